From an optimization exercise on the open Yosys and OpenROAD flow, aimed at small area and a short achievable clock period; shortcuts taken in it are not production practice. RTL that was checked went through simulation tests only; none was proved equivalent to the original. Order is by start time. A run may have started before the one above it ended, and the first run may already hold edits. Not every run is shown, and edits may drop behaviour that the tests do not exercise. No functional check of the RTL was part of runs 1 to 3.

===== design/flow/design.v =====
module fsm_pe (RD, FDi, clk, rst, GD, FDo, result, result_ld);
	parameter DATA_WIDTH=16,
			reset=0,
			calc_0=1,
			calc_1=2,
			ld_result=3,
			drain_0=4,
			drain_1=5;
	input [(2*DATA_WIDTH)-1:0] RD;
	input [DATA_WIDTH-1:0] FDi;
	input clk, rst, result_ld;
	output reg [DATA_WIDTH-1:0] FDo;
	output reg [(2*DATA_WIDTH)-1:0] GD;
	output reg [(2*DATA_WIDTH)-1:0] result;
	wire [(2*DATA_WIDTH)-1:0] multi;
	reg [2:0] p_state, n_state;
	always @(*)
	begin
		case (p_state)
			reset:     n_state = calc_0;
			calc_0:    n_state = result_ld ? ld_result : calc_1;
			calc_1:    n_state = result_ld ? ld_result : calc_0;
			ld_result: n_state = drain_0;
			drain_0:   n_state = drain_1;
			drain_1:   n_state = drain_0;
			default:   n_state = reset;
		endcase
	end
	assign multi = RD*FDi;
	always @(posedge clk)
	begin
		if (rst) begin
			p_state <= reset;
			result  <= 0;
			FDo     <= 0;
			GD      <= 0;
		end
		else begin
			p_state <= n_state;
			case (n_state)
				reset: begin
					result <= 0;
					FDo    <= 0;
					GD     <= 0;
				end
				calc_0, calc_1: begin
					result <= result + multi;
					FDo    <= FDi;
					GD     <= RD;
				end
				ld_result: begin
					GD <= result;
				end
				default: begin  
					GD <= RD;
				end
			endcase
		end
	end
endmodule
`timescale 1ns/1ns
module systolic_array_4x4(
		      FDi0, FDi4, FDi8, FDi12,
		      RD0, RD1, RD2, RD3,
		      clk, rst, result_ld,
		      FDo0, FDo4, FDo8, FDo12,
		      sa_GD0, sa_GD1, sa_GD2, sa_GD3);
	parameter DATA_WIDTH=16;
	input [DATA_WIDTH-1:0] FDi0, FDi4, FDi8, FDi12;
	input [(2*DATA_WIDTH)-1:0] RD0, RD1, RD2, RD3;
	input clk, rst, result_ld;
	output [(2*DATA_WIDTH)-1:0] sa_GD0, sa_GD1, sa_GD2, sa_GD3;
	output [DATA_WIDTH-1:0] FDo0, FDo4, FDo8, FDo12;
	wire [(2*DATA_WIDTH)-1:0] result[0:15];
	wire [(2*DATA_WIDTH)-1:0] GD[0:15];
	wire [DATA_WIDTH-1:0] FDo[0:15];
	fsm_pe P0 (RD0, FDi0, clk, rst, GD[0], FDo0, result[0], result_ld);
	fsm_pe P1 (RD1, FDo0, clk, rst, GD[1], FDo[1], result[1], result_ld);
	fsm_pe P2 (RD2, FDo[1], clk, rst, GD[2], FDo[2], result[2], result_ld);
	fsm_pe P3 (RD3, FDo[2], clk, rst, GD[3], FDo[3], result[3], result_ld);
	fsm_pe P4 (GD[0], FDi4, clk, rst, GD[4], FDo4, result[4], result_ld);
	fsm_pe P8 (GD[4], FDi8, clk, rst, GD[8], FDo8, result[8], result_ld);
	fsm_pe P12 (GD[8], FDi12, clk, rst, sa_GD0, FDo12, result[12], result_ld);
	fsm_pe P5 (GD[1], FDo4, clk, rst, GD[5], FDo[5], result[5], result_ld);
	fsm_pe P6 (GD[2], FDo[5], clk, rst, GD[6], FDo[6], result[6], result_ld);
	fsm_pe P7 (GD[3], FDo[6], clk, rst, GD[7], FDo[7], result[7], result_ld);
	fsm_pe P9 (GD[5], FDo8, clk, rst, GD[9], FDo[9], result[9], result_ld);
	fsm_pe P10 (GD[6], FDo[9], clk, rst, GD[10], FDo[10], result[10], result_ld);
	fsm_pe P11 (GD[7], FDo[10], clk, rst, GD[11], FDo[11], result[11], result_ld);
	fsm_pe P13 (GD[9], FDo12, clk, rst, sa_GD1, FDo[13], result[13], result_ld);
	fsm_pe P14 (GD[10], FDo[13], clk, rst, sa_GD2, FDo[14], result[14], result_ld);
	fsm_pe P15 (GD[11], FDo[14], clk, rst, sa_GD3, FDo[15], result[15], result_ld);
endmodule

===== design/flow/run.sh =====
#!/bin/bash
# synth_recipe.tcl (not shown) runs the flow's synth.tcl, then flattens the netlist and writes it again
# the make line also repeats each setting of config.mk as NAME=value (left out here)
make -C /OpenROAD-flow-scripts/flow DESIGN_CONFIG=/design/flow/config.mk WORK_HOME=/design/flow/orfs CLKGATE_MAP_FILE= SYNTH_SCRIPT=/design/flow/synth_recipe.tcl finish

===== design/flow/config.mk =====
export PLATFORM = sky130hd
export DESIGN_NAME = systolic_array_4x4
export DESIGN_NICKNAME = systolic_array_4x4
export VERILOG_FILES = /design/flow/design.v
export SDC_FILE = /design/flow/constraint.sdc
export NUM_CORES = 4
export LEC_CHECK = 0
export CAP_MARGIN = 20
export CORE_MARGIN = 2
export CORE_UTILIZATION = 40
export SLEW_MARGIN = 20

===== design/flow/constraint.sdc =====
create_clock -name core_clock -period 7.5 [get_ports {clk}]
set_input_delay 1.5000 -clock core_clock [delete_from_list [all_inputs] [get_ports {clk}]]
set_output_delay 1.5000 -clock core_clock [all_outputs]
set_load 0.01 [all_outputs]

==> results.py, run 1 <==
metrics = {
    "outcome": {
        "outcome": "timing/DRC/antenna clean",
    },
    "final_layout": {
        "mostFrequentLayoutCell": "inv_1",
        "final_cell_mix": "inv_1 (7201), fa_1 (5344), nand2_1 (4216), and2_1 (2270), buf_4 (1293)",
        "nNetsFinal": 35100,
        "synthToLayoutAreaGrowth_pct": 11.1,
        "final_area_sq_um": 268000,
        "fin_util_pct": 44.5,
        "layout-drive-gt1-share_pct": 6.30,
    },
    "synthesis": {
        "yosysWarnings": 2,
        "synth_area_sq_um": 241000,
        "synth_cells": 28000,
        "synth_compound_area_share_pct": 7.06,
        "synth-main-ff-cell": "dfxtp_1",
        "synth_top_family_by_area": "adder cells",
        "synth-simple-area-share_pct": 15.7,
        "syn_avg_cell_area_sq_um": 8.62,
        "synth_cell_types": 83,
        "yosysSeqAreaShare_pct": 10.5,
        "async_flop_share_pct": 0,
        "synth_xor_area_share_pct": 3.13,
        "synth_seq_cells": 1264,
        "synth-edff-count": 0,
        "synthAdderAreaFrac_pct": 50.1,
        "muxShareOfSynthArea_pct": 0.0586,
    },
    "clock_tree": {
        "clock_insertion_delay_worst_skew_ns": 0.98,
        "cts_tree": "yes",
        "clkSinkCount": 1264,
        "clock_path_buffers": 4,
        "numCtsBuffers": 177,
        "cts-root-buf": "clkbuf_16",
        "htreeDepth": 4,
        "path_clk_slew_ns": 0.06,
    },
    "worst_setup_path": {
        "r2r_cells": 22,
        "worstPathArrival_ns": 8.01,
        "regToRegStartpoint": "P6.FDo[5]$_SDFFE_PP0P_",
        "reg2reg_slack_ns": 0.35,
        "critPathCaptureType": "flop",
        "startpoint_type": "input pin",
        "cp_max_fo": 13,
        "rr_endpoint": "P7.result[30]$_SDFFE_PP0P_",
        "path_class": "in -> reg",
        "critPathRequiredTime_ns": 8.34,
    },
    "route": {
        "drt-met1-wl_um": 311000,
        "drt_pre_antenna_iters": 6,
        "wl_um": 713000,
        "wl_per_cell_um": 19.5,
        "wl_met2_um": 329000,
        "wl_met3_um": 46000,
        "highest_layer": "met4",
        "vias": 184000,
        "ant_nets": 0,
        "drc": 0,
        "viasPerCell": 5.01,
        "drt_iter0_drc": 12600,
    },
    "placed_design": {
        "place_hpwl_um": 579000,
        "gp_congestion": 0.918,
        "dpl_cell_area_sq_um": 261000,
        "portBuffers": 386,
    },
    "sta": {
        "period_minus_slack_ns": 7.17,
        "max_slew_margin_pct": 24.4,
        "fmax_ghz": 0.139,
        "fin_crit_sh_pct": 95.6,
        "setup_viol": 0,
        "fin_worst_skew_ns": 0.108,
        "finalHoldViolCount": 0,
        "worstMarginPinSlew_ns": 1.13,
        "drv_slew": 0,
        "rsz0062_at_grt": "no",
        "fin_setup_tns_ns": 0,
    },
    "global_routing": {
        "overflow": 0,
        "antenna_found_initial": 33,
        "grt_max_degree": 131,
        "grt_pass1_vias": 200000,
        "grt.total_usage_pct": 23.7,
        "grt_first_pass_wirelength_um": 1150000,
    },
    "hold_path": {
        "hold_path_depth": 2,
        "hp-start": "P13.result[27]$_SDFFE_PP0P_",
        "hold_path.class": "reg -> reg",
        "min_to": "P13.result[27]$_SDFFE_PP0P_",
    },
    "floorplan": {
        "dieArea_sq_um": 609000,
        "io-pin-count": 387,
        "core-area_sq_um": 602000,
        "die_y_um": 780,
        "row_count": 285,
        "start_util_pct": 40.1,
        "fp.dieW_um": 780,
    },
    "flow_run": {
        "maxCapViolations": 0,
    },
}
Yosys cell counts, drive strengths merged, types with 18 or more instances:
master | instances | area (sq um)
a32oi | 32 | 280
clkbuf | 1434 | 5380
nor2b | 62 | 388
ha | 1088 | 13600
buf | 34 | 130
o21bai | 62 | 465
a22oi | 991 | 7440
and3 | 29 | 181
or3 | 43 | 269
xnor2 | 643 | 5630
nand2b | 92 | 576
a21oi | 388 | 1950
a31oi | 56 | 350
inv | 7203 | 27000
a211o | 27 | 236
a21o | 193 | 1450
nor2 | 1305 | 4900
a211oi | 60 | 450
nand4 | 22 | 138
xor2 | 219 | 1920
o211ai | 23 | 173
o31ai | 18 | 135
o21ai | 256 | 1280
nor3 | 101 | 505
nand2 | 4217 | 15800
a22o | 131 | 1150
dfxtp | 1264 | 25300
and2 | 2270 | 14200
fa | 5344 | 107000
o21a | 55 | 413
nand3 | 64 | 320
cell type report:
type | instances | area, sq um
fill | 58900 | 334000
multi-input combinational | 18000 | 184000
inverter | 7203 | 27000
sequential | 1264 | 25300
timing repair buffer | 1772 | 15500
tap | 8036 | 10100
clock buffer | 219 | 4840
clock inverter | 106 | 1550
antenna | 41 | 103
layer usage:
layer  GRT usage [%]  vias up
met5               0        -
met4            7.82        0
met3            3.15      969
met2            38.6     5796
met1            32.9    94800
li1                -    82200
worst max path at each step:
stage              from                     endpoint  slack [ns]  cells past startpoint
2_1_floorplan  FDi12[7]  P12.result[31]$_SDFFE_PP0P_       0.006                     23
3_5_place_dp     RD1[6]   P1.result[29]$_SDFFE_PP0P_       -0.84                     23
4_1_cts          RD1[6]   P1.result[31]$_SDFFE_PP0P_        0.17                     25
3_3_place_gp     RD1[6]   P1.result[29]$_SDFFE_PP0P_       -0.80                     23
5_1_grt          RD1[4]   P1.result[31]$_SDFFE_PP0P_        0.03                     25
6_report       FDi12[4]  P12.result[31]$_SDFFE_PP0P_        0.33                     25
worst max-delay path, cell delays in order:
cell and delay [ns]:
clkdlybuf4s50_1 0.46, buf_12 0.18, buf_12 0.15, and2_1 0.15, fa_1 0.53, inv_1 0.05
fa_1 0.46, fa_1 0.51, fa_1 0.55, inv_1 0.05, fa_1 0.47, inv_1 0.05
fa_1 0.47, inv_1 0.04, ha_1 0.30, a21oi_1 0.15, o21ai_1 0.11, a22o_1 0.20
a31o_2 0.26, a31oi_1 0.24, o31ai_1 0.16, or4_1 0.42, a31oi_1 0.23, xnor2_1 0.10
a22o_1 0.23
timing repair:
action                     4_1_cts  5_1_grt
resized for setup                0       10
setup buffers                    0        1
setup endpoints to repair        0        4
hold buffers                     0        0
cell families (layout without fill, tap and decap cells):
logic type | Yosys count | count (layout)
muxes | 13 | 13
adders and majority gates | 6443 | 6443
buffers and inverters | 8671 | 9300
DFF | 1264 | 1264
xor gates and xnor gates | 862 | 862
AOI/OAI and AO/OA | 2427 | 2427
other | 0 | 41
and+or+nand+nor | 8283 | 8283
metrics by stage:
step	std cells	setup WS, ns	hold slack [ns]
global route	36700	0.0257	0.491
floorplan	28000	0.00611	0.430
finish	36700	0.327	0.457
detailed placement	36300	-0.838	0.453
CTS	36600	0.167	0.460
global placement	36300	-0.802	0.452
Power of run 1 is not shown: the default activity estimate is doubtful for this run.
==> inputs of run 2 (changes only) <==
==> design/flow/design.v (replaced) <==
module fsm_pe #(parameter DATA_WIDTH = 16, parameter DEFER = 0, parameter FDO_HOLD = 1) (
	input  clk, rst, calc, load,
	input  [(2*DATA_WIDTH)-1:0] RD,
	input  [DATA_WIDTH-1:0] FDi,
	output reg [(2*DATA_WIDTH)-1:0] GD,
	output reg [DATA_WIDTH-1:0] FDo
);
	reg  [(2*DATA_WIDTH)-1:0] acc;
	wire [(2*DATA_WIDTH)-1:0] sum = DEFER ? acc + GD * FDo : acc + RD * FDi;
	always @(posedge clk) begin
		if (rst) begin
			acc <= 0;
			GD  <= 0;
			FDo <= 0;
		end else begin
			acc <= sum;
			if (load) GD <= DEFER ? sum : acc;
			else      GD <= RD;
			if (calc || !FDO_HOLD) FDo <= FDi;
		end
	end
endmodule
`timescale 1ns/1ns
module systolic_array_4x4(
		      FDi0, FDi4, FDi8, FDi12,
		      RD0, RD1, RD2, RD3,
		      clk, rst, result_ld,
		      FDo0, FDo4, FDo8, FDo12,
		      sa_GD0, sa_GD1, sa_GD2, sa_GD3);
	parameter DATA_WIDTH=16;
	input [DATA_WIDTH-1:0] FDi0, FDi4, FDi8, FDi12;
	input [(2*DATA_WIDTH)-1:0] RD0, RD1, RD2, RD3;
	input clk, rst, result_ld;
	output [(2*DATA_WIDTH)-1:0] sa_GD0, sa_GD1, sa_GD2, sa_GD3;
	output [DATA_WIDTH-1:0] FDo0, FDo4, FDo8, FDo12;
	localparam S_RESET = 2'd0, S_CALC = 2'd1, S_LOAD = 2'd2, S_DRAIN = 2'd3;
	reg [1:0] state;
	reg [1:0] n_state;
	always @(*) begin
		case (state)
			S_RESET: n_state = S_CALC;
			S_CALC:  n_state = result_ld ? S_LOAD : S_CALC;
			default: n_state = S_DRAIN;
		endcase
	end
	always @(posedge clk)
		if (rst) state <= S_RESET;
		else     state <= n_state;
	wire calc = (n_state == S_CALC);
	wire load = (n_state == S_LOAD);
	wire [(2*DATA_WIDTH)-1:0] RD_n [0:3];
	wire [DATA_WIDTH-1:0]     FD_w [0:3];
	assign RD_n[0] = RD0; assign RD_n[1] = RD1; assign RD_n[2] = RD2; assign RD_n[3] = RD3;
	assign FD_w[0] = FDi0; assign FD_w[1] = FDi4; assign FD_w[2] = FDi8; assign FD_w[3] = FDi12;
	wire [(2*DATA_WIDTH)-1:0] GD  [0:15];
	wire [DATA_WIDTH-1:0]     FDo [0:15];
	genvar r, c;
	generate
		for (r = 0; r < 4; r = r + 1) begin : row
			for (c = 0; c < 4; c = c + 1) begin : col
				fsm_pe #(.DATA_WIDTH(DATA_WIDTH), .DEFER((r == 0 || c == 0) ? 1 : 0),
				         .FDO_HOLD(c == 0 ? 1 : 0)) pe (
					.clk(clk), .rst(rst), .calc(calc), .load(load),
					.RD (r == 0 ? RD_n[c] : GD[(r-1)*4 + c]),
					.FDi(c == 0 ? FD_w[r] : FDo[r*4 + c - 1]),
					.GD (GD[r*4 + c]),
					.FDo(FDo[r*4 + c]));
			end
		end
	endgenerate
	assign sa_GD0 = GD[12]; assign sa_GD1 = GD[13]; assign sa_GD2 = GD[14]; assign sa_GD3 = GD[15];
	assign FDo0 = FDo[0]; assign FDo4 = FDo[4]; assign FDo8 = FDo[8]; assign FDo12 = FDo[12];
endmodule
==> run 2 against run 1 <==
Still clean on timing, DRC and antenna. Sequential share of layout area rose by 0.28 points. Die area is 3.0% lower. Core utilization decreased by 0.76 points. Register-to-register slack got worse by 0.05 ns. Synthesized area is 3.1% lower. Global-route usage is 0.58 points lower. Critical path type is now reg -> reg. Critical endpoint is now row[1].col[3].pe.acc[30]$_SDFF_PP0_. Highest routed layer is now met5.
==> results.py, run 2 <==
metrics = {
    "hold_path": {
        "hold_path_depth": 2,
        "min_to": "row[2].col[3].pe.GD[4]$_SDFF_PP0_",
        "hp-start": "row[2].col[3].pe.acc[4]$_SDFF_PP0_",
        "hold_path.class": "reg -> reg",
    },
    "global_routing": {
        "grt_max_degree": 151,
        "grt_first_pass_wirelength_um": 1080000,
        "antenna_found_initial": 33,
        "grt.total_usage_pct": 23.2,
        "overflow": 0,
        "grt_pass1_vias": 191000,
    },
    "clock_tree": {
        "htreeDepth": 4,
        "cts_tree": "yes",
        "numCtsBuffers": 179,
        "cts-root-buf": "clkbuf_16",
        "clock_insertion_delay_worst_skew_ns": 0.99,
        "clkSinkCount": 1234,
        "clock_path_buffers": 4,
        "path_clk_slew_ns": 0.06,
        "post_cts_buffers": 0,
    },
    "final_layout": {
        "fillCellCount": 57200,
        "final_area_sq_um": 255000,
        "nNetsFinal": 33800,
        "top_regs": "row.col.pe.GD (512), row.col.pe.acc (512), row.col.pe.FDo (208)",
        "mostFrequentLayoutCell": "inv_1",
        "multi_input_area_sq_um": 177000,
        "regArea_sq_um": 24800,
        "final_cell_mix": "inv_1 (7255), fa_1 (5344), nand2_1 (5228), and2_1 (2040), dfxtp_1 (1178)",
        "synthToLayoutAreaGrowth_pct": 8.97,
        "layout-drive-gt1-share_pct": 4.23,
        "layout.cells.non_filler": 35100,
    },
    "synthesis": {
        "synth_top_area_cell": "fa_1",
        "yosysSeqAreaShare_pct": 10.6,
        "synth-main-ff-cell": "dfxtp_1",
        "synthTopCellsByArea": "fa_1 (46%), inv_1 (12%), dfxtp_1 (11%)",
        "synth_cells": 27300,
        "async_flop_share_pct": 0,
        "synth_area_sq_um": 234000,
        "synth-edff-count": 0,
        "syn_avg_cell_area_sq_um": 8.56,
        "yosysTopAreaCellShare_pct": 45.8,
        "synth_cell_types": 82,
        "synth_seq_cells": 1234,
        "yosys-top-cells-count": "inv_1 (7256), fa_1 (5344), nand2_1 (5229), and2_1 (2040), clkbuf_1 (1363)",
        "yosysMostFrequentCell": "inv_1",
        "yosysWarnings": 4,
    },
    "placed_design": {
        "dpl_cell_area_sq_um": 248000,
        "place_inst": 34800,
        "place_hpwl_um": 536000,
        "gp_congestion": 0.899,
        "pre_cts_slack_ns": 0.222,
        "portBuffers": 386,
    },
    "floorplan": {
        "dieArea_sq_um": 591000,
        "core-area_sq_um": 582000,
        "fp.dieW_um": 769,
        "die_y_um": 769,
        "start_util_pct": 40.2,
        "row_count": 280,
        "io-pin-count": 387,
    },
    "sta": {
        "fin_worst_skew_ns": 0.0996,
        "period_minus_slack_ns": 7.20,
        "layout_setup_ws_ns": 0.298,
        "finalHoldViolCount": 0,
        "fmax_ghz": 0.139,
        "setup_viol": 0,
        "drv_slew": 0,
        "worstMarginPinSlew_ns": 1.10,
        "fin_crit_sh_pct": 96.0,
        "max_slew_margin_pct": 26.8,
        "fin_setup_tns_ns": 0,
        "rsz0062_at_grt": "no",
    },
    "worst_setup_path": {
        "path_class": "reg -> reg",
        "critPathCaptureType": "flop",
        "cp_max_fo": 16,
        "regToRegStartpoint": "row[0].col[3].pe.GD[7]$_SDFF_PP0_",
        "r2r_cells": 23,
        "startpoint_type": "flop",
        "rr_endpoint": "row[1].col[3].pe.acc[30]$_SDFF_PP0_",
        "worstPathArrival_ns": 8.00,
        "reg2reg_slack_ns": 0.30,
        "critPathRequiredTime_ns": 8.30,
    },
    "flow_run": {
        "maxCapViolations": 0,
    },
    "route": {
        "ant_nets": 0,
        "drt_iter0_drc": 10200,
        "wl_um": 666000,
        "drc": 0,
        "vias": 172000,
        "drt_pre_antenna_iters": 6,
        "wl_per_cell_um": 19.0,
        "viasPerCell": 4.91,
    },
    "outcome": {
        "outcome": "timing/DRC/antenna clean",
    },
}
-- run 2: cell count changes after synthesis, sizes merged, moves of 131 or more --
cell   previous run  this run
nor2b            62       270
a22oi           991         3
a22o            131         0
nand2          4217      5229
and2           2270      2040
nor2           1305       636
a21oi           388       740
-- run 2: per-layer routing --
metal / part of all wire (%) / track usage, % / up-vias
li1: - / - / 76900
met1: 43 / 31.4 / 89200
met2: 47 / 38.8 / 5154
met3: 6.4 / 3.20 / 1071
met4: 3.4 / 6.80 / 8
met5: 0.0086 / 0 / -
-- run 2: how the worst max path moves through the flow --
stage | from | to | slack (ns) | cells after the start
after floorplan | row[2].col[0].pe.FDo[1]$_SDFFE_PP0N_ | row[2].col[1].pe.acc[30]$_SDFF_PP0_ | 0.78 | 25
after global placement | row[3].col[0].pe.FDo[6]$_SDFFE_PP0N_ | row[3].col[0].pe.GD[31]$_SDFF_PP0_ | 0.24 | 25
after detailed placement | row[3].col[2].pe.FDo[2]$_SDFF_PP0_ | row[3].col[3].pe.acc[30]$_SDFF_PP0_ | 0.22 | 23
after CTS | row[3].col[0].pe.FDo[6]$_SDFFE_PP0N_ | row[3].col[0].pe.GD[31]$_SDFF_PP0_ | 0.14 | 25
after global routing | row[2].col[0].pe.FDo[1]$_SDFFE_PP0N_ | row[2].col[0].pe.GD[30]$_SDFF_PP0_ | 0.008 | 23
final | row[0].col[3].pe.GD[7]$_SDFF_PP0_ | row[1].col[3].pe.acc[30]$_SDFF_PP0_ | 0.30 | 23
-- run 2: layout make-up --
class | instances | share of cell area (%)
Multi-Input combinational cell | 17400 | 69.3
Clock buffer | 230 | 1.94
Clock inverter | 96 | 0.563
Timing Repair Buffer | 1125 | 3.92
Sequential cell | 1234 | 9.73
Antenna cell | 18 | 0.0177
Inverter | 7256 | 10.7
Tap cell | 7755 | 3.81
-- run 2: timing repair --
action / in CTS / in global routing
gates resized for setup: 0 / 27
setup endpoints to repair: 0 / 19
hold buffers: 0 / 0
-- run 2: critical path: stages, from the launching register on --
cell	delay, ns
dfxtp_1	0.83
buf_4	0.31
nand2_1	0.09
fa_1	0.49
fa_1	0.49
fa_1	0.53
fa_1	0.55
inv_1	0.05
fa_1	0.47
inv_1	0.05
fa_1	0.47
inv_1	0.04
ha_1	0.35
nand3_1	0.09
o31ai_1	0.37
buf_4	0.20
a31oi_1	0.15
o31ai_1	0.43
o21a_1	0.27
nor4_2	0.08
o41ai_1	0.40
a21oi_1	0.13
xor2_1	0.15
nor2_1	0.05
-- run 2: cells by family (layout without fill, tap and decap cells) --
group | count (synthesis) | count (layout) | share of synthesized area (%)
and+or+nand+nor | 8548 | 8548 | 16.5
adders and majority gates | 6432 | 6432 | 51.6
buffers and inverters | 8665 | 8707 | 13.9
AOI/OAI and AO/OA | 1570 | 1570 | 4.18
muxes | 2 | 2 | 0.00910
xor gates and xnor gates | 856 | 856 | 3.21
other | 0 | 18 | 0
DFF | 1234 | 1234 | 10.6
-- run 2: per-stage QoR --
stage | hold slack (ns) | utilization [%]
floorplan | 0.429 | -
global placement | 0.442 | 42.7
detailed placement | 0.445 | 42.7
CTS | 0.415 | 43.8
global route | 0.455 | 43.8
finish | 0.418 | 43.8
Power of run 2 is not shown: the default activity estimate is doubtful for this run.
==> inputs of run 3 (changes only) <==
==> design/flow/design.v (replaced) <==
module fsm_pe (A, B, S, C, SO, CO);
	input  [31:0] A;
	input  [15:0] B;
	input  [31:0] S, C;
	output [31:0] SO, CO;
	wire one0;
	wire two0;
	wire neg0;
	wire pp1;
	wire q2;
	wire pp3;
	wire q4;
	wire pp5;
	wire q6;
	wire pp7;
	wire q8;
	wire pp9;
	wire q10;
	wire pp11;
	wire q12;
	wire pp13;
	wire q14;
	wire pp15;
	wire q16;
	wire pp17;
	wire q18;
	wire pp19;
	wire q20;
	wire pp21;
	wire q22;
	wire pp23;
	wire q24;
	wire pp25;
	wire q26;
	wire pp27;
	wire q28;
	wire pp29;
	wire q30;
	wire pp31;
	wire q32;
	wire pp33;
	wire q34;
	wire pp35;
	wire q36;
	wire pp37;
	wire q38;
	wire pp39;
	wire q40;
	wire pp41;
	wire q42;
	wire pp43;
	wire q44;
	wire pp45;
	wire q46;
	wire pp47;
	wire q48;
	wire pp49;
	wire q50;
	wire pp51;
	wire q52;
	wire pp53;
	wire q54;
	wire pp55;
	wire q56;
	wire pp57;
	wire q58;
	wire pp59;
	wire q60;
	wire pp61;
	wire q62;
	wire pp63;
	wire q64;
	wire one1;
	wire two1;
	wire neg1;
	wire pp65;
	wire q66;
	wire pp67;
	wire q68;
	wire pp69;
	wire q70;
	wire pp71;
	wire q72;
	wire pp73;
	wire q74;
	wire pp75;
	wire q76;
	wire pp77;
	wire q78;
	wire pp79;
	wire q80;
	wire pp81;
	wire q82;
	wire pp83;
	wire q84;
	wire pp85;
	wire q86;
	wire pp87;
	wire q88;
	wire pp89;
	wire q90;
	wire pp91;
	wire q92;
	wire pp93;
	wire q94;
	wire pp95;
	wire q96;
	wire pp97;
	wire q98;
	wire pp99;
	wire q100;
	wire pp101;
	wire q102;
	wire pp103;
	wire q104;
	wire pp105;
	wire q106;
	wire pp107;
	wire q108;
	wire pp109;
	wire q110;
	wire pp111;
	wire q112;
	wire pp113;
	wire q114;
	wire pp115;
	wire q116;
	wire pp117;
	wire q118;
	wire pp119;
	wire q120;
	wire pp121;
	wire q122;
	wire pp123;
	wire q124;
	wire one2;
	wire two2;
	wire neg2;
	wire pp125;
	wire q126;
	wire pp127;
	wire q128;
	wire pp129;
	wire q130;
	wire pp131;
	wire q132;
	wire pp133;
	wire q134;
	wire pp135;
	wire q136;
	wire pp137;
	wire q138;
	wire pp139;
	wire q140;
	wire pp141;
	wire q142;
	wire pp143;
	wire q144;
	wire pp145;
	wire q146;
	wire pp147;
	wire q148;
	wire pp149;
	wire q150;
	wire pp151;
	wire q152;
	wire pp153;
	wire q154;
	wire pp155;
	wire q156;
	wire pp157;
	wire q158;
	wire pp159;
	wire q160;
	wire pp161;
	wire q162;
	wire pp163;
	wire q164;
	wire pp165;
	wire q166;
	wire pp167;
	wire q168;
	wire pp169;
	wire q170;
	wire pp171;
	wire q172;
	wire pp173;
	wire q174;
	wire pp175;
	wire q176;
	wire pp177;
	wire q178;
	wire pp179;
	wire q180;
	wire one3;
	wire two3;
	wire neg3;
	wire pp181;
	wire q182;
	wire pp183;
	wire q184;
	wire pp185;
	wire q186;
	wire pp187;
	wire q188;
	wire pp189;
	wire q190;
	wire pp191;
	wire q192;
	wire pp193;
	wire q194;
	wire pp195;
	wire q196;
	wire pp197;
	wire q198;
	wire pp199;
	wire q200;
	wire pp201;
	wire q202;
	wire pp203;
	wire q204;
	wire pp205;
	wire q206;
	wire pp207;
	wire q208;
	wire pp209;
	wire q210;
	wire pp211;
	wire q212;
	wire pp213;
	wire q214;
	wire pp215;
	wire q216;
	wire pp217;
	wire q218;
	wire pp219;
	wire q220;
	wire pp221;
	wire q222;
	wire pp223;
	wire q224;
	wire pp225;
	wire q226;
	wire pp227;
	wire q228;
	wire pp229;
	wire q230;
	wire pp231;
	wire q232;
	wire one4;
	wire two4;
	wire neg4;
	wire pp233;
	wire q234;
	wire pp235;
	wire q236;
	wire pp237;
	wire q238;
	wire pp239;
	wire q240;
	wire pp241;
	wire q242;
	wire pp243;
	wire q244;
	wire pp245;
	wire q246;
	wire pp247;
	wire q248;
	wire pp249;
	wire q250;
	wire pp251;
	wire q252;
	wire pp253;
	wire q254;
	wire pp255;
	wire q256;
	wire pp257;
	wire q258;
	wire pp259;
	wire q260;
	wire pp261;
	wire q262;
	wire pp263;
	wire q264;
	wire pp265;
	wire q266;
	wire pp267;
	wire q268;
	wire pp269;
	wire q270;
	wire pp271;
	wire q272;
	wire pp273;
	wire q274;
	wire pp275;
	wire q276;
	wire pp277;
	wire q278;
	wire pp279;
	wire q280;
	wire one5;
	wire two5;
	wire neg5;
	wire pp281;
	wire q282;
	wire pp283;
	wire q284;
	wire pp285;
	wire q286;
	wire pp287;
	wire q288;
	wire pp289;
	wire q290;
	wire pp291;
	wire q292;
	wire pp293;
	wire q294;
	wire pp295;
	wire q296;
	wire pp297;
	wire q298;
	wire pp299;
	wire q300;
	wire pp301;
	wire q302;
	wire pp303;
	wire q304;
	wire pp305;
	wire q306;
	wire pp307;
	wire q308;
	wire pp309;
	wire q310;
	wire pp311;
	wire q312;
	wire pp313;
	wire q314;
	wire pp315;
	wire q316;
	wire pp317;
	wire q318;
	wire pp319;
	wire q320;
	wire pp321;
	wire q322;
	wire pp323;
	wire q324;
	wire one6;
	wire two6;
	wire neg6;
	wire pp325;
	wire q326;
	wire pp327;
	wire q328;
	wire pp329;
	wire q330;
	wire pp331;
	wire q332;
	wire pp333;
	wire q334;
	wire pp335;
	wire q336;
	wire pp337;
	wire q338;
	wire pp339;
	wire q340;
	wire pp341;
	wire q342;
	wire pp343;
	wire q344;
	wire pp345;
	wire q346;
	wire pp347;
	wire q348;
	wire pp349;
	wire q350;
	wire pp351;
	wire q352;
	wire pp353;
	wire q354;
	wire pp355;
	wire q356;
	wire pp357;
	wire q358;
	wire pp359;
	wire q360;
	wire pp361;
	wire q362;
	wire pp363;
	wire q364;
	wire one7;
	wire two7;
	wire neg7;
	wire pp365;
	wire q366;
	wire pp367;
	wire q368;
	wire pp369;
	wire q370;
	wire pp371;
	wire q372;
	wire pp373;
	wire q374;
	wire pp375;
	wire q376;
	wire pp377;
	wire q378;
	wire pp379;
	wire q380;
	wire pp381;
	wire q382;
	wire pp383;
	wire q384;
	wire pp385;
	wire q386;
	wire pp387;
	wire q388;
	wire pp389;
	wire q390;
	wire pp391;
	wire q392;
	wire pp393;
	wire q394;
	wire pp395;
	wire q396;
	wire pp397;
	wire q398;
	wire pp399;
	wire q400;
	wire pp401;
	wire pp402;
	wire pp403;
	wire pp404;
	wire pp405;
	wire pp406;
	wire pp407;
	wire pp408;
	wire pp409;
	wire pp410;
	wire pp411;
	wire pp412;
	wire pp413;
	wire pp414;
	wire pp415;
	wire pp416;
	wire s417;
	wire c418;
	wire s419;
	wire c420;
	wire s421;
	wire c422;
	wire s423;
	wire c424;
	wire s425;
	wire c426;
	wire s427;
	wire c428;
	wire s429;
	wire c430;
	wire s431;
	wire c432;
	wire s433;
	wire c434;
	wire s435;
	wire c436;
	wire s437;
	wire c438;
	wire s439;
	wire c440;
	wire s441;
	wire c442;
	wire s443;
	wire c444;
	wire s445;
	wire c446;
	wire s447;
	wire c448;
	wire s449;
	wire c450;
	wire s451;
	wire c452;
	wire s453;
	wire c454;
	wire s455;
	wire c456;
	wire s457;
	wire c458;
	wire s459;
	wire c460;
	wire s461;
	wire c462;
	wire s463;
	wire c464;
	wire s465;
	wire c466;
	wire s467;
	wire c468;
	wire s469;
	wire c470;
	wire s471;
	wire c472;
	wire s473;
	wire c474;
	wire s475;
	wire c476;
	wire s477;
	wire c478;
	wire s479;
	wire c480;
	wire s481;
	wire c482;
	wire s483;
	wire c484;
	wire s485;
	wire c486;
	wire s487;
	wire c488;
	wire s489;
	wire c490;
	wire s491;
	wire c492;
	wire s493;
	wire c494;
	wire s495;
	wire c496;
	wire s497;
	wire c498;
	wire s499;
	wire c500;
	wire s501;
	wire c502;
	wire s503;
	wire c504;
	wire s505;
	wire c506;
	wire s507;
	wire c508;
	wire s509;
	wire c510;
	wire s511;
	wire c512;
	wire s513;
	wire c514;
	wire s515;
	wire c516;
	wire s517;
	wire c518;
	wire s519;
	wire c520;
	wire s521;
	wire c522;
	wire s523;
	wire c524;
	wire s525;
	wire c526;
	wire s527;
	wire c528;
	wire s529;
	wire c530;
	wire s531;
	wire c532;
	wire s533;
	wire c534;
	wire s535;
	wire c536;
	wire s537;
	wire c538;
	wire s539;
	wire c540;
	wire s541;
	wire c542;
	wire s543;
	wire c544;
	wire s545;
	wire c546;
	wire s547;
	wire c548;
	wire s549;
	wire c550;
	wire s551;
	wire c552;
	wire s553;
	wire c554;
	wire s555;
	wire c556;
	wire s557;
	wire c558;
	wire s559;
	wire c560;
	wire s561;
	wire c562;
	wire s563;
	wire c564;
	wire s565;
	wire c566;
	wire s567;
	wire c568;
	wire s569;
	wire c570;
	wire s571;
	wire c572;
	wire s573;
	wire c574;
	wire s575;
	wire c576;
	wire s577;
	wire c578;
	wire s579;
	wire c580;
	wire s581;
	wire c582;
	wire s583;
	wire c584;
	wire s585;
	wire c586;
	wire s587;
	wire c588;
	wire s589;
	wire c590;
	wire s591;
	wire c592;
	wire s593;
	wire c594;
	wire s595;
	wire c596;
	wire s597;
	wire c598;
	wire s599;
	wire c600;
	wire s601;
	wire c602;
	wire s603;
	wire c604;
	wire s605;
	wire c606;
	wire s607;
	wire c608;
	wire s609;
	wire c610;
	wire s611;
	wire c612;
	wire s613;
	wire c614;
	wire s615;
	wire c616;
	wire s617;
	wire c618;
	wire s619;
	wire c620;
	wire s621;
	wire c622;
	wire s623;
	wire c624;
	wire s625;
	wire c626;
	wire s627;
	wire c628;
	wire s629;
	wire c630;
	wire s631;
	wire c632;
	wire s633;
	wire c634;
	wire s635;
	wire c636;
	wire s637;
	wire c638;
	wire s639;
	wire c640;
	wire s641;
	wire c642;
	wire s643;
	wire c644;
	wire s645;
	wire c646;
	wire s647;
	wire c648;
	wire s649;
	wire c650;
	wire s651;
	wire c652;
	wire s653;
	wire c654;
	wire s655;
	wire c656;
	wire s657;
	wire c658;
	wire s659;
	wire c660;
	wire s661;
	wire c662;
	wire s663;
	wire c664;
	wire s665;
	wire c666;
	wire s667;
	wire c668;
	wire s669;
	wire c670;
	wire s671;
	wire c672;
	wire s673;
	wire c674;
	wire s675;
	wire c676;
	wire s677;
	wire c678;
	wire s679;
	wire c680;
	wire s681;
	wire c682;
	wire s683;
	wire c684;
	wire s685;
	wire c686;
	wire s687;
	wire c688;
	wire s689;
	wire c690;
	wire s691;
	wire c692;
	wire s693;
	wire c694;
	wire s695;
	wire c696;
	wire s697;
	wire c698;
	wire s699;
	wire c700;
	wire s701;
	wire c702;
	wire s703;
	wire c704;
	wire s705;
	wire c706;
	wire s707;
	wire c708;
	wire s709;
	wire c710;
	wire s711;
	wire c712;
	wire s713;
	wire c714;
	wire s715;
	wire c716;
	wire s717;
	wire c718;
	wire s719;
	wire c720;
	wire s721;
	wire c722;
	wire s723;
	wire c724;
	wire s725;
	wire c726;
	wire s727;
	wire c728;
	wire s729;
	wire c730;
	wire s731;
	wire c732;
	wire s733;
	wire c734;
	wire s735;
	wire c736;
	wire s737;
	wire c738;
	wire s739;
	wire c740;
	wire s741;
	wire c742;
	wire s743;
	wire c744;
	wire s745;
	wire c746;
	wire s747;
	wire c748;
	wire s749;
	wire c750;
	wire s751;
	wire c752;
	wire s753;
	wire c754;
	wire s755;
	wire c756;
	wire s757;
	wire c758;
	wire s759;
	wire c760;
	wire s761;
	wire c762;
	wire s763;
	wire c764;
	wire s765;
	wire c766;
	wire s767;
	wire c768;
	wire s769;
	wire c770;
	wire s771;
	wire c772;
	wire s773;
	wire c774;
	wire s775;
	wire c776;
	wire s777;
	wire c778;
	wire s779;
	wire c780;
	wire s781;
	wire c782;
	wire s783;
	wire c784;
	wire s785;
	wire c786;
	wire s787;
	wire c788;
	wire s789;
	wire c790;
	wire s791;
	wire c792;
	wire s793;
	wire c794;
	wire s795;
	wire c796;
	wire s797;
	wire c798;
	wire s799;
	wire c800;
	wire s801;
	wire c802;
	wire s803;
	wire c804;
	wire s805;
	wire c806;
	wire s807;
	wire c808;
	wire s809;
	wire c810;
	wire s811;
	wire c812;
	wire s813;
	wire c814;
	wire s815;
	wire c816;
	wire s817;
	wire c818;
	wire s819;
	wire c820;
	wire s821;
	wire c822;
	wire s823;
	wire c824;
	wire s825;
	wire c826;
	wire s827;
	wire c828;
	wire s829;
	wire c830;
	wire s831;
	wire s832;
	wire s833;
	wire s834;
	wire s835;
	wire s836;
	wire s837;
	wire s838;
	wire s839;
	assign one0 = B[0] ^ 1'b0;
	assign two0 = (B[1] & ~B[0] & ~1'b0) | (~B[1] & B[0] & 1'b0);
	assign neg0 = B[1];
	pe_ao22 uq2 (.a(one0), .b(A[0]), .c(two0), .d(1'b0), .y(q2));
	pe_xor2 upp1 (.a(q2), .b(neg0), .y(pp1));
	pe_ao22 uq4 (.a(one0), .b(A[1]), .c(two0), .d(A[0]), .y(q4));
	pe_xor2 upp3 (.a(q4), .b(neg0), .y(pp3));
	pe_ao22 uq6 (.a(one0), .b(A[2]), .c(two0), .d(A[1]), .y(q6));
	pe_xor2 upp5 (.a(q6), .b(neg0), .y(pp5));
	pe_ao22 uq8 (.a(one0), .b(A[3]), .c(two0), .d(A[2]), .y(q8));
	pe_xor2 upp7 (.a(q8), .b(neg0), .y(pp7));
	pe_ao22 uq10 (.a(one0), .b(A[4]), .c(two0), .d(A[3]), .y(q10));
	pe_xor2 upp9 (.a(q10), .b(neg0), .y(pp9));
	pe_ao22 uq12 (.a(one0), .b(A[5]), .c(two0), .d(A[4]), .y(q12));
	pe_xor2 upp11 (.a(q12), .b(neg0), .y(pp11));
	pe_ao22 uq14 (.a(one0), .b(A[6]), .c(two0), .d(A[5]), .y(q14));
	pe_xor2 upp13 (.a(q14), .b(neg0), .y(pp13));
	pe_ao22 uq16 (.a(one0), .b(A[7]), .c(two0), .d(A[6]), .y(q16));
	pe_xor2 upp15 (.a(q16), .b(neg0), .y(pp15));
	pe_ao22 uq18 (.a(one0), .b(A[8]), .c(two0), .d(A[7]), .y(q18));
	pe_xor2 upp17 (.a(q18), .b(neg0), .y(pp17));
	pe_ao22 uq20 (.a(one0), .b(A[9]), .c(two0), .d(A[8]), .y(q20));
	pe_xor2 upp19 (.a(q20), .b(neg0), .y(pp19));
	pe_ao22 uq22 (.a(one0), .b(A[10]), .c(two0), .d(A[9]), .y(q22));
	pe_xor2 upp21 (.a(q22), .b(neg0), .y(pp21));
	pe_ao22 uq24 (.a(one0), .b(A[11]), .c(two0), .d(A[10]), .y(q24));
	pe_xor2 upp23 (.a(q24), .b(neg0), .y(pp23));
	pe_ao22 uq26 (.a(one0), .b(A[12]), .c(two0), .d(A[11]), .y(q26));
	pe_xor2 upp25 (.a(q26), .b(neg0), .y(pp25));
	pe_ao22 uq28 (.a(one0), .b(A[13]), .c(two0), .d(A[12]), .y(q28));
	pe_xor2 upp27 (.a(q28), .b(neg0), .y(pp27));
	pe_ao22 uq30 (.a(one0), .b(A[14]), .c(two0), .d(A[13]), .y(q30));
	pe_xor2 upp29 (.a(q30), .b(neg0), .y(pp29));
	pe_ao22 uq32 (.a(one0), .b(A[15]), .c(two0), .d(A[14]), .y(q32));
	pe_xor2 upp31 (.a(q32), .b(neg0), .y(pp31));
	pe_ao22 uq34 (.a(one0), .b(A[16]), .c(two0), .d(A[15]), .y(q34));
	pe_xor2 upp33 (.a(q34), .b(neg0), .y(pp33));
	pe_ao22 uq36 (.a(one0), .b(A[17]), .c(two0), .d(A[16]), .y(q36));
	pe_xor2 upp35 (.a(q36), .b(neg0), .y(pp35));
	pe_ao22 uq38 (.a(one0), .b(A[18]), .c(two0), .d(A[17]), .y(q38));
	pe_xor2 upp37 (.a(q38), .b(neg0), .y(pp37));
	pe_ao22 uq40 (.a(one0), .b(A[19]), .c(two0), .d(A[18]), .y(q40));
	pe_xor2 upp39 (.a(q40), .b(neg0), .y(pp39));
	pe_ao22 uq42 (.a(one0), .b(A[20]), .c(two0), .d(A[19]), .y(q42));
	pe_xor2 upp41 (.a(q42), .b(neg0), .y(pp41));
	pe_ao22 uq44 (.a(one0), .b(A[21]), .c(two0), .d(A[20]), .y(q44));
	pe_xor2 upp43 (.a(q44), .b(neg0), .y(pp43));
	pe_ao22 uq46 (.a(one0), .b(A[22]), .c(two0), .d(A[21]), .y(q46));
	pe_xor2 upp45 (.a(q46), .b(neg0), .y(pp45));
	pe_ao22 uq48 (.a(one0), .b(A[23]), .c(two0), .d(A[22]), .y(q48));
	pe_xor2 upp47 (.a(q48), .b(neg0), .y(pp47));
	pe_ao22 uq50 (.a(one0), .b(A[24]), .c(two0), .d(A[23]), .y(q50));
	pe_xor2 upp49 (.a(q50), .b(neg0), .y(pp49));
	pe_ao22 uq52 (.a(one0), .b(A[25]), .c(two0), .d(A[24]), .y(q52));
	pe_xor2 upp51 (.a(q52), .b(neg0), .y(pp51));
	pe_ao22 uq54 (.a(one0), .b(A[26]), .c(two0), .d(A[25]), .y(q54));
	pe_xor2 upp53 (.a(q54), .b(neg0), .y(pp53));
	pe_ao22 uq56 (.a(one0), .b(A[27]), .c(two0), .d(A[26]), .y(q56));
	pe_xor2 upp55 (.a(q56), .b(neg0), .y(pp55));
	pe_ao22 uq58 (.a(one0), .b(A[28]), .c(two0), .d(A[27]), .y(q58));
	pe_xor2 upp57 (.a(q58), .b(neg0), .y(pp57));
	pe_ao22 uq60 (.a(one0), .b(A[29]), .c(two0), .d(A[28]), .y(q60));
	pe_xor2 upp59 (.a(q60), .b(neg0), .y(pp59));
	pe_ao22 uq62 (.a(one0), .b(A[30]), .c(two0), .d(A[29]), .y(q62));
	pe_xor2 upp61 (.a(q62), .b(neg0), .y(pp61));
	pe_ao22 uq64 (.a(one0), .b(A[31]), .c(two0), .d(A[30]), .y(q64));
	pe_xor2 upp63 (.a(q64), .b(neg0), .y(pp63));
	assign one1 = B[2] ^ B[1];
	assign two1 = (B[3] & ~B[2] & ~B[1]) | (~B[3] & B[2] & B[1]);
	assign neg1 = B[3];
	pe_ao22 uq66 (.a(one1), .b(A[0]), .c(two1), .d(1'b0), .y(q66));
	pe_xor2 upp65 (.a(q66), .b(neg1), .y(pp65));
	pe_ao22 uq68 (.a(one1), .b(A[1]), .c(two1), .d(A[0]), .y(q68));
	pe_xor2 upp67 (.a(q68), .b(neg1), .y(pp67));
	pe_ao22 uq70 (.a(one1), .b(A[2]), .c(two1), .d(A[1]), .y(q70));
	pe_xor2 upp69 (.a(q70), .b(neg1), .y(pp69));
	pe_ao22 uq72 (.a(one1), .b(A[3]), .c(two1), .d(A[2]), .y(q72));
	pe_xor2 upp71 (.a(q72), .b(neg1), .y(pp71));
	pe_ao22 uq74 (.a(one1), .b(A[4]), .c(two1), .d(A[3]), .y(q74));
	pe_xor2 upp73 (.a(q74), .b(neg1), .y(pp73));
	pe_ao22 uq76 (.a(one1), .b(A[5]), .c(two1), .d(A[4]), .y(q76));
	pe_xor2 upp75 (.a(q76), .b(neg1), .y(pp75));
	pe_ao22 uq78 (.a(one1), .b(A[6]), .c(two1), .d(A[5]), .y(q78));
	pe_xor2 upp77 (.a(q78), .b(neg1), .y(pp77));
	pe_ao22 uq80 (.a(one1), .b(A[7]), .c(two1), .d(A[6]), .y(q80));
	pe_xor2 upp79 (.a(q80), .b(neg1), .y(pp79));
	pe_ao22 uq82 (.a(one1), .b(A[8]), .c(two1), .d(A[7]), .y(q82));
	pe_xor2 upp81 (.a(q82), .b(neg1), .y(pp81));
	pe_ao22 uq84 (.a(one1), .b(A[9]), .c(two1), .d(A[8]), .y(q84));
	pe_xor2 upp83 (.a(q84), .b(neg1), .y(pp83));
	pe_ao22 uq86 (.a(one1), .b(A[10]), .c(two1), .d(A[9]), .y(q86));
	pe_xor2 upp85 (.a(q86), .b(neg1), .y(pp85));
	pe_ao22 uq88 (.a(one1), .b(A[11]), .c(two1), .d(A[10]), .y(q88));
	pe_xor2 upp87 (.a(q88), .b(neg1), .y(pp87));
	pe_ao22 uq90 (.a(one1), .b(A[12]), .c(two1), .d(A[11]), .y(q90));
	pe_xor2 upp89 (.a(q90), .b(neg1), .y(pp89));
	pe_ao22 uq92 (.a(one1), .b(A[13]), .c(two1), .d(A[12]), .y(q92));
	pe_xor2 upp91 (.a(q92), .b(neg1), .y(pp91));
	pe_ao22 uq94 (.a(one1), .b(A[14]), .c(two1), .d(A[13]), .y(q94));
	pe_xor2 upp93 (.a(q94), .b(neg1), .y(pp93));
	pe_ao22 uq96 (.a(one1), .b(A[15]), .c(two1), .d(A[14]), .y(q96));
	pe_xor2 upp95 (.a(q96), .b(neg1), .y(pp95));
	pe_ao22 uq98 (.a(one1), .b(A[16]), .c(two1), .d(A[15]), .y(q98));
	pe_xor2 upp97 (.a(q98), .b(neg1), .y(pp97));
	pe_ao22 uq100 (.a(one1), .b(A[17]), .c(two1), .d(A[16]), .y(q100));
	pe_xor2 upp99 (.a(q100), .b(neg1), .y(pp99));
	pe_ao22 uq102 (.a(one1), .b(A[18]), .c(two1), .d(A[17]), .y(q102));
	pe_xor2 upp101 (.a(q102), .b(neg1), .y(pp101));
	pe_ao22 uq104 (.a(one1), .b(A[19]), .c(two1), .d(A[18]), .y(q104));
	pe_xor2 upp103 (.a(q104), .b(neg1), .y(pp103));
	pe_ao22 uq106 (.a(one1), .b(A[20]), .c(two1), .d(A[19]), .y(q106));
	pe_xor2 upp105 (.a(q106), .b(neg1), .y(pp105));
	pe_ao22 uq108 (.a(one1), .b(A[21]), .c(two1), .d(A[20]), .y(q108));
	pe_xor2 upp107 (.a(q108), .b(neg1), .y(pp107));
	pe_ao22 uq110 (.a(one1), .b(A[22]), .c(two1), .d(A[21]), .y(q110));
	pe_xor2 upp109 (.a(q110), .b(neg1), .y(pp109));
	pe_ao22 uq112 (.a(one1), .b(A[23]), .c(two1), .d(A[22]), .y(q112));
	pe_xor2 upp111 (.a(q112), .b(neg1), .y(pp111));
	pe_ao22 uq114 (.a(one1), .b(A[24]), .c(two1), .d(A[23]), .y(q114));
	pe_xor2 upp113 (.a(q114), .b(neg1), .y(pp113));
	pe_ao22 uq116 (.a(one1), .b(A[25]), .c(two1), .d(A[24]), .y(q116));
	pe_xor2 upp115 (.a(q116), .b(neg1), .y(pp115));
	pe_ao22 uq118 (.a(one1), .b(A[26]), .c(two1), .d(A[25]), .y(q118));
	pe_xor2 upp117 (.a(q118), .b(neg1), .y(pp117));
	pe_ao22 uq120 (.a(one1), .b(A[27]), .c(two1), .d(A[26]), .y(q120));
	pe_xor2 upp119 (.a(q120), .b(neg1), .y(pp119));
	pe_ao22 uq122 (.a(one1), .b(A[28]), .c(two1), .d(A[27]), .y(q122));
	pe_xor2 upp121 (.a(q122), .b(neg1), .y(pp121));
	pe_ao22 uq124 (.a(one1), .b(A[29]), .c(two1), .d(A[28]), .y(q124));
	pe_xor2 upp123 (.a(q124), .b(neg1), .y(pp123));
	assign one2 = B[4] ^ B[3];
	assign two2 = (B[5] & ~B[4] & ~B[3]) | (~B[5] & B[4] & B[3]);
	assign neg2 = B[5];
	pe_ao22 uq126 (.a(one2), .b(A[0]), .c(two2), .d(1'b0), .y(q126));
	pe_xor2 upp125 (.a(q126), .b(neg2), .y(pp125));
	pe_ao22 uq128 (.a(one2), .b(A[1]), .c(two2), .d(A[0]), .y(q128));
	pe_xor2 upp127 (.a(q128), .b(neg2), .y(pp127));
	pe_ao22 uq130 (.a(one2), .b(A[2]), .c(two2), .d(A[1]), .y(q130));
	pe_xor2 upp129 (.a(q130), .b(neg2), .y(pp129));
	pe_ao22 uq132 (.a(one2), .b(A[3]), .c(two2), .d(A[2]), .y(q132));
	pe_xor2 upp131 (.a(q132), .b(neg2), .y(pp131));
	pe_ao22 uq134 (.a(one2), .b(A[4]), .c(two2), .d(A[3]), .y(q134));
	pe_xor2 upp133 (.a(q134), .b(neg2), .y(pp133));
	pe_ao22 uq136 (.a(one2), .b(A[5]), .c(two2), .d(A[4]), .y(q136));
	pe_xor2 upp135 (.a(q136), .b(neg2), .y(pp135));
	pe_ao22 uq138 (.a(one2), .b(A[6]), .c(two2), .d(A[5]), .y(q138));
	pe_xor2 upp137 (.a(q138), .b(neg2), .y(pp137));
	pe_ao22 uq140 (.a(one2), .b(A[7]), .c(two2), .d(A[6]), .y(q140));
	pe_xor2 upp139 (.a(q140), .b(neg2), .y(pp139));
	pe_ao22 uq142 (.a(one2), .b(A[8]), .c(two2), .d(A[7]), .y(q142));
	pe_xor2 upp141 (.a(q142), .b(neg2), .y(pp141));
	pe_ao22 uq144 (.a(one2), .b(A[9]), .c(two2), .d(A[8]), .y(q144));
	pe_xor2 upp143 (.a(q144), .b(neg2), .y(pp143));
	pe_ao22 uq146 (.a(one2), .b(A[10]), .c(two2), .d(A[9]), .y(q146));
	pe_xor2 upp145 (.a(q146), .b(neg2), .y(pp145));
	pe_ao22 uq148 (.a(one2), .b(A[11]), .c(two2), .d(A[10]), .y(q148));
	pe_xor2 upp147 (.a(q148), .b(neg2), .y(pp147));
	pe_ao22 uq150 (.a(one2), .b(A[12]), .c(two2), .d(A[11]), .y(q150));
	pe_xor2 upp149 (.a(q150), .b(neg2), .y(pp149));
	pe_ao22 uq152 (.a(one2), .b(A[13]), .c(two2), .d(A[12]), .y(q152));
	pe_xor2 upp151 (.a(q152), .b(neg2), .y(pp151));
	pe_ao22 uq154 (.a(one2), .b(A[14]), .c(two2), .d(A[13]), .y(q154));
	pe_xor2 upp153 (.a(q154), .b(neg2), .y(pp153));
	pe_ao22 uq156 (.a(one2), .b(A[15]), .c(two2), .d(A[14]), .y(q156));
	pe_xor2 upp155 (.a(q156), .b(neg2), .y(pp155));
	pe_ao22 uq158 (.a(one2), .b(A[16]), .c(two2), .d(A[15]), .y(q158));
	pe_xor2 upp157 (.a(q158), .b(neg2), .y(pp157));
	pe_ao22 uq160 (.a(one2), .b(A[17]), .c(two2), .d(A[16]), .y(q160));
	pe_xor2 upp159 (.a(q160), .b(neg2), .y(pp159));
	pe_ao22 uq162 (.a(one2), .b(A[18]), .c(two2), .d(A[17]), .y(q162));
	pe_xor2 upp161 (.a(q162), .b(neg2), .y(pp161));
	pe_ao22 uq164 (.a(one2), .b(A[19]), .c(two2), .d(A[18]), .y(q164));
	pe_xor2 upp163 (.a(q164), .b(neg2), .y(pp163));
	pe_ao22 uq166 (.a(one2), .b(A[20]), .c(two2), .d(A[19]), .y(q166));
	pe_xor2 upp165 (.a(q166), .b(neg2), .y(pp165));
	pe_ao22 uq168 (.a(one2), .b(A[21]), .c(two2), .d(A[20]), .y(q168));
	pe_xor2 upp167 (.a(q168), .b(neg2), .y(pp167));
	pe_ao22 uq170 (.a(one2), .b(A[22]), .c(two2), .d(A[21]), .y(q170));
	pe_xor2 upp169 (.a(q170), .b(neg2), .y(pp169));
	pe_ao22 uq172 (.a(one2), .b(A[23]), .c(two2), .d(A[22]), .y(q172));
	pe_xor2 upp171 (.a(q172), .b(neg2), .y(pp171));
	pe_ao22 uq174 (.a(one2), .b(A[24]), .c(two2), .d(A[23]), .y(q174));
	pe_xor2 upp173 (.a(q174), .b(neg2), .y(pp173));
	pe_ao22 uq176 (.a(one2), .b(A[25]), .c(two2), .d(A[24]), .y(q176));
	pe_xor2 upp175 (.a(q176), .b(neg2), .y(pp175));
	pe_ao22 uq178 (.a(one2), .b(A[26]), .c(two2), .d(A[25]), .y(q178));
	pe_xor2 upp177 (.a(q178), .b(neg2), .y(pp177));
	pe_ao22 uq180 (.a(one2), .b(A[27]), .c(two2), .d(A[26]), .y(q180));
	pe_xor2 upp179 (.a(q180), .b(neg2), .y(pp179));
	assign one3 = B[6] ^ B[5];
	assign two3 = (B[7] & ~B[6] & ~B[5]) | (~B[7] & B[6] & B[5]);
	assign neg3 = B[7];
	pe_ao22 uq182 (.a(one3), .b(A[0]), .c(two3), .d(1'b0), .y(q182));
	pe_xor2 upp181 (.a(q182), .b(neg3), .y(pp181));
	pe_ao22 uq184 (.a(one3), .b(A[1]), .c(two3), .d(A[0]), .y(q184));
	pe_xor2 upp183 (.a(q184), .b(neg3), .y(pp183));
	pe_ao22 uq186 (.a(one3), .b(A[2]), .c(two3), .d(A[1]), .y(q186));
	pe_xor2 upp185 (.a(q186), .b(neg3), .y(pp185));
	pe_ao22 uq188 (.a(one3), .b(A[3]), .c(two3), .d(A[2]), .y(q188));
	pe_xor2 upp187 (.a(q188), .b(neg3), .y(pp187));
	pe_ao22 uq190 (.a(one3), .b(A[4]), .c(two3), .d(A[3]), .y(q190));
	pe_xor2 upp189 (.a(q190), .b(neg3), .y(pp189));
	pe_ao22 uq192 (.a(one3), .b(A[5]), .c(two3), .d(A[4]), .y(q192));
	pe_xor2 upp191 (.a(q192), .b(neg3), .y(pp191));
	pe_ao22 uq194 (.a(one3), .b(A[6]), .c(two3), .d(A[5]), .y(q194));
	pe_xor2 upp193 (.a(q194), .b(neg3), .y(pp193));
	pe_ao22 uq196 (.a(one3), .b(A[7]), .c(two3), .d(A[6]), .y(q196));
	pe_xor2 upp195 (.a(q196), .b(neg3), .y(pp195));
	pe_ao22 uq198 (.a(one3), .b(A[8]), .c(two3), .d(A[7]), .y(q198));
	pe_xor2 upp197 (.a(q198), .b(neg3), .y(pp197));
	pe_ao22 uq200 (.a(one3), .b(A[9]), .c(two3), .d(A[8]), .y(q200));
	pe_xor2 upp199 (.a(q200), .b(neg3), .y(pp199));
	pe_ao22 uq202 (.a(one3), .b(A[10]), .c(two3), .d(A[9]), .y(q202));
	pe_xor2 upp201 (.a(q202), .b(neg3), .y(pp201));
	pe_ao22 uq204 (.a(one3), .b(A[11]), .c(two3), .d(A[10]), .y(q204));
	pe_xor2 upp203 (.a(q204), .b(neg3), .y(pp203));
	pe_ao22 uq206 (.a(one3), .b(A[12]), .c(two3), .d(A[11]), .y(q206));
	pe_xor2 upp205 (.a(q206), .b(neg3), .y(pp205));
	pe_ao22 uq208 (.a(one3), .b(A[13]), .c(two3), .d(A[12]), .y(q208));
	pe_xor2 upp207 (.a(q208), .b(neg3), .y(pp207));
	pe_ao22 uq210 (.a(one3), .b(A[14]), .c(two3), .d(A[13]), .y(q210));
	pe_xor2 upp209 (.a(q210), .b(neg3), .y(pp209));
	pe_ao22 uq212 (.a(one3), .b(A[15]), .c(two3), .d(A[14]), .y(q212));
	pe_xor2 upp211 (.a(q212), .b(neg3), .y(pp211));
	pe_ao22 uq214 (.a(one3), .b(A[16]), .c(two3), .d(A[15]), .y(q214));
	pe_xor2 upp213 (.a(q214), .b(neg3), .y(pp213));
	pe_ao22 uq216 (.a(one3), .b(A[17]), .c(two3), .d(A[16]), .y(q216));
	pe_xor2 upp215 (.a(q216), .b(neg3), .y(pp215));
	pe_ao22 uq218 (.a(one3), .b(A[18]), .c(two3), .d(A[17]), .y(q218));
	pe_xor2 upp217 (.a(q218), .b(neg3), .y(pp217));
	pe_ao22 uq220 (.a(one3), .b(A[19]), .c(two3), .d(A[18]), .y(q220));
	pe_xor2 upp219 (.a(q220), .b(neg3), .y(pp219));
	pe_ao22 uq222 (.a(one3), .b(A[20]), .c(two3), .d(A[19]), .y(q222));
	pe_xor2 upp221 (.a(q222), .b(neg3), .y(pp221));
	pe_ao22 uq224 (.a(one3), .b(A[21]), .c(two3), .d(A[20]), .y(q224));
	pe_xor2 upp223 (.a(q224), .b(neg3), .y(pp223));
	pe_ao22 uq226 (.a(one3), .b(A[22]), .c(two3), .d(A[21]), .y(q226));
	pe_xor2 upp225 (.a(q226), .b(neg3), .y(pp225));
	pe_ao22 uq228 (.a(one3), .b(A[23]), .c(two3), .d(A[22]), .y(q228));
	pe_xor2 upp227 (.a(q228), .b(neg3), .y(pp227));
	pe_ao22 uq230 (.a(one3), .b(A[24]), .c(two3), .d(A[23]), .y(q230));
	pe_xor2 upp229 (.a(q230), .b(neg3), .y(pp229));
	pe_ao22 uq232 (.a(one3), .b(A[25]), .c(two3), .d(A[24]), .y(q232));
	pe_xor2 upp231 (.a(q232), .b(neg3), .y(pp231));
	assign one4 = B[8] ^ B[7];
	assign two4 = (B[9] & ~B[8] & ~B[7]) | (~B[9] & B[8] & B[7]);
	assign neg4 = B[9];
	pe_ao22 uq234 (.a(one4), .b(A[0]), .c(two4), .d(1'b0), .y(q234));
	pe_xor2 upp233 (.a(q234), .b(neg4), .y(pp233));
	pe_ao22 uq236 (.a(one4), .b(A[1]), .c(two4), .d(A[0]), .y(q236));
	pe_xor2 upp235 (.a(q236), .b(neg4), .y(pp235));
	pe_ao22 uq238 (.a(one4), .b(A[2]), .c(two4), .d(A[1]), .y(q238));
	pe_xor2 upp237 (.a(q238), .b(neg4), .y(pp237));
	pe_ao22 uq240 (.a(one4), .b(A[3]), .c(two4), .d(A[2]), .y(q240));
	pe_xor2 upp239 (.a(q240), .b(neg4), .y(pp239));
	pe_ao22 uq242 (.a(one4), .b(A[4]), .c(two4), .d(A[3]), .y(q242));
	pe_xor2 upp241 (.a(q242), .b(neg4), .y(pp241));
	pe_ao22 uq244 (.a(one4), .b(A[5]), .c(two4), .d(A[4]), .y(q244));
	pe_xor2 upp243 (.a(q244), .b(neg4), .y(pp243));
	pe_ao22 uq246 (.a(one4), .b(A[6]), .c(two4), .d(A[5]), .y(q246));
	pe_xor2 upp245 (.a(q246), .b(neg4), .y(pp245));
	pe_ao22 uq248 (.a(one4), .b(A[7]), .c(two4), .d(A[6]), .y(q248));
	pe_xor2 upp247 (.a(q248), .b(neg4), .y(pp247));
	pe_ao22 uq250 (.a(one4), .b(A[8]), .c(two4), .d(A[7]), .y(q250));
	pe_xor2 upp249 (.a(q250), .b(neg4), .y(pp249));
	pe_ao22 uq252 (.a(one4), .b(A[9]), .c(two4), .d(A[8]), .y(q252));
	pe_xor2 upp251 (.a(q252), .b(neg4), .y(pp251));
	pe_ao22 uq254 (.a(one4), .b(A[10]), .c(two4), .d(A[9]), .y(q254));
	pe_xor2 upp253 (.a(q254), .b(neg4), .y(pp253));
	pe_ao22 uq256 (.a(one4), .b(A[11]), .c(two4), .d(A[10]), .y(q256));
	pe_xor2 upp255 (.a(q256), .b(neg4), .y(pp255));
	pe_ao22 uq258 (.a(one4), .b(A[12]), .c(two4), .d(A[11]), .y(q258));
	pe_xor2 upp257 (.a(q258), .b(neg4), .y(pp257));
	pe_ao22 uq260 (.a(one4), .b(A[13]), .c(two4), .d(A[12]), .y(q260));
	pe_xor2 upp259 (.a(q260), .b(neg4), .y(pp259));
	pe_ao22 uq262 (.a(one4), .b(A[14]), .c(two4), .d(A[13]), .y(q262));
	pe_xor2 upp261 (.a(q262), .b(neg4), .y(pp261));
	pe_ao22 uq264 (.a(one4), .b(A[15]), .c(two4), .d(A[14]), .y(q264));
	pe_xor2 upp263 (.a(q264), .b(neg4), .y(pp263));
	pe_ao22 uq266 (.a(one4), .b(A[16]), .c(two4), .d(A[15]), .y(q266));
	pe_xor2 upp265 (.a(q266), .b(neg4), .y(pp265));
	pe_ao22 uq268 (.a(one4), .b(A[17]), .c(two4), .d(A[16]), .y(q268));
	pe_xor2 upp267 (.a(q268), .b(neg4), .y(pp267));
	pe_ao22 uq270 (.a(one4), .b(A[18]), .c(two4), .d(A[17]), .y(q270));
	pe_xor2 upp269 (.a(q270), .b(neg4), .y(pp269));
	pe_ao22 uq272 (.a(one4), .b(A[19]), .c(two4), .d(A[18]), .y(q272));
	pe_xor2 upp271 (.a(q272), .b(neg4), .y(pp271));
	pe_ao22 uq274 (.a(one4), .b(A[20]), .c(two4), .d(A[19]), .y(q274));
	pe_xor2 upp273 (.a(q274), .b(neg4), .y(pp273));
	pe_ao22 uq276 (.a(one4), .b(A[21]), .c(two4), .d(A[20]), .y(q276));
	pe_xor2 upp275 (.a(q276), .b(neg4), .y(pp275));
	pe_ao22 uq278 (.a(one4), .b(A[22]), .c(two4), .d(A[21]), .y(q278));
	pe_xor2 upp277 (.a(q278), .b(neg4), .y(pp277));
	pe_ao22 uq280 (.a(one4), .b(A[23]), .c(two4), .d(A[22]), .y(q280));
	pe_xor2 upp279 (.a(q280), .b(neg4), .y(pp279));
	assign one5 = B[10] ^ B[9];
	assign two5 = (B[11] & ~B[10] & ~B[9]) | (~B[11] & B[10] & B[9]);
	assign neg5 = B[11];
	pe_ao22 uq282 (.a(one5), .b(A[0]), .c(two5), .d(1'b0), .y(q282));
	pe_xor2 upp281 (.a(q282), .b(neg5), .y(pp281));
	pe_ao22 uq284 (.a(one5), .b(A[1]), .c(two5), .d(A[0]), .y(q284));
	pe_xor2 upp283 (.a(q284), .b(neg5), .y(pp283));
	pe_ao22 uq286 (.a(one5), .b(A[2]), .c(two5), .d(A[1]), .y(q286));
	pe_xor2 upp285 (.a(q286), .b(neg5), .y(pp285));
	pe_ao22 uq288 (.a(one5), .b(A[3]), .c(two5), .d(A[2]), .y(q288));
	pe_xor2 upp287 (.a(q288), .b(neg5), .y(pp287));
	pe_ao22 uq290 (.a(one5), .b(A[4]), .c(two5), .d(A[3]), .y(q290));
	pe_xor2 upp289 (.a(q290), .b(neg5), .y(pp289));
	pe_ao22 uq292 (.a(one5), .b(A[5]), .c(two5), .d(A[4]), .y(q292));
	pe_xor2 upp291 (.a(q292), .b(neg5), .y(pp291));
	pe_ao22 uq294 (.a(one5), .b(A[6]), .c(two5), .d(A[5]), .y(q294));
	pe_xor2 upp293 (.a(q294), .b(neg5), .y(pp293));
	pe_ao22 uq296 (.a(one5), .b(A[7]), .c(two5), .d(A[6]), .y(q296));
	pe_xor2 upp295 (.a(q296), .b(neg5), .y(pp295));
	pe_ao22 uq298 (.a(one5), .b(A[8]), .c(two5), .d(A[7]), .y(q298));
	pe_xor2 upp297 (.a(q298), .b(neg5), .y(pp297));
	pe_ao22 uq300 (.a(one5), .b(A[9]), .c(two5), .d(A[8]), .y(q300));
	pe_xor2 upp299 (.a(q300), .b(neg5), .y(pp299));
	pe_ao22 uq302 (.a(one5), .b(A[10]), .c(two5), .d(A[9]), .y(q302));
	pe_xor2 upp301 (.a(q302), .b(neg5), .y(pp301));
	pe_ao22 uq304 (.a(one5), .b(A[11]), .c(two5), .d(A[10]), .y(q304));
	pe_xor2 upp303 (.a(q304), .b(neg5), .y(pp303));
	pe_ao22 uq306 (.a(one5), .b(A[12]), .c(two5), .d(A[11]), .y(q306));
	pe_xor2 upp305 (.a(q306), .b(neg5), .y(pp305));
	pe_ao22 uq308 (.a(one5), .b(A[13]), .c(two5), .d(A[12]), .y(q308));
	pe_xor2 upp307 (.a(q308), .b(neg5), .y(pp307));
	pe_ao22 uq310 (.a(one5), .b(A[14]), .c(two5), .d(A[13]), .y(q310));
	pe_xor2 upp309 (.a(q310), .b(neg5), .y(pp309));
	pe_ao22 uq312 (.a(one5), .b(A[15]), .c(two5), .d(A[14]), .y(q312));
	pe_xor2 upp311 (.a(q312), .b(neg5), .y(pp311));
	pe_ao22 uq314 (.a(one5), .b(A[16]), .c(two5), .d(A[15]), .y(q314));
	pe_xor2 upp313 (.a(q314), .b(neg5), .y(pp313));
	pe_ao22 uq316 (.a(one5), .b(A[17]), .c(two5), .d(A[16]), .y(q316));
	pe_xor2 upp315 (.a(q316), .b(neg5), .y(pp315));
	pe_ao22 uq318 (.a(one5), .b(A[18]), .c(two5), .d(A[17]), .y(q318));
	pe_xor2 upp317 (.a(q318), .b(neg5), .y(pp317));
	pe_ao22 uq320 (.a(one5), .b(A[19]), .c(two5), .d(A[18]), .y(q320));
	pe_xor2 upp319 (.a(q320), .b(neg5), .y(pp319));
	pe_ao22 uq322 (.a(one5), .b(A[20]), .c(two5), .d(A[19]), .y(q322));
	pe_xor2 upp321 (.a(q322), .b(neg5), .y(pp321));
	pe_ao22 uq324 (.a(one5), .b(A[21]), .c(two5), .d(A[20]), .y(q324));
	pe_xor2 upp323 (.a(q324), .b(neg5), .y(pp323));
	assign one6 = B[12] ^ B[11];
	assign two6 = (B[13] & ~B[12] & ~B[11]) | (~B[13] & B[12] & B[11]);
	assign neg6 = B[13];
	pe_ao22 uq326 (.a(one6), .b(A[0]), .c(two6), .d(1'b0), .y(q326));
	pe_xor2 upp325 (.a(q326), .b(neg6), .y(pp325));
	pe_ao22 uq328 (.a(one6), .b(A[1]), .c(two6), .d(A[0]), .y(q328));
	pe_xor2 upp327 (.a(q328), .b(neg6), .y(pp327));
	pe_ao22 uq330 (.a(one6), .b(A[2]), .c(two6), .d(A[1]), .y(q330));
	pe_xor2 upp329 (.a(q330), .b(neg6), .y(pp329));
	pe_ao22 uq332 (.a(one6), .b(A[3]), .c(two6), .d(A[2]), .y(q332));
	pe_xor2 upp331 (.a(q332), .b(neg6), .y(pp331));
	pe_ao22 uq334 (.a(one6), .b(A[4]), .c(two6), .d(A[3]), .y(q334));
	pe_xor2 upp333 (.a(q334), .b(neg6), .y(pp333));
	pe_ao22 uq336 (.a(one6), .b(A[5]), .c(two6), .d(A[4]), .y(q336));
	pe_xor2 upp335 (.a(q336), .b(neg6), .y(pp335));
	pe_ao22 uq338 (.a(one6), .b(A[6]), .c(two6), .d(A[5]), .y(q338));
	pe_xor2 upp337 (.a(q338), .b(neg6), .y(pp337));
	pe_ao22 uq340 (.a(one6), .b(A[7]), .c(two6), .d(A[6]), .y(q340));
	pe_xor2 upp339 (.a(q340), .b(neg6), .y(pp339));
	pe_ao22 uq342 (.a(one6), .b(A[8]), .c(two6), .d(A[7]), .y(q342));
	pe_xor2 upp341 (.a(q342), .b(neg6), .y(pp341));
	pe_ao22 uq344 (.a(one6), .b(A[9]), .c(two6), .d(A[8]), .y(q344));
	pe_xor2 upp343 (.a(q344), .b(neg6), .y(pp343));
	pe_ao22 uq346 (.a(one6), .b(A[10]), .c(two6), .d(A[9]), .y(q346));
	pe_xor2 upp345 (.a(q346), .b(neg6), .y(pp345));
	pe_ao22 uq348 (.a(one6), .b(A[11]), .c(two6), .d(A[10]), .y(q348));
	pe_xor2 upp347 (.a(q348), .b(neg6), .y(pp347));
	pe_ao22 uq350 (.a(one6), .b(A[12]), .c(two6), .d(A[11]), .y(q350));
	pe_xor2 upp349 (.a(q350), .b(neg6), .y(pp349));
	pe_ao22 uq352 (.a(one6), .b(A[13]), .c(two6), .d(A[12]), .y(q352));
	pe_xor2 upp351 (.a(q352), .b(neg6), .y(pp351));
	pe_ao22 uq354 (.a(one6), .b(A[14]), .c(two6), .d(A[13]), .y(q354));
	pe_xor2 upp353 (.a(q354), .b(neg6), .y(pp353));
	pe_ao22 uq356 (.a(one6), .b(A[15]), .c(two6), .d(A[14]), .y(q356));
	pe_xor2 upp355 (.a(q356), .b(neg6), .y(pp355));
	pe_ao22 uq358 (.a(one6), .b(A[16]), .c(two6), .d(A[15]), .y(q358));
	pe_xor2 upp357 (.a(q358), .b(neg6), .y(pp357));
	pe_ao22 uq360 (.a(one6), .b(A[17]), .c(two6), .d(A[16]), .y(q360));
	pe_xor2 upp359 (.a(q360), .b(neg6), .y(pp359));
	pe_ao22 uq362 (.a(one6), .b(A[18]), .c(two6), .d(A[17]), .y(q362));
	pe_xor2 upp361 (.a(q362), .b(neg6), .y(pp361));
	pe_ao22 uq364 (.a(one6), .b(A[19]), .c(two6), .d(A[18]), .y(q364));
	pe_xor2 upp363 (.a(q364), .b(neg6), .y(pp363));
	assign one7 = B[14] ^ B[13];
	assign two7 = (B[15] & ~B[14] & ~B[13]) | (~B[15] & B[14] & B[13]);
	assign neg7 = B[15];
	pe_ao22 uq366 (.a(one7), .b(A[0]), .c(two7), .d(1'b0), .y(q366));
	pe_xor2 upp365 (.a(q366), .b(neg7), .y(pp365));
	pe_ao22 uq368 (.a(one7), .b(A[1]), .c(two7), .d(A[0]), .y(q368));
	pe_xor2 upp367 (.a(q368), .b(neg7), .y(pp367));
	pe_ao22 uq370 (.a(one7), .b(A[2]), .c(two7), .d(A[1]), .y(q370));
	pe_xor2 upp369 (.a(q370), .b(neg7), .y(pp369));
	pe_ao22 uq372 (.a(one7), .b(A[3]), .c(two7), .d(A[2]), .y(q372));
	pe_xor2 upp371 (.a(q372), .b(neg7), .y(pp371));
	pe_ao22 uq374 (.a(one7), .b(A[4]), .c(two7), .d(A[3]), .y(q374));
	pe_xor2 upp373 (.a(q374), .b(neg7), .y(pp373));
	pe_ao22 uq376 (.a(one7), .b(A[5]), .c(two7), .d(A[4]), .y(q376));
	pe_xor2 upp375 (.a(q376), .b(neg7), .y(pp375));
	pe_ao22 uq378 (.a(one7), .b(A[6]), .c(two7), .d(A[5]), .y(q378));
	pe_xor2 upp377 (.a(q378), .b(neg7), .y(pp377));
	pe_ao22 uq380 (.a(one7), .b(A[7]), .c(two7), .d(A[6]), .y(q380));
	pe_xor2 upp379 (.a(q380), .b(neg7), .y(pp379));
	pe_ao22 uq382 (.a(one7), .b(A[8]), .c(two7), .d(A[7]), .y(q382));
	pe_xor2 upp381 (.a(q382), .b(neg7), .y(pp381));
	pe_ao22 uq384 (.a(one7), .b(A[9]), .c(two7), .d(A[8]), .y(q384));
	pe_xor2 upp383 (.a(q384), .b(neg7), .y(pp383));
	pe_ao22 uq386 (.a(one7), .b(A[10]), .c(two7), .d(A[9]), .y(q386));
	pe_xor2 upp385 (.a(q386), .b(neg7), .y(pp385));
	pe_ao22 uq388 (.a(one7), .b(A[11]), .c(two7), .d(A[10]), .y(q388));
	pe_xor2 upp387 (.a(q388), .b(neg7), .y(pp387));
	pe_ao22 uq390 (.a(one7), .b(A[12]), .c(two7), .d(A[11]), .y(q390));
	pe_xor2 upp389 (.a(q390), .b(neg7), .y(pp389));
	pe_ao22 uq392 (.a(one7), .b(A[13]), .c(two7), .d(A[12]), .y(q392));
	pe_xor2 upp391 (.a(q392), .b(neg7), .y(pp391));
	pe_ao22 uq394 (.a(one7), .b(A[14]), .c(two7), .d(A[13]), .y(q394));
	pe_xor2 upp393 (.a(q394), .b(neg7), .y(pp393));
	pe_ao22 uq396 (.a(one7), .b(A[15]), .c(two7), .d(A[14]), .y(q396));
	pe_xor2 upp395 (.a(q396), .b(neg7), .y(pp395));
	pe_ao22 uq398 (.a(one7), .b(A[16]), .c(two7), .d(A[15]), .y(q398));
	pe_xor2 upp397 (.a(q398), .b(neg7), .y(pp397));
	pe_ao22 uq400 (.a(one7), .b(A[17]), .c(two7), .d(A[16]), .y(q400));
	pe_xor2 upp399 (.a(q400), .b(neg7), .y(pp399));
	assign pp401 = A[0] & B[15];
	assign pp402 = A[1] & B[15];
	assign pp403 = A[2] & B[15];
	assign pp404 = A[3] & B[15];
	assign pp405 = A[4] & B[15];
	assign pp406 = A[5] & B[15];
	assign pp407 = A[6] & B[15];
	assign pp408 = A[7] & B[15];
	assign pp409 = A[8] & B[15];
	assign pp410 = A[9] & B[15];
	assign pp411 = A[10] & B[15];
	assign pp412 = A[11] & B[15];
	assign pp413 = A[12] & B[15];
	assign pp414 = A[13] & B[15];
	assign pp415 = A[14] & B[15];
	assign pp416 = A[15] & B[15];
	pe_fa us417 (.a(S[0]), .b(C[0]), .c(neg0), .s(s417), .co(c418));
	pe_fa us419 (.a(S[1]), .b(C[1]), .c(c418), .s(s419), .co(c420));
	pe_fa us421 (.a(S[2]), .b(C[2]), .c(neg1), .s(s421), .co(c422));
	pe_fa us423 (.a(s421), .b(pp5), .c(pp65), .s(s423), .co(c424));
	pe_fa us425 (.a(S[3]), .b(C[3]), .c(c422), .s(s425), .co(c426));
	pe_fa us427 (.a(pp7), .b(pp67), .c(s425), .s(s427), .co(c428));
	pe_fa us429 (.a(S[4]), .b(C[4]), .c(neg2), .s(s429), .co(c430));
	pe_fa us431 (.a(s429), .b(pp9), .c(pp69), .s(s431), .co(c432));
	pe_fa us433 (.a(pp125), .b(c426), .c(s431), .s(s433), .co(c434));
	pe_fa us435 (.a(S[5]), .b(C[5]), .c(c430), .s(s435), .co(c436));
	pe_fa us437 (.a(pp11), .b(pp71), .c(pp127), .s(s437), .co(c438));
	pe_fa us439 (.a(s435), .b(c432), .c(s437), .s(s439), .co(c440));
	pe_fa us441 (.a(S[6]), .b(C[6]), .c(neg3), .s(s441), .co(c442));
	pe_fa us443 (.a(s441), .b(pp13), .c(pp73), .s(s443), .co(c444));
	pe_fa us445 (.a(pp129), .b(pp181), .c(c436), .s(s445), .co(c446));
	pe_fa us447 (.a(c438), .b(s443), .c(s445), .s(s447), .co(c448));
	pe_fa us449 (.a(S[7]), .b(C[7]), .c(c442), .s(s449), .co(c450));
	pe_fa us451 (.a(pp15), .b(pp75), .c(pp131), .s(s451), .co(c452));
	pe_fa us453 (.a(pp183), .b(s449), .c(c444), .s(s453), .co(c454));
	pe_fa us455 (.a(s451), .b(c446), .c(s453), .s(s455), .co(c456));
	pe_fa us457 (.a(S[8]), .b(C[8]), .c(neg4), .s(s457), .co(c458));
	pe_fa us459 (.a(s457), .b(pp17), .c(pp77), .s(s459), .co(c460));
	pe_fa us461 (.a(pp133), .b(pp185), .c(pp233), .s(s461), .co(c462));
	pe_fa us463 (.a(c450), .b(c452), .c(s459), .s(s463), .co(c464));
	pe_fa us465 (.a(s461), .b(c454), .c(s463), .s(s465), .co(c466));
	pe_fa us467 (.a(S[9]), .b(C[9]), .c(c458), .s(s467), .co(c468));
	pe_fa us469 (.a(pp19), .b(pp79), .c(pp135), .s(s469), .co(c470));
	pe_fa us471 (.a(pp187), .b(pp235), .c(s467), .s(s471), .co(c472));
	pe_fa us473 (.a(c460), .b(c462), .c(s469), .s(s473), .co(c474));
	pe_fa us475 (.a(s471), .b(c464), .c(s473), .s(s475), .co(c476));
	pe_fa us477 (.a(S[10]), .b(C[10]), .c(neg5), .s(s477), .co(c478));
	pe_fa us479 (.a(s477), .b(pp21), .c(pp81), .s(s479), .co(c480));
	pe_fa us481 (.a(pp137), .b(pp189), .c(pp237), .s(s481), .co(c482));
	pe_fa us483 (.a(pp281), .b(c468), .c(c470), .s(s483), .co(c484));
	pe_fa us485 (.a(s479), .b(s481), .c(c472), .s(s485), .co(c486));
	pe_fa us487 (.a(c474), .b(s483), .c(s485), .s(s487), .co(c488));
	pe_fa us489 (.a(S[11]), .b(C[11]), .c(c478), .s(s489), .co(c490));
	pe_fa us491 (.a(pp23), .b(pp83), .c(pp139), .s(s491), .co(c492));
	pe_fa us493 (.a(pp191), .b(pp239), .c(pp283), .s(s493), .co(c494));
	pe_fa us495 (.a(s489), .b(c480), .c(c482), .s(s495), .co(c496));
	pe_fa us497 (.a(s491), .b(s493), .c(c484), .s(s497), .co(c498));
	pe_fa us499 (.a(s495), .b(c486), .c(s497), .s(s499), .co(c500));
	pe_fa us501 (.a(S[12]), .b(C[12]), .c(neg6), .s(s501), .co(c502));
	pe_fa us503 (.a(s501), .b(pp25), .c(pp85), .s(s503), .co(c504));
	pe_fa us505 (.a(pp141), .b(pp193), .c(pp241), .s(s505), .co(c506));
	pe_fa us507 (.a(pp285), .b(pp325), .c(c490), .s(s507), .co(c508));
	pe_fa us509 (.a(c492), .b(c494), .c(s503), .s(s509), .co(c510));
	pe_fa us511 (.a(s505), .b(s507), .c(c496), .s(s511), .co(c512));
	pe_fa us513 (.a(s509), .b(c498), .c(s511), .s(s513), .co(c514));
	pe_fa us515 (.a(S[13]), .b(C[13]), .c(c502), .s(s515), .co(c516));
	pe_fa us517 (.a(pp27), .b(pp87), .c(pp143), .s(s517), .co(c518));
	pe_fa us519 (.a(pp195), .b(pp243), .c(pp287), .s(s519), .co(c520));
	pe_fa us521 (.a(pp327), .b(s515), .c(c504), .s(s521), .co(c522));
	pe_fa us523 (.a(c506), .b(s517), .c(s519), .s(s523), .co(c524));
	pe_fa us525 (.a(c508), .b(c510), .c(s521), .s(s525), .co(c526));
	pe_fa us527 (.a(s523), .b(c512), .c(s525), .s(s527), .co(c528));
	pe_fa us529 (.a(S[14]), .b(C[14]), .c(neg7), .s(s529), .co(c530));
	pe_fa us531 (.a(s529), .b(pp29), .c(pp89), .s(s531), .co(c532));
	pe_fa us533 (.a(pp145), .b(pp197), .c(pp245), .s(s533), .co(c534));
	pe_fa us535 (.a(pp289), .b(pp329), .c(pp365), .s(s535), .co(c536));
	pe_fa us537 (.a(c516), .b(c518), .c(c520), .s(s537), .co(c538));
	pe_fa us539 (.a(s531), .b(s533), .c(s535), .s(s539), .co(c540));
	pe_fa us541 (.a(c522), .b(c524), .c(s537), .s(s541), .co(c542));
	pe_fa us543 (.a(s539), .b(c526), .c(s541), .s(s543), .co(c544));
	pe_fa us545 (.a(S[15]), .b(C[15]), .c(c530), .s(s545), .co(c546));
	pe_fa us547 (.a(pp31), .b(pp91), .c(pp147), .s(s547), .co(c548));
	pe_fa us549 (.a(pp199), .b(pp247), .c(pp291), .s(s549), .co(c550));
	pe_fa us551 (.a(pp331), .b(pp367), .c(s545), .s(s551), .co(c552));
	pe_fa us553 (.a(c532), .b(c534), .c(c536), .s(s553), .co(c554));
	pe_fa us555 (.a(s547), .b(s549), .c(s551), .s(s555), .co(c556));
	pe_fa us557 (.a(c538), .b(c540), .c(s553), .s(s557), .co(c558));
	pe_fa us559 (.a(s555), .b(c542), .c(s557), .s(s559), .co(c560));
	pe_fa us561 (.a(S[16]), .b(C[16]), .c(pp401), .s(s561), .co(c562));
	pe_fa us563 (.a(pp33), .b(pp93), .c(pp149), .s(s563), .co(c564));
	pe_fa us565 (.a(pp201), .b(pp249), .c(pp293), .s(s565), .co(c566));
	pe_fa us567 (.a(pp333), .b(pp369), .c(c546), .s(s567), .co(c568));
	pe_fa us569 (.a(s561), .b(c548), .c(c550), .s(s569), .co(c570));
	pe_fa us571 (.a(s563), .b(s565), .c(c552), .s(s571), .co(c572));
	pe_fa us573 (.a(s567), .b(c554), .c(s569), .s(s573), .co(c574));
	pe_fa us575 (.a(s571), .b(c556), .c(c558), .s(s575), .co(c576));
	pe_fa us577 (.a(s573), .b(c560), .c(s575), .s(s577), .co(c578));
	pe_fa us579 (.a(S[17]), .b(C[17]), .c(pp402), .s(s579), .co(c580));
	pe_fa us581 (.a(pp35), .b(pp95), .c(pp151), .s(s581), .co(c582));
	pe_fa us583 (.a(pp203), .b(pp251), .c(pp295), .s(s583), .co(c584));
	pe_fa us585 (.a(pp335), .b(pp371), .c(c562), .s(s585), .co(c586));
	pe_fa us587 (.a(s579), .b(c564), .c(c566), .s(s587), .co(c588));
	pe_fa us589 (.a(s581), .b(s583), .c(c568), .s(s589), .co(c590));
	pe_fa us591 (.a(s585), .b(c570), .c(s587), .s(s591), .co(c592));
	pe_fa us593 (.a(s589), .b(c572), .c(c574), .s(s593), .co(c594));
	pe_fa us595 (.a(s591), .b(c576), .c(s593), .s(s595), .co(c596));
	pe_fa us597 (.a(S[18]), .b(C[18]), .c(pp403), .s(s597), .co(c598));
	pe_fa us599 (.a(pp37), .b(pp97), .c(pp153), .s(s599), .co(c600));
	pe_fa us601 (.a(pp205), .b(pp253), .c(pp297), .s(s601), .co(c602));
	pe_fa us603 (.a(pp337), .b(pp373), .c(c580), .s(s603), .co(c604));
	pe_fa us605 (.a(s597), .b(c582), .c(c584), .s(s605), .co(c606));
	pe_fa us607 (.a(s599), .b(s601), .c(c586), .s(s607), .co(c608));
	pe_fa us609 (.a(s603), .b(c588), .c(s605), .s(s609), .co(c610));
	pe_fa us611 (.a(c590), .b(s607), .c(c592), .s(s611), .co(c612));
	pe_fa us613 (.a(s609), .b(c594), .c(s611), .s(s613), .co(c614));
	pe_fa us615 (.a(S[19]), .b(C[19]), .c(pp404), .s(s615), .co(c616));
	pe_fa us617 (.a(pp39), .b(pp99), .c(pp155), .s(s617), .co(c618));
	pe_fa us619 (.a(pp207), .b(pp255), .c(pp299), .s(s619), .co(c620));
	pe_fa us621 (.a(pp339), .b(pp375), .c(c598), .s(s621), .co(c622));
	pe_fa us623 (.a(s615), .b(c600), .c(c602), .s(s623), .co(c624));
	pe_fa us625 (.a(s617), .b(s619), .c(c604), .s(s625), .co(c626));
	pe_fa us627 (.a(s621), .b(c606), .c(s623), .s(s627), .co(c628));
	pe_fa us629 (.a(c608), .b(s625), .c(c610), .s(s629), .co(c630));
	pe_fa us631 (.a(s627), .b(c612), .c(s629), .s(s631), .co(c632));
	pe_fa us633 (.a(S[20]), .b(C[20]), .c(pp405), .s(s633), .co(c634));
	pe_fa us635 (.a(pp41), .b(pp101), .c(pp157), .s(s635), .co(c636));
	pe_fa us637 (.a(pp209), .b(pp257), .c(pp301), .s(s637), .co(c638));
	pe_fa us639 (.a(pp341), .b(pp377), .c(c616), .s(s639), .co(c640));
	pe_fa us641 (.a(s633), .b(c618), .c(c620), .s(s641), .co(c642));
	pe_fa us643 (.a(s635), .b(s637), .c(c622), .s(s643), .co(c644));
	pe_fa us645 (.a(s639), .b(c624), .c(s641), .s(s645), .co(c646));
	pe_fa us647 (.a(c626), .b(s643), .c(c628), .s(s647), .co(c648));
	pe_fa us649 (.a(s645), .b(c630), .c(s647), .s(s649), .co(c650));
	pe_fa us651 (.a(S[21]), .b(C[21]), .c(pp406), .s(s651), .co(c652));
	pe_fa us653 (.a(pp43), .b(pp103), .c(pp159), .s(s653), .co(c654));
	pe_fa us655 (.a(pp211), .b(pp259), .c(pp303), .s(s655), .co(c656));
	pe_fa us657 (.a(pp343), .b(pp379), .c(c634), .s(s657), .co(c658));
	pe_fa us659 (.a(s651), .b(c636), .c(c638), .s(s659), .co(c660));
	pe_fa us661 (.a(s653), .b(s655), .c(c640), .s(s661), .co(c662));
	pe_fa us663 (.a(s657), .b(c642), .c(s659), .s(s663), .co(c664));
	pe_fa us665 (.a(c644), .b(s661), .c(c646), .s(s665), .co(c666));
	pe_fa us667 (.a(s663), .b(c648), .c(s665), .s(s667), .co(c668));
	pe_fa us669 (.a(S[22]), .b(C[22]), .c(pp407), .s(s669), .co(c670));
	pe_fa us671 (.a(pp45), .b(pp105), .c(pp161), .s(s671), .co(c672));
	pe_fa us673 (.a(pp213), .b(pp261), .c(pp305), .s(s673), .co(c674));
	pe_fa us675 (.a(pp345), .b(pp381), .c(c652), .s(s675), .co(c676));
	pe_fa us677 (.a(s669), .b(c654), .c(c656), .s(s677), .co(c678));
	pe_fa us679 (.a(s671), .b(s673), .c(c658), .s(s679), .co(c680));
	pe_fa us681 (.a(s675), .b(c660), .c(s677), .s(s681), .co(c682));
	pe_fa us683 (.a(c662), .b(s679), .c(c664), .s(s683), .co(c684));
	pe_fa us685 (.a(s681), .b(c666), .c(s683), .s(s685), .co(c686));
	pe_fa us687 (.a(S[23]), .b(C[23]), .c(pp408), .s(s687), .co(c688));
	pe_fa us689 (.a(pp47), .b(pp107), .c(pp163), .s(s689), .co(c690));
	pe_fa us691 (.a(pp215), .b(pp263), .c(pp307), .s(s691), .co(c692));
	pe_fa us693 (.a(pp347), .b(pp383), .c(c670), .s(s693), .co(c694));
	pe_fa us695 (.a(s687), .b(c672), .c(c674), .s(s695), .co(c696));
	pe_fa us697 (.a(s689), .b(s691), .c(c676), .s(s697), .co(c698));
	pe_fa us699 (.a(s693), .b(c678), .c(s695), .s(s699), .co(c700));
	pe_fa us701 (.a(c680), .b(s697), .c(c682), .s(s701), .co(c702));
	pe_fa us703 (.a(s699), .b(c684), .c(s701), .s(s703), .co(c704));
	pe_fa us705 (.a(S[24]), .b(C[24]), .c(pp409), .s(s705), .co(c706));
	pe_fa us707 (.a(pp49), .b(pp109), .c(pp165), .s(s707), .co(c708));
	pe_fa us709 (.a(pp217), .b(pp265), .c(pp309), .s(s709), .co(c710));
	pe_fa us711 (.a(pp349), .b(pp385), .c(c688), .s(s711), .co(c712));
	pe_fa us713 (.a(s705), .b(c690), .c(c692), .s(s713), .co(c714));
	pe_fa us715 (.a(s707), .b(s709), .c(c694), .s(s715), .co(c716));
	pe_fa us717 (.a(s711), .b(c696), .c(s713), .s(s717), .co(c718));
	pe_fa us719 (.a(c698), .b(s715), .c(c700), .s(s719), .co(c720));
	pe_fa us721 (.a(s717), .b(c702), .c(s719), .s(s721), .co(c722));
	pe_fa us723 (.a(S[25]), .b(C[25]), .c(pp410), .s(s723), .co(c724));
	pe_fa us725 (.a(pp51), .b(pp111), .c(pp167), .s(s725), .co(c726));
	pe_fa us727 (.a(pp219), .b(pp267), .c(pp311), .s(s727), .co(c728));
	pe_fa us729 (.a(pp351), .b(pp387), .c(c706), .s(s729), .co(c730));
	pe_fa us731 (.a(s723), .b(c708), .c(c710), .s(s731), .co(c732));
	pe_fa us733 (.a(s725), .b(s727), .c(c712), .s(s733), .co(c734));
	pe_fa us735 (.a(s729), .b(c714), .c(s731), .s(s735), .co(c736));
	pe_fa us737 (.a(c716), .b(s733), .c(c718), .s(s737), .co(c738));
	pe_fa us739 (.a(s735), .b(c720), .c(s737), .s(s739), .co(c740));
	pe_fa us741 (.a(S[26]), .b(C[26]), .c(pp411), .s(s741), .co(c742));
	pe_fa us743 (.a(pp53), .b(pp113), .c(pp169), .s(s743), .co(c744));
	pe_fa us745 (.a(pp221), .b(pp269), .c(pp313), .s(s745), .co(c746));
	pe_fa us747 (.a(pp353), .b(pp389), .c(c724), .s(s747), .co(c748));
	pe_fa us749 (.a(s741), .b(c726), .c(c728), .s(s749), .co(c750));
	pe_fa us751 (.a(s743), .b(s745), .c(c730), .s(s751), .co(c752));
	pe_fa us753 (.a(s747), .b(c732), .c(s749), .s(s753), .co(c754));
	pe_fa us755 (.a(c734), .b(s751), .c(c736), .s(s755), .co(c756));
	pe_fa us757 (.a(s753), .b(c738), .c(s755), .s(s757), .co(c758));
	pe_fa us759 (.a(S[27]), .b(C[27]), .c(pp412), .s(s759), .co(c760));
	pe_fa us761 (.a(pp55), .b(pp115), .c(pp171), .s(s761), .co(c762));
	pe_fa us763 (.a(pp223), .b(pp271), .c(pp315), .s(s763), .co(c764));
	pe_fa us765 (.a(pp355), .b(pp391), .c(c742), .s(s765), .co(c766));
	pe_fa us767 (.a(s759), .b(c744), .c(c746), .s(s767), .co(c768));
	pe_fa us769 (.a(s761), .b(s763), .c(c748), .s(s769), .co(c770));
	pe_fa us771 (.a(s765), .b(c750), .c(s767), .s(s771), .co(c772));
	pe_fa us773 (.a(c752), .b(s769), .c(c754), .s(s773), .co(c774));
	pe_fa us775 (.a(s771), .b(c756), .c(s773), .s(s775), .co(c776));
	pe_fa us777 (.a(S[28]), .b(C[28]), .c(pp413), .s(s777), .co(c778));
	pe_fa us779 (.a(pp57), .b(pp117), .c(pp173), .s(s779), .co(c780));
	pe_fa us781 (.a(pp225), .b(pp273), .c(pp317), .s(s781), .co(c782));
	pe_fa us783 (.a(pp357), .b(pp393), .c(c760), .s(s783), .co(c784));
	pe_fa us785 (.a(s777), .b(c762), .c(c764), .s(s785), .co(c786));
	pe_fa us787 (.a(s779), .b(s781), .c(c766), .s(s787), .co(c788));
	pe_fa us789 (.a(s783), .b(c768), .c(s785), .s(s789), .co(c790));
	pe_fa us791 (.a(c770), .b(s787), .c(c772), .s(s791), .co(c792));
	pe_fa us793 (.a(s789), .b(c774), .c(s791), .s(s793), .co(c794));
	pe_fa us795 (.a(S[29]), .b(C[29]), .c(pp414), .s(s795), .co(c796));
	pe_fa us797 (.a(pp59), .b(pp119), .c(pp175), .s(s797), .co(c798));
	pe_fa us799 (.a(pp227), .b(pp275), .c(pp319), .s(s799), .co(c800));
	pe_fa us801 (.a(pp359), .b(pp395), .c(c778), .s(s801), .co(c802));
	pe_fa us803 (.a(s795), .b(c780), .c(c782), .s(s803), .co(c804));
	pe_fa us805 (.a(s797), .b(s799), .c(c784), .s(s805), .co(c806));
	pe_fa us807 (.a(s801), .b(c786), .c(s803), .s(s807), .co(c808));
	pe_fa us809 (.a(c788), .b(s805), .c(c790), .s(s809), .co(c810));
	pe_fa us811 (.a(s807), .b(c792), .c(s809), .s(s811), .co(c812));
	pe_fa us813 (.a(S[30]), .b(C[30]), .c(pp415), .s(s813), .co(c814));
	pe_fa us815 (.a(pp61), .b(pp121), .c(pp177), .s(s815), .co(c816));
	pe_fa us817 (.a(pp229), .b(pp277), .c(pp321), .s(s817), .co(c818));
	pe_fa us819 (.a(pp361), .b(pp397), .c(c796), .s(s819), .co(c820));
	pe_fa us821 (.a(s813), .b(c798), .c(c800), .s(s821), .co(c822));
	pe_fa us823 (.a(s815), .b(s817), .c(c802), .s(s823), .co(c824));
	pe_fa us825 (.a(s819), .b(c804), .c(s821), .s(s825), .co(c826));
	pe_fa us827 (.a(c806), .b(s823), .c(c808), .s(s827), .co(c828));
	pe_fa us829 (.a(s825), .b(c810), .c(s827), .s(s829), .co(c830));
	assign s831 = S[31] ^ C[31] ^ pp416;
	assign s832 = pp63 ^ pp123 ^ pp179;
	assign s833 = pp231 ^ pp279 ^ pp323;
	assign s834 = pp363 ^ pp399 ^ c814;
	assign s835 = s831 ^ c816 ^ c818;
	assign s836 = s832 ^ s833 ^ c820;
	assign s837 = s834 ^ c822 ^ s835;
	assign s838 = c824 ^ s836 ^ c826;
	assign s839 = s837 ^ c828 ^ s838;
	assign SO[0] = s417;
	assign CO[0] = pp1;
	assign SO[1] = pp3;
	assign CO[1] = s419;
	assign SO[2] = c420;
	assign CO[2] = s423;
	assign SO[3] = c424;
	assign CO[3] = s427;
	assign SO[4] = c428;
	assign CO[4] = s433;
	assign SO[5] = c434;
	assign CO[5] = s439;
	assign SO[6] = c440;
	assign CO[6] = s447;
	assign SO[7] = c448;
	assign CO[7] = s455;
	assign SO[8] = c456;
	assign CO[8] = s465;
	assign SO[9] = c466;
	assign CO[9] = s475;
	assign SO[10] = c476;
	assign CO[10] = s487;
	assign SO[11] = c488;
	assign CO[11] = s499;
	assign SO[12] = c500;
	assign CO[12] = s513;
	assign SO[13] = c514;
	assign CO[13] = s527;
	assign SO[14] = c528;
	assign CO[14] = s543;
	assign SO[15] = c544;
	assign CO[15] = s559;
	assign SO[16] = s577;
	assign CO[16] = 1'b0;
	assign SO[17] = c578;
	assign CO[17] = s595;
	assign SO[18] = c596;
	assign CO[18] = s613;
	assign SO[19] = c614;
	assign CO[19] = s631;
	assign SO[20] = c632;
	assign CO[20] = s649;
	assign SO[21] = c650;
	assign CO[21] = s667;
	assign SO[22] = c668;
	assign CO[22] = s685;
	assign SO[23] = c686;
	assign CO[23] = s703;
	assign SO[24] = c704;
	assign CO[24] = s721;
	assign SO[25] = c722;
	assign CO[25] = s739;
	assign SO[26] = c740;
	assign CO[26] = s757;
	assign SO[27] = c758;
	assign CO[27] = s775;
	assign SO[28] = c776;
	assign CO[28] = s793;
	assign SO[29] = c794;
	assign CO[29] = s811;
	assign SO[30] = c812;
	assign CO[30] = s829;
	assign SO[31] = c830;
	assign CO[31] = s839;
endmodule
module pe_ao22 (a, b, c, d, y);
	input a, b, c, d;
	output y;
	assign y = (a & b) | (c & d);
endmodule
module pe_xor2 (a, b, y);
	input a, b;
	output y;
	assign y = a ^ b;
endmodule
module pe_fa (a, b, c, s, co);
	input a, b, c;
	output s, co;
	assign s = a ^ b ^ c;
	assign co = (a & b) | (a & c) | (b & c);
endmodule
module pe_cpa (a, b, y);
	input  [31:0] a, b;
	output [31:0] y;
	assign y = a + b;
endmodule
`timescale 1ns/1ns
module systolic_array_4x4(
		      FDi0, FDi4, FDi8, FDi12,
		      RD0, RD1, RD2, RD3,
		      clk, rst, result_ld,
		      FDo0, FDo4, FDo8, FDo12,
		      sa_GD0, sa_GD1, sa_GD2, sa_GD3);
	parameter DATA_WIDTH=16;
	input [DATA_WIDTH-1:0] FDi0, FDi4, FDi8, FDi12;
	input [(2*DATA_WIDTH)-1:0] RD0, RD1, RD2, RD3;
	input clk, rst, result_ld;
	output [(2*DATA_WIDTH)-1:0] sa_GD0, sa_GD1, sa_GD2, sa_GD3;
	output [DATA_WIDTH-1:0] FDo0, FDo4, FDo8, FDo12;
	localparam S_RESET = 3'd0, S_CALC = 3'd1, S_LOAD = 3'd2, S_D1 = 3'd3,
	           S_D2 = 3'd4, S_DRAIN = 3'd5;
	reg [2:0] state;
	reg [2:0] n_state;
	always @(*) begin
		case (state)
			S_RESET: n_state = S_CALC;
			S_CALC:  n_state = result_ld ? S_LOAD : S_CALC;
			S_LOAD:  n_state = S_D1;
			S_D1:    n_state = S_D2;
			default: n_state = S_DRAIN;
		endcase
	end
	always @(posedge clk)
		if (rst) state <= S_RESET;
		else     state <= n_state;
	wire calc  = (n_state == S_CALC);                        
	wire load  = (state == S_CALC) && result_ld;             
	wire shift = load || state == S_LOAD || state == S_D1;
	wire win   = shift || state == S_D2;
	wire sh    = shift & ~rst;
	wire ac    = ~shift & ~rst;
	wire [31:0] RD_n [0:3];
	wire [15:0] FD_w [0:3];
	assign RD_n[0] = RD0; assign RD_n[1] = RD1; assign RD_n[2] = RD2; assign RD_n[3] = RD3;
	assign FD_w[0] = FDi0; assign FD_w[1] = FDi4; assign FD_w[2] = FDi8; assign FD_w[3] = FDi12;
	reg  [31:0] GD  [0:15];
	reg  [15:0] FDo [0:15];
	reg  [31:0] S   [0:15];
	reg  [31:0] C   [0:15];
	wire [31:0] SO  [0:15];
	wire [31:0] CO  [0:15];
	wire [31:0] res [0:3];
	genvar r, c;
	generate
		for (r = 0; r < 4; r = r + 1) begin : row
			for (c = 0; c < 4; c = c + 1) begin : col
				localparam integer i = r*4 + c;
				wire [31:0] rd_in = (r == 0) ? RD_n[c] : GD[i-4];
				wire [15:0] fd_in = (c == 0) ? FD_w[r] : FDo[i-1];
				fsm_pe mac (.A(rd_in), .B(fd_in), .S(S[i]), .C(C[i]), .SO(SO[i]), .CO(CO[i]));
				if (r == 0) begin : acc_top
					always @(posedge clk)
						if (rst) begin
							S[i] <= 0;
							C[i] <= 0;
						end else begin
							S[i] <= SO[i];
							C[i] <= CO[i];
						end
				end else begin : acc_shift
					always @(posedge clk) begin
						S[i] <= ({32{sh}} & S[i-4]) | ({32{ac}} & SO[i]);
						C[i] <= ({32{sh}} & C[i-4]) | ({32{ac}} & CO[i]);
					end
				end
				if (r < 3) begin : gd_pass
					always @(posedge clk)
						if (rst) GD[i] <= 0;
						else     GD[i] <= rd_in;
				end else begin : gd_out
					pe_cpa cpa (.a(S[i]), .b(C[i]), .y(res[c]));
					always @(posedge clk)
						if (rst)      GD[i] <= 0;
						else if (win) GD[i] <= res[c];
						else          GD[i] <= rd_in;
				end
				if (c == 0) begin : fdo_hold
					always @(posedge clk)
						if (rst)       FDo[i] <= 0;
						else if (calc) FDo[i] <= fd_in;
				end else if (c < 3) begin : fdo_pass
					always @(posedge clk)
						if (rst) FDo[i] <= 0;
						else     FDo[i] <= fd_in;
				end
			end
		end
	endgenerate
	assign sa_GD0 = GD[12]; assign sa_GD1 = GD[13]; assign sa_GD2 = GD[14]; assign sa_GD3 = GD[15];
	assign FDo0 = FDo[0]; assign FDo4 = FDo[4]; assign FDo8 = FDo[8]; assign FDo12 = FDo[12];
endmodule
--- a/design/flow/config.mk
+++ b/design/flow/config.mk
@@ -8,4 +8,7 @@
 export CAP_MARGIN = 20
 export CORE_MARGIN = 2
 export CORE_UTILIZATION = 40
+export SETUP_SLACK_MARGIN = 3.6
 export SLEW_MARGIN = 20
+export SYNTH_HIERARCHICAL = 1
+export SYNTH_MINIMUM_KEEP_SIZE = 0
==> run 3 against run 2 <==
Still clean on timing, DRC and antenna. Routed wire length grew 26%. Synthesized area shrank 16%. Global-route usage grew 9.6 points. Sequential share of layout area grew 4.7 points. Synthesized cell count shrank 38%. Critical path depth shrank 9. First-iteration DRC count grew 84%. Cell count shrank 28%. Core utilization grew 6.1 points. Maximum frequency grew 69%.
==> results.py, run 3 <==
metrics = {
    "route": {
        "ant_nets": 0,
        "wl_per_cell_um": 33.3,
        "drc": 0,
        "wl_um": 842000,
        "drt_iter0_drc": 18800,
        "vias": 157000,
        "viasPerCell": 6.20,
        "drt_pre_antenna_iters": 9,
    },
    "worst_setup_path": {
        "cp_num_buf_inv": 4,
        "critPathRequiredTime_ns": 8.34,
        "cp_slowest_stage_delay_ns": 0.54,
        "cp_max_fo": 8,
        "path_common_cell": "fa_2",
        "worstPathArrival_ns": 5.10,
        "cp_top_family": "adder cells",
        "regToRegStartpoint": "GD[4][14]$_SDFF_PP0_",
        "critPathCaptureType": "flop",
        "path_cells": "buf_16 > nand3b_1 > buf_4 > o21ai_4 > buf_12 > buf_6 > a22o_1 > xor2_2 > fa_2 > fa_2 > fa_2 > fa_2 > fa_2 > a22o_1",
        "startpoint_type": "input pin",
        "crit_start": "FDi8[5]",
        "slowest_stage": "fa_2",
        "path_class": "in -> reg",
    },
    "flow_run": {
        "maxCapViolations": 0,
    },
    "clock_tree": {
        "clkSinkCount": 1731,
        "cts-root-buf": "clkbuf_16",
        "clock_path_buffers": 4,
        "htreeDepth": 4,
        "clock_insertion_delay_worst_skew_ns": 1.01,
        "path_clk_slew_ns": 0.06,
        "cts_tree": "yes",
        "holdBufCountCts": 0,
        "numCtsBuffers": 213,
    },
    "final_layout": {
        "synthToLayoutAreaGrowth_pct": 24.3,
        "mostFrequentLayoutCell": "a22o_1",
        "layout-drive-gt1-share_pct": 26.8,
        "nNetsFinal": 22200,
        "top_regs": "C (512), GD (512), S (512)",
        "final_cell_mix": "a22o_1 (3945), xor2_1 (3095), fa_1 (1879), dfxtp_1 (1500), fa_2 (1437)",
    },
    "sta": {
        "fin_crit_sh_pct": 56.9,
        "fmax_ghz": 0.235,
        "worstMarginPinSlew_ns": 1.23,
        "fin_worst_skew_ns": 0.104,
        "fin_setup_tns_ns": 0,
        "finalHoldViolCount": 0,
        "setup_viol": 0,
        "rsz0062_at_grt": "yes",
        "max_slew_margin_pct": 17.9,
        "period_minus_slack_ns": 4.26,
        "drv_slew": 0,
        "layout_setup_ws_ns": 3.24,
    },
    "synthesis": {
        "synth_area_sq_um": 197000,
        "synth_cells": 17100,
        "synthAdderAreaFrac_pct": 34.6,
        "syn_avg_cell_area_sq_um": 11.5,
        "yosysTopAreaCellShare_pct": 33.8,
        "synth_cell_types": 60,
        "synth_seq_cells": 1731,
        "synth_compound_area_share_pct": 19.7,
        "synth-simple-area-share_pct": 5.80,
        "synthTopCellsByArea": "fa_1 (34%), a22o_1 (18%), dfxtp_1 (18%)",
        "async_flop_share_pct": 0,
        "synth-main-ff-cell": "dfxtp_1",
        "yosysMostFrequentCell": "a22o_1",
        "synth_top_area_cell": "fa_1",
        "yosysWarnings": 15,
        "muxShareOfSynthArea_pct": 0.672,
        "yosys-top-cells-count": "a22o_1 (3968), xor2_1 (3376), fa_1 (3316), dfxtp_1 (1731), buf_4 (1091)",
        "synth-edff-count": 0,
        "synth_xor_area_share_pct": 16.7,
        "synth_top_family_by_area": "adder cells",
        "yosysSeqAreaShare_pct": 17.6,
    },
    "global_routing": {
        "overflow": 0,
        "grt_pass1_vias": 161000,
        "antenna_found_initial": 51,
        "grt_max_degree": 213,
        "grt_first_pass_wirelength_um": 1200000,
        "grt.total_usage_pct": 32.8,
    },
    "placed_design": {
        "place_hpwl_um": 518000,
        "portBuffers": 386,
        "pre_cts_slack_ns": 1.46,
        "gp_congestion": 0.949,
    },
    "floorplan": {
        "start_util_pct": 40.1,
        "dieArea_sq_um": 497000,
        "core-area_sq_um": 490000,
        "row_count": 257,
        "io-pin-count": 387,
        "die_y_um": 705,
        "fp.dieW_um": 705,
    },
    "outcome": {
        "outcome": "timing/DRC/antenna clean",
    },
    "hold_path": {
        "hold_path.class": "reg -> reg",
        "hp-start": "S[4][6]$_DFF_P_",
    },
}
==> run 3: cell type report <==
class	count	area, sq um
clock buffer	278	6090
clock inverter	116	1410
multi-input combinational	14100	165000
tap	6475	8100
sequential	1731	35300
fill	42800	245000
inverter	57	214
antenna	13	32.5
timing repair buffer	2470	28600
==> run 3: path summary, 6_finish.rpt <==
path | to | cells after the start | slack [ns]
worst max-delay path | C[8][25]$_DFF_P_ | 14 | 3.24
worst min register to register | S[8][6]$_DFF_P_ | 1 | 0.49
worst min-delay path | S[8][6]$_DFF_P_ | 1 | 0.49
worst max register to register | S[8][16]$_DFF_P_ | 8 | 3.42
==> run 3: modules after synthesis, one instance, submodules excluded <==
module | times used | cell area (sq um) | cells
pe_cpa | 4 | 1860 | 271
fsm_pe | 16 | 950 | 130
pe_fa | 3312 | 20.0 | 1
systolic_array_4x4 | 1 | 51600 | 4175
pe_ao22 | 3200 | 8.76 | 1
pe_xor2 | 3200 | 8.76 | 1
==> run 3: per-layer routing <==
metal | GRT usage, % | share of wire (%) | routed length, um | up-vias
li1 | - | - | - | 62300
met1 | 42.6 | 38 | 322000 | 80600
met2 | 48.3 | 43 | 358000 | 11100
met3 | 10.7 | 12 | 104000 | 2554
met4 | 17.5 | 6.8 | 57600 | 40
met5 | 0 | 0.033 | 281 | -
==> run 3: repair_timing <==
action	4_1_cts	5_1_grt
setup endpoints to repair	777	436
resized for setup	1726	560
hold endpoints to repair	0	0
pin swaps	610	405
cloned	180	22
setup buffers	1429	229
==> run 3: kinds of logic after synthesis <==
group | after synthesis
AO/OA/AOI/OAI | 4596
XOR/XNOR | 3700
adder cells (fa/ha/maj) | 3440
AND/OR/NAND/NOR | 1976
flip-flops | 1731
buffers and inverters | 1460
multiplexers | 132
other | 16
==> run 3: worst reg2reg max path: stages (launching register included) <==
cell and delay (ns):
dfxtp_1 0.99, a22o_1 0.37, xor2_2 0.24, fa_2 0.50, fa_2 0.35, fa_2 0.36, fa_2 0.55, fa_2 0.42
a22o_1 0.21
==> run 3: stage by stage <==
step,hold slack [ns],std cells,util (%),cell area [sq um]
2_1_floorplan,0.439,17200,-,204000
3_3_place_gp,0.474,23000,42.6,209000
3_5_place_dp,0.490,23000,42.6,209000
4_1_cts,0.489,25000,48.9,239000
5_1_grt,0.513,25300,49.9,244000
6_report,0.491,25300,49.9,244000
Power of run 3 is not shown: the default activity estimate is doubtful for this run.
==> inputs of run 4 (changes only) <==
--- a/design/flow/design.v
+++ b/design/flow/design.v
@@ -866,6 +866,15 @@
 	wire s837;
 	wire s838;
 	wire s839;
+	wire s840;
+	wire s841;
+	wire s842;
+	wire s843;
+	wire s844;
+	wire s845;
+	wire s846;
+	wire s847;
+	wire s848;
 	assign one0 = B[0] ^ 1'b0;
 	assign two0 = (B[1] & ~B[0] & ~1'b0) | (~B[1] & B[0] & 1'b0);
 	assign neg0 = B[1];
@@ -1513,15 +1522,24 @@
 	pe_fa us825 (.a(s819), .b(c804), .c(s821), .s(s825), .co(c826));
 	pe_fa us827 (.a(c806), .b(s823), .c(c808), .s(s827), .co(c828));
 	pe_fa us829 (.a(s825), .b(c810), .c(s827), .s(s829), .co(c830));
-	assign s831 = S[31] ^ C[31] ^ pp416;
-	assign s832 = pp63 ^ pp123 ^ pp179;
-	assign s833 = pp231 ^ pp279 ^ pp323;
-	assign s834 = pp363 ^ pp399 ^ c814;
-	assign s835 = s831 ^ c816 ^ c818;
-	assign s836 = s832 ^ s833 ^ c820;
-	assign s837 = s834 ^ c822 ^ s835;
-	assign s838 = c824 ^ s836 ^ c826;
-	assign s839 = s837 ^ c828 ^ s838;
+	pe_xor2 us831 (.a(S[31]), .b(C[31]), .y(s831));
+	pe_xor2 us832 (.a(s831), .b(pp416), .y(s832));
+	pe_xor2 us833 (.a(pp63), .b(pp123), .y(s833));
+	pe_xor2 us834 (.a(pp179), .b(pp231), .y(s834));
+	pe_xor2 us835 (.a(pp279), .b(pp323), .y(s835));
+	pe_xor2 us836 (.a(pp363), .b(pp399), .y(s836));
+	pe_xor2 us837 (.a(s832), .b(c814), .y(s837));
+	pe_xor2 us838 (.a(s833), .b(s834), .y(s838));
+	pe_xor2 us839 (.a(s835), .b(s836), .y(s839));
+	pe_xor2 us840 (.a(c816), .b(c818), .y(s840));
+	pe_xor2 us841 (.a(s837), .b(s838), .y(s841));
+	pe_xor2 us842 (.a(s839), .b(c820), .y(s842));
+	pe_xor2 us843 (.a(s840), .b(s841), .y(s843));
+	pe_xor2 us844 (.a(c822), .b(s842), .y(s844));
+	pe_xor2 us845 (.a(s843), .b(c824), .y(s845));
+	pe_xor2 us846 (.a(s844), .b(s845), .y(s846));
+	pe_xor2 us847 (.a(c826), .b(s846), .y(s847));
+	pe_xor2 us848 (.a(s847), .b(c828), .y(s848));
 	assign SO[0] = s417;
 	assign CO[0] = pp1;
 	assign SO[1] = pp3;
@@ -1585,7 +1603,7 @@
 	assign SO[30] = c812;
 	assign CO[30] = s829;
 	assign SO[31] = c830;
-	assign CO[31] = s839;
+	assign CO[31] = s848;
 endmodule
 module pe_ao22 (a, b, c, d, y);
 	input a, b, c, d;
--- a/design/flow/config.mk
+++ b/design/flow/config.mk
@@ -8,7 +8,8 @@
 export CAP_MARGIN = 20
 export CORE_MARGIN = 2
 export CORE_UTILIZATION = 40
-export SETUP_SLACK_MARGIN = 3.6
+export SETUP_SLACK_MARGIN = 3.8
 export SLEW_MARGIN = 20
 export SYNTH_HIERARCHICAL = 1
 export SYNTH_MINIMUM_KEEP_SIZE = 0
+export TNS_END_PERCENT = 0
==> run 4 against run 3 <==
Still clean on timing, DRC and antenna. Maximum frequency decreased by 0.61%. Routed wire length decreased by 6.5%. Non-clock buffer count decreased by 926. Cell count decreased by 4.0%. Synthesized cell count about the same. Synthesized area increased by 0.10%. Critical path depth decreased by 1. Flip-flop and latch count unchanged. Largest cell class unchanged.
==> results.py, run 4 <==
metrics = {
    "outcome": {
        "outcome": "timing/DRC/antenna clean",
    },
    "route": {
        "drt_pre_antenna_iters": 8,
        "ant_nets": 0,
        "wl_um": 787000,
        "drt_iter0_drc": 17400,
        "wl_per_cell_um": 32.5,
        "drc": 0,
        "vias": 149000,
        "viasPerCell": 6.16,
    },
    "worst_setup_path": {
        "startpoint_type": "input pin",
        "critPathCaptureType": "flop",
        "critPathRequiredTime_ns": 8.32,
        "cp_max_fo": 12,
        "r2r_cells": 8,
        "worstPathArrival_ns": 5.11,
        "reg2reg_slack_ns": 3.25,
        "path_class": "in -> reg",
    },
    "sta": {
        "finalHoldViolCount": 0,
        "worstMarginPinSlew_ns": 1.19,
        "drv_slew": 0,
        "max_slew_margin_pct": 20.8,
        "rsz0062_at_grt": "yes",
        "layout_setup_ws_ns": 3.21,
        "fin_setup_tns_ns": 0,
        "fin_worst_skew_ns": 0.0931,
        "period_minus_slack_ns": 4.29,
        "fmax_ghz": 0.233,
        "fin_crit_sh_pct": 57.2,
        "setup_viol": 0,
    },
    "clock_tree": {
        "clock_path_buffers": 4,
        "cts-root-buf": "clkbuf_16",
        "clock_insertion_delay_worst_skew_ns": 1.02,
        "holdBufCountCts": 0,
        "path_clk_slew_ns": 0.07,
        "numCtsBuffers": 216,
        "cts_tree": "yes",
        "clkSinkCount": 1731,
        "htreeDepth": 4,
    },
    "final_layout": {
        "top_regs": "C (512), GD (512), S (512)",
        "fillCellCount": 45000,
        "mostFrequentLayoutCell": "a22o_1",
        "final_area_sq_um": 227000,
        "final_cell_mix": "a22o_1 (3967), xor2_1 (3499), fa_1 (3165), dfxtp_1 (1585), nor2b_1 (774)",
        "synthToLayoutAreaGrowth_pct": 15.1,
        "nNetsFinal": 21200,
        "layout-drive-gt1-share_pct": 14.2,
    },
    "hold_path": {
        "hold_path_depth": 2,
        "hold_path.class": "reg -> reg",
    },
    "synthesis": {
        "synthTopCellsByArea": "fa_1 (34%), a22o_1 (18%), dfxtp_1 (18%)",
        "async_flop_share_pct": 0,
        "yosysTopAreaCellShare_pct": 33.7,
        "yosysMostFrequentCell": "a22o_1",
        "syn_avg_cell_area_sq_um": 11.6,
        "synth_top_area_cell": "fa_1",
        "synth_cell_types": 60,
        "yosysSeqAreaShare_pct": 17.6,
        "synth-edff-count": 0,
        "yosysWarnings": 15,
        "synth_area_sq_um": 197000,
        "synth_seq_cells": 1731,
        "synth-main-ff-cell": "dfxtp_1",
        "yosys-top-cells-count": "a22o_1 (3968), xor2_1 (3632), fa_1 (3316), dfxtp_1 (1731), buf_4 (1091)",
        "synth_cells": 17000,
    },
    "floorplan": {
        "fp.dieW_um": 705,
        "io-pin-count": 387,
        "start_util_pct": 40.2,
        "dieArea_sq_um": 498000,
        "row_count": 257,
        "core-area_sq_um": 490000,
        "die_y_um": 705,
    },
    "flow_run": {
        "maxCapViolations": 0,
    },
    "global_routing": {
        "grt_first_pass_wirelength_um": 1120000,
        "antenna_found_initial": 38,
        "grt_max_degree": 215,
        "grt_pass1_vias": 154000,
        "overflow": 0,
        "grt.total_usage_pct": 30.6,
    },
    "placed_design": {
        "dpl_cell_area_sq_um": 205000,
        "place_hpwl_um": 522000,
        "portBuffers": 386,
        "gp_congestion": 0.946,
        "pre_cts_slack_ns": 1.45,
    },
}
==> run 4: cell families after synthesis <==
kind of cell	synth area share, %
XOR/XNOR	16.5
other	0.0305
AND/OR/NAND/NOR	5.92
multiplexers	0.671
adder cells (fa/ha/maj)	34.5
buffers and inverters	5.05
AO/OA/AOI/OAI	19.7
flip-flops	17.6
==> run 4: critical path, stage by stage <==
cell and delay (ns):
buf_4 0.18, buf_12 0.18, nand2b_4 0.15, o22ai_4 0.29, buf_4 0.19, clkbuf_16 0.14
a22o_1 0.17, xor2_2 0.18, fa_1 0.48, fa_1 0.46, fa_1 0.53, fa_1 0.42
a22o_1 0.21
==> run 4: metrics by stage <==
| stage | hold slack, ns | instances | util (%) |
|---|---|---|---|
| floorplan | 0.439 | 17200 | - |
| global placement | 0.485 | 23100 | 41.9 |
| detailed placement | 0.485 | 23100 | 41.9 |
| CTS | 0.485 | 24100 | 45.7 |
| global route | 0.506 | 24200 | 46.2 |
| finish | 0.488 | 24300 | 46.2 |
==> run 4: final timing paths <==
check	end	from
min reg2reg	GD[12][31]$_SDFF_PP0_	GD[8][31]$_SDFF_PP0_
max reg2reg	S[13][16]$_DFF_P_	GD[9][7]$_SDFF_PP0_
max	C[12][18]$_DFF_P_	FDi12[13]
min	GD[12][31]$_SDFF_PP0_	GD[8][31]$_SDFF_PP0_
==> run 4: layer usage <==
metal	up-vias	GRT usage, %	routed length (um)
met4	34	14.9	46800
li1	60300	-	-
met1	77400	40.2	305000
met3	1853	9.66	93300
met5	-	0	218
met2	9780	45.5	342000
==> run 4: timing repair <==
action | in CTS | in global routing
resized for setup | 1077 | 319
cloned | 128 | 29
pin swaps | 166 | 56
buffers inserted | 478 | 108
setup endpoints to repair | 896 | 742
==> run 4: layout make-up <==
type / count / area [sq um] / area share, %
multi-input cells: 14100 / 158000 / 69.7
flip-flops and latches: 1731 / 35100 / 15.5
repair buffers: 1544 / 17700 / 7.83
well taps: 6475 / 8100 / 3.58
clock buffers: 278 / 5970 / 2.64
clock inverters: 112 / 1530 / 0.676
inverters: 57 / 214 / 0.0945
diodes: 8 / 20.0 / 0.00884
==> run 4: modules after synthesis, one instance, submodules excluded <==
module,cells,flip-flops and latches,cell area (sq um),times used
fsm_pe,111,0,805,16
systolic_array_4x4,4175,1731,51600,1
pe_cpa,271,0,1860,4
pe_xor2,1,0,8.76,3488
pe_ao22,1,0,8.76,3200
pe_fa,1,0,20.0,3312
Power of run 4 is not shown: the default activity estimate is doubtful for this run.
==> inputs of run 5 (changes only) <==
==> design/flow/design.v (replaced) <==
module fsm_pe (A, B, S, C, SO, CO);
	input  [31:0] A;
	input  [15:0] B;
	input  [31:0] S, C;
	output [31:0] SO, CO;
	wire one0;
	wire two0;
	wire neg0;
	wire x1;
	wire x2;
	wire x3;
	wire x4;
	wire x5;
	wire x6;
	wire x7;
	wire x8;
	wire x9;
	wire x10;
	wire x11;
	wire x12;
	wire x13;
	wire x14;
	wire x15;
	wire x16;
	wire x17;
	wire x18;
	wire x19;
	wire x20;
	wire x21;
	wire x22;
	wire x23;
	wire x24;
	wire x25;
	wire x26;
	wire x27;
	wire x28;
	wire x29;
	wire x30;
	wire x31;
	wire x32;
	wire pp33;
	wire pp34;
	wire pp35;
	wire pp36;
	wire pp37;
	wire pp38;
	wire pp39;
	wire pp40;
	wire pp41;
	wire pp42;
	wire pp43;
	wire pp44;
	wire pp45;
	wire pp46;
	wire pp47;
	wire pp48;
	wire pp49;
	wire pp50;
	wire pp51;
	wire pp52;
	wire pp53;
	wire pp54;
	wire pp55;
	wire pp56;
	wire pp57;
	wire pp58;
	wire pp59;
	wire pp60;
	wire pp61;
	wire pp62;
	wire pp63;
	wire pp64;
	wire one1;
	wire two1;
	wire neg1;
	wire x65;
	wire x66;
	wire x67;
	wire x68;
	wire x69;
	wire x70;
	wire x71;
	wire x72;
	wire x73;
	wire x74;
	wire x75;
	wire x76;
	wire x77;
	wire x78;
	wire x79;
	wire x80;
	wire x81;
	wire x82;
	wire x83;
	wire x84;
	wire x85;
	wire x86;
	wire x87;
	wire x88;
	wire x89;
	wire x90;
	wire x91;
	wire x92;
	wire x93;
	wire x94;
	wire pp95;
	wire pp96;
	wire pp97;
	wire pp98;
	wire pp99;
	wire pp100;
	wire pp101;
	wire pp102;
	wire pp103;
	wire pp104;
	wire pp105;
	wire pp106;
	wire pp107;
	wire pp108;
	wire pp109;
	wire pp110;
	wire pp111;
	wire pp112;
	wire pp113;
	wire pp114;
	wire pp115;
	wire pp116;
	wire pp117;
	wire pp118;
	wire pp119;
	wire pp120;
	wire pp121;
	wire pp122;
	wire pp123;
	wire pp124;
	wire one2;
	wire two2;
	wire neg2;
	wire x125;
	wire x126;
	wire x127;
	wire x128;
	wire x129;
	wire x130;
	wire x131;
	wire x132;
	wire x133;
	wire x134;
	wire x135;
	wire x136;
	wire x137;
	wire x138;
	wire x139;
	wire x140;
	wire x141;
	wire x142;
	wire x143;
	wire x144;
	wire x145;
	wire x146;
	wire x147;
	wire x148;
	wire x149;
	wire x150;
	wire x151;
	wire x152;
	wire pp153;
	wire pp154;
	wire pp155;
	wire pp156;
	wire pp157;
	wire pp158;
	wire pp159;
	wire pp160;
	wire pp161;
	wire pp162;
	wire pp163;
	wire pp164;
	wire pp165;
	wire pp166;
	wire pp167;
	wire pp168;
	wire pp169;
	wire pp170;
	wire pp171;
	wire pp172;
	wire pp173;
	wire pp174;
	wire pp175;
	wire pp176;
	wire pp177;
	wire pp178;
	wire pp179;
	wire pp180;
	wire one3;
	wire two3;
	wire neg3;
	wire x181;
	wire x182;
	wire x183;
	wire x184;
	wire x185;
	wire x186;
	wire x187;
	wire x188;
	wire x189;
	wire x190;
	wire x191;
	wire x192;
	wire x193;
	wire x194;
	wire x195;
	wire x196;
	wire x197;
	wire x198;
	wire x199;
	wire x200;
	wire x201;
	wire x202;
	wire x203;
	wire x204;
	wire x205;
	wire x206;
	wire pp207;
	wire pp208;
	wire pp209;
	wire pp210;
	wire pp211;
	wire pp212;
	wire pp213;
	wire pp214;
	wire pp215;
	wire pp216;
	wire pp217;
	wire pp218;
	wire pp219;
	wire pp220;
	wire pp221;
	wire pp222;
	wire pp223;
	wire pp224;
	wire pp225;
	wire pp226;
	wire pp227;
	wire pp228;
	wire pp229;
	wire pp230;
	wire pp231;
	wire pp232;
	wire one4;
	wire two4;
	wire neg4;
	wire x233;
	wire x234;
	wire x235;
	wire x236;
	wire x237;
	wire x238;
	wire x239;
	wire x240;
	wire x241;
	wire x242;
	wire x243;
	wire x244;
	wire x245;
	wire x246;
	wire x247;
	wire x248;
	wire x249;
	wire x250;
	wire x251;
	wire x252;
	wire x253;
	wire x254;
	wire x255;
	wire x256;
	wire pp257;
	wire pp258;
	wire pp259;
	wire pp260;
	wire pp261;
	wire pp262;
	wire pp263;
	wire pp264;
	wire pp265;
	wire pp266;
	wire pp267;
	wire pp268;
	wire pp269;
	wire pp270;
	wire pp271;
	wire pp272;
	wire pp273;
	wire pp274;
	wire pp275;
	wire pp276;
	wire pp277;
	wire pp278;
	wire pp279;
	wire pp280;
	wire one5;
	wire two5;
	wire neg5;
	wire x281;
	wire x282;
	wire x283;
	wire x284;
	wire x285;
	wire x286;
	wire x287;
	wire x288;
	wire x289;
	wire x290;
	wire x291;
	wire x292;
	wire x293;
	wire x294;
	wire x295;
	wire x296;
	wire x297;
	wire x298;
	wire x299;
	wire x300;
	wire x301;
	wire x302;
	wire pp303;
	wire pp304;
	wire pp305;
	wire pp306;
	wire pp307;
	wire pp308;
	wire pp309;
	wire pp310;
	wire pp311;
	wire pp312;
	wire pp313;
	wire pp314;
	wire pp315;
	wire pp316;
	wire pp317;
	wire pp318;
	wire pp319;
	wire pp320;
	wire pp321;
	wire pp322;
	wire pp323;
	wire pp324;
	wire one6;
	wire two6;
	wire neg6;
	wire x325;
	wire x326;
	wire x327;
	wire x328;
	wire x329;
	wire x330;
	wire x331;
	wire x332;
	wire x333;
	wire x334;
	wire x335;
	wire x336;
	wire x337;
	wire x338;
	wire x339;
	wire x340;
	wire x341;
	wire x342;
	wire x343;
	wire x344;
	wire pp345;
	wire pp346;
	wire pp347;
	wire pp348;
	wire pp349;
	wire pp350;
	wire pp351;
	wire pp352;
	wire pp353;
	wire pp354;
	wire pp355;
	wire pp356;
	wire pp357;
	wire pp358;
	wire pp359;
	wire pp360;
	wire pp361;
	wire pp362;
	wire pp363;
	wire pp364;
	wire one7;
	wire two7;
	wire neg7;
	wire x365;
	wire x366;
	wire x367;
	wire x368;
	wire x369;
	wire x370;
	wire x371;
	wire x372;
	wire x373;
	wire x374;
	wire x375;
	wire x376;
	wire x377;
	wire x378;
	wire x379;
	wire x380;
	wire x381;
	wire x382;
	wire pp383;
	wire pp384;
	wire pp385;
	wire pp386;
	wire pp387;
	wire pp388;
	wire pp389;
	wire pp390;
	wire pp391;
	wire pp392;
	wire pp393;
	wire pp394;
	wire pp395;
	wire pp396;
	wire pp397;
	wire pp398;
	wire pp399;
	wire pp400;
	wire pp401;
	wire pp402;
	wire pp403;
	wire pp404;
	wire pp405;
	wire pp406;
	wire pp407;
	wire pp408;
	wire pp409;
	wire pp410;
	wire pp411;
	wire pp412;
	wire pp413;
	wire pp414;
	wire pp415;
	wire pp416;
	wire s417;
	wire c418;
	wire s419;
	wire c420;
	wire s421;
	wire c422;
	wire s423;
	wire c424;
	wire s425;
	wire c426;
	wire s427;
	wire c428;
	wire s429;
	wire c430;
	wire s431;
	wire c432;
	wire s433;
	wire c434;
	wire s435;
	wire c436;
	wire s437;
	wire c438;
	wire s439;
	wire c440;
	wire s441;
	wire c442;
	wire s443;
	wire c444;
	wire s445;
	wire c446;
	wire s447;
	wire c448;
	wire s449;
	wire c450;
	wire s451;
	wire c452;
	wire s453;
	wire c454;
	wire s455;
	wire c456;
	wire s457;
	wire c458;
	wire s459;
	wire c460;
	wire s461;
	wire c462;
	wire s463;
	wire c464;
	wire s465;
	wire c466;
	wire s467;
	wire c468;
	wire s469;
	wire c470;
	wire s471;
	wire c472;
	wire s473;
	wire c474;
	wire s475;
	wire c476;
	wire s477;
	wire c478;
	wire s479;
	wire c480;
	wire s481;
	wire c482;
	wire s483;
	wire c484;
	wire s485;
	wire c486;
	wire s487;
	wire c488;
	wire s489;
	wire c490;
	wire s491;
	wire c492;
	wire s493;
	wire c494;
	wire s495;
	wire c496;
	wire s497;
	wire c498;
	wire s499;
	wire c500;
	wire s501;
	wire c502;
	wire s503;
	wire c504;
	wire s505;
	wire c506;
	wire s507;
	wire c508;
	wire s509;
	wire c510;
	wire s511;
	wire c512;
	wire s513;
	wire c514;
	wire s515;
	wire c516;
	wire s517;
	wire c518;
	wire s519;
	wire c520;
	wire s521;
	wire c522;
	wire s523;
	wire c524;
	wire s525;
	wire c526;
	wire s527;
	wire c528;
	wire s529;
	wire c530;
	wire s531;
	wire c532;
	wire s533;
	wire c534;
	wire s535;
	wire c536;
	wire s537;
	wire c538;
	wire s539;
	wire c540;
	wire s541;
	wire c542;
	wire s543;
	wire c544;
	wire s545;
	wire c546;
	wire s547;
	wire c548;
	wire s549;
	wire c550;
	wire s551;
	wire c552;
	wire s553;
	wire c554;
	wire s555;
	wire c556;
	wire s557;
	wire c558;
	wire s559;
	wire c560;
	wire s561;
	wire c562;
	wire s563;
	wire c564;
	wire s565;
	wire c566;
	wire s567;
	wire c568;
	wire s569;
	wire c570;
	wire s571;
	wire c572;
	wire s573;
	wire c574;
	wire s575;
	wire c576;
	wire s577;
	wire c578;
	wire s579;
	wire c580;
	wire s581;
	wire c582;
	wire s583;
	wire c584;
	wire s585;
	wire c586;
	wire s587;
	wire c588;
	wire s589;
	wire c590;
	wire s591;
	wire c592;
	wire s593;
	wire c594;
	wire s595;
	wire c596;
	wire s597;
	wire c598;
	wire s599;
	wire c600;
	wire s601;
	wire c602;
	wire s603;
	wire c604;
	wire s605;
	wire c606;
	wire s607;
	wire c608;
	wire s609;
	wire c610;
	wire s611;
	wire c612;
	wire s613;
	wire c614;
	wire s615;
	wire c616;
	wire s617;
	wire c618;
	wire s619;
	wire c620;
	wire s621;
	wire c622;
	wire s623;
	wire c624;
	wire s625;
	wire c626;
	wire s627;
	wire c628;
	wire s629;
	wire c630;
	wire s631;
	wire c632;
	wire s633;
	wire c634;
	wire s635;
	wire c636;
	wire s637;
	wire c638;
	wire s639;
	wire c640;
	wire s641;
	wire c642;
	wire s643;
	wire c644;
	wire s645;
	wire c646;
	wire s647;
	wire c648;
	wire s649;
	wire c650;
	wire s651;
	wire c652;
	wire s653;
	wire c654;
	wire s655;
	wire c656;
	wire s657;
	wire c658;
	wire s659;
	wire c660;
	wire s661;
	wire c662;
	wire s663;
	wire c664;
	wire s665;
	wire c666;
	wire s667;
	wire c668;
	wire s669;
	wire c670;
	wire s671;
	wire c672;
	wire s673;
	wire c674;
	wire s675;
	wire c676;
	wire s677;
	wire c678;
	wire s679;
	wire c680;
	wire s681;
	wire c682;
	wire s683;
	wire c684;
	wire s685;
	wire c686;
	wire s687;
	wire c688;
	wire s689;
	wire c690;
	wire s691;
	wire c692;
	wire s693;
	wire c694;
	wire s695;
	wire c696;
	wire s697;
	wire c698;
	wire s699;
	wire c700;
	wire s701;
	wire c702;
	wire s703;
	wire c704;
	wire s705;
	wire c706;
	wire s707;
	wire c708;
	wire s709;
	wire c710;
	wire s711;
	wire c712;
	wire s713;
	wire c714;
	wire s715;
	wire c716;
	wire s717;
	wire c718;
	wire s719;
	wire c720;
	wire s721;
	wire c722;
	wire s723;
	wire c724;
	wire s725;
	wire c726;
	wire s727;
	wire c728;
	wire s729;
	wire c730;
	wire s731;
	wire c732;
	wire s733;
	wire c734;
	wire s735;
	wire c736;
	wire s737;
	wire c738;
	wire s739;
	wire c740;
	wire s741;
	wire c742;
	wire s743;
	wire c744;
	wire s745;
	wire c746;
	wire s747;
	wire c748;
	wire s749;
	wire c750;
	wire s751;
	wire c752;
	wire s753;
	wire c754;
	wire s755;
	wire c756;
	wire s757;
	wire c758;
	wire s759;
	wire c760;
	wire s761;
	wire c762;
	wire s763;
	wire c764;
	wire s765;
	wire c766;
	wire s767;
	wire c768;
	wire s769;
	wire c770;
	wire s771;
	wire c772;
	wire s773;
	wire c774;
	wire s775;
	wire c776;
	wire s777;
	wire c778;
	wire s779;
	wire c780;
	wire s781;
	wire c782;
	wire s783;
	wire c784;
	wire s785;
	wire c786;
	wire s787;
	wire c788;
	wire s789;
	wire c790;
	wire s791;
	wire c792;
	wire s793;
	wire c794;
	wire s795;
	wire c796;
	wire s797;
	wire c798;
	wire s799;
	wire c800;
	wire s801;
	wire c802;
	wire s803;
	wire c804;
	wire s805;
	wire c806;
	wire s807;
	wire c808;
	wire s809;
	wire c810;
	wire s811;
	wire c812;
	wire s813;
	wire c814;
	wire s815;
	wire c816;
	wire s817;
	wire c818;
	wire s819;
	wire c820;
	wire s821;
	wire c822;
	wire s823;
	wire c824;
	wire s825;
	wire c826;
	wire s827;
	wire c828;
	wire s829;
	wire c830;
	wire s831;
	wire s832;
	wire s833;
	wire s834;
	wire s835;
	wire s836;
	wire s837;
	wire s838;
	wire s839;
	wire s840;
	wire s841;
	wire s842;
	wire s843;
	wire s844;
	wire s845;
	wire s846;
	wire s847;
	wire s848;
	assign one0 = B[0] ^ 1'b0;
	assign two0 = (B[1] & ~B[0] & ~1'b0) | (~B[1] & B[0] & 1'b0);
	assign neg0 = B[1] & ~(B[0] & 1'b0);
	pe_xor2 ux1 (.a(A[0]), .b(neg0), .y(x1));
	pe_xor2 ux2 (.a(A[1]), .b(neg0), .y(x2));
	pe_xor2 ux3 (.a(A[2]), .b(neg0), .y(x3));
	pe_xor2 ux4 (.a(A[3]), .b(neg0), .y(x4));
	pe_xor2 ux5 (.a(A[4]), .b(neg0), .y(x5));
	pe_xor2 ux6 (.a(A[5]), .b(neg0), .y(x6));
	pe_xor2 ux7 (.a(A[6]), .b(neg0), .y(x7));
	pe_xor2 ux8 (.a(A[7]), .b(neg0), .y(x8));
	pe_xor2 ux9 (.a(A[8]), .b(neg0), .y(x9));
	pe_xor2 ux10 (.a(A[9]), .b(neg0), .y(x10));
	pe_xor2 ux11 (.a(A[10]), .b(neg0), .y(x11));
	pe_xor2 ux12 (.a(A[11]), .b(neg0), .y(x12));
	pe_xor2 ux13 (.a(A[12]), .b(neg0), .y(x13));
	pe_xor2 ux14 (.a(A[13]), .b(neg0), .y(x14));
	pe_xor2 ux15 (.a(A[14]), .b(neg0), .y(x15));
	pe_xor2 ux16 (.a(A[15]), .b(neg0), .y(x16));
	pe_xor2 ux17 (.a(A[16]), .b(neg0), .y(x17));
	pe_xor2 ux18 (.a(A[17]), .b(neg0), .y(x18));
	pe_xor2 ux19 (.a(A[18]), .b(neg0), .y(x19));
	pe_xor2 ux20 (.a(A[19]), .b(neg0), .y(x20));
	pe_xor2 ux21 (.a(A[20]), .b(neg0), .y(x21));
	pe_xor2 ux22 (.a(A[21]), .b(neg0), .y(x22));
	pe_xor2 ux23 (.a(A[22]), .b(neg0), .y(x23));
	pe_xor2 ux24 (.a(A[23]), .b(neg0), .y(x24));
	pe_xor2 ux25 (.a(A[24]), .b(neg0), .y(x25));
	pe_xor2 ux26 (.a(A[25]), .b(neg0), .y(x26));
	pe_xor2 ux27 (.a(A[26]), .b(neg0), .y(x27));
	pe_xor2 ux28 (.a(A[27]), .b(neg0), .y(x28));
	pe_xor2 ux29 (.a(A[28]), .b(neg0), .y(x29));
	pe_xor2 ux30 (.a(A[29]), .b(neg0), .y(x30));
	pe_xor2 ux31 (.a(A[30]), .b(neg0), .y(x31));
	pe_xor2 ux32 (.a(A[31]), .b(neg0), .y(x32));
	pe_ao22 upp33 (.a(one0), .b(x1), .c(two0), .d(neg0), .y(pp33));
	pe_ao22 upp34 (.a(one0), .b(x2), .c(two0), .d(x1), .y(pp34));
	pe_ao22 upp35 (.a(one0), .b(x3), .c(two0), .d(x2), .y(pp35));
	pe_ao22 upp36 (.a(one0), .b(x4), .c(two0), .d(x3), .y(pp36));
	pe_ao22 upp37 (.a(one0), .b(x5), .c(two0), .d(x4), .y(pp37));
	pe_ao22 upp38 (.a(one0), .b(x6), .c(two0), .d(x5), .y(pp38));
	pe_ao22 upp39 (.a(one0), .b(x7), .c(two0), .d(x6), .y(pp39));
	pe_ao22 upp40 (.a(one0), .b(x8), .c(two0), .d(x7), .y(pp40));
	pe_ao22 upp41 (.a(one0), .b(x9), .c(two0), .d(x8), .y(pp41));
	pe_ao22 upp42 (.a(one0), .b(x10), .c(two0), .d(x9), .y(pp42));
	pe_ao22 upp43 (.a(one0), .b(x11), .c(two0), .d(x10), .y(pp43));
	pe_ao22 upp44 (.a(one0), .b(x12), .c(two0), .d(x11), .y(pp44));
	pe_ao22 upp45 (.a(one0), .b(x13), .c(two0), .d(x12), .y(pp45));
	pe_ao22 upp46 (.a(one0), .b(x14), .c(two0), .d(x13), .y(pp46));
	pe_ao22 upp47 (.a(one0), .b(x15), .c(two0), .d(x14), .y(pp47));
	pe_ao22 upp48 (.a(one0), .b(x16), .c(two0), .d(x15), .y(pp48));
	pe_ao22 upp49 (.a(one0), .b(x17), .c(two0), .d(x16), .y(pp49));
	pe_ao22 upp50 (.a(one0), .b(x18), .c(two0), .d(x17), .y(pp50));
	pe_ao22 upp51 (.a(one0), .b(x19), .c(two0), .d(x18), .y(pp51));
	pe_ao22 upp52 (.a(one0), .b(x20), .c(two0), .d(x19), .y(pp52));
	pe_ao22 upp53 (.a(one0), .b(x21), .c(two0), .d(x20), .y(pp53));
	pe_ao22 upp54 (.a(one0), .b(x22), .c(two0), .d(x21), .y(pp54));
	pe_ao22 upp55 (.a(one0), .b(x23), .c(two0), .d(x22), .y(pp55));
	pe_ao22 upp56 (.a(one0), .b(x24), .c(two0), .d(x23), .y(pp56));
	pe_ao22 upp57 (.a(one0), .b(x25), .c(two0), .d(x24), .y(pp57));
	pe_ao22 upp58 (.a(one0), .b(x26), .c(two0), .d(x25), .y(pp58));
	pe_ao22 upp59 (.a(one0), .b(x27), .c(two0), .d(x26), .y(pp59));
	pe_ao22 upp60 (.a(one0), .b(x28), .c(two0), .d(x27), .y(pp60));
	pe_ao22 upp61 (.a(one0), .b(x29), .c(two0), .d(x28), .y(pp61));
	pe_ao22 upp62 (.a(one0), .b(x30), .c(two0), .d(x29), .y(pp62));
	pe_ao22 upp63 (.a(one0), .b(x31), .c(two0), .d(x30), .y(pp63));
	pe_ao22 upp64 (.a(one0), .b(x32), .c(two0), .d(x31), .y(pp64));
	assign one1 = B[2] ^ B[1];
	assign two1 = (B[3] & ~B[2] & ~B[1]) | (~B[3] & B[2] & B[1]);
	assign neg1 = B[3] & ~(B[2] & B[1]);
	pe_xor2 ux65 (.a(A[0]), .b(neg1), .y(x65));
	pe_xor2 ux66 (.a(A[1]), .b(neg1), .y(x66));
	pe_xor2 ux67 (.a(A[2]), .b(neg1), .y(x67));
	pe_xor2 ux68 (.a(A[3]), .b(neg1), .y(x68));
	pe_xor2 ux69 (.a(A[4]), .b(neg1), .y(x69));
	pe_xor2 ux70 (.a(A[5]), .b(neg1), .y(x70));
	pe_xor2 ux71 (.a(A[6]), .b(neg1), .y(x71));
	pe_xor2 ux72 (.a(A[7]), .b(neg1), .y(x72));
	pe_xor2 ux73 (.a(A[8]), .b(neg1), .y(x73));
	pe_xor2 ux74 (.a(A[9]), .b(neg1), .y(x74));
	pe_xor2 ux75 (.a(A[10]), .b(neg1), .y(x75));
	pe_xor2 ux76 (.a(A[11]), .b(neg1), .y(x76));
	pe_xor2 ux77 (.a(A[12]), .b(neg1), .y(x77));
	pe_xor2 ux78 (.a(A[13]), .b(neg1), .y(x78));
	pe_xor2 ux79 (.a(A[14]), .b(neg1), .y(x79));
	pe_xor2 ux80 (.a(A[15]), .b(neg1), .y(x80));
	pe_xor2 ux81 (.a(A[16]), .b(neg1), .y(x81));
	pe_xor2 ux82 (.a(A[17]), .b(neg1), .y(x82));
	pe_xor2 ux83 (.a(A[18]), .b(neg1), .y(x83));
	pe_xor2 ux84 (.a(A[19]), .b(neg1), .y(x84));
	pe_xor2 ux85 (.a(A[20]), .b(neg1), .y(x85));
	pe_xor2 ux86 (.a(A[21]), .b(neg1), .y(x86));
	pe_xor2 ux87 (.a(A[22]), .b(neg1), .y(x87));
	pe_xor2 ux88 (.a(A[23]), .b(neg1), .y(x88));
	pe_xor2 ux89 (.a(A[24]), .b(neg1), .y(x89));
	pe_xor2 ux90 (.a(A[25]), .b(neg1), .y(x90));
	pe_xor2 ux91 (.a(A[26]), .b(neg1), .y(x91));
	pe_xor2 ux92 (.a(A[27]), .b(neg1), .y(x92));
	pe_xor2 ux93 (.a(A[28]), .b(neg1), .y(x93));
	pe_xor2 ux94 (.a(A[29]), .b(neg1), .y(x94));
	pe_ao22 upp95 (.a(one1), .b(x65), .c(two1), .d(neg1), .y(pp95));
	pe_ao22 upp96 (.a(one1), .b(x66), .c(two1), .d(x65), .y(pp96));
	pe_ao22 upp97 (.a(one1), .b(x67), .c(two1), .d(x66), .y(pp97));
	pe_ao22 upp98 (.a(one1), .b(x68), .c(two1), .d(x67), .y(pp98));
	pe_ao22 upp99 (.a(one1), .b(x69), .c(two1), .d(x68), .y(pp99));
	pe_ao22 upp100 (.a(one1), .b(x70), .c(two1), .d(x69), .y(pp100));
	pe_ao22 upp101 (.a(one1), .b(x71), .c(two1), .d(x70), .y(pp101));
	pe_ao22 upp102 (.a(one1), .b(x72), .c(two1), .d(x71), .y(pp102));
	pe_ao22 upp103 (.a(one1), .b(x73), .c(two1), .d(x72), .y(pp103));
	pe_ao22 upp104 (.a(one1), .b(x74), .c(two1), .d(x73), .y(pp104));
	pe_ao22 upp105 (.a(one1), .b(x75), .c(two1), .d(x74), .y(pp105));
	pe_ao22 upp106 (.a(one1), .b(x76), .c(two1), .d(x75), .y(pp106));
	pe_ao22 upp107 (.a(one1), .b(x77), .c(two1), .d(x76), .y(pp107));
	pe_ao22 upp108 (.a(one1), .b(x78), .c(two1), .d(x77), .y(pp108));
	pe_ao22 upp109 (.a(one1), .b(x79), .c(two1), .d(x78), .y(pp109));
	pe_ao22 upp110 (.a(one1), .b(x80), .c(two1), .d(x79), .y(pp110));
	pe_ao22 upp111 (.a(one1), .b(x81), .c(two1), .d(x80), .y(pp111));
	pe_ao22 upp112 (.a(one1), .b(x82), .c(two1), .d(x81), .y(pp112));
	pe_ao22 upp113 (.a(one1), .b(x83), .c(two1), .d(x82), .y(pp113));
	pe_ao22 upp114 (.a(one1), .b(x84), .c(two1), .d(x83), .y(pp114));
	pe_ao22 upp115 (.a(one1), .b(x85), .c(two1), .d(x84), .y(pp115));
	pe_ao22 upp116 (.a(one1), .b(x86), .c(two1), .d(x85), .y(pp116));
	pe_ao22 upp117 (.a(one1), .b(x87), .c(two1), .d(x86), .y(pp117));
	pe_ao22 upp118 (.a(one1), .b(x88), .c(two1), .d(x87), .y(pp118));
	pe_ao22 upp119 (.a(one1), .b(x89), .c(two1), .d(x88), .y(pp119));
	pe_ao22 upp120 (.a(one1), .b(x90), .c(two1), .d(x89), .y(pp120));
	pe_ao22 upp121 (.a(one1), .b(x91), .c(two1), .d(x90), .y(pp121));
	pe_ao22 upp122 (.a(one1), .b(x92), .c(two1), .d(x91), .y(pp122));
	pe_ao22 upp123 (.a(one1), .b(x93), .c(two1), .d(x92), .y(pp123));
	pe_ao22 upp124 (.a(one1), .b(x94), .c(two1), .d(x93), .y(pp124));
	assign one2 = B[4] ^ B[3];
	assign two2 = (B[5] & ~B[4] & ~B[3]) | (~B[5] & B[4] & B[3]);
	assign neg2 = B[5] & ~(B[4] & B[3]);
	pe_xor2 ux125 (.a(A[0]), .b(neg2), .y(x125));
	pe_xor2 ux126 (.a(A[1]), .b(neg2), .y(x126));
	pe_xor2 ux127 (.a(A[2]), .b(neg2), .y(x127));
	pe_xor2 ux128 (.a(A[3]), .b(neg2), .y(x128));
	pe_xor2 ux129 (.a(A[4]), .b(neg2), .y(x129));
	pe_xor2 ux130 (.a(A[5]), .b(neg2), .y(x130));
	pe_xor2 ux131 (.a(A[6]), .b(neg2), .y(x131));
	pe_xor2 ux132 (.a(A[7]), .b(neg2), .y(x132));
	pe_xor2 ux133 (.a(A[8]), .b(neg2), .y(x133));
	pe_xor2 ux134 (.a(A[9]), .b(neg2), .y(x134));
	pe_xor2 ux135 (.a(A[10]), .b(neg2), .y(x135));
	pe_xor2 ux136 (.a(A[11]), .b(neg2), .y(x136));
	pe_xor2 ux137 (.a(A[12]), .b(neg2), .y(x137));
	pe_xor2 ux138 (.a(A[13]), .b(neg2), .y(x138));
	pe_xor2 ux139 (.a(A[14]), .b(neg2), .y(x139));
	pe_xor2 ux140 (.a(A[15]), .b(neg2), .y(x140));
	pe_xor2 ux141 (.a(A[16]), .b(neg2), .y(x141));
	pe_xor2 ux142 (.a(A[17]), .b(neg2), .y(x142));
	pe_xor2 ux143 (.a(A[18]), .b(neg2), .y(x143));
	pe_xor2 ux144 (.a(A[19]), .b(neg2), .y(x144));
	pe_xor2 ux145 (.a(A[20]), .b(neg2), .y(x145));
	pe_xor2 ux146 (.a(A[21]), .b(neg2), .y(x146));
	pe_xor2 ux147 (.a(A[22]), .b(neg2), .y(x147));
	pe_xor2 ux148 (.a(A[23]), .b(neg2), .y(x148));
	pe_xor2 ux149 (.a(A[24]), .b(neg2), .y(x149));
	pe_xor2 ux150 (.a(A[25]), .b(neg2), .y(x150));
	pe_xor2 ux151 (.a(A[26]), .b(neg2), .y(x151));
	pe_xor2 ux152 (.a(A[27]), .b(neg2), .y(x152));
	pe_ao22 upp153 (.a(one2), .b(x125), .c(two2), .d(neg2), .y(pp153));
	pe_ao22 upp154 (.a(one2), .b(x126), .c(two2), .d(x125), .y(pp154));
	pe_ao22 upp155 (.a(one2), .b(x127), .c(two2), .d(x126), .y(pp155));
	pe_ao22 upp156 (.a(one2), .b(x128), .c(two2), .d(x127), .y(pp156));
	pe_ao22 upp157 (.a(one2), .b(x129), .c(two2), .d(x128), .y(pp157));
	pe_ao22 upp158 (.a(one2), .b(x130), .c(two2), .d(x129), .y(pp158));
	pe_ao22 upp159 (.a(one2), .b(x131), .c(two2), .d(x130), .y(pp159));
	pe_ao22 upp160 (.a(one2), .b(x132), .c(two2), .d(x131), .y(pp160));
	pe_ao22 upp161 (.a(one2), .b(x133), .c(two2), .d(x132), .y(pp161));
	pe_ao22 upp162 (.a(one2), .b(x134), .c(two2), .d(x133), .y(pp162));
	pe_ao22 upp163 (.a(one2), .b(x135), .c(two2), .d(x134), .y(pp163));
	pe_ao22 upp164 (.a(one2), .b(x136), .c(two2), .d(x135), .y(pp164));
	pe_ao22 upp165 (.a(one2), .b(x137), .c(two2), .d(x136), .y(pp165));
	pe_ao22 upp166 (.a(one2), .b(x138), .c(two2), .d(x137), .y(pp166));
	pe_ao22 upp167 (.a(one2), .b(x139), .c(two2), .d(x138), .y(pp167));
	pe_ao22 upp168 (.a(one2), .b(x140), .c(two2), .d(x139), .y(pp168));
	pe_ao22 upp169 (.a(one2), .b(x141), .c(two2), .d(x140), .y(pp169));
	pe_ao22 upp170 (.a(one2), .b(x142), .c(two2), .d(x141), .y(pp170));
	pe_ao22 upp171 (.a(one2), .b(x143), .c(two2), .d(x142), .y(pp171));
	pe_ao22 upp172 (.a(one2), .b(x144), .c(two2), .d(x143), .y(pp172));
	pe_ao22 upp173 (.a(one2), .b(x145), .c(two2), .d(x144), .y(pp173));
	pe_ao22 upp174 (.a(one2), .b(x146), .c(two2), .d(x145), .y(pp174));
	pe_ao22 upp175 (.a(one2), .b(x147), .c(two2), .d(x146), .y(pp175));
	pe_ao22 upp176 (.a(one2), .b(x148), .c(two2), .d(x147), .y(pp176));
	pe_ao22 upp177 (.a(one2), .b(x149), .c(two2), .d(x148), .y(pp177));
	pe_ao22 upp178 (.a(one2), .b(x150), .c(two2), .d(x149), .y(pp178));
	pe_ao22 upp179 (.a(one2), .b(x151), .c(two2), .d(x150), .y(pp179));
	pe_ao22 upp180 (.a(one2), .b(x152), .c(two2), .d(x151), .y(pp180));
	assign one3 = B[6] ^ B[5];
	assign two3 = (B[7] & ~B[6] & ~B[5]) | (~B[7] & B[6] & B[5]);
	assign neg3 = B[7] & ~(B[6] & B[5]);
	pe_xor2 ux181 (.a(A[0]), .b(neg3), .y(x181));
	pe_xor2 ux182 (.a(A[1]), .b(neg3), .y(x182));
	pe_xor2 ux183 (.a(A[2]), .b(neg3), .y(x183));
	pe_xor2 ux184 (.a(A[3]), .b(neg3), .y(x184));
	pe_xor2 ux185 (.a(A[4]), .b(neg3), .y(x185));
	pe_xor2 ux186 (.a(A[5]), .b(neg3), .y(x186));
	pe_xor2 ux187 (.a(A[6]), .b(neg3), .y(x187));
	pe_xor2 ux188 (.a(A[7]), .b(neg3), .y(x188));
	pe_xor2 ux189 (.a(A[8]), .b(neg3), .y(x189));
	pe_xor2 ux190 (.a(A[9]), .b(neg3), .y(x190));
	pe_xor2 ux191 (.a(A[10]), .b(neg3), .y(x191));
	pe_xor2 ux192 (.a(A[11]), .b(neg3), .y(x192));
	pe_xor2 ux193 (.a(A[12]), .b(neg3), .y(x193));
	pe_xor2 ux194 (.a(A[13]), .b(neg3), .y(x194));
	pe_xor2 ux195 (.a(A[14]), .b(neg3), .y(x195));
	pe_xor2 ux196 (.a(A[15]), .b(neg3), .y(x196));
	pe_xor2 ux197 (.a(A[16]), .b(neg3), .y(x197));
	pe_xor2 ux198 (.a(A[17]), .b(neg3), .y(x198));
	pe_xor2 ux199 (.a(A[18]), .b(neg3), .y(x199));
	pe_xor2 ux200 (.a(A[19]), .b(neg3), .y(x200));
	pe_xor2 ux201 (.a(A[20]), .b(neg3), .y(x201));
	pe_xor2 ux202 (.a(A[21]), .b(neg3), .y(x202));
	pe_xor2 ux203 (.a(A[22]), .b(neg3), .y(x203));
	pe_xor2 ux204 (.a(A[23]), .b(neg3), .y(x204));
	pe_xor2 ux205 (.a(A[24]), .b(neg3), .y(x205));
	pe_xor2 ux206 (.a(A[25]), .b(neg3), .y(x206));
	pe_ao22 upp207 (.a(one3), .b(x181), .c(two3), .d(neg3), .y(pp207));
	pe_ao22 upp208 (.a(one3), .b(x182), .c(two3), .d(x181), .y(pp208));
	pe_ao22 upp209 (.a(one3), .b(x183), .c(two3), .d(x182), .y(pp209));
	pe_ao22 upp210 (.a(one3), .b(x184), .c(two3), .d(x183), .y(pp210));
	pe_ao22 upp211 (.a(one3), .b(x185), .c(two3), .d(x184), .y(pp211));
	pe_ao22 upp212 (.a(one3), .b(x186), .c(two3), .d(x185), .y(pp212));
	pe_ao22 upp213 (.a(one3), .b(x187), .c(two3), .d(x186), .y(pp213));
	pe_ao22 upp214 (.a(one3), .b(x188), .c(two3), .d(x187), .y(pp214));
	pe_ao22 upp215 (.a(one3), .b(x189), .c(two3), .d(x188), .y(pp215));
	pe_ao22 upp216 (.a(one3), .b(x190), .c(two3), .d(x189), .y(pp216));
	pe_ao22 upp217 (.a(one3), .b(x191), .c(two3), .d(x190), .y(pp217));
	pe_ao22 upp218 (.a(one3), .b(x192), .c(two3), .d(x191), .y(pp218));
	pe_ao22 upp219 (.a(one3), .b(x193), .c(two3), .d(x192), .y(pp219));
	pe_ao22 upp220 (.a(one3), .b(x194), .c(two3), .d(x193), .y(pp220));
	pe_ao22 upp221 (.a(one3), .b(x195), .c(two3), .d(x194), .y(pp221));
	pe_ao22 upp222 (.a(one3), .b(x196), .c(two3), .d(x195), .y(pp222));
	pe_ao22 upp223 (.a(one3), .b(x197), .c(two3), .d(x196), .y(pp223));
	pe_ao22 upp224 (.a(one3), .b(x198), .c(two3), .d(x197), .y(pp224));
	pe_ao22 upp225 (.a(one3), .b(x199), .c(two3), .d(x198), .y(pp225));
	pe_ao22 upp226 (.a(one3), .b(x200), .c(two3), .d(x199), .y(pp226));
	pe_ao22 upp227 (.a(one3), .b(x201), .c(two3), .d(x200), .y(pp227));
	pe_ao22 upp228 (.a(one3), .b(x202), .c(two3), .d(x201), .y(pp228));
	pe_ao22 upp229 (.a(one3), .b(x203), .c(two3), .d(x202), .y(pp229));
	pe_ao22 upp230 (.a(one3), .b(x204), .c(two3), .d(x203), .y(pp230));
	pe_ao22 upp231 (.a(one3), .b(x205), .c(two3), .d(x204), .y(pp231));
	pe_ao22 upp232 (.a(one3), .b(x206), .c(two3), .d(x205), .y(pp232));
	assign one4 = B[8] ^ B[7];
	assign two4 = (B[9] & ~B[8] & ~B[7]) | (~B[9] & B[8] & B[7]);
	assign neg4 = B[9] & ~(B[8] & B[7]);
	pe_xor2 ux233 (.a(A[0]), .b(neg4), .y(x233));
	pe_xor2 ux234 (.a(A[1]), .b(neg4), .y(x234));
	pe_xor2 ux235 (.a(A[2]), .b(neg4), .y(x235));
	pe_xor2 ux236 (.a(A[3]), .b(neg4), .y(x236));
	pe_xor2 ux237 (.a(A[4]), .b(neg4), .y(x237));
	pe_xor2 ux238 (.a(A[5]), .b(neg4), .y(x238));
	pe_xor2 ux239 (.a(A[6]), .b(neg4), .y(x239));
	pe_xor2 ux240 (.a(A[7]), .b(neg4), .y(x240));
	pe_xor2 ux241 (.a(A[8]), .b(neg4), .y(x241));
	pe_xor2 ux242 (.a(A[9]), .b(neg4), .y(x242));
	pe_xor2 ux243 (.a(A[10]), .b(neg4), .y(x243));
	pe_xor2 ux244 (.a(A[11]), .b(neg4), .y(x244));
	pe_xor2 ux245 (.a(A[12]), .b(neg4), .y(x245));
	pe_xor2 ux246 (.a(A[13]), .b(neg4), .y(x246));
	pe_xor2 ux247 (.a(A[14]), .b(neg4), .y(x247));
	pe_xor2 ux248 (.a(A[15]), .b(neg4), .y(x248));
	pe_xor2 ux249 (.a(A[16]), .b(neg4), .y(x249));
	pe_xor2 ux250 (.a(A[17]), .b(neg4), .y(x250));
	pe_xor2 ux251 (.a(A[18]), .b(neg4), .y(x251));
	pe_xor2 ux252 (.a(A[19]), .b(neg4), .y(x252));
	pe_xor2 ux253 (.a(A[20]), .b(neg4), .y(x253));
	pe_xor2 ux254 (.a(A[21]), .b(neg4), .y(x254));
	pe_xor2 ux255 (.a(A[22]), .b(neg4), .y(x255));
	pe_xor2 ux256 (.a(A[23]), .b(neg4), .y(x256));
	pe_ao22 upp257 (.a(one4), .b(x233), .c(two4), .d(neg4), .y(pp257));
	pe_ao22 upp258 (.a(one4), .b(x234), .c(two4), .d(x233), .y(pp258));
	pe_ao22 upp259 (.a(one4), .b(x235), .c(two4), .d(x234), .y(pp259));
	pe_ao22 upp260 (.a(one4), .b(x236), .c(two4), .d(x235), .y(pp260));
	pe_ao22 upp261 (.a(one4), .b(x237), .c(two4), .d(x236), .y(pp261));
	pe_ao22 upp262 (.a(one4), .b(x238), .c(two4), .d(x237), .y(pp262));
	pe_ao22 upp263 (.a(one4), .b(x239), .c(two4), .d(x238), .y(pp263));
	pe_ao22 upp264 (.a(one4), .b(x240), .c(two4), .d(x239), .y(pp264));
	pe_ao22 upp265 (.a(one4), .b(x241), .c(two4), .d(x240), .y(pp265));
	pe_ao22 upp266 (.a(one4), .b(x242), .c(two4), .d(x241), .y(pp266));
	pe_ao22 upp267 (.a(one4), .b(x243), .c(two4), .d(x242), .y(pp267));
	pe_ao22 upp268 (.a(one4), .b(x244), .c(two4), .d(x243), .y(pp268));
	pe_ao22 upp269 (.a(one4), .b(x245), .c(two4), .d(x244), .y(pp269));
	pe_ao22 upp270 (.a(one4), .b(x246), .c(two4), .d(x245), .y(pp270));
	pe_ao22 upp271 (.a(one4), .b(x247), .c(two4), .d(x246), .y(pp271));
	pe_ao22 upp272 (.a(one4), .b(x248), .c(two4), .d(x247), .y(pp272));
	pe_ao22 upp273 (.a(one4), .b(x249), .c(two4), .d(x248), .y(pp273));
	pe_ao22 upp274 (.a(one4), .b(x250), .c(two4), .d(x249), .y(pp274));
	pe_ao22 upp275 (.a(one4), .b(x251), .c(two4), .d(x250), .y(pp275));
	pe_ao22 upp276 (.a(one4), .b(x252), .c(two4), .d(x251), .y(pp276));
	pe_ao22 upp277 (.a(one4), .b(x253), .c(two4), .d(x252), .y(pp277));
	pe_ao22 upp278 (.a(one4), .b(x254), .c(two4), .d(x253), .y(pp278));
	pe_ao22 upp279 (.a(one4), .b(x255), .c(two4), .d(x254), .y(pp279));
	pe_ao22 upp280 (.a(one4), .b(x256), .c(two4), .d(x255), .y(pp280));
	assign one5 = B[10] ^ B[9];
	assign two5 = (B[11] & ~B[10] & ~B[9]) | (~B[11] & B[10] & B[9]);
	assign neg5 = B[11] & ~(B[10] & B[9]);
	pe_xor2 ux281 (.a(A[0]), .b(neg5), .y(x281));
	pe_xor2 ux282 (.a(A[1]), .b(neg5), .y(x282));
	pe_xor2 ux283 (.a(A[2]), .b(neg5), .y(x283));
	pe_xor2 ux284 (.a(A[3]), .b(neg5), .y(x284));
	pe_xor2 ux285 (.a(A[4]), .b(neg5), .y(x285));
	pe_xor2 ux286 (.a(A[5]), .b(neg5), .y(x286));
	pe_xor2 ux287 (.a(A[6]), .b(neg5), .y(x287));
	pe_xor2 ux288 (.a(A[7]), .b(neg5), .y(x288));
	pe_xor2 ux289 (.a(A[8]), .b(neg5), .y(x289));
	pe_xor2 ux290 (.a(A[9]), .b(neg5), .y(x290));
	pe_xor2 ux291 (.a(A[10]), .b(neg5), .y(x291));
	pe_xor2 ux292 (.a(A[11]), .b(neg5), .y(x292));
	pe_xor2 ux293 (.a(A[12]), .b(neg5), .y(x293));
	pe_xor2 ux294 (.a(A[13]), .b(neg5), .y(x294));
	pe_xor2 ux295 (.a(A[14]), .b(neg5), .y(x295));
	pe_xor2 ux296 (.a(A[15]), .b(neg5), .y(x296));
	pe_xor2 ux297 (.a(A[16]), .b(neg5), .y(x297));
	pe_xor2 ux298 (.a(A[17]), .b(neg5), .y(x298));
	pe_xor2 ux299 (.a(A[18]), .b(neg5), .y(x299));
	pe_xor2 ux300 (.a(A[19]), .b(neg5), .y(x300));
	pe_xor2 ux301 (.a(A[20]), .b(neg5), .y(x301));
	pe_xor2 ux302 (.a(A[21]), .b(neg5), .y(x302));
	pe_ao22 upp303 (.a(one5), .b(x281), .c(two5), .d(neg5), .y(pp303));
	pe_ao22 upp304 (.a(one5), .b(x282), .c(two5), .d(x281), .y(pp304));
	pe_ao22 upp305 (.a(one5), .b(x283), .c(two5), .d(x282), .y(pp305));
	pe_ao22 upp306 (.a(one5), .b(x284), .c(two5), .d(x283), .y(pp306));
	pe_ao22 upp307 (.a(one5), .b(x285), .c(two5), .d(x284), .y(pp307));
	pe_ao22 upp308 (.a(one5), .b(x286), .c(two5), .d(x285), .y(pp308));
	pe_ao22 upp309 (.a(one5), .b(x287), .c(two5), .d(x286), .y(pp309));
	pe_ao22 upp310 (.a(one5), .b(x288), .c(two5), .d(x287), .y(pp310));
	pe_ao22 upp311 (.a(one5), .b(x289), .c(two5), .d(x288), .y(pp311));
	pe_ao22 upp312 (.a(one5), .b(x290), .c(two5), .d(x289), .y(pp312));
	pe_ao22 upp313 (.a(one5), .b(x291), .c(two5), .d(x290), .y(pp313));
	pe_ao22 upp314 (.a(one5), .b(x292), .c(two5), .d(x291), .y(pp314));
	pe_ao22 upp315 (.a(one5), .b(x293), .c(two5), .d(x292), .y(pp315));
	pe_ao22 upp316 (.a(one5), .b(x294), .c(two5), .d(x293), .y(pp316));
	pe_ao22 upp317 (.a(one5), .b(x295), .c(two5), .d(x294), .y(pp317));
	pe_ao22 upp318 (.a(one5), .b(x296), .c(two5), .d(x295), .y(pp318));
	pe_ao22 upp319 (.a(one5), .b(x297), .c(two5), .d(x296), .y(pp319));
	pe_ao22 upp320 (.a(one5), .b(x298), .c(two5), .d(x297), .y(pp320));
	pe_ao22 upp321 (.a(one5), .b(x299), .c(two5), .d(x298), .y(pp321));
	pe_ao22 upp322 (.a(one5), .b(x300), .c(two5), .d(x299), .y(pp322));
	pe_ao22 upp323 (.a(one5), .b(x301), .c(two5), .d(x300), .y(pp323));
	pe_ao22 upp324 (.a(one5), .b(x302), .c(two5), .d(x301), .y(pp324));
	assign one6 = B[12] ^ B[11];
	assign two6 = (B[13] & ~B[12] & ~B[11]) | (~B[13] & B[12] & B[11]);
	assign neg6 = B[13] & ~(B[12] & B[11]);
	pe_xor2 ux325 (.a(A[0]), .b(neg6), .y(x325));
	pe_xor2 ux326 (.a(A[1]), .b(neg6), .y(x326));
	pe_xor2 ux327 (.a(A[2]), .b(neg6), .y(x327));
	pe_xor2 ux328 (.a(A[3]), .b(neg6), .y(x328));
	pe_xor2 ux329 (.a(A[4]), .b(neg6), .y(x329));
	pe_xor2 ux330 (.a(A[5]), .b(neg6), .y(x330));
	pe_xor2 ux331 (.a(A[6]), .b(neg6), .y(x331));
	pe_xor2 ux332 (.a(A[7]), .b(neg6), .y(x332));
	pe_xor2 ux333 (.a(A[8]), .b(neg6), .y(x333));
	pe_xor2 ux334 (.a(A[9]), .b(neg6), .y(x334));
	pe_xor2 ux335 (.a(A[10]), .b(neg6), .y(x335));
	pe_xor2 ux336 (.a(A[11]), .b(neg6), .y(x336));
	pe_xor2 ux337 (.a(A[12]), .b(neg6), .y(x337));
	pe_xor2 ux338 (.a(A[13]), .b(neg6), .y(x338));
	pe_xor2 ux339 (.a(A[14]), .b(neg6), .y(x339));
	pe_xor2 ux340 (.a(A[15]), .b(neg6), .y(x340));
	pe_xor2 ux341 (.a(A[16]), .b(neg6), .y(x341));
	pe_xor2 ux342 (.a(A[17]), .b(neg6), .y(x342));
	pe_xor2 ux343 (.a(A[18]), .b(neg6), .y(x343));
	pe_xor2 ux344 (.a(A[19]), .b(neg6), .y(x344));
	pe_ao22 upp345 (.a(one6), .b(x325), .c(two6), .d(neg6), .y(pp345));
	pe_ao22 upp346 (.a(one6), .b(x326), .c(two6), .d(x325), .y(pp346));
	pe_ao22 upp347 (.a(one6), .b(x327), .c(two6), .d(x326), .y(pp347));
	pe_ao22 upp348 (.a(one6), .b(x328), .c(two6), .d(x327), .y(pp348));
	pe_ao22 upp349 (.a(one6), .b(x329), .c(two6), .d(x328), .y(pp349));
	pe_ao22 upp350 (.a(one6), .b(x330), .c(two6), .d(x329), .y(pp350));
	pe_ao22 upp351 (.a(one6), .b(x331), .c(two6), .d(x330), .y(pp351));
	pe_ao22 upp352 (.a(one6), .b(x332), .c(two6), .d(x331), .y(pp352));
	pe_ao22 upp353 (.a(one6), .b(x333), .c(two6), .d(x332), .y(pp353));
	pe_ao22 upp354 (.a(one6), .b(x334), .c(two6), .d(x333), .y(pp354));
	pe_ao22 upp355 (.a(one6), .b(x335), .c(two6), .d(x334), .y(pp355));
	pe_ao22 upp356 (.a(one6), .b(x336), .c(two6), .d(x335), .y(pp356));
	pe_ao22 upp357 (.a(one6), .b(x337), .c(two6), .d(x336), .y(pp357));
	pe_ao22 upp358 (.a(one6), .b(x338), .c(two6), .d(x337), .y(pp358));
	pe_ao22 upp359 (.a(one6), .b(x339), .c(two6), .d(x338), .y(pp359));
	pe_ao22 upp360 (.a(one6), .b(x340), .c(two6), .d(x339), .y(pp360));
	pe_ao22 upp361 (.a(one6), .b(x341), .c(two6), .d(x340), .y(pp361));
	pe_ao22 upp362 (.a(one6), .b(x342), .c(two6), .d(x341), .y(pp362));
	pe_ao22 upp363 (.a(one6), .b(x343), .c(two6), .d(x342), .y(pp363));
	pe_ao22 upp364 (.a(one6), .b(x344), .c(two6), .d(x343), .y(pp364));
	assign one7 = B[14] ^ B[13];
	assign two7 = (B[15] & ~B[14] & ~B[13]) | (~B[15] & B[14] & B[13]);
	assign neg7 = B[15] & ~(B[14] & B[13]);
	pe_xor2 ux365 (.a(A[0]), .b(neg7), .y(x365));
	pe_xor2 ux366 (.a(A[1]), .b(neg7), .y(x366));
	pe_xor2 ux367 (.a(A[2]), .b(neg7), .y(x367));
	pe_xor2 ux368 (.a(A[3]), .b(neg7), .y(x368));
	pe_xor2 ux369 (.a(A[4]), .b(neg7), .y(x369));
	pe_xor2 ux370 (.a(A[5]), .b(neg7), .y(x370));
	pe_xor2 ux371 (.a(A[6]), .b(neg7), .y(x371));
	pe_xor2 ux372 (.a(A[7]), .b(neg7), .y(x372));
	pe_xor2 ux373 (.a(A[8]), .b(neg7), .y(x373));
	pe_xor2 ux374 (.a(A[9]), .b(neg7), .y(x374));
	pe_xor2 ux375 (.a(A[10]), .b(neg7), .y(x375));
	pe_xor2 ux376 (.a(A[11]), .b(neg7), .y(x376));
	pe_xor2 ux377 (.a(A[12]), .b(neg7), .y(x377));
	pe_xor2 ux378 (.a(A[13]), .b(neg7), .y(x378));
	pe_xor2 ux379 (.a(A[14]), .b(neg7), .y(x379));
	pe_xor2 ux380 (.a(A[15]), .b(neg7), .y(x380));
	pe_xor2 ux381 (.a(A[16]), .b(neg7), .y(x381));
	pe_xor2 ux382 (.a(A[17]), .b(neg7), .y(x382));
	pe_ao22 upp383 (.a(one7), .b(x365), .c(two7), .d(neg7), .y(pp383));
	pe_ao22 upp384 (.a(one7), .b(x366), .c(two7), .d(x365), .y(pp384));
	pe_ao22 upp385 (.a(one7), .b(x367), .c(two7), .d(x366), .y(pp385));
	pe_ao22 upp386 (.a(one7), .b(x368), .c(two7), .d(x367), .y(pp386));
	pe_ao22 upp387 (.a(one7), .b(x369), .c(two7), .d(x368), .y(pp387));
	pe_ao22 upp388 (.a(one7), .b(x370), .c(two7), .d(x369), .y(pp388));
	pe_ao22 upp389 (.a(one7), .b(x371), .c(two7), .d(x370), .y(pp389));
	pe_ao22 upp390 (.a(one7), .b(x372), .c(two7), .d(x371), .y(pp390));
	pe_ao22 upp391 (.a(one7), .b(x373), .c(two7), .d(x372), .y(pp391));
	pe_ao22 upp392 (.a(one7), .b(x374), .c(two7), .d(x373), .y(pp392));
	pe_ao22 upp393 (.a(one7), .b(x375), .c(two7), .d(x374), .y(pp393));
	pe_ao22 upp394 (.a(one7), .b(x376), .c(two7), .d(x375), .y(pp394));
	pe_ao22 upp395 (.a(one7), .b(x377), .c(two7), .d(x376), .y(pp395));
	pe_ao22 upp396 (.a(one7), .b(x378), .c(two7), .d(x377), .y(pp396));
	pe_ao22 upp397 (.a(one7), .b(x379), .c(two7), .d(x378), .y(pp397));
	pe_ao22 upp398 (.a(one7), .b(x380), .c(two7), .d(x379), .y(pp398));
	pe_ao22 upp399 (.a(one7), .b(x381), .c(two7), .d(x380), .y(pp399));
	pe_ao22 upp400 (.a(one7), .b(x382), .c(two7), .d(x381), .y(pp400));
	assign pp401 = A[0] & B[15];
	assign pp402 = A[1] & B[15];
	assign pp403 = A[2] & B[15];
	assign pp404 = A[3] & B[15];
	assign pp405 = A[4] & B[15];
	assign pp406 = A[5] & B[15];
	assign pp407 = A[6] & B[15];
	assign pp408 = A[7] & B[15];
	assign pp409 = A[8] & B[15];
	assign pp410 = A[9] & B[15];
	assign pp411 = A[10] & B[15];
	assign pp412 = A[11] & B[15];
	assign pp413 = A[12] & B[15];
	assign pp414 = A[13] & B[15];
	assign pp415 = A[14] & B[15];
	assign pp416 = A[15] & B[15];
	pe_fa us417 (.a(S[0]), .b(C[0]), .c(neg0), .s(s417), .co(c418));
	pe_fa us419 (.a(S[1]), .b(C[1]), .c(c418), .s(s419), .co(c420));
	pe_fa us421 (.a(S[2]), .b(C[2]), .c(neg1), .s(s421), .co(c422));
	pe_fa us423 (.a(s421), .b(pp35), .c(pp95), .s(s423), .co(c424));
	pe_fa us425 (.a(S[3]), .b(C[3]), .c(c422), .s(s425), .co(c426));
	pe_fa us427 (.a(pp36), .b(pp96), .c(s425), .s(s427), .co(c428));
	pe_fa us429 (.a(S[4]), .b(C[4]), .c(neg2), .s(s429), .co(c430));
	pe_fa us431 (.a(s429), .b(pp37), .c(pp97), .s(s431), .co(c432));
	pe_fa us433 (.a(pp153), .b(c426), .c(s431), .s(s433), .co(c434));
	pe_fa us435 (.a(S[5]), .b(C[5]), .c(c430), .s(s435), .co(c436));
	pe_fa us437 (.a(pp38), .b(pp98), .c(pp154), .s(s437), .co(c438));
	pe_fa us439 (.a(s435), .b(c432), .c(s437), .s(s439), .co(c440));
	pe_fa us441 (.a(S[6]), .b(C[6]), .c(neg3), .s(s441), .co(c442));
	pe_fa us443 (.a(s441), .b(pp39), .c(pp99), .s(s443), .co(c444));
	pe_fa us445 (.a(pp155), .b(pp207), .c(c436), .s(s445), .co(c446));
	pe_fa us447 (.a(c438), .b(s443), .c(s445), .s(s447), .co(c448));
	pe_fa us449 (.a(S[7]), .b(C[7]), .c(c442), .s(s449), .co(c450));
	pe_fa us451 (.a(pp40), .b(pp100), .c(pp156), .s(s451), .co(c452));
	pe_fa us453 (.a(pp208), .b(s449), .c(c444), .s(s453), .co(c454));
	pe_fa us455 (.a(s451), .b(c446), .c(s453), .s(s455), .co(c456));
	pe_fa us457 (.a(S[8]), .b(C[8]), .c(neg4), .s(s457), .co(c458));
	pe_fa us459 (.a(s457), .b(pp41), .c(pp101), .s(s459), .co(c460));
	pe_fa us461 (.a(pp157), .b(pp209), .c(pp257), .s(s461), .co(c462));
	pe_fa us463 (.a(c450), .b(c452), .c(s459), .s(s463), .co(c464));
	pe_fa us465 (.a(s461), .b(c454), .c(s463), .s(s465), .co(c466));
	pe_fa us467 (.a(S[9]), .b(C[9]), .c(c458), .s(s467), .co(c468));
	pe_fa us469 (.a(pp42), .b(pp102), .c(pp158), .s(s469), .co(c470));
	pe_fa us471 (.a(pp210), .b(pp258), .c(s467), .s(s471), .co(c472));
	pe_fa us473 (.a(c460), .b(c462), .c(s469), .s(s473), .co(c474));
	pe_fa us475 (.a(s471), .b(c464), .c(s473), .s(s475), .co(c476));
	pe_fa us477 (.a(S[10]), .b(C[10]), .c(neg5), .s(s477), .co(c478));
	pe_fa us479 (.a(s477), .b(pp43), .c(pp103), .s(s479), .co(c480));
	pe_fa us481 (.a(pp159), .b(pp211), .c(pp259), .s(s481), .co(c482));
	pe_fa us483 (.a(pp303), .b(c468), .c(c470), .s(s483), .co(c484));
	pe_fa us485 (.a(s479), .b(s481), .c(c472), .s(s485), .co(c486));
	pe_fa us487 (.a(c474), .b(s483), .c(s485), .s(s487), .co(c488));
	pe_fa us489 (.a(S[11]), .b(C[11]), .c(c478), .s(s489), .co(c490));
	pe_fa us491 (.a(pp44), .b(pp104), .c(pp160), .s(s491), .co(c492));
	pe_fa us493 (.a(pp212), .b(pp260), .c(pp304), .s(s493), .co(c494));
	pe_fa us495 (.a(s489), .b(c480), .c(c482), .s(s495), .co(c496));
	pe_fa us497 (.a(s491), .b(s493), .c(c484), .s(s497), .co(c498));
	pe_fa us499 (.a(s495), .b(c486), .c(s497), .s(s499), .co(c500));
	pe_fa us501 (.a(S[12]), .b(C[12]), .c(neg6), .s(s501), .co(c502));
	pe_fa us503 (.a(s501), .b(pp45), .c(pp105), .s(s503), .co(c504));
	pe_fa us505 (.a(pp161), .b(pp213), .c(pp261), .s(s505), .co(c506));
	pe_fa us507 (.a(pp305), .b(pp345), .c(c490), .s(s507), .co(c508));
	pe_fa us509 (.a(c492), .b(c494), .c(s503), .s(s509), .co(c510));
	pe_fa us511 (.a(s505), .b(s507), .c(c496), .s(s511), .co(c512));
	pe_fa us513 (.a(s509), .b(c498), .c(s511), .s(s513), .co(c514));
	pe_fa us515 (.a(S[13]), .b(C[13]), .c(c502), .s(s515), .co(c516));
	pe_fa us517 (.a(pp46), .b(pp106), .c(pp162), .s(s517), .co(c518));
	pe_fa us519 (.a(pp214), .b(pp262), .c(pp306), .s(s519), .co(c520));
	pe_fa us521 (.a(pp346), .b(s515), .c(c504), .s(s521), .co(c522));
	pe_fa us523 (.a(c506), .b(s517), .c(s519), .s(s523), .co(c524));
	pe_fa us525 (.a(c508), .b(c510), .c(s521), .s(s525), .co(c526));
	pe_fa us527 (.a(s523), .b(c512), .c(s525), .s(s527), .co(c528));
	pe_fa us529 (.a(S[14]), .b(C[14]), .c(neg7), .s(s529), .co(c530));
	pe_fa us531 (.a(s529), .b(pp47), .c(pp107), .s(s531), .co(c532));
	pe_fa us533 (.a(pp163), .b(pp215), .c(pp263), .s(s533), .co(c534));
	pe_fa us535 (.a(pp307), .b(pp347), .c(pp383), .s(s535), .co(c536));
	pe_fa us537 (.a(c516), .b(c518), .c(c520), .s(s537), .co(c538));
	pe_fa us539 (.a(s531), .b(s533), .c(s535), .s(s539), .co(c540));
	pe_fa us541 (.a(c522), .b(c524), .c(s537), .s(s541), .co(c542));
	pe_fa us543 (.a(s539), .b(c526), .c(s541), .s(s543), .co(c544));
	pe_fa us545 (.a(S[15]), .b(C[15]), .c(c530), .s(s545), .co(c546));
	pe_fa us547 (.a(pp48), .b(pp108), .c(pp164), .s(s547), .co(c548));
	pe_fa us549 (.a(pp216), .b(pp264), .c(pp308), .s(s549), .co(c550));
	pe_fa us551 (.a(pp348), .b(pp384), .c(s545), .s(s551), .co(c552));
	pe_fa us553 (.a(c532), .b(c534), .c(c536), .s(s553), .co(c554));
	pe_fa us555 (.a(s547), .b(s549), .c(s551), .s(s555), .co(c556));
	pe_fa us557 (.a(c538), .b(c540), .c(s553), .s(s557), .co(c558));
	pe_fa us559 (.a(s555), .b(c542), .c(s557), .s(s559), .co(c560));
	pe_fa us561 (.a(S[16]), .b(C[16]), .c(pp401), .s(s561), .co(c562));
	pe_fa us563 (.a(pp49), .b(pp109), .c(pp165), .s(s563), .co(c564));
	pe_fa us565 (.a(pp217), .b(pp265), .c(pp309), .s(s565), .co(c566));
	pe_fa us567 (.a(pp349), .b(pp385), .c(c546), .s(s567), .co(c568));
	pe_fa us569 (.a(s561), .b(c548), .c(c550), .s(s569), .co(c570));
	pe_fa us571 (.a(s563), .b(s565), .c(c552), .s(s571), .co(c572));
	pe_fa us573 (.a(s567), .b(c554), .c(s569), .s(s573), .co(c574));
	pe_fa us575 (.a(s571), .b(c556), .c(c558), .s(s575), .co(c576));
	pe_fa us577 (.a(s573), .b(c560), .c(s575), .s(s577), .co(c578));
	pe_fa us579 (.a(S[17]), .b(C[17]), .c(pp402), .s(s579), .co(c580));
	pe_fa us581 (.a(pp50), .b(pp110), .c(pp166), .s(s581), .co(c582));
	pe_fa us583 (.a(pp218), .b(pp266), .c(pp310), .s(s583), .co(c584));
	pe_fa us585 (.a(pp350), .b(pp386), .c(c562), .s(s585), .co(c586));
	pe_fa us587 (.a(s579), .b(c564), .c(c566), .s(s587), .co(c588));
	pe_fa us589 (.a(s581), .b(s583), .c(c568), .s(s589), .co(c590));
	pe_fa us591 (.a(s585), .b(c570), .c(s587), .s(s591), .co(c592));
	pe_fa us593 (.a(s589), .b(c572), .c(c574), .s(s593), .co(c594));
	pe_fa us595 (.a(s591), .b(c576), .c(s593), .s(s595), .co(c596));
	pe_fa us597 (.a(S[18]), .b(C[18]), .c(pp403), .s(s597), .co(c598));
	pe_fa us599 (.a(pp51), .b(pp111), .c(pp167), .s(s599), .co(c600));
	pe_fa us601 (.a(pp219), .b(pp267), .c(pp311), .s(s601), .co(c602));
	pe_fa us603 (.a(pp351), .b(pp387), .c(c580), .s(s603), .co(c604));
	pe_fa us605 (.a(s597), .b(c582), .c(c584), .s(s605), .co(c606));
	pe_fa us607 (.a(s599), .b(s601), .c(c586), .s(s607), .co(c608));
	pe_fa us609 (.a(s603), .b(c588), .c(s605), .s(s609), .co(c610));
	pe_fa us611 (.a(c590), .b(s607), .c(c592), .s(s611), .co(c612));
	pe_fa us613 (.a(s609), .b(c594), .c(s611), .s(s613), .co(c614));
	pe_fa us615 (.a(S[19]), .b(C[19]), .c(pp404), .s(s615), .co(c616));
	pe_fa us617 (.a(pp52), .b(pp112), .c(pp168), .s(s617), .co(c618));
	pe_fa us619 (.a(pp220), .b(pp268), .c(pp312), .s(s619), .co(c620));
	pe_fa us621 (.a(pp352), .b(pp388), .c(c598), .s(s621), .co(c622));
	pe_fa us623 (.a(s615), .b(c600), .c(c602), .s(s623), .co(c624));
	pe_fa us625 (.a(s617), .b(s619), .c(c604), .s(s625), .co(c626));
	pe_fa us627 (.a(s621), .b(c606), .c(s623), .s(s627), .co(c628));
	pe_fa us629 (.a(c608), .b(s625), .c(c610), .s(s629), .co(c630));
	pe_fa us631 (.a(s627), .b(c612), .c(s629), .s(s631), .co(c632));
	pe_fa us633 (.a(S[20]), .b(C[20]), .c(pp405), .s(s633), .co(c634));
	pe_fa us635 (.a(pp53), .b(pp113), .c(pp169), .s(s635), .co(c636));
	pe_fa us637 (.a(pp221), .b(pp269), .c(pp313), .s(s637), .co(c638));
	pe_fa us639 (.a(pp353), .b(pp389), .c(c616), .s(s639), .co(c640));
	pe_fa us641 (.a(s633), .b(c618), .c(c620), .s(s641), .co(c642));
	pe_fa us643 (.a(s635), .b(s637), .c(c622), .s(s643), .co(c644));
	pe_fa us645 (.a(s639), .b(c624), .c(s641), .s(s645), .co(c646));
	pe_fa us647 (.a(c626), .b(s643), .c(c628), .s(s647), .co(c648));
	pe_fa us649 (.a(s645), .b(c630), .c(s647), .s(s649), .co(c650));
	pe_fa us651 (.a(S[21]), .b(C[21]), .c(pp406), .s(s651), .co(c652));
	pe_fa us653 (.a(pp54), .b(pp114), .c(pp170), .s(s653), .co(c654));
	pe_fa us655 (.a(pp222), .b(pp270), .c(pp314), .s(s655), .co(c656));
	pe_fa us657 (.a(pp354), .b(pp390), .c(c634), .s(s657), .co(c658));
	pe_fa us659 (.a(s651), .b(c636), .c(c638), .s(s659), .co(c660));
	pe_fa us661 (.a(s653), .b(s655), .c(c640), .s(s661), .co(c662));
	pe_fa us663 (.a(s657), .b(c642), .c(s659), .s(s663), .co(c664));
	pe_fa us665 (.a(c644), .b(s661), .c(c646), .s(s665), .co(c666));
	pe_fa us667 (.a(s663), .b(c648), .c(s665), .s(s667), .co(c668));
	pe_fa us669 (.a(S[22]), .b(C[22]), .c(pp407), .s(s669), .co(c670));
	pe_fa us671 (.a(pp55), .b(pp115), .c(pp171), .s(s671), .co(c672));
	pe_fa us673 (.a(pp223), .b(pp271), .c(pp315), .s(s673), .co(c674));
	pe_fa us675 (.a(pp355), .b(pp391), .c(c652), .s(s675), .co(c676));
	pe_fa us677 (.a(s669), .b(c654), .c(c656), .s(s677), .co(c678));
	pe_fa us679 (.a(s671), .b(s673), .c(c658), .s(s679), .co(c680));
	pe_fa us681 (.a(s675), .b(c660), .c(s677), .s(s681), .co(c682));
	pe_fa us683 (.a(c662), .b(s679), .c(c664), .s(s683), .co(c684));
	pe_fa us685 (.a(s681), .b(c666), .c(s683), .s(s685), .co(c686));
	pe_fa us687 (.a(S[23]), .b(C[23]), .c(pp408), .s(s687), .co(c688));
	pe_fa us689 (.a(pp56), .b(pp116), .c(pp172), .s(s689), .co(c690));
	pe_fa us691 (.a(pp224), .b(pp272), .c(pp316), .s(s691), .co(c692));
	pe_fa us693 (.a(pp356), .b(pp392), .c(c670), .s(s693), .co(c694));
	pe_fa us695 (.a(s687), .b(c672), .c(c674), .s(s695), .co(c696));
	pe_fa us697 (.a(s689), .b(s691), .c(c676), .s(s697), .co(c698));
	pe_fa us699 (.a(s693), .b(c678), .c(s695), .s(s699), .co(c700));
	pe_fa us701 (.a(c680), .b(s697), .c(c682), .s(s701), .co(c702));
	pe_fa us703 (.a(s699), .b(c684), .c(s701), .s(s703), .co(c704));
	pe_fa us705 (.a(S[24]), .b(C[24]), .c(pp409), .s(s705), .co(c706));
	pe_fa us707 (.a(pp57), .b(pp117), .c(pp173), .s(s707), .co(c708));
	pe_fa us709 (.a(pp225), .b(pp273), .c(pp317), .s(s709), .co(c710));
	pe_fa us711 (.a(pp357), .b(pp393), .c(c688), .s(s711), .co(c712));
	pe_fa us713 (.a(s705), .b(c690), .c(c692), .s(s713), .co(c714));
	pe_fa us715 (.a(s707), .b(s709), .c(c694), .s(s715), .co(c716));
	pe_fa us717 (.a(s711), .b(c696), .c(s713), .s(s717), .co(c718));
	pe_fa us719 (.a(c698), .b(s715), .c(c700), .s(s719), .co(c720));
	pe_fa us721 (.a(s717), .b(c702), .c(s719), .s(s721), .co(c722));
	pe_fa us723 (.a(S[25]), .b(C[25]), .c(pp410), .s(s723), .co(c724));
	pe_fa us725 (.a(pp58), .b(pp118), .c(pp174), .s(s725), .co(c726));
	pe_fa us727 (.a(pp226), .b(pp274), .c(pp318), .s(s727), .co(c728));
	pe_fa us729 (.a(pp358), .b(pp394), .c(c706), .s(s729), .co(c730));
	pe_fa us731 (.a(s723), .b(c708), .c(c710), .s(s731), .co(c732));
	pe_fa us733 (.a(s725), .b(s727), .c(c712), .s(s733), .co(c734));
	pe_fa us735 (.a(s729), .b(c714), .c(s731), .s(s735), .co(c736));
	pe_fa us737 (.a(c716), .b(s733), .c(c718), .s(s737), .co(c738));
	pe_fa us739 (.a(s735), .b(c720), .c(s737), .s(s739), .co(c740));
	pe_fa us741 (.a(S[26]), .b(C[26]), .c(pp411), .s(s741), .co(c742));
	pe_fa us743 (.a(pp59), .b(pp119), .c(pp175), .s(s743), .co(c744));
	pe_fa us745 (.a(pp227), .b(pp275), .c(pp319), .s(s745), .co(c746));
	pe_fa us747 (.a(pp359), .b(pp395), .c(c724), .s(s747), .co(c748));
	pe_fa us749 (.a(s741), .b(c726), .c(c728), .s(s749), .co(c750));
	pe_fa us751 (.a(s743), .b(s745), .c(c730), .s(s751), .co(c752));
	pe_fa us753 (.a(s747), .b(c732), .c(s749), .s(s753), .co(c754));
	pe_fa us755 (.a(c734), .b(s751), .c(c736), .s(s755), .co(c756));
	pe_fa us757 (.a(s753), .b(c738), .c(s755), .s(s757), .co(c758));
	pe_fa us759 (.a(S[27]), .b(C[27]), .c(pp412), .s(s759), .co(c760));
	pe_fa us761 (.a(pp60), .b(pp120), .c(pp176), .s(s761), .co(c762));
	pe_fa us763 (.a(pp228), .b(pp276), .c(pp320), .s(s763), .co(c764));
	pe_fa us765 (.a(pp360), .b(pp396), .c(c742), .s(s765), .co(c766));
	pe_fa us767 (.a(s759), .b(c744), .c(c746), .s(s767), .co(c768));
	pe_fa us769 (.a(s761), .b(s763), .c(c748), .s(s769), .co(c770));
	pe_fa us771 (.a(s765), .b(c750), .c(s767), .s(s771), .co(c772));
	pe_fa us773 (.a(c752), .b(s769), .c(c754), .s(s773), .co(c774));
	pe_fa us775 (.a(s771), .b(c756), .c(s773), .s(s775), .co(c776));
	pe_fa us777 (.a(S[28]), .b(C[28]), .c(pp413), .s(s777), .co(c778));
	pe_fa us779 (.a(pp61), .b(pp121), .c(pp177), .s(s779), .co(c780));
	pe_fa us781 (.a(pp229), .b(pp277), .c(pp321), .s(s781), .co(c782));
	pe_fa us783 (.a(pp361), .b(pp397), .c(c760), .s(s783), .co(c784));
	pe_fa us785 (.a(s777), .b(c762), .c(c764), .s(s785), .co(c786));
	pe_fa us787 (.a(s779), .b(s781), .c(c766), .s(s787), .co(c788));
	pe_fa us789 (.a(s783), .b(c768), .c(s785), .s(s789), .co(c790));
	pe_fa us791 (.a(c770), .b(s787), .c(c772), .s(s791), .co(c792));
	pe_fa us793 (.a(s789), .b(c774), .c(s791), .s(s793), .co(c794));
	pe_fa us795 (.a(S[29]), .b(C[29]), .c(pp414), .s(s795), .co(c796));
	pe_fa us797 (.a(pp62), .b(pp122), .c(pp178), .s(s797), .co(c798));
	pe_fa us799 (.a(pp230), .b(pp278), .c(pp322), .s(s799), .co(c800));
	pe_fa us801 (.a(pp362), .b(pp398), .c(c778), .s(s801), .co(c802));
	pe_fa us803 (.a(s795), .b(c780), .c(c782), .s(s803), .co(c804));
	pe_fa us805 (.a(s797), .b(s799), .c(c784), .s(s805), .co(c806));
	pe_fa us807 (.a(s801), .b(c786), .c(s803), .s(s807), .co(c808));
	pe_fa us809 (.a(c788), .b(s805), .c(c790), .s(s809), .co(c810));
	pe_fa us811 (.a(s807), .b(c792), .c(s809), .s(s811), .co(c812));
	pe_fa us813 (.a(S[30]), .b(C[30]), .c(pp415), .s(s813), .co(c814));
	pe_fa us815 (.a(pp63), .b(pp123), .c(pp179), .s(s815), .co(c816));
	pe_fa us817 (.a(pp231), .b(pp279), .c(pp323), .s(s817), .co(c818));
	pe_fa us819 (.a(pp363), .b(pp399), .c(c796), .s(s819), .co(c820));
	pe_fa us821 (.a(s813), .b(c798), .c(c800), .s(s821), .co(c822));
	pe_fa us823 (.a(s815), .b(s817), .c(c802), .s(s823), .co(c824));
	pe_fa us825 (.a(s819), .b(c804), .c(s821), .s(s825), .co(c826));
	pe_fa us827 (.a(c806), .b(s823), .c(c808), .s(s827), .co(c828));
	pe_fa us829 (.a(s825), .b(c810), .c(s827), .s(s829), .co(c830));
	pe_xor2 us831 (.a(S[31]), .b(C[31]), .y(s831));
	pe_xor2 us832 (.a(s831), .b(pp416), .y(s832));
	pe_xor2 us833 (.a(pp64), .b(pp124), .y(s833));
	pe_xor2 us834 (.a(pp180), .b(pp232), .y(s834));
	pe_xor2 us835 (.a(pp280), .b(pp324), .y(s835));
	pe_xor2 us836 (.a(pp364), .b(pp400), .y(s836));
	pe_xor2 us837 (.a(s832), .b(c814), .y(s837));
	pe_xor2 us838 (.a(s833), .b(s834), .y(s838));
	pe_xor2 us839 (.a(s835), .b(s836), .y(s839));
	pe_xor2 us840 (.a(c816), .b(c818), .y(s840));
	pe_xor2 us841 (.a(s837), .b(s838), .y(s841));
	pe_xor2 us842 (.a(s839), .b(c820), .y(s842));
	pe_xor2 us843 (.a(s840), .b(s841), .y(s843));
	pe_xor2 us844 (.a(c822), .b(s842), .y(s844));
	pe_xor2 us845 (.a(s843), .b(c824), .y(s845));
	pe_xor2 us846 (.a(s844), .b(s845), .y(s846));
	pe_xor2 us847 (.a(c826), .b(s846), .y(s847));
	pe_xor2 us848 (.a(s847), .b(c828), .y(s848));
	assign SO[0] = s417;
	assign CO[0] = pp33;
	assign SO[1] = pp34;
	assign CO[1] = s419;
	assign SO[2] = c420;
	assign CO[2] = s423;
	assign SO[3] = c424;
	assign CO[3] = s427;
	assign SO[4] = c428;
	assign CO[4] = s433;
	assign SO[5] = c434;
	assign CO[5] = s439;
	assign SO[6] = c440;
	assign CO[6] = s447;
	assign SO[7] = c448;
	assign CO[7] = s455;
	assign SO[8] = c456;
	assign CO[8] = s465;
	assign SO[9] = c466;
	assign CO[9] = s475;
	assign SO[10] = c476;
	assign CO[10] = s487;
	assign SO[11] = c488;
	assign CO[11] = s499;
	assign SO[12] = c500;
	assign CO[12] = s513;
	assign SO[13] = c514;
	assign CO[13] = s527;
	assign SO[14] = c528;
	assign CO[14] = s543;
	assign SO[15] = c544;
	assign CO[15] = s559;
	assign SO[16] = s577;
	assign CO[16] = 1'b0;
	assign SO[17] = c578;
	assign CO[17] = s595;
	assign SO[18] = c596;
	assign CO[18] = s613;
	assign SO[19] = c614;
	assign CO[19] = s631;
	assign SO[20] = c632;
	assign CO[20] = s649;
	assign SO[21] = c650;
	assign CO[21] = s667;
	assign SO[22] = c668;
	assign CO[22] = s685;
	assign SO[23] = c686;
	assign CO[23] = s703;
	assign SO[24] = c704;
	assign CO[24] = s721;
	assign SO[25] = c722;
	assign CO[25] = s739;
	assign SO[26] = c740;
	assign CO[26] = s757;
	assign SO[27] = c758;
	assign CO[27] = s775;
	assign SO[28] = c776;
	assign CO[28] = s793;
	assign SO[29] = c794;
	assign CO[29] = s811;
	assign SO[30] = c812;
	assign CO[30] = s829;
	assign SO[31] = c830;
	assign CO[31] = s848;
endmodule
module pe_ao22 (a, b, c, d, y);
	input a, b, c, d;
	output y;
	assign y = (a & b) | (c & d);
endmodule
module pe_xor2 (a, b, y);
	input a, b;
	output y;
	assign y = a ^ b;
endmodule
module pe_fa (a, b, c, s, co);
	input a, b, c;
	output s, co;
	assign s = a ^ b ^ c;
	assign co = (a & b) | (a & c) | (b & c);
endmodule
module pe_cpa (a, b, y);
	input  [31:0] a, b;
	output [31:0] y;
	assign y = a + b;
endmodule
`timescale 1ns/1ns
module systolic_array_4x4(
		      FDi0, FDi4, FDi8, FDi12,
		      RD0, RD1, RD2, RD3,
		      clk, rst, result_ld,
		      FDo0, FDo4, FDo8, FDo12,
		      sa_GD0, sa_GD1, sa_GD2, sa_GD3);
	parameter DATA_WIDTH=16;
	input [DATA_WIDTH-1:0] FDi0, FDi4, FDi8, FDi12;
	input [(2*DATA_WIDTH)-1:0] RD0, RD1, RD2, RD3;
	input clk, rst, result_ld;
	output [(2*DATA_WIDTH)-1:0] sa_GD0, sa_GD1, sa_GD2, sa_GD3;
	output [DATA_WIDTH-1:0] FDo0, FDo4, FDo8, FDo12;
	localparam S_RESET = 3'd0, S_CALC = 3'd1, S_LOAD = 3'd2, S_D1 = 3'd3,
	           S_D2 = 3'd4, S_DRAIN = 3'd5;
	reg [2:0] state;
	reg [2:0] n_state;
	always @(*) begin
		case (state)
			S_RESET: n_state = S_CALC;
			S_CALC:  n_state = result_ld ? S_LOAD : S_CALC;
			S_LOAD:  n_state = S_D1;
			S_D1:    n_state = S_D2;
			default: n_state = S_DRAIN;
		endcase
	end
	always @(posedge clk)
		if (rst) state <= S_RESET;
		else     state <= n_state;
	wire calc  = (n_state == S_CALC);                        
	wire load  = (state == S_CALC) && result_ld;             
	wire shift = load || state == S_LOAD || state == S_D1;
	wire win   = shift || state == S_D2;
	wire sh    = shift & ~rst;
	wire ac    = ~shift & ~rst;
	wire [31:0] RD_n [0:3];
	wire [15:0] FD_w [0:3];
	assign RD_n[0] = RD0; assign RD_n[1] = RD1; assign RD_n[2] = RD2; assign RD_n[3] = RD3;
	assign FD_w[0] = FDi0; assign FD_w[1] = FDi4; assign FD_w[2] = FDi8; assign FD_w[3] = FDi12;
	reg  [31:0] GD  [0:15];
	reg  [15:0] FDo [0:15];
	reg  [31:0] S   [0:15];
	reg  [31:0] C   [0:15];
	wire [31:0] SO  [0:15];
	wire [31:0] CO  [0:15];
	wire [31:0] res [0:3];
	genvar r, c;
	generate
		for (r = 0; r < 4; r = r + 1) begin : row
			for (c = 0; c < 4; c = c + 1) begin : col
				localparam integer i = r*4 + c;
				wire [31:0] rd_in = (r == 0) ? RD_n[c] : GD[i-4];
				wire [15:0] fd_in = (c == 0) ? FD_w[r] : FDo[i-1];
				fsm_pe mac (.A(rd_in), .B(fd_in), .S(S[i]), .C(C[i]), .SO(SO[i]), .CO(CO[i]));
				if (r == 0) begin : acc_top
					always @(posedge clk)
						if (rst) begin
							S[i] <= 0;
							C[i] <= 0;
						end else begin
							S[i] <= SO[i];
							C[i] <= CO[i];
						end
				end else begin : acc_shift
					always @(posedge clk) begin
						S[i] <= ({32{sh}} & S[i-4]) | ({32{ac}} & SO[i]);
						C[i] <= ({32{sh}} & C[i-4]) | ({32{ac}} & CO[i]);
					end
				end
				if (r < 3) begin : gd_pass
					always @(posedge clk)
						if (rst) GD[i] <= 0;
						else     GD[i] <= rd_in;
				end else begin : gd_out
					pe_cpa cpa (.a(S[i]), .b(C[i]), .y(res[c]));
					always @(posedge clk)
						if (rst)      GD[i] <= 0;
						else if (win) GD[i] <= res[c];
						else          GD[i] <= rd_in;
				end
				if (c == 0) begin : fdo_hold
					always @(posedge clk)
						if (rst)       FDo[i] <= 0;
						else if (calc) FDo[i] <= fd_in;
				end else if (c < 3) begin : fdo_pass
					always @(posedge clk)
						if (rst) FDo[i] <= 0;
						else     FDo[i] <= fd_in;
				end
			end
		end
	endgenerate
	assign sa_GD0 = GD[12]; assign sa_GD1 = GD[13]; assign sa_GD2 = GD[14]; assign sa_GD3 = GD[15];
	assign FDo0 = FDo[0]; assign FDo4 = FDo[4]; assign FDo8 = FDo[8]; assign FDo12 = FDo[12];
endmodule
--- a/design/flow/config.mk
+++ b/design/flow/config.mk
@@ -7,7 +7,8 @@
 export LEC_CHECK = 0
 export CAP_MARGIN = 20
 export CORE_MARGIN = 2
-export CORE_UTILIZATION = 40
+export CORE_UTILIZATION = 55
+export CTS_BUF_LIST = sky130_fd_sc_hd__clkbuf_4 sky130_fd_sc_hd__clkbuf_8
 export SETUP_SLACK_MARGIN = 3.8
 export SLEW_MARGIN = 20
 export SYNTH_HIERARCHICAL = 1
==> run 5 against run 4 <==
Maximum frequency is 3.6% higher. Worst setup slack better by 0.15 ns. Global-route usage is 8.7 points higher. Via count is 1.9% lower. Flip-flop and latch count stayed put. Synthesized area is 0.47% higher. Clock skew is 0.018 ns lower. Synthesized cell count is 0.66% higher. Critical path depth is 3 lower. Core utilization is 15 points higher.
==> results.py, run 5 <==
metrics = {
    "synthesis": {
        "synth_cell_types": 59,
        "async_flop_share_pct": 0,
        "synth-main-ff-cell": "dfxtp_1",
        "yosys-top-cells-count": "a22o_1 (3968), xor2_1 (3520), fa_1 (3316), dfxtp_1 (1731), buf_4 (1091)",
        "yosysMostFrequentCell": "a22o_1",
        "synth_top_area_cell": "fa_1",
        "synth_seq_cells": 1731,
        "yosysSeqAreaShare_pct": 17.5,
        "yosysTopAreaCellShare_pct": 33.6,
        "synth_area_sq_um": 198000,
        "syn_avg_cell_area_sq_um": 11.5,
        "synthTopCellsByArea": "fa_1 (34%), a22o_1 (18%), dfxtp_1 (18%)",
        "synth_cells": 17100,
        "yosysWarnings": 15,
        "synth-edff-count": 0,
    },
    "clock_tree": {
        "path_clk_slew_ns": 0.06,
        "numCtsBuffers": 329,
        "cts_tree": "yes",
        "htreeDepth": 5,
        "clock_path_buffers": 4,
        "clock_insertion_delay_worst_skew_ns": 1.18,
        "cts-root-buf": "clkbuf_8",
        "clkSinkCount": 1731,
        "holdBufCountCts": 0,
    },
    "route": {
        "drt_iter0_drc": 15500,
        "ant_nets": 0,
        "wl_per_cell_um": 32.2,
        "vias": 147000,
        "drc": 0,
        "wl_um": 724000,
        "viasPerCell": 6.53,
        "drt_pre_antenna_iters": 8,
    },
    "worst_setup_path": {
        "cp_num_buf_inv": 0,
        "slowest_stage": "mux2i_1",
        "cp_slowest_stage_delay_ns": 0.84,
        "cp_max_fo": 5,
        "crit_start": "C[15][1]$_DFF_P_",
        "cp_top_family": "compound AO/OA/AOI/OAI gates",
        "path_cells": "ha_1 > a211oi_1 > o21ai_1 > and2b_1 > a21oi_1 > o31a_1 > o311ai_0 > nand2_1 > nand2b_1 > mux2i_1",
        "startpoint_type": "flop",
        "critPathCaptureType": "flop",
        "worstPathArrival_ns": 5.04,
        "critPathRequiredTime_ns": 8.40,
        "regToRegStartpoint": "C[15][1]$_DFF_P_",
        "reg2reg_slack_ns": 3.36,
        "path_class": "reg -> reg",
    },
    "placed_design": {
        "gp_congestion": 0.964,
        "place_hpwl_um": 535000,
        "portBuffers": 386,
    },
    "floorplan": {
        "fp.dieW_um": 604,
        "dieArea_sq_um": 364000,
        "row_count": 220,
        "io-pin-count": 387,
        "die_y_um": 604,
        "start_util_pct": 55.2,
        "core-area_sq_um": 358000,
    },
    "final_layout": {
        "final_cell_mix": "a22o_1 (3968), xor2_1 (3471), fa_1 (2974), dfxtp_1 (1588), nor2b_1 (776)",
        "fillCellCount": 29800,
        "synthToLayoutAreaGrowth_pct": 11.9,
        "nNetsFinal": 21100,
        "mostFrequentLayoutCell": "a22o_1",
        "layout-drive-gt1-share_pct": 14.2,
        "top_regs": "C (512), GD (512), S (512)",
    },
    "global_routing": {
        "grt_pass1_vias": 157000,
        "antenna_found_initial": 37,
        "grt_first_pass_wirelength_um": 1050000,
        "grt_max_degree": 198,
        "grt.total_usage_pct": 39.2,
        "overflow": 0,
    },
    "hold_path": {
        "hp-start": "C[6][14]$_DFF_P_",
        "hold_path.class": "reg -> reg",
    },
    "flow_run": {
        "maxCapViolations": 0,
    },
    "sta": {
        "fin_setup_tns_ns": 0,
        "finalHoldViolCount": 0,
        "fin_crit_sh_pct": 55.2,
        "max_slew_margin_pct": 20.2,
        "rsz0062_at_grt": "yes",
        "worstMarginPinSlew_ns": 1.19,
        "fmax_ghz": 0.241,
        "period_minus_slack_ns": 4.14,
        "fin_worst_skew_ns": 0.0752,
        "setup_viol": 0,
        "drv_slew": 0,
    },
    "outcome": {
        "outcome": "timing/DRC/antenna clean",
    },
}
==> run 5: cell types whose count changed in the layout (fill, tap and decap cells not counted), sizes merged, moves of 12 or more <==
cell           before   now
buf              1141   869
clkbuf            321   501
nor2b             800   954
xor2             3667  3520
conb              144    16
ha                124   236
diode               8    42
o22ai              37    16
nand2             244   228
nand3b             80    96
clkdlybuf4s15      60    72
clkinvlp           28    16
==> run 5: path summary, 6_finish.rpt <==
path | end | cells past startpoint
min reg2reg | C[10][14]$_DFF_P_ | 1
max reg2reg | GD[15][31]$_SDFF_PP0_ | 10
min | C[10][14]$_DFF_P_ | 1
max | GD[15][31]$_SDFF_PP0_ | 10
==> run 5: modules after synthesis (local to each module, per instance) <==
module,cells,cell area (sq um),flip-flops and latches
systolic_array_4x4,4175,51600,1731
pe_cpa,271,1860,0
fsm_pe,118,862,0
pe_fa,1,20.0,0
pe_ao22,1,8.76,0
pe_xor2,1,8.76,0
==> run 5: final cells by class <==
type | instances | area [sq um] | share of cell area (%)
Multi-Input combinational cell | 14000 | 157000 | 71.1
Sequential cell | 1731 | 35000 | 15.8
Timing Repair Buffer | 1262 | 15100 | 6.81
Clock buffer | 467 | 6010 | 2.72
Tap cell | 4773 | 5970 | 2.70
Clock inverter | 117 | 1560 | 0.707
Inverter | 57 | 214 | 0.0968
Antenna cell | 42 | 105 | 0.0475
==> run 5: through the flow <==
step / setup WS [ns] / utilization, % / area (sq um) / hold slack [ns] / std cells
floorplan: 2.20 / - / 198000 / 0.458 / 17100
global placement: 1.07 / 56.4 / 202000 / 0.488 / 21300
detailed placement: 1.04 / 56.4 / 202000 / 0.490 / 21300
CTS: 3.47 / 61.1 / 219000 / 0.490 / 22300
global route: 3.34 / 61.7 / 221000 / 0.495 / 22400
finish: 3.36 / 61.7 / 221000 / 0.488 / 22500
==> run 5: cell families after synthesis <==
logic type | after synthesis | share of synthesized area (%)
compound gates | 4596 | 19.6
xor+xnor | 3604 | 16.0
fa+ha+maj | 3552 | 35.1
buf+inv | 1460 | 5.02
flops | 1731 | 17.5
mux | 132 | 0.668
other cells | 16 | 0.0304
simple gates | 2056 | 6.15
==> run 5: timing repair <==
item                       in CTS  in global routing
pin swaps                      86                122
setup buffers                 366                 72
resized for setup            1324                293
cloned                        102                 18
setup endpoints to repair     882                724
==> run 5: worst reg2reg max path: stages, from the launching register on <==
cell and delay, ns:
dfxtp_1 0.42, ha_1 0.28, a211oi_1 0.57, o21ai_1 0.30
and2b_1 0.31, a21oi_1 0.33, o31a_1 0.36, o311ai_0 0.17
nand2_1 0.26, nand2b_1 0.09, mux2i_1 0.84
==> run 5: per-layer routing <==
metal  track usage [%]  wire length [um]  vias up
li1                  -                 -    60500
met1              49.9            282000    76400
met2              61.9            330000     7865
met3              8.82             63200     1909
met4              22.0             48000       14
met5                 0                99        -
Power of run 5 is not shown: the default activity estimate is doubtful for this run.
==> inputs of run 6 (changes only) <==
--- a/design/flow/design.v
+++ b/design/flow/design.v
@@ -1605,6 +1605,333 @@
 	assign SO[31] = c830;
 	assign CO[31] = s848;
 endmodule
+module pe_cpa (a, b, y);
+	input  [31:0] a, b;
+	output [31:0] y;
+	wire [31:0] p0, g0;
+	pe_ha h0 (.a(a[0]), .b(b[0]), .s(p0[0]), .c(g0[0]));
+	pe_ha h1 (.a(a[1]), .b(b[1]), .s(p0[1]), .c(g0[1]));
+	pe_ha h2 (.a(a[2]), .b(b[2]), .s(p0[2]), .c(g0[2]));
+	pe_ha h3 (.a(a[3]), .b(b[3]), .s(p0[3]), .c(g0[3]));
+	pe_ha h4 (.a(a[4]), .b(b[4]), .s(p0[4]), .c(g0[4]));
+	pe_ha h5 (.a(a[5]), .b(b[5]), .s(p0[5]), .c(g0[5]));
+	pe_ha h6 (.a(a[6]), .b(b[6]), .s(p0[6]), .c(g0[6]));
+	pe_ha h7 (.a(a[7]), .b(b[7]), .s(p0[7]), .c(g0[7]));
+	pe_ha h8 (.a(a[8]), .b(b[8]), .s(p0[8]), .c(g0[8]));
+	pe_ha h9 (.a(a[9]), .b(b[9]), .s(p0[9]), .c(g0[9]));
+	pe_ha h10 (.a(a[10]), .b(b[10]), .s(p0[10]), .c(g0[10]));
+	pe_ha h11 (.a(a[11]), .b(b[11]), .s(p0[11]), .c(g0[11]));
+	pe_ha h12 (.a(a[12]), .b(b[12]), .s(p0[12]), .c(g0[12]));
+	pe_ha h13 (.a(a[13]), .b(b[13]), .s(p0[13]), .c(g0[13]));
+	pe_ha h14 (.a(a[14]), .b(b[14]), .s(p0[14]), .c(g0[14]));
+	pe_ha h15 (.a(a[15]), .b(b[15]), .s(p0[15]), .c(g0[15]));
+	pe_ha h16 (.a(a[16]), .b(b[16]), .s(p0[16]), .c(g0[16]));
+	pe_ha h17 (.a(a[17]), .b(b[17]), .s(p0[17]), .c(g0[17]));
+	pe_ha h18 (.a(a[18]), .b(b[18]), .s(p0[18]), .c(g0[18]));
+	pe_ha h19 (.a(a[19]), .b(b[19]), .s(p0[19]), .c(g0[19]));
+	pe_ha h20 (.a(a[20]), .b(b[20]), .s(p0[20]), .c(g0[20]));
+	pe_ha h21 (.a(a[21]), .b(b[21]), .s(p0[21]), .c(g0[21]));
+	pe_ha h22 (.a(a[22]), .b(b[22]), .s(p0[22]), .c(g0[22]));
+	pe_ha h23 (.a(a[23]), .b(b[23]), .s(p0[23]), .c(g0[23]));
+	pe_ha h24 (.a(a[24]), .b(b[24]), .s(p0[24]), .c(g0[24]));
+	pe_ha h25 (.a(a[25]), .b(b[25]), .s(p0[25]), .c(g0[25]));
+	pe_ha h26 (.a(a[26]), .b(b[26]), .s(p0[26]), .c(g0[26]));
+	pe_ha h27 (.a(a[27]), .b(b[27]), .s(p0[27]), .c(g0[27]));
+	pe_ha h28 (.a(a[28]), .b(b[28]), .s(p0[28]), .c(g0[28]));
+	pe_ha h29 (.a(a[29]), .b(b[29]), .s(p0[29]), .c(g0[29]));
+	pe_ha h30 (.a(a[30]), .b(b[30]), .s(p0[30]), .c(g0[30]));
+	pe_ha h31 (.a(a[31]), .b(b[31]), .s(p0[31]), .c(g0[31]));
+	wire g1_1;
+	pe_gg n1_1 (.gh(g0[1]), .ph(p0[1]), .gl(g0[0]), .g(g1_1));
+	wire g1_2, p1_2;
+	pe_gp n1_2 (.gh(g0[2]), .ph(p0[2]), .gl(g0[1]), .pl(p0[1]), .g(g1_2), .p(p1_2));
+	wire g1_3, p1_3;
+	pe_gp n1_3 (.gh(g0[3]), .ph(p0[3]), .gl(g0[2]), .pl(p0[2]), .g(g1_3), .p(p1_3));
+	wire g1_4, p1_4;
+	pe_gp n1_4 (.gh(g0[4]), .ph(p0[4]), .gl(g0[3]), .pl(p0[3]), .g(g1_4), .p(p1_4));
+	wire g1_5, p1_5;
+	pe_gp n1_5 (.gh(g0[5]), .ph(p0[5]), .gl(g0[4]), .pl(p0[4]), .g(g1_5), .p(p1_5));
+	wire g1_6, p1_6;
+	pe_gp n1_6 (.gh(g0[6]), .ph(p0[6]), .gl(g0[5]), .pl(p0[5]), .g(g1_6), .p(p1_6));
+	wire g1_7, p1_7;
+	pe_gp n1_7 (.gh(g0[7]), .ph(p0[7]), .gl(g0[6]), .pl(p0[6]), .g(g1_7), .p(p1_7));
+	wire g1_8, p1_8;
+	pe_gp n1_8 (.gh(g0[8]), .ph(p0[8]), .gl(g0[7]), .pl(p0[7]), .g(g1_8), .p(p1_8));
+	wire g1_9, p1_9;
+	pe_gp n1_9 (.gh(g0[9]), .ph(p0[9]), .gl(g0[8]), .pl(p0[8]), .g(g1_9), .p(p1_9));
+	wire g1_10, p1_10;
+	pe_gp n1_10 (.gh(g0[10]), .ph(p0[10]), .gl(g0[9]), .pl(p0[9]), .g(g1_10), .p(p1_10));
+	wire g1_11, p1_11;
+	pe_gp n1_11 (.gh(g0[11]), .ph(p0[11]), .gl(g0[10]), .pl(p0[10]), .g(g1_11), .p(p1_11));
+	wire g1_12, p1_12;
+	pe_gp n1_12 (.gh(g0[12]), .ph(p0[12]), .gl(g0[11]), .pl(p0[11]), .g(g1_12), .p(p1_12));
+	wire g1_13, p1_13;
+	pe_gp n1_13 (.gh(g0[13]), .ph(p0[13]), .gl(g0[12]), .pl(p0[12]), .g(g1_13), .p(p1_13));
+	wire g1_14, p1_14;
+	pe_gp n1_14 (.gh(g0[14]), .ph(p0[14]), .gl(g0[13]), .pl(p0[13]), .g(g1_14), .p(p1_14));
+	wire g1_15, p1_15;
+	pe_gp n1_15 (.gh(g0[15]), .ph(p0[15]), .gl(g0[14]), .pl(p0[14]), .g(g1_15), .p(p1_15));
+	wire g1_16, p1_16;
+	pe_gp n1_16 (.gh(g0[16]), .ph(p0[16]), .gl(g0[15]), .pl(p0[15]), .g(g1_16), .p(p1_16));
+	wire g1_17, p1_17;
+	pe_gp n1_17 (.gh(g0[17]), .ph(p0[17]), .gl(g0[16]), .pl(p0[16]), .g(g1_17), .p(p1_17));
+	wire g1_18, p1_18;
+	pe_gp n1_18 (.gh(g0[18]), .ph(p0[18]), .gl(g0[17]), .pl(p0[17]), .g(g1_18), .p(p1_18));
+	wire g1_19, p1_19;
+	pe_gp n1_19 (.gh(g0[19]), .ph(p0[19]), .gl(g0[18]), .pl(p0[18]), .g(g1_19), .p(p1_19));
+	wire g1_20, p1_20;
+	pe_gp n1_20 (.gh(g0[20]), .ph(p0[20]), .gl(g0[19]), .pl(p0[19]), .g(g1_20), .p(p1_20));
+	wire g1_21, p1_21;
+	pe_gp n1_21 (.gh(g0[21]), .ph(p0[21]), .gl(g0[20]), .pl(p0[20]), .g(g1_21), .p(p1_21));
+	wire g1_22, p1_22;
+	pe_gp n1_22 (.gh(g0[22]), .ph(p0[22]), .gl(g0[21]), .pl(p0[21]), .g(g1_22), .p(p1_22));
+	wire g1_23, p1_23;
+	pe_gp n1_23 (.gh(g0[23]), .ph(p0[23]), .gl(g0[22]), .pl(p0[22]), .g(g1_23), .p(p1_23));
+	wire g1_24, p1_24;
+	pe_gp n1_24 (.gh(g0[24]), .ph(p0[24]), .gl(g0[23]), .pl(p0[23]), .g(g1_24), .p(p1_24));
+	wire g1_25, p1_25;
+	pe_gp n1_25 (.gh(g0[25]), .ph(p0[25]), .gl(g0[24]), .pl(p0[24]), .g(g1_25), .p(p1_25));
+	wire g1_26, p1_26;
+	pe_gp n1_26 (.gh(g0[26]), .ph(p0[26]), .gl(g0[25]), .pl(p0[25]), .g(g1_26), .p(p1_26));
+	wire g1_27, p1_27;
+	pe_gp n1_27 (.gh(g0[27]), .ph(p0[27]), .gl(g0[26]), .pl(p0[26]), .g(g1_27), .p(p1_27));
+	wire g1_28, p1_28;
+	pe_gp n1_28 (.gh(g0[28]), .ph(p0[28]), .gl(g0[27]), .pl(p0[27]), .g(g1_28), .p(p1_28));
+	wire g1_29, p1_29;
+	pe_gp n1_29 (.gh(g0[29]), .ph(p0[29]), .gl(g0[28]), .pl(p0[28]), .g(g1_29), .p(p1_29));
+	wire g1_30, p1_30;
+	pe_gp n1_30 (.gh(g0[30]), .ph(p0[30]), .gl(g0[29]), .pl(p0[29]), .g(g1_30), .p(p1_30));
+	wire g1_31, p1_31;
+	pe_gp n1_31 (.gh(g0[31]), .ph(p0[31]), .gl(g0[30]), .pl(p0[30]), .g(g1_31), .p(p1_31));
+	wire g2_2;
+	pe_gg n2_2 (.gh(g1_2), .ph(p1_2), .gl(g0[0]), .g(g2_2));
+	wire g2_3;
+	pe_gg n2_3 (.gh(g1_3), .ph(p1_3), .gl(g1_1), .g(g2_3));
+	wire g2_4, p2_4;
+	pe_gp n2_4 (.gh(g1_4), .ph(p1_4), .gl(g1_2), .pl(p1_2), .g(g2_4), .p(p2_4));
+	wire g2_5, p2_5;
+	pe_gp n2_5 (.gh(g1_5), .ph(p1_5), .gl(g1_3), .pl(p1_3), .g(g2_5), .p(p2_5));
+	wire g2_6, p2_6;
+	pe_gp n2_6 (.gh(g1_6), .ph(p1_6), .gl(g1_4), .pl(p1_4), .g(g2_6), .p(p2_6));
+	wire g2_7, p2_7;
+	pe_gp n2_7 (.gh(g1_7), .ph(p1_7), .gl(g1_5), .pl(p1_5), .g(g2_7), .p(p2_7));
+	wire g2_8, p2_8;
+	pe_gp n2_8 (.gh(g1_8), .ph(p1_8), .gl(g1_6), .pl(p1_6), .g(g2_8), .p(p2_8));
+	wire g2_9, p2_9;
+	pe_gp n2_9 (.gh(g1_9), .ph(p1_9), .gl(g1_7), .pl(p1_7), .g(g2_9), .p(p2_9));
+	wire g2_10, p2_10;
+	pe_gp n2_10 (.gh(g1_10), .ph(p1_10), .gl(g1_8), .pl(p1_8), .g(g2_10), .p(p2_10));
+	wire g2_11, p2_11;
+	pe_gp n2_11 (.gh(g1_11), .ph(p1_11), .gl(g1_9), .pl(p1_9), .g(g2_11), .p(p2_11));
+	wire g2_12, p2_12;
+	pe_gp n2_12 (.gh(g1_12), .ph(p1_12), .gl(g1_10), .pl(p1_10), .g(g2_12), .p(p2_12));
+	wire g2_13, p2_13;
+	pe_gp n2_13 (.gh(g1_13), .ph(p1_13), .gl(g1_11), .pl(p1_11), .g(g2_13), .p(p2_13));
+	wire g2_14, p2_14;
+	pe_gp n2_14 (.gh(g1_14), .ph(p1_14), .gl(g1_12), .pl(p1_12), .g(g2_14), .p(p2_14));
+	wire g2_15, p2_15;
+	pe_gp n2_15 (.gh(g1_15), .ph(p1_15), .gl(g1_13), .pl(p1_13), .g(g2_15), .p(p2_15));
+	wire g2_16, p2_16;
+	pe_gp n2_16 (.gh(g1_16), .ph(p1_16), .gl(g1_14), .pl(p1_14), .g(g2_16), .p(p2_16));
+	wire g2_17, p2_17;
+	pe_gp n2_17 (.gh(g1_17), .ph(p1_17), .gl(g1_15), .pl(p1_15), .g(g2_17), .p(p2_17));
+	wire g2_18, p2_18;
+	pe_gp n2_18 (.gh(g1_18), .ph(p1_18), .gl(g1_16), .pl(p1_16), .g(g2_18), .p(p2_18));
+	wire g2_19, p2_19;
+	pe_gp n2_19 (.gh(g1_19), .ph(p1_19), .gl(g1_17), .pl(p1_17), .g(g2_19), .p(p2_19));
+	wire g2_20, p2_20;
+	pe_gp n2_20 (.gh(g1_20), .ph(p1_20), .gl(g1_18), .pl(p1_18), .g(g2_20), .p(p2_20));
+	wire g2_21, p2_21;
+	pe_gp n2_21 (.gh(g1_21), .ph(p1_21), .gl(g1_19), .pl(p1_19), .g(g2_21), .p(p2_21));
+	wire g2_22, p2_22;
+	pe_gp n2_22 (.gh(g1_22), .ph(p1_22), .gl(g1_20), .pl(p1_20), .g(g2_22), .p(p2_22));
+	wire g2_23, p2_23;
+	pe_gp n2_23 (.gh(g1_23), .ph(p1_23), .gl(g1_21), .pl(p1_21), .g(g2_23), .p(p2_23));
+	wire g2_24, p2_24;
+	pe_gp n2_24 (.gh(g1_24), .ph(p1_24), .gl(g1_22), .pl(p1_22), .g(g2_24), .p(p2_24));
+	wire g2_25, p2_25;
+	pe_gp n2_25 (.gh(g1_25), .ph(p1_25), .gl(g1_23), .pl(p1_23), .g(g2_25), .p(p2_25));
+	wire g2_26, p2_26;
+	pe_gp n2_26 (.gh(g1_26), .ph(p1_26), .gl(g1_24), .pl(p1_24), .g(g2_26), .p(p2_26));
+	wire g2_27, p2_27;
+	pe_gp n2_27 (.gh(g1_27), .ph(p1_27), .gl(g1_25), .pl(p1_25), .g(g2_27), .p(p2_27));
+	wire g2_28, p2_28;
+	pe_gp n2_28 (.gh(g1_28), .ph(p1_28), .gl(g1_26), .pl(p1_26), .g(g2_28), .p(p2_28));
+	wire g2_29, p2_29;
+	pe_gp n2_29 (.gh(g1_29), .ph(p1_29), .gl(g1_27), .pl(p1_27), .g(g2_29), .p(p2_29));
+	wire g2_30, p2_30;
+	pe_gp n2_30 (.gh(g1_30), .ph(p1_30), .gl(g1_28), .pl(p1_28), .g(g2_30), .p(p2_30));
+	wire g2_31, p2_31;
+	pe_gp n2_31 (.gh(g1_31), .ph(p1_31), .gl(g1_29), .pl(p1_29), .g(g2_31), .p(p2_31));
+	wire g3_4;
+	pe_gg n3_4 (.gh(g2_4), .ph(p2_4), .gl(g0[0]), .g(g3_4));
+	wire g3_5;
+	pe_gg n3_5 (.gh(g2_5), .ph(p2_5), .gl(g1_1), .g(g3_5));
+	wire g3_6;
+	pe_gg n3_6 (.gh(g2_6), .ph(p2_6), .gl(g2_2), .g(g3_6));
+	wire g3_7;
+	pe_gg n3_7 (.gh(g2_7), .ph(p2_7), .gl(g2_3), .g(g3_7));
+	wire g3_8, p3_8;
+	pe_gp n3_8 (.gh(g2_8), .ph(p2_8), .gl(g2_4), .pl(p2_4), .g(g3_8), .p(p3_8));
+	wire g3_9, p3_9;
+	pe_gp n3_9 (.gh(g2_9), .ph(p2_9), .gl(g2_5), .pl(p2_5), .g(g3_9), .p(p3_9));
+	wire g3_10, p3_10;
+	pe_gp n3_10 (.gh(g2_10), .ph(p2_10), .gl(g2_6), .pl(p2_6), .g(g3_10), .p(p3_10));
+	wire g3_11, p3_11;
+	pe_gp n3_11 (.gh(g2_11), .ph(p2_11), .gl(g2_7), .pl(p2_7), .g(g3_11), .p(p3_11));
+	wire g3_12, p3_12;
+	pe_gp n3_12 (.gh(g2_12), .ph(p2_12), .gl(g2_8), .pl(p2_8), .g(g3_12), .p(p3_12));
+	wire g3_13, p3_13;
+	pe_gp n3_13 (.gh(g2_13), .ph(p2_13), .gl(g2_9), .pl(p2_9), .g(g3_13), .p(p3_13));
+	wire g3_14, p3_14;
+	pe_gp n3_14 (.gh(g2_14), .ph(p2_14), .gl(g2_10), .pl(p2_10), .g(g3_14), .p(p3_14));
+	wire g3_15, p3_15;
+	pe_gp n3_15 (.gh(g2_15), .ph(p2_15), .gl(g2_11), .pl(p2_11), .g(g3_15), .p(p3_15));
+	wire g3_16, p3_16;
+	pe_gp n3_16 (.gh(g2_16), .ph(p2_16), .gl(g2_12), .pl(p2_12), .g(g3_16), .p(p3_16));
+	wire g3_17, p3_17;
+	pe_gp n3_17 (.gh(g2_17), .ph(p2_17), .gl(g2_13), .pl(p2_13), .g(g3_17), .p(p3_17));
+	wire g3_18, p3_18;
+	pe_gp n3_18 (.gh(g2_18), .ph(p2_18), .gl(g2_14), .pl(p2_14), .g(g3_18), .p(p3_18));
+	wire g3_19, p3_19;
+	pe_gp n3_19 (.gh(g2_19), .ph(p2_19), .gl(g2_15), .pl(p2_15), .g(g3_19), .p(p3_19));
+	wire g3_20, p3_20;
+	pe_gp n3_20 (.gh(g2_20), .ph(p2_20), .gl(g2_16), .pl(p2_16), .g(g3_20), .p(p3_20));
+	wire g3_21, p3_21;
+	pe_gp n3_21 (.gh(g2_21), .ph(p2_21), .gl(g2_17), .pl(p2_17), .g(g3_21), .p(p3_21));
+	wire g3_22, p3_22;
+	pe_gp n3_22 (.gh(g2_22), .ph(p2_22), .gl(g2_18), .pl(p2_18), .g(g3_22), .p(p3_22));
+	wire g3_23, p3_23;
+	pe_gp n3_23 (.gh(g2_23), .ph(p2_23), .gl(g2_19), .pl(p2_19), .g(g3_23), .p(p3_23));
+	wire g3_24, p3_24;
+	pe_gp n3_24 (.gh(g2_24), .ph(p2_24), .gl(g2_20), .pl(p2_20), .g(g3_24), .p(p3_24));
+	wire g3_25, p3_25;
+	pe_gp n3_25 (.gh(g2_25), .ph(p2_25), .gl(g2_21), .pl(p2_21), .g(g3_25), .p(p3_25));
+	wire g3_26, p3_26;
+	pe_gp n3_26 (.gh(g2_26), .ph(p2_26), .gl(g2_22), .pl(p2_22), .g(g3_26), .p(p3_26));
+	wire g3_27, p3_27;
+	pe_gp n3_27 (.gh(g2_27), .ph(p2_27), .gl(g2_23), .pl(p2_23), .g(g3_27), .p(p3_27));
+	wire g3_28, p3_28;
+	pe_gp n3_28 (.gh(g2_28), .ph(p2_28), .gl(g2_24), .pl(p2_24), .g(g3_28), .p(p3_28));
+	wire g3_29, p3_29;
+	pe_gp n3_29 (.gh(g2_29), .ph(p2_29), .gl(g2_25), .pl(p2_25), .g(g3_29), .p(p3_29));
+	wire g3_30, p3_30;
+	pe_gp n3_30 (.gh(g2_30), .ph(p2_30), .gl(g2_26), .pl(p2_26), .g(g3_30), .p(p3_30));
+	wire g3_31, p3_31;
+	pe_gp n3_31 (.gh(g2_31), .ph(p2_31), .gl(g2_27), .pl(p2_27), .g(g3_31), .p(p3_31));
+	wire g4_8;
+	pe_gg n4_8 (.gh(g3_8), .ph(p3_8), .gl(g0[0]), .g(g4_8));
+	wire g4_9;
+	pe_gg n4_9 (.gh(g3_9), .ph(p3_9), .gl(g1_1), .g(g4_9));
+	wire g4_10;
+	pe_gg n4_10 (.gh(g3_10), .ph(p3_10), .gl(g2_2), .g(g4_10));
+	wire g4_11;
+	pe_gg n4_11 (.gh(g3_11), .ph(p3_11), .gl(g2_3), .g(g4_11));
+	wire g4_12;
+	pe_gg n4_12 (.gh(g3_12), .ph(p3_12), .gl(g3_4), .g(g4_12));
+	wire g4_13;
+	pe_gg n4_13 (.gh(g3_13), .ph(p3_13), .gl(g3_5), .g(g4_13));
+	wire g4_14;
+	pe_gg n4_14 (.gh(g3_14), .ph(p3_14), .gl(g3_6), .g(g4_14));
+	wire g4_15;
+	pe_gg n4_15 (.gh(g3_15), .ph(p3_15), .gl(g3_7), .g(g4_15));
+	wire g4_16, p4_16;
+	pe_gp n4_16 (.gh(g3_16), .ph(p3_16), .gl(g3_8), .pl(p3_8), .g(g4_16), .p(p4_16));
+	wire g4_17, p4_17;
+	pe_gp n4_17 (.gh(g3_17), .ph(p3_17), .gl(g3_9), .pl(p3_9), .g(g4_17), .p(p4_17));
+	wire g4_18, p4_18;
+	pe_gp n4_18 (.gh(g3_18), .ph(p3_18), .gl(g3_10), .pl(p3_10), .g(g4_18), .p(p4_18));
+	wire g4_19, p4_19;
+	pe_gp n4_19 (.gh(g3_19), .ph(p3_19), .gl(g3_11), .pl(p3_11), .g(g4_19), .p(p4_19));
+	wire g4_20, p4_20;
+	pe_gp n4_20 (.gh(g3_20), .ph(p3_20), .gl(g3_12), .pl(p3_12), .g(g4_20), .p(p4_20));
+	wire g4_21, p4_21;
+	pe_gp n4_21 (.gh(g3_21), .ph(p3_21), .gl(g3_13), .pl(p3_13), .g(g4_21), .p(p4_21));
+	wire g4_22, p4_22;
+	pe_gp n4_22 (.gh(g3_22), .ph(p3_22), .gl(g3_14), .pl(p3_14), .g(g4_22), .p(p4_22));
+	wire g4_23, p4_23;
+	pe_gp n4_23 (.gh(g3_23), .ph(p3_23), .gl(g3_15), .pl(p3_15), .g(g4_23), .p(p4_23));
+	wire g4_24, p4_24;
+	pe_gp n4_24 (.gh(g3_24), .ph(p3_24), .gl(g3_16), .pl(p3_16), .g(g4_24), .p(p4_24));
+	wire g4_25, p4_25;
+	pe_gp n4_25 (.gh(g3_25), .ph(p3_25), .gl(g3_17), .pl(p3_17), .g(g4_25), .p(p4_25));
+	wire g4_26, p4_26;
+	pe_gp n4_26 (.gh(g3_26), .ph(p3_26), .gl(g3_18), .pl(p3_18), .g(g4_26), .p(p4_26));
+	wire g4_27, p4_27;
+	pe_gp n4_27 (.gh(g3_27), .ph(p3_27), .gl(g3_19), .pl(p3_19), .g(g4_27), .p(p4_27));
+	wire g4_28, p4_28;
+	pe_gp n4_28 (.gh(g3_28), .ph(p3_28), .gl(g3_20), .pl(p3_20), .g(g4_28), .p(p4_28));
+	wire g4_29, p4_29;
+	pe_gp n4_29 (.gh(g3_29), .ph(p3_29), .gl(g3_21), .pl(p3_21), .g(g4_29), .p(p4_29));
+	wire g4_30, p4_30;
+	pe_gp n4_30 (.gh(g3_30), .ph(p3_30), .gl(g3_22), .pl(p3_22), .g(g4_30), .p(p4_30));
+	wire g4_31, p4_31;
+	pe_gp n4_31 (.gh(g3_31), .ph(p3_31), .gl(g3_23), .pl(p3_23), .g(g4_31), .p(p4_31));
+	wire g5_16;
+	pe_gg n5_16 (.gh(g4_16), .ph(p4_16), .gl(g0[0]), .g(g5_16));
+	wire g5_17;
+	pe_gg n5_17 (.gh(g4_17), .ph(p4_17), .gl(g1_1), .g(g5_17));
+	wire g5_18;
+	pe_gg n5_18 (.gh(g4_18), .ph(p4_18), .gl(g2_2), .g(g5_18));
+	wire g5_19;
+	pe_gg n5_19 (.gh(g4_19), .ph(p4_19), .gl(g2_3), .g(g5_19));
+	wire g5_20;
+	pe_gg n5_20 (.gh(g4_20), .ph(p4_20), .gl(g3_4), .g(g5_20));
+	wire g5_21;
+	pe_gg n5_21 (.gh(g4_21), .ph(p4_21), .gl(g3_5), .g(g5_21));
+	wire g5_22;
+	pe_gg n5_22 (.gh(g4_22), .ph(p4_22), .gl(g3_6), .g(g5_22));
+	wire g5_23;
+	pe_gg n5_23 (.gh(g4_23), .ph(p4_23), .gl(g3_7), .g(g5_23));
+	wire g5_24;
+	pe_gg n5_24 (.gh(g4_24), .ph(p4_24), .gl(g4_8), .g(g5_24));
+	wire g5_25;
+	pe_gg n5_25 (.gh(g4_25), .ph(p4_25), .gl(g4_9), .g(g5_25));
+	wire g5_26;
+	pe_gg n5_26 (.gh(g4_26), .ph(p4_26), .gl(g4_10), .g(g5_26));
+	wire g5_27;
+	pe_gg n5_27 (.gh(g4_27), .ph(p4_27), .gl(g4_11), .g(g5_27));
+	wire g5_28;
+	pe_gg n5_28 (.gh(g4_28), .ph(p4_28), .gl(g4_12), .g(g5_28));
+	wire g5_29;
+	pe_gg n5_29 (.gh(g4_29), .ph(p4_29), .gl(g4_13), .g(g5_29));
+	wire g5_30;
+	pe_gg n5_30 (.gh(g4_30), .ph(p4_30), .gl(g4_14), .g(g5_30));
+	wire g5_31;
+	pe_gg n5_31 (.gh(g4_31), .ph(p4_31), .gl(g4_15), .g(g5_31));
+	assign y[0] = p0[0];
+	pe_xor2 s1 (.a(p0[1]), .b(g0[0]), .y(y[1]));
+	pe_xor2 s2 (.a(p0[2]), .b(g1_1), .y(y[2]));
+	pe_xor2 s3 (.a(p0[3]), .b(g2_2), .y(y[3]));
+	pe_xor2 s4 (.a(p0[4]), .b(g2_3), .y(y[4]));
+	pe_xor2 s5 (.a(p0[5]), .b(g3_4), .y(y[5]));
+	pe_xor2 s6 (.a(p0[6]), .b(g3_5), .y(y[6]));
+	pe_xor2 s7 (.a(p0[7]), .b(g3_6), .y(y[7]));
+	pe_xor2 s8 (.a(p0[8]), .b(g3_7), .y(y[8]));
+	pe_xor2 s9 (.a(p0[9]), .b(g4_8), .y(y[9]));
+	pe_xor2 s10 (.a(p0[10]), .b(g4_9), .y(y[10]));
+	pe_xor2 s11 (.a(p0[11]), .b(g4_10), .y(y[11]));
+	pe_xor2 s12 (.a(p0[12]), .b(g4_11), .y(y[12]));
+	pe_xor2 s13 (.a(p0[13]), .b(g4_12), .y(y[13]));
+	pe_xor2 s14 (.a(p0[14]), .b(g4_13), .y(y[14]));
+	pe_xor2 s15 (.a(p0[15]), .b(g4_14), .y(y[15]));
+	pe_xor2 s16 (.a(p0[16]), .b(g4_15), .y(y[16]));
+	pe_xor2 s17 (.a(p0[17]), .b(g5_16), .y(y[17]));
+	pe_xor2 s18 (.a(p0[18]), .b(g5_17), .y(y[18]));
+	pe_xor2 s19 (.a(p0[19]), .b(g5_18), .y(y[19]));
+	pe_xor2 s20 (.a(p0[20]), .b(g5_19), .y(y[20]));
+	pe_xor2 s21 (.a(p0[21]), .b(g5_20), .y(y[21]));
+	pe_xor2 s22 (.a(p0[22]), .b(g5_21), .y(y[22]));
+	pe_xor2 s23 (.a(p0[23]), .b(g5_22), .y(y[23]));
+	pe_xor2 s24 (.a(p0[24]), .b(g5_23), .y(y[24]));
+	pe_xor2 s25 (.a(p0[25]), .b(g5_24), .y(y[25]));
+	pe_xor2 s26 (.a(p0[26]), .b(g5_25), .y(y[26]));
+	pe_xor2 s27 (.a(p0[27]), .b(g5_26), .y(y[27]));
+	pe_xor2 s28 (.a(p0[28]), .b(g5_27), .y(y[28]));
+	pe_xor2 s29 (.a(p0[29]), .b(g5_28), .y(y[29]));
+	pe_xor2 s30 (.a(p0[30]), .b(g5_29), .y(y[30]));
+	pe_xor2 s31 (.a(p0[31]), .b(g5_30), .y(y[31]));
+endmodule
 module pe_ao22 (a, b, c, d, y);
 	input a, b, c, d;
 	output y;
@@ -1621,10 +1948,22 @@
 	assign s = a ^ b ^ c;
 	assign co = (a & b) | (a & c) | (b & c);
 endmodule
-module pe_cpa (a, b, y);
-	input  [31:0] a, b;
-	output [31:0] y;
-	assign y = a + b;
+module pe_ha (a, b, s, c);
+	input a, b;
+	output s, c;
+	assign s = a ^ b;
+	assign c = a & b;
+endmodule
+module pe_gp (gh, ph, gl, pl, g, p);
+	input gh, ph, gl, pl;
+	output g, p;
+	assign g = gh | (ph & gl);
+	assign p = ph & pl;
+endmodule
+module pe_gg (gh, ph, gl, g);
+	input gh, ph, gl;
+	output g;
+	assign g = gh | (ph & gl);
 endmodule
 `timescale 1ns/1ns
 module systolic_array_4x4(
@@ -1655,23 +1994,27 @@
 	always @(posedge clk)
 		if (rst) state <= S_RESET;
 		else     state <= n_state;
-	wire calc  = (n_state == S_CALC);                        
-	wire load  = (state == S_CALC) && result_ld;             
-	wire shift = load || state == S_LOAD || state == S_D1;
-	wire win   = shift || state == S_D2;
-	wire sh    = shift & ~rst;
-	wire ac    = ~shift & ~rst;
+	wire calc = (n_state == S_CALC);                   
+	wire load = (state == S_CALC) && result_ld;        
+	reg q3, q2, q1, q0;
+	always @(posedge clk) begin
+		q3 <= !rst && n_state == S_CALC;
+		q2 <= !rst && n_state == S_LOAD;
+		q1 <= !rst && n_state == S_D1;
+		q0 <= !rst && n_state == S_D2;
+	end
+	wire win  = load || state == S_LOAD || state == S_D1 || state == S_D2;
 	wire [31:0] RD_n [0:3];
 	wire [15:0] FD_w [0:3];
 	assign RD_n[0] = RD0; assign RD_n[1] = RD1; assign RD_n[2] = RD2; assign RD_n[3] = RD3;
 	assign FD_w[0] = FDi0; assign FD_w[1] = FDi4; assign FD_w[2] = FDi8; assign FD_w[3] = FDi12;
 	reg  [31:0] GD  [0:15];
-	reg  [15:0] FDo [0:15];
+	reg  [15:0] FDo [0:15];    
+	reg  [15:0] FDz [0:3];     
 	reg  [31:0] S   [0:15];
 	reg  [31:0] C   [0:15];
 	wire [31:0] SO  [0:15];
 	wire [31:0] CO  [0:15];
-	wire [31:0] res [0:3];
 	genvar r, c;
 	generate
 		for (r = 0; r < 4; r = r + 1) begin : row
@@ -1679,41 +2022,50 @@
 				localparam integer i = r*4 + c;
 				wire [31:0] rd_in = (r == 0) ? RD_n[c] : GD[i-4];
 				wire [15:0] fd_in = (c == 0) ? FD_w[r] : FDo[i-1];
-				fsm_pe mac (.A(rd_in), .B(fd_in), .S(S[i]), .C(C[i]), .SO(SO[i]), .CO(CO[i]));
-				if (r == 0) begin : acc_top
-					always @(posedge clk)
-						if (rst) begin
-							S[i] <= 0;
-							C[i] <= 0;
-						end else begin
-							S[i] <= SO[i];
-							C[i] <= CO[i];
-						end
-				end else begin : acc_shift
-					always @(posedge clk) begin
-						S[i] <= ({32{sh}} & S[i-4]) | ({32{ac}} & SO[i]);
-						C[i] <= ({32{sh}} & C[i-4]) | ({32{ac}} & CO[i]);
-					end
+				if (r < 3) begin : own
+					fsm_pe mac (.A(GD[i]), .B(c == 0 ? FDz[r] : FDo[i]),
+					            .S(S[i]), .C(C[i]), .SO(SO[i]), .CO(CO[i]));
+				end else begin : direct
+					fsm_pe mac (.A(rd_in), .B(fd_in),
+					            .S(S[i]), .C(C[i]), .SO(SO[i]), .CO(CO[i]));
 				end
+				always @(posedge clk)
+					if (rst) begin
+						S[i] <= 0;
+						C[i] <= 0;
+					end else begin
+						S[i] <= SO[i];
+						C[i] <= CO[i];
+					end
 				if (r < 3) begin : gd_pass
 					always @(posedge clk)
 						if (rst) GD[i] <= 0;
 						else     GD[i] <= rd_in;
 				end else begin : gd_out
-					pe_cpa cpa (.a(S[i]), .b(C[i]), .y(res[c]));
+					wire [31:0] sa = ({32{q3}} & S[i]) | ({32{q2}} & S[i-4]) |
+					                 ({32{q1}} & S[i-8]) | ({32{q0}} & S[i-12]);
+					wire [31:0] ca = ({32{q3}} & C[i]) | ({32{q2}} & C[i-4]) |
+					                 ({32{q1}} & C[i-8]) | ({32{q0}} & C[i-12]);
+					wire [31:0] res;
+					pe_cpa cpa (.a(sa), .b(ca), .y(res));
 					always @(posedge clk)
 						if (rst)      GD[i] <= 0;
-						else if (win) GD[i] <= res[c];
+						else if (win) GD[i] <= res;
 						else          GD[i] <= rd_in;
 				end
 				if (c == 0) begin : fdo_hold
 					always @(posedge clk)
 						if (rst)       FDo[i] <= 0;
 						else if (calc) FDo[i] <= fd_in;
-				end else if (c < 3) begin : fdo_pass
+					if (r < 3) begin : fdz
+						always @(posedge clk)
+							if (calc && !rst) FDz[r] <= fd_in;
+							else              FDz[r] <= 0;
+					end
+				end else if (c < 3 || r < 3) begin : fdo_pass
 					always @(posedge clk)
-						if (rst) FDo[i] <= 0;
-						else     FDo[i] <= fd_in;
+						if (calc && !rst) FDo[i] <= fd_in;
+						else              FDo[i] <= 0;
 				end
 			end
 		end
--- a/design/flow/config.mk
+++ b/design/flow/config.mk
@@ -8,7 +8,6 @@
 export CAP_MARGIN = 20
 export CORE_MARGIN = 2
 export CORE_UTILIZATION = 55
-export CTS_BUF_LIST = sky130_fd_sc_hd__clkbuf_4 sky130_fd_sc_hd__clkbuf_8
 export SETUP_SLACK_MARGIN = 3.8
 export SLEW_MARGIN = 20
 export SYNTH_HIERARCHICAL = 1
==> run 6 against run 5 <==
Still clean. Register-to-register slack got worse by 0.07 ns. Worst setup slack worse by 0.073 ns. Sequential share of layout area up 0.57 points. Cell area is 1.7% higher. Cell count is 4.2% higher. Critical path type unchanged. Critical endpoint is now GD[13][28]$_SDFF_PP0_.
==> results.py, run 6 <==
metrics = {
    "final_layout": {
        "top_regs": "C (512), GD (512), S (512)",
        "multi_input_area_sq_um": 161000,
        "final_cell_mix": "xor2_1 (3583), a22o_1 (3200), fa_1 (3162), dfxtp_1 (1713), nor2b_1 (1407)",
        "final_area_sq_um": 225000,
        "fillCellCount": 31400,
        "mostFrequentLayoutCell": "xor2_1",
        "regArea_sq_um": 36900,
        "layout.cells.non_filler": 23400,
        "synthToLayoutAreaGrowth_pct": 10.1,
        "nNetsFinal": 21900,
        "layout-drive-gt1-share_pct": 10.1,
    },
    "clock_tree": {
        "numCtsBuffers": 224,
        "clkSinkCount": 1831,
        "clock_insertion_delay_worst_skew_ns": 1.00,
        "cts_tree": "yes",
        "path_clk_slew_ns": 0.06,
        "clock_path_buffers": 4,
        "cts-root-buf": "clkbuf_16",
        "htreeDepth": 4,
    },
    "synthesis": {
        "muxShareOfSynthArea_pct": 0.00551,
        "yosysSeqAreaShare_pct": 17.9,
        "synthTopCellsByArea": "fa_1 (32%), dfxtp_1 (18%), xor2_1 (15%)",
        "synth_area_sq_um": 204000,
        "synth_cell_types": 35,
        "yosys-top-cells-count": "xor2_1 (3612), fa_1 (3312), a22o_1 (3200), dfxtp_1 (1831), nor2b_1 (1536)",
        "synth_cells": 18200,
        "synth-main-ff-cell": "dfxtp_1",
        "synth-edff-count": 0,
        "yosysMostFrequentCell": "xor2_1",
        "syn_avg_cell_area_sq_um": 11.2,
        "synthAdderAreaFrac_pct": 33.9,
        "synth_top_family_by_area": "adder cells",
        "yosysWarnings": 17,
        "synth_top_area_cell": "fa_1",
        "synth_compound_area_share_pct": 18.8,
        "synth-simple-area-share_pct": 9.10,
        "async_flop_share_pct": 0,
        "synth_seq_cells": 1831,
        "synth_xor_area_share_pct": 15.5,
        "yosysTopAreaCellShare_pct": 32.5,
    },
    "sta": {
        "fmax_ghz": 0.237,
        "period_minus_slack_ns": 4.21,
        "setup_viol": 0,
        "worstMarginPinSlew_ns": 1.21,
        "max_slew_margin_pct": 19.4,
        "fin_setup_tns_ns": 0,
        "fin_worst_skew_ns": 0.0910,
        "fin_crit_sh_pct": 56.2,
        "drv_slew": 0,
        "rsz0062_at_grt": "yes",
        "finalHoldViolCount": 0,
    },
    "placed_design": {
        "dpl_cell_area_sq_um": 210000,
        "gp_congestion": 0.984,
        "place_hpwl_um": 567000,
        "place_inst": 22600,
        "portBuffers": 386,
    },
    "hold_path": {
        "hp-start": "GD[5][0]$_SDFF_PP0_",
        "hold_path_depth": 1,
        "hold_path.class": "reg -> reg",
        "min_to": "GD[9][0]$_SDFF_PP0_",
    },
    "global_routing": {
        "grt_pass1_vias": 163000,
        "grt.total_usage_pct": 39.9,
        "antenna_found_initial": 51,
        "grt_max_degree": 166,
        "grt_use_met3_pct": 9.45,
        "overflow": 0,
        "grt_first_pass_wirelength_um": 1100000,
        "grt_most_used_layer": "met2",
        "gr-usage-met2_pct": 63.0,
        "grt_util_met1_pct": 49.9,
    },
    "route": {
        "wl_per_cell_um": 32.4,
        "vias": 151000,
        "wl_um": 758000,
        "ant_nets": 0,
        "drc": 0,
        "drt_iter0_drc": 14800,
        "drt_pre_antenna_iters": 6,
        "viasPerCell": 6.44,
    },
    "worst_setup_path": {
        "cp_max_fo": 128,
        "critPathRequiredTime_ns": 8.33,
        "rr_endpoint": "GD[13][28]$_SDFF_PP0_",
        "worstPathArrival_ns": 5.04,
        "path_class": "reg -> reg",
        "regToRegStartpoint": "q1$_DFF_P_",
        "reg2reg_slack_ns": 3.29,
        "critPathCaptureType": "flop",
        "startpoint_type": "flop",
        "r2r_cells": 12,
    },
    "floorplan": {
        "dieArea_sq_um": 376000,
        "die_y_um": 613,
        "start_util_pct": 55.3,
        "row_count": 223,
        "fp.dieW_um": 613,
        "core-area_sq_um": 369000,
        "io-pin-count": 387,
    },
    "flow_run": {
        "maxCapViolations": 0,
    },
    "outcome": {
        "outcome": "timing/DRC/antenna clean",
    },
}
-- run 6: critical path, stage by stage, from the launching register on --
cell	delay (ns)
dfxtp_4	0.43
buf_12	0.21
a22oi_1	0.88
nand2_1	0.18
ha_1	0.43
and2_1	0.23
and2_1	0.15
and2_1	0.16
and2_1	0.15
a21o_1	0.19
xor2_1	0.27
nand3_1	0.12
a21oi_1	0.36
-- run 6: cells by family after synthesis --
family,Yosys count
buf+inv,1432
flops,1831
fa+ha+maj,3552
simple gates,3138
compound gates,4645
xor+xnor,3612
other cells,16
mux,1
-- run 6: repair_timing --
action | in CTS | in global routing
endpoints found under the setup margin | 837 | 724
hold endpoints to repair | 0 | 0
cloned | 75 | 3
resized for setup | 698 | 98
pin swaps | 85 | 55
hold buffers | 0 | 0
setup buffers | 243 | 16
-- run 6: worst max-delay path by stage --
stage | startpoint | to | cells after the start
floorplan | FDi12[1] | S[12][16]$_SDFF_PP0_ | 11
global placement | FDi12[7] | S[12][16]$_SDFF_PP0_ | 11
detailed placement | FDi12[7] | C[12][25]$_SDFF_PP0_ | 11
CTS | FDi12[4] | C[12][30]$_SDFF_PP0_ | 12
global route | FDo[3][3]$_SDFF_PN0_ | S[3][16]$_SDFF_PP0_ | 11
finish | q1$_DFF_P_ | GD[13][28]$_SDFF_PP0_ | 12
-- run 6: cell type report --
cell class	count	area share (%)
Clock buffer	276	2.72
Tap cell	4950	2.75
Sequential cell	1831	16.4
Antenna cell	86	0.0957
Clock inverter	135	0.830
Timing Repair Buffer	1124	5.59
Multi-Input combinational cell	15000	71.6
-- run 6: through the flow --
stage,hold WS [ns],setup slack (ns),util (%)
after floorplan,0.458,2.26,-
after global placement,0.445,1.40,56.7
after global routing,0.487,3.32,60.9
after CTS,0.465,3.42,60.7
final,0.464,3.29,60.9
after detailed placement,0.451,1.39,56.7
-- run 6: Yosys stat by module, one instance, submodules excluded --
| module | flops+latches | copies in the design | cell area (sq um) |
|---|---|---|---|
| pe_ha | 0 | 128 | 12.5 |
| pe_xor2 | 0 | 3612 | 8.76 |
| pe_ao22 | 0 | 3200 | 8.76 |
| systolic_array_4x4 | 1831 | 1 | 56800 |
| fsm_pe | 0 | 16 | 862 |
| pe_fa | 0 | 3312 | 20.0 |
| pe_cpa | 0 | 4 | 7.51 |
| pe_gg | 0 | 120 | 7.51 |
| pe_gp | 0 | 376 | 13.8 |
-- run 6: per-layer routing --
layer	share of wire, %	wire [um]	up-vias
li1	-	-	62800
met1	39	297000	78300
met2	45	344000	7662
met3	8.5	64500	2052
met4	7.0	52900	20
met5	0.019	145	-
Power of run 6 is not shown: the default activity estimate is doubtful for this run.
==> inputs of run 7 (changes only) <==
==> design/flow/design.v: back to that of run 5 <==
--- a/design/flow/config.mk
+++ b/design/flow/config.mk
@@ -7,7 +7,9 @@
 export LEC_CHECK = 0
 export CAP_MARGIN = 20
 export CORE_MARGIN = 2
-export CORE_UTILIZATION = 55
+export CORE_UTILIZATION = 66
+export CTS_BUF_LIST = sky130_fd_sc_hd__clkbuf_4 sky130_fd_sc_hd__clkbuf_8
+export PLACE_DENSITY = 0.74
 export SETUP_SLACK_MARGIN = 3.8
 export SLEW_MARGIN = 20
 export SYNTH_HIERARCHICAL = 1
==> run 7 against run 6 <==
Cell count fell by 7.7%. Register-to-register slack improved by 0.07 ns. Cell area fell by 2.7%. Critical path depth fell by 3. First-iteration DRC count rose by 30%. Worst hold slack improved by 0.017 ns. Routed wire length fell by 7.8%. Critical endpoint is now C[0][29]$_SDFF_PP0_. Highest routed layer unchanged.
==> results.py, run 7 <==
metrics = {
    "floorplan": {
        "fp.dieW_um": 551,
        "io-pin-count": 387,
        "dieArea_sq_um": 304000,
        "row_count": 200,
        "core-area_sq_um": 298000,
        "die_y_um": 551,
        "start_util_pct": 66.4,
    },
    "clock_tree": {
        "holdBufCountCts": 0,
        "path_clk_slew_ns": 0.06,
        "cts-root-buf": "clkbuf_8",
        "cts_tree": "yes",
        "htreeDepth": 5,
        "clkSinkCount": 1731,
        "numCtsBuffers": 316,
        "clock_insertion_delay_worst_skew_ns": 1.15,
        "clock_path_buffers": 4,
    },
    "route": {
        "drt_iter0_drc": 19200,
        "wl_per_cell_um": 32.4,
        "drt_pre_antenna_iters": 8,
        "wl_um": 699000,
        "ant_nets": 0,
        "viasPerCell": 6.97,
        "vias": 151000,
        "drc": 0,
    },
    "global_routing": {
        "grt_max_degree": 199,
        "grt_first_pass_wirelength_um": 1020000,
        "grt_pass1_vias": 158000,
        "grt.total_usage_pct": 45.5,
        "overflow": 0,
        "antenna_found_initial": 43,
    },
    "synthesis": {
        "yosysSeqAreaShare_pct": 17.5,
        "synth_cell_types": 59,
        "synthTopCellsByArea": "fa_1 (34%), a22o_1 (18%), dfxtp_1 (18%)",
        "yosysMostFrequentCell": "a22o_1",
        "synth_cells": 17100,
        "yosys-top-cells-count": "a22o_1 (3968), xor2_1 (3520), fa_1 (3316), dfxtp_1 (1731), buf_4 (1091)",
        "synth-edff-count": 0,
        "yosysTopAreaCellShare_pct": 33.6,
        "synth_top_area_cell": "fa_1",
        "syn_avg_cell_area_sq_um": 11.5,
        "synth-main-ff-cell": "dfxtp_1",
        "async_flop_share_pct": 0,
        "synth_area_sq_um": 198000,
        "synth_seq_cells": 1731,
        "yosysWarnings": 15,
    },
    "worst_setup_path": {
        "path_class": "in -> reg",
        "cp_top_family": "adder cells",
        "cp_slowest_stage_delay_ns": 0.73,
        "startpoint_type": "input pin",
        "critPathRequiredTime_ns": 8.49,
        "cp_max_fo": 4,
        "slowest_stage": "clkdlybuf4s50_1",
        "critPathCaptureType": "flop",
        "path_cells": "clkdlybuf4s50_1 > xor2_1 > a22o_1 > fa_2 > fa_1 > fa_1 > fa_1 > fa_1 > nor2b_1",
        "path_common_cell": "fa_1",
        "worstPathArrival_ns": 5.17,
        "cp_num_buf_inv": 1,
    },
    "placed_design": {
        "place_hpwl_um": 510000,
        "gp_congestion": 1.00,
        "portBuffers": 386,
    },
    "final_layout": {
        "nNetsFinal": 21100,
        "layout-drive-gt1-share_pct": 13.3,
        "fillCellCount": 21200,
        "top_regs": "C (512), GD (512), S (512)",
        "synthToLayoutAreaGrowth_pct": 10.7,
        "final_cell_mix": "a22o_1 (3967), xor2_1 (3488), fa_1 (3057), dfxtp_1 (1618), nor2b_1 (776)",
        "mostFrequentLayoutCell": "a22o_1",
    },
    "sta": {
        "fin_setup_tns_ns": 0,
        "fin_crit_sh_pct": 55.6,
        "finalHoldViolCount": 0,
        "period_minus_slack_ns": 4.17,
        "rsz0062_at_grt": "yes",
        "fin_worst_skew_ns": 0.0691,
        "setup_viol": 0,
        "max_slew_margin_pct": 20.0,
        "hold-worst-slack_ns": 0.481,
        "drv_slew": 0,
        "fmax_ghz": 0.240,
        "worstMarginPinSlew_ns": 1.20,
    },
    "outcome": {
        "outcome": "timing/DRC/antenna clean",
    },
    "hold_path": {
        "hold_path.class": "reg -> reg",
    },
    "flow_run": {
        "maxCapViolations": 0,
    },
}
==> run 7: cell count changes in the layout (fill, tap and decap cells not counted), moves of 132 or more <==
cell             change
a22o_1             +767
nor2b_1            -631
and2_1             -596
a22oi_1            -507
a21o_1             -435
clkbuf_8           +350
nand2b_1           +253
clkbuf_16          -218
nand2_1            -178
clkdlybuf4s50_1    -152
mux2i_1            +132
==> run 7: Yosys stat by module, one instance, submodules excluded <==
| module | cells inside | area (sq um) |
|---|---|---|
| systolic_array_4x4 | 4175 | 51600 |
| pe_cpa | 271 | 1860 |
| pe_fa | 1 | 20.0 |
| pe_ao22 | 1 | 8.76 |
| fsm_pe | 118 | 862 |
| pe_xor2 | 1 | 8.76 |
==> run 7: final timing paths <==
check | startpoint | to | slack (ns) | cells past startpoint
worst max-delay path | RD0[27] | C[0][29]$_SDFF_PP0_ | 3.33 | 9
worst min-delay path | GD[1][30]$_SDFF_PP0_ | GD[5][30]$_SDFF_PP0_ | 0.48 | 1
worst max register to register | GD[9][11]$_SDFF_PP0_ | C[13][19]$_DFF_P_ | 3.36 | 8
worst min register to register | GD[1][30]$_SDFF_PP0_ | GD[5][30]$_SDFF_PP0_ | 0.48 | 1
==> run 7: kinds of logic after synthesis <==
logic type | Yosys count | synth area share (%)
DFF | 1731 | 17.5
AOI/OAI and AO/OA | 4596 | 19.6
muxes | 132 | 0.668
buffers and inverters | 1460 | 5.02
other | 16 | 0.0304
and+or+nand+nor | 2056 | 6.15
xor gates and xnor gates | 3604 | 16.0
adders and majority gates | 3552 | 35.1
==> run 7: worst register-to-register path: cells and delay by family (launching register included) <==
family,cells,cell delay (ns)
AOI/OAI and AO/OA,2,0.52
DFF,1,0.95
adders and majority gates,5,2.26
xor gates and xnor gates,1,0.28
==> run 7: area by class of cell <==
cell class                 instances  area, sq um  share of cell area (%)
clock inverter                   115         1540                   0.706
clock buffer                     449         5750                    2.63
tap                             3939         4930                    2.25
antenna                           38         95.1                  0.0435
inverter                          57          214                  0.0978
multi-input combinational      14000       157000                    71.7
timing repair buffer            1258        14400                    6.59
sequential                      1731        35000                    16.0
==> run 7: timing repair <==
action,in CTS,in global routing
endpoints found under the setup margin,887,733
gates resized for setup,1183,225
gates cloned,102,12
pin swaps,80,86
hold endpoints to repair,0,0
buffers inserted,348,111
==> run 7: through the flow <==
stage               setup slack (ns)  instance area [sq um]  cells  utilization [%]
global route                    3.31                 219000  21600             73.5
finish                          3.33                 219000  21600             73.5
global placement                1.29                 201000  20400             67.5
CTS                             3.44                 217000  21400             72.9
floorplan                       2.20                 198000  17100                -
detailed placement              1.23                 201000  20400             67.6
==> run 7: per-layer routing <==
layer | share of wire (%) | wire length (um) | global-route usage, %
met1 | 36 | 253000 | 56.6
met2 | 44 | 306000 | 68.6
met3 | 12 | 82300 | 13.9
met4 | 8.2 | 57200 | 30.7
met5 | 0.041 | 285 | 0
Power of run 7 is not shown: the default activity estimate is doubtful for this run.
--- run 8: outline of the changes from run 7 ---
design/flow/design.v: 1723 -> 3787 lines; modules unchanged: 3
  fsm_pe: edited, 1607 -> 1559 lines, shown in part
  pe_enc: new, 29 lines
  pe_mul2: new, 1460 lines, not shown
  pe_acc2: new, 262 lines
  pe_cpa: edited, 5 -> 327 lines, not shown
  pe_ha: new, 6 lines
  pe_gp: new, 6 lines
  pe_gg: new, 5 lines
  systolic_array_4x4: edited, 94 -> 116 lines
==> module fsm_pe as of run 8, first 149 of 1559 lines <==
module fsm_pe (A, E, S, C, SO, CO);
	input  [31:0] A;
	input  [24:0] E;
	input  [31:0] S, C;
	output [31:0] SO, CO;
	wire x1;
	wire x2;
	wire x3;
	wire x4;
	wire x5;
	wire x6;
	wire x7;
	wire x8;
	wire x9;
	wire x10;
	wire x11;
	wire x12;
	wire x13;
	wire x14;
	wire x15;
	wire x16;
	wire x17;
	wire x18;
	wire x19;
	wire x20;
	wire x21;
	wire x22;
	wire x23;
	wire x24;
	wire x25;
	wire x26;
	wire x27;
	wire x28;
	wire x29;
	wire x30;
	wire x31;
	wire x32;
	wire pp33;
	wire pp34;
	wire pp35;
	wire pp36;
	wire pp37;
	wire pp38;
	wire pp39;
	wire pp40;
	wire pp41;
	wire pp42;
	wire pp43;
	wire pp44;
	wire pp45;
	wire pp46;
	wire pp47;
	wire pp48;
	wire pp49;
	wire pp50;
	wire pp51;
	wire pp52;
	wire pp53;
	wire pp54;
	wire pp55;
	wire pp56;
	wire pp57;
	wire pp58;
	wire pp59;
	wire pp60;
	wire pp61;
	wire pp62;
	wire pp63;
	wire pp64;
	wire x65;
	wire x66;
	wire x67;
	wire x68;
	wire x69;
	wire x70;
	wire x71;
	wire x72;
	wire x73;
	wire x74;
	wire x75;
	wire x76;
	wire x77;
	wire x78;
	wire x79;
	wire x80;
	wire x81;
	wire x82;
	wire x83;
	wire x84;
	wire x85;
	wire x86;
	wire x87;
	wire x88;
	wire x89;
	wire x90;
	wire x91;
	wire x92;
	wire x93;
	wire x94;
	wire pp95;
	wire pp96;
	wire pp97;
	wire pp98;
	wire pp99;
	wire pp100;
	wire pp101;
	wire pp102;
	wire pp103;
	wire pp104;
	wire pp105;
	wire pp106;
	wire pp107;
	wire pp108;
	wire pp109;
	wire pp110;
	wire pp111;
	wire pp112;
	wire pp113;
	wire pp114;
	wire pp115;
	wire pp116;
	wire pp117;
	wire pp118;
	wire pp119;
	wire pp120;
	wire pp121;
	wire pp122;
	wire pp123;
	wire pp124;
	wire x125;
	wire x126;
	wire x127;
	wire x128;
	wire x129;
	wire x130;
	wire x131;
	wire x132;
	wire x133;
	wire x134;
	wire x135;
	wire x136;
	wire x137;
	wire x138;
	wire x139;
	wire x140;
	wire x141;
	wire x142;
	wire x143;
	wire x144;
==> module pe_enc as of run 8 <==
module pe_enc (B, E);
	input  [15:0] B;
	output [24:0] E;
	assign E[0] = B[0] ^ 1'b0;
	assign E[8] = (B[1] & ~B[0] & ~1'b0) | (~B[1] & B[0] & 1'b0);
	assign E[16] = B[1] & ~(B[0] & 1'b0);
	assign E[1] = B[2] ^ B[1];
	assign E[9] = (B[3] & ~B[2] & ~B[1]) | (~B[3] & B[2] & B[1]);
	assign E[17] = B[3] & ~(B[2] & B[1]);
	assign E[2] = B[4] ^ B[3];
	assign E[10] = (B[5] & ~B[4] & ~B[3]) | (~B[5] & B[4] & B[3]);
	assign E[18] = B[5] & ~(B[4] & B[3]);
	assign E[3] = B[6] ^ B[5];
	assign E[11] = (B[7] & ~B[6] & ~B[5]) | (~B[7] & B[6] & B[5]);
	assign E[19] = B[7] & ~(B[6] & B[5]);
	assign E[4] = B[8] ^ B[7];
	assign E[12] = (B[9] & ~B[8] & ~B[7]) | (~B[9] & B[8] & B[7]);
	assign E[20] = B[9] & ~(B[8] & B[7]);
	assign E[5] = B[10] ^ B[9];
	assign E[13] = (B[11] & ~B[10] & ~B[9]) | (~B[11] & B[10] & B[9]);
	assign E[21] = B[11] & ~(B[10] & B[9]);
	assign E[6] = B[12] ^ B[11];
	assign E[14] = (B[13] & ~B[12] & ~B[11]) | (~B[13] & B[12] & B[11]);
	assign E[22] = B[13] & ~(B[12] & B[11]);
	assign E[7] = B[14] ^ B[13];
	assign E[15] = (B[15] & ~B[14] & ~B[13]) | (~B[15] & B[14] & B[13]);
	assign E[23] = B[15] & ~(B[14] & B[13]);
	assign E[24] = B[15];
endmodule
==> module pe_acc2 as of run 8 <==
module pe_acc2 (S, C, P0, P1, SO, CO);
	input  [31:0] S, C, P0, P1;
	output [31:0] SO, CO;
	wire s1;
	wire c2;
	wire s3;
	wire c4;
	wire s5;
	wire c6;
	wire s7;
	wire c8;
	wire s9;
	wire c10;
	wire s11;
	wire c12;
	wire s13;
	wire c14;
	wire s15;
	wire c16;
	wire s17;
	wire c18;
	wire s19;
	wire c20;
	wire s21;
	wire c22;
	wire s23;
	wire c24;
	wire s25;
	wire c26;
	wire s27;
	wire c28;
	wire s29;
	wire c30;
	wire s31;
	wire c32;
	wire s33;
	wire c34;
	wire s35;
	wire c36;
	wire s37;
	wire c38;
	wire s39;
	wire c40;
	wire s41;
	wire c42;
	wire s43;
	wire c44;
	wire s45;
	wire c46;
	wire s47;
	wire c48;
	wire s49;
	wire c50;
	wire s51;
	wire c52;
	wire s53;
	wire c54;
	wire s55;
	wire c56;
	wire s57;
	wire c58;
	wire s59;
	wire c60;
	wire s61;
	wire c62;
	wire s63;
	wire s64;
	wire s65;
	wire c66;
	wire s67;
	wire c68;
	wire s69;
	wire c70;
	wire s71;
	wire c72;
	wire s73;
	wire c74;
	wire s75;
	wire c76;
	wire s77;
	wire c78;
	wire s79;
	wire c80;
	wire s81;
	wire c82;
	wire s83;
	wire c84;
	wire s85;
	wire c86;
	wire s87;
	wire c88;
	wire s89;
	wire c90;
	wire s91;
	wire c92;
	wire s93;
	wire c94;
	wire s95;
	wire c96;
	wire s97;
	wire c98;
	wire s99;
	wire c100;
	wire s101;
	wire c102;
	wire s103;
	wire c104;
	wire s105;
	wire c106;
	wire s107;
	wire c108;
	wire s109;
	wire c110;
	wire s111;
	wire c112;
	wire s113;
	wire c114;
	wire s115;
	wire c116;
	wire s117;
	wire c118;
	wire s119;
	wire c120;
	wire s121;
	wire c122;
	wire s123;
	wire c124;
	wire s125;
	wire c126;
	wire s127;
	wire s128;
	pe_ha us1 (.a(S[0]), .b(C[0]), .s(s1), .c(c2));
	pe_fa us3 (.a(S[1]), .b(C[1]), .c(P0[1]), .s(s3), .co(c4));
	pe_fa us5 (.a(S[2]), .b(C[2]), .c(P0[2]), .s(s5), .co(c6));
	pe_fa us7 (.a(S[3]), .b(C[3]), .c(P0[3]), .s(s7), .co(c8));
	pe_fa us9 (.a(S[4]), .b(C[4]), .c(P0[4]), .s(s9), .co(c10));
	pe_fa us11 (.a(S[5]), .b(C[5]), .c(P0[5]), .s(s11), .co(c12));
	pe_fa us13 (.a(S[6]), .b(C[6]), .c(P0[6]), .s(s13), .co(c14));
	pe_fa us15 (.a(S[7]), .b(C[7]), .c(P0[7]), .s(s15), .co(c16));
	pe_fa us17 (.a(S[8]), .b(C[8]), .c(P0[8]), .s(s17), .co(c18));
	pe_fa us19 (.a(S[9]), .b(C[9]), .c(P0[9]), .s(s19), .co(c20));
	pe_fa us21 (.a(S[10]), .b(C[10]), .c(P0[10]), .s(s21), .co(c22));
	pe_fa us23 (.a(S[11]), .b(C[11]), .c(P0[11]), .s(s23), .co(c24));
	pe_fa us25 (.a(S[12]), .b(C[12]), .c(P0[12]), .s(s25), .co(c26));
	pe_fa us27 (.a(S[13]), .b(C[13]), .c(P0[13]), .s(s27), .co(c28));
	pe_fa us29 (.a(S[14]), .b(C[14]), .c(P0[14]), .s(s29), .co(c30));
	pe_fa us31 (.a(S[15]), .b(C[15]), .c(P0[15]), .s(s31), .co(c32));
	pe_fa us33 (.a(S[16]), .b(C[16]), .c(P0[16]), .s(s33), .co(c34));
	pe_fa us35 (.a(S[17]), .b(C[17]), .c(P0[17]), .s(s35), .co(c36));
	pe_fa us37 (.a(S[18]), .b(C[18]), .c(P0[18]), .s(s37), .co(c38));
	pe_fa us39 (.a(S[19]), .b(C[19]), .c(P0[19]), .s(s39), .co(c40));
	pe_fa us41 (.a(S[20]), .b(C[20]), .c(P0[20]), .s(s41), .co(c42));
	pe_fa us43 (.a(S[21]), .b(C[21]), .c(P0[21]), .s(s43), .co(c44));
	pe_fa us45 (.a(S[22]), .b(C[22]), .c(P0[22]), .s(s45), .co(c46));
	pe_fa us47 (.a(S[23]), .b(C[23]), .c(P0[23]), .s(s47), .co(c48));
	pe_fa us49 (.a(S[24]), .b(C[24]), .c(P0[24]), .s(s49), .co(c50));
	pe_fa us51 (.a(S[25]), .b(C[25]), .c(P0[25]), .s(s51), .co(c52));
	pe_fa us53 (.a(S[26]), .b(C[26]), .c(P0[26]), .s(s53), .co(c54));
	pe_fa us55 (.a(S[27]), .b(C[27]), .c(P0[27]), .s(s55), .co(c56));
	pe_fa us57 (.a(S[28]), .b(C[28]), .c(P0[28]), .s(s57), .co(c58));
	pe_fa us59 (.a(S[29]), .b(C[29]), .c(P0[29]), .s(s59), .co(c60));
	pe_fa us61 (.a(S[30]), .b(C[30]), .c(P0[30]), .s(s61), .co(c62));
	pe_xor2 us63 (.a(S[31]), .b(C[31]), .y(s63));
	pe_xor2 us64 (.a(P0[31]), .b(P1[31]), .y(s64));
	pe_ha us65 (.a(P0[0]), .b(P1[0]), .s(s65), .c(c66));
	pe_fa us67 (.a(P1[1]), .b(c2), .c(s3), .s(s67), .co(c68));
	pe_fa us69 (.a(P1[2]), .b(c4), .c(s5), .s(s69), .co(c70));
	pe_fa us71 (.a(P1[3]), .b(c6), .c(s7), .s(s71), .co(c72));
	pe_fa us73 (.a(P1[4]), .b(c8), .c(s9), .s(s73), .co(c74));
	pe_fa us75 (.a(P1[5]), .b(c10), .c(s11), .s(s75), .co(c76));
	pe_fa us77 (.a(P1[6]), .b(c12), .c(s13), .s(s77), .co(c78));
	pe_fa us79 (.a(P1[7]), .b(c14), .c(s15), .s(s79), .co(c80));
	pe_fa us81 (.a(P1[8]), .b(c16), .c(s17), .s(s81), .co(c82));
	pe_fa us83 (.a(P1[9]), .b(c18), .c(s19), .s(s83), .co(c84));
	pe_fa us85 (.a(P1[10]), .b(c20), .c(s21), .s(s85), .co(c86));
	pe_fa us87 (.a(P1[11]), .b(c22), .c(s23), .s(s87), .co(c88));
	pe_fa us89 (.a(P1[12]), .b(c24), .c(s25), .s(s89), .co(c90));
	pe_fa us91 (.a(P1[13]), .b(c26), .c(s27), .s(s91), .co(c92));
	pe_fa us93 (.a(P1[14]), .b(c28), .c(s29), .s(s93), .co(c94));
	pe_fa us95 (.a(P1[15]), .b(c30), .c(s31), .s(s95), .co(c96));
	pe_fa us97 (.a(P1[16]), .b(c32), .c(s33), .s(s97), .co(c98));
	pe_fa us99 (.a(P1[17]), .b(c34), .c(s35), .s(s99), .co(c100));
	pe_fa us101 (.a(P1[18]), .b(c36), .c(s37), .s(s101), .co(c102));
	pe_fa us103 (.a(P1[19]), .b(c38), .c(s39), .s(s103), .co(c104));
	pe_fa us105 (.a(P1[20]), .b(c40), .c(s41), .s(s105), .co(c106));
	pe_fa us107 (.a(P1[21]), .b(c42), .c(s43), .s(s107), .co(c108));
	pe_fa us109 (.a(P1[22]), .b(c44), .c(s45), .s(s109), .co(c110));
	pe_fa us111 (.a(P1[23]), .b(c46), .c(s47), .s(s111), .co(c112));
	pe_fa us113 (.a(P1[24]), .b(c48), .c(s49), .s(s113), .co(c114));
	pe_fa us115 (.a(P1[25]), .b(c50), .c(s51), .s(s115), .co(c116));
	pe_fa us117 (.a(P1[26]), .b(c52), .c(s53), .s(s117), .co(c118));
	pe_fa us119 (.a(P1[27]), .b(c54), .c(s55), .s(s119), .co(c120));
	pe_fa us121 (.a(P1[28]), .b(c56), .c(s57), .s(s121), .co(c122));
	pe_fa us123 (.a(P1[29]), .b(c58), .c(s59), .s(s123), .co(c124));
	pe_fa us125 (.a(P1[30]), .b(c60), .c(s61), .s(s125), .co(c126));
	pe_xor2 us127 (.a(s63), .b(s64), .y(s127));
	pe_xor2 us128 (.a(c62), .b(c126), .y(s128));
	assign SO[0] = s65;
	assign CO[0] = s1;
	assign SO[1] = c66;
	assign CO[1] = s67;
	assign SO[2] = c68;
	assign CO[2] = s69;
	assign SO[3] = c70;
	assign CO[3] = s71;
	assign SO[4] = c72;
	assign CO[4] = s73;
	assign SO[5] = c74;
	assign CO[5] = s75;
	assign SO[6] = c76;
	assign CO[6] = s77;
	assign SO[7] = c78;
	assign CO[7] = s79;
	assign SO[8] = c80;
	assign CO[8] = s81;
	assign SO[9] = c82;
	assign CO[9] = s83;
	assign SO[10] = c84;
	assign CO[10] = s85;
	assign SO[11] = c86;
	assign CO[11] = s87;
	assign SO[12] = c88;
	assign CO[12] = s89;
	assign SO[13] = c90;
	assign CO[13] = s91;
	assign SO[14] = c92;
	assign CO[14] = s93;
	assign SO[15] = c94;
	assign CO[15] = s95;
	assign SO[16] = c96;
	assign CO[16] = s97;
	assign SO[17] = c98;
	assign CO[17] = s99;
	assign SO[18] = c100;
	assign CO[18] = s101;
	assign SO[19] = c102;
	assign CO[19] = s103;
	assign SO[20] = c104;
	assign CO[20] = s105;
	assign SO[21] = c106;
	assign CO[21] = s107;
	assign SO[22] = c108;
	assign CO[22] = s109;
	assign SO[23] = c110;
	assign CO[23] = s111;
	assign SO[24] = c112;
	assign CO[24] = s113;
	assign SO[25] = c114;
	assign CO[25] = s115;
	assign SO[26] = c116;
	assign CO[26] = s117;
	assign SO[27] = c118;
	assign CO[27] = s119;
	assign SO[28] = c120;
	assign CO[28] = s121;
	assign SO[29] = c122;
	assign CO[29] = s123;
	assign SO[30] = c124;
	assign CO[30] = s125;
	assign SO[31] = s127;
	assign CO[31] = s128;
endmodule
==> module pe_ha as of run 8 <==
module pe_ha (a, b, s, c);
	input a, b;
	output s, c;
	assign s = a ^ b;
	assign c = a & b;
endmodule
==> module pe_gp as of run 8 <==
module pe_gp (gh, ph, gl, pl, g, p);
	input gh, ph, gl, pl;
	output g, p;
	assign g = gh | (ph & gl);
	assign p = ph & pl;
endmodule
==> module pe_gg as of run 8 <==
module pe_gg (gh, ph, gl, g);
	input gh, ph, gl;
	output g;
	assign g = gh | (ph & gl);
endmodule
==> module systolic_array_4x4 as of run 8 <==
module systolic_array_4x4(
		      FDi0, FDi4, FDi8, FDi12,
		      RD0, RD1, RD2, RD3,
		      clk, rst, result_ld,
		      FDo0, FDo4, FDo8, FDo12,
		      sa_GD0, sa_GD1, sa_GD2, sa_GD3);
	parameter DATA_WIDTH=16;
	input [DATA_WIDTH-1:0] FDi0, FDi4, FDi8, FDi12;
	input [(2*DATA_WIDTH)-1:0] RD0, RD1, RD2, RD3;
	input clk, rst, result_ld;
	output [(2*DATA_WIDTH)-1:0] sa_GD0, sa_GD1, sa_GD2, sa_GD3;
	output [DATA_WIDTH-1:0] FDo0, FDo4, FDo8, FDo12;
	localparam S_RESET = 3'd0, S_CALC = 3'd1, S_LOAD = 3'd2, S_D1 = 3'd3,
	           S_D2 = 3'd4, S_DRAIN = 3'd5;
	reg [2:0] state;
	reg [2:0] n_state;
	always @(*) begin
		case (state)
			S_RESET: n_state = S_CALC;
			S_CALC:  n_state = result_ld ? S_LOAD : S_CALC;
			S_LOAD:  n_state = S_D1;
			S_D1:    n_state = S_D2;
			default: n_state = S_DRAIN;
		endcase
	end
	always @(posedge clk)
		if (rst) state <= S_RESET;
		else     state <= n_state;
	wire calc = (n_state == S_CALC);                   
	wire load = (state == S_CALC) && result_ld;        
	reg q3, q2, q1, q0;
	always @(posedge clk) begin
		q3 <= !rst && n_state == S_CALC;
		q2 <= !rst && n_state == S_LOAD;
		q1 <= !rst && n_state == S_D1;
		q0 <= !rst && n_state == S_D2;
	end
	wire win  = load || state == S_LOAD || state == S_D1 || state == S_D2;
	wire [31:0] RD_n [0:3];
	wire [15:0] FD_w [0:3];
	assign RD_n[0] = RD0; assign RD_n[1] = RD1; assign RD_n[2] = RD2; assign RD_n[3] = RD3;
	assign FD_w[0] = FDi0; assign FD_w[1] = FDi4; assign FD_w[2] = FDi8; assign FD_w[3] = FDi12;
	reg  [31:0] GD  [0:15];
	reg  [15:0] FDo [0:3];     
	reg  [24:0] E   [0:15];    
	reg  [31:0] S   [0:15];
	reg  [31:0] C   [0:15];
	wire [31:0] SO  [0:15];
	wire [31:0] CO  [0:15];
	wire [24:0] EF  [0:3];     
	genvar r, c;
	generate
		for (r = 0; r < 4; r = r + 1) begin : row
			pe_enc enc (.B(FD_w[r]), .E(EF[r]));
			always @(posedge clk)
				if (rst)       FDo[r] <= 0;
				else if (calc) FDo[r] <= FD_w[r];
			for (c = 0; c < 4; c = c + 1) begin : col
				localparam integer i = r*4 + c;
				wire [31:0] rd_in = (r == 0) ? RD_n[c] : GD[i-4];
				wire [24:0] e_in  = (c == 0) ? EF[r] : E[i-1];
				if (r < 3 || c < 3) begin : e_reg
					always @(posedge clk)
						if (calc && !rst) E[i] <= e_in;
						else              E[i] <= 0;
				end
				if (r < 3) begin : own
					fsm_pe mac (.A(GD[i]), .E(E[i]),
					            .S(S[i]), .C(C[i]), .SO(SO[i]), .CO(CO[i]));
				end else if (c > 0) begin : direct
					fsm_pe mac (.A(rd_in), .E(e_in),
					            .S(S[i]), .C(C[i]), .SO(SO[i]), .CO(CO[i]));
				end else begin : piped
					wire [31:0] p0, p1;
					reg  [31:0] P0, P1;
					pe_mul2 mul (.A(rd_in), .B(FD_w[r]), .P0(p0), .P1(p1));
					always @(posedge clk)
						if (rst) begin
							P0 <= 0; P1 <= 0;
						end else begin
							P0 <= p0; P1 <= p1;
						end
					pe_acc2 mac (.S(S[i]), .C(C[i]), .P0(P0), .P1(P1), .SO(SO[i]), .CO(CO[i]));
				end
				always @(posedge clk)
					if (rst) begin
						S[i] <= 0;
						C[i] <= 0;
					end else begin
						S[i] <= SO[i];
						C[i] <= CO[i];
					end
				if (r < 3) begin : gd_pass
					always @(posedge clk)
						if (rst) GD[i] <= 0;
						else     GD[i] <= rd_in;
				end else begin : gd_out
					wire [31:0] s3 = c == 0 ? SO[i] : S[i];
					wire [31:0] c3 = c == 0 ? CO[i] : C[i];
					wire [31:0] sa = ({32{q3}} & s3) | ({32{q2}} & S[i-4]) |
					                 ({32{q1}} & S[i-8]) | ({32{q0}} & S[i-12]);
					wire [31:0] ca = ({32{q3}} & c3) | ({32{q2}} & C[i-4]) |
					                 ({32{q1}} & C[i-8]) | ({32{q0}} & C[i-12]);
					wire [31:0] res;
					pe_cpa cpa (.a(sa), .b(ca), .y(res));
					always @(posedge clk)
						if (rst)      GD[i] <= 0;
						else if (win) GD[i] <= res;
						else          GD[i] <= rd_in;
				end
			end
		end
	endgenerate
	assign sa_GD0 = GD[12]; assign sa_GD1 = GD[13]; assign sa_GD2 = GD[14]; assign sa_GD3 = GD[15];
	assign FDo0 = FDo[0]; assign FDo4 = FDo[1]; assign FDo8 = FDo[2]; assign FDo12 = FDo[3];
endmodule
--- a/design/flow/config.mk
+++ b/design/flow/config.mk
@@ -7,9 +7,7 @@
 export LEC_CHECK = 0
 export CAP_MARGIN = 20
 export CORE_MARGIN = 2
-export CORE_UTILIZATION = 66
-export CTS_BUF_LIST = sky130_fd_sc_hd__clkbuf_4 sky130_fd_sc_hd__clkbuf_8
-export PLACE_DENSITY = 0.74
+export CORE_UTILIZATION = 55
 export SETUP_SLACK_MARGIN = 3.8
 export SLEW_MARGIN = 20
 export SYNTH_HIERARCHICAL = 1
==> run 8 against run 7 <==
Cell area is 2.5% higher. Synthesized cell count increased by 7.2%. Core utilization is 14 points lower. Global-route usage is 8.2 points lower. Count of clock-buffer cells in the layout fell by 117.
==> results.py, run 8 <==
metrics = {
    "sta": {
        "max_slew_margin_pct": 26.2,
        "setup_viol": 0,
        "fin_worst_skew_ns": 0.0539,
        "fin_crit_sh_pct": 53.0,
        "rsz0062_at_grt": "yes",
        "layout_setup_ws_ns": 3.52,
        "period_minus_slack_ns": 3.98,
        "finalHoldViolCount": 0,
        "worstMarginPinSlew_ns": 1.11,
        "fin_setup_tns_ns": 0,
        "fmax_ghz": 0.252,
        "drv_slew": 0,
    },
    "route": {
        "ant_nets": 0,
        "vias": 147000,
        "wl_um": 728000,
        "drt_pre_antenna_iters": 6,
        "viasPerCell": 6.34,
        "drc": 0,
        "wl_per_cell_um": 31.3,
        "drt_iter0_drc": 14900,
    },
    "clock_tree": {
        "cts_tree": "yes",
        "clock_insertion_delay_worst_skew_ns": 0.97,
        "clock_path_buffers": 4,
        "numCtsBuffers": 263,
        "htreeDepth": 5,
        "holdBufCountCts": 0,
        "path_clk_slew_ns": 0.06,
        "clkSinkCount": 2046,
        "cts-root-buf": "clkbuf_16",
    },
    "synthesis": {
        "synth-main-ff-cell": "dfxtp_1",
        "yosysTopAreaCellShare_pct": 31.9,
        "yosysSeqAreaShare_pct": 19.7,
        "synth_seq_cells": 2046,
        "yosysWarnings": 17,
        "synth_top_area_cell": "fa_1",
        "synth_cell_types": 36,
        "async_flop_share_pct": 0,
        "yosysMostFrequentCell": "xor2_1",
        "synth_cells": 18400,
        "synthTopCellsByArea": "fa_1 (32%), dfxtp_1 (20%), xor2_1 (15%)",
        "syn_avg_cell_area_sq_um": 11.3,
        "yosys-top-cells-count": "xor2_1 (3612), fa_1 (3312), a22o_1 (3200), dfxtp_1 (2046), nor2b_1 (1512)",
        "synth-edff-count": 0,
        "synth_area_sq_um": 208000,
    },
    "final_layout": {
        "nNetsFinal": 21700,
        "synthToLayoutAreaGrowth_pct": 7.79,
        "layout-drive-gt1-share_pct": 9.81,
        "final_cell_mix": "xor2_1 (3580), fa_1 (3251), a22o_1 (3200), dfxtp_1 (1763), nor2b_1 (1504)",
        "mostFrequentLayoutCell": "xor2_1",
        "final_area_sq_um": 224000,
        "top_regs": "C (512), GD (512), S (512)",
    },
    "placed_design": {
        "gp_congestion": 0.954,
        "portBuffers": 386,
        "place_hpwl_um": 549000,
        "pre_cts_slack_ns": 1.49,
        "dpl_cell_area_sq_um": 212000,
    },
    "global_routing": {
        "overflow": 0,
        "grt_first_pass_wirelength_um": 1060000,
        "grt_pass1_vias": 157000,
        "antenna_found_initial": 43,
        "grt.total_usage_pct": 37.4,
        "grt_max_degree": 193,
    },
    "floorplan": {
        "dieArea_sq_um": 383000,
        "die_y_um": 619,
        "fp.dieW_um": 619,
        "row_count": 225,
        "core-area_sq_um": 376000,
        "start_util_pct": 55.3,
        "io-pin-count": 387,
    },
    "worst_setup_path": {
        "cp_num_buf_inv": 1,
        "path_cells": "buf_16 > a22oi_1 > nand2_1 > ha_1 > and2_1 > and2_1 > and2_1 > a21o_1 > a21o_1 > xor2_1 > nand3_1 > a21oi_1",
        "cp_top_family": "compound AO/OA/AOI/OAI gates",
        "critPathRequiredTime_ns": 8.28,
        "cp_slowest_stage_delay_ns": 0.65,
        "startpoint_type": "flop",
        "critPathCaptureType": "flop",
        "cp_max_fo": 100,
        "worstPathArrival_ns": 4.76,
        "slowest_stage": "dfxtp_4",
        "path_class": "reg -> reg",
        "path_common_cell": "and2_1",
    },
    "hold_path": {
        "hold_path.class": "reg -> reg",
    },
    "outcome": {
        "outcome": "timing/DRC/antenna clean",
    },
    "flow_run": {
        "maxCapViolations": 0,
    },
}
-- run 8: cell count changes in the layout (fill, tap and decap cells not counted), moves of 198 or more --
cell       delta
buf_4       -204
clkbuf_8    -344
a22o_1      -767
nor2b_1     +728
a22oi_1     +425
and2_1      +567
clkbuf_16   +263
fa_2        -198
a21o_1      +435
nand2b_1    -330
-- run 8: through the flow --
step,util (%),instances,hold WS [ns]
2_1_floorplan,-,18400,0.458
5_1_grt,59.6,23200,0.469
3_5_place_dp,56.3,22600,0.442
6_report,59.6,23200,0.455
4_1_cts,59.2,23200,0.453
3_3_place_gp,56.3,22600,0.440
-- run 8: worst register-to-register path: stages, from the launching register on --
cell	delay (ns)
dfxtp_4	0.65
buf_16	0.34
a22oi_1	0.60
nand2_1	0.13
ha_1	0.28
and2_1	0.20
and2_1	0.19
and2_1	0.19
a21o_1	0.26
a21o_1	0.22
xor2_1	0.15
nand3_1	0.08
a21oi_1	0.54
-- run 8: final cells by class --
class,instances,area (sq um)
flip-flops and latches,2046,41500
fillers,32000,152000
well taps,4994,6250
clock buffers,332,7300
multi-input cells,14800,158000
repair buffers,896,9340
clock inverters,131,1730
diodes,14,35.0
-- run 8: repair_timing --
item | 4_1_cts | 5_1_grt
resized for setup | 415 | 326
pin swaps | 31 | 40
gates cloned | 10 | 5
setup buffers | 53 | 37
endpoints found under the hold margin | 0 | 0
endpoints found under the setup margin | 637 | 579
-- run 8: worst paths after layout --
| kind | startpoint | to | slack (ns) | depth (start not counted) |
|---|---|---|---|---|
| setup / recovery | q3$_DFF_P_ | GD[13][25]$_SDFF_PP0_ | 3.52 | 12 |
| hold reg to reg | FDo[2][4]$_SDFFE_PP0N_ | FDo[2][4]$_SDFFE_PP0N_ | 0.45 | 2 |
| setup reg to reg | q3$_DFF_P_ | GD[13][25]$_SDFF_PP0_ | 3.52 | 12 |
| hold / removal | FDo[2][4]$_SDFFE_PP0N_ | FDo[2][4]$_SDFFE_PP0N_ | 0.45 | 2 |
-- run 8: per-module statistics from Yosys (local to each module, per instance), a selection --
module | cell area (sq um) | flip-flops and latches | cells inside
pe_fa | 20.0 | 0 | 1
pe_enc | 293 | 0 | 39
pe_ha | 12.5 | 0 | 1
pe_acc2 | 480 | 0 | 64
pe_cpa | 7.51 | 0 | 1
pe_gp | 13.8 | 0 | 2
pe_mul2 | 860 | 0 | 118
fsm_pe | 611 | 0 | 82
pe_xor2 | 8.76 | 0 | 1
-- run 8: cell families (layout without fill, tap and decap cells) --
family | Yosys count | count (layout) | share of synthesized area, %
AOI/OAI and AO/OA | 4568 | 4569 | 18.3
xor gates and xnor gates | 3612 | 3612 | 15.2
adders and majority gates | 3491 | 3491 | 32.9
buffers and inverters | 1532 | 1359 | 4.90
DFF | 2046 | 2046 | 19.7
muxes | 1 | 1 | 0.00541
other | 16 | 30 | 0.0289
and+or+nand+nor | 3111 | 3118 | 8.92
-- run 8: layer usage --
layer | vias up | global-route usage (%) | share of wire [%]
met4 | 12 | 24.6 | 7.7
li1 | 62100 | - | -
met3 | 1820 | 5.51 | 6.8
met5 | - | 0 | 0.010
met2 | 7019 | 60.6 | 47
met1 | 76200 | 46.6 | 39
Power of run 8 is not shown: the default activity estimate is doubtful for this run.
==> inputs of run 9 (changes only) <==
--- a/design/flow/design.v
+++ b/design/flow/design.v
@@ -3635,6 +3635,189 @@
 	pe_xor2 s30 (.a(p0[30]), .b(g5_29), .y(y[30]));
 	pe_xor2 s31 (.a(p0[31]), .b(g5_30), .y(y[31]));
 endmodule
+module pe_cpa_bk (a, b, y);
+	input  [31:0] a, b;
+	output [31:0] y;
+	wire [31:0] p0, g0;
+	pe_ha h0 (.a(a[0]), .b(b[0]), .s(p0[0]), .c(g0[0]));
+	pe_ha h1 (.a(a[1]), .b(b[1]), .s(p0[1]), .c(g0[1]));
+	pe_ha h2 (.a(a[2]), .b(b[2]), .s(p0[2]), .c(g0[2]));
+	pe_ha h3 (.a(a[3]), .b(b[3]), .s(p0[3]), .c(g0[3]));
+	pe_ha h4 (.a(a[4]), .b(b[4]), .s(p0[4]), .c(g0[4]));
+	pe_ha h5 (.a(a[5]), .b(b[5]), .s(p0[5]), .c(g0[5]));
+	pe_ha h6 (.a(a[6]), .b(b[6]), .s(p0[6]), .c(g0[6]));
+	pe_ha h7 (.a(a[7]), .b(b[7]), .s(p0[7]), .c(g0[7]));
+	pe_ha h8 (.a(a[8]), .b(b[8]), .s(p0[8]), .c(g0[8]));
+	pe_ha h9 (.a(a[9]), .b(b[9]), .s(p0[9]), .c(g0[9]));
+	pe_ha h10 (.a(a[10]), .b(b[10]), .s(p0[10]), .c(g0[10]));
+	pe_ha h11 (.a(a[11]), .b(b[11]), .s(p0[11]), .c(g0[11]));
+	pe_ha h12 (.a(a[12]), .b(b[12]), .s(p0[12]), .c(g0[12]));
+	pe_ha h13 (.a(a[13]), .b(b[13]), .s(p0[13]), .c(g0[13]));
+	pe_ha h14 (.a(a[14]), .b(b[14]), .s(p0[14]), .c(g0[14]));
+	pe_ha h15 (.a(a[15]), .b(b[15]), .s(p0[15]), .c(g0[15]));
+	pe_ha h16 (.a(a[16]), .b(b[16]), .s(p0[16]), .c(g0[16]));
+	pe_ha h17 (.a(a[17]), .b(b[17]), .s(p0[17]), .c(g0[17]));
+	pe_ha h18 (.a(a[18]), .b(b[18]), .s(p0[18]), .c(g0[18]));
+	pe_ha h19 (.a(a[19]), .b(b[19]), .s(p0[19]), .c(g0[19]));
+	pe_ha h20 (.a(a[20]), .b(b[20]), .s(p0[20]), .c(g0[20]));
+	pe_ha h21 (.a(a[21]), .b(b[21]), .s(p0[21]), .c(g0[21]));
+	pe_ha h22 (.a(a[22]), .b(b[22]), .s(p0[22]), .c(g0[22]));
+	pe_ha h23 (.a(a[23]), .b(b[23]), .s(p0[23]), .c(g0[23]));
+	pe_ha h24 (.a(a[24]), .b(b[24]), .s(p0[24]), .c(g0[24]));
+	pe_ha h25 (.a(a[25]), .b(b[25]), .s(p0[25]), .c(g0[25]));
+	pe_ha h26 (.a(a[26]), .b(b[26]), .s(p0[26]), .c(g0[26]));
+	pe_ha h27 (.a(a[27]), .b(b[27]), .s(p0[27]), .c(g0[27]));
+	pe_ha h28 (.a(a[28]), .b(b[28]), .s(p0[28]), .c(g0[28]));
+	pe_ha h29 (.a(a[29]), .b(b[29]), .s(p0[29]), .c(g0[29]));
+	pe_ha h30 (.a(a[30]), .b(b[30]), .s(p0[30]), .c(g0[30]));
+	pe_ha h31 (.a(a[31]), .b(b[31]), .s(p0[31]), .c(g0[31]));
+	wire bg1;
+	pe_gg b1 (.gh(g0[1]), .ph(p0[1]), .gl(g0[0]), .g(bg1));
+	wire bg2, bp2;
+	pe_gp b2 (.gh(g0[3]), .ph(p0[3]), .gl(g0[2]), .pl(p0[2]), .g(bg2), .p(bp2));
+	wire bg3, bp3;
+	pe_gp b3 (.gh(g0[5]), .ph(p0[5]), .gl(g0[4]), .pl(p0[4]), .g(bg3), .p(bp3));
+	wire bg4, bp4;
+	pe_gp b4 (.gh(g0[7]), .ph(p0[7]), .gl(g0[6]), .pl(p0[6]), .g(bg4), .p(bp4));
+	wire bg5, bp5;
+	pe_gp b5 (.gh(g0[9]), .ph(p0[9]), .gl(g0[8]), .pl(p0[8]), .g(bg5), .p(bp5));
+	wire bg6, bp6;
+	pe_gp b6 (.gh(g0[11]), .ph(p0[11]), .gl(g0[10]), .pl(p0[10]), .g(bg6), .p(bp6));
+	wire bg7, bp7;
+	pe_gp b7 (.gh(g0[13]), .ph(p0[13]), .gl(g0[12]), .pl(p0[12]), .g(bg7), .p(bp7));
+	wire bg8, bp8;
+	pe_gp b8 (.gh(g0[15]), .ph(p0[15]), .gl(g0[14]), .pl(p0[14]), .g(bg8), .p(bp8));
+	wire bg9, bp9;
+	pe_gp b9 (.gh(g0[17]), .ph(p0[17]), .gl(g0[16]), .pl(p0[16]), .g(bg9), .p(bp9));
+	wire bg10, bp10;
+	pe_gp b10 (.gh(g0[19]), .ph(p0[19]), .gl(g0[18]), .pl(p0[18]), .g(bg10), .p(bp10));
+	wire bg11, bp11;
+	pe_gp b11 (.gh(g0[21]), .ph(p0[21]), .gl(g0[20]), .pl(p0[20]), .g(bg11), .p(bp11));
+	wire bg12, bp12;
+	pe_gp b12 (.gh(g0[23]), .ph(p0[23]), .gl(g0[22]), .pl(p0[22]), .g(bg12), .p(bp12));
+	wire bg13, bp13;
+	pe_gp b13 (.gh(g0[25]), .ph(p0[25]), .gl(g0[24]), .pl(p0[24]), .g(bg13), .p(bp13));
+	wire bg14, bp14;
+	pe_gp b14 (.gh(g0[27]), .ph(p0[27]), .gl(g0[26]), .pl(p0[26]), .g(bg14), .p(bp14));
+	wire bg15, bp15;
+	pe_gp b15 (.gh(g0[29]), .ph(p0[29]), .gl(g0[28]), .pl(p0[28]), .g(bg15), .p(bp15));
+	wire bg16, bp16;
+	pe_gp b16 (.gh(g0[31]), .ph(p0[31]), .gl(g0[30]), .pl(p0[30]), .g(bg16), .p(bp16));
+	wire bg17;
+	pe_gg b17 (.gh(bg2), .ph(bp2), .gl(bg1), .g(bg17));
+	wire bg18, bp18;
+	pe_gp b18 (.gh(bg4), .ph(bp4), .gl(bg3), .pl(bp3), .g(bg18), .p(bp18));
+	wire bg19, bp19;
+	pe_gp b19 (.gh(bg6), .ph(bp6), .gl(bg5), .pl(bp5), .g(bg19), .p(bp19));
+	wire bg20, bp20;
+	pe_gp b20 (.gh(bg8), .ph(bp8), .gl(bg7), .pl(bp7), .g(bg20), .p(bp20));
+	wire bg21, bp21;
+	pe_gp b21 (.gh(bg10), .ph(bp10), .gl(bg9), .pl(bp9), .g(bg21), .p(bp21));
+	wire bg22, bp22;
+	pe_gp b22 (.gh(bg12), .ph(bp12), .gl(bg11), .pl(bp11), .g(bg22), .p(bp22));
+	wire bg23, bp23;
+	pe_gp b23 (.gh(bg14), .ph(bp14), .gl(bg13), .pl(bp13), .g(bg23), .p(bp23));
+	wire bg24, bp24;
+	pe_gp b24 (.gh(bg16), .ph(bp16), .gl(bg15), .pl(bp15), .g(bg24), .p(bp24));
+	wire bg25;
+	pe_gg b25 (.gh(bg18), .ph(bp18), .gl(bg17), .g(bg25));
+	wire bg26, bp26;
+	pe_gp b26 (.gh(bg20), .ph(bp20), .gl(bg19), .pl(bp19), .g(bg26), .p(bp26));
+	wire bg27, bp27;
+	pe_gp b27 (.gh(bg22), .ph(bp22), .gl(bg21), .pl(bp21), .g(bg27), .p(bp27));
+	wire bg28, bp28;
+	pe_gp b28 (.gh(bg24), .ph(bp24), .gl(bg23), .pl(bp23), .g(bg28), .p(bp28));
+	wire bg29;
+	pe_gg b29 (.gh(bg26), .ph(bp26), .gl(bg25), .g(bg29));
+	wire bg30, bp30;
+	pe_gp b30 (.gh(bg28), .ph(bp28), .gl(bg27), .pl(bp27), .g(bg30), .p(bp30));
+	wire bg31;
+	pe_gg b31 (.gh(bg30), .ph(bp30), .gl(bg29), .g(bg31));
+	wire bg32;
+	pe_gg b32 (.gh(bg27), .ph(bp27), .gl(bg29), .g(bg32));
+	wire bg33;
+	pe_gg b33 (.gh(bg19), .ph(bp19), .gl(bg25), .g(bg33));
+	wire bg34;
+	pe_gg b34 (.gh(bg21), .ph(bp21), .gl(bg29), .g(bg34));
+	wire bg35;
+	pe_gg b35 (.gh(bg23), .ph(bp23), .gl(bg32), .g(bg35));
+	wire bg36;
+	pe_gg b36 (.gh(bg3), .ph(bp3), .gl(bg17), .g(bg36));
+	wire bg37;
+	pe_gg b37 (.gh(bg5), .ph(bp5), .gl(bg25), .g(bg37));
+	wire bg38;
+	pe_gg b38 (.gh(bg7), .ph(bp7), .gl(bg33), .g(bg38));
+	wire bg39;
+	pe_gg b39 (.gh(bg9), .ph(bp9), .gl(bg29), .g(bg39));
+	wire bg40;
+	pe_gg b40 (.gh(bg11), .ph(bp11), .gl(bg34), .g(bg40));
+	wire bg41;
+	pe_gg b41 (.gh(bg13), .ph(bp13), .gl(bg32), .g(bg41));
+	wire bg42;
+	pe_gg b42 (.gh(bg15), .ph(bp15), .gl(bg35), .g(bg42));
+	wire bg43;
+	pe_gg b43 (.gh(g0[2]), .ph(p0[2]), .gl(bg1), .g(bg43));
+	wire bg44;
+	pe_gg b44 (.gh(g0[4]), .ph(p0[4]), .gl(bg17), .g(bg44));
+	wire bg45;
+	pe_gg b45 (.gh(g0[6]), .ph(p0[6]), .gl(bg36), .g(bg45));
+	wire bg46;
+	pe_gg b46 (.gh(g0[8]), .ph(p0[8]), .gl(bg25), .g(bg46));
+	wire bg47;
+	pe_gg b47 (.gh(g0[10]), .ph(p0[10]), .gl(bg37), .g(bg47));
+	wire bg48;
+	pe_gg b48 (.gh(g0[12]), .ph(p0[12]), .gl(bg33), .g(bg48));
+	wire bg49;
+	pe_gg b49 (.gh(g0[14]), .ph(p0[14]), .gl(bg38), .g(bg49));
+	wire bg50;
+	pe_gg b50 (.gh(g0[16]), .ph(p0[16]), .gl(bg29), .g(bg50));
+	wire bg51;
+	pe_gg b51 (.gh(g0[18]), .ph(p0[18]), .gl(bg39), .g(bg51));
+	wire bg52;
+	pe_gg b52 (.gh(g0[20]), .ph(p0[20]), .gl(bg34), .g(bg52));
+	wire bg53;
+	pe_gg b53 (.gh(g0[22]), .ph(p0[22]), .gl(bg40), .g(bg53));
+	wire bg54;
+	pe_gg b54 (.gh(g0[24]), .ph(p0[24]), .gl(bg32), .g(bg54));
+	wire bg55;
+	pe_gg b55 (.gh(g0[26]), .ph(p0[26]), .gl(bg41), .g(bg55));
+	wire bg56;
+	pe_gg b56 (.gh(g0[28]), .ph(p0[28]), .gl(bg35), .g(bg56));
+	wire bg57;
+	pe_gg b57 (.gh(g0[30]), .ph(p0[30]), .gl(bg42), .g(bg57));
+	assign y[0] = p0[0];
+	pe_xor2 t1 (.a(p0[1]), .b(g0[0]), .y(y[1]));
+	pe_xor2 t2 (.a(p0[2]), .b(bg1), .y(y[2]));
+	pe_xor2 t3 (.a(p0[3]), .b(bg43), .y(y[3]));
+	pe_xor2 t4 (.a(p0[4]), .b(bg17), .y(y[4]));
+	pe_xor2 t5 (.a(p0[5]), .b(bg44), .y(y[5]));
+	pe_xor2 t6 (.a(p0[6]), .b(bg36), .y(y[6]));
+	pe_xor2 t7 (.a(p0[7]), .b(bg45), .y(y[7]));
+	pe_xor2 t8 (.a(p0[8]), .b(bg25), .y(y[8]));
+	pe_xor2 t9 (.a(p0[9]), .b(bg46), .y(y[9]));
+	pe_xor2 t10 (.a(p0[10]), .b(bg37), .y(y[10]));
+	pe_xor2 t11 (.a(p0[11]), .b(bg47), .y(y[11]));
+	pe_xor2 t12 (.a(p0[12]), .b(bg33), .y(y[12]));
+	pe_xor2 t13 (.a(p0[13]), .b(bg48), .y(y[13]));
+	pe_xor2 t14 (.a(p0[14]), .b(bg38), .y(y[14]));
+	pe_xor2 t15 (.a(p0[15]), .b(bg49), .y(y[15]));
+	pe_xor2 t16 (.a(p0[16]), .b(bg29), .y(y[16]));
+	pe_xor2 t17 (.a(p0[17]), .b(bg50), .y(y[17]));
+	pe_xor2 t18 (.a(p0[18]), .b(bg39), .y(y[18]));
+	pe_xor2 t19 (.a(p0[19]), .b(bg51), .y(y[19]));
+	pe_xor2 t20 (.a(p0[20]), .b(bg34), .y(y[20]));
+	pe_xor2 t21 (.a(p0[21]), .b(bg52), .y(y[21]));
+	pe_xor2 t22 (.a(p0[22]), .b(bg40), .y(y[22]));
+	pe_xor2 t23 (.a(p0[23]), .b(bg53), .y(y[23]));
+	pe_xor2 t24 (.a(p0[24]), .b(bg32), .y(y[24]));
+	pe_xor2 t25 (.a(p0[25]), .b(bg54), .y(y[25]));
+	pe_xor2 t26 (.a(p0[26]), .b(bg41), .y(y[26]));
+	pe_xor2 t27 (.a(p0[27]), .b(bg55), .y(y[27]));
+	pe_xor2 t28 (.a(p0[28]), .b(bg35), .y(y[28]));
+	pe_xor2 t29 (.a(p0[29]), .b(bg56), .y(y[29]));
+	pe_xor2 t30 (.a(p0[30]), .b(bg42), .y(y[30]));
+	pe_xor2 t31 (.a(p0[31]), .b(bg57), .y(y[31]));
+endmodule
 module pe_ao22 (a, b, c, d, y);
 	input a, b, c, d;
 	output y;
@@ -3773,7 +3956,11 @@
 					wire [31:0] ca = ({32{q3}} & c3) | ({32{q2}} & C[i-4]) |
 					                 ({32{q1}} & C[i-8]) | ({32{q0}} & C[i-12]);
 					wire [31:0] res;
-					pe_cpa cpa (.a(sa), .b(ca), .y(res));
+					if (c == 0) begin : ks
+						pe_cpa cpa (.a(sa), .b(ca), .y(res));
+					end else begin : bk
+						pe_cpa_bk cpa (.a(sa), .b(ca), .y(res));
+					end
 					always @(posedge clk)
 						if (rst)      GD[i] <= 0;
 						else if (win) GD[i] <= res;
==> run 9 against run 8 <==
Synthesized area is 1.4% lower. Global-route usage is 0.72 points lower. Cell count is 1.9% lower. Cell area is 1.7% lower. Worst hold slack worse by 0.0027 ns. Critical path depth stayed put. First-iteration DRC count is 4.4% lower. Register-to-register slack better by 0.09 ns. Maximum frequency is 1.8% higher. Count of clock-buffer cells in the layout is 7 higher. Critical path type is now in -> reg. Largest cell class unchanged.
==> results.py, run 9 <==
metrics = {
    "outcome": {
        "outcome": "timing/DRC/antenna clean",
    },
    "global_routing": {
        "grt.total_usage_pct": 36.6,
        "grt_first_pass_wirelength_um": 1030000,
        "grt_util_met1_pct": 45.2,
        "gr-usage-met2_pct": 60.6,
        "grt_use_met3_pct": 4.73,
        "grt_pass1_vias": 153000,
        "grt_max_degree": 179,
        "antenna_found_initial": 41,
        "grt_most_used_layer": "met2",
        "overflow": 0,
    },
    "route": {
        "wl_um": 702000,
        "drt_iter0_drc": 14200,
        "ant_nets": 0,
        "vias": 144000,
        "drt_pre_antenna_iters": 6,
        "viasPerCell": 6.31,
        "wl_per_cell_um": 30.8,
        "drc": 0,
    },
    "hold_path": {
        "min_to": "E[1][22]$_SDFF_PN0_",
        "hold_path_depth": 1,
        "hp-start": "E[0][22]$_SDFF_PN0_",
        "hold_path.class": "reg -> reg",
    },
    "flow_run": {
        "maxCapViolations": 0,
    },
    "clock_tree": {
        "cts_tree": "yes",
        "clock_path_buffers": 4,
        "htreeDepth": 5,
        "numCtsBuffers": 262,
        "clock_insertion_delay_worst_skew_ns": 0.93,
        "holdBufCountCts": 0,
        "path_clk_slew_ns": 0.06,
        "clkSinkCount": 2046,
        "cts-root-buf": "clkbuf_16",
    },
    "synthesis": {
        "synth-edff-count": 0,
        "synth-main-ff-cell": "dfxtp_1",
        "yosys-top-cells-count": "xor2_1 (3612), fa_1 (3312), a22o_1 (3200), dfxtp_1 (2046), nor2b_1 (1512)",
        "synthTopCellsByArea": "fa_1 (32%), dfxtp_1 (20%), xor2_1 (15%)",
        "synth_cell_types": 36,
        "yosysTopAreaCellShare_pct": 32.3,
        "syn_avg_cell_area_sq_um": 11.4,
        "synth_top_area_cell": "fa_1",
        "synth_cells": 17900,
        "yosysWarnings": 17,
        "yosysMostFrequentCell": "xor2_1",
        "async_flop_share_pct": 0,
        "yosysSeqAreaShare_pct": 20.0,
        "synth_area_sq_um": 205000,
        "synth_seq_cells": 2046,
    },
    "final_layout": {
        "fillCellCount": 31900,
        "nNetsFinal": 21300,
        "multi_input_area_sq_um": 155000,
        "top_regs": "C (512), GD (512), S (512)",
        "regArea_sq_um": 41400,
        "synthToLayoutAreaGrowth_pct": 7.52,
        "mostFrequentLayoutCell": "xor2_1",
        "layout-drive-gt1-share_pct": 9.41,
        "final_cell_mix": "xor2_1 (3591), fa_1 (3271), a22o_1 (3200), dfxtp_1 (1822), nor2b_1 (1504)",
    },
    "worst_setup_path": {
        "cp_slowest_stage_delay_ns": 0.57,
        "path_common_cell": "fa_1",
        "worstPathArrival_ns": 4.70,
        "r2r_cells": 13,
        "path_cells": "buf_8 > ha_4 > nor2b_4 > buf_12 > buf_4 > xor2_1 > a22o_1 > fa_1 > fa_2 > fa_1 > fa_1 > nor2b_1",
        "slowest_stage": "fa_2",
        "critPathCaptureType": "flop",
        "regToRegStartpoint": "S[12][17]$_SDFF_PP0_",
        "reg2reg_slack_ns": 3.61,
        "path_class": "in -> reg",
        "cp_max_fo": 15,
        "startpoint_type": "input pin",
        "critPathRequiredTime_ns": 8.29,
        "rr_endpoint": "GD[12][18]$_SDFF_PP0_",
    },
    "sta": {
        "finalHoldViolCount": 0,
        "fin_crit_sh_pct": 52.1,
        "setup_viol": 0,
        "rsz0062_at_grt": "yes",
        "worstMarginPinSlew_ns": 1.15,
        "fmax_ghz": 0.256,
        "fin_setup_tns_ns": 0,
        "period_minus_slack_ns": 3.91,
        "drv_slew": 0,
        "fin_worst_skew_ns": 0.0464,
        "max_slew_margin_pct": 22.4,
    },
    "placed_design": {
        "portBuffers": 386,
        "gp_congestion": 0.944,
        "place_hpwl_um": 530000,
    },
    "floorplan": {
        "io-pin-count": 387,
        "die_y_um": 615,
        "start_util_pct": 55.2,
        "fp.dieW_um": 615,
        "core-area_sq_um": 372000,
        "dieArea_sq_um": 378000,
        "row_count": 224,
    },
}
[run 9: cell type report]
type / instances / area share (%)
Timing Repair Buffer: 905 / 4.00
Multi-Input combinational cell: 14400 / 70.3
Antenna cell: 10 / 0.0113
Clock buffer: 339 / 3.35
Clock inverter: 121 / 0.788
Tap cell: 4972 / 2.82
Sequential cell: 2046 / 18.8
[run 9: critical path, delay by kind of cell]
kind | cells | cell delay [ns]
and+or+nand+nor | 2 | 0.18
AOI/OAI and AO/OA | 1 | 0.27
adders and majority gates | 5 | 2.11
buffers and inverters | 3 | 0.45
xor gates and xnor gates | 1 | 0.18
[run 9: worst max-delay path by stage]
stage                         start                                             to  slack, ns  cells after the start
6_report                   FDi12[5]  row[3].col[0].genblk2.piped.P1[22]$_SDFF_PP0_       3.59                     12
5_1_grt        S[12][28]$_SDFF_PP0_                          GD[12][31]$_SDFF_PP0_       3.55                     13
4_1_cts        GD[9][24]$_SDFF_PP0_                           C[13][26]$_SDFF_PP0_       3.58                      8
3_5_place_dp               FDi12[5]  row[3].col[0].genblk2.piped.P1[17]$_SDFF_PP0_       1.54                     11
3_3_place_gp               FDi12[5]  row[3].col[0].genblk2.piped.P1[17]$_SDFF_PP0_       1.56                     11
2_1_floorplan              FDi12[1]  row[3].col[0].genblk2.piped.P1[31]$_SDFF_PP0_       2.54                     11
[run 9: logic make-up after synthesis]
| logic type | share of synthesized area, % |
|---|---|
| AO/OA/AOI/OAI | 17.8 |
| XOR/XNOR | 15.4 |
| adder cells (fa/ha/maj) | 33.4 |
| buffers and inverters | 4.97 |
| flip-flops | 20.0 |
| multiplexers | 0.00549 |
| other | 0.0293 |
| AND/OR/NAND/NOR | 8.39 |
[run 9: what timing repair did]
| action | in CTS | in global routing |
|---|---|---|
| gates cloned | 12 | 5 |
| gates resized for setup | 261 | 265 |
| pin swaps | 4 | 32 |
| endpoints found under the hold margin | 0 | 0 |
| setup buffers | 52 | 40 |
| setup endpoints to repair | 667 | 563 |
[run 9: modules after synthesis, one instance, submodules excluded]
| module | times used | flip-flops and latches | cell area [sq um] | cells |
|---|---|---|---|---|
| pe_cpa | 1 | 0 | 7.51 | 1 |
| fsm_pe | 15 | 0 | 611 | 82 |
| pe_mul2 | 1 | 0 | 860 | 118 |
| pe_xor2 | 3612 | 0 | 8.76 | 1 |
| pe_ha | 144 | 0 | 12.5 | 1 |
| pe_cpa_bk | 3 | 0 | 7.51 | 1 |
| pe_gp | 160 | 0 | 13.8 | 2 |
| pe_acc2 | 1 | 0 | 480 | 64 |
| systolic_array_4x4 | 1 | 2046 | 62500 | 5665 |
| pe_gg | 120 | 0 | 7.51 | 1 |
| pe_fa | 3312 | 0 | 20.0 | 1 |
| pe_ao22 | 3200 | 0 | 8.76 | 1 |
| pe_enc | 4 | 0 | 293 | 39 |
[run 9: stage by stage]
stage / cell area [sq um] / hold WS [ns] / std cells / setup WS [ns] / utilization, %
2_1_floorplan: 205000 / 0.458 / 17900 / 2.54 / -
5_1_grt: 221000 / 0.471 / 22800 / 3.55 / 59.3
3_3_place_gp: 209000 / 0.440 / 22200 / 1.56 / 56.1
6_report: 221000 / 0.452 / 22800 / 3.59 / 59.3
4_1_cts: 219000 / 0.453 / 22700 / 3.58 / 59.0
3_5_place_dp: 209000 / 0.440 / 22200 / 1.54 / 56.1
[run 9: per-layer routing]
metal / vias up / share of wire, %
li1: 60600 / -
met1: 74700 / 39
met2: 6613 / 48
met3: 1767 / 6.0
met4: 12 / 7.7
met5: - / 0.051
Power of run 9 is not shown: the default activity estimate is doubtful for this run.
==> inputs of run 10 (changes only) <==
--- a/design/flow/design.v
+++ b/design/flow/design.v
@@ -3834,6 +3834,11 @@
 	assign s = a ^ b ^ c;
 	assign co = (a & b) | (a & c) | (b & c);
 endmodule
+module pe_ao21 (a, b, c, y);
+	input a, b, c;
+	output y;
+	assign y = (a & b) | c;
+endmodule
 module pe_ha (a, b, s, c);
 	input a, b;
 	output s, c;
@@ -3889,6 +3894,7 @@
 		q1 <= !rst && n_state == S_D1;
 		q0 <= !rst && n_state == S_D2;
 	end
+	wire clr3 = (state == S_RESET);
 	wire win  = load || state == S_LOAD || state == S_D1 || state == S_D2;
 	wire [31:0] RD_n [0:3];
 	wire [15:0] FD_w [0:3];
@@ -3928,16 +3934,13 @@
 					wire [31:0] p0, p1;
 					reg  [31:0] P0, P1;
 					pe_mul2 mul (.A(rd_in), .B(FD_w[r]), .P0(p0), .P1(p1));
-					always @(posedge clk)
-						if (rst) begin
-							P0 <= 0; P1 <= 0;
-						end else begin
-							P0 <= p0; P1 <= p1;
-						end
+					always @(posedge clk) begin
+						P0 <= p0; P1 <= p1;
+					end
 					pe_acc2 mac (.S(S[i]), .C(C[i]), .P0(P0), .P1(P1), .SO(SO[i]), .CO(CO[i]));
 				end
 				always @(posedge clk)
-					if (rst) begin
+					if (rst || (i == 12 && clr3)) begin
 						S[i] <= 0;
 						C[i] <= 0;
 					end else begin
@@ -3949,12 +3952,19 @@
 						if (rst) GD[i] <= 0;
 						else     GD[i] <= rd_in;
 				end else begin : gd_out
-					wire [31:0] s3 = c == 0 ? SO[i] : S[i];
-					wire [31:0] c3 = c == 0 ? CO[i] : C[i];
-					wire [31:0] sa = ({32{q3}} & s3) | ({32{q2}} & S[i-4]) |
-					                 ({32{q1}} & S[i-8]) | ({32{q0}} & S[i-12]);
-					wire [31:0] ca = ({32{q3}} & c3) | ({32{q2}} & C[i-4]) |
-					                 ({32{q1}} & C[i-8]) | ({32{q0}} & C[i-12]);
+					wire [31:0] s_lo = ({32{q2}} & S[i-4]) | ({32{q1}} & S[i-8]) | ({32{q0}} & S[i-12]);
+					wire [31:0] c_lo = ({32{q2}} & C[i-4]) | ({32{q1}} & C[i-8]) | ({32{q0}} & C[i-12]);
+					wire [31:0] sa, ca;
+					if (c == 0) begin : late
+						genvar b;
+						for (b = 0; b < 32; b = b + 1) begin : bit_
+							pe_ao21 ms (.a(q3), .b(SO[i][b]), .c(s_lo[b]), .y(sa[b]));
+							pe_ao21 mc (.a(q3), .b(CO[i][b]), .c(c_lo[b]), .y(ca[b]));
+						end
+					end else begin : early
+						assign sa = ({32{q3}} & S[i]) | s_lo;
+						assign ca = ({32{q3}} & C[i]) | c_lo;
+					end
 					wire [31:0] res;
 					if (c == 0) begin : ks
 						pe_cpa cpa (.a(sa), .b(ca), .y(res));
==> run 10 against run 9 <==
Still clean on timing, DRC and antenna. Worst setup slack improved by 0.11 ns. Sequential share of layout area fell by 0.11 points. Maximum frequency up 2.9%. Global-route usage grew 0.40 points. Count of clock-buffer cells in the layout is 31 lower. Routed wire length up 3.1%. First-iteration DRC count grew 7.9%. Flip-flop and latch count did not move. Synthesized cell count down 0.42%. Critical path type is now reg -> reg.
==> results.py, run 10 <==
metrics = {
    "outcome": {
        "outcome": "timing/DRC/antenna clean",
    },
    "route": {
        "drc": 0,
        "highest_layer": "met5",
        "wl_met2_um": 338000,
        "ant_nets": 0,
        "drt_pre_antenna_iters": 8,
        "wl_per_cell_um": 31.6,
        "drt-met1-wl_um": 278000,
        "wl_met3_um": 49200,
        "viasPerCell": 6.34,
        "drt_iter0_drc": 15400,
        "wl_um": 724000,
        "vias": 145000,
    },
    "sta": {
        "fin_setup_tns_ns": 0,
        "period_minus_slack_ns": 3.80,
        "worstMarginPinSlew_ns": 1.25,
        "setup_viol": 0,
        "fmax_ghz": 0.263,
        "drv_slew": 0,
        "fin_worst_skew_ns": 0.0819,
        "max_slew_margin_pct": 15.6,
        "fin_crit_sh_pct": 50.6,
        "rsz0062_at_grt": "yes",
        "finalHoldViolCount": 0,
    },
    "clock_tree": {
        "clock_path_buffers": 4,
        "htreeDepth": 4,
        "cts_tree": "yes",
        "numCtsBuffers": 241,
        "clkSinkCount": 2046,
        "clock_insertion_delay_worst_skew_ns": 1.02,
        "path_clk_slew_ns": 0.06,
        "cts-root-buf": "clkbuf_16",
        "holdBufCountCts": 0,
    },
    "synthesis": {
        "synth-edff-count": 0,
        "synth_seq_cells": 2046,
        "yosysWarnings": 17,
        "syn_avg_cell_area_sq_um": 11.5,
        "yosysTopAreaCellShare_pct": 32.4,
        "synth-main-ff-cell": "dfxtp_1",
        "synth_cell_types": 38,
        "async_flop_share_pct": 0,
        "yosysMostFrequentCell": "xor2_1",
        "synthTopCellsByArea": "fa_1 (32%), dfxtp_1 (20%), xor2_1 (15%)",
        "yosysSeqAreaShare_pct": 20.0,
        "yosys-top-cells-count": "xor2_1 (3612), fa_1 (3312), a22o_1 (3200), dfxtp_1 (2046), nor2b_1 (1384)",
        "synth_area_sq_um": 205000,
        "synth_cells": 17900,
        "synth_top_area_cell": "fa_1",
    },
    "worst_setup_path": {
        "path_cells": "buf_16 > buf_8 > a222oi_1 > inv_1 > a21o_1 > ha_1 > and2_1 > and2_1 > a21o_1 > a21o_1 > a21o_1 > xor2_1 > nand3_1 > a21oi_2",
        "critPathCaptureType": "flop",
        "crit_end": "GD[12][27]$_SDFF_PP0_",
        "startpoint_type": "flop",
        "slowest_stage": "a222oi_1",
        "worstPathArrival_ns": 4.72,
        "regToRegStartpoint": "q1$_DFF_P_",
        "rr_endpoint": "GD[12][27]$_SDFF_PP0_",
        "cp_max_fo": 21,
        "reg2reg_slack_ns": 3.70,
        "crit_start": "q1$_DFF_P_",
        "path_class": "reg -> reg",
        "r2r_cells": 14,
        "path_common_cell": "a21o_1",
        "critPathRequiredTime_ns": 8.42,
        "cp_slowest_stage_delay_ns": 0.84,
    },
    "final_layout": {
        "layout-drive-gt1-share_pct": 11.1,
        "final_area_sq_um": 223000,
        "final_cell_mix": "xor2_1 (3592), fa_1 (3238), a22o_1 (3200), dfxtp_1 (1700), nor2b_1 (1376)",
        "synthToLayoutAreaGrowth_pct": 8.96,
        "top_regs": "C (512), GD (512), S (512)",
        "nNetsFinal": 21300,
        "layout.cells.non_filler": 22900,
        "mostFrequentLayoutCell": "xor2_1",
    },
    "placed_design": {
        "place_hpwl_um": 532000,
        "place_inst": 22100,
        "portBuffers": 386,
        "dpl_cell_area_sq_um": 208000,
        "gp_congestion": 0.941,
    },
    "global_routing": {
        "grt_pass1_vias": 153000,
        "overflow": 0,
        "grt_max_degree": 243,
        "grt_first_pass_wirelength_um": 1040000,
        "antenna_found_initial": 54,
        "grt.total_usage_pct": 37.0,
    },
    "floorplan": {
        "core-area_sq_um": 372000,
        "start_util_pct": 55.1,
        "row_count": 224,
        "die_y_um": 614,
        "io-pin-count": 387,
        "dieArea_sq_um": 377000,
        "fp.dieW_um": 614,
    },
    "flow_run": {
        "maxCapViolations": 0,
    },
    "hold_path": {
        "hold_path.class": "reg -> reg",
    },
}
==> run 10: changes by cell type after synthesis, sizes merged, moves of 2 or more <==
cell / previous run / this run
a21o: 280 / 344
and2: 791 / 855
inv: 0 / 64
buf: 1200 / 1202
a22oi: 512 / 384
nor3: 2 / 4
a222oi: 0 / 64
nor2b: 1512 / 1384
nand2: 396 / 332
clkbuf: 332 / 315
==> run 10: area by class of cell <==
class / instances / area (sq um)
Clock buffer: 308 / 6760
Timing Repair Buffer: 996 / 11200
Inverter: 64 / 240
Sequential cell: 2046 / 41600
Clock inverter: 143 / 1790
Tap cell: 4972 / 6220
Antenna cell: 89 / 223
Fill cell: 31900 / 148000
Multi-Input combinational cell: 14300 / 155000
==> run 10: Yosys stat by module, one instance, submodules excluded, a selection <==
module	flops+latches	cells	copies in the design
pe_enc	0	39	4
pe_cpa_bk	0	1	3
pe_ha	0	1	144
pe_gp	0	2	160
pe_mul2	0	118	1
pe_cpa	0	1	1
==> run 10: routing by layer <==
layer	track usage, %	vias to the layer above
li1	-	60700
met1	46.1	75300
met4	25.3	10
met3	5.24	1846
met2	60.0	7083
met5	0	-
==> run 10: critical path: cells and delay by family, from the launching register on <==
family,cells,cell delay [ns]
AOI/OAI and AO/OA,6,1.72
xor gates and xnor gates,1,0.23
adders and majority gates,1,0.33
buffers and inverters,3,0.47
DFF,1,0.40
and+or+nand+nor,3,0.54
==> run 10: cells by family after synthesis <==
family	Yosys count	share of synthesized area (%)
AO/OA/AOI/OAI	4353	17.9
XOR/XNOR	3612	15.4
adder cells (fa/ha/maj)	3491	33.5
buffers and inverters	1581	5.09
flip-flops	2046	20.0
other	16	0.0293
AND/OR/NAND/NOR	2770	8.09
==> run 10: repair_timing <==
item / CTS / global route
pin swaps: 8 / 56
setup endpoints to repair: 670 / 528
cloned: 13 / 20
buffers inserted: 70 / 126
resized for setup: 342 / 634
==> run 10: worst min-delay path by stage <==
stage | endpoint | cells after the start | start | slack, ns
floorplan | GD[10][30]$_SDFF_PP0_ | 1 | GD[6][30]$_SDFF_PP0_ | 0.46
global placement | FDo[0][10]$_SDFFE_PP0N_ | 2 | FDo[0][10]$_SDFFE_PP0N_ | 0.44
detailed placement | FDo[1][14]$_SDFFE_PP0N_ | 2 | FDo[1][14]$_SDFFE_PP0N_ | 0.45
CTS | FDo[1][1]$_SDFFE_PP0N_ | 2 | FDo[1][1]$_SDFFE_PP0N_ | 0.46
global route | FDo[0][13]$_SDFFE_PP0N_ | 2 | FDo[0][13]$_SDFFE_PP0N_ | 0.47
finish | FDo[1][14]$_SDFFE_PP0N_ | 2 | FDo[1][14]$_SDFFE_PP0N_ | 0.46
==> run 10: through the flow <==
step / worst slack, ns / utilization (%) / hold slack (ns)
floorplan: 2.67 / - / 0.458
detailed placement: 1.53 / 56.0 / 0.448
global route: 3.67 / 60.1 / 0.471
global placement: 1.61 / 56.0 / 0.441
finish: 3.70 / 60.1 / 0.456
CTS: 3.65 / 58.8 / 0.455
Power of run 10 is not shown: the default activity estimate is doubtful for this run.
## Run 11: large edit since run 10, in outline
design/flow/design.v: 3984 -> 3939 lines; modules unchanged: 12
  pe_mul2: edited, 1460 -> 1416 lines, shown in part
  systolic_array_4x4: edited, 125 -> 124 lines
==> module pe_mul2 as of run 11, first 149 of 1416 lines <==
module pe_mul2 (A, B, P0, P1);
	input  [31:0] A;
	input  [15:0] B;
	output [31:0] P0, P1;
	wire [24:0] E0;
	wire [24:0] E1;
	wire x1;
	wire x2;
	wire x3;
	wire x4;
	wire x5;
	wire x6;
	wire x7;
	wire x8;
	wire x9;
	wire x10;
	wire x11;
	wire x12;
	wire x13;
	wire x14;
	wire x15;
	wire x16;
	wire x17;
	wire x18;
	wire x19;
	wire x20;
	wire x21;
	wire x22;
	wire x23;
	wire x24;
	wire x25;
	wire x26;
	wire x27;
	wire x28;
	wire x29;
	wire x30;
	wire x31;
	wire x32;
	wire pp33;
	wire pp34;
	wire pp35;
	wire pp36;
	wire pp37;
	wire pp38;
	wire pp39;
	wire pp40;
	wire pp41;
	wire pp42;
	wire pp43;
	wire pp44;
	wire pp45;
	wire pp46;
	wire pp47;
	wire pp48;
	wire pp49;
	wire pp50;
	wire pp51;
	wire pp52;
	wire pp53;
	wire pp54;
	wire pp55;
	wire pp56;
	wire pp57;
	wire pp58;
	wire pp59;
	wire pp60;
	wire pp61;
	wire pp62;
	wire pp63;
	wire pp64;
	wire x65;
	wire x66;
	wire x67;
	wire x68;
	wire x69;
	wire x70;
	wire x71;
	wire x72;
	wire x73;
	wire x74;
	wire x75;
	wire x76;
	wire x77;
	wire x78;
	wire x79;
	wire x80;
	wire x81;
	wire x82;
	wire x83;
	wire x84;
	wire x85;
	wire x86;
	wire x87;
	wire x88;
	wire x89;
	wire x90;
	wire x91;
	wire x92;
	wire x93;
	wire x94;
	wire pp95;
	wire pp96;
	wire pp97;
	wire pp98;
	wire pp99;
	wire pp100;
	wire pp101;
	wire pp102;
	wire pp103;
	wire pp104;
	wire pp105;
	wire pp106;
	wire pp107;
	wire pp108;
	wire pp109;
	wire pp110;
	wire pp111;
	wire pp112;
	wire pp113;
	wire pp114;
	wire pp115;
	wire pp116;
	wire pp117;
	wire pp118;
	wire pp119;
	wire pp120;
	wire pp121;
	wire pp122;
	wire pp123;
	wire pp124;
	wire x125;
	wire x126;
	wire x127;
	wire x128;
	wire x129;
	wire x130;
	wire x131;
	wire x132;
	wire x133;
	wire x134;
	wire x135;
	wire x136;
	wire x137;
	wire x138;
	wire x139;
	wire x140;
	wire x141;
	wire x142;
	wire x143;
==> module systolic_array_4x4, changes in run 11 <==
@@ -93,18 +93,17 @@
 						if (rst) GD[i] <= 0;
 						else     GD[i] <= rd_in;
 				end else begin : gd_out
-					wire [31:0] s_lo = ({32{q2}} & S[i-4]) | ({32{q1}} & S[i-8]) | ({32{q0}} & S[i-12]);
-					wire [31:0] c_lo = ({32{q2}} & C[i-4]) | ({32{q1}} & C[i-8]) | ({32{q0}} & C[i-12]);
-					wire [31:0] sa, ca;
-					if (c == 0) begin : late
-						genvar b;
-						for (b = 0; b < 32; b = b + 1) begin : bit_
-							pe_ao21 ms (.a(q3), .b(SO[i][b]), .c(s_lo[b]), .y(sa[b]));
-							pe_ao21 mc (.a(q3), .b(CO[i][b]), .c(c_lo[b]), .y(ca[b]));
-						end
-					end else begin : early
-						assign sa = ({32{q3}} & S[i]) | s_lo;
-						assign ca = ({32{q3}} & C[i]) | c_lo;
+					wire [31:0] s3 = c == 0 ? SO[i] : S[i];
+					wire [31:0] c3 = c == 0 ? CO[i] : C[i];
+					wire [31:0] s21, c21, s_lo, c_lo, sa, ca;
+					genvar b;
+					for (b = 0; b < 32; b = b + 1) begin : bit_
+						pe_ao22 ms21 (.a(q2), .b(S[i-4][b]), .c(q1), .d(S[i-8][b]), .y(s21[b]));
+						pe_ao22 mc21 (.a(q2), .b(C[i-4][b]), .c(q1), .d(C[i-8][b]), .y(c21[b]));
+						pe_ao21 ms0 (.a(q0), .b(S[i-12][b]), .c(s21[b]), .y(s_lo[b]));
+						pe_ao21 mc0 (.a(q0), .b(C[i-12][b]), .c(c21[b]), .y(c_lo[b]));
+						pe_ao21 ms (.a(q3), .b(s3[b]), .c(s_lo[b]), .y(sa[b]));
+						pe_ao21 mc (.a(q3), .b(c3[b]), .c(c_lo[b]), .y(ca[b]));
 					end
 					wire [31:0] res;
 					if (c == 0) begin : ks
==> run 11 against run 10 <==
Non-clock buffer count fell by 90. Global-route usage rose by 0.19 points. Cell count fell by 0.23%. Via count fell by 0.38%.
==> results.py, run 11 <==
metrics = {
    "outcome": {
        "outcome": "timing/DRC/antenna clean",
    },
    "clock_tree": {
        "cts-root-buf": "clkbuf_16",
        "numCtsBuffers": 264,
        "clock_path_buffers": 4,
        "htreeDepth": 5,
        "cts_tree": "yes",
        "path_clk_slew_ns": 0.06,
        "clkSinkCount": 2046,
        "clock_insertion_delay_worst_skew_ns": 0.96,
    },
    "floorplan": {
        "start_util_pct": 55.3,
        "die_y_um": 616,
        "io-pin-count": 387,
        "row_count": 224,
        "fp.dieW_um": 616,
        "dieArea_sq_um": 379000,
        "core-area_sq_um": 372000,
    },
    "global_routing": {
        "grt_max_degree": 199,
        "grt_use_met3_pct": 6.73,
        "antenna_found_initial": 62,
        "grt.total_usage_pct": 37.2,
        "grt_first_pass_wirelength_um": 1050000,
        "grt_util_met1_pct": 46.7,
        "gr-usage-met2_pct": 58.9,
        "grt_most_used_layer": "met2",
        "grt_pass1_vias": 155000,
        "overflow": 0,
    },
    "synthesis": {
        "synth_cell_types": 37,
        "synth-edff-count": 0,
        "synth_seq_cells": 2046,
        "yosysSeqAreaShare_pct": 19.9,
        "yosysWarnings": 17,
        "synthTopCellsByArea": "fa_1 (32%), dfxtp_1 (20%), xor2_1 (15%)",
        "synth_cells": 17800,
        "synth-main-ff-cell": "dfxtp_1",
        "synth_area_sq_um": 206000,
        "yosysTopAreaCellShare_pct": 32.2,
        "async_flop_share_pct": 0,
        "yosysMostFrequentCell": "xor2_1",
        "yosys-top-cells-count": "xor2_1 (3612), a22o_1 (3456), fa_1 (3312), dfxtp_1 (2046), nor2b_1 (1392)",
        "syn_avg_cell_area_sq_um": 11.6,
        "synth_top_area_cell": "fa_1",
    },
    "sta": {
        "period_minus_slack_ns": 3.92,
        "fin_worst_skew_ns": 0.0557,
        "fin_setup_tns_ns": 0,
        "setup_viol": 0,
        "worstMarginPinSlew_ns": 1.15,
        "max_slew_margin_pct": 23.2,
        "layout_setup_ws_ns": 3.58,
        "fin_crit_sh_pct": 52.3,
        "fmax_ghz": 0.255,
        "drv_slew": 0,
        "finalHoldViolCount": 0,
        "rsz0062_at_grt": "yes",
    },
    "route": {
        "wl_um": 708000,
        "drt_iter0_drc": 15900,
        "ant_nets": 0,
        "drc": 0,
        "wl_per_cell_um": 31.0,
        "drt_pre_antenna_iters": 6,
        "vias": 144000,
        "viasPerCell": 6.33,
    },
    "worst_setup_path": {
        "cp_slowest_stage_delay_ns": 0.82,
        "slowest_stage": "dfxtp_1",
        "critPathCaptureType": "flop",
        "cp_max_fo": 9,
        "path_common_cell": "fa_1",
        "path_class": "reg -> reg",
        "path_cells": "xor2_1 > a22o_1 > fa_1 > fa_1 > fa_1 > fa_1 > fa_1 > nor2b_1",
        "worstPathArrival_ns": 4.67,
        "critPathRequiredTime_ns": 8.25,
        "startpoint_type": "flop",
    },
    "placed_design": {
        "gp_congestion": 0.939,
        "pre_cts_slack_ns": 1.64,
        "portBuffers": 386,
        "place_hpwl_um": 552000,
    },
    "final_layout": {
        "mostFrequentLayoutCell": "xor2_1",
        "nNetsFinal": 21300,
        "layout-drive-gt1-share_pct": 9.34,
        "top_regs": "C (512), GD (512), S (512)",
        "synthToLayoutAreaGrowth_pct": 7.79,
        "final_cell_mix": "xor2_1 (3608), a22o_1 (3456), fa_1 (3261), dfxtp_1 (1783), nor2b_1 (1376)",
    },
    "hold_path": {
        "hold_path.class": "reg -> reg",
    },
    "flow_run": {
        "maxCapViolations": 0,
    },
}
[run 11: cells by family (layout without fill, tap and decap cells)]
family / count (synthesis) / in the layout / share of synthesized area, %
and+or+nand+nor: 2598 / 2598 / 7.77
AOI/OAI and AO/OA: 4615 / 4615 / 18.8
other: 16 / 109 / 0.0292
DFF: 2046 / 2046 / 19.9
buffers and inverters: 1416 / 1368 / 4.76
adders and majority gates: 3498 / 3498 / 33.3
muxes: 1 / 1 / 0.00547
xor gates and xnor gates: 3612 / 3612 / 15.4
[run 11: timing repair]
item,4_1_cts,5_1_grt
buffers inserted,55,32
hold buffers,0,0
gates cloned,7,3
endpoints found under the setup margin,654,550
endpoints found under the hold margin,0,0
pin swaps,1,25
gates resized for setup,418,99
[run 11: cell type report]
type / count / area (sq um)
diodes: 93 / 233
clock buffers: 354 / 7550
clock inverters: 108 / 1460
fillers: 31800 / 151000
multi-input cells: 14300 / 156000
flip-flops and latches: 2046 / 41500
well taps: 4972 / 6220
repair buffers: 906 / 9020
[run 11: worst paths after layout]
| path | from | endpoint | slack [ns] | cells after the start |
|---|---|---|---|---|
| setup / recovery | GD[8][25]$_SDFF_PP0_ | C[8][27]$_SDFF_PP0_ | 3.58 | 8 |
| hold / removal | FDo[3][9]$_SDFFE_PP0N_ | FDo[3][9]$_SDFFE_PP0N_ | 0.45 | 2 |
| setup reg to reg | GD[8][25]$_SDFF_PP0_ | C[8][27]$_SDFF_PP0_ | 3.58 | 8 |
| hold reg to reg | FDo[3][9]$_SDFFE_PP0N_ | FDo[3][9]$_SDFFE_PP0N_ | 0.45 | 2 |
[run 11: layer usage]
metal / share of wire [%] / wire length (um) / up-vias
met1: 39 / 274000 / 74800
met3: 7.5 / 53400 / 1579
li1: - / - / 60700
met4: 7.9 / 56000 / 12
met2: 46 / 325000 / 7355
met5: 0.011 / 76 / -
[run 11: worst max-delay path, delay by kind of cell (launching register included)]
family	cells	cell delay [ns]
adder cells (fa/ha/maj)	5	2.32
AO/OA/AOI/OAI	1	0.28
flip-flops	1	0.82
AND/OR/NAND/NOR	1	0.14
XOR/XNOR	1	0.20
[run 11: per-module statistics from Yosys (local to each module, per instance)]
module	cells	area, sq um
pe_mul2	80	577
pe_ao21	1	7.51
systolic_array_4x4	4714	56900
pe_cpa	1	7.51
pe_fa	1	20.0
pe_acc2	64	480
pe_xor2	1	8.76
pe_gp	2	13.8
pe_enc	39	293
pe_ao22	1	8.76
pe_cpa_bk	1	7.51
fsm_pe	82	611
pe_ha	1	12.5
pe_gg	1	7.51
[run 11: metrics by stage]
step | cell area, sq um | utilization, % | hold slack [ns] | instances
3_5_place_dp | 210000 | 56.3 | 0.435 | 22200
3_3_place_gp | 210000 | 56.3 | 0.432 | 22200
6_report | 222000 | 59.6 | 0.452 | 22800
4_1_cts | 221000 | 59.3 | 0.455 | 22700
2_1_floorplan | 206000 | - | 0.458 | 17800
5_1_grt | 222000 | 59.6 | 0.477 | 22800
Power of run 11 is not shown: the default activity estimate is doubtful for this run.

==> port drivers added, routing unchanged <==
The results above use ideal ports. As a check the final layouts listed here were re-extracted and re-timed, cells and wires unchanged.
Step 1 assumes that a clkbuf_16 drives the clock port and a buf_2 every other input.
Step 2 moves the port delays by t, midway between the first and last clock arrival at a register: inputs arrive t later, outputs are due t later. That takes back most of the time a late clock gives input paths.
Slacks: no drivers / after step 1 / after step 2; pairs: no drivers / after step 1.
| run | t, ns | setup slack, ns | worst hold slack (ns) | clock arrival spread, ns | worst data-port slew with drivers (ns) |
|---|---|---|---|---|---|
| run 1 | 1.052 | 0.327 / 0.353 / -0.698 | 0.457 / 0.457 / 0.457 | 0.108 / 0.108 | 0.12 |
| run 2 | 1.071 | 0.298 / 0.298 / 0.298 | 0.418 / 0.418 / 0.418 | 0.105 / 0.105 | 0.18 |
| run 3 | 1.089 | 3.236 / 3.297 / 2.208 | 0.491 / 0.491 / 0.491 | 0.107 / 0.108 | 0.13 |
| run 4 | 1.099 | 3.210 / 3.194 / 2.095 | 0.488 / 0.488 / 0.488 | 0.111 / 0.111 | 0.26 |
| run 5 | 1.258 | 3.359 / 3.297 / 2.039 | 0.488 / 0.488 / 0.488 | 0.091 / 0.090 | 0.25 |
| run 6 | 1.078 | 3.286 / 3.286 / 2.317 | 0.464 / 0.464 / 0.464 | 0.094 / 0.094 | 0.14 |
| run 7 | 1.226 | 3.328 / 3.298 / 2.128 | 0.481 / 0.481 / 0.481 | 0.076 / 0.077 | 0.16 |
| run 8 | 1.064 | 3.524 / 3.524 / 2.562 | 0.455 / 0.455 / 0.455 | 0.055 / 0.056 | 0.19 |
| run 9 | 1.027 | 3.595 / 3.537 / 2.626 | 0.452 / 0.452 / 0.452 | 0.048 / 0.049 | 0.17 |
| run 10 | 1.099 | 3.703 / 3.702 / 2.737 | 0.456 / 0.456 / 0.456 | 0.087 / 0.087 | 0.16 |
| run 11 | 1.050 | 3.581 / 3.581 / 2.628 | 0.452 / 0.452 / 0.452 | 0.070 / 0.071 | 0.17 |
With both steps, setup timing fails in run 1, where it was met with ideal ports. The setup slack of run 5, which loses most, moves by -0.062 ns with the drivers and by -1.320 ns with both steps.
